Background: an optimization exercise with open tools, aiming at small area and a short achievable clock period. Do not read the settings as production practice.
RTL that was checked went through simulation tests only; none was proved equivalent to the original.
The runs stand in the order in which they began. Some may have run side by side, so a run need not build on the results above it, and the first need not be the original design.
Some runs may be left out. An edit can pass the tests and still lose a function that they never use.
Function not checked in runs 9, 10, 13, 22 and 25: the RTL went through the layout flow alone.

[flow/run.sh]
#!/bin/bash
# synth_recipe.tcl (not shown) runs the flow's synth.tcl, then flattens the netlist and writes it again
# the make line also repeats each setting of config.mk as NAME=value (left out here)
make -C /OpenROAD-flow-scripts/flow DESIGN_CONFIG=/design/flow/config.mk WORK_HOME=/design/flow/orfs CLKGATE_MAP_FILE= SYNTH_SCRIPT=/design/flow/synth_recipe.tcl finish
[flow/config.mk]
export PLATFORM = sky130hd
export DESIGN_NAME = dadda_32_reg
export DESIGN_NICKNAME = dadda_32_reg
export VERILOG_FILES = /design/flow/design.v
export SDC_FILE = /design/flow/constraint.sdc
export NUM_CORES = 4
export LEC_CHECK = 0
export CAP_MARGIN = 20
export CORE_MARGIN = 2
export CORE_UTILIZATION = 40
export SLEW_MARGIN = 20
[flow/constraint.sdc]
create_clock -name core_clock -period 24.0 [get_ports {clk}]
set_input_delay 4.8000 -clock core_clock [delete_from_list [all_inputs] [get_ports {clk}]]
set_output_delay 4.8000 -clock core_clock [all_outputs]
set_load 0.01 [all_outputs]
[flow/design.v]
module dadda_32_reg(clk, A, B, Y);
    input clk;
    input [31:0] A;
    input [31:0] B;
    output reg [63:0] Y;
    reg [31:0] a_r, b_r;
    wire [63:0] p;
    dadda_32 mult(.A(a_r), .B(b_r), .Y(p));
    always @(posedge clk) begin
        a_r <= A;
        b_r <= B;
        Y   <= p;
    end
endmodule

module HA(a, b, Sum, Cout);
input a, b;  
output Sum, Cout;  
assign Sum = a ^ b; 
assign Cout = a & b; 
endmodule
module csa_dadda(A,B,Cin,Y,Cout);
input A,B,Cin;
output Y,Cout;
assign Y = A^B^Cin;
assign Cout = (A&B)|(A&Cin)|(B&Cin);
endmodule
module dadda_8(A,B,y);
    input [7:0] A;
    input [7:0] B;
    output wire [15:0] y;
    wire  gen_pp [0:7][7:0];
    wire [0:5]s1,c1;
    wire [0:13]s2,c2;   
    wire [0:9]s3,c3;
    wire [0:11]s4,c4;
    wire [0:13]s5,c5;
genvar i;
genvar j;
for(i = 0; i<8; i=i+1)begin
   for(j = 0; j<8;j = j+1)begin
      assign gen_pp[i][j] = A[j]*B[i];
end
end
    HA h1(.a(gen_pp[6][0]),.b(gen_pp[5][1]),.Sum(s1[0]),.Cout(c1[0]));
    HA h2(.a(gen_pp[4][3]),.b(gen_pp[3][4]),.Sum(s1[2]),.Cout(c1[2]));
    HA h3(.a(gen_pp[4][4]),.b(gen_pp[3][5]),.Sum(s1[4]),.Cout(c1[4]));
    csa_dadda c11(.A(gen_pp[7][0]),.B(gen_pp[6][1]),.Cin(gen_pp[5][2]),.Y(s1[1]),.Cout(c1[1]));
    csa_dadda c12(.A(gen_pp[7][1]),.B(gen_pp[6][2]),.Cin(gen_pp[5][3]),.Y(s1[3]),.Cout(c1[3]));     
    csa_dadda c13(.A(gen_pp[7][2]),.B(gen_pp[6][3]),.Cin(gen_pp[5][4]),.Y(s1[5]),.Cout(c1[5]));
    HA h4(.a(gen_pp[4][0]),.b(gen_pp[3][1]),.Sum(s2[0]),.Cout(c2[0]));
    HA h5(.a(gen_pp[2][3]),.b(gen_pp[1][4]),.Sum(s2[2]),.Cout(c2[2]));
    csa_dadda c21(.A(gen_pp[5][0]),.B(gen_pp[4][1]),.Cin(gen_pp[3][2]),.Y(s2[1]),.Cout(c2[1]));
    csa_dadda c22(.A(s1[0]),.B(gen_pp[4][2]),.Cin(gen_pp[3][3]),.Y(s2[3]),.Cout(c2[3]));
    csa_dadda c23(.A(gen_pp[2][4]),.B(gen_pp[1][5]),.Cin(gen_pp[0][6]),.Y(s2[4]),.Cout(c2[4]));
    csa_dadda c24(.A(s1[1]),.B(s1[2]),.Cin(c1[0]),.Y(s2[5]),.Cout(c2[5]));
    csa_dadda c25(.A(gen_pp[2][5]),.B(gen_pp[1][6]),.Cin(gen_pp[0][7]),.Y(s2[6]),.Cout(c2[6]));
    csa_dadda c26(.A(s1[3]),.B(s1[4]),.Cin(c1[1]),.Y(s2[7]),.Cout(c2[7]));
    csa_dadda c27(.A(c1[2]),.B(gen_pp[2][6]),.Cin(gen_pp[1][7]),.Y(s2[8]),.Cout(c2[8]));
    csa_dadda c28(.A(s1[5]),.B(c1[3]),.Cin(c1[4]),.Y(s2[9]),.Cout(c2[9]));
    csa_dadda c29(.A(gen_pp[4][5]),.B(gen_pp[3][6]),.Cin(gen_pp[2][7]),.Y(s2[10]),.Cout(c2[10]));
    csa_dadda c210(.A(gen_pp[7][3]),.B(c1[5]),.Cin(gen_pp[6][4]),.Y(s2[11]),.Cout(c2[11]));
    csa_dadda c211(.A(gen_pp[5][5]),.B(gen_pp[4][6]),.Cin(gen_pp[3][7]),.Y(s2[12]),.Cout(c2[12]));
    csa_dadda c212(.A(gen_pp[7][4]),.B(gen_pp[6][5]),.Cin(gen_pp[5][6]),.Y(s2[13]),.Cout(c2[13]));
    HA h6(.a(gen_pp[3][0]),.b(gen_pp[2][1]),.Sum(s3[0]),.Cout(c3[0]));
    csa_dadda c31(.A(s2[0]),.B(gen_pp[2][2]),.Cin(gen_pp[1][3]),.Y(s3[1]),.Cout(c3[1]));
    csa_dadda c32(.A(s2[1]),.B(s2[2]),.Cin(c2[0]),.Y(s3[2]),.Cout(c3[2]));
    csa_dadda c33(.A(c2[1]),.B(c2[2]),.Cin(s2[3]),.Y(s3[3]),.Cout(c3[3]));
    csa_dadda c34(.A(c2[3]),.B(c2[4]),.Cin(s2[5]),.Y(s3[4]),.Cout(c3[4]));
    csa_dadda c35(.A(c2[5]),.B(c2[6]),.Cin(s2[7]),.Y(s3[5]),.Cout(c3[5]));
    csa_dadda c36(.A(c2[7]),.B(c2[8]),.Cin(s2[9]),.Y(s3[6]),.Cout(c3[6]));
    csa_dadda c37(.A(c2[9]),.B(c2[10]),.Cin(s2[11]),.Y(s3[7]),.Cout(c3[7]));
    csa_dadda c38(.A(c2[11]),.B(c2[12]),.Cin(s2[13]),.Y(s3[8]),.Cout(c3[8]));
    csa_dadda c39(.A(gen_pp[7][5]),.B(gen_pp[6][6]),.Cin(gen_pp[5][7]),.Y(s3[9]),.Cout(c3[9]));
    HA h7(.a(gen_pp[2][0]),.b(gen_pp[1][1]),.Sum(s4[0]),.Cout(c4[0]));
    csa_dadda c41(.A(s3[0]),.B(gen_pp[1][2]),.Cin(gen_pp[0][3]),.Y(s4[1]),.Cout(c4[1]));
    csa_dadda c42(.A(c3[0]),.B(s3[1]),.Cin(gen_pp[0][4]),.Y(s4[2]),.Cout(c4[2]));
    csa_dadda c43(.A(c3[1]),.B(s3[2]),.Cin(gen_pp[0][5]),.Y(s4[3]),.Cout(c4[3]));
    csa_dadda c44(.A(c3[2]),.B(s3[3]),.Cin(s2[4]),.Y(s4[4]),.Cout(c4[4]));
    csa_dadda c45(.A(c3[3]),.B(s3[4]),.Cin(s2[6]),.Y(s4[5]),.Cout(c4[5]));
    csa_dadda c46(.A(c3[4]),.B(s3[5]),.Cin(s2[8]),.Y(s4[6]),.Cout(c4[6]));
    csa_dadda c47(.A(c3[5]),.B(s3[6]),.Cin(s2[10]),.Y(s4[7]),.Cout(c4[7]));
    csa_dadda c48(.A(c3[6]),.B(s3[7]),.Cin(s2[12]),.Y(s4[8]),.Cout(c4[8]));
    csa_dadda c49(.A(c3[7]),.B(s3[8]),.Cin(gen_pp[4][7]),.Y(s4[9]),.Cout(c4[9]));
    csa_dadda c410(.A(c3[8]),.B(s3[9]),.Cin(c2[13]),.Y(s4[10]),.Cout(c4[10]));
    csa_dadda c411(.A(c3[9]),.B(gen_pp[7][6]),.Cin(gen_pp[6][7]),.Y(s4[11]),.Cout(c4[11]));
    HA h8(.a(gen_pp[1][0]),.b(gen_pp[0][1]),.Sum(y[1]),.Cout(c5[0]));
    csa_dadda c51(.A(s4[0]),.B(gen_pp[0][2]),.Cin(c5[0]),.Y(y[2]),.Cout(c5[1]));
    csa_dadda c52(.A(c4[0]),.B(s4[1]),.Cin(c5[1]),.Y(y[3]),.Cout(c5[2]));
    csa_dadda c54(.A(c4[1]),.B(s4[2]),.Cin(c5[2]),.Y(y[4]),.Cout(c5[3]));
    csa_dadda c55(.A(c4[2]),.B(s4[3]),.Cin(c5[3]),.Y(y[5]),.Cout(c5[4]));
    csa_dadda c56(.A(c4[3]),.B(s4[4]),.Cin(c5[4]),.Y(y[6]),.Cout(c5[5]));
    csa_dadda c57(.A(c4[4]),.B(s4[5]),.Cin(c5[5]),.Y(y[7]),.Cout(c5[6]));
    csa_dadda c58(.A(c4[5]),.B(s4[6]),.Cin(c5[6]),.Y(y[8]),.Cout(c5[7]));
    csa_dadda c59(.A(c4[6]),.B(s4[7]),.Cin(c5[7]),.Y(y[9]),.Cout(c5[8]));
    csa_dadda c510(.A(c4[7]),.B(s4[8]),.Cin(c5[8]),.Y(y[10]),.Cout(c5[9]));
    csa_dadda c511(.A(c4[8]),.B(s4[9]),.Cin(c5[9]),.Y(y[11]),.Cout(c5[10]));
    csa_dadda c512(.A(c4[9]),.B(s4[10]),.Cin(c5[10]),.Y(y[12]),.Cout(c5[11]));
    csa_dadda c513(.A(c4[10]),.B(s4[11]),.Cin(c5[11]),.Y(y[13]),.Cout(c5[12]));
    csa_dadda c514(.A(c4[11]),.B(gen_pp[7][7]),.Cin(c5[12]),.Y(y[14]),.Cout(c5[13]));
    assign y[0] =  gen_pp[0][0];
    assign y[15] = c5[13];
endmodule 
module dadda_16(A,B,Y);
    input [15:0]A;
    input [15:0]B;
    output wire [31:0] Y;
    wire [15:0]y11,y12,y21,y22;
    wire [15:0]s_1,c_1;    
    wire [22:0] c_2;
    dadda_8 d1(.A(A[7:0]),.B(B[7:0]),.y(y11));
    dadda_8 d2(.A(A[7:0]),.B(B[15:8]),.y(y12));
    dadda_8 d3(.A(A[15:8]),.B(B[7:0]),.y(y21));
    dadda_8 d4(.A(A[15:8]),.B(B[15:8]),.y(y22));
    assign Y[7:0] = y11[7:0];
    csa_dadda c_11(.A(y11[8]),.B(y12[0]),.Cin(y21[0]),.Y(s_1[0]),.Cout(c_1[0]));
    assign Y[8] = s_1[0];
    csa_dadda c_12(.A(y11[9]),.B(y12[1]),.Cin(y21[1]),.Y(s_1[1]),.Cout(c_1[1]));
    csa_dadda c_13(.A(y11[10]),.B(y12[2]),.Cin(y21[2]),.Y(s_1[2]),.Cout(c_1[2]));
    csa_dadda c_14(.A(y11[11]),.B(y12[3]),.Cin(y21[3]),.Y(s_1[3]),.Cout(c_1[3]));
    csa_dadda c_15(.A(y11[12]),.B(y12[4]),.Cin(y21[4]),.Y(s_1[4]),.Cout(c_1[4]));
    csa_dadda c_16(.A(y11[13]),.B(y12[5]),.Cin(y21[5]),.Y(s_1[5]),.Cout(c_1[5]));
    csa_dadda c_17(.A(y11[14]),.B(y12[6]),.Cin(y21[6]),.Y(s_1[6]),.Cout(c_1[6]));
    csa_dadda c_18(.A(y11[15]),.B(y12[7]),.Cin(y21[7]),.Y(s_1[7]),.Cout(c_1[7]));
    csa_dadda c_19(.A(y22[0]),.B(y12[8]),.Cin(y21[8]),.Y(s_1[8]),.Cout(c_1[8]));
    csa_dadda c_110(.A(y22[1]),.B(y12[9]),.Cin(y21[9]),.Y(s_1[9]),.Cout(c_1[9]));
    csa_dadda c_111(.A(y22[2]),.B(y12[10]),.Cin(y21[10]),.Y(s_1[10]),.Cout(c_1[10]));
    csa_dadda c_112(.A(y22[3]),.B(y12[11]),.Cin(y21[11]),.Y(s_1[11]),.Cout(c_1[11]));
    csa_dadda c_113(.A(y22[4]),.B(y12[12]),.Cin(y21[12]),.Y(s_1[12]),.Cout(c_1[12]));
    csa_dadda c_114(.A(y22[5]),.B(y12[13]),.Cin(y21[13]),.Y(s_1[13]),.Cout(c_1[13]));
    csa_dadda c_115(.A(y22[6]),.B(y12[14]),.Cin(y21[14]),.Y(s_1[14]),.Cout(c_1[14]));
    csa_dadda c_116(.A(y22[7]),.B(y12[15]),.Cin(y21[15]),.Y(s_1[15]),.Cout(c_1[15]));
    HA h1(.a(s_1[1]),.b(c_1[0]),.Sum(Y[9]),.Cout(c_2[0]));
    csa_dadda c_22(.A(s_1[2]),.B(c_1[1]),.Cin(c_2[0]),.Y(Y[10]),.Cout(c_2[1]));
    csa_dadda c_23(.A(s_1[3]),.B(c_1[2]),.Cin(c_2[1]),.Y(Y[11]),.Cout(c_2[2]));
    csa_dadda c_24(.A(s_1[4]),.B(c_1[3]),.Cin(c_2[2]),.Y(Y[12]),.Cout(c_2[3]));
    csa_dadda c_25(.A(s_1[5]),.B(c_1[4]),.Cin(c_2[3]),.Y(Y[13]),.Cout(c_2[4]));
    csa_dadda c_26(.A(s_1[6]),.B(c_1[5]),.Cin(c_2[4]),.Y(Y[14]),.Cout(c_2[5]));
    csa_dadda c_27(.A(s_1[7]),.B(c_1[6]),.Cin(c_2[5]),.Y(Y[15]),.Cout(c_2[6]));
    csa_dadda c_28(.A(s_1[8]),.B(c_1[7]),.Cin(c_2[6]),.Y(Y[16]),.Cout(c_2[7]));
    csa_dadda c_29(.A(s_1[9]),.B(c_1[8]),.Cin(c_2[7]),.Y(Y[17]),.Cout(c_2[8]));
    csa_dadda c_210(.A(s_1[10]),.B(c_1[9]),.Cin(c_2[8]),.Y(Y[18]),.Cout(c_2[9]));
    csa_dadda c_211(.A(s_1[11]),.B(c_1[10]),.Cin(c_2[9]),.Y(Y[19]),.Cout(c_2[10]));
    csa_dadda c_212(.A(s_1[12]),.B(c_1[11]),.Cin(c_2[10]),.Y(Y[20]),.Cout(c_2[11]));
    csa_dadda c_213(.A(s_1[13]),.B(c_1[12]),.Cin(c_2[11]),.Y(Y[21]),.Cout(c_2[12]));
    csa_dadda c_214(.A(s_1[14]),.B(c_1[13]),.Cin(c_2[12]),.Y(Y[22]),.Cout(c_2[13]));
    csa_dadda c_215(.A(s_1[15]),.B(c_1[14]),.Cin(c_2[13]),.Y(Y[23]),.Cout(c_2[14]));
    csa_dadda c_216(.A(y22[8]),.B(c_1[15]),.Cin(c_2[14]),.Y(Y[24]),.Cout(c_2[15]));
    HA h2(.a(y22[9]),.b(c_2[15]),.Sum(Y[25]),.Cout(c_2[16]));
    HA h3(.a(y22[10]),.b(c_2[16]),.Sum(Y[26]),.Cout(c_2[17]));
    HA h4(.a(y22[11]),.b(c_2[17]),.Sum(Y[27]),.Cout(c_2[18]));
    HA h5(.a(y22[12]),.b(c_2[18]),.Sum(Y[28]),.Cout(c_2[19]));
    HA h6(.a(y22[13]),.b(c_2[19]),.Sum(Y[29]),.Cout(c_2[20]));
    HA h7(.a(y22[14]),.b(c_2[20]),.Sum(Y[30]),.Cout(c_2[21]));
    HA h8(.a(y22[15]),.b(c_2[21]),.Sum(Y[31]),.Cout(c_2[22]));
endmodule
module dadda_32(A,B,Y);
    input [31:0]A;
    input [31:0]B;  
    output wire [63:0] Y;
    wire [31:0]y11,y12,y21,y22;
    wire [31:0]s_1,c_1; 
    wire [46:0]c_2;
    dadda_16 d1(.A(A[15:0]),.B(B[15:0]),.Y(y11));
    assign Y[15:0] = y11[15:0];
    dadda_16 d2(.A(A[15:0]),.B(B[31:16]),.Y(y12));
    dadda_16 d3(.A(A[31:16]),.B(B[15:0]),.Y(y21));
    dadda_16 d4(.A(A[31:16]),.B(B[31:16]),.Y(y22));
    csa_dadda c_11(.A(y11[16]),.B(y12[0]),.Cin(y21[0]),.Y(s_1[0]),.Cout(c_1[0]));
    assign Y[16] = s_1[0];
    csa_dadda c_12(.A(y11[17]),.B(y12[1]),.Cin(y21[1]),.Y(s_1[1]),.Cout(c_1[1]));
    csa_dadda c_13(.A(y11[18]),.B(y12[2]),.Cin(y21[2]),.Y(s_1[2]),.Cout(c_1[2]));
    csa_dadda c_14(.A(y11[19]),.B(y12[3]),.Cin(y21[3]),.Y(s_1[3]),.Cout(c_1[3]));
    csa_dadda c_15(.A(y11[20]),.B(y12[4]),.Cin(y21[4]),.Y(s_1[4]),.Cout(c_1[4]));
    csa_dadda c_16(.A(y11[21]),.B(y12[5]),.Cin(y21[5]),.Y(s_1[5]),.Cout(c_1[5]));
    csa_dadda c_17(.A(y11[22]),.B(y12[6]),.Cin(y21[6]),.Y(s_1[6]),.Cout(c_1[6]));
    csa_dadda c_18(.A(y11[23]),.B(y12[7]),.Cin(y21[7]),.Y(s_1[7]),.Cout(c_1[7]));
    csa_dadda c_19(.A(y11[24]),.B(y12[8]),.Cin(y21[8]),.Y(s_1[8]),.Cout(c_1[8]));
    csa_dadda c_110(.A(y11[25]),.B(y12[9]),.Cin(y21[9]),.Y(s_1[9]),.Cout(c_1[9]));
    csa_dadda c_111(.A(y11[26]),.B(y12[10]),.Cin(y21[10]),.Y(s_1[10]),.Cout(c_1[10]));
    csa_dadda c_112(.A(y11[27]),.B(y12[11]),.Cin(y21[11]),.Y(s_1[11]),.Cout(c_1[11]));
    csa_dadda c_113(.A(y11[28]),.B(y12[12]),.Cin(y21[12]),.Y(s_1[12]),.Cout(c_1[12]));
    csa_dadda c_114(.A(y11[29]),.B(y12[13]),.Cin(y21[13]),.Y(s_1[13]),.Cout(c_1[13]));
    csa_dadda c_115(.A(y11[30]),.B(y12[14]),.Cin(y21[14]),.Y(s_1[14]),.Cout(c_1[14]));
    csa_dadda c_116(.A(y11[31]),.B(y12[15]),.Cin(y21[15]),.Y(s_1[15]),.Cout(c_1[15]));
    csa_dadda c_117(.A(y22[0]),.B(y12[16]),.Cin(y21[16]),.Y(s_1[16]),.Cout(c_1[16]));
    csa_dadda c_118(.A(y22[1]),.B(y12[17]),.Cin(y21[17]),.Y(s_1[17]),.Cout(c_1[17]));
    csa_dadda c_119(.A(y22[2]),.B(y12[18]),.Cin(y21[18]),.Y(s_1[18]),.Cout(c_1[18]));
    csa_dadda c_120(.A(y22[3]),.B(y12[19]),.Cin(y21[19]),.Y(s_1[19]),.Cout(c_1[19]));
    csa_dadda c_121(.A(y22[4]),.B(y12[20]),.Cin(y21[20]),.Y(s_1[20]),.Cout(c_1[20]));
    csa_dadda c_122(.A(y22[5]),.B(y12[21]),.Cin(y21[21]),.Y(s_1[21]),.Cout(c_1[21]));
    csa_dadda c_123(.A(y22[6]),.B(y12[22]),.Cin(y21[22]),.Y(s_1[22]),.Cout(c_1[22]));
    csa_dadda c_124(.A(y22[7]),.B(y12[23]),.Cin(y21[23]),.Y(s_1[23]),.Cout(c_1[23]));
    csa_dadda c_125(.A(y22[8]),.B(y12[24]),.Cin(y21[24]),.Y(s_1[24]),.Cout(c_1[24]));
    csa_dadda c_126(.A(y22[9]),.B(y12[25]),.Cin(y21[25]),.Y(s_1[25]),.Cout(c_1[25]));
    csa_dadda c_127(.A(y22[10]),.B(y12[26]),.Cin(y21[26]),.Y(s_1[26]),.Cout(c_1[26]));
    csa_dadda c_128(.A(y22[11]),.B(y12[27]),.Cin(y21[27]),.Y(s_1[27]),.Cout(c_1[27]));
    csa_dadda c_129(.A(y22[12]),.B(y12[28]),.Cin(y21[28]),.Y(s_1[28]),.Cout(c_1[28]));
    csa_dadda c_130(.A(y22[13]),.B(y12[29]),.Cin(y21[29]),.Y(s_1[29]),.Cout(c_1[29]));
    csa_dadda c_131(.A(y22[14]),.B(y12[30]),.Cin(y21[30]),.Y(s_1[30]),.Cout(c_1[30]));
    csa_dadda c_132(.A(y22[15]),.B(y12[31]),.Cin(y21[31]),.Y(s_1[31]),.Cout(c_1[31]));
    HA h1(.a(s_1[1]),.b(c_1[0]),.Sum(Y[17]),.Cout(c_2[0]));
    csa_dadda c_22(.A(s_1[2]),.B(c_1[1]),.Cin(c_2[0]),.Y(Y[18]),.Cout(c_2[1]));
    csa_dadda c_23(.A(s_1[3]),.B(c_1[2]),.Cin(c_2[1]),.Y(Y[19]),.Cout(c_2[2]));
    csa_dadda c_24(.A(s_1[4]),.B(c_1[3]),.Cin(c_2[2]),.Y(Y[20]),.Cout(c_2[3]));
    csa_dadda c_25(.A(s_1[5]),.B(c_1[4]),.Cin(c_2[3]),.Y(Y[21]),.Cout(c_2[4]));
    csa_dadda c_26(.A(s_1[6]),.B(c_1[5]),.Cin(c_2[4]),.Y(Y[22]),.Cout(c_2[5]));
    csa_dadda c_27(.A(s_1[7]),.B(c_1[6]),.Cin(c_2[5]),.Y(Y[23]),.Cout(c_2[6]));
    csa_dadda c_28(.A(s_1[8]),.B(c_1[7]),.Cin(c_2[6]),.Y(Y[24]),.Cout(c_2[7]));
    csa_dadda c_29(.A(s_1[9]),.B(c_1[8]),.Cin(c_2[7]),.Y(Y[25]),.Cout(c_2[8]));
    csa_dadda c_210(.A(s_1[10]),.B(c_1[9]),.Cin(c_2[8]),.Y(Y[26]),.Cout(c_2[9]));
    csa_dadda c_211(.A(s_1[11]),.B(c_1[10]),.Cin(c_2[9]),.Y(Y[27]),.Cout(c_2[10]));
    csa_dadda c_212(.A(s_1[12]),.B(c_1[11]),.Cin(c_2[10]),.Y(Y[28]),.Cout(c_2[11]));
    csa_dadda c_213(.A(s_1[13]),.B(c_1[12]),.Cin(c_2[11]),.Y(Y[29]),.Cout(c_2[12]));
    csa_dadda c_214(.A(s_1[14]),.B(c_1[13]),.Cin(c_2[12]),.Y(Y[30]),.Cout(c_2[13]));
    csa_dadda c_215(.A(s_1[15]),.B(c_1[14]),.Cin(c_2[13]),.Y(Y[31]),.Cout(c_2[14]));
    csa_dadda c_216(.A(s_1[16]),.B(c_1[15]),.Cin(c_2[14]),.Y(Y[32]),.Cout(c_2[15]));
    csa_dadda c_217(.A(s_1[17]),.B(c_1[16]),.Cin(c_2[15]),.Y(Y[33]),.Cout(c_2[16]));
    csa_dadda c_218(.A(s_1[18]),.B(c_1[17]),.Cin(c_2[16]),.Y(Y[34]),.Cout(c_2[17]));
    csa_dadda c_219(.A(s_1[19]),.B(c_1[18]),.Cin(c_2[17]),.Y(Y[35]),.Cout(c_2[18]));
    csa_dadda c_220(.A(s_1[20]),.B(c_1[19]),.Cin(c_2[18]),.Y(Y[36]),.Cout(c_2[19]));
    csa_dadda c_221(.A(s_1[21]),.B(c_1[20]),.Cin(c_2[19]),.Y(Y[37]),.Cout(c_2[20]));
    csa_dadda c_222(.A(s_1[22]),.B(c_1[21]),.Cin(c_2[20]),.Y(Y[38]),.Cout(c_2[21]));
    csa_dadda c_223(.A(s_1[23]),.B(c_1[22]),.Cin(c_2[21]),.Y(Y[39]),.Cout(c_2[22]));
    csa_dadda c_224(.A(s_1[24]),.B(c_1[23]),.Cin(c_2[22]),.Y(Y[40]),.Cout(c_2[23]));
    csa_dadda c_225(.A(s_1[25]),.B(c_1[24]),.Cin(c_2[23]),.Y(Y[41]),.Cout(c_2[24]));
    csa_dadda c_226(.A(s_1[26]),.B(c_1[25]),.Cin(c_2[24]),.Y(Y[42]),.Cout(c_2[25]));
    csa_dadda c_227(.A(s_1[27]),.B(c_1[26]),.Cin(c_2[25]),.Y(Y[43]),.Cout(c_2[26]));
    csa_dadda c_228(.A(s_1[28]),.B(c_1[27]),.Cin(c_2[26]),.Y(Y[44]),.Cout(c_2[27]));
    csa_dadda c_229(.A(s_1[29]),.B(c_1[28]),.Cin(c_2[27]),.Y(Y[45]),.Cout(c_2[28]));
    csa_dadda c_230(.A(s_1[30]),.B(c_1[29]),.Cin(c_2[28]),.Y(Y[46]),.Cout(c_2[29]));
    csa_dadda c_231(.A(s_1[31]),.B(c_1[30]),.Cin(c_2[29]),.Y(Y[47]),.Cout(c_2[30])); 
    csa_dadda c_232(.A(y22[16]),.B(c_1[31]),.Cin(c_2[30]),.Y(Y[48]),.Cout(c_2[31]));
    HA h2(.a(y22[17]),.b(c_2[31]),.Sum(Y[49]),.Cout(c_2[32]));
    HA h3(.a(y22[18]),.b(c_2[32]),.Sum(Y[50]),.Cout(c_2[33]));
    HA h4(.a(y22[19]),.b(c_2[33]),.Sum(Y[51]),.Cout(c_2[34]));
    HA h5(.a(y22[20]),.b(c_2[34]),.Sum(Y[52]),.Cout(c_2[35]));
    HA h6(.a(y22[21]),.b(c_2[35]),.Sum(Y[53]),.Cout(c_2[36]));
    HA h7(.a(y22[22]),.b(c_2[36]),.Sum(Y[54]),.Cout(c_2[37]));
    HA h8(.a(y22[23]),.b(c_2[37]),.Sum(Y[55]),.Cout(c_2[38]));
    HA h9(.a(y22[24]),.b(c_2[38]),.Sum(Y[56]),.Cout(c_2[39]));
    HA h10(.a(y22[25]),.b(c_2[39]),.Sum(Y[57]),.Cout(c_2[40]));
    HA h11(.a(y22[26]),.b(c_2[40]),.Sum(Y[58]),.Cout(c_2[41]));
    HA h12(.a(y22[27]),.b(c_2[41]),.Sum(Y[59]),.Cout(c_2[42]));
    HA h13(.a(y22[28]),.b(c_2[42]),.Sum(Y[60]),.Cout(c_2[43]));
    HA h14(.a(y22[29]),.b(c_2[43]),.Sum(Y[61]),.Cout(c_2[44]));
    HA h15(.a(y22[30]),.b(c_2[44]),.Sum(Y[62]),.Cout(c_2[45]));
    HA h16(.a(y22[31]),.b(c_2[45]),.Sum(Y[63]),.Cout(c_2[46]));
endmodule
==> impl_metrics.tcl, run 1 <==
set metrics [dict create \
    die_y_um 298 \
    yosysSeqAreaShare_pct 7.41 \
    finalWirelength_um 84100 \
    rsz0062_at_grt "no" \
    fin_crit_sh_pct 96.8 \
    hold_viol_final 0 \
    drive_gt1_share_pct 3.47 \
    end_kind "flip-flop" \
    remaining_drc_errors 0 \
    cts.repair.resized 0 \
    cts_htree_levels 4 \
    clock_sinks 128 \
    hp-class "reg2reg" \
    dieArea_mm2 0.0888 \
    synthToLayoutAreaGrowth_pct 8.36 \
    yosys_warnings 2 \
    place_area_mm2 0.0368 \
    clockRootBuffer "clkbuf_16" \
    start_util_pct 40.5 \
    via_count 21700 \
    clock_latency_ns 0.52 \
    cp.depth 80 \
    overflow 0 \
    fin_crit_ns 23.23 \
    critical_path_arrival_ns 23.62 \
    fill_cells 8443 \
    critPathBufInv 12 \
    postCtsSetupBuffers 0 \
    syn_area_mm2 0.0346 \
    ys_ff_latch 128 \
    cts_inserted_buffers 17 \
    slew_headroom_pct 41.7 \
    tns_ns 0 \
    grt_usage_pct 20.6 \
    clk_pin_slew_ns 0.07 \
    drv_cap 0 \
    critPathMaxFanout 4 \
    fin_nets 4748 \
    grt_max_degree 33 \
    fp.dieW_um 298 \
    grt_antenna_before_repair 7 \
    critical_path_class "reg2reg" \
    fmax_mhz 43.1 \
    core_area_mm2 0.0854 \
    hold_buffers 0 \
    worst_pin_slew_ns 0.874 \
    tritoncts "yes" \
    dp_hpwl_um 65100 \
    io_buffers 128 \
    fin_area_mm2 0.0375 \
    critPathSlowestCell "fa_1" \
    slew_violations 0 \
    worst-r2r-cell-count 80 \
    routedWlPerCell_um 17.8 \
    fin_util_pct 43.9 \
    postSynthCellCount 3530 \
    syn_avg_cell_area_um2 9.80 \
    cpMostUsedCell "fa_1" \
    cp.required_ns 24.40 \
    hold-path-cell-count 2 \
    start_kind "flip-flop" \
    ctsLongestPathBuffers 2 \
    cpPeakStageDelay_ns 0.54 \
    dp_slack_ns 0.262 \
    cp-startpoint "b_r[4]" \
    setup_viol 0 \
    worst_slack_ns 0.771 \
    gp_congestion 0.832 \
    grt_pass1_vias 24800 \
    ant_nets 0 \
    dr.pass1.iters 5 \
    rows 107 \
    drt_iter0_markers 910 \
    finalClockSkew_ns 0.0201 \
    vias_per_cell 4.61 \
    hold_start "a_r[0]" \
    outcome "no timing/DRC/antenna violations" \
    grt_first_pass_wirelength_um 139000 \
    ios 129 \
    synth_cell_types 12 \
    cp_top_family "adder cells" \
    timing.rr.start "b_r[4]" \
]
-- area by class of cell --
type | count | area (um^2) | share of cell area, %
flip-flops and latches | 128 | 2570 | 6.87
inverters | 1056 | 3960 | 10.6
clock inverters | 13 | 135 | 0.361
well taps | 1144 | 1430 | 3.82
repair buffers | 200 | 1830 | 4.87
diodes | 3 | 7.51 | 0.0200
clock buffers | 19 | 453 | 1.21
multi-input cells | 2154 | 27100 | 72.3
-- synth_stat cells --
master / count / share of area (%)
clkbuf_2: 90 / 1.3
inv_1: 1056 / 11
fa_1: 955 / 55
ha_1: 171 / 6.2
buf_4: 14 / 0.30
xor3_1: 1 / 0.069
dfxtp_1: 128 / 7.4
buf_2: 88 / 1.3
and2_1: 763 / 14
xnor2_1: 1 / 0.025
xor2_1: 2 / 0.051
nand2_1: 261 / 2.8
-- per-layer routing --
metal / global-route usage, % / vias to the layer above / share of wire, %
li1: - / 9599 / -
met1: 26.6 / 11600 / 41
met2: 35.1 / 438 / 50
met3: 3.57 / 91 / 5.2
met4: 6.75 / 0 / 2.9
met5: 0 / - / 0
-- layout by cell type, fill, tap and decap left out --
cell	n
fa_2	9
dfxtp_2	10
fa_1	946
xor2_1	2
clkdlybuf4s50_1	128
xnor2_1	1
xor3_1	1
inv_1	1055
ha_1	171
clkinv_2	5
clkinvlp_4	2
inv_2	1
clkbuf_16	17
and2_1	763
clkinv_4	2
dfxtp_1	118
inv_6	2
buf_6	1
diode_2	3
nand2_1	261
clkbuf_8	2
bufinv_16	2
buf_4	71
-- state kept, by name (all words and copies together), names as in the netlist --
register  cells
Y            64
a_r          32
b_r          32
-- path summary, 6_finish.rpt --
path	slack, ns	endpoint
worst max register to register	0.77	Y[63]
worst min register to register	0.74	Y[0]
worst min-delay path	0.74	Y[0]
worst max-delay path	0.77	Y[63]
-- per-stage QoR --
step,instances,hold WS [ns]
after floorplan,3530,0.635
after global placement,4682,0.764
after detailed placement,4682,0.755
after CTS,4714,0.750
after global routing,4714,0.762
final,4717,0.741
-- logic make-up (layout without fill, tap and decap cells) --
logic type	count (synthesis)	in the layout	synth area share, %
other	0	3	0
buffers and inverters	1248	1288	14.3
adders and majority gates	1126	1126	61.5
DFF	128	128	7.41
xor gates and xnor gates	4	4	0.145
and+or+nand+nor	1024	1024	16.6
-- worst register-to-register path, delay by kind of cell (launching register included) --
| family | cells | cell delay, ns |
|---|---|---|
| adders and majority gates | 66 | 21.73 |
| buffers and inverters | 12 | 0.74 |
| DFF | 1 | 0.34 |
| xor gates and xnor gates | 1 | 0.17 |
| and+or+nand+nor | 1 | 0.16 |
Power of run 1 is not shown: default switching activity piles up to over one toggle a cycle in this logic, so the estimate is an artifact.
## Run 2: large edit since run 1, in outline
flow/design.v: 249 -> 5031 lines; modules unchanged: 3
  dadda_32: edited, 93 -> 5004 lines, shown in part
  removed: dadda_8, dadda_16
==> module dadda_32 as of run 2, first 78 of 5004 lines <==
module dadda_32(A, B, Y);
    input [31:0] A;
    input [31:0] B;
    output wire [63:0] Y;
    wire pp_0_0;
    wire pp_0_1;
    wire pp_0_2;
    wire pp_0_3;
    wire pp_0_4;
    wire pp_0_5;
    wire pp_0_6;
    wire pp_0_7;
    wire pp_0_8;
    wire pp_0_9;
    wire pp_0_10;
    wire pp_0_11;
    wire pp_0_12;
    wire pp_0_13;
    wire pp_0_14;
    wire pp_0_15;
    wire pp_0_16;
    wire pp_0_17;
    wire pp_0_18;
    wire pp_0_19;
    wire pp_0_20;
    wire pp_0_21;
    wire pp_0_22;
    wire pp_0_23;
    wire pp_0_24;
    wire pp_0_25;
    wire pp_0_26;
    wire pp_0_27;
    wire pp_0_28;
    wire pp_0_29;
    wire pp_0_30;
    wire pp_0_31;
    wire pp_1_0;
    wire pp_1_1;
    wire pp_1_2;
    wire pp_1_3;
    wire pp_1_4;
    wire pp_1_5;
    wire pp_1_6;
    wire pp_1_7;
    wire pp_1_8;
    wire pp_1_9;
    wire pp_1_10;
    wire pp_1_11;
    wire pp_1_12;
    wire pp_1_13;
    wire pp_1_14;
    wire pp_1_15;
    wire pp_1_16;
    wire pp_1_17;
    wire pp_1_18;
    wire pp_1_19;
    wire pp_1_20;
    wire pp_1_21;
    wire pp_1_22;
    wire pp_1_23;
    wire pp_1_24;
    wire pp_1_25;
    wire pp_1_26;
    wire pp_1_27;
    wire pp_1_28;
    wire pp_1_29;
    wire pp_1_30;
    wire pp_1_31;
    wire pp_2_0;
    wire pp_2_1;
    wire pp_2_2;
    wire pp_2_3;
    wire pp_2_4;
    wire pp_2_5;
    wire pp_2_6;
    wire pp_2_7;
    wire pp_2_8;
    wire pp_2_9;
--- a/flow/config.mk
+++ b/flow/config.mk
@@ -9,3 +9,5 @@
 export CORE_MARGIN = 2
 export CORE_UTILIZATION = 40
 export SLEW_MARGIN = 20
+export SYNTH_HIERARCHICAL = 1
+export SYNTH_MINIMUM_KEEP_SIZE = 0
==> impl_metrics.tcl, run 2 <==
set metrics [dict create \
    outcome "no timing/DRC/antenna violations" \
    cp_cell_sequence "buf_4 -> nand2_1 -> fa_1 -> fa_1 -> fa_1 -> fa_1 -> fa_1 -> fa_1 -> fa_1 -> inv_1 -> ha_1 -> nand4_1 -> nor2_1 -> nand2_1 -> a31oi_1 -> o21ai_0 -> a2111oi_1 -> nor2_1 -> o211ai_1 -> a221oi_1 -> xnor2_1" \
    worst-r2r-cell-count 21 \
    synth.area.top_cells "fa_1 (60%), nand2_1 (13%), dfxtp_1 (8.6%)" \
    grt_first_pass_wirelength_um 157000 \
    cpPeakStageDelay_ns 0.83 \
    cts_htree_levels 4 \
    cp_top_family "adder cells" \
    overflow 0 \
    yosysSeqAreaShare_pct 8.57 \
    syn_avg_cell_area_um2 10.0 \
    drv_cap 0 \
    rsz0062_at_grt "no" \
    yosys.area.top_type_share_pct 60.3 \
    grt_max_degree 33 \
    grt_usage_pct 27.5 \
    vias_per_cell 5.67 \
    fmax_mhz 122 \
    slew_headroom_pct 16.4 \
    yosys_warnings 7 \
    yosysMostFrequentCell "nand2_1" \
    drive_gt1_share_pct 3.71 \
    dr.pass1.iters 6 \
    hp-class "reg2reg" \
    fin_crit_ns 8.17 \
    slew_violations 0 \
    largest_reg_flops 64 \
    cts_inserted_buffers 17 \
    worst_pin_slew_ns 1.24 \
    synth-edff-count 0 \
    timing.rr.start "a_r[16]" \
    ios 129 \
    cts.repair.resized 0 \
    cp.depth 21 \
    rows 100 \
    remaining_drc_errors 0 \
    io_buffers 128 \
    clock_latency_ns 0.50 \
    cp.required_ns 24.36 \
    layout_commonest_cell "nand2_1" \
    finalClockSkew_ns 0.0235 \
    synth_common_cells "nand2_1 (1,008), fa_1 (900), clkbuf_1 (206), inv_1 (202), dfxtp_1 (128)" \
    hold_buffers 0 \
    critical_path_arrival_ns 8.53 \
    synthToLayoutAreaGrowth_pct 9.27 \
    start_util_pct 40.3 \
    top_register "Y" \
    synth-async-reset-ratio_pct 0 \
    clock_sinks 128 \
    dp_hpwl_um 70500 \
    dp_slack_ns 16.09 \
    critical_path_class "reg2reg" \
    cpMostUsedCell "fa_1" \
    tns_ns 0 \
    via_count 22400 \
    end_kind "flip-flop" \
    fin_crit_sh_pct 34.0 \
    gp_congestion 0.918 \
    start_kind "flip-flop" \
    routedWlPerCell_um 25.3 \
    ctsLongestPathBuffers 2 \
    die_y_um 277 \
    grt_pass1_vias 25600 \
    postCtsSetupBuffers 0 \
    reg.largest.list "Y (64), a_r (32), b_r (32)" \
    yosysTopAreaCell "fa_1" \
    diodes 0 \
    r2r_setup_slack_ns 15.83 \
    setup_viol 0 \
    synth_cell_types 58 \
    critPathBufInv 2 \
    clk_pin_slew_ns 0.07 \
    grt_antenna_before_repair 0 \
    drt_iter0_markers 1954 \
    endpoint "Y[56]" \
    postSynthCellCount 2976 \
    ys_ff_latch 128 \
    critPathSlowestCell "dfxtp_1" \
    hold_start "b_r[0]" \
    clockRootBuffer "clkbuf_16" \
    fin_nets 4035 \
    finalWirelength_um 100000 \
    core_area_mm2 0.0742 \
    fp.dieW_um 277 \
    hold_viol_final 0 \
    tritoncts "yes" \
    dieArea_mm2 0.0769 \
    cp-startpoint "a_r[16]" \
    r2r-end "Y[56]" \
    critPathMaxFanout 19 \
    worst_slack_ns 15.83 \
    syn_area_mm2 0.0299 \
    ys.flop_type "dfxtp_1" \
    ant_nets 0 \
    layout_common_cells "nand2_1 (1,008), fa_1 (900), inv_1 (202)" \
]
run 2: metrics by stage:
stage / utilization, % / area (um^2) / hold slack, ns / instances
after floorplan: - / 29900 / 0.487 / 2976
after global placement: 43.2 / 32100 / 0.814 / 3927
after detailed placement: 43.2 / 32100 / 0.826 / 3927
after CTS: 44.0 / 32700 / 0.823 / 3959
after global routing: 44.0 / 32700 / 0.850 / 3959
final: 44.0 / 32700 / 0.825 / 3959
run 2: layout make-up:
cell class                      instances  area (um^2)
Clock buffer                           17          425
Clock inverter                         15          166
Fill cell                            7074        41500
Inverter                              202          758
Multi-Input combinational cell       2436        25800
Sequential cell                       128         2560
Tap cell                              969         1210
Timing Repair Buffer                  192         1760
run 2: per-layer routing:
metal / global-route usage (%) / vias to the layer above / wire [um] / share of wire [%]
met2: 44.5 / 1445 / 47200 / 47
met5: 0 / - / 0 / 0
met3: 6.51 / 335 / 10800 / 11
met4: 15.5 / 0 / 6530 / 6.5
met1: 33.9 / 11700 / 35800 / 36
li1: - / 8977 / - / -
run 2: cell families after synthesis:
| group | count (synthesis) | synth area share, % |
|---|---|---|
| adders and majority gates | 993 | 64.2 |
| and+or+nand+nor | 1179 | 15.8 |
| buffers and inverters | 412 | 5.19 |
| xor gates and xnor gates | 60 | 1.76 |
| DFF | 128 | 8.57 |
| AOI/OAI and AO/OA | 204 | 4.52 |
run 2: worst reg2reg max path, cell delays in order (launching register included):
cell and delay (ns):
dfxtp_1 0.83, buf_4 0.45, nand2_1 0.14, fa_1 0.52
fa_1 0.56, fa_1 0.44, fa_1 0.49, fa_1 0.42
fa_1 0.46, fa_1 0.49, inv_1 0.04, ha_1 0.45
nand4_1 0.20, nor2_1 0.24, nand2_1 0.09, a31oi_1 0.57
o21ai_0 0.31, a2111oi_1 0.65, nor2_1 0.14, o211ai_1 0.28
a221oi_1 0.13, xnor2_1 0.15
run 2: how the worst min path moves through the flow:
stage | to | slack (ns) | depth (start not counted)
after floorplan | Y[0] | 0.49 | 1
after global placement | Y[0] | 0.81 | 2
after detailed placement | Y[0] | 0.83 | 2
after CTS | Y[0] | 0.82 | 2
after global routing | Y[0] | 0.85 | 2
final | Y[0] | 0.83 | 2
run 2: per-module statistics from Yosys (local to each module, per instance):
| module | flops+latches | area [um^2] | cells inside | copies in the design |
|---|---|---|---|---|
| csa_dadda | 0 | 20.0 | 1 | 899 |
| dadda_32 | 0 | 9330 | 1949 | 1 |
| dadda_32_reg | 128 | 2560 | 128 | 1 |
Power of run 2 is left out for the same reason.
## Run 3: large edit since run 2, in outline
flow/design.v: 5031 -> 3371 lines; modules unchanged: 2
  HA: edited, 6 -> 5 lines
  dadda_32: edited, 5004 -> 3345 lines, shown in part
==> module HA as of run 3 <==
module HA(a, b, Sum, Cout);
input a, b;
output Sum, Cout;
csa_dadda fa(.A(a), .B(b), .Cin(1'b1), .Y(Sum), .Cout(Cout));
endmodule
==> module dadda_32 as of run 3, first 80 of 3345 lines <==
module dadda_32(A, B, Y);
    input [31:0] A;
    input [31:0] B;
    output wire [63:0] Y;
    wire one0;
    wire two0;
    wire neg0;
    wire bp_0_0;
    wire bp_0_1;
    wire bp_0_2;
    wire bp_0_3;
    wire bp_0_4;
    wire bp_0_5;
    wire bp_0_6;
    wire bp_0_7;
    wire bp_0_8;
    wire bp_0_9;
    wire bp_0_10;
    wire bp_0_11;
    wire bp_0_12;
    wire bp_0_13;
    wire bp_0_14;
    wire bp_0_15;
    wire bp_0_16;
    wire bp_0_17;
    wire bp_0_18;
    wire bp_0_19;
    wire bp_0_20;
    wire bp_0_21;
    wire bp_0_22;
    wire bp_0_23;
    wire bp_0_24;
    wire bp_0_25;
    wire bp_0_26;
    wire bp_0_27;
    wire bp_0_28;
    wire bp_0_29;
    wire bp_0_30;
    wire bp_0_31;
    wire bp_0_32;
    wire nn0;
    wire one1;
    wire two1;
    wire neg1;
    wire bp_1_0;
    wire bp_1_1;
    wire bp_1_2;
    wire bp_1_3;
    wire bp_1_4;
    wire bp_1_5;
    wire bp_1_6;
    wire bp_1_7;
    wire bp_1_8;
    wire bp_1_9;
    wire bp_1_10;
    wire bp_1_11;
    wire bp_1_12;
    wire bp_1_13;
    wire bp_1_14;
    wire bp_1_15;
    wire bp_1_16;
    wire bp_1_17;
    wire bp_1_18;
    wire bp_1_19;
    wire bp_1_20;
    wire bp_1_21;
    wire bp_1_22;
    wire bp_1_23;
    wire bp_1_24;
    wire bp_1_25;
    wire bp_1_26;
    wire bp_1_27;
    wire bp_1_28;
    wire bp_1_29;
    wire bp_1_30;
    wire bp_1_31;
    wire bp_1_32;
    wire nn1;
    wire one2;
    wire two2;
==> impl_metrics.tcl, run 3 <==
set metrics [dict create \
    outcome "no timing/DRC/antenna violations" \
    yosysMostFrequentCell "fa_1" \
    syn_avg_cell_area_um2 10.4 \
    grt_first_pass_wirelength_um 141000 \
    core_area_mm2 0.0655 \
    ant_nets 0 \
    r2r-end "Y[39]" \
    slew_violations 0 \
    via_count 20900 \
    fin_crit_sh_pct 34.4 \
    hold_buffers 0 \
    hold_ws_ns 0.761 \
    worst-r2r-cell-count 19 \
    vias_per_cell 6.22 \
    fin_cells 3362 \
    cp-startpoint "b_r[11]" \
    yosys.area.top_type_share_pct 40.1 \
    ys.flop_type "dfxtp_1" \
    largest_reg_flops 64 \
    clock_sinks 128 \
    fin_nets 3157 \
    clock_latency_ns 0.51 \
    dieArea_mm2 0.0679 \
    top_register "Y" \
    start_util_pct 40.2 \
    slew_headroom_pct 25.0 \
    rows 94 \
    fin_crit_ns 8.25 \
    cts.repair.resized 0 \
    rsz0062_at_grt "no" \
    synth-edff-count 0 \
    layout_common_cells "fa_1 (528), xnor2_1 (510), a22oi_1 (466)" \
    setup_viol 0 \
    postCtsSetupBuffers 0 \
    grt_antenna_before_repair 0 \
    grt_usage_pct 27.9 \
    synth-async-reset-ratio_pct 0 \
    tritoncts "yes" \
    worst_pin_slew_ns 1.12 \
    yosysTopAreaCell "fa_1" \
    io_buffers 128 \
    fp.dieW_um 261 \
    hp-class "reg2reg" \
    yosysSeqAreaShare_pct 9.73 \
    gp_congestion 0.890 \
    endpoint "Y[39]" \
    remaining_drc_errors 0 \
    clk_pin_slew_ns 0.08 \
    yosys_warnings 7 \
    dp_cells 3331 \
    fmax_mhz 121 \
    drive_gt1_share_pct 6.53 \
    cts_inserted_buffers 17 \
    fin_util_pct 44.1 \
    ys_ff_latch 128 \
    clockRootBuffer "clkbuf_16" \
    fill_cells 6190 \
    r2r_setup_slack_ns 15.75 \
    drt_iter0_markers 2576 \
    reg.largest.list "Y (64), a_r (32), b_r (32)" \
    start_kind "flip-flop" \
    critical_path_class "reg2reg" \
    finalWirelength_um 92200 \
    critical_path_arrival_ns 8.61 \
    synth_common_cells "fa_1 (528), xnor2_1 (510), a22oi_1 (466), clkbuf_1 (229), dfxtp_1 (128)" \
    routedWlPerCell_um 27.4 \
    grt_pass1_vias 22600 \
    grt_max_degree 71 \
    hold_viol_final 0 \
    postSynthCellCount 2541 \
    dr.pass1.iters 6 \
    synthToLayoutAreaGrowth_pct 9.67 \
    die_y_um 261 \
    ctsLongestPathBuffers 2 \
    timing.rr.start "b_r[11]" \
    critPathMaxFanout 23 \
    drv_cap 0 \
    end_kind "flip-flop" \
    diodes 0 \
    tns_ns 0 \
    overflow 0 \
    finalClockSkew_ns 0.0225 \
    ios 129 \
    cts_htree_levels 4 \
    synth_cell_types 63 \
    layout_commonest_cell "fa_1" \
    syn_area_mm2 0.0263 \
    dp_hpwl_um 60800 \
    cp.required_ns 24.36 \
    synth.area.top_cells "fa_1 (40%), xnor2_1 (17%), a22oi_1 (13%)" \
]
## run 3: kinds of logic after synthesis
kind of cell | after synthesis | synth area share (%)
fa+ha+maj | 606 | 43.9
other cells | 44 | 0.627
compound gates | 653 | 18.2
simple gates | 241 | 4.80
xor+xnor | 547 | 18.2
flops | 128 | 9.73
buf+inv | 322 | 4.59
## run 3: modules after synthesis, one instance, submodules excluded
module | cells inside | cell area (um^2) | flops+latches
HA | 1 | 3.75 | 0
dadda_32_reg | 128 | 2560 | 128
csa_dadda | 1 | 20.0 | 0
dadda_32 | 1846 | 13100 | 0
## run 3: area by class of cell
| cell class | instances | area (um^2) | area share, % |
|---|---|---|---|
| multi-input combinational | 2104 | 22700 | 78.6 |
| sequential | 128 | 2570 | 8.90 |
| timing repair buffer | 198 | 1820 | 6.30 |
| tap | 864 | 1080 | 3.74 |
| clock buffer | 19 | 443 | 1.53 |
| inverter | 37 | 139 | 0.481 |
| clock inverter | 12 | 134 | 0.464 |
## run 3: metal layers
metal  part of all wire (%)  GRT usage [%]
met2                     47           44.5
met3                     11           7.31
met1                     37           35.3
met5                  0.076          0.783
met4                    4.7           13.0
## run 3: worst max-delay path, stage by stage, from the launching register on
cell and delay, ns:
dfxtp_1 0.57, nor2b_1 0.62, inv_2 0.36, buf_4 0.38
xnor2_1 0.27, fa_1 0.50, fa_1 0.51, fa_1 0.59
fa_1 0.47, fa_1 0.54, fa_1 0.43, ha_1 0.38
nand2_1 0.12, nor4_1 0.66, a21boi_2 0.46, o21ai_1 0.21
o21ai_2 0.40, a21oi_1 0.22, nor4b_1 0.31, a211oi_1 0.08
## run 3: per-stage QoR
step	worst slack [ns]	instance area (um^2)
after floorplan	17.62	26400
after global placement	15.90	28300
after detailed placement	15.93	28300
after CTS	15.86	28900
after global routing	15.57	28900
final	15.75	28900
## run 3: how the worst min path moves through the flow
stage,to,start,cells after the start
2_1_floorplan,Y[0],b_r[1],2
3_3_place_gp,Y[0],b_r[1],1
3_5_place_dp,Y[0],b_r[1],1
4_1_cts,Y[0],b_r[1],1
5_1_grt,Y[0],b_r[1],1
6_report,Y[0],b_r[1],1
Power of run 3 is left out for the same reason.
## Run 4: large edit since run 3, in outline
flow/design.v: 3371 -> 5389 lines; modules unchanged: 3
  dadda_32: edited, 3345 -> 5363 lines, shown in part
==> module dadda_32 as of run 4, first 89 of 5363 lines <==
module dadda_32(A, B, Y);
    input [31:0] A;
    input [31:0] B;
    output wire [63:0] Y;
    wire pp_0_0;
    wire pp_0_1;
    wire pp_0_2;
    wire pp_0_3;
    wire pp_0_4;
    wire pp_0_5;
    wire pp_0_6;
    wire pp_0_7;
    wire pp_0_8;
    wire pp_0_9;
    wire pp_0_10;
    wire pp_0_11;
    wire pp_0_12;
    wire pp_0_13;
    wire pp_0_14;
    wire pp_0_15;
    wire pp_0_16;
    wire pp_0_17;
    wire pp_0_18;
    wire pp_0_19;
    wire pp_0_20;
    wire pp_0_21;
    wire pp_0_22;
    wire pp_0_23;
    wire pp_0_24;
    wire pp_0_25;
    wire pp_0_26;
    wire pp_0_27;
    wire pp_0_28;
    wire pp_0_29;
    wire pp_0_30;
    wire pp_0_31;
    wire pp_1_0;
    wire pp_1_1;
    wire pp_1_2;
    wire pp_1_3;
    wire pp_1_4;
    wire pp_1_5;
    wire pp_1_6;
    wire pp_1_7;
    wire pp_1_8;
    wire pp_1_9;
    wire pp_1_10;
    wire pp_1_11;
    wire pp_1_12;
    wire pp_1_13;
    wire pp_1_14;
    wire pp_1_15;
    wire pp_1_16;
    wire pp_1_17;
    wire pp_1_18;
    wire pp_1_19;
    wire pp_1_20;
    wire pp_1_21;
    wire pp_1_22;
    wire pp_1_23;
    wire pp_1_24;
    wire pp_1_25;
    wire pp_1_26;
    wire pp_1_27;
    wire pp_1_28;
    wire pp_1_29;
    wire pp_1_30;
    wire pp_1_31;
    wire pp_2_0;
    wire pp_2_1;
    wire pp_2_2;
    wire pp_2_3;
    wire pp_2_4;
    wire pp_2_5;
    wire pp_2_6;
    wire pp_2_7;
    wire pp_2_8;
    wire pp_2_9;
    wire pp_2_10;
    wire pp_2_11;
    wire pp_2_12;
    wire pp_2_13;
    wire pp_2_14;
    wire pp_2_15;
    wire pp_2_16;
    wire pp_2_17;
    wire pp_2_18;
    wire pp_2_19;
    wire pp_2_20;
==> impl_metrics.tcl, run 4 <==
set metrics [dict create \
    outcome "no timing/DRC/antenna violations" \
    critPathSlowestCell "dfxtp_1" \
    rsz0062_at_grt "no" \
    diodes 0 \
    io_buffers 128 \
    drt_iter0_markers 1917 \
    cp_top_family "adder cells" \
    routedWlPerCell_um 25.8 \
    dp_hpwl_um 64100 \
    synth_cell_types 56 \
    syn_area_mm2 0.0286 \
    hold_viol_final 0 \
    reg.largest.list "Y (64), a_r (32), b_r (32)" \
    slew_violations 0 \
    clock_sinks 128 \
    finalWirelength_um 93800 \
    tritoncts "yes" \
    cpPeakStageDelay_ns 0.65 \
    critical_path_class "reg2reg" \
    fin_crit_ns 7.93 \
    grt_first_pass_wirelength_um 147000 \
    overflow 0 \
    largest_reg_flops 64 \
    synth_common_cells "nand2_1 (1,039), fa_1 (934), clkbuf_1 (192), dfxtp_1 (128), ha_1 (62)" \
    setup_viol 0 \
    slew_headroom_pct 26.9 \
    core_area_mm2 0.0711 \
    dr.pass1.iters 7 \
    remaining_drc_errors 0 \
    fp.dieW_um 271 \
    start_kind "flip-flop" \
    cts.repair.resized 0 \
    end_kind "flip-flop" \
    grt_max_degree 33 \
    ant_nets 0 \
    grt_pass1_vias 24700 \
    drv_cap 0 \
    clock_latency_ns 0.52 \
    postCtsSetupBuffers 0 \
    layout_commonest_cell "nand2_1" \
    fill_cells 6593 \
    start_util_pct 40.2 \
    ys.flop_type "dfxtp_1" \
    fmax_mhz 126 \
    finalClockSkew_ns 0.0369 \
    syn_avg_cell_area_um2 10.8 \
    critPathBufInv 1 \
    yosysMostFrequentCell "nand2_1" \
    hold_buffers 0 \
    critPathMaxFanout 20 \
    fin_crit_sh_pct 33.0 \
    grt_antenna_before_repair 0 \
    cp_cell_sequence "buf_4 -> nand2_1 -> fa_1 -> fa_1 -> fa_1 -> fa_1 -> fa_1 -> fa_1 -> fa_1 -> fa_1 -> ha_1 -> nand4_1 -> nor2_1 -> nand3_1 -> nor2_1 -> o21ai_4 -> and2_1 -> o211ai_1 -> a31oi_1 -> xor2_1" \
    r2r_setup_slack_ns 16.07 \
    clk_pin_slew_ns 0.07 \
    ys_ff_latch 128 \
    cpMostUsedCell "fa_1" \
    cts_inserted_buffers 17 \
    drive_gt1_share_pct 4.74 \
    synth-async-reset-ratio_pct 0 \
    hp-class "reg2reg" \
    top_register "Y" \
    vias_per_cell 5.75 \
    via_count 20900 \
    cts_htree_levels 4 \
    yosys_warnings 7 \
    synth-edff-count 0 \
    cp.required_ns 24.37 \
    fin_nets 3729 \
    dieArea_mm2 0.0736 \
    yosys.area.top_type_share_pct 65.4 \
    tns_ns 0 \
    rows 98 \
    clockRootBuffer "clkbuf_16" \
    grt_usage_pct 26.9 \
    fin_util_pct 44.1 \
    die_y_um 271 \
    ios 129 \
    layout_common_cells "nand2_1 (1,039), fa_1 (934), clkdlybuf4s50_1 (128)" \
    synth.area.top_cells "fa_1 (65%), nand2_1 (14%), dfxtp_1 (9.0%)" \
    ctsLongestPathBuffers 2 \
    critical_path_arrival_ns 8.30 \
    gp_congestion 0.897 \
    yosysTopAreaCell "fa_1" \
    worst_pin_slew_ns 1.10 \
    postSynthCellCount 2656 \
    yosysSeqAreaShare_pct 8.96 \
    synthToLayoutAreaGrowth_pct 9.75 \
]
-- run 4: per-layer routing --
layer | share of wire (%) | global-route usage (%)
met4 | 4.8 | 12.3
met5 | 0 | 0
met2 | 48 | 43.4
met3 | 12 | 8.11
met1 | 36 | 33.3
-- run 4: worst min-delay path: cells and delay by family (launching register included) --
kind	cells	cell delay (ns)
DFF	1	0.29
buffers and inverters	1	0.27
and+or+nand+nor	1	0.20
-- run 4: per-stage QoR --
stage / cells / hold WS (ns) / instance area (um^2) / setup slack (ns)
6_report: 3631 / 0.807 / 31400 / 16.07
5_1_grt: 3631 / 0.842 / 31400 / 15.79
4_1_cts: 3631 / 0.792 / 31400 / 16.16
3_5_place_dp: 3599 / 0.784 / 30800 / 16.20
3_3_place_gp: 3599 / 0.781 / 30800 / 16.35
2_1_floorplan: 2656 / 0.485 / 28600 / 17.34
-- run 4: kinds of logic after synthesis --
kind of cell	count (synthesis)	synth area share (%)
and+or+nand+nor	1122	15.3
DFF	128	8.96
buffers and inverters	219	2.88
AOI/OAI and AO/OA	117	2.95
adders and majority gates	996	68.1
other	30	0.394
xor gates and xnor gates	44	1.35
-- run 4: final timing paths --
path / from / end / depth (start not counted)
setup reg to reg: b_r[18] / Y[58] / 20
hold reg to reg: a_r[0] / Y[0] / 2
hold / removal: a_r[0] / Y[0] / 2
setup / recovery: b_r[18] / Y[58] / 20
-- run 4: layout make-up --
class / count / area (um^2) / share of cell area, %
clock buffers: 19 / 453 / 1.44
clock inverters: 13 / 128 / 0.407
inverters: 27 / 101 / 0.323
multi-input cells: 2309 / 25200 / 80.3
flip-flops and latches: 128 / 2590 / 8.26
well taps: 950 / 1190 / 3.79
repair buffers: 185 / 1710 / 5.45
-- run 4: Yosys stat by module (local to each module, per instance) --
module        copies in the design  flops+latches
csa_dadda                      930              0
HA                              30              0
dadda_32_reg                     1            128
dadda_32                         1              0
Power of run 4 is left out for the same reason.
==> inputs of run 5 (changes only) <==
==> flow/design.v: back to that of run 3 <==
==> flow/flow/run.sh (new file) <==
#!/bin/bash
# The standard layout, with timing repair aiming for a setup slack of
# 16.5 ns at the design's 24 ns clock, so that the achieved period shrinks.
bash standard.sh SETUP_SLACK_MARGIN=16.5 finish > standard.log 2>&1
==> flow/standard.sh (new file) <==
#!/bin/bash
# synth_recipe.tcl (not shown) runs the flow's synth.tcl, then flattens the netlist and writes it again
# the make line also repeats each setting of config.mk as NAME=value (left out here)
make -C /OpenROAD-flow-scripts/flow DESIGN_CONFIG=/design/flow/config.mk WORK_HOME=/design/flow/orfs CLKGATE_MAP_FILE= SYNTH_SCRIPT=/design/flow/synth_recipe.tcl "${@:-finish}"
removed: flow/run.sh
==> impl_metrics.tcl, run 5 <==
set metrics [dict create \
    io_buffers 128 \
    cp.depth 20 \
    synth_top_family_by_area "adder cells" \
    drv_cap 0 \
    setup_viol 0 \
    dr.pass1.iters 8 \
    die_y_um 261 \
    cpMostUsedCell "fa_1" \
    endpoint "Y[39]" \
    synth_cell_types 63 \
    synth_compound_area_share_pct 18.2 \
    outcome "no timing/DRC/antenna violations" \
    rows 94 \
    clk_pin_slew_ns 0.08 \
    start_util_pct 40.2 \
    critical_path_class "reg2reg" \
    synthSimpleGateAreaFrac_pct 4.80 \
    via_count 20800 \
    cp-startpoint "b_r[1]" \
    synth_xor_area_share_pct 18.2 \
    synthToLayoutAreaGrowth_pct 10.2 \
    dp_hpwl_um 60800 \
    drt_iter0_markers 2577 \
    clock_latency_ns 0.51 \
    critPathBufInv 1 \
    syn_avg_cell_area_um2 10.4 \
    layout_commonest_cell "fa_1" \
    worst-r2r-cell-count 20 \
    hold-path-cell-count 1 \
    grt_usage_pct 27.9 \
    ctsLongestPathBuffers 2 \
    slew_headroom_pct 28.4 \
    timing.rr.start "b_r[1]" \
    r2r-end "Y[39]" \
    cts_htree_levels 4 \
    synth-async-reset-ratio_pct 0 \
    fp.dieW_um 261 \
    hp-class "reg2reg" \
    critPathSlowestCell "fa_1" \
    core_area_mm2 0.0655 \
    clockRootBuffer "clkbuf_16" \
    finalClockSkew_ns 0.0219 \
    tns_ns 0 \
    cts_inserted_buffers 17 \
    postCtsSetupBuffers 0 \
    fmax_mhz 137 \
    yosysSeqAreaShare_pct 9.73 \
    worst_pin_slew_ns 1.07 \
    critPathMaxFanout 32 \
    reg.largest.list "Y (64), a_r (32), b_r (32)" \
    synth.area.top_cells "fa_1 (40%), xnor2_1 (17%), a22oi_1 (13%)" \
    grt_pass1_vias 22700 \
    cp_cell_sequence "ha_1 -> buf_4 -> a22oi_1 -> xnor2_1 -> fa_1 -> fa_1 -> fa_1 -> fa_1 -> fa_1 -> fa_1 -> ha_1 -> nand2_1 -> or2_1 -> nor4_2 -> a21boi_4 -> o21ai_1 -> o21ai_4 -> a21oi_1 -> nor4b_1 -> a211oi_1" \
    start_kind "flip-flop" \
    ys_ff_latch 128 \
    cp_top_family "adder cells" \
    hold_viol_final 0 \
    drive_gt1_share_pct 7.13 \
    ant_nets 0 \
    layout_common_cells "fa_1 (528), xnor2_1 (509), a22oi_1 (466)" \
    top_register "Y" \
    ys.flop_type "dfxtp_1" \
    synth_common_cells "fa_1 (528), xnor2_1 (510), a22oi_1 (466), clkbuf_1 (229), dfxtp_1 (128)" \
    routedWlPerCell_um 27.5 \
    gp_congestion 0.890 \
    grt_first_pass_wirelength_um 141000 \
    fin_crit_sh_pct 30.5 \
    yosys_warnings 7 \
    yosysMostFrequentCell "fa_1" \
    cpPeakStageDelay_ns 0.54 \
    yosys.area.top_type_share_pct 40.1 \
    vias_per_cell 6.20 \
    fin_nets 3157 \
    synth.area.mux_share_pct 0 \
    diodes 0 \
    end_kind "flip-flop" \
    overflow 0 \
    grt_antenna_before_repair 0 \
    postSynthCellCount 2541 \
    grt_max_degree 71 \
    yosysTopAreaCell "fa_1" \
    ios 129 \
    remaining_drc_errors 0 \
    cp.required_ns 24.36 \
    r2r_setup_slack_ns 16.68 \
    clock_sinks 128 \
    largest_reg_flops 64 \
    critical_path_arrival_ns 7.68 \
    synth-edff-count 0 \
    tritoncts "yes" \
    slew_violations 0 \
    finalWirelength_um 92500 \
    fin_crit_ns 7.32 \
    syn_area_mm2 0.0263 \
    dieArea_mm2 0.0679 \
    synthAdderAreaFrac_pct 43.9 \
    rsz0062_at_grt "yes" \
]
-- run 5: cell count changes in the layout (fill, tap and decap cells not counted), moves of 16 or more --
cell	delta
fa_1	-406
nor2b_1	+34
dfxtp_2	-16
dfxtp_1	+16
conb_1	+27
a211oi_1	+31
xnor2_1	+481
a22oi_1	+465
nand2_1	-950
a31oi_1	+35
xor2_1	+21
-- run 5: layout make-up --
type / count / area, um^2
Clock buffer: 19 / 443
Clock inverter: 12 / 134
Fill cell: 6185 / 36500
Inverter: 37 / 151
Multi-Input combinational cell: 2104 / 22800
Sequential cell: 128 / 2570
Tap cell: 864 / 1080
Timing Repair Buffer: 198 / 1860
-- run 5: layer usage --
layer	global-route usage, %	wire (um)	vias up
met5	0.783	69	-
met4	13.0	4380	2
met3	7.51	9770	285
met2	44.6	43400	1329
met1	35.1	34900	10700
li1	-	-	8509
-- run 5: metrics by stage --
stage | std cells | instance area (um^2) | worst slack (ns) | hold slack (ns) | utilization (%)
global placement | 3330 | 28300 | 15.90 | 0.730 | 43.2
detailed placement | 3331 | 28300 | 15.93 | 0.755 | 43.2
global route | 3362 | 29000 | 16.49 | 0.659 | 44.3
CTS | 3362 | 28900 | 16.50 | 0.632 | 44.2
finish | 3362 | 29000 | 16.68 | 0.624 | 44.3
floorplan | 2554 | 26400 | 17.62 | 0.632 | -
-- run 5: how the worst min path moves through the flow --
stage            from   end  slack, ns
5_1_grt        b_r[1]  Y[0]       0.66
2_1_floorplan  b_r[1]  Y[0]       0.63
3_3_place_gp   b_r[1]  Y[0]       0.73
3_5_place_dp   b_r[1]  Y[0]       0.76
6_report       b_r[1]  Y[0]       0.62
4_1_cts        b_r[1]  Y[0]       0.63
-- run 5: cell families (layout without fill, tap and decap cells) --
family | count (synthesis) | in the layout
flops | 128 | 128
compound gates | 653 | 653
xor+xnor | 547 | 547
fa+ha+maj | 606 | 606
buf+inv | 322 | 266
other cells | 44 | 57
simple gates | 241 | 241
-- run 5: per-module statistics from Yosys (local to each module, per instance) --
module | flops+latches | area [um^2] | cells inside | copies in the design
dadda_32_reg | 128 | 2560 | 128 | 1
dadda_32 | 0 | 13100 | 1846 | 1
HA | 0 | 3.75 | 1 | 43
csa_dadda | 0 | 20.0 | 1 | 524
-- run 5: what timing repair did --
action | CTS | global route
hold endpoints to repair | 0 | 0
resized for setup | 20 | 17
hold buffers | 0 | 0
setup endpoints to repair | 28 | 14
Power of run 5 is left out for the same reason.
==> inputs of run 6 (changes only) <==
==> flow/flow/run.sh (replaced) <==
#!/bin/bash
# The standard layout, with timing repair aiming for a setup slack of
# 17.5 ns at the design's 24 ns clock, so that the achieved period shrinks.
bash standard.sh SETUP_SLACK_MARGIN=17.5 finish > standard.log 2>&1
==> impl_metrics.tcl, run 6 <==
set metrics [dict create \
    fin_crit_sh_pct 27.6 \
    hold_buffers 0 \
    rows 94 \
    yosysMostFrequentCell "fa_1" \
    drv_cap 0 \
    fmax_mhz 151 \
    synth_common_cells "fa_1 (528), xnor2_1 (510), a22oi_1 (466), clkbuf_1 (229), dfxtp_1 (128)" \
    slew_violations 0 \
    grt_antenna_before_repair 0 \
    routedLengthMet1_um 35600 \
    synth_cell_types 63 \
    grt_max_degree 71 \
    clock_latency_ns 0.51 \
    dp_hpwl_um 60800 \
    vias_per_cell 6.30 \
    end_kind "flip-flop" \
    dr.pass1.iters 7 \
    yosys_warnings 7 \
    hold_start "b_r[1]" \
    io_buffers 128 \
    ctsLongestPathBuffers 2 \
    largest_reg_flops 64 \
    reg.largest.list "Y (64), a_r (32), b_r (32)" \
    fin_nets 3234 \
    hold_viol_final 0 \
    hp-class "reg2reg" \
    syn_avg_cell_area_um2 10.4 \
    slew_headroom_pct 42.1 \
    gp_congestion 0.890 \
    core_area_mm2 0.0655 \
    clk_pin_slew_ns 0.08 \
    ys.flop_type "dfxtp_1" \
    via_count 21700 \
    cp.required_ns 24.39 \
    synth.area.top_cells "fa_1 (40%), xnor2_1 (17%), a22oi_1 (13%)" \
    yosys.area.top_type_share_pct 40.1 \
    drive_gt1_share_pct 15.0 \
    overflow 0 \
    outcome "no timing/DRC/antenna violations" \
    layout_common_cells "xnor2_1 (498), fa_1 (498), a22oi_1 (446)" \
    yosysSeqAreaShare_pct 9.73 \
    cts_htree_levels 4 \
    remaining_drc_errors 0 \
    critPathMaxFanout 8 \
    cp-startpoint "b_r[21]" \
    finalWirelength_um 97400 \
    top_register "Y" \
    start_kind "flip-flop" \
    critical_path_class "reg2reg" \
    clock_sinks 128 \
    ys_ff_latch 128 \
    timing.rr.start "b_r[21]" \
    clockRootBuffer "clkbuf_16" \
    tns_ns 0 \
    routedWlPerCell_um 28.3 \
    regArea_mm2 0.00262 \
    dieArea_mm2 0.0679 \
    yosysTopAreaCell "fa_1" \
    fin_crit_ns 6.62 \
    wl_met3_um 11000 \
    fill_cells 5967 \
    ant_nets 0 \
    postSynthCellCount 2541 \
    finalClockSkew_ns 0.0241 \
    grt_first_pass_wirelength_um 146000 \
    grt_pass1_vias 23300 \
    syn_area_mm2 0.0263 \
    die_y_um 261 \
    rsz0062_at_grt "yes" \
    synthToLayoutAreaGrowth_pct 19.1 \
    worst_pin_slew_ns 0.869 \
    multi_input_comb_area_mm2 0.0237 \
    fp.dieW_um 261 \
    grt_usage_pct 29.0 \
    synth-edff-count 0 \
    critical_path_arrival_ns 7.00 \
    wl_met2_um 45800 \
    ios 129 \
    drt_iter0_markers 2596 \
    top_layer_used "met4" \
    start_util_pct 40.2 \
    tritoncts "yes" \
    synth-async-reset-ratio_pct 0 \
    cts_inserted_buffers 17 \
    setup_viol 0 \
]
## run 6: cell counts after synthesis
Identical to the previous run, type by type.
## run 6: Yosys stat by module, one instance, submodules excluded
| module | cell area (um^2) | times used | flip-flops and latches | cells |
|---|---|---|---|---|
| dadda_32 | 13100 | 1 | 0 | 1846 |
| dadda_32_reg | 2560 | 1 | 128 | 128 |
| csa_dadda | 20.0 | 524 | 0 | 1 |
| HA | 3.75 | 43 | 0 | 1 |
## run 6: layout make-up
type                    count  area share (%)
clock buffers              19            1.41
well taps                 864            3.45
clock inverters            12           0.427
inverters                  37           0.539
flip-flops and latches    128            8.35
repair buffers            275            10.2
multi-input cells        2104            75.6
diodes                      1         0.00798
## run 6: worst paths after layout
| kind | end | slack, ns | cells after the start |
|---|---|---|---|
| hold / removal | Y[0] | 0.72 | 2 |
| setup / recovery | Y[55] | 17.38 | 23 |
| setup reg to reg | Y[55] | 17.38 | 23 |
| hold reg to reg | Y[0] | 0.72 | 2 |
## run 6: per-stage QoR
step	util, %	instances	setup slack [ns]	cell area [um^2]	hold slack (ns)
after global routing	47.8	3439	17.26	31300	0.753
after global placement	43.2	3330	15.90	28300	0.730
after floorplan	-	2554	17.62	26400	0.632
final	47.8	3440	17.38	31300	0.720
after CTS	47.0	3419	17.49	30800	0.715
after detailed placement	43.2	3331	15.93	28300	0.755
## run 6: metal layers
layer	track usage, %	vias up
met2	46.3	1486
met1	35.7	11200
met3	8.71	344
met5	0	-
met4	14.9	0
li1	-	8679
## run 6: cells by family after synthesis
group	after synthesis	share of synthesized area, %
AOI/OAI and AO/OA	653	18.2
xor gates and xnor gates	547	18.2
and+or+nand+nor	241	4.80
adders and majority gates	606	43.9
other	44	0.627
buffers and inverters	322	4.59
DFF	128	9.73
## run 6: critical path, stage by stage (launching register included)
cell      delay, ns
dfxtp_4        0.38
nand3b_1       0.21
o21ai_4        0.13
buf_12         0.18
buf_12         0.15
a22oi_2        0.07
xnor2_1        0.23
fa_1           0.48
fa_2           0.58
fa_2           0.46
fa_2           0.37
fa_1           0.46
fa_1           0.52
ha_4           0.31
nand2_2        0.05
or2_4          0.25
nor4_4         0.39
a21boi_4       0.37
buf_6          0.16
or2_4          0.12
a31o_4         0.19
a31o_1         0.23
a21oi_2        0.08
xor2_1         0.14
## run 6: repair_timing
item | CTS | global route
buffers inserted | 46 | 18
gates cloned | 11 | 2
gates resized for setup | 258 | 77
pin swaps | 51 | 53
setup endpoints to repair | 38 | 34
Power of run 6 is left out for the same reason.
==> inputs of run 7 (changes only) <==
==> flow/flow/run.sh (replaced) <==
#!/bin/bash
# The standard layout, with timing repair aiming for a setup slack of
# 18.5 ns at the design's 24 ns clock, so that the achieved period shrinks.
bash standard.sh SETUP_SLACK_MARGIN=18.5 finish > standard.log 2>&1
==> impl_metrics.tcl, run 7 <==
set metrics [dict create \
    fin_crit_ns 6.59 \
    hold_buffers 0 \
    cpMostUsedCell "fa_1" \
    syn_avg_cell_area_um2 10.4 \
    postSynthCellCount 2541 \
    fmax_mhz 152 \
    synth_cell_types 63 \
    tritoncts "yes" \
    fin_nets 3366 \
    yosys.area.top_type_share_pct 40.1 \
    grt_max_degree 63 \
    vias_per_cell 6.31 \
    finalClockSkew_ns 0.0585 \
    grt_util_met3_pct 9.55 \
    dp_hpwl_um 59500 \
    fin_crit_sh_pct 27.5 \
    dieArea_mm2 0.0679 \
    yosysTopAreaCell "fa_1" \
    multi_input_comb_area_mm2 0.0246 \
    met1_usage_pct 36.0 \
    cp_cell_sequence "nand2b_4 -> o21ai_4 -> clkbuf_16 -> a22oi_2 -> xnor2_2 -> fa_1 -> fa_1 -> fa_1 -> fa_1 -> fa_1 -> fa_1 -> ha_4 -> nand4_1 -> or2_4 -> nor4_4 -> a21boi_4 -> buf_4 -> o211ai_4 -> o211ai_4 -> buf_6 -> a21o_1 -> a21oi_2 -> xor2_1" \
    syn_area_mm2 0.0263 \
    core_area_mm2 0.0655 \
    layout_common_cells "fa_1 (476), xnor2_1 (463), a22oi_1 (426)" \
    fill_cells 5606 \
    rows 94 \
    finalWirelength_um 104000 \
    grt_pass1_vias 24300 \
    critPathSlowestCell "fa_1" \
    ant_nets 0 \
    grt_first_pass_wirelength_um 153000 \
    cp.required_ns 24.36 \
    ios 129 \
    cp_top_family "adder cells" \
    io_buffers 128 \
    grt_antenna_before_repair 3 \
    yosysSeqAreaShare_pct 9.73 \
    cts_inserted_buffers 17 \
    critPathBufInv 3 \
    gp_congestion 0.894 \
    dr.pass1.iters 7 \
    start_kind "flip-flop" \
    drive_gt1_share_pct 27.8 \
    synth_common_cells "fa_1 (528), xnor2_1 (510), a22oi_1 (466), clkbuf_1 (229), dfxtp_1 (128)" \
    diodes 0 \
    slew_violations 0 \
    drv_cap 0 \
    clock_sinks 128 \
    ctsLongestPathBuffers 2 \
    cpPeakStageDelay_ns 0.57 \
    largest_reg_flops 64 \
    critical_path_arrival_ns 6.96 \
    outcome "no timing/DRC/antenna violations" \
    overflow 0 \
    tns_ns 0 \
    grt_util_met2_pct 48.8 \
    end_kind "flip-flop" \
    hold_viol_final 0 \
    clockRootBuffer "clkbuf_16" \
    worst_pin_slew_ns 0.644 \
    die_y_um 261 \
    routedWlPerCell_um 29.2 \
    start_util_pct 40.2 \
    yosysMostFrequentCell "fa_1" \
    slew_headroom_pct 56.9 \
    regArea_mm2 0.00268 \
    reg.largest.list "Y (64), a_r (32), b_r (32)" \
    remaining_drc_errors 0 \
    synth-async-reset-ratio_pct 0 \
    setup_viol 0 \
    ys_ff_latch 128 \
    clk_pin_slew_ns 0.06 \
    grt-busiest-layer "met2" \
    hp-class "reg2reg" \
    clock_latency_ns 0.52 \
    cts_htree_levels 4 \
    top_register "Y" \
    synth.area.top_cells "fa_1 (40%), xnor2_1 (17%), a22oi_1 (13%)" \
    critical_path_class "reg2reg" \
    layout_commonest_cell "fa_1" \
    yosys_warnings 7 \
    rsz0062_at_grt "yes" \
    synth-edff-count 0 \
    drt_iter0_markers 2842 \
    ys.flop_type "dfxtp_1" \
    via_count 22600 \
    synthToLayoutAreaGrowth_pct 28.5 \
    grt_usage_pct 30.6 \
    fp.dieW_um 261 \
    critPathMaxFanout 6 \
]
[run 7: cell counts after synthesis]
Identical to the previous run, type by type.
[run 7: layout make-up]
class	instances	share of cell area (%)
multi-input cells	2104	72.7
repair buffers	407	14.0
flip-flops and latches	128	7.93
well taps	864	3.20
clock buffers	20	1.38
inverters	37	0.466
clock inverters	12	0.296
[run 7: Yosys stat by module (local to each module, per instance)]
module,area [um^2],cells
csa_dadda,20.0,1
dadda_32,13100,1846
dadda_32_reg,2560,128
HA,3.75,1
[run 7: logic make-up (layout without fill, tap and decap cells)]
family / after synthesis / count (layout) / share of synthesized area [%]
AOI/OAI and AO/OA: 653 / 653 / 18.2
xor gates and xnor gates: 547 / 547 / 18.2
adders and majority gates: 606 / 606 / 43.9
buffers and inverters: 322 / 476 / 4.59
DFF: 128 / 128 / 9.73
other: 44 / 57 / 0.627
and+or+nand+nor: 241 / 241 / 4.80
[run 7: worst min-delay path, delay by kind of cell (launching register included)]
kind | cells | cell delay [ns]
flops | 1 | 0.42
buf+inv | 1 | 0.15
xor+xnor | 1 | 0.06
[run 7: per-stage QoR]
step | cells | cell area, um^2 | utilization (%) | worst slack, ns | hold slack [ns]
after global routing | 3572 | 33800 | 51.6 | 17.23 | 0.699
after detailed placement | 3330 | 28900 | 44.1 | 16.15 | 0.583
final | 3572 | 33800 | 51.6 | 17.41 | 0.676
after floorplan | 2554 | 27400 | - | 18.09 | 0.604
after global placement | 3330 | 28900 | 44.1 | 16.40 | 0.577
after CTS | 3522 | 32500 | 49.6 | 17.49 | 0.678
[run 7: repair_timing]
action,in CTS,in global routing
pin swaps,104,159
resized for setup,573,190
gates cloned,18,4
buffers inserted,142,46
endpoints found under the setup margin,112,112
[run 7: metal layers]
layer / vias to the layer above / routed length [um]
li1: 8936 / -
met1: 11500 / 35900
met2: 1694 / 48300
met3: 463 / 12900
met4: 4 / 7270
met5: - / 23
[run 7: worst paths after layout]
path	from	endpoint	slack (ns)	cells after the start
worst max-delay path	b_r[20]	Y[59]	17.41	23
worst min-delay path	b_r[1]	Y[0]	0.68	2
worst max register to register	b_r[20]	Y[59]	17.41	23
worst min register to register	b_r[1]	Y[0]	0.68	2
Power of run 7 is left out for the same reason.
==> inputs of run 8 (changes only) <==
==> flow/flow/run.sh (replaced) <==
#!/bin/bash
# The standard layout, with timing repair aiming for a setup slack of
# 19.5 ns at the design's 24 ns clock, so that the achieved period shrinks.
bash standard.sh SETUP_SLACK_MARGIN=19.5 finish > standard.log 2>&1
==> impl_metrics.tcl, run 8 <==
set metrics [dict create \
    outcome "no timing/DRC/antenna violations" \
    core_area_mm2 0.0655 \
    fp.dieW_um 261 \
    via_count 22000 \
    cts_htree_levels 4 \
    synthToLayoutAreaGrowth_pct 24.8 \
    clk_pin_slew_ns 0.06 \
    clock_sinks 128 \
    fin_cells 3514 \
    fin_crit_sh_pct 27.4 \
    ios 129 \
    grt_usage_pct 30.5 \
    finalWirelength_um 102000 \
    remaining_drc_errors 0 \
    cts_inserted_buffers 17 \
    dp_cells 3325 \
    finalClockSkew_ns 0.0163 \
    cp_cell_sequence "buf_4 -> a22oi_1 -> xnor2_1 -> fa_1 -> fa_1 -> fa_2 -> fa_2 -> fa_1 -> fa_2 -> ha_4 -> a21o_1 -> a41oi_2 -> o31ai_4 -> o211ai_2 -> o211ai_4 -> o41a_4 -> o41ai_2" \
    drv_cap 0 \
    largest_reg_flops 64 \
    clockRootBuffer "clkbuf_16" \
    fin_crit_ns 6.57 \
    grt_max_degree 63 \
    hp-class "reg2reg" \
    io_buffers 128 \
    dr.pass1.iters 6 \
    layout_commonest_cell "fa_1" \
    ant_nets 0 \
    reg.largest.list "Y (64), a_r (32), b_r (32)" \
    critPathMaxFanout 34 \
    setup_viol 0 \
    slew_violations 0 \
    yosysSeqAreaShare_pct 9.73 \
    critical_path_class "reg2reg" \
    die_y_um 261 \
    dieArea_mm2 0.0679 \
    synth-async-reset-ratio_pct 0 \
    start_util_pct 40.2 \
    start_kind "flip-flop" \
    cpPeakStageDelay_ns 0.62 \
    grt_antenna_before_repair 2 \
    grt_first_pass_wirelength_um 152000 \
    tritoncts "yes" \
    tns_ns 0 \
    grt_pass1_vias 23700 \
    drt_iter0_markers 2768 \
    drive_gt1_share_pct 28.7 \
    overflow 0 \
    routedWlPerCell_um 29.2 \
    synth.area.top_cells "fa_1 (40%), xnor2_1 (17%), a22oi_1 (13%)" \
    yosys_warnings 7 \
    ys.flop_type "dfxtp_1" \
    yosysMostFrequentCell "fa_1" \
    critical_path_arrival_ns 6.96 \
    dp_hpwl_um 60300 \
    cp_top_family "adder cells" \
    gp_congestion 0.916 \
    worst_pin_slew_ns 0.717 \
    ctsLongestPathBuffers 2 \
    r2r_setup_slack_ns 17.43 \
    fin_nets 3305 \
    synth_cell_types 63 \
    slew_headroom_pct 52.2 \
    yosysTopAreaCell "fa_1" \
    rows 94 \
    layout_common_cells "fa_1 (492), xnor2_1 (465), a22oi_1 (426)" \
    synth_common_cells "fa_1 (528), xnor2_1 (510), a22oi_1 (466), clkbuf_1 (229), dfxtp_1 (128)" \
    end_kind "flip-flop" \
    hold_viol_final 0 \
    vias_per_cell 6.26 \
    syn_area_mm2 0.0263 \
    postSynthCellCount 2541 \
    clock_latency_ns 0.50 \
    ys_ff_latch 128 \
    cp.required_ns 24.39 \
    critPathBufInv 1 \
    top_register "Y" \
    syn_avg_cell_area_um2 10.4 \
    fmax_mhz 152 \
    yosys.area.top_type_share_pct 40.1 \
    synth-edff-count 0 \
    critPathSlowestCell "fa_2" \
    rsz0062_at_grt "yes" \
]
[run 8: cell counts after synthesis]
No cell type changed its count.
[run 8: cells by family after synthesis]
family / share of synthesized area [%]
and+or+nand+nor: 4.80
buffers and inverters: 4.59
DFF: 9.73
other: 0.627
adders and majority gates: 43.9
AOI/OAI and AO/OA: 18.2
xor gates and xnor gates: 18.2
[run 8: final timing paths]
kind | from | to | cells past startpoint
max | a_r[11] | Y[63] | 17
max reg2reg | a_r[11] | Y[63] | 17
min | b_r[1] | Y[0] | 1
min reg2reg | b_r[1] | Y[0] | 1
[run 8: metrics by stage]
stage / utilization (%) / setup WS [ns] / instance area [um^2] / hold slack (ns)
after detailed placement: 45.0 / 16.50 / 29500 / 0.586
final: 50.2 / 17.43 / 32900 / 0.535
after global placement: 45.0 / 16.64 / 29500 / 0.581
after global routing: 50.1 / 17.28 / 32900 / 0.541
after floorplan: - / 18.09 / 28200 / 0.596
after CTS: 48.5 / 17.49 / 31800 / 0.537
[run 8: timing repair]
item | CTS | global route
hold buffers | 0 | 0
endpoints found under the setup margin | 184 | 120
buffers inserted | 83 | 56
resized for setup | 689 | 101
pin swaps | 51 | 65
cloned | 12 | 3
[run 8: final cells by class]
cell class | instances | area, um^2
Sequential cell | 128 | 2710
Clock buffer | 17 | 425
Inverter | 37 | 153
Clock inverter | 15 | 185
Tap cell | 864 | 1080
Multi-Input combinational cell | 2105 | 24500
Antenna cell | 3 | 7.51
Timing Repair Buffer | 345 | 3840
Fill cell | 5750 | 32700
[run 8: Yosys stat by module (local to each module, per instance)]
module        copies in the design  area, um^2  cells
csa_dadda                      524        20.0      1
dadda_32                         1       13100   1846
HA                              43        3.75      1
dadda_32_reg                     1        2560    128
[run 8: routing by layer]
| metal | wire length [um] | track usage, % |
|---|---|---|
| met1 | 35900 | 36.9 |
| met2 | 47200 | 48.1 |
| met5 | 0 | 0 |
| met4 | 6790 | 16.7 |
| met3 | 12600 | 9.98 |
Power of run 8 is left out for the same reason.
--- run 9: outline of the changes from run 8 ---
flow/design.v: 3371 -> 3629 lines; modules unchanged: 3
  dadda_32: edited, 3345 -> 3603 lines, shown in part
==> module dadda_32, changes in run 9, first 19 of 1322 lines <==
@@ -2611,84 +2611,84 @@
     HA ha30 (.a(s345), .b(s347), .Sum(s621), .Cout(c622));
     csa_dadda fa280 (.A(c346), .B(c348), .Cin(s349), .Y(s623), .Cout(c624));
     HA ha31 (.a(s351), .b(s353), .Sum(s625), .Cout(c626));
-    csa_dadda fa281 (.A(s359), .B(c350), .Cin(c352), .Y(s627), .Cout(c628));
-    csa_dadda fa282 (.A(c354), .B(s355), .Cin(s357), .Y(s629), .Cout(c630));
-    csa_dadda fa283 (.A(c360), .B(c356), .Cin(c358), .Y(s631), .Cout(c632));
+    csa_dadda fa281 (.A(c350), .B(c352), .Cin(c354), .Y(s627), .Cout(c628));
+    csa_dadda fa282 (.A(s355), .B(s357), .Cin(s359), .Y(s629), .Cout(c630));
+    csa_dadda fa283 (.A(c356), .B(c358), .Cin(c360), .Y(s631), .Cout(c632));
     csa_dadda fa284 (.A(s361), .B(s363), .Cin(s365), .Y(s633), .Cout(c634));
     csa_dadda fa285 (.A(c362), .B(c364), .Cin(s367), .Y(s635), .Cout(c636));
     csa_dadda fa286 (.A(s369), .B(c366), .Cin(s371), .Y(s637), .Cout(c638));
     csa_dadda fa287 (.A(c368), .B(c370), .Cin(s373), .Y(s639), .Cout(c640));
-    csa_dadda fa288 (.A(c372), .B(s377), .Cin(s375), .Y(s641), .Cout(c642));
-    csa_dadda fa289 (.A(c374), .B(s379), .Cin(c378), .Y(s643), .Cout(c644));
-    csa_dadda fa290 (.A(s383), .B(c376), .Cin(s381), .Y(s645), .Cout(c646));
-    csa_dadda fa291 (.A(c380), .B(s385), .Cin(c384), .Y(s647), .Cout(c648));
-    csa_dadda fa292 (.A(s389), .B(c382), .Cin(s387), .Y(s649), .Cout(c650));
==> flow/flow/run.sh (replaced) <==
#!/bin/bash
# The standard layout, with timing repair aiming for a setup slack of
# 17.5 ns at the design's 24 ns clock, so that the achieved period shrinks.
bash standard.sh SETUP_SLACK_MARGIN=17.5 finish > standard.log 2>&1
==> impl_metrics.tcl, run 9 <==
set metrics [dict create \
    fp.dieW_um 266 \
    cts_htree_levels 4 \
    fin_cells 3684 \
    ios 129 \
    reg.largest.list "Y (64), a_r (32), b_r (32)" \
    setup_viol 0 \
    hold_ws_ns 0.973 \
    critical_path_arrival_ns 6.96 \
    routedWlPerCell_um 29.2 \
    worst_pin_slew_ns 0.881 \
    yosysTopAreaCell "fa_1" \
    dieArea_mm2 0.0710 \
    grt_usage_pct 30.0 \
    clock_latency_ns 0.51 \
    synth-async-reset-ratio_pct 0 \
    largest_reg_flops 64 \
    finalWirelength_um 108000 \
    io_buffers 128 \
    slew_violations 0 \
    synth_cell_types 79 \
    synth.area.top_cells "fa_1 (38%), xnor2_1 (16%), a22oi_1 (13%)" \
    ant_nets 0 \
    synth_common_cells "fa_1 (524), xnor2_1 (513), a22oi_1 (466), clkbuf_1 (235), dfxtp_1 (128)" \
    ctsLongestPathBuffers 2 \
    drv_cap 0 \
    fin_util_pct 47.9 \
    fmax_mhz 152 \
    rows 96 \
    finalClockSkew_ns 0.0257 \
    core_area_mm2 0.0683 \
    slew_headroom_pct 40.7 \
    via_count 23800 \
    synth-edff-count 0 \
    hold_viol_final 0 \
    fin_crit_sh_pct 27.4 \
    top_register "Y" \
    layout_common_cells "xnor2_1 (497), fa_1 (497), a22oi_1 (451)" \
    fin_nets 3454 \
    syn_avg_cell_area_um2 9.91 \
    drt_iter0_markers 3116 \
    grt_first_pass_wirelength_um 158000 \
    cts_inserted_buffers 17 \
    rsz0062_at_grt "yes" \
    grt_pass1_vias 25100 \
    ys_ff_latch 128 \
    vias_per_cell 6.46 \
    grt_antenna_before_repair 0 \
    critical_path_class "reg2reg" \
    hp-class "reg2reg" \
    grt_max_degree 66 \
    start_util_pct 40.3 \
    remaining_drc_errors 0 \
    dr.pass1.iters 8 \
    gp_congestion 0.902 \
    outcome "no timing/DRC/antenna violations" \
    postSynthCellCount 2780 \
    yosys.area.top_type_share_pct 38.1 \
    clockRootBuffer "clkbuf_16" \
    multi_input_comb_area_mm2 0.0250 \
    ys.flop_type "dfxtp_1" \
    clock_sinks 128 \
    clk_pin_slew_ns 0.07 \
    dp_hpwl_um 68300 \
    end_kind "flip-flop" \
    die_y_um 266 \
    regArea_mm2 0.00260 \
    drive_gt1_share_pct 15.1 \
    overflow 0 \
    tritoncts "yes" \
    tns_ns 0 \
    cp.required_ns 24.37 \
    syn_area_mm2 0.0275 \
    critPathMaxFanout 16 \
    yosys_warnings 7 \
    yosysMostFrequentCell "fa_1" \
    fin_crit_ns 6.59 \
    synthToLayoutAreaGrowth_pct 18.8 \
    yosysSeqAreaShare_pct 9.30 \
    dp_cells 3578 \
    fill_cells 6173 \
    start_kind "flip-flop" \
]
[run 9: changes by cell type after synthesis, sizes merged, moves of 27 or more]
cell	previous run	this run
a211oi	34	7
nor3	11	44
a21oi	37	103
nand2	89	122
nor2b	48	19
a31oi	36	8
xor2	37	66
[run 9: per-module statistics from Yosys, one instance, submodules excluded]
module | times used | flip-flops and latches | cells
dadda_32_reg | 1 | 128 | 128
dadda_32 | 1 | 0 | 2085
HA | 43 | 0 | 1
csa_dadda | 524 | 0 | 1
[run 9: repair_timing]
action,in CTS,in global routing
hold buffers,0,0
endpoints found under the setup margin,43,26
pin swaps,22,77
buffers inserted,18,42
gates resized for setup,221,171
cloned,8,5
[run 9: cell type report]
cell class / instances / area share [%]
inverter: 42 / 0.650
multi-input combinational: 2316 / 76.3
antenna: 1 / 0.00764
timing repair buffer: 283 / 9.95
clock inverter: 13 / 0.390
sequential: 128 / 7.95
tap: 882 / 3.37
clock buffer: 19 / 1.35
[run 9: worst max-delay path, stage by stage (launching register included)]
cell and delay (ns):
dfxtp_4 0.39, ha_4 0.18, nor2b_4 0.28, inv_4 0.22, xnor2_1 0.32, fa_1 0.47
fa_1 0.52, fa_1 0.45, fa_2 0.38, fa_1 0.57, fa_1 0.46, ha_4 0.27
a21oi_4 0.19, o21bai_1 0.09, a21o_1 0.27, a311oi_2 0.41, o22ai_2 0.16, a31oi_4 0.28
nor2_1 0.08, or4_1 0.46
[run 9: routing by layer]
layer | global-route usage, % | vias up | routed length, um
met4 | 17.7 | 0 | 7290
li1 | - | 9508 | -
met5 | 0 | - | 0
met3 | 7.88 | 484 | 13900
met1 | 37.6 | 11900 | 38400
met2 | 46.6 | 1889 | 48100
[run 9: path summary, 6_finish.rpt]
| check | from | to | slack (ns) | cells past startpoint |
|---|---|---|---|---|
| worst min-delay path | b_r[1] | Y[0] | 0.97 | 3 |
| worst max register to register | b_r[27] | Y[61] | 17.41 | 19 |
| worst max-delay path | b_r[27] | Y[61] | 17.41 | 19 |
| worst min register to register | b_r[1] | Y[0] | 0.97 | 3 |
[run 9: through the flow]
| stage | instance area [um^2] | worst slack, ns |
|---|---|---|
| 6_report | 32700 | 17.41 |
| 4_1_cts | 31400 | 17.42 |
| 3_3_place_gp | 29500 | 15.14 |
| 3_5_place_dp | 29500 | 15.15 |
| 5_1_grt | 32700 | 17.25 |
| 2_1_floorplan | 27600 | 17.65 |
[run 9: cells by family (layout without fill, tap and decap cells)]
kind of cell               Yosys count  after routing  share of synthesized area [%]
and+or+nand+nor                    333            333                           6.06
adders and majority gates          601            601                           41.6
muxes                                3              3                          0.114
AOI/OAI and AO/OA                  743            743                           19.1
other                               44             58                          0.600
buffers and inverters              349            357                           4.85
xor gates and xnor gates           579            579                           18.4
DFF                                128            128                           9.30
Power of run 9 is left out for the same reason.
==> inputs of run 10 (changes only) <==
--- a/flow/design.v
+++ b/flow/design.v
@@ -2977,653 +2977,5 @@
     assign ny[62] = c1044;
     assign nx[63] = c1046;
     assign ny[63] = s1047;
-    wire [63:0] g0, p0;
-    assign g0 = nx & ny;
-    assign p0 = nx ^ ny;
-    wire gc0; assign gc0 = g0[0] | p0[0];
-    wire gg1; assign gg1 = g0[1] | (p0[1] & gc0);
-    wire gg2; assign gg2 = g0[2] | (p0[2] & g0[1]);
-    wire pg2; assign pg2 = p0[2] & p0[1];
-    wire gg3; assign gg3 = g0[3] | (p0[3] & g0[2]);
-    wire pg3; assign pg3 = p0[3] & p0[2];
-    wire gg4; assign gg4 = g0[4] | (p0[4] & g0[3]);
-    wire pg4; assign pg4 = p0[4] & p0[3];
-    wire gg5; assign gg5 = g0[5] | (p0[5] & g0[4]);
-    wire pg5; assign pg5 = p0[5] & p0[4];
-    wire gg6; assign gg6 = g0[6] | (p0[6] & g0[5]);
-    wire pg6; assign pg6 = p0[6] & p0[5];
-    wire gg7; assign gg7 = g0[7] | (p0[7] & g0[6]);
-    wire pg7; assign pg7 = p0[7] & p0[6];
-    wire gg8; assign gg8 = g0[8] | (p0[8] & g0[7]);
-    wire pg8; assign pg8 = p0[8] & p0[7];
-    wire gg9; assign gg9 = g0[9] | (p0[9] & g0[8]);
-    wire pg9; assign pg9 = p0[9] & p0[8];
-    wire gg10; assign gg10 = g0[10] | (p0[10] & g0[9]);
-    wire pg10; assign pg10 = p0[10] & p0[9];
-    wire gg11; assign gg11 = g0[11] | (p0[11] & g0[10]);
-    wire pg11; assign pg11 = p0[11] & p0[10];
-    wire gg12; assign gg12 = g0[12] | (p0[12] & g0[11]);
-    wire pg12; assign pg12 = p0[12] & p0[11];
-    wire gg13; assign gg13 = g0[13] | (p0[13] & g0[12]);
-    wire pg13; assign pg13 = p0[13] & p0[12];
-    wire gg14; assign gg14 = g0[14] | (p0[14] & g0[13]);
-    wire pg14; assign pg14 = p0[14] & p0[13];
-    wire gg15; assign gg15 = g0[15] | (p0[15] & g0[14]);
-    wire pg15; assign pg15 = p0[15] & p0[14];
-    wire gg16; assign gg16 = g0[16] | (p0[16] & g0[15]);
-    wire pg16; assign pg16 = p0[16] & p0[15];
-    wire gg17; assign gg17 = g0[17] | (p0[17] & g0[16]);
-    wire pg17; assign pg17 = p0[17] & p0[16];
-    wire gg18; assign gg18 = g0[18] | (p0[18] & g0[17]);
-    wire pg18; assign pg18 = p0[18] & p0[17];
-    wire gg19; assign gg19 = g0[19] | (p0[19] & g0[18]);
-    wire pg19; assign pg19 = p0[19] & p0[18];
-    wire gg20; assign gg20 = g0[20] | (p0[20] & g0[19]);
-    wire pg20; assign pg20 = p0[20] & p0[19];
-    wire gg21; assign gg21 = g0[21] | (p0[21] & g0[20]);
-    wire pg21; assign pg21 = p0[21] & p0[20];
-    wire gg22; assign gg22 = g0[22] | (p0[22] & g0[21]);
-    wire pg22; assign pg22 = p0[22] & p0[21];
-    wire gg23; assign gg23 = g0[23] | (p0[23] & g0[22]);
-    wire pg23; assign pg23 = p0[23] & p0[22];
-    wire gg24; assign gg24 = g0[24] | (p0[24] & g0[23]);
-    wire pg24; assign pg24 = p0[24] & p0[23];
-    wire gg25; assign gg25 = g0[25] | (p0[25] & g0[24]);
-    wire pg25; assign pg25 = p0[25] & p0[24];
-    wire gg26; assign gg26 = g0[26] | (p0[26] & g0[25]);
-    wire pg26; assign pg26 = p0[26] & p0[25];
-    wire gg27; assign gg27 = g0[27] | (p0[27] & g0[26]);
-    wire pg27; assign pg27 = p0[27] & p0[26];
-    wire gg28; assign gg28 = g0[28] | (p0[28] & g0[27]);
-    wire pg28; assign pg28 = p0[28] & p0[27];
-    wire gg29; assign gg29 = g0[29] | (p0[29] & g0[28]);
-    wire pg29; assign pg29 = p0[29] & p0[28];
-    wire gg30; assign gg30 = g0[30] | (p0[30] & g0[29]);
-    wire pg30; assign pg30 = p0[30] & p0[29];
-    wire gg31; assign gg31 = g0[31] | (p0[31] & g0[30]);
-    wire pg31; assign pg31 = p0[31] & p0[30];
-    wire gg32; assign gg32 = g0[32] | (p0[32] & g0[31]);
-    wire pg32; assign pg32 = p0[32] & p0[31];
-    wire gg33; assign gg33 = g0[33] | (p0[33] & g0[32]);
-    wire pg33; assign pg33 = p0[33] & p0[32];
-    wire gg34; assign gg34 = g0[34] | (p0[34] & g0[33]);
-    wire pg34; assign pg34 = p0[34] & p0[33];
-    wire gg35; assign gg35 = g0[35] | (p0[35] & g0[34]);
-    wire pg35; assign pg35 = p0[35] & p0[34];
-    wire gg36; assign gg36 = g0[36] | (p0[36] & g0[35]);
-    wire pg36; assign pg36 = p0[36] & p0[35];
-    wire gg37; assign gg37 = g0[37] | (p0[37] & g0[36]);
-    wire pg37; assign pg37 = p0[37] & p0[36];
-    wire gg38; assign gg38 = g0[38] | (p0[38] & g0[37]);
-    wire pg38; assign pg38 = p0[38] & p0[37];
-    wire gg39; assign gg39 = g0[39] | (p0[39] & g0[38]);
-    wire pg39; assign pg39 = p0[39] & p0[38];
-    wire gg40; assign gg40 = g0[40] | (p0[40] & g0[39]);
-    wire pg40; assign pg40 = p0[40] & p0[39];
-    wire gg41; assign gg41 = g0[41] | (p0[41] & g0[40]);
-    wire pg41; assign pg41 = p0[41] & p0[40];
-    wire gg42; assign gg42 = g0[42] | (p0[42] & g0[41]);
-    wire pg42; assign pg42 = p0[42] & p0[41];
-    wire gg43; assign gg43 = g0[43] | (p0[43] & g0[42]);
-    wire pg43; assign pg43 = p0[43] & p0[42];
-    wire gg44; assign gg44 = g0[44] | (p0[44] & g0[43]);
-    wire pg44; assign pg44 = p0[44] & p0[43];
-    wire gg45; assign gg45 = g0[45] | (p0[45] & g0[44]);
-    wire pg45; assign pg45 = p0[45] & p0[44];
-    wire gg46; assign gg46 = g0[46] | (p0[46] & g0[45]);
-    wire pg46; assign pg46 = p0[46] & p0[45];
-    wire gg47; assign gg47 = g0[47] | (p0[47] & g0[46]);
-    wire pg47; assign pg47 = p0[47] & p0[46];
-    wire gg48; assign gg48 = g0[48] | (p0[48] & g0[47]);
-    wire pg48; assign pg48 = p0[48] & p0[47];
-    wire gg49; assign gg49 = g0[49] | (p0[49] & g0[48]);
-    wire pg49; assign pg49 = p0[49] & p0[48];
-    wire gg50; assign gg50 = g0[50] | (p0[50] & g0[49]);
-    wire pg50; assign pg50 = p0[50] & p0[49];
-    wire gg51; assign gg51 = g0[51] | (p0[51] & g0[50]);
-    wire pg51; assign pg51 = p0[51] & p0[50];
-    wire gg52; assign gg52 = g0[52] | (p0[52] & g0[51]);
-    wire pg52; assign pg52 = p0[52] & p0[51];
-    wire gg53; assign gg53 = g0[53] | (p0[53] & g0[52]);
-    wire pg53; assign pg53 = p0[53] & p0[52];
-    wire gg54; assign gg54 = g0[54] | (p0[54] & g0[53]);
-    wire pg54; assign pg54 = p0[54] & p0[53];
-    wire gg55; assign gg55 = g0[55] | (p0[55] & g0[54]);
-    wire pg55; assign pg55 = p0[55] & p0[54];
-    wire gg56; assign gg56 = g0[56] | (p0[56] & g0[55]);
-    wire pg56; assign pg56 = p0[56] & p0[55];
-    wire gg57; assign gg57 = g0[57] | (p0[57] & g0[56]);
-    wire pg57; assign pg57 = p0[57] & p0[56];
-    wire gg58; assign gg58 = g0[58] | (p0[58] & g0[57]);
-    wire pg58; assign pg58 = p0[58] & p0[57];
-    wire gg59; assign gg59 = g0[59] | (p0[59] & g0[58]);
-    wire pg59; assign pg59 = p0[59] & p0[58];
-    wire gg60; assign gg60 = g0[60] | (p0[60] & g0[59]);
-    wire pg60; assign pg60 = p0[60] & p0[59];
-    wire gg61; assign gg61 = g0[61] | (p0[61] & g0[60]);
-    wire pg61; assign pg61 = p0[61] & p0[60];
-    wire gg62; assign gg62 = g0[62] | (p0[62] & g0[61]);
-    wire pg62; assign pg62 = p0[62] & p0[61];
-    wire gg63; assign gg63 = g0[63] | (p0[63] & g0[62]);
-    wire pg63; assign pg63 = p0[63] & p0[62];
-    wire gg64; assign gg64 = gg2 | (pg2 & gc0);
-    wire gg65; assign gg65 = gg3 | (pg3 & gg1);
-    wire gg66; assign gg66 = gg4 | (pg4 & gg2);
-    wire pg66; assign pg66 = pg4 & pg2;
-    wire gg67; assign gg67 = gg5 | (pg5 & gg3);
-    wire pg67; assign pg67 = pg5 & pg3;
-    wire gg68; assign gg68 = gg6 | (pg6 & gg4);
-    wire pg68; assign pg68 = pg6 & pg4;
-    wire gg69; assign gg69 = gg7 | (pg7 & gg5);
-    wire pg69; assign pg69 = pg7 & pg5;
-    wire gg70; assign gg70 = gg8 | (pg8 & gg6);
-    wire pg70; assign pg70 = pg8 & pg6;
-    wire gg71; assign gg71 = gg9 | (pg9 & gg7);
-    wire pg71; assign pg71 = pg9 & pg7;
-    wire gg72; assign gg72 = gg10 | (pg10 & gg8);
-    wire pg72; assign pg72 = pg10 & pg8;
-    wire gg73; assign gg73 = gg11 | (pg11 & gg9);
-    wire pg73; assign pg73 = pg11 & pg9;
-    wire gg74; assign gg74 = gg12 | (pg12 & gg10);
-    wire pg74; assign pg74 = pg12 & pg10;
-    wire gg75; assign gg75 = gg13 | (pg13 & gg11);
-    wire pg75; assign pg75 = pg13 & pg11;
-    wire gg76; assign gg76 = gg14 | (pg14 & gg12);
-    wire pg76; assign pg76 = pg14 & pg12;
-    wire gg77; assign gg77 = gg15 | (pg15 & gg13);
-    wire pg77; assign pg77 = pg15 & pg13;
-    wire gg78; assign gg78 = gg16 | (pg16 & gg14);
-    wire pg78; assign pg78 = pg16 & pg14;
-    wire gg79; assign gg79 = gg17 | (pg17 & gg15);
-    wire pg79; assign pg79 = pg17 & pg15;
-    wire gg80; assign gg80 = gg18 | (pg18 & gg16);
-    wire pg80; assign pg80 = pg18 & pg16;
-    wire gg81; assign gg81 = gg19 | (pg19 & gg17);
-    wire pg81; assign pg81 = pg19 & pg17;
-    wire gg82; assign gg82 = gg20 | (pg20 & gg18);
-    wire pg82; assign pg82 = pg20 & pg18;
-    wire gg83; assign gg83 = gg21 | (pg21 & gg19);
-    wire pg83; assign pg83 = pg21 & pg19;
-    wire gg84; assign gg84 = gg22 | (pg22 & gg20);
-    wire pg84; assign pg84 = pg22 & pg20;
-    wire gg85; assign gg85 = gg23 | (pg23 & gg21);
-    wire pg85; assign pg85 = pg23 & pg21;
-    wire gg86; assign gg86 = gg24 | (pg24 & gg22);
-    wire pg86; assign pg86 = pg24 & pg22;
-    wire gg87; assign gg87 = gg25 | (pg25 & gg23);
-    wire pg87; assign pg87 = pg25 & pg23;
-    wire gg88; assign gg88 = gg26 | (pg26 & gg24);
-    wire pg88; assign pg88 = pg26 & pg24;
-    wire gg89; assign gg89 = gg27 | (pg27 & gg25);
-    wire pg89; assign pg89 = pg27 & pg25;
-    wire gg90; assign gg90 = gg28 | (pg28 & gg26);
-    wire pg90; assign pg90 = pg28 & pg26;
-    wire gg91; assign gg91 = gg29 | (pg29 & gg27);
-    wire pg91; assign pg91 = pg29 & pg27;
-    wire gg92; assign gg92 = gg30 | (pg30 & gg28);
-    wire pg92; assign pg92 = pg30 & pg28;
-    wire gg93; assign gg93 = gg31 | (pg31 & gg29);
-    wire pg93; assign pg93 = pg31 & pg29;
-    wire gg94; assign gg94 = gg32 | (pg32 & gg30);
-    wire pg94; assign pg94 = pg32 & pg30;
-    wire gg95; assign gg95 = gg33 | (pg33 & gg31);
-    wire pg95; assign pg95 = pg33 & pg31;
-    wire gg96; assign gg96 = gg34 | (pg34 & gg32);
-    wire pg96; assign pg96 = pg34 & pg32;
-    wire gg97; assign gg97 = gg35 | (pg35 & gg33);
-    wire pg97; assign pg97 = pg35 & pg33;
-    wire gg98; assign gg98 = gg36 | (pg36 & gg34);
-    wire pg98; assign pg98 = pg36 & pg34;
-    wire gg99; assign gg99 = gg37 | (pg37 & gg35);
-    wire pg99; assign pg99 = pg37 & pg35;
-    wire gg100; assign gg100 = gg38 | (pg38 & gg36);
-    wire pg100; assign pg100 = pg38 & pg36;
-    wire gg101; assign gg101 = gg39 | (pg39 & gg37);
-    wire pg101; assign pg101 = pg39 & pg37;
-    wire gg102; assign gg102 = gg40 | (pg40 & gg38);
-    wire pg102; assign pg102 = pg40 & pg38;
-    wire gg103; assign gg103 = gg41 | (pg41 & gg39);
-    wire pg103; assign pg103 = pg41 & pg39;
-    wire gg104; assign gg104 = gg42 | (pg42 & gg40);
-    wire pg104; assign pg104 = pg42 & pg40;
-    wire gg105; assign gg105 = gg43 | (pg43 & gg41);
-    wire pg105; assign pg105 = pg43 & pg41;
-    wire gg106; assign gg106 = gg44 | (pg44 & gg42);
-    wire pg106; assign pg106 = pg44 & pg42;
-    wire gg107; assign gg107 = gg45 | (pg45 & gg43);
-    wire pg107; assign pg107 = pg45 & pg43;
-    wire gg108; assign gg108 = gg46 | (pg46 & gg44);
-    wire pg108; assign pg108 = pg46 & pg44;
-    wire gg109; assign gg109 = gg47 | (pg47 & gg45);
-    wire pg109; assign pg109 = pg47 & pg45;
-    wire gg110; assign gg110 = gg48 | (pg48 & gg46);
-    wire pg110; assign pg110 = pg48 & pg46;
-    wire gg111; assign gg111 = gg49 | (pg49 & gg47);
-    wire pg111; assign pg111 = pg49 & pg47;
-    wire gg112; assign gg112 = gg50 | (pg50 & gg48);
-    wire pg112; assign pg112 = pg50 & pg48;
-    wire gg113; assign gg113 = gg51 | (pg51 & gg49);
-    wire pg113; assign pg113 = pg51 & pg49;
-    wire gg114; assign gg114 = gg52 | (pg52 & gg50);
-    wire pg114; assign pg114 = pg52 & pg50;
-    wire gg115; assign gg115 = gg53 | (pg53 & gg51);
-    wire pg115; assign pg115 = pg53 & pg51;
-    wire gg116; assign gg116 = gg54 | (pg54 & gg52);
-    wire pg116; assign pg116 = pg54 & pg52;
-    wire gg117; assign gg117 = gg55 | (pg55 & gg53);
-    wire pg117; assign pg117 = pg55 & pg53;
-    wire gg118; assign gg118 = gg56 | (pg56 & gg54);
-    wire pg118; assign pg118 = pg56 & pg54;
-    wire gg119; assign gg119 = gg57 | (pg57 & gg55);
-    wire pg119; assign pg119 = pg57 & pg55;
-    wire gg120; assign gg120 = gg58 | (pg58 & gg56);
-    wire pg120; assign pg120 = pg58 & pg56;
-    wire gg121; assign gg121 = gg59 | (pg59 & gg57);
-    wire pg121; assign pg121 = pg59 & pg57;
-    wire gg122; assign gg122 = gg60 | (pg60 & gg58);
-    wire pg122; assign pg122 = pg60 & pg58;
-    wire gg123; assign gg123 = gg61 | (pg61 & gg59);
-    wire pg123; assign pg123 = pg61 & pg59;
-    wire gg124; assign gg124 = gg62 | (pg62 & gg60);
-    wire pg124; assign pg124 = pg62 & pg60;
-    wire gg125; assign gg125 = gg63 | (pg63 & gg61);
-    wire pg125; assign pg125 = pg63 & pg61;
-    wire gg126; assign gg126 = gg66 | (pg66 & gc0);
-    wire gg127; assign gg127 = gg67 | (pg67 & gg1);
-    wire gg128; assign gg128 = gg68 | (pg68 & gg64);
-    wire gg129; assign gg129 = gg69 | (pg69 & gg65);
-    wire gg130; assign gg130 = gg70 | (pg70 & gg66);
-    wire pg130; assign pg130 = pg70 & pg66;
-    wire gg131; assign gg131 = gg71 | (pg71 & gg67);
-    wire pg131; assign pg131 = pg71 & pg67;
-    wire gg132; assign gg132 = gg72 | (pg72 & gg68);
-    wire pg132; assign pg132 = pg72 & pg68;
-    wire gg133; assign gg133 = gg73 | (pg73 & gg69);
-    wire pg133; assign pg133 = pg73 & pg69;
-    wire gg134; assign gg134 = gg74 | (pg74 & gg70);
-    wire pg134; assign pg134 = pg74 & pg70;
-    wire gg135; assign gg135 = gg75 | (pg75 & gg71);
-    wire pg135; assign pg135 = pg75 & pg71;
-    wire gg136; assign gg136 = gg76 | (pg76 & gg72);
-    wire pg136; assign pg136 = pg76 & pg72;
-    wire gg137; assign gg137 = gg77 | (pg77 & gg73);
-    wire pg137; assign pg137 = pg77 & pg73;
-    wire gg138; assign gg138 = gg78 | (pg78 & gg74);
-    wire pg138; assign pg138 = pg78 & pg74;
-    wire gg139; assign gg139 = gg79 | (pg79 & gg75);
-    wire pg139; assign pg139 = pg79 & pg75;
-    wire gg140; assign gg140 = gg80 | (pg80 & gg76);
-    wire pg140; assign pg140 = pg80 & pg76;
-    wire gg141; assign gg141 = gg81 | (pg81 & gg77);
-    wire pg141; assign pg141 = pg81 & pg77;
-    wire gg142; assign gg142 = gg82 | (pg82 & gg78);
-    wire pg142; assign pg142 = pg82 & pg78;
-    wire gg143; assign gg143 = gg83 | (pg83 & gg79);
-    wire pg143; assign pg143 = pg83 & pg79;
-    wire gg144; assign gg144 = gg84 | (pg84 & gg80);
-    wire pg144; assign pg144 = pg84 & pg80;
-    wire gg145; assign gg145 = gg85 | (pg85 & gg81);
-    wire pg145; assign pg145 = pg85 & pg81;
-    wire gg146; assign gg146 = gg86 | (pg86 & gg82);
-    wire pg146; assign pg146 = pg86 & pg82;
-    wire gg147; assign gg147 = gg87 | (pg87 & gg83);
-    wire pg147; assign pg147 = pg87 & pg83;
-    wire gg148; assign gg148 = gg88 | (pg88 & gg84);
-    wire pg148; assign pg148 = pg88 & pg84;
-    wire gg149; assign gg149 = gg89 | (pg89 & gg85);
-    wire pg149; assign pg149 = pg89 & pg85;
-    wire gg150; assign gg150 = gg90 | (pg90 & gg86);
-    wire pg150; assign pg150 = pg90 & pg86;
-    wire gg151; assign gg151 = gg91 | (pg91 & gg87);
-    wire pg151; assign pg151 = pg91 & pg87;
-    wire gg152; assign gg152 = gg92 | (pg92 & gg88);
-    wire pg152; assign pg152 = pg92 & pg88;
-    wire gg153; assign gg153 = gg93 | (pg93 & gg89);
-    wire pg153; assign pg153 = pg93 & pg89;
-    wire gg154; assign gg154 = gg94 | (pg94 & gg90);
-    wire pg154; assign pg154 = pg94 & pg90;
-    wire gg155; assign gg155 = gg95 | (pg95 & gg91);
-    wire pg155; assign pg155 = pg95 & pg91;
-    wire gg156; assign gg156 = gg96 | (pg96 & gg92);
-    wire pg156; assign pg156 = pg96 & pg92;
-    wire gg157; assign gg157 = gg97 | (pg97 & gg93);
-    wire pg157; assign pg157 = pg97 & pg93;
-    wire gg158; assign gg158 = gg98 | (pg98 & gg94);
-    wire pg158; assign pg158 = pg98 & pg94;
-    wire gg159; assign gg159 = gg99 | (pg99 & gg95);
-    wire pg159; assign pg159 = pg99 & pg95;
-    wire gg160; assign gg160 = gg100 | (pg100 & gg96);
-    wire pg160; assign pg160 = pg100 & pg96;
-    wire gg161; assign gg161 = gg101 | (pg101 & gg97);
-    wire pg161; assign pg161 = pg101 & pg97;
-    wire gg162; assign gg162 = gg102 | (pg102 & gg98);
-    wire pg162; assign pg162 = pg102 & pg98;
-    wire gg163; assign gg163 = gg103 | (pg103 & gg99);
-    wire pg163; assign pg163 = pg103 & pg99;
-    wire gg164; assign gg164 = gg104 | (pg104 & gg100);
-    wire pg164; assign pg164 = pg104 & pg100;
-    wire gg165; assign gg165 = gg105 | (pg105 & gg101);
-    wire pg165; assign pg165 = pg105 & pg101;
-    wire gg166; assign gg166 = gg106 | (pg106 & gg102);
-    wire pg166; assign pg166 = pg106 & pg102;
-    wire gg167; assign gg167 = gg107 | (pg107 & gg103);
-    wire pg167; assign pg167 = pg107 & pg103;
-    wire gg168; assign gg168 = gg108 | (pg108 & gg104);
-    wire pg168; assign pg168 = pg108 & pg104;
-    wire gg169; assign gg169 = gg109 | (pg109 & gg105);
-    wire pg169; assign pg169 = pg109 & pg105;
-    wire gg170; assign gg170 = gg110 | (pg110 & gg106);
-    wire pg170; assign pg170 = pg110 & pg106;
-    wire gg171; assign gg171 = gg111 | (pg111 & gg107);
-    wire pg171; assign pg171 = pg111 & pg107;
-    wire gg172; assign gg172 = gg112 | (pg112 & gg108);
-    wire pg172; assign pg172 = pg112 & pg108;
-    wire gg173; assign gg173 = gg113 | (pg113 & gg109);
-    wire pg173; assign pg173 = pg113 & pg109;
-    wire gg174; assign gg174 = gg114 | (pg114 & gg110);
-    wire pg174; assign pg174 = pg114 & pg110;
-    wire gg175; assign gg175 = gg115 | (pg115 & gg111);
-    wire pg175; assign pg175 = pg115 & pg111;
-    wire gg176; assign gg176 = gg116 | (pg116 & gg112);
-    wire pg176; assign pg176 = pg116 & pg112;
-    wire gg177; assign gg177 = gg117 | (pg117 & gg113);
-    wire pg177; assign pg177 = pg117 & pg113;
-    wire gg178; assign gg178 = gg118 | (pg118 & gg114);
-    wire pg178; assign pg178 = pg118 & pg114;
-    wire gg179; assign gg179 = gg119 | (pg119 & gg115);
-    wire pg179; assign pg179 = pg119 & pg115;
-    wire gg180; assign gg180 = gg120 | (pg120 & gg116);
-    wire pg180; assign pg180 = pg120 & pg116;
-    wire gg181; assign gg181 = gg121 | (pg121 & gg117);
-    wire pg181; assign pg181 = pg121 & pg117;
-    wire gg182; assign gg182 = gg122 | (pg122 & gg118);
-    wire pg182; assign pg182 = pg122 & pg118;
-    wire gg183; assign gg183 = gg123 | (pg123 & gg119);
-    wire pg183; assign pg183 = pg123 & pg119;
-    wire gg184; assign gg184 = gg124 | (pg124 & gg120);
-    wire pg184; assign pg184 = pg124 & pg120;
-    wire gg185; assign gg185 = gg125 | (pg125 & gg121);
-    wire pg185; assign pg185 = pg125 & pg121;
-    wire gg186; assign gg186 = gg130 | (pg130 & gc0);
-    wire gg187; assign gg187 = gg131 | (pg131 & gg1);
-    wire gg188; assign gg188 = gg132 | (pg132 & gg64);
-    wire gg189; assign gg189 = gg133 | (pg133 & gg65);
-    wire gg190; assign gg190 = gg134 | (pg134 & gg126);
-    wire gg191; assign gg191 = gg135 | (pg135 & gg127);
-    wire gg192; assign gg192 = gg136 | (pg136 & gg128);
-    wire gg193; assign gg193 = gg137 | (pg137 & gg129);
-    wire gg194; assign gg194 = gg138 | (pg138 & gg130);
-    wire pg194; assign pg194 = pg138 & pg130;
-    wire gg195; assign gg195 = gg139 | (pg139 & gg131);
-    wire pg195; assign pg195 = pg139 & pg131;
-    wire gg196; assign gg196 = gg140 | (pg140 & gg132);
-    wire pg196; assign pg196 = pg140 & pg132;
-    wire gg197; assign gg197 = gg141 | (pg141 & gg133);
-    wire pg197; assign pg197 = pg141 & pg133;
-    wire gg198; assign gg198 = gg142 | (pg142 & gg134);
-    wire pg198; assign pg198 = pg142 & pg134;
-    wire gg199; assign gg199 = gg143 | (pg143 & gg135);
-    wire pg199; assign pg199 = pg143 & pg135;
-    wire gg200; assign gg200 = gg144 | (pg144 & gg136);
-    wire pg200; assign pg200 = pg144 & pg136;
-    wire gg201; assign gg201 = gg145 | (pg145 & gg137);
-    wire pg201; assign pg201 = pg145 & pg137;
-    wire gg202; assign gg202 = gg146 | (pg146 & gg138);
-    wire pg202; assign pg202 = pg146 & pg138;
-    wire gg203; assign gg203 = gg147 | (pg147 & gg139);
-    wire pg203; assign pg203 = pg147 & pg139;
-    wire gg204; assign gg204 = gg148 | (pg148 & gg140);
-    wire pg204; assign pg204 = pg148 & pg140;
-    wire gg205; assign gg205 = gg149 | (pg149 & gg141);
-    wire pg205; assign pg205 = pg149 & pg141;
-    wire gg206; assign gg206 = gg150 | (pg150 & gg142);
-    wire pg206; assign pg206 = pg150 & pg142;
-    wire gg207; assign gg207 = gg151 | (pg151 & gg143);
-    wire pg207; assign pg207 = pg151 & pg143;
-    wire gg208; assign gg208 = gg152 | (pg152 & gg144);
-    wire pg208; assign pg208 = pg152 & pg144;
-    wire gg209; assign gg209 = gg153 | (pg153 & gg145);
-    wire pg209; assign pg209 = pg153 & pg145;
-    wire gg210; assign gg210 = gg154 | (pg154 & gg146);
-    wire pg210; assign pg210 = pg154 & pg146;
-    wire gg211; assign gg211 = gg155 | (pg155 & gg147);
-    wire pg211; assign pg211 = pg155 & pg147;
-    wire gg212; assign gg212 = gg156 | (pg156 & gg148);
-    wire pg212; assign pg212 = pg156 & pg148;
-    wire gg213; assign gg213 = gg157 | (pg157 & gg149);
-    wire pg213; assign pg213 = pg157 & pg149;
-    wire gg214; assign gg214 = gg158 | (pg158 & gg150);
-    wire pg214; assign pg214 = pg158 & pg150;
-    wire gg215; assign gg215 = gg159 | (pg159 & gg151);
-    wire pg215; assign pg215 = pg159 & pg151;
-    wire gg216; assign gg216 = gg160 | (pg160 & gg152);
-    wire pg216; assign pg216 = pg160 & pg152;
-    wire gg217; assign gg217 = gg161 | (pg161 & gg153);
-    wire pg217; assign pg217 = pg161 & pg153;
-    wire gg218; assign gg218 = gg162 | (pg162 & gg154);
-    wire pg218; assign pg218 = pg162 & pg154;
-    wire gg219; assign gg219 = gg163 | (pg163 & gg155);
-    wire pg219; assign pg219 = pg163 & pg155;
-    wire gg220; assign gg220 = gg164 | (pg164 & gg156);
-    wire pg220; assign pg220 = pg164 & pg156;
-    wire gg221; assign gg221 = gg165 | (pg165 & gg157);
-    wire pg221; assign pg221 = pg165 & pg157;
-    wire gg222; assign gg222 = gg166 | (pg166 & gg158);
-    wire pg222; assign pg222 = pg166 & pg158;
-    wire gg223; assign gg223 = gg167 | (pg167 & gg159);
-    wire pg223; assign pg223 = pg167 & pg159;
-    wire gg224; assign gg224 = gg168 | (pg168 & gg160);
-    wire pg224; assign pg224 = pg168 & pg160;
-    wire gg225; assign gg225 = gg169 | (pg169 & gg161);
-    wire pg225; assign pg225 = pg169 & pg161;
-    wire gg226; assign gg226 = gg170 | (pg170 & gg162);
-    wire pg226; assign pg226 = pg170 & pg162;
-    wire gg227; assign gg227 = gg171 | (pg171 & gg163);
-    wire pg227; assign pg227 = pg171 & pg163;
-    wire gg228; assign gg228 = gg172 | (pg172 & gg164);
-    wire pg228; assign pg228 = pg172 & pg164;
-    wire gg229; assign gg229 = gg173 | (pg173 & gg165);
-    wire pg229; assign pg229 = pg173 & pg165;
-    wire gg230; assign gg230 = gg174 | (pg174 & gg166);
-    wire pg230; assign pg230 = pg174 & pg166;
-    wire gg231; assign gg231 = gg175 | (pg175 & gg167);
-    wire pg231; assign pg231 = pg175 & pg167;
-    wire gg232; assign gg232 = gg176 | (pg176 & gg168);
-    wire pg232; assign pg232 = pg176 & pg168;
-    wire gg233; assign gg233 = gg177 | (pg177 & gg169);
-    wire pg233; assign pg233 = pg177 & pg169;
-    wire gg234; assign gg234 = gg178 | (pg178 & gg170);
-    wire pg234; assign pg234 = pg178 & pg170;
-    wire gg235; assign gg235 = gg179 | (pg179 & gg171);
-    wire pg235; assign pg235 = pg179 & pg171;
-    wire gg236; assign gg236 = gg180 | (pg180 & gg172);
-    wire pg236; assign pg236 = pg180 & pg172;
-    wire gg237; assign gg237 = gg181 | (pg181 & gg173);
-    wire pg237; assign pg237 = pg181 & pg173;
-    wire gg238; assign gg238 = gg182 | (pg182 & gg174);
-    wire pg238; assign pg238 = pg182 & pg174;
-    wire gg239; assign gg239 = gg183 | (pg183 & gg175);
-    wire pg239; assign pg239 = pg183 & pg175;
-    wire gg240; assign gg240 = gg184 | (pg184 & gg176);
-    wire pg240; assign pg240 = pg184 & pg176;
-    wire gg241; assign gg241 = gg185 | (pg185 & gg177);
-    wire pg241; assign pg241 = pg185 & pg177;
-    wire gg242; assign gg242 = gg194 | (pg194 & gc0);
-    wire gg243; assign gg243 = gg195 | (pg195 & gg1);
-    wire gg244; assign gg244 = gg196 | (pg196 & gg64);
-    wire gg245; assign gg245 = gg197 | (pg197 & gg65);
-    wire gg246; assign gg246 = gg198 | (pg198 & gg126);
-    wire gg247; assign gg247 = gg199 | (pg199 & gg127);
-    wire gg248; assign gg248 = gg200 | (pg200 & gg128);
-    wire gg249; assign gg249 = gg201 | (pg201 & gg129);
-    wire gg250; assign gg250 = gg202 | (pg202 & gg186);
-    wire gg251; assign gg251 = gg203 | (pg203 & gg187);
-    wire gg252; assign gg252 = gg204 | (pg204 & gg188);
-    wire gg253; assign gg253 = gg205 | (pg205 & gg189);
-    wire gg254; assign gg254 = gg206 | (pg206 & gg190);
-    wire gg255; assign gg255 = gg207 | (pg207 & gg191);
-    wire gg256; assign gg256 = gg208 | (pg208 & gg192);
-    wire gg257; assign gg257 = gg209 | (pg209 & gg193);
-    wire gg258; assign gg258 = gg210 | (pg210 & gg194);
-    wire pg258; assign pg258 = pg210 & pg194;
-    wire gg259; assign gg259 = gg211 | (pg211 & gg195);
-    wire pg259; assign pg259 = pg211 & pg195;
-    wire gg260; assign gg260 = gg212 | (pg212 & gg196);
-    wire pg260; assign pg260 = pg212 & pg196;
-    wire gg261; assign gg261 = gg213 | (pg213 & gg197);
-    wire pg261; assign pg261 = pg213 & pg197;
-    wire gg262; assign gg262 = gg214 | (pg214 & gg198);
-    wire pg262; assign pg262 = pg214 & pg198;
-    wire gg263; assign gg263 = gg215 | (pg215 & gg199);
-    wire pg263; assign pg263 = pg215 & pg199;
-    wire gg264; assign gg264 = gg216 | (pg216 & gg200);
-    wire pg264; assign pg264 = pg216 & pg200;
-    wire gg265; assign gg265 = gg217 | (pg217 & gg201);
-    wire pg265; assign pg265 = pg217 & pg201;
-    wire gg266; assign gg266 = gg218 | (pg218 & gg202);
-    wire pg266; assign pg266 = pg218 & pg202;
-    wire gg267; assign gg267 = gg219 | (pg219 & gg203);
-    wire pg267; assign pg267 = pg219 & pg203;
-    wire gg268; assign gg268 = gg220 | (pg220 & gg204);
-    wire pg268; assign pg268 = pg220 & pg204;
-    wire gg269; assign gg269 = gg221 | (pg221 & gg205);
-    wire pg269; assign pg269 = pg221 & pg205;
-    wire gg270; assign gg270 = gg222 | (pg222 & gg206);
-    wire pg270; assign pg270 = pg222 & pg206;
-    wire gg271; assign gg271 = gg223 | (pg223 & gg207);
-    wire pg271; assign pg271 = pg223 & pg207;
-    wire gg272; assign gg272 = gg224 | (pg224 & gg208);
-    wire pg272; assign pg272 = pg224 & pg208;
-    wire gg273; assign gg273 = gg225 | (pg225 & gg209);
-    wire pg273; assign pg273 = pg225 & pg209;
-    wire gg274; assign gg274 = gg226 | (pg226 & gg210);
-    wire pg274; assign pg274 = pg226 & pg210;
-    wire gg275; assign gg275 = gg227 | (pg227 & gg211);
-    wire pg275; assign pg275 = pg227 & pg211;
-    wire gg276; assign gg276 = gg228 | (pg228 & gg212);
-    wire pg276; assign pg276 = pg228 & pg212;
-    wire gg277; assign gg277 = gg229 | (pg229 & gg213);
-    wire pg277; assign pg277 = pg229 & pg213;
-    wire gg278; assign gg278 = gg230 | (pg230 & gg214);
-    wire pg278; assign pg278 = pg230 & pg214;
-    wire gg279; assign gg279 = gg231 | (pg231 & gg215);
-    wire pg279; assign pg279 = pg231 & pg215;
-    wire gg280; assign gg280 = gg232 | (pg232 & gg216);
-    wire pg280; assign pg280 = pg232 & pg216;
-    wire gg281; assign gg281 = gg233 | (pg233 & gg217);
-    wire pg281; assign pg281 = pg233 & pg217;
-    wire gg282; assign gg282 = gg234 | (pg234 & gg218);
-    wire pg282; assign pg282 = pg234 & pg218;
-    wire gg283; assign gg283 = gg235 | (pg235 & gg219);
-    wire pg283; assign pg283 = pg235 & pg219;
-    wire gg284; assign gg284 = gg236 | (pg236 & gg220);
-    wire pg284; assign pg284 = pg236 & pg220;
-    wire gg285; assign gg285 = gg237 | (pg237 & gg221);
-    wire pg285; assign pg285 = pg237 & pg221;
-    wire gg286; assign gg286 = gg238 | (pg238 & gg222);
-    wire pg286; assign pg286 = pg238 & pg222;
-    wire gg287; assign gg287 = gg239 | (pg239 & gg223);
-    wire pg287; assign pg287 = pg239 & pg223;
-    wire gg288; assign gg288 = gg240 | (pg240 & gg224);
-    wire pg288; assign pg288 = pg240 & pg224;
-    wire gg289; assign gg289 = gg241 | (pg241 & gg225);
-    wire pg289; assign pg289 = pg241 & pg225;
-    wire gg290; assign gg290 = gg258 | (pg258 & gc0);
-    wire gg291; assign gg291 = gg259 | (pg259 & gg1);
-    wire gg292; assign gg292 = gg260 | (pg260 & gg64);
-    wire gg293; assign gg293 = gg261 | (pg261 & gg65);
-    wire gg294; assign gg294 = gg262 | (pg262 & gg126);
-    wire gg295; assign gg295 = gg263 | (pg263 & gg127);
-    wire gg296; assign gg296 = gg264 | (pg264 & gg128);
-    wire gg297; assign gg297 = gg265 | (pg265 & gg129);
-    wire gg298; assign gg298 = gg266 | (pg266 & gg186);
-    wire gg299; assign gg299 = gg267 | (pg267 & gg187);
-    wire gg300; assign gg300 = gg268 | (pg268 & gg188);
-    wire gg301; assign gg301 = gg269 | (pg269 & gg189);
-    wire gg302; assign gg302 = gg270 | (pg270 & gg190);
-    wire gg303; assign gg303 = gg271 | (pg271 & gg191);
-    wire gg304; assign gg304 = gg272 | (pg272 & gg192);
-    wire gg305; assign gg305 = gg273 | (pg273 & gg193);
-    wire gg306; assign gg306 = gg274 | (pg274 & gg242);
-    wire gg307; assign gg307 = gg275 | (pg275 & gg243);
-    wire gg308; assign gg308 = gg276 | (pg276 & gg244);
-    wire gg309; assign gg309 = gg277 | (pg277 & gg245);
-    wire gg310; assign gg310 = gg278 | (pg278 & gg246);
-    wire gg311; assign gg311 = gg279 | (pg279 & gg247);
-    wire gg312; assign gg312 = gg280 | (pg280 & gg248);
-    wire gg313; assign gg313 = gg281 | (pg281 & gg249);
-    wire gg314; assign gg314 = gg282 | (pg282 & gg250);
-    wire gg315; assign gg315 = gg283 | (pg283 & gg251);
-    wire gg316; assign gg316 = gg284 | (pg284 & gg252);
-    wire gg317; assign gg317 = gg285 | (pg285 & gg253);
-    wire gg318; assign gg318 = gg286 | (pg286 & gg254);
-    wire gg319; assign gg319 = gg287 | (pg287 & gg255);
-    wire gg320; assign gg320 = gg288 | (pg288 & gg256);
-    wire gg321; assign gg321 = gg289 | (pg289 & gg257);
-    wire [63:0] cc;
-    assign cc[0] = gc0;
-    assign cc[1] = gg1;
-    assign cc[2] = gg64;
-    assign cc[3] = gg65;
-    assign cc[4] = gg126;
-    assign cc[5] = gg127;
-    assign cc[6] = gg128;
-    assign cc[7] = gg129;
-    assign cc[8] = gg186;
-    assign cc[9] = gg187;
-    assign cc[10] = gg188;
-    assign cc[11] = gg189;
-    assign cc[12] = gg190;
-    assign cc[13] = gg191;
-    assign cc[14] = gg192;
-    assign cc[15] = gg193;
-    assign cc[16] = gg242;
-    assign cc[17] = gg243;
-    assign cc[18] = gg244;
-    assign cc[19] = gg245;
-    assign cc[20] = gg246;
-    assign cc[21] = gg247;
-    assign cc[22] = gg248;
-    assign cc[23] = gg249;
-    assign cc[24] = gg250;
-    assign cc[25] = gg251;
-    assign cc[26] = gg252;
-    assign cc[27] = gg253;
-    assign cc[28] = gg254;
-    assign cc[29] = gg255;
-    assign cc[30] = gg256;
-    assign cc[31] = gg257;
-    assign cc[32] = gg290;
-    assign cc[33] = gg291;
-    assign cc[34] = gg292;
-    assign cc[35] = gg293;
-    assign cc[36] = gg294;
-    assign cc[37] = gg295;
-    assign cc[38] = gg296;
-    assign cc[39] = gg297;
-    assign cc[40] = gg298;
-    assign cc[41] = gg299;
-    assign cc[42] = gg300;
-    assign cc[43] = gg301;
-    assign cc[44] = gg302;
-    assign cc[45] = gg303;
-    assign cc[46] = gg304;
-    assign cc[47] = gg305;
-    assign cc[48] = gg306;
-    assign cc[49] = gg307;
-    assign cc[50] = gg308;
-    assign cc[51] = gg309;
-    assign cc[52] = gg310;
-    assign cc[53] = gg311;
-    assign cc[54] = gg312;
-    assign cc[55] = gg313;
-    assign cc[56] = gg314;
-    assign cc[57] = gg315;
-    assign cc[58] = gg316;
-    assign cc[59] = gg317;
-    assign cc[60] = gg318;
-    assign cc[61] = gg319;
-    assign cc[62] = gg320;
-    assign cc[63] = gg321;
-    assign Y = ~(p0 ^ {cc[62:0], 1'b1});
+    assign Y = ~(nx + ny + 64'd1);
 endmodule
==> impl_metrics.tcl, run 10 <==
set metrics [dict create \
    core_area_mm2 0.0685 \
    r2r-end "Y[54]" \
    hold_viol_final 0 \
    ios 129 \
    gp_congestion 0.945 \
    critical_path_class "reg2reg" \
    postSynthCellCount 2757 \
    synth-async-reset-ratio_pct 0 \
    fin_cells 3678 \
    slew_violations 0 \
    finalClockSkew_ns 0.0195 \
    routedWlPerCell_um 29.1 \
    die_y_um 267 \
    remaining_drc_errors 0 \
    cpPeakStageDelay_ns 0.59 \
    syn_avg_cell_area_um2 10.0 \
    fp.dieW_um 267 \
    fin_crit_sh_pct 27.2 \
    synthToLayoutAreaGrowth_pct 19.6 \
    drt_iter0_markers 2994 \
    hold_ws_ns 0.667 \
    drv_cap 0 \
    grt_usage_pct 29.0 \
    ant_nets 0 \
    via_count 23600 \
    hold-path-cell-count 2 \
    synth_common_cells "fa_1 (524), xnor2_1 (523), a22oi_1 (466), clkbuf_1 (232), dfxtp_1 (128)" \
    critPathMaxFanout 19 \
    outcome "no timing/DRC/antenna violations" \
    grt_pass1_vias 24900 \
    synth-edff-count 0 \
    ys_ff_latch 128 \
    layout_common_cells "xnor2_1 (500), fa_1 (488), a22oi_1 (438)" \
    end_kind "flip-flop" \
    reg.largest.list "Y (64), a_r (32), b_r (32)" \
    rsz0062_at_grt "yes" \
    critPathSlowestCell "fa_1" \
    drive_gt1_share_pct 16.6 \
    cp_cell_sequence "nand3b_1 -> o21ai_4 -> buf_6 -> a22oi_1 -> xnor2_1 -> fa_1 -> fa_1 -> fa_1 -> fa_2 -> fa_1 -> fa_2 -> ha_4 -> nand4_1 -> or3_4 -> a211oi_4 -> buf_6 -> o21ai_4 -> a21oi_4 -> nor2_2 -> o311ai_1" \
    dr.pass1.iters 6 \
    cpMostUsedCell "fa_1" \
    clk_pin_slew_ns 0.07 \
    rows 96 \
    synth_cell_types 82 \
    yosys.area.top_type_share_pct 38.0 \
    grt_first_pass_wirelength_um 154000 \
    finalWirelength_um 107000 \
    hold_path_end "Y[0]" \
    ctsLongestPathBuffers 2 \
    top_register "Y" \
    cts_htree_levels 4 \
    dp_cells 3548 \
    syn_area_mm2 0.0276 \
    clock_sinks 128 \
    largest_reg_flops 64 \
    cp-startpoint "b_r[21]" \
    fmax_mhz 153 \
    setup_viol 0 \
    io_buffers 128 \
    cts_inserted_buffers 17 \
    hold_start "b_r[1]" \
    tritoncts "yes" \
    multi_input_comb_area_mm2 0.0250 \
    hold_buffers 0 \
    hp-class "reg2reg" \
    grt_antenna_before_repair 1 \
    start_util_pct 40.3 \
    yosys_warnings 7 \
    grt_max_degree 63 \
    synth.area.top_cells "fa_1 (38%), xnor2_1 (17%), a22oi_1 (13%)" \
    dieArea_mm2 0.0712 \
    fill_cells 6189 \
    slew_headroom_pct 53.1 \
    ys.flop_type "dfxtp_1" \
    critical_path_arrival_ns 6.92 \
    yosysSeqAreaShare_pct 9.28 \
    layout_commonest_cell "xnor2_1" \
    fin_nets 3448 \
    tns_ns 0 \
    cp.required_ns 24.40 \
    vias_per_cell 6.41 \
    overflow 0 \
    clock_latency_ns 0.50 \
    worst_pin_slew_ns 0.696 \
    clockRootBuffer "clkbuf_16" \
    timing.rr.start "b_r[21]" \
    regArea_mm2 0.00262 \
    yosysMostFrequentCell "fa_1" \
    r2r_setup_slack_ns 17.48 \
    yosysTopAreaCell "fa_1" \
    start_kind "flip-flop" \
    fin_crit_ns 6.52 \
    dp_hpwl_um 68000 \
    worst-r2r-cell-count 20 \
]
run 10: area by class of cell:
| class | instances | area share, % |
|---|---|---|
| Sequential cell | 128 | 7.93 |
| Antenna cell | 1 | 0.00757 |
| Multi-Input combinational cell | 2294 | 75.8 |
| Clock buffer | 18 | 1.33 |
| Timing Repair Buffer | 302 | 10.6 |
| Timing Repair inverter | 1 | 0.0265 |
| Tap cell | 882 | 3.34 |
| Inverter | 38 | 0.557 |
| Clock inverter | 14 | 0.424 |
run 10: worst max path at each step:
stage | to | slack (ns) | cells after the start
finish | Y[54] | 17.48 | 20
global route | Y[59] | 17.35 | 19
CTS | Y[54] | 17.42 | 20
detailed placement | Y[54] | 15.99 | 18
global placement | Y[62] | 16.08 | 18
floorplan | Y[49] | 17.67 | 21
run 10: per-layer routing:
metal  GRT usage [%]  vias to the layer above  wire, um
met2            46.7                     1801     49400
met1            34.5                    11900     37400
met3            8.06                      437     12600
met5          0.0693                        -         0
met4            17.4                        0      7590
li1                -                     9484         -
run 10: critical path: cells and delay by family (launching register included):
kind                       cells  cell delay [ns]
AOI/OAI and AO/OA              6             1.08
xor gates and xnor gates       1             0.24
adders and majority gates      7             3.27
buffers and inverters          2             0.42
DFF                            1             0.38
and+or+nand+nor                4             1.01
run 10: per-module statistics from Yosys (local to each module, per instance):
module,cells,flops+latches
HA,1,0
dadda_32,2062,0
dadda_32_reg,128,128
csa_dadda,1,0
run 10: cell families (layout without fill, tap and decap cells):
logic type	after synthesis	in the layout	share of synthesized area (%)
simple gates	304	304	5.70
xor+xnor	554	554	17.6
compound gates	776	776	20.3
fa+ha+maj	601	601	41.5
flops	128	128	9.28
other cells	44	58	0.598
mux	2	2	0.0725
buf+inv	348	373	5.03
run 10: stage by stage:
stage	setup slack, ns	util (%)	cell area (um^2)
global placement	16.08	43.0	29500
detailed placement	15.99	43.0	29500
floorplan	17.67	-	27700
CTS	17.42	45.4	31100
global route	17.35	48.3	33000
finish	17.48	48.3	33000
run 10: what timing repair did:
action                                  in CTS  in global routing
endpoints found under the setup margin      37                 28
cloned                                       2                 19
pin swaps                                   19                 77
setup buffers                               15                 61
gates resized for setup                    190                221
Power of run 10 is left out for the same reason.
==> inputs of run 11 (changes only) <==
--- a/flow/design.v
+++ b/flow/design.v
@@ -16,7 +16,18 @@
 module HA(a, b, Sum, Cout);
 input a, b;
 output Sum, Cout;
-csa_dadda fa(.A(a), .B(b), .Cin(1'b1), .Y(Sum), .Cout(Cout));
+HA_sum s(.a(a), .b(b), .y(Sum));
+HA_carry c(.a(a), .b(b), .y(Cout));
+endmodule
+module HA_sum(a, b, y);
+input a, b;
+output y;
+assign y = ~(a ^ b);
+endmodule
+module HA_carry(a, b, y);
+input a, b;
+output y;
+assign y = a | b;
 endmodule
 module csa_dadda(A,B,Cin,Y,Cout);
 input A,B,Cin;
@@ -2637,84 +2648,84 @@
     HA ha30 (.a(s345), .b(s347), .Sum(s621), .Cout(c622));
     csa_dadda fa280 (.A(c346), .B(c348), .Cin(s349), .Y(s623), .Cout(c624));
     HA ha31 (.a(s351), .b(s353), .Sum(s625), .Cout(c626));
-    csa_dadda fa281 (.A(c350), .B(c352), .Cin(c354), .Y(s627), .Cout(c628));
-    csa_dadda fa282 (.A(s355), .B(s357), .Cin(s359), .Y(s629), .Cout(c630));
-    csa_dadda fa283 (.A(c356), .B(c358), .Cin(c360), .Y(s631), .Cout(c632));
+    csa_dadda fa281 (.A(s359), .B(c350), .Cin(c352), .Y(s627), .Cout(c628));
+    csa_dadda fa282 (.A(c354), .B(s355), .Cin(s357), .Y(s629), .Cout(c630));
+    csa_dadda fa283 (.A(c360), .B(c356), .Cin(c358), .Y(s631), .Cout(c632));
     csa_dadda fa284 (.A(s361), .B(s363), .Cin(s365), .Y(s633), .Cout(c634));
     csa_dadda fa285 (.A(c362), .B(c364), .Cin(s367), .Y(s635), .Cout(c636));
     csa_dadda fa286 (.A(s369), .B(c366), .Cin(s371), .Y(s637), .Cout(c638));
     csa_dadda fa287 (.A(c368), .B(c370), .Cin(s373), .Y(s639), .Cout(c640));
-    csa_dadda fa288 (.A(c372), .B(s375), .Cin(s377), .Y(s641), .Cout(c642));
-    csa_dadda fa289 (.A(c374), .B(s379), .Cin(c376), .Y(s643), .Cout(c644));
-    csa_dadda fa290 (.A(c378), .B(s381), .Cin(s383), .Y(s645), .Cout(c646));
-    csa_dadda fa291 (.A(c380), .B(s385), .Cin(c382), .Y(s647), .Cout(c648));
-    csa_dadda fa292 (.A(c384), .B(s387), .Cin(s389), .Y(s649), .Cout(c650));
-    csa_dadda fa293 (.A(c386), .B(c388), .Cin(c390), .Y(s651), .Cout(c652));
-    csa_dadda fa294 (.A(s391), .B(s393), .Cin(s395), .Y(s653), .Cout(c654));
-    csa_dadda fa295 (.A(c392), .B(c394), .Cin(c396), .Y(s655), .Cout(c656));
-    csa_dadda fa296 (.A(s397), .B(s399), .Cin(s401), .Y(s657), .Cout(c658));
-    csa_dadda fa297 (.A(c398), .B(c400), .Cin(c402), .Y(s659), .Cout(c660));
-    csa_dadda fa298 (.A(s403), .B(s405), .Cin(s407), .Y(s661), .Cout(c662));
-    csa_dadda fa299 (.A(c404), .B(c406), .Cin(c408), .Y(s663), .Cout(c664));
+    csa_dadda fa288 (.A(c372), .B(s377), .Cin(s375), .Y(s641), .Cout(c642));
+    csa_dadda fa289 (.A(c374), .B(s379), .Cin(c378), .Y(s643), .Cout(c644));
+    csa_dadda fa290 (.A(s383), .B(c376), .Cin(s381), .Y(s645), .Cout(c646));
+    csa_dadda fa291 (.A(c380), .B(s385), .Cin(c384), .Y(s647), .Cout(c648));
+    csa_dadda fa292 (.A(s389), .B(c382), .Cin(s387), .Y(s649), .Cout(c650));
+    csa_dadda fa293 (.A(c386), .B(c390), .Cin(s395), .Y(s651), .Cout(c652));
+    csa_dadda fa294 (.A(c388), .B(s391), .Cin(s393), .Y(s653), .Cout(c654));
+    csa_dadda fa295 (.A(c396), .B(s401), .Cin(c392), .Y(s655), .Cout(c656));
+    csa_dadda fa296 (.A(c394), .B(s397), .Cin(s399), .Y(s657), .Cout(c658));
+    csa_dadda fa297 (.A(c402), .B(s407), .Cin(c398), .Y(s659), .Cout(c660));
+    csa_dadda fa298 (.A(c400), .B(s403), .Cin(s405), .Y(s661), .Cout(c662));
+    csa_dadda fa299 (.A(c408), .B(c404), .Cin(c406), .Y(s663), .Cout(c664));
     csa_dadda fa300 (.A(s409), .B(s411), .Cin(s413), .Y(s665), .Cout(c666));
     csa_dadda fa301 (.A(c410), .B(c412), .Cin(s415), .Y(s667), .Cout(c668));
     csa_dadda fa302 (.A(s417), .B(c414), .Cin(s419), .Y(s669), .Cout(c670));
     csa_dadda fa303 (.A(c416), .B(c418), .Cin(s421), .Y(s671), .Cout(c672));
     csa_dadda fa304 (.A(s423), .B(c420), .Cin(s425), .Y(s673), .Cout(c674));
     csa_dadda fa305 (.A(c422), .B(c424), .Cin(s427), .Y(s675), .Cout(c676));
-    csa_dadda fa306 (.A(c426), .B(s429), .Cin(s431), .Y(s677), .Cout(c678));
-    csa_dadda fa307 (.A(c428), .B(s433), .Cin(c430), .Y(s679), .Cout(c680));
-    csa_dadda fa308 (.A(c432), .B(s435), .Cin(s437), .Y(s681), .Cout(c682));
-    csa_dadda fa309 (.A(c434), .B(s439), .Cin(c436), .Y(s683), .Cout(c684));
-    csa_dadda fa310 (.A(c438), .B(s441), .Cin(s443), .Y(s685), .Cout(c686));
-    csa_dadda fa311 (.A(c440), .B(s445), .Cin(c442), .Y(s687), .Cout(c688));
-    csa_dadda fa312 (.A(c444), .B(s447), .Cin(s449), .Y(s689), .Cout(c690));
-    csa_dadda fa313 (.A(c446), .B(c448), .Cin(s451), .Y(s691), .Cout(c692));
-    csa_dadda fa314 (.A(c450), .B(s453), .Cin(s455), .Y(s693), .Cout(c694));
-    csa_dadda fa315 (.A(s457), .B(c452), .Cin(c454), .Y(s695), .Cout(c696));
-    csa_dadda fa316 (.A(c456), .B(s459), .Cin(s461), .Y(s697), .Cout(c698));
+    csa_dadda fa306 (.A(c426), .B(s431), .Cin(s429), .Y(s677), .Cout(c678));
+    csa_dadda fa307 (.A(c428), .B(s433), .Cin(c432), .Y(s679), .Cout(c680));
+    csa_dadda fa308 (.A(s437), .B(c430), .Cin(s435), .Y(s681), .Cout(c682));
+    csa_dadda fa309 (.A(c434), .B(s439), .Cin(c438), .Y(s683), .Cout(c684));
+    csa_dadda fa310 (.A(s443), .B(c436), .Cin(s441), .Y(s685), .Cout(c686));
+    csa_dadda fa311 (.A(c440), .B(s445), .Cin(c444), .Y(s687), .Cout(c688));
+    csa_dadda fa312 (.A(s449), .B(c442), .Cin(s447), .Y(s689), .Cout(c690));
+    csa_dadda fa313 (.A(c446), .B(c450), .Cin(s455), .Y(s691), .Cout(c692));
+    csa_dadda fa314 (.A(c448), .B(s451), .Cin(s453), .Y(s693), .Cout(c694));
+    csa_dadda fa315 (.A(s457), .B(c456), .Cin(c452), .Y(s695), .Cout(c696));
+    csa_dadda fa316 (.A(c454), .B(s459), .Cin(s461), .Y(s697), .Cout(c698));
     csa_dadda fa317 (.A(c458), .B(s463), .Cin(c460), .Y(s699), .Cout(c700));
     csa_dadda fa318 (.A(c462), .B(s465), .Cin(s467), .Y(s701), .Cout(c702));
     csa_dadda fa319 (.A(c464), .B(s469), .Cin(c466), .Y(s703), .Cout(c704));
     csa_dadda fa320 (.A(c468), .B(s471), .Cin(s473), .Y(s705), .Cout(c706));
     csa_dadda fa321 (.A(c470), .B(s475), .Cin(c472), .Y(s707), .Cout(c708));
     csa_dadda fa322 (.A(s477), .B(c474), .Cin(s479), .Y(s709), .Cout(c710));
-    csa_dadda fa323 (.A(c476), .B(s481), .Cin(c478), .Y(s711), .Cout(c712));
-    csa_dadda fa324 (.A(c480), .B(s483), .Cin(s485), .Y(s713), .Cout(c714));
-    csa_dadda fa325 (.A(s487), .B(c482), .Cin(c484), .Y(s715), .Cout(c716));
-    csa_dadda fa326 (.A(c486), .B(s489), .Cin(s491), .Y(s717), .Cout(c718));
-    csa_dadda fa327 (.A(c488), .B(s493), .Cin(c490), .Y(s719), .Cout(c720));
-    csa_dadda fa328 (.A(c492), .B(s495), .Cin(s497), .Y(s721), .Cout(c722));
-    csa_dadda fa329 (.A(c494), .B(s499), .Cin(c496), .Y(s723), .Cout(c724));
-    csa_dadda fa330 (.A(s501), .B(c498), .Cin(s503), .Y(s725), .Cout(c726));
-    csa_dadda fa331 (.A(c500), .B(s505), .Cin(c502), .Y(s727), .Cout(c728));
-    csa_dadda fa332 (.A(c504), .B(s507), .Cin(s509), .Y(s729), .Cout(c730));
+    csa_dadda fa323 (.A(c476), .B(s481), .Cin(s485), .Y(s711), .Cout(c712));
+    csa_dadda fa324 (.A(c478), .B(c480), .Cin(s483), .Y(s713), .Cout(c714));
+    csa_dadda fa325 (.A(s487), .B(c482), .Cin(c486), .Y(s715), .Cout(c716));
+    csa_dadda fa326 (.A(c484), .B(s489), .Cin(s491), .Y(s717), .Cout(c718));
+    csa_dadda fa327 (.A(c488), .B(s493), .Cin(s497), .Y(s719), .Cout(c720));
+    csa_dadda fa328 (.A(c490), .B(c492), .Cin(s495), .Y(s721), .Cout(c722));
+    csa_dadda fa329 (.A(c494), .B(s499), .Cin(c498), .Y(s723), .Cout(c724));
+    csa_dadda fa330 (.A(c496), .B(s501), .Cin(s503), .Y(s725), .Cout(c726));
+    csa_dadda fa331 (.A(c500), .B(s505), .Cin(s509), .Y(s727), .Cout(c728));
+    csa_dadda fa332 (.A(c502), .B(c504), .Cin(s507), .Y(s729), .Cout(c730));
     csa_dadda fa333 (.A(c506), .B(s511), .Cin(s513), .Y(s731), .Cout(c732));
-    csa_dadda fa334 (.A(c508), .B(c510), .Cin(s515), .Y(s733), .Cout(c734));
+    csa_dadda fa334 (.A(c510), .B(c508), .Cin(s515), .Y(s733), .Cout(c734));
     csa_dadda fa335 (.A(c512), .B(c514), .Cin(s517), .Y(s735), .Cout(c736));
-    csa_dadda fa336 (.A(s519), .B(c516), .Cin(s521), .Y(s737), .Cout(c738));
+    csa_dadda fa336 (.A(s519), .B(s521), .Cin(c516), .Y(s737), .Cout(c738));
     csa_dadda fa337 (.A(c518), .B(c520), .Cin(s523), .Y(s739), .Cout(c740));
     csa_dadda fa338 (.A(s525), .B(c522), .Cin(s527), .Y(s741), .Cout(c742));
-    csa_dadda fa339 (.A(c524), .B(c526), .Cin(s529), .Y(s743), .Cout(c744));
-    csa_dadda fa340 (.A(s531), .B(s533), .Cin(c528), .Y(s745), .Cout(c746));
-    csa_dadda fa341 (.A(c530), .B(c532), .Cin(c534), .Y(s747), .Cout(c748));
+    csa_dadda fa339 (.A(s533), .B(c524), .Cin(c526), .Y(s743), .Cout(c744));
+    csa_dadda fa340 (.A(s529), .B(s531), .Cin(c528), .Y(s745), .Cout(c746));
+    csa_dadda fa341 (.A(c534), .B(c530), .Cin(c532), .Y(s747), .Cout(c748));
     csa_dadda fa342 (.A(s535), .B(s537), .Cin(s539), .Y(s749), .Cout(c750));
-    csa_dadda fa343 (.A(c536), .B(c538), .Cin(c540), .Y(s751), .Cout(c752));
-    csa_dadda fa344 (.A(s541), .B(s543), .Cin(s545), .Y(s753), .Cout(c754));
-    csa_dadda fa345 (.A(s547), .B(c542), .Cin(c544), .Y(s755), .Cout(c756));
-    csa_dadda fa346 (.A(c546), .B(s549), .Cin(s551), .Y(s757), .Cout(c758));
-    csa_dadda fa347 (.A(c548), .B(s553), .Cin(c550), .Y(s759), .Cout(c760));
-    csa_dadda fa348 (.A(c552), .B(s555), .Cin(s557), .Y(s761), .Cout(c762));
+    csa_dadda fa343 (.A(s545), .B(c536), .Cin(c538), .Y(s751), .Cout(c752));
+    csa_dadda fa344 (.A(c540), .B(s541), .Cin(s543), .Y(s753), .Cout(c754));
+    csa_dadda fa345 (.A(s547), .B(c546), .Cin(c542), .Y(s755), .Cout(c756));
+    csa_dadda fa346 (.A(c544), .B(s549), .Cin(s551), .Y(s757), .Cout(c758));
+    csa_dadda fa347 (.A(c548), .B(s553), .Cin(s557), .Y(s759), .Cout(c760));
+    csa_dadda fa348 (.A(c550), .B(c552), .Cin(s555), .Y(s761), .Cout(c762));
     csa_dadda fa349 (.A(c554), .B(s559), .Cin(s561), .Y(s763), .Cout(c764));
-    csa_dadda fa350 (.A(c556), .B(c558), .Cin(s563), .Y(s765), .Cout(c766));
+    csa_dadda fa350 (.A(c558), .B(c556), .Cin(s563), .Y(s765), .Cout(c766));
     csa_dadda fa351 (.A(c560), .B(c562), .Cin(s565), .Y(s767), .Cout(c768));
-    csa_dadda fa352 (.A(s567), .B(c564), .Cin(s569), .Y(s769), .Cout(c770));
+    csa_dadda fa352 (.A(s567), .B(s569), .Cin(c564), .Y(s769), .Cout(c770));
     csa_dadda fa353 (.A(c566), .B(c568), .Cin(s571), .Y(s771), .Cout(c772));
     csa_dadda fa354 (.A(s573), .B(c570), .Cin(s575), .Y(s773), .Cout(c774));
-    csa_dadda fa355 (.A(c572), .B(c574), .Cin(s577), .Y(s775), .Cout(c776));
-    csa_dadda fa356 (.A(s579), .B(s581), .Cin(c576), .Y(s777), .Cout(c778));
-    csa_dadda fa357 (.A(bp_15_23), .B(c578), .Cin(c580), .Y(s779), .Cout(c780));
-    csa_dadda fa358 (.A(c582), .B(s583), .Cin(s585), .Y(s781), .Cout(c782));
+    csa_dadda fa355 (.A(s581), .B(c572), .Cin(c574), .Y(s775), .Cout(c776));
+    csa_dadda fa356 (.A(s577), .B(s579), .Cin(c576), .Y(s777), .Cout(c778));
+    csa_dadda fa357 (.A(bp_15_23), .B(c582), .Cin(c578), .Y(s779), .Cout(c780));
+    csa_dadda fa358 (.A(c580), .B(s583), .Cin(s585), .Y(s781), .Cout(c782));
     csa_dadda fa359 (.A(bp_15_24), .B(c584), .Cin(c586), .Y(s783), .Cout(c784));
     HA ha32 (.a(s587), .b(s589), .Sum(s785), .Cout(c786));
     csa_dadda fa360 (.A(bp_13_29), .B(bp_14_27), .Cin(bp_15_25), .Y(s787), .Cout(c788));
@@ -2732,21 +2743,21 @@
     csa_dadda fa370 (.A(bp_2_2), .B(bp_3_0), .Cin(s595), .Y(s811), .Cout(c812));
     csa_dadda fa371 (.A(bp_3_1), .B(c596), .Cin(s597), .Y(s813), .Cout(c814));
     csa_dadda fa372 (.A(c598), .B(s599), .Cin(s601), .Y(s815), .Cout(c816));
-    csa_dadda fa373 (.A(c600), .B(c602), .Cin(s603), .Y(s817), .Cout(c818));
-    csa_dadda fa374 (.A(c604), .B(c606), .Cin(s607), .Y(s819), .Cout(c820));
+    csa_dadda fa373 (.A(s605), .B(c600), .Cin(c602), .Y(s817), .Cout(c818));
+    csa_dadda fa374 (.A(c606), .B(c604), .Cin(s607), .Y(s819), .Cout(c820));
     csa_dadda fa375 (.A(c608), .B(s611), .Cin(c610), .Y(s821), .Cout(c822));
-    csa_dadda fa376 (.A(c612), .B(c614), .Cin(s615), .Y(s823), .Cout(c824));
-    csa_dadda fa377 (.A(c616), .B(c618), .Cin(s619), .Y(s825), .Cout(c826));
-    csa_dadda fa378 (.A(c620), .B(c622), .Cin(s623), .Y(s827), .Cout(c828));
-    csa_dadda fa379 (.A(c624), .B(c626), .Cin(s627), .Y(s829), .Cout(c830));
+    csa_dadda fa376 (.A(c612), .B(c614), .Cin(s617), .Y(s823), .Cout(c824));
+    csa_dadda fa377 (.A(c618), .B(s621), .Cin(c616), .Y(s825), .Cout(c826));
+    csa_dadda fa378 (.A(c622), .B(s625), .Cin(c620), .Y(s827), .Cout(c828));
+    csa_dadda fa379 (.A(c626), .B(c624), .Cin(s627), .Y(s829), .Cout(c830));
     csa_dadda fa380 (.A(c628), .B(c630), .Cin(s631), .Y(s831), .Cout(c832));
     csa_dadda fa381 (.A(c632), .B(s635), .Cin(c634), .Y(s833), .Cout(c834));
     csa_dadda fa382 (.A(c636), .B(s639), .Cin(c638), .Y(s835), .Cout(c836));
     csa_dadda fa383 (.A(c640), .B(s643), .Cin(c642), .Y(s837), .Cout(c838));
     csa_dadda fa384 (.A(c644), .B(s647), .Cin(c646), .Y(s839), .Cout(c840));
-    csa_dadda fa385 (.A(c648), .B(c650), .Cin(s651), .Y(s841), .Cout(c842));
-    csa_dadda fa386 (.A(c652), .B(c654), .Cin(s655), .Y(s843), .Cout(c844));
-    csa_dadda fa387 (.A(c656), .B(c658), .Cin(s659), .Y(s845), .Cout(c846));
+    csa_dadda fa385 (.A(c648), .B(s651), .Cin(c650), .Y(s841), .Cout(c842));
+    csa_dadda fa386 (.A(c652), .B(s655), .Cin(c654), .Y(s843), .Cout(c844));
+    csa_dadda fa387 (.A(c656), .B(s659), .Cin(c658), .Y(s845), .Cout(c846));
     csa_dadda fa388 (.A(c660), .B(c662), .Cin(s663), .Y(s847), .Cout(c848));
     csa_dadda fa389 (.A(c664), .B(s667), .Cin(c666), .Y(s849), .Cout(c850));
     csa_dadda fa390 (.A(c668), .B(s671), .Cin(c670), .Y(s851), .Cout(c852));
@@ -2759,30 +2770,30 @@
     csa_dadda fa397 (.A(c696), .B(s699), .Cin(c698), .Y(s865), .Cout(c866));
     csa_dadda fa398 (.A(c700), .B(s703), .Cin(c702), .Y(s867), .Cout(c868));
     csa_dadda fa399 (.A(c704), .B(s707), .Cin(c706), .Y(s869), .Cout(c870));
-    csa_dadda fa400 (.A(c708), .B(s711), .Cin(c710), .Y(s871), .Cout(c872));
-    csa_dadda fa401 (.A(c712), .B(s715), .Cin(c714), .Y(s873), .Cout(c874));
+    csa_dadda fa400 (.A(s711), .B(c708), .Cin(c710), .Y(s871), .Cout(c872));
+    csa_dadda fa401 (.A(s715), .B(c712), .Cin(c714), .Y(s873), .Cout(c874));
     csa_dadda fa402 (.A(c716), .B(s719), .Cin(c718), .Y(s875), .Cout(c876));
-    csa_dadda fa403 (.A(c720), .B(s723), .Cin(c722), .Y(s877), .Cout(c878));
+    csa_dadda fa403 (.A(s723), .B(c720), .Cin(c722), .Y(s877), .Cout(c878));
     csa_dadda fa404 (.A(c724), .B(s727), .Cin(c726), .Y(s879), .Cout(c880));
     csa_dadda fa405 (.A(s731), .B(c728), .Cin(c730), .Y(s881), .Cout(c882));
     csa_dadda fa406 (.A(c732), .B(s735), .Cin(c734), .Y(s883), .Cout(c884));
     csa_dadda fa407 (.A(c736), .B(s739), .Cin(c738), .Y(s885), .Cout(c886));
     csa_dadda fa408 (.A(c740), .B(s743), .Cin(c742), .Y(s887), .Cout(c888));
     csa_dadda fa409 (.A(c744), .B(s747), .Cin(s749), .Y(s889), .Cout(c890));
-    csa_dadda fa410 (.A(c748), .B(c750), .Cin(s751), .Y(s891), .Cout(c892));
-    csa_dadda fa411 (.A(c752), .B(c754), .Cin(s755), .Y(s893), .Cout(c894));
-    csa_dadda fa412 (.A(c756), .B(s759), .Cin(c758), .Y(s895), .Cout(c896));
+    csa_dadda fa410 (.A(c748), .B(s751), .Cin(c750), .Y(s891), .Cout(c892));
+    csa_dadda fa411 (.A(c752), .B(s755), .Cin(c754), .Y(s893), .Cout(c894));
+    csa_dadda fa412 (.A(s759), .B(c756), .Cin(c758), .Y(s895), .Cout(c896));
     csa_dadda fa413 (.A(s763), .B(c760), .Cin(c762), .Y(s897), .Cout(c898));
     csa_dadda fa414 (.A(c764), .B(s767), .Cin(c766), .Y(s899), .Cout(c900));
     csa_dadda fa415 (.A(c768), .B(s771), .Cin(c770), .Y(s901), .Cout(c902));
     csa_dadda fa416 (.A(c772), .B(s775), .Cin(c774), .Y(s903), .Cout(c904));
     csa_dadda fa417 (.A(c776), .B(s779), .Cin(s781), .Y(s905), .Cout(c906));
-    csa_dadda fa418 (.A(c780), .B(c782), .Cin(s783), .Y(s907), .Cout(c908));
-    csa_dadda fa419 (.A(s787), .B(c784), .Cin(c786), .Y(s909), .Cout(c910));
-    csa_dadda fa420 (.A(c788), .B(s791), .Cin(c790), .Y(s911), .Cout(c912));
+    csa_dadda fa418 (.A(s785), .B(c780), .Cin(c782), .Y(s907), .Cout(c908));
+    csa_dadda fa419 (.A(s787), .B(c786), .Cin(c784), .Y(s909), .Cout(c910));
+    csa_dadda fa420 (.A(c788), .B(s791), .Cin(s793), .Y(s911), .Cout(c912));
     csa_dadda fa421 (.A(c792), .B(s795), .Cin(c794), .Y(s913), .Cout(c914));
-    csa_dadda fa422 (.A(c796), .B(s799), .Cin(s801), .Y(s915), .Cout(c916));
-    csa_dadda fa423 (.A(bp_15_29), .B(c800), .Cin(c802), .Y(s917), .Cout(c918));
+    csa_dadda fa422 (.A(s801), .B(c796), .Cin(s799), .Y(s915), .Cout(c916));
+    csa_dadda fa423 (.A(bp_15_29), .B(c802), .Cin(c800), .Y(s917), .Cout(c918));
     csa_dadda fa424 (.A(bp_15_30), .B(c804), .Cin(s805), .Y(s919), .Cout(c920));
     csa_dadda fa425 (.A(pp_16_29), .B(neg14), .Cin(bp_15_31), .Y(s921), .Cout(c922));
     csa_dadda fa426 (.A(1'b0), .B(pp_16_30), .Cin(bp_15_32), .Y(s923), .Cout(c924));
@@ -2793,23 +2804,23 @@
     HA ha38 (.a(c810), .b(s811), .Sum(s933), .Cout(c934));
     HA ha39 (.a(c812), .b(s813), .Sum(s935), .Cout(c936));
     HA ha40 (.a(c814), .b(s815), .Sum(s937), .Cout(c938));
-    csa_dadda fa428 (.A(s605), .B(c816), .Cin(s817), .Y(s939), .Cout(c940));
-    csa_dadda fa429 (.A(c818), .B(s609), .Cin(s819), .Y(s941), .Cout(c942));
-    csa_dadda fa430 (.A(c820), .B(s613), .Cin(s821), .Y(s943), .Cout(c944));
-    csa_dadda fa431 (.A(s617), .B(c822), .Cin(s823), .Y(s945), .Cout(c946));
-    csa_dadda fa432 (.A(s621), .B(c824), .Cin(s825), .Y(s947), .Cout(c948));
-    csa_dadda fa433 (.A(s625), .B(c826), .Cin(s827), .Y(s949), .Cout(c950));
+    csa_dadda fa428 (.A(s603), .B(c816), .Cin(s817), .Y(s939), .Cout(c940));
+    csa_dadda fa429 (.A(s609), .B(c818), .Cin(s819), .Y(s941), .Cout(c942));
+    csa_dadda fa430 (.A(s613), .B(c820), .Cin(s821), .Y(s943), .Cout(c944));
+    csa_dadda fa431 (.A(s615), .B(c822), .Cin(s823), .Y(s945), .Cout(c946));
+    csa_dadda fa432 (.A(s619), .B(c824), .Cin(s825), .Y(s947), .Cout(c948));
+    csa_dadda fa433 (.A(s623), .B(c826), .Cin(s827), .Y(s949), .Cout(c950));
     csa_dadda fa434 (.A(s629), .B(c828), .Cin(s829), .Y(s951), .Cout(c952));
-    csa_dadda fa435 (.A(c830), .B(s831), .Cin(s633), .Y(s953), .Cout(c954));
-    csa_dadda fa436 (.A(c832), .B(s637), .Cin(s833), .Y(s955), .Cout(c956));
+    csa_dadda fa435 (.A(s633), .B(c830), .Cin(s831), .Y(s953), .Cout(c954));
+    csa_dadda fa436 (.A(s637), .B(c832), .Cin(s833), .Y(s955), .Cout(c956));
     csa_dadda fa437 (.A(s641), .B(c834), .Cin(s835), .Y(s957), .Cout(c958));
     csa_dadda fa438 (.A(s645), .B(c836), .Cin(s837), .Y(s959), .Cout(c960));
     csa_dadda fa439 (.A(s649), .B(c838), .Cin(s839), .Y(s961), .Cout(c962));
     csa_dadda fa440 (.A(s653), .B(c840), .Cin(s841), .Y(s963), .Cout(c964));
     csa_dadda fa441 (.A(s657), .B(c842), .Cin(s843), .Y(s965), .Cout(c966));
     csa_dadda fa442 (.A(s661), .B(c844), .Cin(s845), .Y(s967), .Cout(c968));
-    csa_dadda fa443 (.A(c846), .B(s847), .Cin(s665), .Y(s969), .Cout(c970));
-    csa_dadda fa444 (.A(c848), .B(s669), .Cin(s849), .Y(s971), .Cout(c972));
+    csa_dadda fa443 (.A(s665), .B(c846), .Cin(s847), .Y(s969), .Cout(c970));
+    csa_dadda fa444 (.A(s669), .B(c848), .Cin(s849), .Y(s971), .Cout(c972));
     csa_dadda fa445 (.A(s673), .B(c850), .Cin(s851), .Y(s973), .Cout(c974));
     csa_dadda fa446 (.A(s677), .B(c852), .Cin(s853), .Y(s975), .Cout(c976));
     csa_dadda fa447 (.A(s681), .B(c854), .Cin(s855), .Y(s977), .Cout(c978));
@@ -2838,10 +2849,10 @@
     csa_dadda fa470 (.A(s773), .B(c900), .Cin(s901), .Y(s1023), .Cout(c1024));
     csa_dadda fa471 (.A(s777), .B(c902), .Cin(s903), .Y(s1025), .Cout(c1026));
     csa_dadda fa472 (.A(c778), .B(s905), .Cin(c904), .Y(s1027), .Cout(c1028));
-    csa_dadda fa473 (.A(s785), .B(c906), .Cin(s907), .Y(s1029), .Cout(c1030));
+    csa_dadda fa473 (.A(s783), .B(c906), .Cin(s907), .Y(s1029), .Cout(c1030));
     csa_dadda fa474 (.A(s789), .B(c908), .Cin(s909), .Y(s1031), .Cout(c1032));
-    csa_dadda fa475 (.A(s793), .B(c910), .Cin(s911), .Y(s1033), .Cout(c1034));
-    csa_dadda fa476 (.A(s797), .B(c912), .Cin(s913), .Y(s1035), .Cout(c1036));
+    csa_dadda fa475 (.A(c790), .B(s911), .Cin(c910), .Y(s1033), .Cout(c1034));
+    csa_dadda fa476 (.A(s797), .B(s913), .Cin(c912), .Y(s1035), .Cout(c1036));
     csa_dadda fa477 (.A(c798), .B(s915), .Cin(c914), .Y(s1037), .Cout(c1038));
     csa_dadda fa478 (.A(s803), .B(c916), .Cin(s917), .Y(s1039), .Cout(c1040));
     HA ha41 (.a(c918), .b(s919), .Sum(s1041), .Cout(c1042));
@@ -2855,8 +2866,8 @@
     assign ny[1] = 1'b1;
     assign nx[2] = s925;
     assign ny[2] = 1'b1;
-    assign nx[3] = c926;
-    assign ny[3] = s927;
+    assign nx[3] = s927;
+    assign ny[3] = c926;
     assign nx[4] = c928;
     assign ny[4] = s929;
     assign nx[5] = c930;
@@ -2963,19 +2974,409 @@
     assign ny[55] = s1031;
     assign nx[56] = c1032;
     assign ny[56] = s1033;
-    assign nx[57] = c1034;
-    assign ny[57] = s1035;
-    assign nx[58] = c1036;
-    assign ny[58] = s1037;
+    assign nx[57] = s1035;
+    assign ny[57] = c1034;
+    assign nx[58] = s1037;
+    assign ny[58] = c1036;
     assign nx[59] = s1039;
     assign ny[59] = c1038;
-    assign nx[60] = c1040;
-    assign ny[60] = s1041;
+    assign nx[60] = s1041;
+    assign ny[60] = c1040;
     assign nx[61] = c1042;
     assign ny[61] = s1043;
     assign nx[62] = s1045;
     assign ny[62] = c1044;
     assign nx[63] = c1046;
     assign ny[63] = s1047;
-    assign Y = ~(nx + ny + 64'd1);
+    wire [63:0] g0, p0;
+    assign g0 = nx & ny;
+    assign p0 = nx ^ ny;
+    wire gc0; assign gc0 = g0[0] | p0[0];
+    wire gg1; assign gg1 = g0[1] | (p0[1] & gc0);
+    wire gg2; assign gg2 = g0[3] | (p0[3] & g0[2]);
+    wire pg2; assign pg2 = p0[3] & p0[2];
+    wire gg3; assign gg3 = g0[5] | (p0[5] & g0[4]);
+    wire pg3; assign pg3 = p0[5] & p0[4];
+    wire gg4; assign gg4 = g0[7] | (p0[7] & g0[6]);
+    wire pg4; assign pg4 = p0[7] & p0[6];
+    wire gg5; assign gg5 = g0[9] | (p0[9] & g0[8]);
+    wire pg5; assign pg5 = p0[9] & p0[8];
+    wire gg6; assign gg6 = g0[11] | (p0[11] & g0[10]);
+    wire pg6; assign pg6 = p0[11] & p0[10];
+    wire gg7; assign gg7 = g0[13] | (p0[13] & g0[12]);
+    wire pg7; assign pg7 = p0[13] & p0[12];
+    wire gg8; assign gg8 = g0[15] | (p0[15] & g0[14]);
+    wire pg8; assign pg8 = p0[15] & p0[14];
+    wire gg9; assign gg9 = g0[17] | (p0[17] & g0[16]);
+    wire pg9; assign pg9 = p0[17] & p0[16];
+    wire gg10; assign gg10 = g0[19] | (p0[19] & g0[18]);
+    wire pg10; assign pg10 = p0[19] & p0[18];
+    wire gg11; assign gg11 = g0[21] | (p0[21] & g0[20]);
+    wire pg11; assign pg11 = p0[21] & p0[20];
+    wire gg12; assign gg12 = g0[23] | (p0[23] & g0[22]);
+    wire pg12; assign pg12 = p0[23] & p0[22];
+    wire gg13; assign gg13 = g0[25] | (p0[25] & g0[24]);
+    wire pg13; assign pg13 = p0[25] & p0[24];
+    wire gg14; assign gg14 = g0[27] | (p0[27] & g0[26]);
+    wire pg14; assign pg14 = p0[27] & p0[26];
+    wire gg15; assign gg15 = g0[29] | (p0[29] & g0[28]);
+    wire pg15; assign pg15 = p0[29] & p0[28];
+    wire gg16; assign gg16 = g0[31] | (p0[31] & g0[30]);
+    wire pg16; assign pg16 = p0[31] & p0[30];
+    wire gg17; assign gg17 = g0[33] | (p0[33] & g0[32]);
+    wire pg17; assign pg17 = p0[33] & p0[32];
+    wire gg18; assign gg18 = g0[35] | (p0[35] & g0[34]);
+    wire pg18; assign pg18 = p0[35] & p0[34];
+    wire gg19; assign gg19 = g0[37] | (p0[37] & g0[36]);
+    wire pg19; assign pg19 = p0[37] & p0[36];
+    wire gg20; assign gg20 = g0[39] | (p0[39] & g0[38]);
+    wire pg20; assign pg20 = p0[39] & p0[38];
+    wire gg21; assign gg21 = g0[41] | (p0[41] & g0[40]);
+    wire pg21; assign pg21 = p0[41] & p0[40];
+    wire gg22; assign gg22 = g0[43] | (p0[43] & g0[42]);
+    wire pg22; assign pg22 = p0[43] & p0[42];
+    wire gg23; assign gg23 = g0[45] | (p0[45] & g0[44]);
+    wire pg23; assign pg23 = p0[45] & p0[44];
+    wire gg24; assign gg24 = g0[47] | (p0[47] & g0[46]);
+    wire pg24; assign pg24 = p0[47] & p0[46];
+    wire gg25; assign gg25 = g0[49] | (p0[49] & g0[48]);
+    wire pg25; assign pg25 = p0[49] & p0[48];
+    wire gg26; assign gg26 = g0[51] | (p0[51] & g0[50]);
+    wire pg26; assign pg26 = p0[51] & p0[50];
+    wire gg27; assign gg27 = g0[53] | (p0[53] & g0[52]);
+    wire pg27; assign pg27 = p0[53] & p0[52];
+    wire gg28; assign gg28 = g0[55] | (p0[55] & g0[54]);
+    wire pg28; assign pg28 = p0[55] & p0[54];
+    wire gg29; assign gg29 = g0[57] | (p0[57] & g0[56]);
+    wire pg29; assign pg29 = p0[57] & p0[56];
+    wire gg30; assign gg30 = g0[59] | (p0[59] & g0[58]);
+    wire pg30; assign pg30 = p0[59] & p0[58];
+    wire gg31; assign gg31 = g0[61] | (p0[61] & g0[60]);
+    wire pg31; assign pg31 = p0[61] & p0[60];
+    wire gg32; assign gg32 = g0[63] | (p0[63] & g0[62]);
+    wire pg32; assign pg32 = p0[63] & p0[62];
+    wire gg33; assign gg33 = g0[2] | (p0[2] & gg1);
+    wire gg34; assign gg34 = gg2 | (pg2 & gg1);
+    wire gg35; assign gg35 = g0[6] | (p0[6] & gg3);
+    wire pg35; assign pg35 = p0[6] & pg3;
+    wire gg36; assign gg36 = gg4 | (pg4 & gg3);
+    wire pg36; assign pg36 = pg4 & pg3;
+    wire gg37; assign gg37 = g0[10] | (p0[10] & gg5);
+    wire pg37; assign pg37 = p0[10] & pg5;
+    wire gg38; assign gg38 = gg6 | (pg6 & gg5);
+    wire pg38; assign pg38 = pg6 & pg5;
+    wire gg39; assign gg39 = g0[14] | (p0[14] & gg7);
+    wire pg39; assign pg39 = p0[14] & pg7;
+    wire gg40; assign gg40 = gg8 | (pg8 & gg7);
+    wire pg40; assign pg40 = pg8 & pg7;
+    wire gg41; assign gg41 = g0[18] | (p0[18] & gg9);
+    wire pg41; assign pg41 = p0[18] & pg9;
+    wire gg42; assign gg42 = gg10 | (pg10 & gg9);
+    wire pg42; assign pg42 = pg10 & pg9;
+    wire gg43; assign gg43 = g0[22] | (p0[22] & gg11);
+    wire pg43; assign pg43 = p0[22] & pg11;
+    wire gg44; assign gg44 = gg12 | (pg12 & gg11);
+    wire pg44; assign pg44 = pg12 & pg11;
+    wire gg45; assign gg45 = g0[26] | (p0[26] & gg13);
+    wire pg45; assign pg45 = p0[26] & pg13;
+    wire gg46; assign gg46 = gg14 | (pg14 & gg13);
+    wire pg46; assign pg46 = pg14 & pg13;
+    wire gg47; assign gg47 = g0[30] | (p0[30] & gg15);
+    wire pg47; assign pg47 = p0[30] & pg15;
+    wire gg48; assign gg48 = gg16 | (pg16 & gg15);
+    wire pg48; assign pg48 = pg16 & pg15;
+    wire gg49; assign gg49 = g0[34] | (p0[34] & gg17);
+    wire pg49; assign pg49 = p0[34] & pg17;
+    wire gg50; assign gg50 = gg18 | (pg18 & gg17);
+    wire pg50; assign pg50 = pg18 & pg17;
+    wire gg51; assign gg51 = g0[38] | (p0[38] & gg19);
+    wire pg51; assign pg51 = p0[38] & pg19;
+    wire gg52; assign gg52 = gg20 | (pg20 & gg19);
+    wire pg52; assign pg52 = pg20 & pg19;
+    wire gg53; assign gg53 = g0[42] | (p0[42] & gg21);
+    wire pg53; assign pg53 = p0[42] & pg21;
+    wire gg54; assign gg54 = gg22 | (pg22 & gg21);
+    wire pg54; assign pg54 = pg22 & pg21;
+    wire gg55; assign gg55 = g0[46] | (p0[46] & gg23);
+    wire pg55; assign pg55 = p0[46] & pg23;
+    wire gg56; assign gg56 = gg24 | (pg24 & gg23);
+    wire pg56; assign pg56 = pg24 & pg23;
+    wire gg57; assign gg57 = g0[50] | (p0[50] & gg25);
+    wire pg57; assign pg57 = p0[50] & pg25;
+    wire gg58; assign gg58 = gg26 | (pg26 & gg25);
+    wire pg58; assign pg58 = pg26 & pg25;
+    wire gg59; assign gg59 = g0[54] | (p0[54] & gg27);
+    wire pg59; assign pg59 = p0[54] & pg27;
+    wire gg60; assign gg60 = gg28 | (pg28 & gg27);
+    wire pg60; assign pg60 = pg28 & pg27;
+    wire gg61; assign gg61 = g0[58] | (p0[58] & gg29);
+    wire pg61; assign pg61 = p0[58] & pg29;
+    wire gg62; assign gg62 = gg30 | (pg30 & gg29);
+    wire pg62; assign pg62 = pg30 & pg29;
+    wire gg63; assign gg63 = g0[62] | (p0[62] & gg31);
+    wire pg63; assign pg63 = p0[62] & pg31;
+    wire gg64; assign gg64 = gg32 | (pg32 & gg31);
+    wire pg64; assign pg64 = pg32 & pg31;
+    wire gg65; assign gg65 = g0[4] | (p0[4] & gg34);
+    wire gg66; assign gg66 = gg3 | (pg3 & gg34);
+    wire gg67; assign gg67 = gg35 | (pg35 & gg34);
+    wire gg68; assign gg68 = gg36 | (pg36 & gg34);
+    wire gg69; assign gg69 = g0[12] | (p0[12] & gg38);
+    wire pg69; assign pg69 = p0[12] & pg38;
+    wire gg70; assign gg70 = gg7 | (pg7 & gg38);
+    wire pg70; assign pg70 = pg7 & pg38;
+    wire gg71; assign gg71 = gg39 | (pg39 & gg38);
+    wire pg71; assign pg71 = pg39 & pg38;
+    wire gg72; assign gg72 = gg40 | (pg40 & gg38);
+    wire pg72; assign pg72 = pg40 & pg38;
+    wire gg73; assign gg73 = g0[20] | (p0[20] & gg42);
+    wire pg73; assign pg73 = p0[20] & pg42;
+    wire gg74; assign gg74 = gg11 | (pg11 & gg42);
+    wire pg74; assign pg74 = pg11 & pg42;
+    wire gg75; assign gg75 = gg43 | (pg43 & gg42);
+    wire pg75; assign pg75 = pg43 & pg42;
+    wire gg76; assign gg76 = gg44 | (pg44 & gg42);
+    wire pg76; assign pg76 = pg44 & pg42;
+    wire gg77; assign gg77 = g0[28] | (p0[28] & gg46);
+    wire pg77; assign pg77 = p0[28] & pg46;
+    wire gg78; assign gg78 = gg15 | (pg15 & gg46);
+    wire pg78; assign pg78 = pg15 & pg46;
+    wire gg79; assign gg79 = gg47 | (pg47 & gg46);
+    wire pg79; assign pg79 = pg47 & pg46;
+    wire gg80; assign gg80 = gg48 | (pg48 & gg46);
+    wire pg80; assign pg80 = pg48 & pg46;
+    wire gg81; assign gg81 = g0[36] | (p0[36] & gg50);
+    wire pg81; assign pg81 = p0[36] & pg50;
+    wire gg82; assign gg82 = gg19 | (pg19 & gg50);
+    wire pg82; assign pg82 = pg19 & pg50;
+    wire gg83; assign gg83 = gg51 | (pg51 & gg50);
+    wire pg83; assign pg83 = pg51 & pg50;
+    wire gg84; assign gg84 = gg52 | (pg52 & gg50);
+    wire pg84; assign pg84 = pg52 & pg50;
+    wire gg85; assign gg85 = g0[44] | (p0[44] & gg54);
+    wire pg85; assign pg85 = p0[44] & pg54;
+    wire gg86; assign gg86 = gg23 | (pg23 & gg54);
+    wire pg86; assign pg86 = pg23 & pg54;
+    wire gg87; assign gg87 = gg55 | (pg55 & gg54);
+    wire pg87; assign pg87 = pg55 & pg54;
+    wire gg88; assign gg88 = gg56 | (pg56 & gg54);
+    wire pg88; assign pg88 = pg56 & pg54;
+    wire gg89; assign gg89 = g0[52] | (p0[52] & gg58);
+    wire pg89; assign pg89 = p0[52] & pg58;
+    wire gg90; assign gg90 = gg27 | (pg27 & gg58);
+    wire pg90; assign pg90 = pg27 & pg58;
+    wire gg91; assign gg91 = gg59 | (pg59 & gg58);
+    wire pg91; assign pg91 = pg59 & pg58;
+    wire gg92; assign gg92 = gg60 | (pg60 & gg58);
+    wire pg92; assign pg92 = pg60 & pg58;
+    wire gg93; assign gg93 = g0[60] | (p0[60] & gg62);
+    wire pg93; assign pg93 = p0[60] & pg62;
+    wire gg94; assign gg94 = gg31 | (pg31 & gg62);
+    wire pg94; assign pg94 = pg31 & pg62;
+    wire gg95; assign gg95 = gg63 | (pg63 & gg62);
+    wire pg95; assign pg95 = pg63 & pg62;
+    wire gg96; assign gg96 = gg64 | (pg64 & gg62);
+    wire pg96; assign pg96 = pg64 & pg62;
+    wire gg97; assign gg97 = g0[8] | (p0[8] & gg68);
+    wire gg98; assign gg98 = gg5 | (pg5 & gg68);
+    wire gg99; assign gg99 = gg37 | (pg37 & gg68);
+    wire gg100; assign gg100 = gg38 | (pg38 & gg68);
+    wire gg101; assign gg101 = gg69 | (pg69 & gg68);
+    wire gg102; assign gg102 = gg70 | (pg70 & gg68);
+    wire gg103; assign gg103 = gg71 | (pg71 & gg68);
+    wire gg104; assign gg104 = gg72 | (pg72 & gg68);
+    wire gg105; assign gg105 = g0[24] | (p0[24] & gg76);
+    wire pg105; assign pg105 = p0[24] & pg76;
+    wire gg106; assign gg106 = gg13 | (pg13 & gg76);
+    wire pg106; assign pg106 = pg13 & pg76;
+    wire gg107; assign gg107 = gg45 | (pg45 & gg76);
+    wire pg107; assign pg107 = pg45 & pg76;
+    wire gg108; assign gg108 = gg46 | (pg46 & gg76);
+    wire pg108; assign pg108 = pg46 & pg76;
+    wire gg109; assign gg109 = gg77 | (pg77 & gg76);
+    wire pg109; assign pg109 = pg77 & pg76;
+    wire gg110; assign gg110 = gg78 | (pg78 & gg76);
+    wire pg110; assign pg110 = pg78 & pg76;
+    wire gg111; assign gg111 = gg79 | (pg79 & gg76);
+    wire pg111; assign pg111 = pg79 & pg76;
+    wire gg112; assign gg112 = gg80 | (pg80 & gg76);
+    wire pg112; assign pg112 = pg80 & pg76;
+    wire gg113; assign gg113 = g0[40] | (p0[40] & gg84);
+    wire pg113; assign pg113 = p0[40] & pg84;
+    wire gg114; assign gg114 = gg21 | (pg21 & gg84);
+    wire pg114; assign pg114 = pg21 & pg84;
+    wire gg115; assign gg115 = gg53 | (pg53 & gg84);
+    wire pg115; assign pg115 = pg53 & pg84;
+    wire gg116; assign gg116 = gg54 | (pg54 & gg84);
+    wire pg116; assign pg116 = pg54 & pg84;
+    wire gg117; assign gg117 = gg85 | (pg85 & gg84);
+    wire pg117; assign pg117 = pg85 & pg84;
+    wire gg118; assign gg118 = gg86 | (pg86 & gg84);
+    wire pg118; assign pg118 = pg86 & pg84;
+    wire gg119; assign gg119 = gg87 | (pg87 & gg84);
+    wire pg119; assign pg119 = pg87 & pg84;
+    wire gg120; assign gg120 = gg88 | (pg88 & gg84);
+    wire pg120; assign pg120 = pg88 & pg84;
+    wire gg121; assign gg121 = g0[56] | (p0[56] & gg92);
+    wire pg121; assign pg121 = p0[56] & pg92;
+    wire gg122; assign gg122 = gg29 | (pg29 & gg92);
+    wire pg122; assign pg122 = pg29 & pg92;
+    wire gg123; assign gg123 = gg61 | (pg61 & gg92);
+    wire pg123; assign pg123 = pg61 & pg92;
+    wire gg124; assign gg124 = gg62 | (pg62 & gg92);
+    wire pg124; assign pg124 = pg62 & pg92;
+    wire gg125; assign gg125 = gg93 | (pg93 & gg92);
+    wire pg125; assign pg125 = pg93 & pg92;
+    wire gg126; assign gg126 = gg94 | (pg94 & gg92);
+    wire pg126; assign pg126 = pg94 & pg92;
+    wire gg127; assign gg127 = gg95 | (pg95 & gg92);
+    wire pg127; assign pg127 = pg95 & pg92;
+    wire gg128; assign gg128 = gg96 | (pg96 & gg92);
+    wire pg128; assign pg128 = pg96 & pg92;
+    wire gg129; assign gg129 = g0[16] | (p0[16] & gg104);
+    wire gg130; assign gg130 = gg9 | (pg9 & gg104);
+    wire gg131; assign gg131 = gg41 | (pg41 & gg104);
+    wire gg132; assign gg132 = gg42 | (pg42 & gg104);
+    wire gg133; assign gg133 = gg73 | (pg73 & gg104);
+    wire gg134; assign gg134 = gg74 | (pg74 & gg104);
+    wire gg135; assign gg135 = gg75 | (pg75 & gg104);
+    wire gg136; assign gg136 = gg76 | (pg76 & gg104);
+    wire gg137; assign gg137 = gg105 | (pg105 & gg104);
+    wire gg138; assign gg138 = gg106 | (pg106 & gg104);
+    wire gg139; assign gg139 = gg107 | (pg107 & gg104);
+    wire gg140; assign gg140 = gg108 | (pg108 & gg104);
+    wire gg141; assign gg141 = gg109 | (pg109 & gg104);
+    wire gg142; assign gg142 = gg110 | (pg110 & gg104);
+    wire gg143; assign gg143 = gg111 | (pg111 & gg104);
+    wire gg144; assign gg144 = gg112 | (pg112 & gg104);
+    wire gg145; assign gg145 = g0[48] | (p0[48] & gg120);
+    wire pg145; assign pg145 = p0[48] & pg120;
+    wire gg146; assign gg146 = gg25 | (pg25 & gg120);
+    wire pg146; assign pg146 = pg25 & pg120;
+    wire gg147; assign gg147 = gg57 | (pg57 & gg120);
+    wire pg147; assign pg147 = pg57 & pg120;
+    wire gg148; assign gg148 = gg58 | (pg58 & gg120);
+    wire pg148; assign pg148 = pg58 & pg120;
+    wire gg149; assign gg149 = gg89 | (pg89 & gg120);
+    wire pg149; assign pg149 = pg89 & pg120;
+    wire gg150; assign gg150 = gg90 | (pg90 & gg120);
+    wire pg150; assign pg150 = pg90 & pg120;
+    wire gg151; assign gg151 = gg91 | (pg91 & gg120);
+    wire pg151; assign pg151 = pg91 & pg120;
+    wire gg152; assign gg152 = gg92 | (pg92 & gg120);
+    wire pg152; assign pg152 = pg92 & pg120;
+    wire gg153; assign gg153 = gg121 | (pg121 & gg120);
+    wire pg153; assign pg153 = pg121 & pg120;
+    wire gg154; assign gg154 = gg122 | (pg122 & gg120);
+    wire pg154; assign pg154 = pg122 & pg120;
+    wire gg155; assign gg155 = gg123 | (pg123 & gg120);
+    wire pg155; assign pg155 = pg123 & pg120;
+    wire gg156; assign gg156 = gg124 | (pg124 & gg120);
+    wire pg156; assign pg156 = pg124 & pg120;
+    wire gg157; assign gg157 = gg125 | (pg125 & gg120);
+    wire pg157; assign pg157 = pg125 & pg120;
+    wire gg158; assign gg158 = gg126 | (pg126 & gg120);
+    wire pg158; assign pg158 = pg126 & pg120;
+    wire gg159; assign gg159 = gg127 | (pg127 & gg120);
+    wire pg159; assign pg159 = pg127 & pg120;
+    wire gg160; assign gg160 = gg128 | (pg128 & gg120);
+    wire pg160; assign pg160 = pg128 & pg120;
+    wire gg161; assign gg161 = g0[32] | (p0[32] & gg144);
+    wire gg162; assign gg162 = gg17 | (pg17 & gg144);
+    wire gg163; assign gg163 = gg49 | (pg49 & gg144);
+    wire gg164; assign gg164 = gg50 | (pg50 & gg144);
+    wire gg165; assign gg165 = gg81 | (pg81 & gg144);
+    wire gg166; assign gg166 = gg82 | (pg82 & gg144);
+    wire gg167; assign gg167 = gg83 | (pg83 & gg144);
+    wire gg168; assign gg168 = gg84 | (pg84 & gg144);
+    wire gg169; assign gg169 = gg113 | (pg113 & gg144);
+    wire gg170; assign gg170 = gg114 | (pg114 & gg144);
+    wire gg171; assign gg171 = gg115 | (pg115 & gg144);
+    wire gg172; assign gg172 = gg116 | (pg116 & gg144);
+    wire gg173; assign gg173 = gg117 | (pg117 & gg144);
+    wire gg174; assign gg174 = gg118 | (pg118 & gg144);
+    wire gg175; assign gg175 = gg119 | (pg119 & gg144);
+    wire gg176; assign gg176 = gg120 | (pg120 & gg144);
+    wire gg177; assign gg177 = gg145 | (pg145 & gg144);
+    wire gg178; assign gg178 = gg146 | (pg146 & gg144);
+    wire gg179; assign gg179 = gg147 | (pg147 & gg144);
+    wire gg180; assign gg180 = gg148 | (pg148 & gg144);
+    wire gg181; assign gg181 = gg149 | (pg149 & gg144);
+    wire gg182; assign gg182 = gg150 | (pg150 & gg144);
+    wire gg183; assign gg183 = gg151 | (pg151 & gg144);
+    wire gg184; assign gg184 = gg152 | (pg152 & gg144);
+    wire gg185; assign gg185 = gg153 | (pg153 & gg144);
+    wire gg186; assign gg186 = gg154 | (pg154 & gg144);
+    wire gg187; assign gg187 = gg155 | (pg155 & gg144);
+    wire gg188; assign gg188 = gg156 | (pg156 & gg144);
+    wire gg189; assign gg189 = gg157 | (pg157 & gg144);
+    wire gg190; assign gg190 = gg158 | (pg158 & gg144);
+    wire gg191; assign gg191 = gg159 | (pg159 & gg144);
+    wire gg192; assign gg192 = gg160 | (pg160 & gg144);
+    wire [63:0] cc;
+    assign cc[0] = gc0;
+    assign cc[1] = gg1;
+    assign cc[2] = gg33;
+    assign cc[3] = gg34;
+    assign cc[4] = gg65;
+    assign cc[5] = gg66;
+    assign cc[6] = gg67;
+    assign cc[7] = gg68;
+    assign cc[8] = gg97;
+    assign cc[9] = gg98;
+    assign cc[10] = gg99;
+    assign cc[11] = gg100;
+    assign cc[12] = gg101;
+    assign cc[13] = gg102;
+    assign cc[14] = gg103;
+    assign cc[15] = gg104;
+    assign cc[16] = gg129;
+    assign cc[17] = gg130;
+    assign cc[18] = gg131;
+    assign cc[19] = gg132;
+    assign cc[20] = gg133;
+    assign cc[21] = gg134;
+    assign cc[22] = gg135;
+    assign cc[23] = gg136;
+    assign cc[24] = gg137;
+    assign cc[25] = gg138;
+    assign cc[26] = gg139;
+    assign cc[27] = gg140;
+    assign cc[28] = gg141;
+    assign cc[29] = gg142;
+    assign cc[30] = gg143;
+    assign cc[31] = gg144;
+    assign cc[32] = gg161;
+    assign cc[33] = gg162;
+    assign cc[34] = gg163;
+    assign cc[35] = gg164;
+    assign cc[36] = gg165;
+    assign cc[37] = gg166;
+    assign cc[38] = gg167;
+    assign cc[39] = gg168;
+    assign cc[40] = gg169;
+    assign cc[41] = gg170;
+    assign cc[42] = gg171;
+    assign cc[43] = gg172;
+    assign cc[44] = gg173;
+    assign cc[45] = gg174;
+    assign cc[46] = gg175;
+    assign cc[47] = gg176;
+    assign cc[48] = gg177;
+    assign cc[49] = gg178;
+    assign cc[50] = gg179;
+    assign cc[51] = gg180;
+    assign cc[52] = gg181;
+    assign cc[53] = gg182;
+    assign cc[54] = gg183;
+    assign cc[55] = gg184;
+    assign cc[56] = gg185;
+    assign cc[57] = gg186;
+    assign cc[58] = gg187;
+    assign cc[59] = gg188;
+    assign cc[60] = gg189;
+    assign cc[61] = gg190;
+    assign cc[62] = gg191;
+    assign cc[63] = gg192;
+    assign Y = ~(p0 ^ {cc[62:0], 1'b1});
 endmodule
==> impl_metrics.tcl, run 11 <==
set metrics [dict create \
    vias_per_cell 6.30 \
    grt_pass1_vias 23100 \
    core_area_mm2 0.0643 \
    synth-async-reset-ratio_pct 0 \
    grt_max_degree 55 \
    grt-busiest-layer "met2" \
    clock_sinks 128 \
    grt_util_met3_pct 9.02 \
    synth_cell_types 63 \
    met1_usage_pct 35.0 \
    clk_pin_slew_ns 0.06 \
    synth_common_cells "xnor2_1 (553), fa_1 (485), a22oi_1 (466), clkbuf_1 (229), dfxtp_1 (128)" \
    clock_latency_ns 0.51 \
    critical_path_arrival_ns 6.86 \
    yosys_warnings 7 \
    fin_nets 3177 \
    grt_antenna_before_repair 0 \
    worst_pin_slew_ns 0.817 \
    rsz0062_at_grt "yes" \
    ant_nets 0 \
    largest_reg_flops 64 \
    io_buffers 128 \
    remaining_drc_errors 0 \
    cts_htree_levels 4 \
    end_kind "flip-flop" \
    yosys.area.top_type_share_pct 37.4 \
    drive_gt1_share_pct 15.3 \
    start_kind "flip-flop" \
    start_util_pct 40.3 \
    outcome "no timing/DRC/antenna violations" \
    fill_cells 5831 \
    r2r_setup_slack_ns 17.52 \
    ctsLongestPathBuffers 2 \
    dp_hpwl_um 59300 \
    r2r-end "Y[63]" \
    grt_first_pass_wirelength_um 144000 \
    cp.required_ns 24.38 \
    cp-startpoint "b_r[19]" \
    fin_crit_sh_pct 27.0 \
    syn_avg_cell_area_um2 10.2 \
    hp-class "reg2reg" \
    critical_path_class "reg2reg" \
    worst-r2r-cell-count 21 \
    overflow 0 \
    reg.largest.list "Y (64), a_r (32), b_r (32)" \
    ys.flop_type "dfxtp_1" \
    ios 129 \
    layout_common_cells "xnor2_1 (528), fa_1 (460), a22oi_1 (439)" \
    hold_viol_final 0 \
    tritoncts "yes" \
    fmax_mhz 154 \
    rows 93 \
    grt_util_met2_pct 45.1 \
    layout_commonest_cell "xnor2_1" \
    setup_viol 0 \
    slew_violations 0 \
    routedWlPerCell_um 28.1 \
    dr.pass1.iters 7 \
    timing.rr.start "b_r[19]" \
    gp_congestion 0.908 \
    slew_headroom_pct 45.5 \
    fin_crit_ns 6.48 \
    synth.area.top_cells "fa_1 (37%), xnor2_1 (19%), a22oi_1 (13%)" \
    fp.dieW_um 259 \
    yosysMostFrequentCell "xnor2_1" \
    yosysSeqAreaShare_pct 9.87 \
    clockRootBuffer "clkbuf_16" \
    via_count 21500 \
    drt_iter0_markers 2482 \
    drv_cap 0 \
    critPathMaxFanout 10 \
    finalClockSkew_ns 0.0270 \
    postSynthCellCount 2541 \
    die_y_um 259 \
    finalWirelength_um 96000 \
    grt_usage_pct 28.8 \
    syn_area_mm2 0.0260 \
    synthToLayoutAreaGrowth_pct 19.2 \
    endpoint "Y[63]" \
    diodes 0 \
    tns_ns 0 \
    yosysTopAreaCell "fa_1" \
    synth-edff-count 0 \
    ys_ff_latch 128 \
    dieArea_mm2 0.0669 \
    top_register "Y" \
    cts_inserted_buffers 17 \
]
-- run 11: cell count changes in the layout (fill, tap and decap cells not counted), moves of 13 or more --
cell and change:
buf_4 -30, nand2_1 -33, conb_1 -43, ha_1 +13, clkbuf_16 -14, a21oi_1 -38
fa_1 -28, xnor2_1 +28, or2_1 +41, a21o_1 -33
-- run 11: metrics by stage --
stage	utilization (%)	hold WS, ns	worst slack, ns	instance area (um^2)	cells
after floorplan	-	0.632	17.77	26000	2554
after global placement	43.4	0.720	16.32	27900	3320
after detailed placement	43.4	0.732	16.22	27900	3320
after CTS	46.7	0.590	17.49	30100	3387
after global routing	48.1	0.617	17.43	30900	3417
final	48.1	0.581	17.52	30900	3417
-- run 11: cells by family after synthesis --
group,after synthesis,share of synthesized area [%]
buffers and inverters,322,4.66
and+or+nand+nor,284,5.90
DFF,128,9.87
other,1,0.0145
AOI/OAI and AO/OA,653,18.5
xor gates and xnor gates,590,19.9
adders and majority gates,563,41.2
-- run 11: critical path, stage by stage (launching register included) --
cell	delay (ns)
dfxtp_4	0.37
ha_4	0.34
buf_12	0.16
buf_4	0.14
a22oi_2	0.09
xnor2_2	0.19
fa_2	0.64
fa_1	0.47
fa_1	0.56
fa_2	0.40
fa_1	0.49
fa_2	0.66
ha_4	0.25
a21o_1	0.20
a31oi_2	0.20
or4_4	0.17
o211ai_4	0.10
nand3_2	0.12
o211ai_4	0.11
o41a_4	0.41
a41oi_2	0.17
o41ai_2	0.10
-- run 11: worst min-delay path by stage --
stage | end | slack [ns] | cells after the start | from
after floorplan | Y[0] | 0.63 | 2 | b_r[1]
after global placement | Y[0] | 0.72 | 1 | b_r[1]
after detailed placement | Y[0] | 0.73 | 1 | b_r[1]
after CTS | Y[0] | 0.59 | 1 | b_r[1]
after global routing | Y[0] | 0.62 | 1 | b_r[1]
final | Y[0] | 0.58 | 1 | b_r[1]
-- run 11: metal layers --
layer  vias to the layer above  routed length (um)
met5                         -                   0
met4                         0                5940
met3                       379               11300
met2                      1510               43900
met1                     10900               34900
li1                       8732                   -
-- run 11: layout make-up --
class                           instances  area (um^2)  share of cell area [%]
Multi-Input combinational cell       2104        23400                    75.6
Tap cell                              855         1070                    3.46
Inverter                               37          183                   0.591
Sequential cell                       128         2620                    8.48
Timing Repair Buffer                  261         3070                    9.92
Clock buffer                           19          443                    1.43
Clock inverter                         13          163                   0.526
-- run 11: per-module statistics from Yosys (local to each module, per instance), excerpt --
module / cell area (um^2) / flops+latches / cells inside / copies in the design
HA_carry: 6.26 / 0 / 1 / 43
HA_sum: 8.76 / 0 / 1 / 43
csa_dadda: 20.0 / 0 / 1 / 481
dadda_32: 13100 / 0 / 1846 / 1
dadda_32_reg: 2560 / 128 / 128 / 1
-- run 11: what timing repair did --
item | CTS | global route
hold buffers | 0 | 0
buffers inserted | 28 | 27
endpoints found under the setup margin | 35 | 28
cloned | 7 | 3
pin swaps | 32 | 80
gates resized for setup | 229 | 116
Power of run 11 is left out for the same reason.
==> inputs of run 12 (changes only) <==
--- a/flow/config.mk
+++ b/flow/config.mk
@@ -7,7 +7,7 @@
 export LEC_CHECK = 0
 export CAP_MARGIN = 20
 export CORE_MARGIN = 2
-export CORE_UTILIZATION = 40
+export CORE_UTILIZATION = 55
 export SLEW_MARGIN = 20
 export SYNTH_HIERARCHICAL = 1
 export SYNTH_MINIMUM_KEEP_SIZE = 0
==> impl_metrics.tcl, run 12 <==
set metrics [dict create \
    outcome "no timing/DRC/antenna violations" \
    overflow 0 \
    tns_ns 0 \
    regArea_mm2 0.00265 \
    cp.required_ns 24.37 \
    gp_congestion 0.909 \
    setup_viol 0 \
    fmax_mhz 156 \
    synth-edff-count 0 \
    diodes 0 \
    fp.dieW_um 221 \
    synth_common_cells "xnor2_1 (553), fa_1 (485), a22oi_1 (466), clkbuf_1 (229), dfxtp_1 (128)" \
    cts_inserted_buffers 17 \
    cp_top_family "adder cells" \
    grt_max_degree 63 \
    core_area_mm2 0.0466 \
    dr.pass1.iters 7 \
    vias_per_cell 6.85 \
    fin_crit_sh_pct 26.8 \
    synth-async-reset-ratio_pct 0 \
    fin_crit_ns 6.43 \
    ios 129 \
    yosys.area.top_type_share_pct 37.4 \
    ys.flop_type "dfxtp_1" \
    synth.area.top_cells "fa_1 (37%), xnor2_1 (19%), a22oi_1 (13%)" \
    drive_gt1_share_pct 15.8 \
    hold_viol_final 0 \
    synth_cell_types 63 \
    synthToLayoutAreaGrowth_pct 18.8 \
    remaining_drc_errors 0 \
    multi_input_comb_area_mm2 0.0235 \
    die_y_um 221 \
    cpMostUsedCell "fa_1" \
    grt_first_pass_wirelength_um 143000 \
    syn_avg_cell_area_um2 10.2 \
    dieArea_mm2 0.0489 \
    yosys_warnings 7 \
    fill_cells 3693 \
    critPathBufInv 2 \
    grt_usage_pct 38.7 \
    yosysTopAreaCell "fa_1" \
    clock_sinks 128 \
    finalWirelength_um 95100 \
    drv_cap 0 \
    routedWlPerCell_um 30.0 \
    critical_path_arrival_ns 6.80 \
    fin_nets 3178 \
    critical_path_class "reg2reg" \
    fin_util_pct 66.2 \
    layout_common_cells "xnor2_1 (516), fa_1 (460), a22oi_1 (437)" \
    clk_pin_slew_ns 0.06 \
    critPathMaxFanout 9 \
    largest_reg_flops 64 \
    via_count 21700 \
    slew_headroom_pct 38.8 \
    rsz0062_at_grt "yes" \
    rows 79 \
    cts_htree_levels 4 \
    slew_violations 0 \
    postSynthCellCount 2541 \
    tritoncts "yes" \
    cp_cell_sequence "nand2b_4 -> o21ai_4 -> buf_4 -> buf_6 -> a22oi_2 -> xnor2_2 -> fa_1 -> fa_1 -> fa_1 -> fa_1 -> fa_1 -> fa_2 -> ha_4 -> a21o_1 -> a31oi_4 -> or4_4 -> o211ai_4 -> nand3_2 -> o211ai_4 -> o41a_4 -> a41oi_2 -> o41ai_2" \
    start_kind "flip-flop" \
    ctsLongestPathBuffers 2 \
    dp_hpwl_um 59300 \
    clockRootBuffer "clkbuf_16" \
    critPathSlowestCell "fa_2" \
    finalClockSkew_ns 0.0187 \
    worst_pin_slew_ns 0.918 \
    start_util_pct 55.7 \
    cpPeakStageDelay_ns 0.65 \
    ys_ff_latch 128 \
    yosysMostFrequentCell "xnor2_1" \
    layout_commonest_cell "xnor2_1" \
    drt_iter0_markers 2954 \
    grt_antenna_before_repair 0 \
    ant_nets 0 \
    syn_area_mm2 0.0260 \
    end_kind "flip-flop" \
    reg.largest.list "Y (64), a_r (32), b_r (32)" \
    hp-class "reg2reg" \
    top_register "Y" \
    yosysSeqAreaShare_pct 9.87 \
    io_buffers 128 \
    grt_pass1_vias 22800 \
    clock_latency_ns 0.50 \
    hold_buffers 0 \
]
==> run 12: per-module statistics from Yosys (local to each module, per instance), excerpt <==
module,copies in the design,area (um^2),cells
HA_carry,43,6.26,1
csa_dadda,481,20.0,1
HA_sum,43,8.76,1
dadda_32,1,13100,1846
dadda_32_reg,1,2560,128
==> run 12: kinds of logic (layout without fill, tap and decap cells) <==
logic type / Yosys count / after routing / synth area share [%]
adder cells (fa/ha/maj): 563 / 563 / 41.2
buffers and inverters: 322 / 328 / 4.66
other: 1 / 14 / 0.0145
AO/OA/AOI/OAI: 653 / 654 / 18.5
XOR/XNOR: 590 / 590 / 19.9
AND/OR/NAND/NOR: 284 / 284 / 5.90
flip-flops: 128 / 128 / 9.87
==> run 12: through the flow <==
| stage | setup WS [ns] | hold slack [ns] | area, um^2 | cells |
|---|---|---|---|---|
| after floorplan | 17.77 | 0.632 | 26000 | 2554 |
| after global placement | 16.67 | 0.689 | 27600 | 3070 |
| after detailed placement | 16.59 | 0.694 | 27600 | 3070 |
| after CTS | 17.49 | 0.564 | 29500 | 3128 |
| after global routing | 17.44 | 0.605 | 30800 | 3168 |
| final | 17.57 | 0.583 | 30800 | 3168 |
==> run 12: final timing paths <==
kind | start | endpoint | slack (ns) | cells past startpoint
worst max-delay path | b_r[22] | Y[63] | 17.57 | 22
worst max register to register | b_r[22] | Y[63] | 17.57 | 22
worst min-delay path | b_r[1] | Y[0] | 0.58 | 1
worst min register to register | b_r[1] | Y[0] | 0.58 | 1
==> run 12: repair_timing <==
item | 4_1_cts | 5_1_grt
endpoints found under the setup margin | 34 | 28
gates cloned | 6 | 8
gates resized for setup | 212 | 166
pin swaps | 22 | 64
setup buffers | 22 | 32
==> run 12: worst reg2reg max path: cells and delay by family (launching register included) <==
family,cells,cell delay [ns]
adder cells (fa/ha/maj),7,3.34
AO/OA/AOI/OAI,9,1.70
AND/OR/NAND/NOR,3,0.44
flip-flops,1,0.36
buffers and inverters,2,0.29
XOR/XNOR,1,0.18
==> run 12: layer usage <==
| layer | up-vias | global-route usage [%] | part of all wire (%) |
|---|---|---|---|
| met1 | 11000 | 50.5 | 37 |
| met2 | 1596 | 59.7 | 46 |
| met5 | - | 0 | 0 |
| met4 | 0 | 18.7 | 4.8 |
| li1 | 8734 | - | - |
| met3 | 357 | 10.6 | 12 |
==> run 12: final cells by class <==
type                            instances  share of cell area, %
Inverter                               37                  0.572
Clock buffer                           20                   1.45
Sequential cell                       128                   8.60
Timing Repair Buffer                  261                   10.1
Multi-Input combinational cell       2105                   76.3
Clock inverter                         10                  0.528
Tap cell                              607                   2.46
Power of run 12 is left out for the same reason.
==> inputs of run 13 (changes only) <==
--- a/flow/design.v
+++ b/flow/design.v
@@ -2993,390 +2993,372 @@
     assign p0 = nx ^ ny;
     wire gc0; assign gc0 = g0[0] | p0[0];
     wire gg1; assign gg1 = g0[1] | (p0[1] & gc0);
-    wire gg2; assign gg2 = g0[3] | (p0[3] & g0[2]);
-    wire pg2; assign pg2 = p0[3] & p0[2];
-    wire gg3; assign gg3 = g0[5] | (p0[5] & g0[4]);
-    wire pg3; assign pg3 = p0[5] & p0[4];
-    wire gg4; assign gg4 = g0[7] | (p0[7] & g0[6]);
-    wire pg4; assign pg4 = p0[7] & p0[6];
-    wire gg5; assign gg5 = g0[9] | (p0[9] & g0[8]);
-    wire pg5; assign pg5 = p0[9] & p0[8];
-    wire gg6; assign gg6 = g0[11] | (p0[11] & g0[10]);
-    wire pg6; assign pg6 = p0[11] & p0[10];
-    wire gg7; assign gg7 = g0[13] | (p0[13] & g0[12]);
-    wire pg7; assign pg7 = p0[13] & p0[12];
-    wire gg8; assign gg8 = g0[15] | (p0[15] & g0[14]);
-    wire pg8; assign pg8 = p0[15] & p0[14];
-    wire gg9; assign gg9 = g0[17] | (p0[17] & g0[16]);
-    wire pg9; assign pg9 = p0[17] & p0[16];
-    wire gg10; assign gg10 = g0[19] | (p0[19] & g0[18]);
-    wire pg10; assign pg10 = p0[19] & p0[18];
-    wire gg11; assign gg11 = g0[21] | (p0[21] & g0[20]);
-    wire pg11; assign pg11 = p0[21] & p0[20];
-    wire gg12; assign gg12 = g0[23] | (p0[23] & g0[22]);
-    wire pg12; assign pg12 = p0[23] & p0[22];
-    wire gg13; assign gg13 = g0[25] | (p0[25] & g0[24]);
-    wire pg13; assign pg13 = p0[25] & p0[24];
-    wire gg14; assign gg14 = g0[27] | (p0[27] & g0[26]);
-    wire pg14; assign pg14 = p0[27] & p0[26];
-    wire gg15; assign gg15 = g0[29] | (p0[29] & g0[28]);
-    wire pg15; assign pg15 = p0[29] & p0[28];
-    wire gg16; assign gg16 = g0[31] | (p0[31] & g0[30]);
-    wire pg16; assign pg16 = p0[31] & p0[30];
-    wire gg17; assign gg17 = g0[33] | (p0[33] & g0[32]);
-    wire pg17; assign pg17 = p0[33] & p0[32];
-    wire gg18; assign gg18 = g0[35] | (p0[35] & g0[34]);
-    wire pg18; assign pg18 = p0[35] & p0[34];
-    wire gg19; assign gg19 = g0[37] | (p0[37] & g0[36]);
-    wire pg19; assign pg19 = p0[37] & p0[36];
-    wire gg20; assign gg20 = g0[39] | (p0[39] & g0[38]);
-    wire pg20; assign pg20 = p0[39] & p0[38];
-    wire gg21; assign gg21 = g0[41] | (p0[41] & g0[40]);
-    wire pg21; assign pg21 = p0[41] & p0[40];
-    wire gg22; assign gg22 = g0[43] | (p0[43] & g0[42]);
-    wire pg22; assign pg22 = p0[43] & p0[42];
-    wire gg23; assign gg23 = g0[45] | (p0[45] & g0[44]);
-    wire pg23; assign pg23 = p0[45] & p0[44];
-    wire gg24; assign gg24 = g0[47] | (p0[47] & g0[46]);
-    wire pg24; assign pg24 = p0[47] & p0[46];
-    wire gg25; assign gg25 = g0[49] | (p0[49] & g0[48]);
-    wire pg25; assign pg25 = p0[49] & p0[48];
-    wire gg26; assign gg26 = g0[51] | (p0[51] & g0[50]);
-    wire pg26; assign pg26 = p0[51] & p0[50];
-    wire gg27; assign gg27 = g0[53] | (p0[53] & g0[52]);
-    wire pg27; assign pg27 = p0[53] & p0[52];
-    wire gg28; assign gg28 = g0[55] | (p0[55] & g0[54]);
-    wire pg28; assign pg28 = p0[55] & p0[54];
-    wire gg29; assign gg29 = g0[57] | (p0[57] & g0[56]);
-    wire pg29; assign pg29 = p0[57] & p0[56];
-    wire gg30; assign gg30 = g0[59] | (p0[59] & g0[58]);
-    wire pg30; assign pg30 = p0[59] & p0[58];
-    wire gg31; assign gg31 = g0[61] | (p0[61] & g0[60]);
-    wire pg31; assign pg31 = p0[61] & p0[60];
-    wire gg32; assign gg32 = g0[63] | (p0[63] & g0[62]);
-    wire pg32; assign pg32 = p0[63] & p0[62];
-    wire gg33; assign gg33 = g0[2] | (p0[2] & gg1);
-    wire gg34; assign gg34 = gg2 | (pg2 & gg1);
-    wire gg35; assign gg35 = g0[6] | (p0[6] & gg3);
-    wire pg35; assign pg35 = p0[6] & pg3;
-    wire gg36; assign gg36 = gg4 | (pg4 & gg3);
-    wire pg36; assign pg36 = pg4 & pg3;
-    wire gg37; assign gg37 = g0[10] | (p0[10] & gg5);
-    wire pg37; assign pg37 = p0[10] & pg5;
-    wire gg38; assign gg38 = gg6 | (pg6 & gg5);
-    wire pg38; assign pg38 = pg6 & pg5;
-    wire gg39; assign gg39 = g0[14] | (p0[14] & gg7);
-    wire pg39; assign pg39 = p0[14] & pg7;
-    wire gg40; assign gg40 = gg8 | (pg8 & gg7);
-    wire pg40; assign pg40 = pg8 & pg7;
-    wire gg41; assign gg41 = g0[18] | (p0[18] & gg9);
-    wire pg41; assign pg41 = p0[18] & pg9;
-    wire gg42; assign gg42 = gg10 | (pg10 & gg9);
-    wire pg42; assign pg42 = pg10 & pg9;
-    wire gg43; assign gg43 = g0[22] | (p0[22] & gg11);
-    wire pg43; assign pg43 = p0[22] & pg11;
-    wire gg44; assign gg44 = gg12 | (pg12 & gg11);
-    wire pg44; assign pg44 = pg12 & pg11;
-    wire gg45; assign gg45 = g0[26] | (p0[26] & gg13);
-    wire pg45; assign pg45 = p0[26] & pg13;
-    wire gg46; assign gg46 = gg14 | (pg14 & gg13);
-    wire pg46; assign pg46 = pg14 & pg13;
-    wire gg47; assign gg47 = g0[30] | (p0[30] & gg15);
-    wire pg47; assign pg47 = p0[30] & pg15;
-    wire gg48; assign gg48 = gg16 | (pg16 & gg15);
-    wire pg48; assign pg48 = pg16 & pg15;
-    wire gg49; assign gg49 = g0[34] | (p0[34] & gg17);
-    wire pg49; assign pg49 = p0[34] & pg17;
-    wire gg50; assign gg50 = gg18 | (pg18 & gg17);
-    wire pg50; assign pg50 = pg18 & pg17;
-    wire gg51; assign gg51 = g0[38] | (p0[38] & gg19);
-    wire pg51; assign pg51 = p0[38] & pg19;
-    wire gg52; assign gg52 = gg20 | (pg20 & gg19);
-    wire pg52; assign pg52 = pg20 & pg19;
-    wire gg53; assign gg53 = g0[42] | (p0[42] & gg21);
-    wire pg53; assign pg53 = p0[42] & pg21;
-    wire gg54; assign gg54 = gg22 | (pg22 & gg21);
-    wire pg54; assign pg54 = pg22 & pg21;
-    wire gg55; assign gg55 = g0[46] | (p0[46] & gg23);
-    wire pg55; assign pg55 = p0[46] & pg23;
-    wire gg56; assign gg56 = gg24 | (pg24 & gg23);
-    wire pg56; assign pg56 = pg24 & pg23;
-    wire gg57; assign gg57 = g0[50] | (p0[50] & gg25);
-    wire pg57; assign pg57 = p0[50] & pg25;
-    wire gg58; assign gg58 = gg26 | (pg26 & gg25);
-    wire pg58; assign pg58 = pg26 & pg25;
-    wire gg59; assign gg59 = g0[54] | (p0[54] & gg27);
-    wire pg59; assign pg59 = p0[54] & pg27;
-    wire gg60; assign gg60 = gg28 | (pg28 & gg27);
-    wire pg60; assign pg60 = pg28 & pg27;
-    wire gg61; assign gg61 = g0[58] | (p0[58] & gg29);
-    wire pg61; assign pg61 = p0[58] & pg29;
-    wire gg62; assign gg62 = gg30 | (pg30 & gg29);
-    wire pg62; assign pg62 = pg30 & pg29;
-    wire gg63; assign gg63 = g0[62] | (p0[62] & gg31);
-    wire pg63; assign pg63 = p0[62] & pg31;
-    wire gg64; assign gg64 = gg32 | (pg32 & gg31);
-    wire pg64; assign pg64 = pg32 & pg31;
-    wire gg65; assign gg65 = g0[4] | (p0[4] & gg34);
-    wire gg66; assign gg66 = gg3 | (pg3 & gg34);
-    wire gg67; assign gg67 = gg35 | (pg35 & gg34);
-    wire gg68; assign gg68 = gg36 | (pg36 & gg34);
-    wire gg69; assign gg69 = g0[12] | (p0[12] & gg38);
-    wire pg69; assign pg69 = p0[12] & pg38;
-    wire gg70; assign gg70 = gg7 | (pg7 & gg38);
-    wire pg70; assign pg70 = pg7 & pg38;
-    wire gg71; assign gg71 = gg39 | (pg39 & gg38);
-    wire pg71; assign pg71 = pg39 & pg38;
-    wire gg72; assign gg72 = gg40 | (pg40 & gg38);
-    wire pg72; assign pg72 = pg40 & pg38;
-    wire gg73; assign gg73 = g0[20] | (p0[20] & gg42);
-    wire pg73; assign pg73 = p0[20] & pg42;
-    wire gg74; assign gg74 = gg11 | (pg11 & gg42);
-    wire pg74; assign pg74 = pg11 & pg42;
-    wire gg75; assign gg75 = gg43 | (pg43 & gg42);
-    wire pg75; assign pg75 = pg43 & pg42;
-    wire gg76; assign gg76 = gg44 | (pg44 & gg42);
-    wire pg76; assign pg76 = pg44 & pg42;
-    wire gg77; assign gg77 = g0[28] | (p0[28] & gg46);
-    wire pg77; assign pg77 = p0[28] & pg46;
-    wire gg78; assign gg78 = gg15 | (pg15 & gg46);
-    wire pg78; assign pg78 = pg15 & pg46;
-    wire gg79; assign gg79 = gg47 | (pg47 & gg46);
-    wire pg79; assign pg79 = pg47 & pg46;
-    wire gg80; assign gg80 = gg48 | (pg48 & gg46);
-    wire pg80; assign pg80 = pg48 & pg46;
-    wire gg81; assign gg81 = g0[36] | (p0[36] & gg50);
-    wire pg81; assign pg81 = p0[36] & pg50;
-    wire gg82; assign gg82 = gg19 | (pg19 & gg50);
-    wire pg82; assign pg82 = pg19 & pg50;
-    wire gg83; assign gg83 = gg51 | (pg51 & gg50);
-    wire pg83; assign pg83 = pg51 & pg50;
-    wire gg84; assign gg84 = gg52 | (pg52 & gg50);
-    wire pg84; assign pg84 = pg52 & pg50;
-    wire gg85; assign gg85 = g0[44] | (p0[44] & gg54);
-    wire pg85; assign pg85 = p0[44] & pg54;
-    wire gg86; assign gg86 = gg23 | (pg23 & gg54);
-    wire pg86; assign pg86 = pg23 & pg54;
-    wire gg87; assign gg87 = gg55 | (pg55 & gg54);
-    wire pg87; assign pg87 = pg55 & pg54;
-    wire gg88; assign gg88 = gg56 | (pg56 & gg54);
-    wire pg88; assign pg88 = pg56 & pg54;
-    wire gg89; assign gg89 = g0[52] | (p0[52] & gg58);
-    wire pg89; assign pg89 = p0[52] & pg58;
-    wire gg90; assign gg90 = gg27 | (pg27 & gg58);
-    wire pg90; assign pg90 = pg27 & pg58;
-    wire gg91; assign gg91 = gg59 | (pg59 & gg58);
-    wire pg91; assign pg91 = pg59 & pg58;
-    wire gg92; assign gg92 = gg60 | (pg60 & gg58);
-    wire pg92; assign pg92 = pg60 & pg58;
-    wire gg93; assign gg93 = g0[60] | (p0[60] & gg62);
-    wire pg93; assign pg93 = p0[60] & pg62;
-    wire gg94; assign gg94 = gg31 | (pg31 & gg62);
-    wire pg94; assign pg94 = pg31 & pg62;
-    wire gg95; assign gg95 = gg63 | (pg63 & gg62);
-    wire pg95; assign pg95 = pg63 & pg62;
-    wire gg96; assign gg96 = gg64 | (pg64 & gg62);
-    wire pg96; assign pg96 = pg64 & pg62;
-    wire gg97; assign gg97 = g0[8] | (p0[8] & gg68);
-    wire gg98; assign gg98 = gg5 | (pg5 & gg68);
-    wire gg99; assign gg99 = gg37 | (pg37 & gg68);
-    wire gg100; assign gg100 = gg38 | (pg38 & gg68);
-    wire gg101; assign gg101 = gg69 | (pg69 & gg68);
-    wire gg102; assign gg102 = gg70 | (pg70 & gg68);
-    wire gg103; assign gg103 = gg71 | (pg71 & gg68);
-    wire gg104; assign gg104 = gg72 | (pg72 & gg68);
-    wire gg105; assign gg105 = g0[24] | (p0[24] & gg76);
-    wire pg105; assign pg105 = p0[24] & pg76;
-    wire gg106; assign gg106 = gg13 | (pg13 & gg76);
-    wire pg106; assign pg106 = pg13 & pg76;
-    wire gg107; assign gg107 = gg45 | (pg45 & gg76);
-    wire pg107; assign pg107 = pg45 & pg76;
-    wire gg108; assign gg108 = gg46 | (pg46 & gg76);
-    wire pg108; assign pg108 = pg46 & pg76;
-    wire gg109; assign gg109 = gg77 | (pg77 & gg76);
-    wire pg109; assign pg109 = pg77 & pg76;
-    wire gg110; assign gg110 = gg78 | (pg78 & gg76);
-    wire pg110; assign pg110 = pg78 & pg76;
-    wire gg111; assign gg111 = gg79 | (pg79 & gg76);
-    wire pg111; assign pg111 = pg79 & pg76;
-    wire gg112; assign gg112 = gg80 | (pg80 & gg76);
-    wire pg112; assign pg112 = pg80 & pg76;
-    wire gg113; assign gg113 = g0[40] | (p0[40] & gg84);
-    wire pg113; assign pg113 = p0[40] & pg84;
-    wire gg114; assign gg114 = gg21 | (pg21 & gg84);
-    wire pg114; assign pg114 = pg21 & pg84;
-    wire gg115; assign gg115 = gg53 | (pg53 & gg84);
-    wire pg115; assign pg115 = pg53 & pg84;
-    wire gg116; assign gg116 = gg54 | (pg54 & gg84);
-    wire pg116; assign pg116 = pg54 & pg84;
-    wire gg117; assign gg117 = gg85 | (pg85 & gg84);
-    wire pg117; assign pg117 = pg85 & pg84;
-    wire gg118; assign gg118 = gg86 | (pg86 & gg84);
-    wire pg118; assign pg118 = pg86 & pg84;
-    wire gg119; assign gg119 = gg87 | (pg87 & gg84);
-    wire pg119; assign pg119 = pg87 & pg84;
-    wire gg120; assign gg120 = gg88 | (pg88 & gg84);
-    wire pg120; assign pg120 = pg88 & pg84;
-    wire gg121; assign gg121 = g0[56] | (p0[56] & gg92);
-    wire pg121; assign pg121 = p0[56] & pg92;
-    wire gg122; assign gg122 = gg29 | (pg29 & gg92);
-    wire pg122; assign pg122 = pg29 & pg92;
-    wire gg123; assign gg123 = gg61 | (pg61 & gg92);
-    wire pg123; assign pg123 = pg61 & pg92;
-    wire gg124; assign gg124 = gg62 | (pg62 & gg92);
-    wire pg124; assign pg124 = pg62 & pg92;
-    wire gg125; assign gg125 = gg93 | (pg93 & gg92);
-    wire pg125; assign pg125 = pg93 & pg92;
-    wire gg126; assign gg126 = gg94 | (pg94 & gg92);
-    wire pg126; assign pg126 = pg94 & pg92;
-    wire gg127; assign gg127 = gg95 | (pg95 & gg92);
-    wire pg127; assign pg127 = pg95 & pg92;
-    wire gg128; assign gg128 = gg96 | (pg96 & gg92);
-    wire pg128; assign pg128 = pg96 & pg92;
-    wire gg129; assign gg129 = g0[16] | (p0[16] & gg104);
-    wire gg130; assign gg130 = gg9 | (pg9 & gg104);
-    wire gg131; assign gg131 = gg41 | (pg41 & gg104);
-    wire gg132; assign gg132 = gg42 | (pg42 & gg104);
-    wire gg133; assign gg133 = gg73 | (pg73 & gg104);
-    wire gg134; assign gg134 = gg74 | (pg74 & gg104);
-    wire gg135; assign gg135 = gg75 | (pg75 & gg104);
-    wire gg136; assign gg136 = gg76 | (pg76 & gg104);
-    wire gg137; assign gg137 = gg105 | (pg105 & gg104);
-    wire gg138; assign gg138 = gg106 | (pg106 & gg104);
-    wire gg139; assign gg139 = gg107 | (pg107 & gg104);
-    wire gg140; assign gg140 = gg108 | (pg108 & gg104);
-    wire gg141; assign gg141 = gg109 | (pg109 & gg104);
-    wire gg142; assign gg142 = gg110 | (pg110 & gg104);
-    wire gg143; assign gg143 = gg111 | (pg111 & gg104);
-    wire gg144; assign gg144 = gg112 | (pg112 & gg104);
-    wire gg145; assign gg145 = g0[48] | (p0[48] & gg120);
-    wire pg145; assign pg145 = p0[48] & pg120;
-    wire gg146; assign gg146 = gg25 | (pg25 & gg120);
-    wire pg146; assign pg146 = pg25 & pg120;
-    wire gg147; assign gg147 = gg57 | (pg57 & gg120);
-    wire pg147; assign pg147 = pg57 & pg120;
-    wire gg148; assign gg148 = gg58 | (pg58 & gg120);
-    wire pg148; assign pg148 = pg58 & pg120;
-    wire gg149; assign gg149 = gg89 | (pg89 & gg120);
-    wire pg149; assign pg149 = pg89 & pg120;
-    wire gg150; assign gg150 = gg90 | (pg90 & gg120);
-    wire pg150; assign pg150 = pg90 & pg120;
-    wire gg151; assign gg151 = gg91 | (pg91 & gg120);
-    wire pg151; assign pg151 = pg91 & pg120;
-    wire gg152; assign gg152 = gg92 | (pg92 & gg120);
-    wire pg152; assign pg152 = pg92 & pg120;
-    wire gg153; assign gg153 = gg121 | (pg121 & gg120);
-    wire pg153; assign pg153 = pg121 & pg120;
-    wire gg154; assign gg154 = gg122 | (pg122 & gg120);
-    wire pg154; assign pg154 = pg122 & pg120;
-    wire gg155; assign gg155 = gg123 | (pg123 & gg120);
-    wire pg155; assign pg155 = pg123 & pg120;
-    wire gg156; assign gg156 = gg124 | (pg124 & gg120);
-    wire pg156; assign pg156 = pg124 & pg120;
-    wire gg157; assign gg157 = gg125 | (pg125 & gg120);
-    wire pg157; assign pg157 = pg125 & pg120;
-    wire gg158; assign gg158 = gg126 | (pg126 & gg120);
-    wire pg158; assign pg158 = pg126 & pg120;
-    wire gg159; assign gg159 = gg127 | (pg127 & gg120);
-    wire pg159; assign pg159 = pg127 & pg120;
-    wire gg160; assign gg160 = gg128 | (pg128 & gg120);
-    wire pg160; assign pg160 = pg128 & pg120;
-    wire gg161; assign gg161 = g0[32] | (p0[32] & gg144);
-    wire gg162; assign gg162 = gg17 | (pg17 & gg144);
-    wire gg163; assign gg163 = gg49 | (pg49 & gg144);
-    wire gg164; assign gg164 = gg50 | (pg50 & gg144);
-    wire gg165; assign gg165 = gg81 | (pg81 & gg144);
-    wire gg166; assign gg166 = gg82 | (pg82 & gg144);
-    wire gg167; assign gg167 = gg83 | (pg83 & gg144);
-    wire gg168; assign gg168 = gg84 | (pg84 & gg144);
-    wire gg169; assign gg169 = gg113 | (pg113 & gg144);
-    wire gg170; assign gg170 = gg114 | (pg114 & gg144);
-    wire gg171; assign gg171 = gg115 | (pg115 & gg144);
-    wire gg172; assign gg172 = gg116 | (pg116 & gg144);
-    wire gg173; assign gg173 = gg117 | (pg117 & gg144);
-    wire gg174; assign gg174 = gg118 | (pg118 & gg144);
-    wire gg175; assign gg175 = gg119 | (pg119 & gg144);
-    wire gg176; assign gg176 = gg120 | (pg120 & gg144);
-    wire gg177; assign gg177 = gg145 | (pg145 & gg144);
-    wire gg178; assign gg178 = gg146 | (pg146 & gg144);
-    wire gg179; assign gg179 = gg147 | (pg147 & gg144);
-    wire gg180; assign gg180 = gg148 | (pg148 & gg144);
-    wire gg181; assign gg181 = gg149 | (pg149 & gg144);
-    wire gg182; assign gg182 = gg150 | (pg150 & gg144);
-    wire gg183; assign gg183 = gg151 | (pg151 & gg144);
-    wire gg184; assign gg184 = gg152 | (pg152 & gg144);
-    wire gg185; assign gg185 = gg153 | (pg153 & gg144);
-    wire gg186; assign gg186 = gg154 | (pg154 & gg144);
-    wire gg187; assign gg187 = gg155 | (pg155 & gg144);
-    wire gg188; assign gg188 = gg156 | (pg156 & gg144);
-    wire gg189; assign gg189 = gg157 | (pg157 & gg144);
-    wire gg190; assign gg190 = gg158 | (pg158 & gg144);
-    wire gg191; assign gg191 = gg159 | (pg159 & gg144);
-    wire gg192; assign gg192 = gg160 | (pg160 & gg144);
+    wire gg2; assign gg2 = g0[2] | (p0[2] & gg1);
+    wire gg3; assign gg3 = g0[3] | (p0[3] & gg2);
+    wire gg4; assign gg4 = g0[5] | (p0[5] & g0[4]);
+    wire pg4; assign pg4 = p0[5] & p0[4];
+    wire gg5; assign gg5 = g0[4] | (p0[4] & gg3);
+    wire gg6; assign gg6 = gg4 | (pg4 & gg3);
+    wire gg7; assign gg7 = g0[6] | (p0[6] & gg6);
+    wire gg8; assign gg8 = g0[8] | (p0[8] & g0[7]);
+    wire pg8; assign pg8 = p0[8] & p0[7];
+    wire gg9; assign gg9 = g0[7] | (p0[7] & gg7);
+    wire gg10; assign gg10 = gg8 | (pg8 & gg7);
+    wire gg11; assign gg11 = g0[10] | (p0[10] & g0[9]);
+    wire pg11; assign pg11 = p0[10] & p0[9];
+    wire gg12; assign gg12 = g0[11] | (p0[11] & gg11);
+    wire pg12; assign pg12 = p0[11] & pg11;
+    wire gg13; assign gg13 = g0[9] | (p0[9] & gg10);
+    wire gg14; assign gg14 = gg11 | (pg11 & gg10);
+    wire gg15; assign gg15 = gg12 | (pg12 & gg10);
+    wire gg16; assign gg16 = g0[13] | (p0[13] & g0[12]);
+    wire pg16; assign pg16 = p0[13] & p0[12];
+    wire gg17; assign gg17 = g0[12] | (p0[12] & gg15);
+    wire gg18; assign gg18 = gg16 | (pg16 & gg15);
+    wire gg19; assign gg19 = g0[15] | (p0[15] & g0[14]);
+    wire pg19; assign pg19 = p0[15] & p0[14];
+    wire gg20; assign gg20 = g0[16] | (p0[16] & gg19);
+    wire pg20; assign pg20 = p0[16] & pg19;
+    wire gg21; assign gg21 = g0[14] | (p0[14] & gg18);
+    wire gg22; assign gg22 = gg19 | (pg19 & gg18);
+    wire gg23; assign gg23 = gg20 | (pg20 & gg18);
+    wire gg24; assign gg24 = g0[18] | (p0[18] & g0[17]);
+    wire pg24; assign pg24 = p0[18] & p0[17];
+    wire gg25; assign gg25 = g0[17] | (p0[17] & gg23);
+    wire gg26; assign gg26 = gg24 | (pg24 & gg23);
+    wire gg27; assign gg27 = g0[20] | (p0[20] & g0[19]);
+    wire pg27; assign pg27 = p0[20] & p0[19];
+    wire gg28; assign gg28 = g0[21] | (p0[21] & gg27);
+    wire pg28; assign pg28 = p0[21] & pg27;
+    wire gg29; assign gg29 = g0[19] | (p0[19] & gg26);
+    wire gg30; assign gg30 = gg27 | (pg27 & gg26);
+    wire gg31; assign gg31 = gg28 | (pg28 & gg26);
+    wire gg32; assign gg32 = g0[23] | (p0[23] & g0[22]);
+    wire pg32; assign pg32 = p0[23] & p0[22];
+    wire gg33; assign gg33 = g0[24] | (p0[24] & gg32);
+    wire pg33; assign pg33 = p0[24] & pg32;
+    wire gg34; assign gg34 = g0[25] | (p0[25] & gg33);
+    wire pg34; assign pg34 = p0[25] & pg33;
+    wire gg35; assign gg35 = g0[22] | (p0[22] & gg31);
+    wire gg36; assign gg36 = gg32 | (pg32 & gg31);
+    wire gg37; assign gg37 = gg33 | (pg33 & gg31);
+    wire gg38; assign gg38 = gg34 | (pg34 & gg31);
+    wire gg39; assign gg39 = g0[27] | (p0[27] & g0[26]);
+    wire pg39; assign pg39 = p0[27] & p0[26];
+    wire gg40; assign gg40 = g0[28] | (p0[28] & gg39);
+    wire pg40; assign pg40 = p0[28] & pg39;
+    wire gg41; assign gg41 = g0[30] | (p0[30] & g0[29]);
+    wire pg41; assign pg41 = p0[30] & p0[29];
+    wire gg42; assign gg42 = g0[29] | (p0[29] & gg40);
+    wire pg42; assign pg42 = p0[29] & pg40;
+    wire gg43; assign gg43 = gg41 | (pg41 & gg40);
+    wire pg43; assign pg43 = pg41 & pg40;
+    wire gg44; assign gg44 = g0[26] | (p0[26] & gg38);
+    wire gg45; assign gg45 = gg39 | (pg39 & gg38);
+    wire gg46; assign gg46 = gg40 | (pg40 & gg38);
+    wire gg47; assign gg47 = gg42 | (pg42 & gg38);
+    wire gg48; assign gg48 = gg43 | (pg43 & gg38);
+    wire gg49; assign gg49 = g0[32] | (p0[32] & g0[31]);
+    wire pg49; assign pg49 = p0[32] & p0[31];
+    wire gg50; assign gg50 = g0[33] | (p0[33] & gg49);
+    wire pg50; assign pg50 = p0[33] & pg49;
+    wire gg51; assign gg51 = g0[35] | (p0[35] & g0[34]);
+    wire pg51; assign pg51 = p0[35] & p0[34];
+    wire gg52; assign gg52 = g0[36] | (p0[36] & gg51);
+    wire pg52; assign pg52 = p0[36] & pg51;
+    wire gg53; assign gg53 = g0[34] | (p0[34] & gg50);
+    wire pg53; assign pg53 = p0[34] & pg50;
+    wire gg54; assign gg54 = gg51 | (pg51 & gg50);
+    wire pg54; assign pg54 = pg51 & pg50;
+    wire gg55; assign gg55 = gg52 | (pg52 & gg50);
+    wire pg55; assign pg55 = pg52 & pg50;
+    wire gg56; assign gg56 = g0[31] | (p0[31] & gg48);
+    wire gg57; assign gg57 = gg49 | (pg49 & gg48);
+    wire gg58; assign gg58 = gg50 | (pg50 & gg48);
+    wire gg59; assign gg59 = gg53 | (pg53 & gg48);
+    wire gg60; assign gg60 = gg54 | (pg54 & gg48);
+    wire gg61; assign gg61 = gg55 | (pg55 & gg48);
+    wire gg62; assign gg62 = g0[38] | (p0[38] & g0[37]);
+    wire pg62; assign pg62 = p0[38] & p0[37];
+    wire gg63; assign gg63 = g0[40] | (p0[40] & g0[39]);
+    wire pg63; assign pg63 = p0[40] & p0[39];
+    wire gg64; assign gg64 = g0[39] | (p0[39] & gg62);
+    wire pg64; assign pg64 = p0[39] & pg62;
+    wire gg65; assign gg65 = gg63 | (pg63 & gg62);
+    wire pg65; assign pg65 = pg63 & pg62;
+    wire gg66; assign gg66 = g0[42] | (p0[42] & g0[41]);
+    wire pg66; assign pg66 = p0[42] & p0[41];
+    wire gg67; assign gg67 = g0[44] | (p0[44] & g0[43]);
+    wire pg67; assign pg67 = p0[44] & p0[43];
+    wire gg68; assign gg68 = g0[43] | (p0[43] & gg66);
+    wire pg68; assign pg68 = p0[43] & pg66;
+    wire gg69; assign gg69 = gg67 | (pg67 & gg66);
+    wire pg69; assign pg69 = pg67 & pg66;
+    wire gg70; assign gg70 = g0[41] | (p0[41] & gg65);
+    wire pg70; assign pg70 = p0[41] & pg65;
+    wire gg71; assign gg71 = gg66 | (pg66 & gg65);
+    wire pg71; assign pg71 = pg66 & pg65;
+    wire gg72; assign gg72 = gg68 | (pg68 & gg65);
+    wire pg72; assign pg72 = pg68 & pg65;
+    wire gg73; assign gg73 = gg69 | (pg69 & gg65);
+    wire pg73; assign pg73 = pg69 & pg65;
+    wire gg74; assign gg74 = g0[48] | (p0[48] & g0[47]);
+    wire pg74; assign pg74 = p0[48] & p0[47];
+    wire gg75; assign gg75 = g0[47] | (p0[47] & g0[46]);
+    wire pg75; assign pg75 = p0[47] & p0[46];
+    wire gg76; assign gg76 = gg74 | (pg74 & g0[46]);
+    wire pg76; assign pg76 = pg74 & p0[46];
+    wire gg77; assign gg77 = g0[46] | (p0[46] & g0[45]);
+    wire pg77; assign pg77 = p0[46] & p0[45];
+    wire gg78; assign gg78 = gg75 | (pg75 & g0[45]);
+    wire pg78; assign pg78 = pg75 & p0[45];
+    wire gg79; assign gg79 = gg76 | (pg76 & g0[45]);
+    wire pg79; assign pg79 = pg76 & p0[45];
+    wire gg80; assign gg80 = g0[50] | (p0[50] & g0[49]);
+    wire pg80; assign pg80 = p0[50] & p0[49];
+    wire gg81; assign gg81 = g0[52] | (p0[52] & g0[51]);
+    wire pg81; assign pg81 = p0[52] & p0[51];
+    wire gg82; assign gg82 = g0[51] | (p0[51] & gg80);
+    wire pg82; assign pg82 = p0[51] & pg80;
+    wire gg83; assign gg83 = gg81 | (pg81 & gg80);
+    wire pg83; assign pg83 = pg81 & pg80;
+    wire gg84; assign gg84 = g0[54] | (p0[54] & g0[53]);
+    wire pg84; assign pg84 = p0[54] & p0[53];
+    wire gg85; assign gg85 = g0[57] | (p0[57] & g0[56]);
+    wire pg85; assign pg85 = p0[57] & p0[56];
+    wire gg86; assign gg86 = g0[56] | (p0[56] & g0[55]);
+    wire pg86; assign pg86 = p0[56] & p0[55];
+    wire gg87; assign gg87 = gg85 | (pg85 & g0[55]);
+    wire pg87; assign pg87 = pg85 & p0[55];
+    wire gg88; assign gg88 = g0[59] | (p0[59] & g0[58]);
+    wire pg88; assign pg88 = p0[59] & p0[58];
+    wire gg89; assign gg89 = g0[61] | (p0[61] & g0[60]);
+    wire pg89; assign pg89 = p0[61] & p0[60];
+    wire gg90; assign gg90 = g0[63] | (p0[63] & g0[62]);
+    wire pg90; assign pg90 = p0[63] & p0[62];
+    wire gg91; assign gg91 = g0[62] | (p0[62] & gg89);
+    wire pg91; assign pg91 = p0[62] & pg89;
+    wire gg92; assign gg92 = gg90 | (pg90 & gg89);
+    wire pg92; assign pg92 = pg90 & pg89;
+    wire gg93; assign gg93 = g0[60] | (p0[60] & gg88);
+    wire pg93; assign pg93 = p0[60] & pg88;
+    wire gg94; assign gg94 = gg89 | (pg89 & gg88);
+    wire pg94; assign pg94 = pg89 & pg88;
+    wire gg95; assign gg95 = gg91 | (pg91 & gg88);
+    wire pg95; assign pg95 = pg91 & pg88;
+    wire gg96; assign gg96 = gg92 | (pg92 & gg88);
+    wire pg96; assign pg96 = pg92 & pg88;
+    wire gg97; assign gg97 = g0[58] | (p0[58] & gg87);
+    wire pg97; assign pg97 = p0[58] & pg87;
+    wire gg98; assign gg98 = gg88 | (pg88 & gg87);
+    wire pg98; assign pg98 = pg88 & pg87;
+    wire gg99; assign gg99 = gg93 | (pg93 & gg87);
+    wire pg99; assign pg99 = pg93 & pg87;
+    wire gg100; assign gg100 = gg94 | (pg94 & gg87);
+    wire pg100; assign pg100 = pg94 & pg87;
+    wire gg101; assign gg101 = gg95 | (pg95 & gg87);
+    wire pg101; assign pg101 = pg95 & pg87;
+    wire gg102; assign gg102 = gg96 | (pg96 & gg87);
+    wire pg102; assign pg102 = pg96 & pg87;
+    wire gg103; assign gg103 = g0[55] | (p0[55] & gg84);
+    wire pg103; assign pg103 = p0[55] & pg84;
+    wire gg104; assign gg104 = gg86 | (pg86 & gg84);
+    wire pg104; assign pg104 = pg86 & pg84;
+    wire gg105; assign gg105 = gg87 | (pg87 & gg84);
+    wire pg105; assign pg105 = pg87 & pg84;
+    wire gg106; assign gg106 = gg97 | (pg97 & gg84);
+    wire pg106; assign pg106 = pg97 & pg84;
+    wire gg107; assign gg107 = gg98 | (pg98 & gg84);
+    wire pg107; assign pg107 = pg98 & pg84;
+    wire gg108; assign gg108 = gg99 | (pg99 & gg84);
+    wire pg108; assign pg108 = pg99 & pg84;
+    wire gg109; assign gg109 = gg100 | (pg100 & gg84);
+    wire pg109; assign pg109 = pg100 & pg84;
+    wire gg110; assign gg110 = gg101 | (pg101 & gg84);
+    wire pg110; assign pg110 = pg101 & pg84;
+    wire gg111; assign gg111 = gg102 | (pg102 & gg84);
+    wire pg111; assign pg111 = pg102 & pg84;
+    wire gg112; assign gg112 = g0[53] | (p0[53] & gg83);
+    wire pg112; assign pg112 = p0[53] & pg83;
+    wire gg113; assign gg113 = gg84 | (pg84 & gg83);
+    wire pg113; assign pg113 = pg84 & pg83;
+    wire gg114; assign gg114 = gg103 | (pg103 & gg83);
+    wire pg114; assign pg114 = pg103 & pg83;
+    wire gg115; assign gg115 = gg104 | (pg104 & gg83);
+    wire pg115; assign pg115 = pg104 & pg83;
+    wire gg116; assign gg116 = gg105 | (pg105 & gg83);
+    wire pg116; assign pg116 = pg105 & pg83;
+    wire gg117; assign gg117 = gg106 | (pg106 & gg83);
+    wire pg117; assign pg117 = pg106 & pg83;
+    wire gg118; assign gg118 = gg107 | (pg107 & gg83);
+    wire pg118; assign pg118 = pg107 & pg83;
+    wire gg119; assign gg119 = gg108 | (pg108 & gg83);
+    wire pg119; assign pg119 = pg108 & pg83;
+    wire gg120; assign gg120 = gg109 | (pg109 & gg83);
+    wire pg120; assign pg120 = pg109 & pg83;
+    wire gg121; assign gg121 = gg110 | (pg110 & gg83);
+    wire pg121; assign pg121 = pg110 & pg83;
+    wire gg122; assign gg122 = gg111 | (pg111 & gg83);
+    wire pg122; assign pg122 = pg111 & pg83;
+    wire gg123; assign gg123 = g0[49] | (p0[49] & gg79);
+    wire pg123; assign pg123 = p0[49] & pg79;
+    wire gg124; assign gg124 = gg80 | (pg80 & gg79);
+    wire pg124; assign pg124 = pg80 & pg79;
+    wire gg125; assign gg125 = gg82 | (pg82 & gg79);
+    wire pg125; assign pg125 = pg82 & pg79;
+    wire gg126; assign gg126 = gg83 | (pg83 & gg79);
+    wire pg126; assign pg126 = pg83 & pg79;
+    wire gg127; assign gg127 = gg112 | (pg112 & gg79);
+    wire pg127; assign pg127 = pg112 & pg79;
+    wire gg128; assign gg128 = gg113 | (pg113 & gg79);
+    wire pg128; assign pg128 = pg113 & pg79;
+    wire gg129; assign gg129 = gg114 | (pg114 & gg79);
+    wire pg129; assign pg129 = pg114 & pg79;
+    wire gg130; assign gg130 = gg115 | (pg115 & gg79);
+    wire pg130; assign pg130 = pg115 & pg79;
+    wire gg131; assign gg131 = gg116 | (pg116 & gg79);
+    wire pg131; assign pg131 = pg116 & pg79;
+    wire gg132; assign gg132 = gg117 | (pg117 & gg79);
+    wire pg132; assign pg132 = pg117 & pg79;
+    wire gg133; assign gg133 = gg118 | (pg118 & gg79);
+    wire pg133; assign pg133 = pg118 & pg79;
+    wire gg134; assign gg134 = gg119 | (pg119 & gg79);
+    wire pg134; assign pg134 = pg119 & pg79;
+    wire gg135; assign gg135 = gg120 | (pg120 & gg79);
+    wire pg135; assign pg135 = pg120 & pg79;
+    wire gg136; assign gg136 = gg121 | (pg121 & gg79);
+    wire pg136; assign pg136 = pg121 & pg79;
+    wire gg137; assign gg137 = gg122 | (pg122 & gg79);
+    wire pg137; assign pg137 = pg122 & pg79;
+    wire gg138; assign gg138 = g0[45] | (p0[45] & gg73);
+    wire pg138; assign pg138 = p0[45] & pg73;
+    wire gg139; assign gg139 = gg77 | (pg77 & gg73);
+    wire pg139; assign pg139 = pg77 & pg73;
+    wire gg140; assign gg140 = gg78 | (pg78 & gg73);
+    wire pg140; assign pg140 = pg78 & pg73;
+    wire gg141; assign gg141 = gg79 | (pg79 & gg73);
+    wire pg141; assign pg141 = pg79 & pg73;
+    wire gg142; assign gg142 = gg123 | (pg123 & gg73);
+    wire pg142; assign pg142 = pg123 & pg73;
+    wire gg143; assign gg143 = gg124 | (pg124 & gg73);
+    wire pg143; assign pg143 = pg124 & pg73;
+    wire gg144; assign gg144 = gg125 | (pg125 & gg73);
+    wire pg144; assign pg144 = pg125 & pg73;
+    wire gg145; assign gg145 = gg126 | (pg126 & gg73);
+    wire pg145; assign pg145 = pg126 & pg73;
+    wire gg146; assign gg146 = gg127 | (pg127 & gg73);
+    wire pg146; assign pg146 = pg127 & pg73;
+    wire gg147; assign gg147 = gg128 | (pg128 & gg73);
+    wire pg147; assign pg147 = pg128 & pg73;
+    wire gg148; assign gg148 = gg129 | (pg129 & gg73);
+    wire pg148; assign pg148 = pg129 & pg73;
+    wire gg149; assign gg149 = gg130 | (pg130 & gg73);
+    wire pg149; assign pg149 = pg130 & pg73;
+    wire gg150; assign gg150 = gg131 | (pg131 & gg73);
+    wire pg150; assign pg150 = pg131 & pg73;
+    wire gg151; assign gg151 = gg132 | (pg132 & gg73);
+    wire pg151; assign pg151 = pg132 & pg73;
+    wire gg152; assign gg152 = gg133 | (pg133 & gg73);
+    wire pg152; assign pg152 = pg133 & pg73;
+    wire gg153; assign gg153 = gg134 | (pg134 & gg73);
+    wire pg153; assign pg153 = pg134 & pg73;
+    wire gg154; assign gg154 = gg135 | (pg135 & gg73);
+    wire pg154; assign pg154 = pg135 & pg73;
+    wire gg155; assign gg155 = gg136 | (pg136 & gg73);
+    wire pg155; assign pg155 = pg136 & pg73;
+    wire gg156; assign gg156 = gg137 | (pg137 & gg73);
+    wire pg156; assign pg156 = pg137 & pg73;
+    wire gg157; assign gg157 = g0[37] | (p0[37] & gg61);
+    wire gg158; assign gg158 = gg62 | (pg62 & gg61);
+    wire gg159; assign gg159 = gg64 | (pg64 & gg61);
+    wire gg160; assign gg160 = gg65 | (pg65 & gg61);
+    wire gg161; assign gg161 = gg70 | (pg70 & gg61);
+    wire gg162; assign gg162 = gg71 | (pg71 & gg61);
+    wire gg163; assign gg163 = gg72 | (pg72 & gg61);
+    wire gg164; assign gg164 = gg73 | (pg73 & gg61);
+    wire gg165; assign gg165 = gg138 | (pg138 & gg61);
+    wire gg166; assign gg166 = gg139 | (pg139 & gg61);
+    wire gg167; assign gg167 = gg140 | (pg140 & gg61);
+    wire gg168; assign gg168 = gg141 | (pg141 & gg61);
+    wire gg169; assign gg169 = gg142 | (pg142 & gg61);
+    wire gg170; assign gg170 = gg143 | (pg143 & gg61);
+    wire gg171; assign gg171 = gg144 | (pg144 & gg61);
+    wire gg172; assign gg172 = gg145 | (pg145 & gg61);
+    wire gg173; assign gg173 = gg146 | (pg146 & gg61);
+    wire gg174; assign gg174 = gg147 | (pg147 & gg61);
+    wire gg175; assign gg175 = gg148 | (pg148 & gg61);
+    wire gg176; assign gg176 = gg149 | (pg149 & gg61);
+    wire gg177; assign gg177 = gg150 | (pg150 & gg61);
+    wire gg178; assign gg178 = gg151 | (pg151 & gg61);
+    wire gg179; assign gg179 = gg152 | (pg152 & gg61);
+    wire gg180; assign gg180 = gg153 | (pg153 & gg61);
+    wire gg181; assign gg181 = gg154 | (pg154 & gg61);
+    wire gg182; assign gg182 = gg155 | (pg155 & gg61);
+    wire gg183; assign gg183 = gg156 | (pg156 & gg61);
     wire [63:0] cc;
     assign cc[0] = gc0;
     assign cc[1] = gg1;
-    assign cc[2] = gg33;
-    assign cc[3] = gg34;
-    assign cc[4] = gg65;
-    assign cc[5] = gg66;
-    assign cc[6] = gg67;
-    assign cc[7] = gg68;
-    assign cc[8] = gg97;
-    assign cc[9] = gg98;
-    assign cc[10] = gg99;
-    assign cc[11] = gg100;
-    assign cc[12] = gg101;
-    assign cc[13] = gg102;
-    assign cc[14] = gg103;
-    assign cc[15] = gg104;
-    assign cc[16] = gg129;
-    assign cc[17] = gg130;
-    assign cc[18] = gg131;
-    assign cc[19] = gg132;
-    assign cc[20] = gg133;
-    assign cc[21] = gg134;
-    assign cc[22] = gg135;
-    assign cc[23] = gg136;
-    assign cc[24] = gg137;
-    assign cc[25] = gg138;
-    assign cc[26] = gg139;
-    assign cc[27] = gg140;
-    assign cc[28] = gg141;
-    assign cc[29] = gg142;
-    assign cc[30] = gg143;
-    assign cc[31] = gg144;
-    assign cc[32] = gg161;
-    assign cc[33] = gg162;
-    assign cc[34] = gg163;
-    assign cc[35] = gg164;
-    assign cc[36] = gg165;
-    assign cc[37] = gg166;
-    assign cc[38] = gg167;
-    assign cc[39] = gg168;
-    assign cc[40] = gg169;
-    assign cc[41] = gg170;
-    assign cc[42] = gg171;
-    assign cc[43] = gg172;
-    assign cc[44] = gg173;
-    assign cc[45] = gg174;
-    assign cc[46] = gg175;
-    assign cc[47] = gg176;
-    assign cc[48] = gg177;
-    assign cc[49] = gg178;
-    assign cc[50] = gg179;
-    assign cc[51] = gg180;
-    assign cc[52] = gg181;
-    assign cc[53] = gg182;
-    assign cc[54] = gg183;
-    assign cc[55] = gg184;
-    assign cc[56] = gg185;
-    assign cc[57] = gg186;
-    assign cc[58] = gg187;
-    assign cc[59] = gg188;
-    assign cc[60] = gg189;
-    assign cc[61] = gg190;
-    assign cc[62] = gg191;
-    assign cc[63] = gg192;
+    assign cc[2] = gg2;
+    assign cc[3] = gg3;
+    assign cc[4] = gg5;
+    assign cc[5] = gg6;
+    assign cc[6] = gg7;
+    assign cc[7] = gg9;
+    assign cc[8] = gg10;
+    assign cc[9] = gg13;
+    assign cc[10] = gg14;
+    assign cc[11] = gg15;
+    assign cc[12] = gg17;
+    assign cc[13] = gg18;
+    assign cc[14] = gg21;
+    assign cc[15] = gg22;
+    assign cc[16] = gg23;
+    assign cc[17] = gg25;
+    assign cc[18] = gg26;
+    assign cc[19] = gg29;
+    assign cc[20] = gg30;
+    assign cc[21] = gg31;
+    assign cc[22] = gg35;
+    assign cc[23] = gg36;
+    assign cc[24] = gg37;
+    assign cc[25] = gg38;
+    assign cc[26] = gg44;
+    assign cc[27] = gg45;
+    assign cc[28] = gg46;
+    assign cc[29] = gg47;
+    assign cc[30] = gg48;
+    assign cc[31] = gg56;
+    assign cc[32] = gg57;
+    assign cc[33] = gg58;
+    assign cc[34] = gg59;
+    assign cc[35] = gg60;
+    assign cc[36] = gg61;
+    assign cc[37] = gg157;
+    assign cc[38] = gg158;
+    assign cc[39] = gg159;
+    assign cc[40] = gg160;
+    assign cc[41] = gg161;
+    assign cc[42] = gg162;
+    assign cc[43] = gg163;
+    assign cc[44] = gg164;
+    assign cc[45] = gg165;
+    assign cc[46] = gg166;
+    assign cc[47] = gg167;
+    assign cc[48] = gg168;
+    assign cc[49] = gg169;
+    assign cc[50] = gg170;
+    assign cc[51] = gg171;
+    assign cc[52] = gg172;
+    assign cc[53] = gg173;
+    assign cc[54] = gg174;
+    assign cc[55] = gg175;
+    assign cc[56] = gg176;
+    assign cc[57] = gg177;
+    assign cc[58] = gg178;
+    assign cc[59] = gg179;
+    assign cc[60] = gg180;
+    assign cc[61] = gg181;
+    assign cc[62] = gg182;
+    assign cc[63] = gg183;
     assign Y = ~(p0 ^ {cc[62:0], 1'b1});
 endmodule
==> flow/flow/run.sh (replaced) <==
#!/bin/bash
# The standard layout, with timing repair aiming for a setup slack of
# 17.5 ns at the design's 24 ns clock, so that the achieved period shrinks,
# and the smallest buffer on each port.
bash standard.sh SETUP_SLACK_MARGIN=17.5 'BUFFER_PORTS_ARGS=-buffer_cell sky130_fd_sc_hd__buf_1' finish > standard.log 2>&1
==> impl_metrics.tcl, run 13 <==
set metrics [dict create \
    synth_common_cells "xnor2_1 (547), fa_1 (494), a22oi_1 (465), clkbuf_1 (225), dfxtp_1 (128)" \
    remaining_drc_errors 0 \
    grt_first_pass_wirelength_um 148000 \
    r2r_setup_slack_ns 17.43 \
    drv_cap 0 \
    finalClockSkew_ns 0.0283 \
    hold_start "b_r[1]" \
    gp_congestion 0.903 \
    diodes 0 \
    fp.dieW_um 221 \
    critPathMaxFanout 6 \
    fin_crit_ns 6.57 \
    synth_cell_types 57 \
    worst_pin_slew_ns 0.716 \
    hold-path-cell-count 2 \
    start_kind "flip-flop" \
    layout_commonest_cell "xnor2_1" \
    timing.rr.start "b_r[19]" \
    syn_avg_cell_area_um2 10.2 \
    yosysTopAreaCell "fa_1" \
    hp-class "reg2reg" \
    fin_nets 3267 \
    syn_area_mm2 0.0259 \
    hold_ws_ns 0.875 \
    hold_viol_final 0 \
    routedWlPerCell_um 31.8 \
    drive_gt1_share_pct 19.0 \
    reg.largest.list "Y (64), a_r (32), b_r (32)" \
    overflow 0 \
    tritoncts "yes" \
    regArea_mm2 0.00266 \
    clock_sinks 128 \
    worst-r2r-cell-count 20 \
    clock_latency_ns 0.51 \
    yosys_warnings 7 \
    fin_util_pct 67.2 \
    io_buffers 128 \
    critical_path_class "reg2reg" \
    outcome "no timing/DRC/antenna violations" \
    fmax_mhz 152 \
    rsz0062_at_grt "yes" \
    hold_path_end "Y[0]" \
    tns_ns 0 \
    multi_input_comb_area_mm2 0.0235 \
    clk_pin_slew_ns 0.06 \
    yosysSeqAreaShare_pct 9.89 \
    dr.pass1.iters 7 \
    synth-edff-count 0 \
    core_area_mm2 0.0466 \
    grt_usage_pct 40.9 \
    grt_antenna_before_repair 2 \
    layout_common_cells "xnor2_1 (511), fa_1 (456), a22oi_1 (431)" \
    grt_max_degree 64 \
    cp.required_ns 24.38 \
    ios 129 \
    dieArea_mm2 0.0489 \
    r2r-end "Y[55]" \
    cts_htree_levels 4 \
    ant_nets 0 \
    hold_buffers 0 \
    fin_crit_sh_pct 27.4 \
    synth-async-reset-ratio_pct 0 \
    start_util_pct 55.7 \
    yosys.area.top_type_share_pct 38.2 \
    finalWirelength_um 103000 \
    cts_inserted_buffers 17 \
    ys.flop_type "dfxtp_1" \
    fill_cells 3502 \
    synthToLayoutAreaGrowth_pct 20.7 \
    clockRootBuffer "clkbuf_16" \
    slew_headroom_pct 52.3 \
    ys_ff_latch 128 \
    grt_pass1_vias 23700 \
    drt_iter0_markers 3465 \
    slew_violations 0 \
    top_register "Y" \
    ctsLongestPathBuffers 2 \
    setup_viol 0 \
    synth.area.top_cells "fa_1 (38%), xnor2_1 (18%), a22oi_1 (13%)" \
    dp_slack_ns 16.28 \
    vias_per_cell 6.99 \
    end_kind "flip-flop" \
    postSynthCellCount 2543 \
    dp_hpwl_um 59700 \
    yosysMostFrequentCell "xnor2_1" \
    worst_slack_ns 17.43 \
    critical_path_arrival_ns 6.95 \
    die_y_um 221 \
    largest_reg_flops 64 \
    via_count 22700 \
    rows 79 \
]
## run 13: final cells by class
type,instances,area share (%)
timing repair buffer,337,11.1
clock buffer,21,1.54
clock inverter,10,0.404
tap,607,2.43
inverter,54,0.836
timing repair inverter,1,0.0280
multi-input combinational,2093,75.2
sequential,128,8.49
## run 13: critical path, cell delays in order, from the launching register on
cell	delay (ns)
dfxtp_4	0.40
ha_4	0.25
buf_12	0.16
buf_4	0.16
a22oi_1	0.27
xnor2_1	0.18
fa_1	0.50
fa_1	0.54
or2_1	0.25
fa_1	0.50
fa_1	0.44
fa_1	0.52
ha_4	0.31
inv_2	0.05
or3_4	0.42
or3_4	0.39
a211o_4	0.42
a21oi_2	0.17
or2_4	0.15
a311oi_2	0.10
a211o_1	0.25
## run 13: worst max-delay path by stage
stage | end | slack [ns] | startpoint | depth (start not counted)
2_1_floorplan | Y[55] | 17.57 | b_r[21] | 20
3_3_place_gp | Y[57] | 16.35 | b_r[5] | 20
3_5_place_dp | Y[57] | 16.28 | b_r[5] | 20
4_1_cts | Y[57] | 17.50 | b_r[1] | 21
5_1_grt | Y[55] | 17.33 | b_r[21] | 23
6_report | Y[55] | 17.43 | b_r[19] | 20
## run 13: kinds of logic (layout without fill, tap and decap cells)
logic type	Yosys count	after routing	synth area share [%]
AO/OA/AOI/OAI	619	619	17.1
XOR/XNOR	609	609	20.6
adder cells (fa/ha/maj)	570	570	41.8
buffers and inverters	335	423	4.85
AND/OR/NAND/NOR	279	279	5.71
flip-flops	128	128	9.89
multiplexers	2	2	0.0772
other	1	14	0.0145
## run 13: stage by stage
step	cells	cell area (um^2)
2_1_floorplan	2556	26000
3_3_place_gp	3080	26800
3_5_place_dp	3080	26800
4_1_cts	3176	29700
5_1_grt	3251	31300
6_report	3251	31300
## run 13: repair_timing
item,4_1_cts,5_1_grt
gates cloned,21,15
endpoints found under the setup margin,42,32
pin swaps,34,79
buffers inserted,44,60
gates resized for setup,288,142
## run 13: modules after synthesis (local to each module, per instance), excerpt
module        copies in the design  cells inside  flops+latches
HA_sum                          43             1              0
csa_dadda                      481             1              0
dadda_32                         1          1848              0
HA_carry                        43             1              0
dadda_32_reg                     1           128            128
## run 13: layer usage
metal	routed length (um)	GRT usage, %
met2	45300	61.7
met5	5	0
met1	34500	49.6
met4	8820	27.6
met3	14600	13.8
Power of run 13 is left out for the same reason.
==> inputs of run 14 (changes only) <==
==> flow/design.v: back to that of run 11 <==
==> impl_metrics.tcl, run 14 <==
set metrics [dict create \
    reg.largest.list "Y (64), a_r (32), b_r (32)" \
    yosys_warnings 7 \
    grt_max_degree 66 \
    ios 129 \
    fin_crit_ns 6.43 \
    synthToLayoutAreaGrowth_pct 13.4 \
    regArea_mm2 0.00263 \
    tns_ns 0 \
    synth_cell_types 63 \
    postSynthCellCount 2541 \
    grt_antenna_before_repair 1 \
    dieArea_mm2 0.0489 \
    ctsLongestPathBuffers 2 \
    fmax_mhz 156 \
    fin_crit_sh_pct 26.8 \
    rows 79 \
    end_kind "flip-flop" \
    fill_cells 3842 \
    fin_area_mm2 0.0294 \
    start_util_pct 55.7 \
    multi_input_comb_area_mm2 0.0233 \
    hp-class "reg2reg" \
    yosysSeqAreaShare_pct 9.87 \
    gp_congestion 0.896 \
    clk_pin_slew_ns 0.06 \
    rsz0062_at_grt "yes" \
    layout_common_cells "xnor2_1 (510), fa_1 (478), a22oi_1 (437)" \
    drt_iter0_markers 2731 \
    fin_cells 3149 \
    clockRootBuffer "clkbuf_16" \
    layout_commonest_cell "xnor2_1" \
    outcome "no timing/DRC/antenna violations" \
    slew_headroom_pct 50.1 \
    synth-edff-count 0 \
    syn_area_mm2 0.0260 \
    critical_path_class "reg2reg" \
    finalClockSkew_ns 0.0249 \
    grt_usage_pct 37.5 \
    cts_inserted_buffers 17 \
    core_area_mm2 0.0466 \
    drv_cap 0 \
    slew_violations 0 \
    drive_gt1_share_pct 13.7 \
    setup_viol 0 \
    via_count 21300 \
    r2r_setup_slack_ns 17.57 \
    synth_common_cells "xnor2_1 (553), fa_1 (485), a22oi_1 (466), clkbuf_1 (229), dfxtp_1 (128)" \
    cp.required_ns 24.37 \
    ys.flop_type "dfxtp_1" \
    synth.area.top_cells "fa_1 (37%), xnor2_1 (19%), a22oi_1 (13%)" \
    ant_nets 0 \
    clock_latency_ns 0.50 \
    dr.pass1.iters 6 \
    yosysMostFrequentCell "xnor2_1" \
    critical_path_arrival_ns 6.80 \
    tritoncts "yes" \
    yosysTopAreaCell "fa_1" \
    fp.dieW_um 221 \
    hold_viol_final 0 \
    hold-path-cell-count 1 \
    finalWirelength_um 91500 \
    die_y_um 221 \
    cts_htree_levels 4 \
    worst_pin_slew_ns 0.749 \
    clock_sinks 128 \
    overflow 0 \
    top_register "Y" \
    grt_first_pass_wirelength_um 138000 \
    dp_cells 3072 \
    yosys.area.top_type_share_pct 37.4 \
    routedWlPerCell_um 29.1 \
    synth-async-reset-ratio_pct 0 \
    syn_avg_cell_area_um2 10.2 \
    dp_hpwl_um 58600 \
    diodes 0 \
    place_area_mm2 0.0268 \
    largest_reg_flops 64 \
    worst-r2r-cell-count 20 \
    hold_ws_ns 0.576 \
    fin_nets 3157 \
    remaining_drc_errors 0 \
    start_kind "flip-flop" \
    io_buffers 128 \
    vias_per_cell 6.76 \
    critPathMaxFanout 32 \
    ys_ff_latch 128 \
    grt_pass1_vias 22600 \
]
## run 14: cell count changes in the layout (fill, tap and decap cells not counted), moves of 21 or more
cell and change:
a211oi_1 +29, xor2_1 -22, buf_4 -60, a21oi_1 -27
a31oi_1 +33, fa_1 +22, nor3_1 -28, buf_12 -21
nor2b_1 +33, fa_2 -31
## run 14: Yosys stat by module (local to each module, per instance), a selection
module        flops+latches  cells
dadda_32_reg            128    128
csa_dadda                 0      1
dadda_32                  0   1846
HA_sum                    0      1
HA_carry                  0      1
## run 14: path summary, 6_finish.rpt
kind                 from     to
setup reg to reg  b_r[29]  Y[62]
setup / recovery  b_r[29]  Y[62]
hold reg to reg    b_r[1]   Y[0]
hold / removal     b_r[1]   Y[0]
## run 14: through the flow
stage	worst slack [ns]	utilization (%)
after floorplan	17.77	-
after global placement	16.61	57.5
after detailed placement	16.53	57.5
after CTS	17.49	60.9
after global routing	17.46	63.2
final	17.57	63.2
## run 14: timing repair
item / in CTS / in global routing
gates cloned: 3 / 4
pin swaps: 13 / 21
setup endpoints to repair: 35 / 30
buffers inserted: 18 / 20
hold buffers: 0 / 0
gates resized for setup: 171 / 152
## run 14: worst max-delay path, stage by stage, from the launching register on
cell and delay [ns]:
dfxtp_2 0.36, ha_1 0.34, buf_12 0.23, a22oi_1 0.14
xnor2_1 0.27, fa_1 0.48, fa_1 0.53, fa_1 0.45
fa_1 0.40, fa_1 0.56, fa_1 0.44, ha_2 0.42
a21o_1 0.18, a31oi_4 0.05, or4_4 0.57, o211ai_4 0.13
nand3_2 0.14, o211ai_4 0.13, o41a_4 0.22, a21oi_1 0.09
xor2_1 0.14
## run 14: final cells by class
cell class	instances	area share (%)
clock inverter	11	0.523
multi-input combinational	2104	79.1
timing repair buffer	241	6.63
clock buffer	21	1.60
inverter	37	0.655
sequential	128	8.95
tap	607	2.58
## run 14: cell families (layout without fill, tap and decap cells)
logic type / after synthesis / in the layout / synth area share (%)
compound gates: 653 / 653 / 18.5
xor+xnor: 590 / 590 / 19.9
fa+ha+maj: 563 / 563 / 41.2
buf+inv: 322 / 310 / 4.66
flops: 128 / 128 / 9.87
other cells: 1 / 14 / 0.0145
simple gates: 284 / 284 / 5.90
## run 14: layer usage
metal / share of wire, % / up-vias / track usage (%)
li1: - / 8700 / -
met1: 37 / 10700 / 48.8
met2: 45 / 1518 / 57.7
met3: 12 / 366 / 10.5
met4: 5.3 / 2 / 18.5
met5: 0.021 / - / 0
Power of run 14 is left out for the same reason.
==> inputs of run 15 (changes only) <==
--- a/flow/config.mk
+++ b/flow/config.mk
@@ -8,6 +8,7 @@
 export CAP_MARGIN = 20
 export CORE_MARGIN = 2
 export CORE_UTILIZATION = 55
+export CTS_BUF_LIST = sky130_fd_sc_hd__clkbuf_4 sky130_fd_sc_hd__clkbuf_8
 export SLEW_MARGIN = 20
 export SYNTH_HIERARCHICAL = 1
 export SYNTH_MINIMUM_KEEP_SIZE = 0
==> impl_metrics.tcl, run 15 <==
set metrics [dict create \
    clk_pin_slew_ns 0.10 \
    r2r_setup_slack_ns 17.51 \
    ios 129 \
    clockRootBuffer "clkbuf_8" \
    via_count 21500 \
    clock_sinks 128 \
    fill_cells 3767 \
    start_kind "flip-flop" \
    tns_ns 0 \
    endpoint "Y[62]" \
    finalWirelength_um 93200 \
    setup_viol 0 \
    wl_met3_um 10800 \
    cts_inserted_buffers 17 \
    critical_path_class "reg2reg" \
    largest_reg_flops 64 \
    tritoncts "yes" \
    fmax_mhz 154 \
    gp_congestion 0.896 \
    synth.area.top_cells "fa_1 (37%), xnor2_1 (19%), a22oi_1 (13%)" \
    yosys.area.top_type_share_pct 37.4 \
    rows 79 \
    worst-r2r-cell-count 22 \
    dr.pass1.iters 9 \
    synth-edff-count 0 \
    fp.dieW_um 221 \
    fin_nets 3181 \
    critical_path_arrival_ns 6.95 \
    r2r-end "Y[62]" \
    drv_cap 0 \
    routedWlPerCell_um 29.4 \
    remaining_drc_errors 0 \
    worst_pin_slew_ns 0.714 \
    hold_ws_ns 0.575 \
    worst_slack_ns 17.51 \
    yosysMostFrequentCell "xnor2_1" \
    grt_pass1_vias 22500 \
    wl_met2_um 42300 \
    synthToLayoutAreaGrowth_pct 14.6 \
    rsz0062_at_grt "no" \
    cp-startpoint "b_r[20]" \
    drive_gt1_share_pct 15.3 \
    reg.largest.list "Y (64), a_r (32), b_r (32)" \
    die_y_um 221 \
    ys_ff_latch 128 \
    yosysSeqAreaShare_pct 9.87 \
    ant_nets 0 \
    yosys_warnings 7 \
    synth-async-reset-ratio_pct 0 \
    core_area_mm2 0.0466 \
    layout_common_cells "xnor2_1 (518), fa_1 (465), a22oi_1 (437)" \
    finalClockSkew_ns 0.0338 \
    slew_headroom_pct 52.4 \
    yosysTopAreaCell "fa_1" \
    dp_hpwl_um 58600 \
    critPathMaxFanout 11 \
    dieArea_mm2 0.0489 \
    top_layer_used "met4" \
    ctsLongestPathBuffers 2 \
    clock_latency_ns 0.58 \
    hp-class "reg2reg" \
    vias_per_cell 6.79 \
    grt_max_degree 66 \
    grt_first_pass_wirelength_um 138000 \
    routedLengthMet1_um 34800 \
    grt_antenna_before_repair 1 \
    dp_cells 3072 \
    slew_violations 0 \
    fin_crit_sh_pct 27.0 \
    cp.required_ns 24.46 \
    hold_viol_final 0 \
    grt_usage_pct 37.5 \
    hold_buffers 0 \
    start_util_pct 55.7 \
    postSynthCellCount 2541 \
    cts_htree_levels 4 \
    syn_area_mm2 0.0260 \
    syn_avg_cell_area_um2 10.2 \
    overflow 0 \
    outcome "no timing/DRC/antenna violations" \
    io_buffers 128 \
    hold-path-cell-count 1 \
    top_register "Y" \
    fin_crit_ns 6.49 \
    synth_common_cells "xnor2_1 (553), fa_1 (485), a22oi_1 (466), clkbuf_1 (229), dfxtp_1 (128)" \
    dp_slack_ns 16.53 \
    end_kind "flip-flop" \
    fin_cells 3174 \
    timing.rr.start "b_r[20]" \
    layout_commonest_cell "xnor2_1" \
    synth_cell_types 63 \
    ys.flop_type "dfxtp_1" \
    drt_iter0_markers 2945 \
]
[run 15: modules after synthesis (local to each module, per instance), excerpt]
module	copies in the design	cells inside	flops+latches	area, um^2
csa_dadda	481	1	0	20.0
dadda_32	1	1846	0	13100
dadda_32_reg	1	128	128	2560
HA_sum	43	1	0	8.76
HA_carry	43	1	0	6.26
[run 15: routing by layer]
layer | vias up | global-route usage, %
li1 | 8763 | -
met1 | 10800 | 49.7
met2 | 1602 | 57.5
met3 | 394 | 9.83
met4 | 0 | 17.6
met5 | - | 0.489
[run 15: final cells by class]
type / count / area, um^2 / area share [%]
Timing Repair Buffer: 265 / 2300 / 7.74
Multi-Input combinational cell: 2104 / 23400 / 78.7
Clock buffer: 21 / 283 / 0.951
Antenna cell: 1 / 2.50 / 0.00841
Tap cell: 607 / 759 / 2.55
Sequential cell: 128 / 2640 / 8.89
Clock inverter: 11 / 154 / 0.517
Inverter: 37 / 195 / 0.656
[run 15: worst min path at each step]
stage / to / from
finish: Y[0] / b_r[1]
global route: Y[0] / b_r[1]
CTS: Y[0] / b_r[1]
detailed placement: Y[0] / b_r[1]
global placement: Y[0] / b_r[1]
floorplan: Y[0] / b_r[1]
[run 15: cells by family (layout without fill, tap and decap cells)]
family          after synthesis  in the layout  share of synthesized area, %
compound gates              653            653                          18.5
buf+inv                     322            334                          4.66
other cells                   1             15                        0.0145
flops                       128            128                          9.87
xor+xnor                    590            590                          19.9
simple gates                284            284                          5.90
fa+ha+maj                   563            563                          41.2
[run 15: critical path: stages (launching register included)]
cell and delay [ns]:
dfxtp_1 0.36, nand2b_1 0.20, o21ai_4 0.19, buf_4 0.16, buf_8 0.15, a22oi_1 0.09
xnor2_1 0.20, fa_1 0.50, fa_1 0.51, fa_1 0.55, fa_1 0.41, fa_1 0.52
fa_2 0.48, ha_4 0.32, a21o_1 0.17, a31oi_4 0.12, or4_4 0.56, o211ai_4 0.14
nand3_2 0.13, o211ai_4 0.14, o41a_4 0.23, a21oi_1 0.09, xor2_1 0.14
[run 15: stage by stage]
| stage | util [%] | instance area (um^2) |
|---|---|---|
| floorplan | - | 26000 |
| global placement | 57.5 | 26800 |
| detailed placement | 57.5 | 26800 |
| CTS | 60.5 | 28200 |
| global route | 63.9 | 29700 |
| finish | 63.9 | 29700 |
[run 15: what timing repair did]
item / 4_1_cts / 5_1_grt
buffers inserted: 18 / 37
pin swaps: 12 / 57
setup endpoints to repair: 35 / 29
cloned: 3 / 11
gates resized for setup: 171 / 187
Power of run 15 is left out for the same reason.
==> inputs of run 16 (changes only) <==
--- a/flow/config.mk
+++ b/flow/config.mk
@@ -7,8 +7,8 @@
 export LEC_CHECK = 0
 export CAP_MARGIN = 20
 export CORE_MARGIN = 2
-export CORE_UTILIZATION = 55
-export CTS_BUF_LIST = sky130_fd_sc_hd__clkbuf_4 sky130_fd_sc_hd__clkbuf_8
+export CORE_UTILIZATION = 70
+export PLACE_DENSITY = 0.8
 export SLEW_MARGIN = 20
 export SYNTH_HIERARCHICAL = 1
 export SYNTH_MINIMUM_KEEP_SIZE = 0
==> impl_metrics.tcl, run 16 <==
set metrics [dict create \
    synthToLayoutAreaGrowth_pct 12.0 \
    critPathMaxFanout 33 \
    hold_viol_final 0 \
    setup_viol 0 \
    yosys.area.top_type_share_pct 37.4 \
    r2r-end "Y[59]" \
    reg.largest.list "Y (64), a_r (32), b_r (32)" \
    ys_ff_latch 128 \
    ant_nets 0 \
    drive_gt1_share_pct 12.7 \
    slew_violations 0 \
    remaining_drc_errors 0 \
    fin_nets 3148 \
    grt_usage_pct 45.8 \
    clockRootBuffer "clkbuf_16" \
    fp.dieW_um 197 \
    drv_cap 0 \
    synth_cell_types 63 \
    hold_path_end "Y[0]" \
    grt_first_pass_wirelength_um 132000 \
    top_register "Y" \
    die_y_um 197 \
    hold-path-cell-count 2 \
    cp_cell_sequence "ha_1 -> nor2b_4 -> inv_2 -> buf_8 -> xnor2_1 -> fa_1 -> fa_1 -> fa_1 -> fa_1 -> fa_1 -> fa_1 -> ha_4 -> a21o_1 -> a31oi_4 -> or4_4 -> o211ai_4 -> nand3_2 -> o211ai_4 -> a21o_1 -> a21oi_1 -> xor2_1" \
    dieArea_mm2 0.0386 \
    postSynthCellCount 2541 \
    dr.pass1.iters 12 \
    gp_congestion 1.00 \
    layout_common_cells "xnor2_1 (526), fa_1 (479), a22oi_1 (443)" \
    core_area_mm2 0.0365 \
    layout_commonest_cell "xnor2_1" \
    clk_pin_slew_ns 0.06 \
    finalWirelength_um 89700 \
    cp_top_family "adder cells" \
    tritoncts "yes" \
    cpPeakStageDelay_ns 0.56 \
    grt_max_degree 63 \
    fmax_mhz 154 \
    timing.rr.start "b_r[29]" \
    slew_headroom_pct 55.1 \
    yosysTopAreaCell "fa_1" \
    dp_hpwl_um 55600 \
    end_kind "flip-flop" \
    synth-edff-count 0 \
    clock_sinks 128 \
    start_kind "flip-flop" \
    r2r_setup_slack_ns 17.51 \
    ctsLongestPathBuffers 2 \
    met1_usage_pct 54.2 \
    vias_per_cell 7.40 \
    dp_cells 2933 \
    syn_area_mm2 0.0260 \
    critical_path_class "reg2reg" \
    cpMostUsedCell "fa_1" \
    syn_avg_cell_area_um2 10.2 \
    rows 70 \
    outcome "no timing/DRC/antenna violations" \
    fin_util_pct 79.6 \
    tns_ns 0 \
    synth.area.top_cells "fa_1 (37%), xnor2_1 (19%), a22oi_1 (13%)" \
    ys.flop_type "dfxtp_1" \
    grt_pass1_vias 23500 \
    critPathSlowestCell "or4_4" \
    start_util_pct 71.1 \
    drt_iter0_markers 3393 \
    fin_cells 3001 \
    overflow 0 \
    synth_common_cells "xnor2_1 (553), fa_1 (485), a22oi_1 (466), clkbuf_1 (229), dfxtp_1 (128)" \
    worst-r2r-cell-count 21 \
    fin_crit_sh_pct 27.0 \
    yosysMostFrequentCell "xnor2_1" \
    cts_inserted_buffers 17 \
    hold_ws_ns 0.696 \
    rsz0062_at_grt "yes" \
    synth-async-reset-ratio_pct 0 \
    grt_util_met2_pct 69.1 \
    grt_antenna_before_repair 1 \
    cp.required_ns 24.35 \
    hold_start "b_r[1]" \
    critical_path_arrival_ns 6.84 \
    cts_htree_levels 4 \
    clock_latency_ns 0.48 \
    fin_crit_ns 6.49 \
    finalClockSkew_ns 0.00917 \
    worst_pin_slew_ns 0.674 \
    yosysSeqAreaShare_pct 9.87 \
    grt-busiest-layer "met2" \
    ios 129 \
    io_buffers 128 \
    grt_util_met3_pct 16.6 \
    largest_reg_flops 64 \
    critPathBufInv 2 \
    yosys_warnings 7 \
    routedWlPerCell_um 29.9 \
    hp-class "reg2reg" \
    via_count 22200 \
]
[run 16: modules after synthesis (local to each module, per instance), excerpt]
module | times used | cells
csa_dadda | 481 | 1
dadda_32_reg | 1 | 128
HA_carry | 43 | 1
HA_sum | 43 | 1
dadda_32 | 1 | 1846
[run 16: cell families after synthesis]
| group | Yosys count | share of synthesized area (%) |
|---|---|---|
| xor+xnor | 590 | 19.9 |
| flops | 128 | 9.87 |
| fa+ha+maj | 563 | 41.2 |
| simple gates | 284 | 5.90 |
| other cells | 1 | 0.0145 |
| buf+inv | 322 | 4.66 |
| compound gates | 653 | 18.5 |
[run 16: routing by layer]
| metal | routed length (um) | share of wire (%) | vias up |
|---|---|---|---|
| met5 | 13 | 0.014 | - |
| met4 | 7910 | 8.8 | 2 |
| met3 | 14100 | 16 | 686 |
| met2 | 38900 | 43 | 2144 |
| met1 | 28800 | 32 | 10700 |
| li1 | - | - | 8676 |
[run 16: layout make-up]
cell class,instances,area (um^2)
multi-input combinational,2104,23200
fill,2270,7460
sequential,128,2620
timing repair buffer,232,1890
tap,468,586
clock buffer,17,425
inverter,37,186
clock inverter,14,179
antenna,1,2.50
[run 16: worst min-delay path, delay by kind of cell (launching register included)]
kind                      cells  cell delay [ns]
DFF                           1             0.42
buffers and inverters         1             0.15
xor gates and xnor gates      1             0.07
[run 16: timing repair]
item | CTS | global route
setup endpoints to repair | 35 | 30
pin swaps | 7 | 25
gates resized for setup | 142 | 162
cloned | 2 | 7
hold buffers | 0 | 0
buffers inserted | 6 | 21
[run 16: how the worst max path moves through the flow]
stage / start / endpoint / slack [ns] / cells past startpoint
finish: b_r[29] / Y[59] / 17.51 / 21
global route: b_r[29] / Y[59] / 17.41 / 21
CTS: a_r[23] / Y[39] / 17.49 / 21
detailed placement: b_r[1] / Y[39] / 16.13 / 20
global placement: b_r[1] / Y[39] / 16.25 / 20
floorplan: b_r[21] / Y[59] / 17.77 / 21
[run 16: through the flow]
step	worst slack, ns	instance area (um^2)
3_3_place_gp	16.25	26600
5_1_grt	17.41	29100
3_5_place_dp	16.13	26600
2_1_floorplan	17.77	26000
4_1_cts	17.49	27900
6_report	17.51	29100
Power of run 16 is left out for the same reason.
==> inputs of run 17 (changes only) <==
==> flow/flow/run.sh (replaced) <==
#!/bin/bash
# The standard layout, with timing repair aiming for a setup slack of
# 17.5 ns at the design's 24 ns clock, so that the achieved period shrinks,
# the smallest buffer on each port, and a light load in ABC's mapping so that
# the single-gate modules map to the smallest cells (timing repair sizes them).
bash standard.sh SETUP_SLACK_MARGIN=17.5 'BUFFER_PORTS_ARGS=-buffer_cell sky130_fd_sc_hd__buf_1' ABC_LOAD_IN_FF=1 finish > standard.log 2>&1
--- a/flow/config.mk
+++ b/flow/config.mk
@@ -7,8 +7,7 @@
 export LEC_CHECK = 0
 export CAP_MARGIN = 20
 export CORE_MARGIN = 2
-export CORE_UTILIZATION = 70
-export PLACE_DENSITY = 0.8
+export CORE_UTILIZATION = 55
 export SLEW_MARGIN = 20
 export SYNTH_HIERARCHICAL = 1
 export SYNTH_MINIMUM_KEEP_SIZE = 0
==> impl_metrics.tcl, run 17 <==
set metrics [dict create \
    ctsLongestPathBuffers 2 \
    grt_first_pass_wirelength_um 139000 \
    slew_violations 0 \
    cts_inserted_buffers 17 \
    worst_pin_slew_ns 0.672 \
    grt_antenna_before_repair 0 \
    clockRootBuffer "clkbuf_16" \
    hold_path_end "Y[0]" \
    critPathMaxFanout 5 \
    synth-async-reset-ratio_pct 0 \
    hold-path-cell-count 1 \
    critical_path_arrival_ns 6.78 \
    routedWlPerCell_um 29.5 \
    tns_ns 0 \
    fin_crit_sh_pct 26.6 \
    hold_viol_final 0 \
    timing.rr.start "b_r[20]" \
    die_y_um 221 \
    finalClockSkew_ns 0.0125 \
    synth_common_cells "xnor2_1 (553), fa_1 (485), a22oi_1 (466), clkbuf_1 (234), dfxtp_1 (128)" \
    cts_htree_levels 4 \
    syn_avg_cell_area_um2 10.2 \
    top_register "Y" \
    rsz0062_at_grt "yes" \
    dieArea_mm2 0.0489 \
    clock_latency_ns 0.51 \
    r2r-end "Y[62]" \
    io_buffers 128 \
    layout_commonest_cell "xnor2_1" \
    yosysMostFrequentCell "xnor2_1" \
    end_kind "flip-flop" \
    remaining_drc_errors 0 \
    finalWirelength_um 94200 \
    ys_ff_latch 128 \
    critical_path_class "reg2reg" \
    start_util_pct 55.7 \
    drive_gt1_share_pct 16.7 \
    slew_headroom_pct 55.2 \
    synth_cell_types 62 \
    fill_cells 3680 \
    synth.area.top_cells "fa_1 (37%), xnor2_1 (19%), a22oi_1 (13%)" \
    largest_reg_flops 64 \
    cp-startpoint "b_r[20]" \
    ant_nets 0 \
    diodes 0 \
    setup_viol 0 \
    rows 79 \
    ys.flop_type "dfxtp_1" \
    yosysTopAreaCell "fa_1" \
    grt_usage_pct 37.6 \
    fin_crit_ns 6.39 \
    hp-class "reg2reg" \
    postSynthCellCount 2541 \
    via_count 21600 \
    yosysSeqAreaShare_pct 9.88 \
    drt_iter0_markers 2620 \
    worst-r2r-cell-count 22 \
    yosys.area.top_type_share_pct 37.4 \
    overflow 0 \
    layout_common_cells "xnor2_1 (506), fa_1 (471), a22oi_1 (427)" \
    core_area_mm2 0.0466 \
    gp_congestion 0.897 \
    start_kind "flip-flop" \
    fin_nets 3198 \
    multi_input_comb_area_mm2 0.0236 \
    grt_pass1_vias 22500 \
    drv_cap 0 \
    dp_hpwl_um 58100 \
    regArea_mm2 0.00265 \
    ios 129 \
    yosys_warnings 7 \
    syn_area_mm2 0.0259 \
    tritoncts "yes" \
    r2r_setup_slack_ns 17.61 \
    clock_sinks 128 \
    synth-edff-count 0 \
    cp.required_ns 24.39 \
    reg.largest.list "Y (64), a_r (32), b_r (32)" \
    synthToLayoutAreaGrowth_pct 16.7 \
    clk_pin_slew_ns 0.07 \
    outcome "no timing/DRC/antenna violations" \
    hold_start "b_r[1]" \
    fmax_mhz 156 \
    dr.pass1.iters 7 \
    grt_max_degree 64 \
    vias_per_cell 6.77 \
    fp.dieW_um 221 \
]
-- run 17: cell types whose count changed after synthesis, sizes merged --
cell,previous run,this run
clkbuf,229,234
buf,56,51
-- run 17: worst max-delay path by stage --
stage | end | slack [ns] | depth (start not counted)
2_1_floorplan | Y[59] | 17.80 | 21
3_3_place_gp | Y[39] | 16.42 | 18
3_5_place_dp | Y[39] | 16.39 | 19
4_1_cts | Y[39] | 17.45 | 20
5_1_grt | Y[63] | 17.44 | 20
6_report | Y[62] | 17.61 | 22
-- run 17: logic make-up (layout without fill, tap and decap cells) --
group | Yosys count | count (layout) | share of synthesized area [%]
other | 1 | 14 | 0.0145
XOR/XNOR | 590 | 590 | 19.9
flip-flops | 128 | 128 | 9.88
AO/OA/AOI/OAI | 653 | 654 | 18.4
AND/OR/NAND/NOR | 284 | 284 | 5.90
adder cells (fa/ha/maj) | 563 | 563 | 41.2
buffers and inverters | 322 | 350 | 4.66
-- run 17: metrics by stage --
step / instances / cell area [um^2] / hold WS (ns) / setup slack [ns] / util, %
4_1_cts: 3125 / 28400 / 0.543 / 17.45 / 61.1
3_3_place_gp: 3069 / 26700 / 0.645 / 16.42 / 57.4
3_5_place_dp: 3069 / 26700 / 0.640 / 16.39 / 57.4
2_1_floorplan: 2554 / 26000 / 0.632 / 17.80 / -
6_report: 3190 / 30300 / 0.577 / 17.61 / 65.0
5_1_grt: 3190 / 30300 / 0.595 / 17.44 / 65.0
-- run 17: final cells by class --
class	instances	share of cell area, %
clock buffer	19	1.46
clock inverter	13	0.430
multi-input combinational	2105	77.8
inverter	37	0.645
sequential	128	8.74
tap	607	2.51
timing repair buffer	280	8.34
timing repair inverter	1	0.0289
-- run 17: worst max-delay path, stage by stage (launching register included) --
cell      delay [ns]
dfxtp_2         0.35
nand2b_4        0.15
o21ai_4         0.21
buf_12          0.16
buf_6           0.18
a22oi_1         0.11
xnor2_1         0.27
fa_1            0.51
fa_1            0.54
fa_1            0.42
fa_1            0.43
fa_1            0.52
fa_1            0.47
ha_4            0.34
nand4_1         0.08
buf_4           0.17
nor4_4          0.43
and3_1          0.23
o211ai_2        0.11
o211ai_4        0.15
o41a_4          0.22
a21oi_2         0.07
xor2_1          0.14
-- run 17: timing repair --
item,CTS,global route
pin swaps,16,65
hold buffers,0,0
buffers inserted,20,53
endpoints found under the setup margin,35,32
gates cloned,4,12
gates resized for setup,194,211
endpoints found under the hold margin,0,0
-- run 17: layer usage --
layer  vias to the layer above  GRT usage (%)  wire length (um)
met5                         -              0                 0
met4                         0           18.2              4810
met3                       389           11.0             11900
met2                      1540           58.1             43400
met1                     10900           48.7             34100
li1                       8785              -                 -
-- run 17: Yosys stat by module, one instance, submodules excluded, a selection --
module | copies in the design | flops+latches | cells inside
HA_carry | 43 | 0 | 1
HA_sum | 43 | 0 | 1
csa_dadda | 481 | 0 | 1
dadda_32 | 1 | 0 | 1846
dadda_32_reg | 1 | 128 | 128
Power of run 17 is left out for the same reason.
==> run 18: too many edits to list; what changed since run 17 <==
flow/design.v: 3382 -> 4777 lines; modules unchanged: 5
  c_inv: new, 4 lines
  c_nand2: new, 4 lines
  c_nor2: new, 4 lines
  c_xor2: new, 4 lines
  c_xnor2: new, 4 lines
  c_aoi21: new, 4 lines
  c_oai21: new, 4 lines
  c_aoi22: new, 4 lines, not shown
  dadda_32: edited, 3345 -> 4708 lines, not shown
==> module c_inv as of run 18 <==
module c_inv(a, y);
input a; output y;
assign y = ~a;
endmodule
==> module c_nand2 as of run 18 <==
module c_nand2(a, b, y);
input a, b; output y;
assign y = ~(a & b);
endmodule
==> module c_nor2 as of run 18 <==
module c_nor2(a, b, y);
input a, b; output y;
assign y = ~(a | b);
endmodule
==> module c_xor2 as of run 18 <==
module c_xor2(a, b, y);
input a, b; output y;
assign y = a ^ b;
endmodule
==> module c_xnor2 as of run 18 <==
module c_xnor2(a, b, y);
input a, b; output y;
assign y = ~(a ^ b);
endmodule
==> module c_aoi21 as of run 18 <==
module c_aoi21(a1, a2, b1, y);
input a1, a2, b1; output y;
assign y = ~((a1 & a2) | b1);
endmodule
==> module c_oai21 as of run 18 <==
module c_oai21(a1, a2, b1, y);
input a1, a2, b1; output y;
assign y = ~((a1 | a2) & b1);
endmodule
==> impl_metrics.tcl, run 18 <==
set metrics [dict create \
    setup_viol 0 \
    critPathSlowestCell "fa_1" \
    slew_headroom_pct 27.8 \
    ys_ff_latch 128 \
    place_area_mm2 0.0274 \
    critPathBufInv 4 \
    drive_gt1_share_pct 7.42 \
    outcome "no timing/DRC/antenna violations" \
    fp.dieW_um 220 \
    wl_met3_um 10500 \
    grt_max_degree 36 \
    largest_reg_flops 64 \
    cp.required_ns 24.38 \
    cpMostUsedCell "fa_1" \
    synthToLayoutAreaGrowth_pct 10.7 \
    clk_pin_slew_ns 0.08 \
    finalWirelength_um 92500 \
    diodes 0 \
    start_kind "flip-flop" \
    dp_hpwl_um 56200 \
    slew_violations 0 \
    gp_congestion 0.902 \
    layout_commonest_cell "xor2_1" \
    critical_path_arrival_ns 6.69 \
    critPathMaxFanout 17 \
    ios 129 \
    syn_area_mm2 0.0257 \
    grt_first_pass_wirelength_um 143000 \
    fill_cells 4004 \
    routedLengthMet1_um 32700 \
    worst_pin_slew_ns 1.08 \
    synth_cell_types 19 \
    io_buffers 128 \
    grt_antenna_before_repair 0 \
    start_util_pct 55.5 \
    reg.largest.list "Y (64), a_r (32), b_r (32)" \
    syn_avg_cell_area_um2 10.1 \
    synth.area.top_cells "fa_1 (37%), xor2_1 (21%), a22oi_1 (14%)" \
    clock_sinks 128 \
    drt_iter0_markers 2435 \
    dr.pass1.iters 7 \
    ctsLongestPathBuffers 2 \
    regArea_mm2 0.00259 \
    ys.flop_type "dfxtp_1" \
    dieArea_mm2 0.0485 \
    core_area_mm2 0.0464 \
    grt_usage_pct 39.7 \
    wl_met2_um 43600 \
    yosys.area.top_type_share_pct 37.4 \
    multi_input_comb_area_mm2 0.0229 \
    cpPeakStageDelay_ns 0.64 \
    fin_crit_sh_pct 26.3 \
    yosysTopAreaCell "fa_1" \
    ant_nets 0 \
    cts_htree_levels 4 \
    fin_crit_ns 6.31 \
    hold_buffers 0 \
    dp_slack_ns 15.98 \
    synth_common_cells "xor2_1 (623), a22oi_1 (496), fa_1 (481), nand2_1 (175), nor2_1 (140)" \
    remaining_drc_errors 0 \
    clock_latency_ns 0.49 \
    critical_path_class "reg2reg" \
    fin_area_mm2 0.0285 \
    worst_slack_ns 17.69 \
    top_register "Y" \
    via_count 22400 \
    tritoncts "yes" \
    yosysMostFrequentCell "xor2_1" \
    die_y_um 220 \
    end_kind "flip-flop" \
    routedWlPerCell_um 27.3 \
    cp_top_family "adder cells" \
    drv_cap 0 \
    hp-class "reg2reg" \
    rows 79 \
    cp_cell_sequence "nand2_1 -> o22ai_4 -> buf_4 -> a22oi_1 -> xor2_1 -> fa_1 -> fa_1 -> fa_1 -> fa_1 -> fa_1 -> fa_1 -> nor2_1 -> nor2_1 -> nand2_1 -> nor2_1 -> nand2_1 -> o21ai_2 -> buf_12 -> clkinvlp_4 -> buf_4 -> o21ai_1 -> xnor2_1" \
    synth-async-reset-ratio_pct 0 \
    yosysSeqAreaShare_pct 9.96 \
    tns_ns 0 \
    hold_viol_final 0 \
    finalClockSkew_ns 0.0141 \
    synth-edff-count 0 \
    fin_nets 3326 \
    cts_inserted_buffers 17 \
    layout_common_cells "xor2_1 (623), a22oi_1 (495), fa_1 (481)" \
    fmax_mhz 158 \
    overflow 0 \
    clockRootBuffer "clkbuf_16" \
    yosys_warnings 7 \
    grt_pass1_vias 24500 \
    rsz0062_at_grt "yes" \
    postSynthCellCount 2560 \
    vias_per_cell 6.63 \
    top_layer_used "met4" \
]
## run 18: changes by cell type after synthesis, moves of 52 or more
cell      before  now
inv_1         21   73
nor2_1        19  140
clkbuf_1     234    0
o21ai_1       21  110
xor2_1        37  623
nand2_1       89  175
buf_4          0   64
ha_1          78   15
xnor2_1      553   75
## run 18: timing repair
action                     CTS  global route
gates cloned                 3             0
pin swaps                    4             2
setup buffers               15            14
resized for setup           19            42
setup endpoints to repair   32            27
## run 18: Yosys stat by module, one instance, submodules excluded, a selection
module | cells inside | cell area [um^2]
c_xor2 | 1 | 8.76
c_oai21 | 1 | 5.00
c_aoi22 | 1 | 7.51
c_inv | 1 | 3.75
dadda_32_reg | 128 | 2560
c_nand2 | 1 | 3.75
c_xnor2 | 1 | 8.76
c_aoi21 | 1 | 5.00
HA_sum | 1 | 8.76
dadda_32 | 142 | 1050
c_nor2 | 1 | 3.75
HA_carry | 1 | 6.26
csa_dadda | 1 | 20.0
## run 18: through the flow
step / cells / utilization (%) / hold slack [ns]
after floorplan: 2578 / - / 0.948
after global placement: 3321 / 59.0 / 0.938
after detailed placement: 3321 / 59.0 / 0.946
after CTS: 3371 / 60.9 / 0.976
after global routing: 3385 / 61.4 / 1.01
final: 3385 / 61.4 / 0.963
## run 18: metal layers
layer | track usage, % | vias up
li1 | - | 9208
met1 | 47.8 | 11200
met2 | 64.2 | 1597
met3 | 10.4 | 463
met4 | 23.7 | 0
met5 | 0 | -
## run 18: final timing paths
kind | start | to | slack [ns] | depth (start not counted)
worst max-delay path | b_r[1] | Y[33] | 17.69 | 22
worst min-delay path | b_r[0] | Y[0] | 0.96 | 4
worst max register to register | b_r[1] | Y[33] | 17.69 | 22
worst min register to register | b_r[0] | Y[0] | 0.96 | 4
## run 18: cells by family (layout without fill, tap and decap cells)
logic type	Yosys count	after routing	share of synthesized area (%)
buffers and inverters	137	334	2.93
AO/OA/AOI/OAI	697	699	18.4
other	2	20	0.0292
adder cells (fa/ha/maj)	496	496	38.2
flip-flops	128	128	9.96
XOR/XNOR	698	698	23.8
AND/OR/NAND/NOR	402	403	6.77
## run 18: area by class of cell
type	instances	share of cell area [%]
tap	607	2.67
multi-input combinational	2316	80.3
clock inverter	15	0.488
sequential	128	9.09
clock buffer	17	1.49
timing repair buffer	229	4.99
inverter	73	1.00
## run 18: worst min-delay path, cell delays in order, from the launching register on
cell and delay (ns):
dfxtp_1 0.30, buf_4 0.25, nand2_1 0.12, xor2_1 0.09
xor2_1 0.16
Power of run 18 is left out for the same reason.
==> inputs of run 19 (changes only) <==
==> flow/flow/run.sh (replaced) <==
#!/bin/bash
# The standard layout, with timing repair aiming for a setup slack of
# 18 ns at the design's 24 ns clock, so that the achieved period shrinks,
# the smallest buffer on each port, and a light load in ABC's mapping so that
# the single-gate modules map to the smallest cells (timing repair sizes them).
bash standard.sh SETUP_SLACK_MARGIN=18 'BUFFER_PORTS_ARGS=-buffer_cell sky130_fd_sc_hd__buf_1' ABC_LOAD_IN_FF=1 finish > standard.log 2>&1
==> impl_metrics.tcl, run 19 <==
set metrics [dict create \
    outcome "no timing/DRC/antenna violations" \
    clock_sinks 128 \
    yosysTopAreaCell "fa_1" \
    diodes 0 \
    drive_gt1_share_pct 13.5 \
    slew_violations 0 \
    synth.area.top_cells "fa_1 (37%), xor2_1 (21%), a22oi_1 (14%)" \
    io_buffers 128 \
    dp_hpwl_um 56700 \
    slew_headroom_pct 54.8 \
    grt_usage_pct 40.6 \
    start_util_pct 55.5 \
    dr.pass1.iters 6 \
    grt_antenna_before_repair 0 \
    layout_commonest_cell "xor2_1" \
    clk_pin_slew_ns 0.07 \
    grt_max_degree 36 \
    critical_path_arrival_ns 6.30 \
    vias_per_cell 6.66 \
    overflow 0 \
    finalWirelength_um 98600 \
    r2r_setup_slack_ns 18.12 \
    syn_avg_cell_area_um2 10.1 \
    end_kind "flip-flop" \
    ios 129 \
    fin_crit_sh_pct 24.5 \
    core_area_mm2 0.0464 \
    rsz0062_at_grt "yes" \
    yosysSeqAreaShare_pct 9.96 \
    clockRootBuffer "clkbuf_16" \
    cts_inserted_buffers 17 \
    yosys_warnings 7 \
    reg.largest.list "Y (64), a_r (32), b_r (32)" \
    drv_cap 0 \
    via_count 22800 \
    critPathMaxFanout 32 \
    worst_pin_slew_ns 0.678 \
    largest_reg_flops 64 \
    fp.dieW_um 220 \
    yosys.area.top_type_share_pct 37.4 \
    postSynthCellCount 2560 \
    drt_iter0_markers 2311 \
    fin_crit_ns 5.88 \
    tns_ns 0 \
    synthToLayoutAreaGrowth_pct 17.2 \
    dieArea_mm2 0.0485 \
    cts_htree_levels 4 \
    place_area_mm2 0.0274 \
    synth_common_cells "xor2_1 (623), a22oi_1 (496), fa_1 (481), nand2_1 (175), nor2_1 (140)" \
    remaining_drc_errors 0 \
    grt_first_pass_wirelength_um 145000 \
    fin_area_mm2 0.0302 \
    fin_util_pct 65.0 \
    ant_nets 0 \
    ys_ff_latch 128 \
    synth-async-reset-ratio_pct 0 \
    die_y_um 220 \
    grt_pass1_vias 24400 \
    fin_nets 3362 \
    hp-class "reg2reg" \
    rows 79 \
    fmax_mhz 170 \
    layout_common_cells "xor2_1 (608), fa_1 (454), a22oi_1 (451)" \
    finalClockSkew_ns 0.0221 \
    tritoncts "yes" \
    syn_area_mm2 0.0257 \
    critical_path_class "reg2reg" \
    yosysMostFrequentCell "xor2_1" \
    cp.required_ns 24.41 \
    ys.flop_type "dfxtp_1" \
    synth-edff-count 0 \
    ctsLongestPathBuffers 2 \
    routedWlPerCell_um 28.8 \
    clock_latency_ns 0.50 \
    hold_viol_final 0 \
    dp_slack_ns 16.76 \
    top_register "Y" \
    synth_cell_types 19 \
    worst_slack_ns 18.12 \
    setup_viol 0 \
    start_kind "flip-flop" \
    gp_congestion 0.906 \
]
==> run 19: cell count changes in the layout (fill, tap and decap cells not counted), sizes merged <==
cell and change:
clkbuf +10, clkinv -1, bufbuf +2, o21ai -1
clkinvlp -1, buf +25, bufinv +1, inv +1
==> run 19: metrics by stage <==
| stage | cells | hold slack, ns |
|---|---|---|
| floorplan | 2578 | 0.948 |
| global placement | 3313 | 0.932 |
| detailed placement | 3315 | 0.941 |
| CTS | 3375 | 0.944 |
| global route | 3421 | 0.942 |
| finish | 3421 | 0.884 |
==> run 19: worst paths after layout <==
| kind | start | endpoint | cells past startpoint |
|---|---|---|---|
| worst max-delay path | b_r[19] | Y[58] | 19 |
| worst min-delay path | b_r[0] | Y[0] | 4 |
| worst max register to register | b_r[19] | Y[58] | 19 |
| worst min register to register | b_r[0] | Y[0] | 4 |
==> run 19: layout make-up <==
class	count	area (um^2)
Inverter	73	284
Tap cell	607	759
Fill cell	3784	16200
Multi-Input combinational cell	2315	23600
Sequential cell	128	2630
Clock inverter	15	161
Clock buffer	17	425
Timing Repair Buffer	266	2310
==> run 19: Yosys stat by module, one instance, submodules excluded, excerpt <==
module / cell area (um^2) / flip-flops and latches
dadda_32_reg: 2560 / 128
csa_dadda: 20.0 / 0
c_xor2: 8.76 / 0
c_xnor2: 8.76 / 0
HA_sum: 8.76 / 0
c_aoi22: 7.51 / 0
HA_carry: 6.26 / 0
c_oai21: 5.00 / 0
c_aoi21: 5.00 / 0
c_inv: 3.75 / 0
c_nand2: 3.75 / 0
c_nor2: 3.75 / 0
==> run 19: kinds of logic (layout without fill, tap and decap cells) <==
kind of cell    after synthesis  in the layout  synth area share (%)
other cells                   2             20                0.0292
fa+ha+maj                   496            496                  38.2
buf+inv                     137            371                  2.93
simple gates                402            403                  6.77
compound gates              697            698                  18.4
xor+xnor                    698            698                  23.8
flops                       128            128                  9.96
==> run 19: per-layer routing <==
layer / GRT usage, % / wire length (um)
met1: 48.6 / 34700
met2: 66.1 / 45300
met3: 10.6 / 11600
met4: 23.9 / 6990
met5: 0 / 0
==> run 19: worst max-delay path: stages, from the launching register on <==
cell and delay, ns:
dfxtp_2 0.36, ha_1 0.33, buf_12 0.19, a22oi_2 0.20
xor2_1 0.28, fa_1 0.49, fa_1 0.55, fa_1 0.44
fa_1 0.39, fa_1 0.46, fa_2 0.61, nor2_4 0.05
nor2_1 0.21, nand2_2 0.13, o21ai_4 0.31, a21oi_4 0.12
buf_4 0.18, o21ai_1 0.17, a21oi_2 0.05, xor2_1 0.22
==> run 19: repair_timing <==
action | 4_1_cts | 5_1_grt
pin swaps | 7 | 57
hold buffers | 0 | 0
gates resized for setup | 91 | 216
setup endpoints to repair | 36 | 32
setup buffers | 24 | 35
cloned | 4 | 11
Power of run 19 is left out for the same reason.
==> inputs of run 20 (changes only) <==
==> flow/flow/run.sh (replaced) <==
#!/bin/bash
# The standard layout, with timing repair aiming for a setup slack of
# 17 ns at the design's 24 ns clock, so that the achieved period shrinks,
# the smallest buffer on each port, and a light load in ABC's mapping so that
# the single-gate modules map to the smallest cells (timing repair sizes them).
bash standard.sh SETUP_SLACK_MARGIN=17 'BUFFER_PORTS_ARGS=-buffer_cell sky130_fd_sc_hd__buf_1' ABC_LOAD_IN_FF=1 finish > standard.log 2>&1
==> impl_metrics.tcl, run 20 <==
set metrics [dict create \
    outcome "no timing/DRC/antenna violations" \
    yosysTopAreaCell "fa_1" \
    clk_pin_slew_ns 0.07 \
    fin_crit_sh_pct 27.9 \
    critical_path_arrival_ns 7.08 \
    synth-edff-count 0 \
    finalWirelength_um 93000 \
    worst_pin_slew_ns 1.13 \
    rows 79 \
    r2r-end "Y[63]" \
    slew_headroom_pct 24.8 \
    cts_htree_levels 4 \
    ys_ff_latch 128 \
    largest_reg_flops 64 \
    cp.required_ns 24.39 \
    drt_iter0_markers 2374 \
    hold_viol_final 0 \
    top_register "Y" \
    slew_violations 0 \
    synth.area.top_cells "fa_1 (37%), xor2_1 (21%), a22oi_1 (14%)" \
    yosysMostFrequentCell "xor2_1" \
    critPathMaxFanout 35 \
    grt_first_pass_wirelength_um 142000 \
    fin_crit_ns 6.69 \
    cts_inserted_buffers 17 \
    reg.largest.list "Y (64), a_r (32), b_r (32)" \
    remaining_drc_errors 0 \
    timing.rr.start "b_r[31]" \
    syn_avg_cell_area_um2 10.1 \
    vias_per_cell 6.57 \
    postSynthCellCount 2560 \
    synthToLayoutAreaGrowth_pct 9.06 \
    yosysSeqAreaShare_pct 9.96 \
    core_area_mm2 0.0464 \
    finalClockSkew_ns 0.0240 \
    rsz0062_at_grt "no" \
    diodes 0 \
    tritoncts "yes" \
    ios 129 \
    fill_cells 3966 \
    endpoint "Y[63]" \
    fmax_mhz 149 \
    via_count 22100 \
    ys.flop_type "dfxtp_1" \
    synth_cell_types 19 \
    ctsLongestPathBuffers 2 \
    routedWlPerCell_um 27.6 \
    layout_commonest_cell "xor2_1" \
    dp_hpwl_um 57100 \
    hp-class "reg2reg" \
    synth_common_cells "xor2_1 (623), a22oi_1 (496), fa_1 (481), nand2_1 (175), nor2_1 (140)" \
    setup_viol 0 \
    grt_usage_pct 39.5 \
    overflow 0 \
    critical_path_class "reg2reg" \
    dr.pass1.iters 7 \
    synth-async-reset-ratio_pct 0 \
    die_y_um 220 \
    grt_antenna_before_repair 0 \
    drv_cap 0 \
    worst-r2r-cell-count 19 \
    clock_sinks 128 \
    yosys_warnings 7 \
    fin_nets 3304 \
    syn_area_mm2 0.0257 \
    gp_congestion 0.916 \
    clockRootBuffer "clkbuf_16" \
    io_buffers 128 \
    drive_gt1_share_pct 6.28 \
    layout_common_cells "xor2_1 (623), a22oi_1 (496), fa_1 (481)" \
    cp-startpoint "b_r[31]" \
    dieArea_mm2 0.0485 \
    start_util_pct 55.5 \
    fp.dieW_um 220 \
    clock_latency_ns 0.51 \
    r2r_setup_slack_ns 17.31 \
    ant_nets 0 \
    grt_pass1_vias 24000 \
    start_kind "flip-flop" \
    tns_ns 0 \
    grt_max_degree 39 \
    yosys.area.top_type_share_pct 37.4 \
    end_kind "flip-flop" \
]
-- run 20: changes by cell type in the layout (fill, tap and decap cells not counted), moves of 15 or more --
cell / before / now
a22oi_1: 451 / 496
a22oi_2: 45 / 0
buf_12: 34 / 0
fa_1: 454 / 481
fa_2: 27 / 0
nor2_1: 118 / 139
dfxtp_4: 15 / 0
xor2_1: 608 / 623
xor2_2: 15 / 0
-- run 20: repair_timing --
action                     4_1_cts  5_1_grt
hold buffers                     0        0
gates cloned                     0        1
resized for setup                5        9
setup endpoints to repair       23       23
pin swaps                        1        0
buffers inserted                 4        4
-- run 20: cells by family after synthesis --
family          share of synthesized area, %
flops                                   9.96
compound gates                          18.4
fa+ha+maj                               38.2
buf+inv                                 2.93
xor+xnor                                23.8
simple gates                            6.77
other cells                           0.0292
-- run 20: layout make-up --
type / instances / area (um^2) / area share, %
clock buffers: 18 / 439 / 1.57
multi-input cells: 2314 / 22800 / 81.1
inverters: 73 / 278 / 0.990
repair buffers: 209 / 1100 / 3.93
well taps: 607 / 759 / 2.71
clock inverters: 14 / 134 / 0.477
flip-flops and latches: 128 / 2580 / 9.19
-- run 20: stage by stage --
step / utilization [%] / area (um^2) / hold slack (ns) / cells / worst slack [ns]
after floorplan: - / 25900 / 1.07 / 2578 / 17.11
after global placement: 59.0 / 27400 / 0.936 / 3322 / 16.29
after detailed placement: 59.0 / 27400 / 0.949 / 3322 / 16.14
after CTS: 60.4 / 28000 / 0.967 / 3358 / 17.01
after global routing: 60.5 / 28100 / 1.02 / 3363 / 17.01
final: 60.5 / 28100 / 0.965 / 3363 / 17.31
-- run 20: worst min-delay path by stage --
stage                     startpoint  endpoint  slack, ns  cells past startpoint
after floorplan               a_r[0]      Y[0]       1.07                      4
after global placement        b_r[0]      Y[0]       0.94                      4
after detailed placement      b_r[0]      Y[0]       0.95                      4
after CTS                     b_r[0]      Y[0]       0.97                      4
after global routing          b_r[0]      Y[0]       1.02                      4
final                         b_r[0]      Y[0]       0.96                      4
-- run 20: Yosys stat by module, one instance, submodules excluded, a selection --
module,times used,flip-flops and latches,cells
dadda_32,1,0,142
c_nor2,140,0,1
c_xor2,623,0,1
c_nand2,173,0,1
HA_carry,43,0,1
dadda_32_reg,1,128,128
c_aoi22,496,0,1
c_inv,73,0,1
csa_dadda,481,0,1
c_oai21,109,0,1
HA_sum,43,0,1
c_xnor2,32,0,1
c_aoi21,77,0,1
-- run 20: per-layer routing --
layer / vias to the layer above / routed length, um / track usage (%)
met5: - / 0 / 0
met4: 0 / 5790 / 23.2
met3: 439 / 10800 / 10.5
met2: 1475 / 43600 / 63.8
met1: 11000 / 32800 / 47.7
li1: 9171 / - / -
-- run 20: critical path, stage by stage, from the launching register on --
cell and delay [ns]:
dfxtp_1 0.30, buf_4 0.45, nor2b_4 0.54, buf_6 0.46, xor2_1 0.22, fa_1 0.45
fa_1 0.52, fa_1 0.43, fa_1 0.39, fa_1 0.45, fa_1 0.55, nor2_1 0.09
nor2_1 0.22, nand2_1 0.12, o21ai_1 0.58, a21oi_4 0.14, inv_1 0.30, a21oi_1 0.13
o21ai_1 0.12, xnor2_1 0.09
Power of run 20 is left out for the same reason.
==> inputs of run 21 (changes only) <==
==> flow/flow/run.sh (replaced) <==
#!/bin/bash
# The standard layout, with timing repair aiming for a setup slack of
# 18.5 ns at the design's 24 ns clock, so that the achieved period shrinks,
# the smallest buffer on each port, and a light load in ABC's mapping so that
# the single-gate modules map to the smallest cells (timing repair sizes them).
bash standard.sh SETUP_SLACK_MARGIN=18.5 'BUFFER_PORTS_ARGS=-buffer_cell sky130_fd_sc_hd__buf_1' ABC_LOAD_IN_FF=1 finish > standard.log 2>&1
==> impl_metrics.tcl, run 21 <==
set metrics [dict create \
    yosysSeqAreaShare_pct 9.96 \
    drv_cap 0 \
    grt_antenna_before_repair 5 \
    hold_viol_final 0 \
    yosysMostFrequentCell "xor2_1" \
    end_kind "flip-flop" \
    cpPeakStageDelay_ns 0.69 \
    grt_max_degree 36 \
    hp-class "reg2reg" \
    slew_headroom_pct 53.6 \
    clock_sinks 128 \
    io_buffers 128 \
    start_util_pct 55.5 \
    vias_per_cell 6.75 \
    routedWlPerCell_um 30.6 \
    hold_ws_ns 0.989 \
    cp_cell_sequence "buf_12 -> nand2b_4 -> o21ai_4 -> buf_12 -> buf_12 -> a22oi_2 -> xor2_1 -> fa_1 -> fa_1 -> fa_1 -> fa_2 -> fa_1 -> fa_2 -> nor2_4 -> nor2_4 -> a21oi_4 -> o21ai_4 -> a21oi_4 -> buf_4 -> buf_12 -> o21ai_2 -> a21oi_2 -> xor2_1" \
    finalClockSkew_ns 0.0180 \
    critical_path_arrival_ns 6.30 \
    fin_nets 3482 \
    largest_reg_flops 64 \
    synth.area.top_cells "fa_1 (37%), xor2_1 (21%), a22oi_1 (14%)" \
    remaining_drc_errors 0 \
    fin_crit_ns 5.88 \
    clock_latency_ns 0.51 \
    via_count 23900 \
    dieArea_mm2 0.0485 \
    ys_ff_latch 128 \
    fp.dieW_um 220 \
    die_y_um 220 \
    fill_cells 3417 \
    timing.rr.start "b_r[21]" \
    reg.largest.list "Y (64), a_r (32), b_r (32)" \
    layout_common_cells "xor2_1 (602), a22oi_1 (447), fa_1 (425)" \
    cts_inserted_buffers 17 \
    slew_violations 0 \
    ctsLongestPathBuffers 2 \
    synth-edff-count 0 \
    start_kind "flip-flop" \
    grt_pass1_vias 25000 \
    hold_path_end "Y[0]" \
    r2r_setup_slack_ns 18.12 \
    hold_start "b_r[1]" \
    dp_slack_ns 16.50 \
    hold_buffers 0 \
    clk_pin_slew_ns 0.08 \
    top_register "Y" \
    critical_path_class "reg2reg" \
    r2r-end "Y[58]" \
    worst_pin_slew_ns 0.696 \
    critPathMaxFanout 8 \
    core_area_mm2 0.0464 \
    synth_common_cells "xor2_1 (623), a22oi_1 (496), fa_1 (481), nand2_1 (175), nor2_1 (140)" \
    drive_gt1_share_pct 25.4 \
    rsz0062_at_grt "yes" \
    dp_hpwl_um 56400 \
    fin_crit_sh_pct 24.5 \
    yosysTopAreaCell "fa_1" \
    fmax_mhz 170 \
    tritoncts "yes" \
    synth-async-reset-ratio_pct 0 \
    yosys_warnings 7 \
    dr.pass1.iters 8 \
    hold-path-cell-count 3 \
    outcome "no timing/DRC/antenna violations" \
    overflow 0 \
    synthToLayoutAreaGrowth_pct 28.3 \
    ant_nets 0 \
    cp_top_family "adder cells" \
    critPathBufInv 5 \
    worst-r2r-cell-count 23 \
    gp_congestion 0.908 \
    syn_avg_cell_area_um2 10.1 \
    cp.required_ns 24.42 \
    postSynthCellCount 2560 \
    cts_htree_levels 4 \
    tns_ns 0 \
    yosys.area.top_type_share_pct 37.4 \
    layout_commonest_cell "xor2_1" \
    setup_viol 0 \
    drt_iter0_markers 3158 \
    grt_first_pass_wirelength_um 156000 \
    synth_cell_types 19 \
    critPathSlowestCell "fa_2" \
    worst_slack_ns 18.12 \
    clockRootBuffer "clkbuf_16" \
    grt_usage_pct 44.6 \
    ys.flop_type "dfxtp_1" \
    syn_area_mm2 0.0257 \
    finalWirelength_um 109000 \
    ios 129 \
    rows 79 \
    multi_input_comb_area_mm2 0.0244 \
    regArea_mm2 0.00271 \
]
-- run 21: changes by cell type in the layout (fill, tap and decap cells not counted), sizes merged --
cell and delta:
bufinv +1, diode +2, clkbuf +5, buf +156, clkinv +2, inv -4, o22ai +1, bufbuf +15
clkinvlp +2
-- run 21: through the flow --
stage	utilization (%)	instance area [um^2]	instances
2_1_floorplan	-	26100	2578
3_3_place_gp	59.0	27400	3311
3_5_place_dp	59.0	27400	3311
4_1_cts	67.5	31300	3484
5_1_grt	71.2	33000	3542
6_report	71.2	33000	3543
-- run 21: modules after synthesis, one instance, submodules excluded, excerpt --
module | cell area [um^2] | cells | times used | flip-flops and latches
dadda_32_reg | 2560 | 128 | 1 | 128
c_xor2 | 8.76 | 1 | 623 | 0
c_nand2 | 3.75 | 1 | 173 | 0
c_xnor2 | 8.76 | 1 | 32 | 0
c_nor2 | 3.75 | 1 | 140 | 0
c_aoi21 | 5.00 | 1 | 77 | 0
c_inv | 3.75 | 1 | 73 | 0
csa_dadda | 20.0 | 1 | 481 | 0
c_aoi22 | 7.51 | 1 | 496 | 0
dadda_32 | 1050 | 142 | 1 | 0
c_oai21 | 5.00 | 1 | 109 | 0
HA_sum | 8.76 | 1 | 43 | 0
-- run 21: cells by family after synthesis --
group | Yosys count | synth area share [%]
buffers and inverters | 137 | 2.93
DFF | 128 | 9.96
and+or+nand+nor | 402 | 6.77
other | 2 | 0.0292
AOI/OAI and AO/OA | 697 | 18.4
xor gates and xnor gates | 698 | 23.8
adders and majority gates | 496 | 38.2
-- run 21: worst max-delay path by stage --
stage                       end  cells after the start  startpoint  slack (ns)
after floorplan           Y[33]                     19      b_r[1]       18.04
after global placement    Y[57]                     17      b_r[3]       16.59
after detailed placement  Y[50]                     18      b_r[1]       16.50
after CTS                 Y[33]                      1       Y[33]       18.18
after global routing      Y[51]                     22     b_r[25]       17.97
final                     Y[58]                     23     b_r[21]       18.12
-- run 21: repair_timing --
action | CTS | global route
pin swaps | 102 | 97
endpoints found under the setup margin | 109 | 101
setup buffers | 116 | 51
cloned | 25 | 6
gates resized for setup | 439 | 236
-- run 21: cell type report --
type                            count  share of cell area (%)
Antenna cell                        2                  0.0152
Clock buffer                       17                    1.29
Clock inverter                     15                   0.565
Inverter                           73                   0.883
Multi-Input combinational cell   2315                    74.0
Sequential cell                   128                    8.20
Tap cell                          607                    2.30
Timing Repair Buffer              386                    12.8
-- run 21: metal layers --
metal	GRT usage, %	part of all wire [%]	wire length, um	up-vias
li1	-	-	-	9531
met1	53.4	34	36700	11900
met2	67.7	45	48700	1899
met3	14.0	13	13700	611
met4	33.1	8.5	9270	5
met5	0	0.096	104	-
-- run 21: worst min-delay path, stage by stage, from the launching register on --
cell and delay (ns):
dfxtp_4 0.40, buf_4 0.18, inv_1 0.22, xor2_1 0.12
Power of run 21 is left out for the same reason.
--- run 22: outline of the changes from run 21 ---
flow/design.v: 4777 -> 4994 lines; modules unchanged: 13
  dadda_32: edited, 4708 -> 4925 lines, shown in part
==> module dadda_32, changes in run 22, first 18 of 1231 lines <==
@@ -4199,510 +4199,727 @@
     wire ad190; c_nor2 u190 (.a(nx[63]), .b(ny[63]), .y(ad190));
     wire ad191; c_nand2 u191 (.a(nx[63]), .b(ny[63]), .y(ad191));
     wire ad192; c_oai21 u192 (.a1(ad66), .a2(ad65), .b1(ad67), .y(ad192));
-    wire ad193; c_oai21 u193 (.a1(ad70), .a2(ad69), .b1(ad71), .y(ad193));
-    wire ad194; c_nor2 u194 (.a(ad70), .b(ad68), .y(ad194));
-    wire ad195; c_oai21 u195 (.a1(ad74), .a2(ad73), .b1(ad75), .y(ad195));
-    wire ad196; c_nor2 u196 (.a(ad74), .b(ad72), .y(ad196));
-    wire ad197; c_oai21 u197 (.a1(ad78), .a2(ad77), .b1(ad79), .y(ad197));
-    wire ad198; c_nor2 u198 (.a(ad78), .b(ad76), .y(ad198));
-    wire ad199; c_oai21 u199 (.a1(ad82), .a2(ad81), .b1(ad83), .y(ad199));
-    wire ad200; c_nor2 u200 (.a(ad82), .b(ad80), .y(ad200));
-    wire ad201; c_oai21 u201 (.a1(ad86), .a2(ad85), .b1(ad87), .y(ad201));
-    wire ad202; c_nor2 u202 (.a(ad86), .b(ad84), .y(ad202));
-    wire ad203; c_oai21 u203 (.a1(ad90), .a2(ad89), .b1(ad91), .y(ad203));
-    wire ad204; c_nor2 u204 (.a(ad90), .b(ad88), .y(ad204));
-    wire ad205; c_oai21 u205 (.a1(ad94), .a2(ad93), .b1(ad95), .y(ad205));
-    wire ad206; c_nor2 u206 (.a(ad94), .b(ad92), .y(ad206));
==> flow/flow/run.sh (replaced) <==
#!/bin/bash
# The standard layout, with timing repair aiming for a setup slack of
# 18 ns at the design's 24 ns clock, so that the achieved period shrinks,
# the smallest buffer on each port, and a light load in ABC's mapping so that
# the single-gate modules map to the smallest cells (timing repair sizes them).
bash standard.sh SETUP_SLACK_MARGIN=18 'BUFFER_PORTS_ARGS=-buffer_cell sky130_fd_sc_hd__buf_1' ABC_LOAD_IN_FF=1 finish > standard.log 2>&1
==> impl_metrics.tcl, run 22 <==
set metrics [dict create \
    outcome "no timing/DRC/antenna violations" \
    yosys_warnings 7 \
    multi_input_comb_area_mm2 0.0244 \
    routedWlPerCell_um 30.7 \
    core_area_mm2 0.0478 \
    diodes 0 \
    clockRootBuffer "clkbuf_16" \
    critPathMaxFanout 1 \
    postSynthCellCount 2777 \
    clock_latency_ns 0.49 \
    hp-class "reg2reg" \
    dr.pass1.iters 7 \
    cp.required_ns 19.20 \
    finalWirelength_um 111000 \
    rsz0062_at_grt "yes" \
    ios 129 \
    cts_inserted_buffers 17 \
    dieArea_mm2 0.0503 \
    setup_viol 0 \
    hold_viol_final 0 \
    ctsLongestPathBuffers 2 \
    slew_violations 0 \
    synth_top_family_by_area "adder cells" \
    critPathSlowestCell "dfxtp_1" \
    grt_max_degree 36 \
    synth_cell_types 19 \
    grt_first_pass_wirelength_um 166000 \
    fmax_mhz 169 \
    synth_compound_area_share_pct 20.1 \
    grt_pass1_vias 27100 \
    drive_gt1_share_pct 10.2 \
    ys.flop_type "dfxtp_1" \
    synth_common_cells "xor2_1 (634), a22oi_1 (496), fa_1 (481), nand2_1 (234), nor2_1 (210)" \
    finalClockSkew_ns 0.0110 \
    top_register "Y" \
    yosysTopAreaCell "fa_1" \
    start_kind "flip-flop" \
    slew_headroom_pct 43.0 \
    vias_per_cell 7.00 \
    cpPeakStageDelay_ns 0.45 \
    synthSimpleGateAreaFrac_pct 8.34 \
    cp_cell_sequence "buf_1" \
    dp_slack_ns 16.76 \
    regArea_mm2 0.00259 \
    worst_slack_ns 18.07 \
    io_buffers 128 \
    via_count 25200 \
    overflow 0 \
    synthToLayoutAreaGrowth_pct 12.5 \
    yosysMostFrequentCell "xor2_1" \
    critPathBufInv 1 \
    cp_top_family "flip-flops" \
    synth-async-reset-ratio_pct 0 \
    synth_xor_area_share_pct 22.9 \
    fin_crit_ns 5.93 \
    tritoncts "yes" \
    fin_nets 3533 \
    end_kind "primary output" \
    tns_ns 0 \
    synth.area.top_cells "fa_1 (36%), xor2_1 (21%), a22oi_1 (14%)" \
    syn_avg_cell_area_um2 9.62 \
    cts_htree_levels 4 \
    synthAdderAreaFrac_pct 36.8 \
    worst_pin_slew_ns 0.855 \
    remaining_drc_errors 0 \
    fin_crit_sh_pct 24.7 \
    synth-edff-count 0 \
    rows 80 \
    clock_sinks 128 \
    syn_area_mm2 0.0267 \
    grt_usage_pct 44.5 \
    ant_nets 0 \
    yosysSeqAreaShare_pct 9.60 \
    largest_reg_flops 64 \
    grt_antenna_before_repair 0 \
    fp.dieW_um 224 \
    yosys.area.top_type_share_pct 36.1 \
    die_y_um 224 \
    layout_common_cells "xor2_1 (630), a22oi_1 (485), fa_1 (467)" \
    clk_pin_slew_ns 0.07 \
    drt_iter0_markers 3743 \
    fill_cells 4119 \
    dp_hpwl_um 73300 \
    gp_congestion 1.03 \
    fin_util_pct 62.8 \
    start_util_pct 55.8 \
    synth.area.mux_share_pct 0 \
    drv_cap 0 \
    layout_commonest_cell "xor2_1" \
    reg.largest.list "Y (64), a_r (32), b_r (32)" \
    hold_buffers 0 \
    critical_path_arrival_ns 1.13 \
    ys_ff_latch 128 \
    critical_path_class "reg2out" \
]
==> run 22: cell count changes in the layout (fill, tap and decap cells not counted), sizes merged, moves of 11 or more <==
cell,before,now
o21ai,122,181
bufbuf,15,1
xor2,623,634
buf,365,212
inv,78,40
a21oi,77,147
xnor2,75,64
nor2,140,210
nand2,175,234
==> run 22: layer usage <==
layer  global-route usage [%]  share of wire [%]  vias to the layer above
met5                        0                  0                        -
met4                     24.2                6.2                        0
met3                     17.9                 15                      601
met2                     68.0                 44                     2256
met1                     53.9                 35                    12300
li1                         -                  -                    10000
==> run 22: area by class of cell <==
type,instances,share of cell area (%)
clock inverters,14,0.554
flip-flops and latches,128,8.61
clock buffers,18,1.46
inverters,32,0.400
repair buffers,221,5.21
well taps,615,2.56
multi-input cells,2572,81.2
==> run 22: worst reg2reg max path: stages (launching register included) <==
cell     delay (ns)
dfxtp_4        0.40
buf_12         0.17
ha_1           0.35
buf_12         0.20
a22oi_2        0.21
xor2_1         0.23
fa_1           0.47
fa_1           0.44
fa_1           0.44
fa_1           0.44
fa_1           0.42
fa_1           0.55
nor2_2         0.24
o21ai_2        0.11
a21oi_2        0.19
o21ai_2        0.13
a21oi_2        0.23
o21ai_1        0.12
a21oi_2        0.29
xor2_2         0.21
==> run 22: per-stage QoR <==
| stage | std cells | instance area, um^2 | hold slack [ns] |
|---|---|---|---|
| after floorplan | 2795 | 26900 | 1.07 |
| after global placement | 3550 | 28300 | 0.986 |
| after detailed placement | 3550 | 28300 | 0.997 |
| after CTS | 3589 | 29400 | 1.01 |
| after global routing | 3600 | 30000 | 0.974 |
| final | 3600 | 30000 | 0.924 |
==> run 22: cell families (layout without fill, tap and decap cells) <==
group | Yosys count | count (layout)
other | 2 | 20
AOI/OAI and AO/OA | 826 | 827
and+or+nand+nor | 531 | 531
DFF | 128 | 128
adders and majority gates | 496 | 496
buffers and inverters | 96 | 285
xor gates and xnor gates | 698 | 698
==> run 22: modules after synthesis (local to each module, per instance), excerpt <==
| module | flip-flops and latches | cells inside | times used | area [um^2] |
|---|---|---|---|---|
| c_inv | 0 | 1 | 32 | 3.75 |
| dadda_32 | 0 | 142 | 1 | 1050 |
| HA_carry | 0 | 1 | 43 | 6.26 |
| c_aoi22 | 0 | 1 | 496 | 7.51 |
| c_nand2 | 0 | 1 | 232 | 3.75 |
| c_aoi21 | 0 | 1 | 147 | 5.00 |
| c_xnor2 | 0 | 1 | 21 | 8.76 |
| c_oai21 | 0 | 1 | 168 | 5.00 |
| csa_dadda | 0 | 1 | 481 | 20.0 |
| c_xor2 | 0 | 1 | 634 | 8.76 |
| c_nor2 | 0 | 1 | 210 | 3.75 |
| HA_sum | 0 | 1 | 43 | 8.76 |
| dadda_32_reg | 128 | 128 | 1 | 2560 |
==> run 22: timing repair <==
action / in CTS / in global routing
endpoints found under the setup margin: 44 / 36
gates cloned: 2 / 3
pin swaps: 4 / 15
buffers inserted: 5 / 8
gates resized for setup: 84 / 166
==> run 22: worst paths after layout <==
| kind | start | to | slack [ns] | depth (start not counted) |
|---|---|---|---|---|
| max | Y[24] | Y[24] | 18.07 | 1 |
| min | b_r[0] | Y[0] | 0.92 | 4 |
| max reg2reg | b_r[1] | Y[42] | 18.08 | 19 |
| min reg2reg | b_r[0] | Y[0] | 0.92 | 4 |
Power of run 22 is left out for the same reason.
--- run 23: outline of the changes from run 22 ---
flow/design.v: 4994 -> 4736 lines; modules unchanged: 13
  dadda_32: edited, 4925 -> 4667 lines, shown in part
==> module dadda_32, changes in run 23, first 18 of 1190 lines <==
@@ -4199,727 +4199,469 @@
     wire ad190; c_nor2 u190 (.a(nx[63]), .b(ny[63]), .y(ad190));
     wire ad191; c_nand2 u191 (.a(nx[63]), .b(ny[63]), .y(ad191));
     wire ad192; c_oai21 u192 (.a1(ad66), .a2(ad65), .b1(ad67), .y(ad192));
-    wire ad193; c_oai21 u193 (.a1(ad68), .a2(ad67), .b1(ad69), .y(ad193));
-    wire ad194; c_nor2 u194 (.a(ad68), .b(ad66), .y(ad194));
-    wire ad195; c_oai21 u195 (.a1(ad70), .a2(ad69), .b1(ad71), .y(ad195));
-    wire ad196; c_nor2 u196 (.a(ad70), .b(ad68), .y(ad196));
-    wire ad197; c_oai21 u197 (.a1(ad72), .a2(ad71), .b1(ad73), .y(ad197));
-    wire ad198; c_nor2 u198 (.a(ad72), .b(ad70), .y(ad198));
-    wire ad199; c_oai21 u199 (.a1(ad74), .a2(ad73), .b1(ad75), .y(ad199));
-    wire ad200; c_nor2 u200 (.a(ad74), .b(ad72), .y(ad200));
-    wire ad201; c_oai21 u201 (.a1(ad76), .a2(ad75), .b1(ad77), .y(ad201));
-    wire ad202; c_nor2 u202 (.a(ad76), .b(ad74), .y(ad202));
-    wire ad203; c_oai21 u203 (.a1(ad78), .a2(ad77), .b1(ad79), .y(ad203));
-    wire ad204; c_nor2 u204 (.a(ad78), .b(ad76), .y(ad204));
-    wire ad205; c_oai21 u205 (.a1(ad80), .a2(ad79), .b1(ad81), .y(ad205));
-    wire ad206; c_nor2 u206 (.a(ad80), .b(ad78), .y(ad206));
==> flow/flow/run.sh (replaced) <==
#!/bin/bash
# The standard layout, with timing repair aiming for a setup slack of
# 17.75 ns at the design's 24 ns clock, so that the achieved period shrinks,
# the smallest buffer on each port, and a light load in ABC's mapping so that
# the single-gate modules map to the smallest cells (timing repair sizes them).
bash standard.sh SETUP_SLACK_MARGIN=17.75 'BUFFER_PORTS_ARGS=-buffer_cell sky130_fd_sc_hd__buf_1' ABC_LOAD_IN_FF=1 finish > standard.log 2>&1
==> impl_metrics.tcl, run 23 <==
set metrics [dict create \
    hold_viol_final 0 \
    critPathSlowestCell "fa_1" \
    hp-class "reg2reg" \
    syn_avg_cell_area_um2 10.2 \
    hold-path-cell-count 3 \
    clock_sinks 128 \
    drive_gt1_share_pct 7.83 \
    synth_common_cells "xor2_1 (613), a22oi_1 (496), fa_1 (481), nand2_1 (180), nor2_1 (135)" \
    slew_violations 0 \
    remaining_drc_errors 0 \
    drt_iter0_markers 2896 \
    cp.depth 19 \
    core_area_mm2 0.0463 \
    start_kind "flip-flop" \
    setup_viol 0 \
    io_buffers 128 \
    cp_top_family "adder cells" \
    synthToLayoutAreaGrowth_pct 11.3 \
    cp_cell_sequence "ha_1 -> buf_4 -> a22oi_1 -> xor2_1 -> fa_1 -> fa_1 -> fa_1 -> fa_1 -> fa_1 -> fa_1 -> nor2_1 -> nor2_2 -> nand2_1 -> nor2_2 -> nand2_1 -> o21ai_1 -> a21oi_4 -> buf_4 -> xor2_1" \
    fill_cells 3984 \
    dieArea_mm2 0.0482 \
    ctsLongestPathBuffers 2 \
    cpPeakStageDelay_ns 0.57 \
    top_register "Y" \
    cp-startpoint "b_r[5]" \
    cp.required_ns 24.39 \
    cpMostUsedCell "fa_1" \
    fp.dieW_um 220 \
    grt_max_degree 40 \
    ios 129 \
    start_util_pct 55.3 \
    layout_commonest_cell "xor2_1" \
    end_kind "flip-flop" \
    overflow 0 \
    critical_path_class "reg2reg" \
    grt_pass1_vias 24100 \
    hold_start "b_r[1]" \
    timing.rr.start "b_r[5]" \
    ys_ff_latch 128 \
    slew_headroom_pct 33.9 \
    fin_crit_ns 6.10 \
    yosysTopAreaCell "fa_1" \
    postSynthCellCount 2519 \
    rows 79 \
    yosysSeqAreaShare_pct 10.0 \
    dp_cells 3280 \
    layout_common_cells "xor2_1 (613), a22oi_1 (495), fa_1 (480)" \
    dr.pass1.iters 6 \
    yosysMostFrequentCell "xor2_1" \
    ys.flop_type "dfxtp_1" \
    vias_per_cell 6.77 \
    fin_crit_sh_pct 25.4 \
    reg.largest.list "Y (64), a_r (32), b_r (32)" \
    grt_antenna_before_repair 0 \
    largest_reg_flops 64 \
    clock_latency_ns 0.51 \
    grt_usage_pct 42.4 \
    synth-async-reset-ratio_pct 0 \
    syn_area_mm2 0.0256 \
    tns_ns 0 \
    clockRootBuffer "clkbuf_16" \
    fin_nets 3268 \
    worst_pin_slew_ns 0.991 \
    tritoncts "yes" \
    cts_htree_levels 4 \
    drv_cap 0 \
    fmax_mhz 164 \
    die_y_um 220 \
    synth.area.top_cells "fa_1 (38%), xor2_1 (21%), a22oi_1 (15%)" \
    synth-edff-count 0 \
    outcome "no timing/DRC/antenna violations" \
    via_count 22500 \
    r2r_setup_slack_ns 17.90 \
    yosys.area.top_type_share_pct 37.6 \
    gp_congestion 0.962 \
    worst-r2r-cell-count 19 \
    finalClockSkew_ns 0.0210 \
    rsz0062_at_grt "yes" \
    fin_cells 3327 \
    dp_hpwl_um 63500 \
    clk_pin_slew_ns 0.08 \
    diodes 0 \
    ant_nets 0 \
    yosys_warnings 7 \
    critPathBufInv 2 \
    hold_buffers 0 \
    critPathMaxFanout 32 \
    grt_first_pass_wirelength_um 149000 \
    cts_inserted_buffers 17 \
    critical_path_arrival_ns 6.49 \
    finalWirelength_um 99800 \
    routedWlPerCell_um 30.0 \
    synth_cell_types 19 \
]
==> run 23: changes by cell type after synthesis <==
cell | before | now
xnor2_1 | 64 | 85
a21oi_1 | 147 | 72
nand2_1 | 234 | 180
nor2_1 | 210 | 135
xor2_1 | 634 | 613
o21ai_1 | 169 | 115
==> run 23: metrics by stage <==
step                utilization, %  worst slack (ns)  hold slack (ns)  cell area (um^2)
floorplan                        -             17.79             1.07             25700
global placement              58.7             17.10             1.01             27100
detailed placement            58.7             17.05             1.03             27100
CTS                           60.5             17.74             1.01             28000
global route                  61.5             17.72             1.06             28500
finish                        61.5             17.90             1.02             28500
==> run 23: final cells by class <==
type / instances / area (um^2) / area share (%)
well taps: 607 / 759 / 2.67
multi-input cells: 2313 / 23000 / 80.7
flip-flops and latches: 128 / 2570 / 9.05
inverters: 32 / 120 / 0.422
clock buffers: 17 / 425 / 1.49
repair buffers: 215 / 1410 / 4.96
clock inverters: 15 / 195 / 0.686
==> run 23: per-module statistics from Yosys, one instance, submodules excluded, a selection <==
module        copies in the design  cell area [um^2]  cells  flip-flops and latches
c_xor2                         613              8.76      1                       0
HA_sum                          43              8.76      1                       0
dadda_32                         1              1050    142                       0
HA_carry                        43              6.26      1                       0
c_inv                           32              3.75      1                       0
c_nand2                        178              3.75      1                       0
dadda_32_reg                     1              2560    128                     128
c_oai21                        114              5.00      1                       0
csa_dadda                      481              20.0      1                       0
c_nor2                         135              3.75      1                       0
c_xnor2                         42              8.76      1                       0
c_aoi21                         72              5.00      1                       0
c_aoi22                        496              7.51      1                       0
==> run 23: final timing paths <==
| kind | endpoint |
|---|---|
| hold reg to reg | Y[0] |
| setup / recovery | Y[42] |
| hold / removal | Y[0] |
| setup reg to reg | Y[42] |
==> run 23: metal layers <==
layer	GRT usage [%]	share of wire, %
met1	54.6	37
met2	62.6	44
met3	14.2	13
met4	23.5	5.5
met5	0	0
==> run 23: logic make-up after synthesis <==
group	count (synthesis)	share of synthesized area [%]
AND/OR/NAND/NOR	402	6.81
adder cells (fa/ha/maj)	496	38.4
other	2	0.0294
flip-flops	128	10.0
XOR/XNOR	698	23.9
buffers and inverters	96	2.35
AO/OA/AOI/OAI	697	18.5
==> run 23: worst min-delay path, stage by stage (launching register included) <==
cell and delay [ns]:
dfxtp_4 0.42, clkbuf_16 0.22, xor2_1 0.16, xor2_1 0.17
==> run 23: what timing repair did <==
action | CTS | global route
cloned | 0 | 2
setup buffers | 5 | 8
pin swaps | 1 | 7
gates resized for setup | 39 | 79
endpoints found under the setup margin | 41 | 38
Power of run 23 is left out for the same reason.
==> inputs of run 24 (changes only) <==
==> flow/flow/run.sh (replaced) <==
#!/bin/bash
# The standard layout, with timing repair aiming for a setup slack of
# 18 ns at the design's 24 ns clock, so that the achieved period shrinks,
# the smallest buffer on each port, and a light load in ABC's mapping so that
# the single-gate modules map to the smallest cells (timing repair sizes them).
bash standard.sh SETUP_SLACK_MARGIN=18 'BUFFER_PORTS_ARGS=-buffer_cell sky130_fd_sc_hd__buf_1' ABC_LOAD_IN_FF=1 finish > standard.log 2>&1
==> impl_metrics.tcl, run 24 <==
set metrics [dict create \
    start_util_pct 55.3 \
    syn_area_mm2 0.0256 \
    start_kind "flip-flop" \
    grt_pass1_vias 24400 \
    drt_iter0_markers 3280 \
    yosysSeqAreaShare_pct 10.0 \
    yosysTopAreaCell "fa_1" \
    hold-path-cell-count 4 \
    hold_buffers 0 \
    grt_first_pass_wirelength_um 154000 \
    dieArea_mm2 0.0482 \
    finalWirelength_um 105000 \
    dp_hpwl_um 63400 \
    ys_ff_latch 128 \
    hp-class "reg2reg" \
    yosysMostFrequentCell "xor2_1" \
    end_kind "flip-flop" \
    slew_violations 0 \
    fin_nets 3302 \
    wl_met2_um 45100 \
    routedLengthMet1_um 38300 \
    synth-async-reset-ratio_pct 0 \
    synthToLayoutAreaGrowth_pct 14.3 \
    rows 79 \
    synth_cell_types 19 \
    cp.required_ns 24.42 \
    tritoncts "yes" \
    slew_headroom_pct 38.9 \
    layout_common_cells "xor2_1 (612), a22oi_1 (489), fa_1 (476)" \
    worst_pin_slew_ns 0.916 \
    fmax_mhz 168 \
    hold_start "b_r[0]" \
    critical_path_arrival_ns 6.36 \
    timing.rr.start "b_r[1]" \
    cts_htree_levels 4 \
    io_buffers 128 \
    r2r-end "Y[51]" \
    synth.area.top_cells "fa_1 (38%), xor2_1 (21%), a22oi_1 (15%)" \
    critPathMaxFanout 12 \
    worst-r2r-cell-count 19 \
    routedWlPerCell_um 31.3 \
    synth_common_cells "xor2_1 (613), a22oi_1 (496), fa_1 (481), nand2_1 (180), nor2_1 (135)" \
    grt_antenna_before_repair 2 \
    outcome "no timing/DRC/antenna violations" \
    grt_usage_pct 44.3 \
    overflow 0 \
    cp-startpoint "b_r[1]" \
    hold_path_end "Y[0]" \
    drv_cap 0 \
    tns_ns 0 \
    core_area_mm2 0.0463 \
    postSynthCellCount 2519 \
    setup_viol 0 \
    clockRootBuffer "clkbuf_16" \
    top_layer_used "met5" \
    die_y_um 220 \
    ys.flop_type "dfxtp_1" \
    rsz0062_at_grt "yes" \
    via_count 23200 \
    gp_congestion 1.00 \
    top_register "Y" \
    r2r_setup_slack_ns 18.05 \
    clock_sinks 128 \
    fin_crit_sh_pct 24.8 \
    fp.dieW_um 220 \
    clk_pin_slew_ns 0.07 \
    critical_path_class "reg2reg" \
    finalClockSkew_ns 0.0202 \
    clock_latency_ns 0.50 \
    dr.pass1.iters 6 \
    grt_max_degree 36 \
    ant_nets 0 \
    remaining_drc_errors 0 \
    reg.largest.list "Y (64), a_r (32), b_r (32)" \
    syn_avg_cell_area_um2 10.2 \
    ios 129 \
    yosys_warnings 7 \
    yosys.area.top_type_share_pct 37.6 \
    wl_met3_um 14800 \
    layout_commonest_cell "xor2_1" \
    largest_reg_flops 64 \
    fin_crit_ns 5.95 \
    cts_inserted_buffers 17 \
    synth-edff-count 0 \
    vias_per_cell 6.88 \
    drive_gt1_share_pct 11.3 \
    worst_slack_ns 18.05 \
    hold_viol_final 0 \
    dp_slack_ns 16.76 \
    ctsLongestPathBuffers 2 \
]
run 24: cell counts after synthesis:
No cell type changed its count.
run 24: per-module statistics from Yosys (local to each module, per instance), a selection:
| module | cells inside | cell area (um^2) |
|---|---|---|
| HA_sum | 1 | 8.76 |
| csa_dadda | 1 | 20.0 |
| c_aoi21 | 1 | 5.00 |
| c_nor2 | 1 | 3.75 |
| dadda_32_reg | 128 | 2560 |
| c_inv | 1 | 3.75 |
| c_xnor2 | 1 | 8.76 |
| c_oai21 | 1 | 5.00 |
| c_xor2 | 1 | 8.76 |
| c_aoi22 | 1 | 7.51 |
| HA_carry | 1 | 6.26 |
run 24: metrics by stage:
step / cells / area [um^2] / hold slack, ns / util [%]
3_3_place_gp: 3278 / 27200 / 1.00 / 58.7
3_5_place_dp: 3278 / 27200 / 1.01 / 58.7
5_1_grt: 3361 / 29200 / 0.998 / 63.2
4_1_cts: 3337 / 28400 / 0.945 / 61.3
6_report: 3363 / 29200 / 0.960 / 63.2
2_1_floorplan: 2537 / 25800 / 0.948 / -
run 24: repair_timing:
| item | CTS | global route |
|---|---|---|
| endpoints found under the setup margin | 47 | 42 |
| cloned | 3 | 3 |
| setup buffers | 24 | 21 |
| pin swaps | 7 | 12 |
| resized for setup | 78 | 163 |
| endpoints found under the hold margin | 0 | 0 |
run 24: routing by layer:
metal,up-vias,GRT usage [%]
met5,-,0
met4,4,25.4
met3,470,15.7
met2,1920,65.6
met1,11600,56.2
li1,9183,-
run 24: cells by family (layout without fill, tap and decap cells):
group	count (synthesis)	in the layout	share of synthesized area, %
adder cells (fa/ha/maj)	496	496	38.4
other	2	22	0.0294
buffers and inverters	96	310	2.35
AO/OA/AOI/OAI	697	699	18.5
AND/OR/NAND/NOR	402	403	6.81
XOR/XNOR	698	698	23.9
flip-flops	128	128	10.0
run 24: area by class of cell:
cell class                 count  area (um^2)
antenna                        2         5.00
clock buffer                  17          425
clock inverter                15          153
fill                        3826        17000
inverter                      32          120
multi-input combinational   2316        23300
sequential                   128         2600
tap                          607          759
timing repair buffer         246         1890
run 24: worst max path at each step:
stage,end,slack (ns),cells past startpoint
6_report,Y[51],18.05,19
3_3_place_gp,Y[41],16.85,19
2_1_floorplan,Y[61],18.00,20
5_1_grt,Y[61],17.89,20
4_1_cts,Y[41],17.98,21
3_5_place_dp,Y[41],16.76,19
run 24: critical path: stages, from the launching register on:
cell and delay, ns:
dfxtp_4 0.41, clkbuf_4 0.21, buf_4 0.16, o22ai_4 0.31
buf_4 0.27, a22oi_1 0.10, xor2_1 0.19, fa_1 0.45
fa_1 0.44, fa_1 0.51, fa_1 0.56, nor2_1 0.08
nor2_1 0.49, nand2_1 0.19, nor2_1 0.33, nand2_1 0.20
o21ai_2 0.47, a21oi_2 0.16, o21ai_1 0.19, xnor2_1 0.13
Power of run 24 is left out for the same reason.
==> inputs of run 25 (changes only) <==
--- a/flow/design.v
+++ b/flow/design.v
@@ -4267,343 +4267,343 @@
     wire ad189; c_nand2 u189 (.a(nx[62]), .b(ny[62]), .y(ad189));
     wire ad190; c_nor2 u190 (.a(nx[63]), .b(ny[63]), .y(ad190));
     wire ad191; c_nand2 u191 (.a(nx[63]), .b(ny[63]), .y(ad191));
-    wire ad192; c_oai21 u192 (.a1(ad66), .a2(ad65), .b1(ad67), .y(ad192));
-    wire ad193; c_oai21 u193 (.a1(ad70), .a2(ad69), .b1(ad71), .y(ad193));
-    wire ad194; c_nor2 u194 (.a(ad70), .b(ad68), .y(ad194));
-    wire ad195; c_oai21 u195 (.a1(ad74), .a2(ad73), .b1(ad75), .y(ad195));
-    wire ad196; c_nor2 u196 (.a(ad74), .b(ad72), .y(ad196));
-    wire ad197; c_oai21 u197 (.a1(ad78), .a2(ad77), .b1(ad79), .y(ad197));
-    wire ad198; c_nor2 u198 (.a(ad78), .b(ad76), .y(ad198));
-    wire ad199; c_oai21 u199 (.a1(ad82), .a2(ad81), .b1(ad83), .y(ad199));
-    wire ad200; c_nor2 u200 (.a(ad82), .b(ad80), .y(ad200));
-    wire ad201; c_oai21 u201 (.a1(ad86), .a2(ad85), .b1(ad87), .y(ad201));
-    wire ad202; c_nor2 u202 (.a(ad86), .b(ad84), .y(ad202));
-    wire ad203; c_oai21 u203 (.a1(ad90), .a2(ad89), .b1(ad91), .y(ad203));
-    wire ad204; c_nor2 u204 (.a(ad90), .b(ad88), .y(ad204));
-    wire ad205; c_oai21 u205 (.a1(ad94), .a2(ad93), .b1(ad95), .y(ad205));
-    wire ad206; c_nor2 u206 (.a(ad94), .b(ad92), .y(ad206));
-    wire ad207; c_oai21 u207 (.a1(ad98), .a2(ad97), .b1(ad99), .y(ad207));
-    wire ad208; c_nor2 u208 (.a(ad98), .b(ad96), .y(ad208));
-    wire ad209; c_oai21 u209 (.a1(ad102), .a2(ad101), .b1(ad103), .y(ad209));
-    wire ad210; c_nor2 u210 (.a(ad102), .b(ad100), .y(ad210));
-    wire ad211; c_oai21 u211 (.a1(ad106), .a2(ad105), .b1(ad107), .y(ad211));
-    wire ad212; c_nor2 u212 (.a(ad106), .b(ad104), .y(ad212));
-    wire ad213; c_oai21 u213 (.a1(ad110), .a2(ad109), .b1(ad111), .y(ad213));
-    wire ad214; c_nor2 u214 (.a(ad110), .b(ad108), .y(ad214));
-    wire ad215; c_oai21 u215 (.a1(ad114), .a2(ad113), .b1(ad115), .y(ad215));
-    wire ad216; c_nor2 u216 (.a(ad114), .b(ad112), .y(ad216));
-    wire ad217; c_oai21 u217 (.a1(ad118), .a2(ad117), .b1(ad119), .y(ad217));
-    wire ad218; c_nor2 u218 (.a(ad118), .b(ad116), .y(ad218));
-    wire ad219; c_oai21 u219 (.a1(ad122), .a2(ad121), .b1(ad123), .y(ad219));
-    wire ad220; c_nor2 u220 (.a(ad122), .b(ad120), .y(ad220));
-    wire ad221; c_oai21 u221 (.a1(ad126), .a2(ad125), .b1(ad127), .y(ad221));
-    wire ad222; c_nor2 u222 (.a(ad126), .b(ad124), .y(ad222));
-    wire ad223; c_oai21 u223 (.a1(ad130), .a2(ad129), .b1(ad131), .y(ad223));
-    wire ad224; c_nor2 u224 (.a(ad130), .b(ad128), .y(ad224));
-    wire ad225; c_oai21 u225 (.a1(ad134), .a2(ad133), .b1(ad135), .y(ad225));
-    wire ad226; c_nor2 u226 (.a(ad134), .b(ad132), .y(ad226));
-    wire ad227; c_oai21 u227 (.a1(ad138), .a2(ad137), .b1(ad139), .y(ad227));
-    wire ad228; c_nor2 u228 (.a(ad138), .b(ad136), .y(ad228));
-    wire ad229; c_oai21 u229 (.a1(ad142), .a2(ad141), .b1(ad143), .y(ad229));
-    wire ad230; c_nor2 u230 (.a(ad142), .b(ad140), .y(ad230));
-    wire ad231; c_oai21 u231 (.a1(ad146), .a2(ad145), .b1(ad147), .y(ad231));
-    wire ad232; c_nor2 u232 (.a(ad146), .b(ad144), .y(ad232));
-    wire ad233; c_oai21 u233 (.a1(ad150), .a2(ad149), .b1(ad151), .y(ad233));
-    wire ad234; c_nor2 u234 (.a(ad150), .b(ad148), .y(ad234));
-    wire ad235; c_oai21 u235 (.a1(ad154), .a2(ad153), .b1(ad155), .y(ad235));
-    wire ad236; c_nor2 u236 (.a(ad154), .b(ad152), .y(ad236));
-    wire ad237; c_oai21 u237 (.a1(ad158), .a2(ad157), .b1(ad159), .y(ad237));
-    wire ad238; c_nor2 u238 (.a(ad158), .b(ad156), .y(ad238));
-    wire ad239; c_oai21 u239 (.a1(ad162), .a2(ad161), .b1(ad163), .y(ad239));
-    wire ad240; c_nor2 u240 (.a(ad162), .b(ad160), .y(ad240));
-    wire ad241; c_oai21 u241 (.a1(ad166), .a2(ad165), .b1(ad167), .y(ad241));
-    wire ad242; c_nor2 u242 (.a(ad166), .b(ad164), .y(ad242));
-    wire ad243; c_oai21 u243 (.a1(ad170), .a2(ad169), .b1(ad171), .y(ad243));
-    wire ad244; c_nor2 u244 (.a(ad170), .b(ad168), .y(ad244));
-    wire ad245; c_oai21 u245 (.a1(ad174), .a2(ad173), .b1(ad175), .y(ad245));
-    wire ad246; c_nor2 u246 (.a(ad174), .b(ad172), .y(ad246));
-    wire ad247; c_oai21 u247 (.a1(ad178), .a2(ad177), .b1(ad179), .y(ad247));
-    wire ad248; c_nor2 u248 (.a(ad178), .b(ad176), .y(ad248));
-    wire ad249; c_oai21 u249 (.a1(ad182), .a2(ad181), .b1(ad183), .y(ad249));
-    wire ad250; c_nor2 u250 (.a(ad182), .b(ad180), .y(ad250));
-    wire ad251; c_oai21 u251 (.a1(ad186), .a2(ad185), .b1(ad187), .y(ad251));
-    wire ad252; c_nor2 u252 (.a(ad186), .b(ad184), .y(ad252));
-    wire ad253; c_oai21 u253 (.a1(ad190), .a2(ad189), .b1(ad191), .y(ad253));
-    wire ad254; c_nor2 u254 (.a(ad190), .b(ad188), .y(ad254));
-    wire ad255; c_aoi21 u255 (.a1(ad194), .a2(ad192), .b1(ad193), .y(ad255));
-    wire ad256; c_aoi21 u256 (.a1(ad196), .a2(ad193), .b1(ad195), .y(ad256));
-    wire ad257; c_nand2 u257 (.a(ad196), .b(ad194), .y(ad257));
-    wire ad258; c_aoi21 u258 (.a1(ad198), .a2(ad195), .b1(ad197), .y(ad258));
-    wire ad259; c_nand2 u259 (.a(ad198), .b(ad196), .y(ad259));
-    wire ad260; c_aoi21 u260 (.a1(ad200), .a2(ad197), .b1(ad199), .y(ad260));
-    wire ad261; c_nand2 u261 (.a(ad200), .b(ad198), .y(ad261));
-    wire ad262; c_aoi21 u262 (.a1(ad202), .a2(ad199), .b1(ad201), .y(ad262));
-    wire ad263; c_nand2 u263 (.a(ad202), .b(ad200), .y(ad263));
-    wire ad264; c_aoi21 u264 (.a1(ad204), .a2(ad201), .b1(ad203), .y(ad264));
-    wire ad265; c_nand2 u265 (.a(ad204), .b(ad202), .y(ad265));
-    wire ad266; c_aoi21 u266 (.a1(ad206), .a2(ad203), .b1(ad205), .y(ad266));
-    wire ad267; c_nand2 u267 (.a(ad206), .b(ad204), .y(ad267));
-    wire ad268; c_aoi21 u268 (.a1(ad208), .a2(ad205), .b1(ad207), .y(ad268));
-    wire ad269; c_nand2 u269 (.a(ad208), .b(ad206), .y(ad269));
-    wire ad270; c_aoi21 u270 (.a1(ad210), .a2(ad207), .b1(ad209), .y(ad270));
-    wire ad271; c_nand2 u271 (.a(ad210), .b(ad208), .y(ad271));
-    wire ad272; c_aoi21 u272 (.a1(ad212), .a2(ad209), .b1(ad211), .y(ad272));
-    wire ad273; c_nand2 u273 (.a(ad212), .b(ad210), .y(ad273));
-    wire ad274; c_aoi21 u274 (.a1(ad214), .a2(ad211), .b1(ad213), .y(ad274));
-    wire ad275; c_nand2 u275 (.a(ad214), .b(ad212), .y(ad275));
-    wire ad276; c_aoi21 u276 (.a1(ad216), .a2(ad213), .b1(ad215), .y(ad276));
-    wire ad277; c_nand2 u277 (.a(ad216), .b(ad214), .y(ad277));
-    wire ad278; c_aoi21 u278 (.a1(ad218), .a2(ad215), .b1(ad217), .y(ad278));
-    wire ad279; c_nand2 u279 (.a(ad218), .b(ad216), .y(ad279));
-    wire ad280; c_aoi21 u280 (.a1(ad220), .a2(ad217), .b1(ad219), .y(ad280));
-    wire ad281; c_nand2 u281 (.a(ad220), .b(ad218), .y(ad281));
-    wire ad282; c_aoi21 u282 (.a1(ad222), .a2(ad219), .b1(ad221), .y(ad282));
-    wire ad283; c_nand2 u283 (.a(ad222), .b(ad220), .y(ad283));
-    wire ad284; c_aoi21 u284 (.a1(ad224), .a2(ad221), .b1(ad223), .y(ad284));
-    wire ad285; c_nand2 u285 (.a(ad224), .b(ad222), .y(ad285));
-    wire ad286; c_aoi21 u286 (.a1(ad226), .a2(ad223), .b1(ad225), .y(ad286));
-    wire ad287; c_nand2 u287 (.a(ad226), .b(ad224), .y(ad287));
-    wire ad288; c_aoi21 u288 (.a1(ad228), .a2(ad225), .b1(ad227), .y(ad288));
-    wire ad289; c_nand2 u289 (.a(ad228), .b(ad226), .y(ad289));
-    wire ad290; c_aoi21 u290 (.a1(ad230), .a2(ad227), .b1(ad229), .y(ad290));
-    wire ad291; c_nand2 u291 (.a(ad230), .b(ad228), .y(ad291));
-    wire ad292; c_aoi21 u292 (.a1(ad232), .a2(ad229), .b1(ad231), .y(ad292));
-    wire ad293; c_nand2 u293 (.a(ad232), .b(ad230), .y(ad293));
-    wire ad294; c_aoi21 u294 (.a1(ad234), .a2(ad231), .b1(ad233), .y(ad294));
-    wire ad295; c_nand2 u295 (.a(ad234), .b(ad232), .y(ad295));
-    wire ad296; c_aoi21 u296 (.a1(ad236), .a2(ad233), .b1(ad235), .y(ad296));
-    wire ad297; c_nand2 u297 (.a(ad236), .b(ad234), .y(ad297));
-    wire ad298; c_aoi21 u298 (.a1(ad238), .a2(ad235), .b1(ad237), .y(ad298));
-    wire ad299; c_nand2 u299 (.a(ad238), .b(ad236), .y(ad299));
-    wire ad300; c_aoi21 u300 (.a1(ad240), .a2(ad237), .b1(ad239), .y(ad300));
-    wire ad301; c_nand2 u301 (.a(ad240), .b(ad238), .y(ad301));
-    wire ad302; c_aoi21 u302 (.a1(ad242), .a2(ad239), .b1(ad241), .y(ad302));
-    wire ad303; c_nand2 u303 (.a(ad242), .b(ad240), .y(ad303));
-    wire ad304; c_aoi21 u304 (.a1(ad244), .a2(ad241), .b1(ad243), .y(ad304));
-    wire ad305; c_nand2 u305 (.a(ad244), .b(ad242), .y(ad305));
-    wire ad306; c_aoi21 u306 (.a1(ad246), .a2(ad243), .b1(ad245), .y(ad306));
-    wire ad307; c_nand2 u307 (.a(ad246), .b(ad244), .y(ad307));
-    wire ad308; c_aoi21 u308 (.a1(ad248), .a2(ad245), .b1(ad247), .y(ad308));
-    wire ad309; c_nand2 u309 (.a(ad248), .b(ad246), .y(ad309));
-    wire ad310; c_aoi21 u310 (.a1(ad250), .a2(ad247), .b1(ad249), .y(ad310));
-    wire ad311; c_nand2 u311 (.a(ad250), .b(ad248), .y(ad311));
-    wire ad312; c_aoi21 u312 (.a1(ad252), .a2(ad249), .b1(ad251), .y(ad312));
-    wire ad313; c_nand2 u313 (.a(ad252), .b(ad250), .y(ad313));
-    wire ad314; c_aoi21 u314 (.a1(ad254), .a2(ad251), .b1(ad253), .y(ad314));
-    wire ad315; c_nand2 u315 (.a(ad254), .b(ad252), .y(ad315));
+    wire ad192; c_aoi21 u192 (.a1(ad67), .a2(ad65), .b1(ad66), .y(ad192));
+    wire ad193; c_aoi21 u193 (.a1(ad71), .a2(ad68), .b1(ad70), .y(ad193));
+    wire ad194; c_nand2 u194 (.a(ad71), .b(ad69), .y(ad194));
+    wire ad195; c_aoi21 u195 (.a1(ad75), .a2(ad72), .b1(ad74), .y(ad195));
+    wire ad196; c_nand2 u196 (.a(ad75), .b(ad73), .y(ad196));
+    wire ad197; c_aoi21 u197 (.a1(ad79), .a2(ad76), .b1(ad78), .y(ad197));
+    wire ad198; c_nand2 u198 (.a(ad79), .b(ad77), .y(ad198));
+    wire ad199; c_aoi21 u199 (.a1(ad83), .a2(ad80), .b1(ad82), .y(ad199));
+    wire ad200; c_nand2 u200 (.a(ad83), .b(ad81), .y(ad200));
+    wire ad201; c_aoi21 u201 (.a1(ad87), .a2(ad84), .b1(ad86), .y(ad201));
+    wire ad202; c_nand2 u202 (.a(ad87), .b(ad85), .y(ad202));
+    wire ad203; c_aoi21 u203 (.a1(ad91), .a2(ad88), .b1(ad90), .y(ad203));
+    wire ad204; c_nand2 u204 (.a(ad91), .b(ad89), .y(ad204));
+    wire ad205; c_aoi21 u205 (.a1(ad95), .a2(ad92), .b1(ad94), .y(ad205));
+    wire ad206; c_nand2 u206 (.a(ad95), .b(ad93), .y(ad206));
+    wire ad207; c_aoi21 u207 (.a1(ad99), .a2(ad96), .b1(ad98), .y(ad207));
+    wire ad208; c_nand2 u208 (.a(ad99), .b(ad97), .y(ad208));
+    wire ad209; c_aoi21 u209 (.a1(ad103), .a2(ad100), .b1(ad102), .y(ad209));
+    wire ad210; c_nand2 u210 (.a(ad103), .b(ad101), .y(ad210));
+    wire ad211; c_aoi21 u211 (.a1(ad107), .a2(ad104), .b1(ad106), .y(ad211));
+    wire ad212; c_nand2 u212 (.a(ad107), .b(ad105), .y(ad212));
+    wire ad213; c_aoi21 u213 (.a1(ad111), .a2(ad108), .b1(ad110), .y(ad213));
+    wire ad214; c_nand2 u214 (.a(ad111), .b(ad109), .y(ad214));
+    wire ad215; c_aoi21 u215 (.a1(ad115), .a2(ad112), .b1(ad114), .y(ad215));
+    wire ad216; c_nand2 u216 (.a(ad115), .b(ad113), .y(ad216));
+    wire ad217; c_aoi21 u217 (.a1(ad119), .a2(ad116), .b1(ad118), .y(ad217));
+    wire ad218; c_nand2 u218 (.a(ad119), .b(ad117), .y(ad218));
+    wire ad219; c_aoi21 u219 (.a1(ad123), .a2(ad120), .b1(ad122), .y(ad219));
+    wire ad220; c_nand2 u220 (.a(ad123), .b(ad121), .y(ad220));
+    wire ad221; c_aoi21 u221 (.a1(ad127), .a2(ad124), .b1(ad126), .y(ad221));
+    wire ad222; c_nand2 u222 (.a(ad127), .b(ad125), .y(ad222));
+    wire ad223; c_aoi21 u223 (.a1(ad131), .a2(ad128), .b1(ad130), .y(ad223));
+    wire ad224; c_nand2 u224 (.a(ad131), .b(ad129), .y(ad224));
+    wire ad225; c_aoi21 u225 (.a1(ad135), .a2(ad132), .b1(ad134), .y(ad225));
+    wire ad226; c_nand2 u226 (.a(ad135), .b(ad133), .y(ad226));
+    wire ad227; c_aoi21 u227 (.a1(ad139), .a2(ad136), .b1(ad138), .y(ad227));
+    wire ad228; c_nand2 u228 (.a(ad139), .b(ad137), .y(ad228));
+    wire ad229; c_aoi21 u229 (.a1(ad143), .a2(ad140), .b1(ad142), .y(ad229));
+    wire ad230; c_nand2 u230 (.a(ad143), .b(ad141), .y(ad230));
+    wire ad231; c_aoi21 u231 (.a1(ad147), .a2(ad144), .b1(ad146), .y(ad231));
+    wire ad232; c_nand2 u232 (.a(ad147), .b(ad145), .y(ad232));
+    wire ad233; c_aoi21 u233 (.a1(ad151), .a2(ad148), .b1(ad150), .y(ad233));
+    wire ad234; c_nand2 u234 (.a(ad151), .b(ad149), .y(ad234));
+    wire ad235; c_aoi21 u235 (.a1(ad155), .a2(ad152), .b1(ad154), .y(ad235));
+    wire ad236; c_nand2 u236 (.a(ad155), .b(ad153), .y(ad236));
+    wire ad237; c_aoi21 u237 (.a1(ad159), .a2(ad156), .b1(ad158), .y(ad237));
+    wire ad238; c_nand2 u238 (.a(ad159), .b(ad157), .y(ad238));
+    wire ad239; c_aoi21 u239 (.a1(ad163), .a2(ad160), .b1(ad162), .y(ad239));
+    wire ad240; c_nand2 u240 (.a(ad163), .b(ad161), .y(ad240));
+    wire ad241; c_aoi21 u241 (.a1(ad167), .a2(ad164), .b1(ad166), .y(ad241));
+    wire ad242; c_nand2 u242 (.a(ad167), .b(ad165), .y(ad242));
+    wire ad243; c_aoi21 u243 (.a1(ad171), .a2(ad168), .b1(ad170), .y(ad243));
+    wire ad244; c_nand2 u244 (.a(ad171), .b(ad169), .y(ad244));
+    wire ad245; c_aoi21 u245 (.a1(ad175), .a2(ad172), .b1(ad174), .y(ad245));
+    wire ad246; c_nand2 u246 (.a(ad175), .b(ad173), .y(ad246));
+    wire ad247; c_aoi21 u247 (.a1(ad179), .a2(ad176), .b1(ad178), .y(ad247));
+    wire ad248; c_nand2 u248 (.a(ad179), .b(ad177), .y(ad248));
+    wire ad249; c_aoi21 u249 (.a1(ad183), .a2(ad180), .b1(ad182), .y(ad249));
+    wire ad250; c_nand2 u250 (.a(ad183), .b(ad181), .y(ad250));
+    wire ad251; c_aoi21 u251 (.a1(ad187), .a2(ad184), .b1(ad186), .y(ad251));
+    wire ad252; c_nand2 u252 (.a(ad187), .b(ad185), .y(ad252));
+    wire ad253; c_aoi21 u253 (.a1(ad191), .a2(ad188), .b1(ad190), .y(ad253));
+    wire ad254; c_nand2 u254 (.a(ad191), .b(ad189), .y(ad254));
+    wire ad255; c_oai21 u255 (.a1(ad194), .a2(ad192), .b1(ad193), .y(ad255));
+    wire ad256; c_oai21 u256 (.a1(ad196), .a2(ad193), .b1(ad195), .y(ad256));
+    wire ad257; c_nor2 u257 (.a(ad196), .b(ad194), .y(ad257));
+    wire ad258; c_oai21 u258 (.a1(ad198), .a2(ad195), .b1(ad197), .y(ad258));
+    wire ad259; c_nor2 u259 (.a(ad198), .b(ad196), .y(ad259));
+    wire ad260; c_oai21 u260 (.a1(ad200), .a2(ad197), .b1(ad199), .y(ad260));
+    wire ad261; c_nor2 u261 (.a(ad200), .b(ad198), .y(ad261));
+    wire ad262; c_oai21 u262 (.a1(ad202), .a2(ad199), .b1(ad201), .y(ad262));
+    wire ad263; c_nor2 u263 (.a(ad202), .b(ad200), .y(ad263));
+    wire ad264; c_oai21 u264 (.a1(ad204), .a2(ad201), .b1(ad203), .y(ad264));
+    wire ad265; c_nor2 u265 (.a(ad204), .b(ad202), .y(ad265));
+    wire ad266; c_oai21 u266 (.a1(ad206), .a2(ad203), .b1(ad205), .y(ad266));
+    wire ad267; c_nor2 u267 (.a(ad206), .b(ad204), .y(ad267));
+    wire ad268; c_oai21 u268 (.a1(ad208), .a2(ad205), .b1(ad207), .y(ad268));
+    wire ad269; c_nor2 u269 (.a(ad208), .b(ad206), .y(ad269));
+    wire ad270; c_oai21 u270 (.a1(ad210), .a2(ad207), .b1(ad209), .y(ad270));
+    wire ad271; c_nor2 u271 (.a(ad210), .b(ad208), .y(ad271));
+    wire ad272; c_oai21 u272 (.a1(ad212), .a2(ad209), .b1(ad211), .y(ad272));
+    wire ad273; c_nor2 u273 (.a(ad212), .b(ad210), .y(ad273));
+    wire ad274; c_oai21 u274 (.a1(ad214), .a2(ad211), .b1(ad213), .y(ad274));
+    wire ad275; c_nor2 u275 (.a(ad214), .b(ad212), .y(ad275));
+    wire ad276; c_oai21 u276 (.a1(ad216), .a2(ad213), .b1(ad215), .y(ad276));
+    wire ad277; c_nor2 u277 (.a(ad216), .b(ad214), .y(ad277));
+    wire ad278; c_oai21 u278 (.a1(ad218), .a2(ad215), .b1(ad217), .y(ad278));
+    wire ad279; c_nor2 u279 (.a(ad218), .b(ad216), .y(ad279));
+    wire ad280; c_oai21 u280 (.a1(ad220), .a2(ad217), .b1(ad219), .y(ad280));
+    wire ad281; c_nor2 u281 (.a(ad220), .b(ad218), .y(ad281));
+    wire ad282; c_oai21 u282 (.a1(ad222), .a2(ad219), .b1(ad221), .y(ad282));
+    wire ad283; c_nor2 u283 (.a(ad222), .b(ad220), .y(ad283));
+    wire ad284; c_oai21 u284 (.a1(ad224), .a2(ad221), .b1(ad223), .y(ad284));
+    wire ad285; c_nor2 u285 (.a(ad224), .b(ad222), .y(ad285));
+    wire ad286; c_oai21 u286 (.a1(ad226), .a2(ad223), .b1(ad225), .y(ad286));
+    wire ad287; c_nor2 u287 (.a(ad226), .b(ad224), .y(ad287));
+    wire ad288; c_oai21 u288 (.a1(ad228), .a2(ad225), .b1(ad227), .y(ad288));
+    wire ad289; c_nor2 u289 (.a(ad228), .b(ad226), .y(ad289));
+    wire ad290; c_oai21 u290 (.a1(ad230), .a2(ad227), .b1(ad229), .y(ad290));
+    wire ad291; c_nor2 u291 (.a(ad230), .b(ad228), .y(ad291));
+    wire ad292; c_oai21 u292 (.a1(ad232), .a2(ad229), .b1(ad231), .y(ad292));
+    wire ad293; c_nor2 u293 (.a(ad232), .b(ad230), .y(ad293));
+    wire ad294; c_oai21 u294 (.a1(ad234), .a2(ad231), .b1(ad233), .y(ad294));
+    wire ad295; c_nor2 u295 (.a(ad234), .b(ad232), .y(ad295));
+    wire ad296; c_oai21 u296 (.a1(ad236), .a2(ad233), .b1(ad235), .y(ad296));
+    wire ad297; c_nor2 u297 (.a(ad236), .b(ad234), .y(ad297));
+    wire ad298; c_oai21 u298 (.a1(ad238), .a2(ad235), .b1(ad237), .y(ad298));
+    wire ad299; c_nor2 u299 (.a(ad238), .b(ad236), .y(ad299));
+    wire ad300; c_oai21 u300 (.a1(ad240), .a2(ad237), .b1(ad239), .y(ad300));
+    wire ad301; c_nor2 u301 (.a(ad240), .b(ad238), .y(ad301));
+    wire ad302; c_oai21 u302 (.a1(ad242), .a2(ad239), .b1(ad241), .y(ad302));
+    wire ad303; c_nor2 u303 (.a(ad242), .b(ad240), .y(ad303));
+    wire ad304; c_oai21 u304 (.a1(ad244), .a2(ad241), .b1(ad243), .y(ad304));
+    wire ad305; c_nor2 u305 (.a(ad244), .b(ad242), .y(ad305));
+    wire ad306; c_oai21 u306 (.a1(ad246), .a2(ad243), .b1(ad245), .y(ad306));
+    wire ad307; c_nor2 u307 (.a(ad246), .b(ad244), .y(ad307));
+    wire ad308; c_oai21 u308 (.a1(ad248), .a2(ad245), .b1(ad247), .y(ad308));
+    wire ad309; c_nor2 u309 (.a(ad248), .b(ad246), .y(ad309));
+    wire ad310; c_oai21 u310 (.a1(ad250), .a2(ad247), .b1(ad249), .y(ad310));
+    wire ad311; c_nor2 u311 (.a(ad250), .b(ad248), .y(ad311));
+    wire ad312; c_oai21 u312 (.a1(ad252), .a2(ad249), .b1(ad251), .y(ad312));
+    wire ad313; c_nor2 u313 (.a(ad252), .b(ad250), .y(ad313));
+    wire ad314; c_oai21 u314 (.a1(ad254), .a2(ad251), .b1(ad253), .y(ad314));
+    wire ad315; c_nor2 u315 (.a(ad254), .b(ad252), .y(ad315));
     wire ad316; c_inv u316 (.a(ad192), .y(ad316));
-    wire ad317; c_oai21 u317 (.a1(ad257), .a2(ad316), .b1(ad256), .y(ad317));
-    wire ad318; c_oai21 u318 (.a1(ad259), .a2(ad255), .b1(ad258), .y(ad318));
-    wire ad319; c_oai21 u319 (.a1(ad261), .a2(ad256), .b1(ad260), .y(ad319));
-    wire ad320; c_nor2 u320 (.a(ad261), .b(ad257), .y(ad320));
-    wire ad321; c_oai21 u321 (.a1(ad263), .a2(ad258), .b1(ad262), .y(ad321));
-    wire ad322; c_nor2 u322 (.a(ad263), .b(ad259), .y(ad322));
-    wire ad323; c_oai21 u323 (.a1(ad265), .a2(ad260), .b1(ad264), .y(ad323));
-    wire ad324; c_nor2 u324 (.a(ad265), .b(ad261), .y(ad324));
-    wire ad325; c_oai21 u325 (.a1(ad267), .a2(ad262), .b1(ad266), .y(ad325));
-    wire ad326; c_nor2 u326 (.a(ad267), .b(ad263), .y(ad326));
-    wire ad327; c_oai21 u327 (.a1(ad269), .a2(ad264), .b1(ad268), .y(ad327));
-    wire ad328; c_nor2 u328 (.a(ad269), .b(ad265), .y(ad328));
-    wire ad329; c_oai21 u329 (.a1(ad271), .a2(ad266), .b1(ad270), .y(ad329));
-    wire ad330; c_nor2 u330 (.a(ad271), .b(ad267), .y(ad330));
-    wire ad331; c_oai21 u331 (.a1(ad273), .a2(ad268), .b1(ad272), .y(ad331));
-    wire ad332; c_nor2 u332 (.a(ad273), .b(ad269), .y(ad332));
-    wire ad333; c_oai21 u333 (.a1(ad275), .a2(ad270), .b1(ad274), .y(ad333));
-    wire ad334; c_nor2 u334 (.a(ad275), .b(ad271), .y(ad334));
-    wire ad335; c_oai21 u335 (.a1(ad277), .a2(ad272), .b1(ad276), .y(ad335));
-    wire ad336; c_nor2 u336 (.a(ad277), .b(ad273), .y(ad336));
-    wire ad337; c_oai21 u337 (.a1(ad279), .a2(ad274), .b1(ad278), .y(ad337));
-    wire ad338; c_nor2 u338 (.a(ad279), .b(ad275), .y(ad338));
-    wire ad339; c_oai21 u339 (.a1(ad281), .a2(ad276), .b1(ad280), .y(ad339));
-    wire ad340; c_nor2 u340 (.a(ad281), .b(ad277), .y(ad340));
-    wire ad341; c_oai21 u341 (.a1(ad283), .a2(ad278), .b1(ad282), .y(ad341));
-    wire ad342; c_nor2 u342 (.a(ad283), .b(ad279), .y(ad342));
-    wire ad343; c_oai21 u343 (.a1(ad285), .a2(ad280), .b1(ad284), .y(ad343));
-    wire ad344; c_nor2 u344 (.a(ad285), .b(ad281), .y(ad344));
-    wire ad345; c_oai21 u345 (.a1(ad287), .a2(ad282), .b1(ad286), .y(ad345));
-    wire ad346; c_nor2 u346 (.a(ad287), .b(ad283), .y(ad346));
-    wire ad347; c_oai21 u347 (.a1(ad289), .a2(ad284), .b1(ad288), .y(ad347));
-    wire ad348; c_nor2 u348 (.a(ad289), .b(ad285), .y(ad348));
-    wire ad349; c_oai21 u349 (.a1(ad291), .a2(ad286), .b1(ad290), .y(ad349));
-    wire ad350; c_nor2 u350 (.a(ad291), .b(ad287), .y(ad350));
-    wire ad351; c_oai21 u351 (.a1(ad293), .a2(ad288), .b1(ad292), .y(ad351));
-    wire ad352; c_nor2 u352 (.a(ad293), .b(ad289), .y(ad352));
-    wire ad353; c_oai21 u353 (.a1(ad295), .a2(ad290), .b1(ad294), .y(ad353));
-    wire ad354; c_nor2 u354 (.a(ad295), .b(ad291), .y(ad354));
-    wire ad355; c_oai21 u355 (.a1(ad297), .a2(ad292), .b1(ad296), .y(ad355));
-    wire ad356; c_nor2 u356 (.a(ad297), .b(ad293), .y(ad356));
-    wire ad357; c_oai21 u357 (.a1(ad299), .a2(ad294), .b1(ad298), .y(ad357));
-    wire ad358; c_nor2 u358 (.a(ad299), .b(ad295), .y(ad358));
-    wire ad359; c_oai21 u359 (.a1(ad301), .a2(ad296), .b1(ad300), .y(ad359));
-    wire ad360; c_nor2 u360 (.a(ad301), .b(ad297), .y(ad360));
-    wire ad361; c_oai21 u361 (.a1(ad303), .a2(ad298), .b1(ad302), .y(ad361));
-    wire ad362; c_nor2 u362 (.a(ad303), .b(ad299), .y(ad362));
-    wire ad363; c_oai21 u363 (.a1(ad305), .a2(ad300), .b1(ad304), .y(ad363));
-    wire ad364; c_nor2 u364 (.a(ad305), .b(ad301), .y(ad364));
-    wire ad365; c_oai21 u365 (.a1(ad307), .a2(ad302), .b1(ad306), .y(ad365));
-    wire ad366; c_nor2 u366 (.a(ad307), .b(ad303), .y(ad366));
-    wire ad367; c_oai21 u367 (.a1(ad309), .a2(ad304), .b1(ad308), .y(ad367));
-    wire ad368; c_nor2 u368 (.a(ad309), .b(ad305), .y(ad368));
-    wire ad369; c_oai21 u369 (.a1(ad311), .a2(ad306), .b1(ad310), .y(ad369));
-    wire ad370; c_nor2 u370 (.a(ad311), .b(ad307), .y(ad370));
-    wire ad371; c_oai21 u371 (.a1(ad313), .a2(ad308), .b1(ad312), .y(ad371));
-    wire ad372; c_nor2 u372 (.a(ad313), .b(ad309), .y(ad372));
-    wire ad373; c_oai21 u373 (.a1(ad315), .a2(ad310), .b1(ad314), .y(ad373));
-    wire ad374; c_nor2 u374 (.a(ad315), .b(ad311), .y(ad374));
-    wire ad375; c_aoi21 u375 (.a1(ad320), .a2(ad192), .b1(ad319), .y(ad375));
+    wire ad317; c_aoi21 u317 (.a1(ad257), .a2(ad316), .b1(ad256), .y(ad317));
+    wire ad318; c_aoi21 u318 (.a1(ad259), .a2(ad255), .b1(ad258), .y(ad318));
+    wire ad319; c_aoi21 u319 (.a1(ad261), .a2(ad256), .b1(ad260), .y(ad319));
+    wire ad320; c_nand2 u320 (.a(ad261), .b(ad257), .y(ad320));
+    wire ad321; c_aoi21 u321 (.a1(ad263), .a2(ad258), .b1(ad262), .y(ad321));
+    wire ad322; c_nand2 u322 (.a(ad263), .b(ad259), .y(ad322));
+    wire ad323; c_aoi21 u323 (.a1(ad265), .a2(ad260), .b1(ad264), .y(ad323));
+    wire ad324; c_nand2 u324 (.a(ad265), .b(ad261), .y(ad324));
+    wire ad325; c_aoi21 u325 (.a1(ad267), .a2(ad262), .b1(ad266), .y(ad325));
+    wire ad326; c_nand2 u326 (.a(ad267), .b(ad263), .y(ad326));
+    wire ad327; c_aoi21 u327 (.a1(ad269), .a2(ad264), .b1(ad268), .y(ad327));
+    wire ad328; c_nand2 u328 (.a(ad269), .b(ad265), .y(ad328));
+    wire ad329; c_aoi21 u329 (.a1(ad271), .a2(ad266), .b1(ad270), .y(ad329));
+    wire ad330; c_nand2 u330 (.a(ad271), .b(ad267), .y(ad330));
+    wire ad331; c_aoi21 u331 (.a1(ad273), .a2(ad268), .b1(ad272), .y(ad331));
+    wire ad332; c_nand2 u332 (.a(ad273), .b(ad269), .y(ad332));
+    wire ad333; c_aoi21 u333 (.a1(ad275), .a2(ad270), .b1(ad274), .y(ad333));
+    wire ad334; c_nand2 u334 (.a(ad275), .b(ad271), .y(ad334));
+    wire ad335; c_aoi21 u335 (.a1(ad277), .a2(ad272), .b1(ad276), .y(ad335));
+    wire ad336; c_nand2 u336 (.a(ad277), .b(ad273), .y(ad336));
+    wire ad337; c_aoi21 u337 (.a1(ad279), .a2(ad274), .b1(ad278), .y(ad337));
+    wire ad338; c_nand2 u338 (.a(ad279), .b(ad275), .y(ad338));
+    wire ad339; c_aoi21 u339 (.a1(ad281), .a2(ad276), .b1(ad280), .y(ad339));
+    wire ad340; c_nand2 u340 (.a(ad281), .b(ad277), .y(ad340));
+    wire ad341; c_aoi21 u341 (.a1(ad283), .a2(ad278), .b1(ad282), .y(ad341));
+    wire ad342; c_nand2 u342 (.a(ad283), .b(ad279), .y(ad342));
+    wire ad343; c_aoi21 u343 (.a1(ad285), .a2(ad280), .b1(ad284), .y(ad343));
+    wire ad344; c_nand2 u344 (.a(ad285), .b(ad281), .y(ad344));
+    wire ad345; c_aoi21 u345 (.a1(ad287), .a2(ad282), .b1(ad286), .y(ad345));
+    wire ad346; c_nand2 u346 (.a(ad287), .b(ad283), .y(ad346));
+    wire ad347; c_aoi21 u347 (.a1(ad289), .a2(ad284), .b1(ad288), .y(ad347));
+    wire ad348; c_nand2 u348 (.a(ad289), .b(ad285), .y(ad348));
+    wire ad349; c_aoi21 u349 (.a1(ad291), .a2(ad286), .b1(ad290), .y(ad349));
+    wire ad350; c_nand2 u350 (.a(ad291), .b(ad287), .y(ad350));
+    wire ad351; c_aoi21 u351 (.a1(ad293), .a2(ad288), .b1(ad292), .y(ad351));
+    wire ad352; c_nand2 u352 (.a(ad293), .b(ad289), .y(ad352));
+    wire ad353; c_aoi21 u353 (.a1(ad295), .a2(ad290), .b1(ad294), .y(ad353));
+    wire ad354; c_nand2 u354 (.a(ad295), .b(ad291), .y(ad354));
+    wire ad355; c_aoi21 u355 (.a1(ad297), .a2(ad292), .b1(ad296), .y(ad355));
+    wire ad356; c_nand2 u356 (.a(ad297), .b(ad293), .y(ad356));
+    wire ad357; c_aoi21 u357 (.a1(ad299), .a2(ad294), .b1(ad298), .y(ad357));
+    wire ad358; c_nand2 u358 (.a(ad299), .b(ad295), .y(ad358));
+    wire ad359; c_aoi21 u359 (.a1(ad301), .a2(ad296), .b1(ad300), .y(ad359));
+    wire ad360; c_nand2 u360 (.a(ad301), .b(ad297), .y(ad360));
+    wire ad361; c_aoi21 u361 (.a1(ad303), .a2(ad298), .b1(ad302), .y(ad361));
+    wire ad362; c_nand2 u362 (.a(ad303), .b(ad299), .y(ad362));
+    wire ad363; c_aoi21 u363 (.a1(ad305), .a2(ad300), .b1(ad304), .y(ad363));
+    wire ad364; c_nand2 u364 (.a(ad305), .b(ad301), .y(ad364));
+    wire ad365; c_aoi21 u365 (.a1(ad307), .a2(ad302), .b1(ad306), .y(ad365));
+    wire ad366; c_nand2 u366 (.a(ad307), .b(ad303), .y(ad366));
+    wire ad367; c_aoi21 u367 (.a1(ad309), .a2(ad304), .b1(ad308), .y(ad367));
+    wire ad368; c_nand2 u368 (.a(ad309), .b(ad305), .y(ad368));
+    wire ad369; c_aoi21 u369 (.a1(ad311), .a2(ad306), .b1(ad310), .y(ad369));
+    wire ad370; c_nand2 u370 (.a(ad311), .b(ad307), .y(ad370));
+    wire ad371; c_aoi21 u371 (.a1(ad313), .a2(ad308), .b1(ad312), .y(ad371));
+    wire ad372; c_nand2 u372 (.a(ad313), .b(ad309), .y(ad372));
+    wire ad373; c_aoi21 u373 (.a1(ad315), .a2(ad310), .b1(ad314), .y(ad373));
+    wire ad374; c_nand2 u374 (.a(ad315), .b(ad311), .y(ad374));
+    wire ad375; c_oai21 u375 (.a1(ad320), .a2(ad192), .b1(ad319), .y(ad375));
     wire ad376; c_inv u376 (.a(ad255), .y(ad376));
-    wire ad377; c_aoi21 u377 (.a1(ad322), .a2(ad376), .b1(ad321), .y(ad377));
-    wire ad378; c_aoi21 u378 (.a1(ad324), .a2(ad317), .b1(ad323), .y(ad378));
-    wire ad379; c_aoi21 u379 (.a1(ad326), .a2(ad318), .b1(ad325), .y(ad379));
-    wire ad380; c_aoi21 u380 (.a1(ad328), .a2(ad319), .b1(ad327), .y(ad380));
-    wire ad381; c_nand2 u381 (.a(ad328), .b(ad320), .y(ad381));
-    wire ad382; c_aoi21 u382 (.a1(ad330), .a2(ad321), .b1(ad329), .y(ad382));
-    wire ad383; c_nand2 u383 (.a(ad330), .b(ad322), .y(ad383));
-    wire ad384; c_aoi21 u384 (.a1(ad332), .a2(ad323), .b1(ad331), .y(ad384));
-    wire ad385; c_nand2 u385 (.a(ad332), .b(ad324), .y(ad385));
-    wire ad386; c_aoi21 u386 (.a1(ad334), .a2(ad325), .b1(ad333), .y(ad386));
-    wire ad387; c_nand2 u387 (.a(ad334), .b(ad326), .y(ad387));
-    wire ad388; c_aoi21 u388 (.a1(ad336), .a2(ad327), .b1(ad335), .y(ad388));
-    wire ad389; c_nand2 u389 (.a(ad336), .b(ad328), .y(ad389));
-    wire ad390; c_aoi21 u390 (.a1(ad338), .a2(ad329), .b1(ad337), .y(ad390));
-    wire ad391; c_nand2 u391 (.a(ad338), .b(ad330), .y(ad391));
-    wire ad392; c_aoi21 u392 (.a1(ad340), .a2(ad331), .b1(ad339), .y(ad392));
-    wire ad393; c_nand2 u393 (.a(ad340), .b(ad332), .y(ad393));
-    wire ad394; c_aoi21 u394 (.a1(ad342), .a2(ad333), .b1(ad341), .y(ad394));
-    wire ad395; c_nand2 u395 (.a(ad342), .b(ad334), .y(ad395));
-    wire ad396; c_aoi21 u396 (.a1(ad344), .a2(ad335), .b1(ad343), .y(ad396));
-    wire ad397; c_nand2 u397 (.a(ad344), .b(ad336), .y(ad397));
-    wire ad398; c_aoi21 u398 (.a1(ad346), .a2(ad337), .b1(ad345), .y(ad398));
-    wire ad399; c_nand2 u399 (.a(ad346), .b(ad338), .y(ad399));
-    wire ad400; c_aoi21 u400 (.a1(ad348), .a2(ad339), .b1(ad347), .y(ad400));
-    wire ad401; c_nand2 u401 (.a(ad348), .b(ad340), .y(ad401));
-    wire ad402; c_aoi21 u402 (.a1(ad350), .a2(ad341), .b1(ad349), .y(ad402));
-    wire ad403; c_nand2 u403 (.a(ad350), .b(ad342), .y(ad403));
-    wire ad404; c_aoi21 u404 (.a1(ad352), .a2(ad343), .b1(ad351), .y(ad404));
-    wire ad405; c_nand2 u405 (.a(ad352), .b(ad344), .y(ad405));
-    wire ad406; c_aoi21 u406 (.a1(ad354), .a2(ad345), .b1(ad353), .y(ad406));
-    wire ad407; c_nand2 u407 (.a(ad354), .b(ad346), .y(ad407));
-    wire ad408; c_aoi21 u408 (.a1(ad356), .a2(ad347), .b1(ad355), .y(ad408));
-    wire ad409; c_nand2 u409 (.a(ad356), .b(ad348), .y(ad409));
-    wire ad410; c_aoi21 u410 (.a1(ad358), .a2(ad349), .b1(ad357), .y(ad410));
-    wire ad411; c_nand2 u411 (.a(ad358), .b(ad350), .y(ad411));
-    wire ad412; c_aoi21 u412 (.a1(ad360), .a2(ad351), .b1(ad359), .y(ad412));
-    wire ad413; c_nand2 u413 (.a(ad360), .b(ad352), .y(ad413));
-    wire ad414; c_aoi21 u414 (.a1(ad362), .a2(ad353), .b1(ad361), .y(ad414));
-    wire ad415; c_nand2 u415 (.a(ad362), .b(ad354), .y(ad415));
-    wire ad416; c_aoi21 u416 (.a1(ad364), .a2(ad355), .b1(ad363), .y(ad416));
-    wire ad417; c_nand2 u417 (.a(ad364), .b(ad356), .y(ad417));
-    wire ad418; c_aoi21 u418 (.a1(ad366), .a2(ad357), .b1(ad365), .y(ad418));
-    wire ad419; c_nand2 u419 (.a(ad366), .b(ad358), .y(ad419));
-    wire ad420; c_aoi21 u420 (.a1(ad368), .a2(ad359), .b1(ad367), .y(ad420));
-    wire ad421; c_nand2 u421 (.a(ad368), .b(ad360), .y(ad421));
-    wire ad422; c_aoi21 u422 (.a1(ad370), .a2(ad361), .b1(ad369), .y(ad422));
-    wire ad423; c_nand2 u423 (.a(ad370), .b(ad362), .y(ad423));
-    wire ad424; c_aoi21 u424 (.a1(ad372), .a2(ad363), .b1(ad371), .y(ad424));
-    wire ad425; c_nand2 u425 (.a(ad372), .b(ad364), .y(ad425));
-    wire ad426; c_aoi21 u426 (.a1(ad374), .a2(ad365), .b1(ad373), .y(ad426));
-    wire ad427; c_nand2 u427 (.a(ad374), .b(ad366), .y(ad427));
-    wire ad428; c_oai21 u428 (.a1(ad381), .a2(ad316), .b1(ad380), .y(ad428));
-    wire ad429; c_oai21 u429 (.a1(ad383), .a2(ad255), .b1(ad382), .y(ad429));
+    wire ad377; c_oai21 u377 (.a1(ad322), .a2(ad376), .b1(ad321), .y(ad377));
+    wire ad378; c_oai21 u378 (.a1(ad324), .a2(ad317), .b1(ad323), .y(ad378));
+    wire ad379; c_oai21 u379 (.a1(ad326), .a2(ad318), .b1(ad325), .y(ad379));
+    wire ad380; c_oai21 u380 (.a1(ad328), .a2(ad319), .b1(ad327), .y(ad380));
+    wire ad381; c_nor2 u381 (.a(ad328), .b(ad320), .y(ad381));
+    wire ad382; c_oai21 u382 (.a1(ad330), .a2(ad321), .b1(ad329), .y(ad382));
+    wire ad383; c_nor2 u383 (.a(ad330), .b(ad322), .y(ad383));
+    wire ad384; c_oai21 u384 (.a1(ad332), .a2(ad323), .b1(ad331), .y(ad384));
+    wire ad385; c_nor2 u385 (.a(ad332), .b(ad324), .y(ad385));
+    wire ad386; c_oai21 u386 (.a1(ad334), .a2(ad325), .b1(ad333), .y(ad386));
+    wire ad387; c_nor2 u387 (.a(ad334), .b(ad326), .y(ad387));
+    wire ad388; c_oai21 u388 (.a1(ad336), .a2(ad327), .b1(ad335), .y(ad388));
+    wire ad389; c_nor2 u389 (.a(ad336), .b(ad328), .y(ad389));
+    wire ad390; c_oai21 u390 (.a1(ad338), .a2(ad329), .b1(ad337), .y(ad390));
+    wire ad391; c_nor2 u391 (.a(ad338), .b(ad330), .y(ad391));
+    wire ad392; c_oai21 u392 (.a1(ad340), .a2(ad331), .b1(ad339), .y(ad392));
+    wire ad393; c_nor2 u393 (.a(ad340), .b(ad332), .y(ad393));
+    wire ad394; c_oai21 u394 (.a1(ad342), .a2(ad333), .b1(ad341), .y(ad394));
+    wire ad395; c_nor2 u395 (.a(ad342), .b(ad334), .y(ad395));
+    wire ad396; c_oai21 u396 (.a1(ad344), .a2(ad335), .b1(ad343), .y(ad396));
+    wire ad397; c_nor2 u397 (.a(ad344), .b(ad336), .y(ad397));
+    wire ad398; c_oai21 u398 (.a1(ad346), .a2(ad337), .b1(ad345), .y(ad398));
+    wire ad399; c_nor2 u399 (.a(ad346), .b(ad338), .y(ad399));
+    wire ad400; c_oai21 u400 (.a1(ad348), .a2(ad339), .b1(ad347), .y(ad400));
+    wire ad401; c_nor2 u401 (.a(ad348), .b(ad340), .y(ad401));
+    wire ad402; c_oai21 u402 (.a1(ad350), .a2(ad341), .b1(ad349), .y(ad402));
+    wire ad403; c_nor2 u403 (.a(ad350), .b(ad342), .y(ad403));
+    wire ad404; c_oai21 u404 (.a1(ad352), .a2(ad343), .b1(ad351), .y(ad404));
+    wire ad405; c_nor2 u405 (.a(ad352), .b(ad344), .y(ad405));
+    wire ad406; c_oai21 u406 (.a1(ad354), .a2(ad345), .b1(ad353), .y(ad406));
+    wire ad407; c_nor2 u407 (.a(ad354), .b(ad346), .y(ad407));
+    wire ad408; c_oai21 u408 (.a1(ad356), .a2(ad347), .b1(ad355), .y(ad408));
+    wire ad409; c_nor2 u409 (.a(ad356), .b(ad348), .y(ad409));
+    wire ad410; c_oai21 u410 (.a1(ad358), .a2(ad349), .b1(ad357), .y(ad410));
+    wire ad411; c_nor2 u411 (.a(ad358), .b(ad350), .y(ad411));
+    wire ad412; c_oai21 u412 (.a1(ad360), .a2(ad351), .b1(ad359), .y(ad412));
+    wire ad413; c_nor2 u413 (.a(ad360), .b(ad352), .y(ad413));
+    wire ad414; c_oai21 u414 (.a1(ad362), .a2(ad353), .b1(ad361), .y(ad414));
+    wire ad415; c_nor2 u415 (.a(ad362), .b(ad354), .y(ad415));
+    wire ad416; c_oai21 u416 (.a1(ad364), .a2(ad355), .b1(ad363), .y(ad416));
+    wire ad417; c_nor2 u417 (.a(ad364), .b(ad356), .y(ad417));
+    wire ad418; c_oai21 u418 (.a1(ad366), .a2(ad357), .b1(ad365), .y(ad418));
+    wire ad419; c_nor2 u419 (.a(ad366), .b(ad358), .y(ad419));
+    wire ad420; c_oai21 u420 (.a1(ad368), .a2(ad359), .b1(ad367), .y(ad420));
+    wire ad421; c_nor2 u421 (.a(ad368), .b(ad360), .y(ad421));
+    wire ad422; c_oai21 u422 (.a1(ad370), .a2(ad361), .b1(ad369), .y(ad422));
+    wire ad423; c_nor2 u423 (.a(ad370), .b(ad362), .y(ad423));
+    wire ad424; c_oai21 u424 (.a1(ad372), .a2(ad363), .b1(ad371), .y(ad424));
+    wire ad425; c_nor2 u425 (.a(ad372), .b(ad364), .y(ad425));
+    wire ad426; c_oai21 u426 (.a1(ad374), .a2(ad365), .b1(ad373), .y(ad426));
+    wire ad427; c_nor2 u427 (.a(ad374), .b(ad366), .y(ad427));
+    wire ad428; c_aoi21 u428 (.a1(ad381), .a2(ad316), .b1(ad380), .y(ad428));
+    wire ad429; c_aoi21 u429 (.a1(ad383), .a2(ad255), .b1(ad382), .y(ad429));
     wire ad430; c_inv u430 (.a(ad317), .y(ad430));
-    wire ad431; c_oai21 u431 (.a1(ad385), .a2(ad430), .b1(ad384), .y(ad431));
+    wire ad431; c_aoi21 u431 (.a1(ad385), .a2(ad430), .b1(ad384), .y(ad431));
     wire ad432; c_inv u432 (.a(ad318), .y(ad432));
-    wire ad433; c_oai21 u433 (.a1(ad387), .a2(ad432), .b1(ad386), .y(ad433));
-    wire ad434; c_oai21 u434 (.a1(ad389), .a2(ad375), .b1(ad388), .y(ad434));
-    wire ad435; c_oai21 u435 (.a1(ad391), .a2(ad377), .b1(ad390), .y(ad435));
-    wire ad436; c_oai21 u436 (.a1(ad393), .a2(ad378), .b1(ad392), .y(ad436));
-    wire ad437; c_oai21 u437 (.a1(ad395), .a2(ad379), .b1(ad394), .y(ad437));
-    wire ad438; c_oai21 u438 (.a1(ad397), .a2(ad380), .b1(ad396), .y(ad438));
-    wire ad439; c_nor2 u439 (.a(ad397), .b(ad381), .y(ad439));
-    wire ad440; c_oai21 u440 (.a1(ad399), .a2(ad382), .b1(ad398), .y(ad440));
-    wire ad441; c_nor2 u441 (.a(ad399), .b(ad383), .y(ad441));
-    wire ad442; c_oai21 u442 (.a1(ad401), .a2(ad384), .b1(ad400), .y(ad442));
-    wire ad443; c_nor2 u443 (.a(ad401), .b(ad385), .y(ad443));
-    wire ad444; c_oai21 u444 (.a1(ad403), .a2(ad386), .b1(ad402), .y(ad444));
-    wire ad445; c_nor2 u445 (.a(ad403), .b(ad387), .y(ad445));
-    wire ad446; c_oai21 u446 (.a1(ad405), .a2(ad388), .b1(ad404), .y(ad446));
-    wire ad447; c_nor2 u447 (.a(ad405), .b(ad389), .y(ad447));
-    wire ad448; c_oai21 u448 (.a1(ad407), .a2(ad390), .b1(ad406), .y(ad448));
-    wire ad449; c_nor2 u449 (.a(ad407), .b(ad391), .y(ad449));
-    wire ad450; c_oai21 u450 (.a1(ad409), .a2(ad392), .b1(ad408), .y(ad450));
-    wire ad451; c_nor2 u451 (.a(ad409), .b(ad393), .y(ad451));
-    wire ad452; c_oai21 u452 (.a1(ad411), .a2(ad394), .b1(ad410), .y(ad452));
-    wire ad453; c_nor2 u453 (.a(ad411), .b(ad395), .y(ad453));
-    wire ad454; c_oai21 u454 (.a1(ad413), .a2(ad396), .b1(ad412), .y(ad454));
-    wire ad455; c_nor2 u455 (.a(ad413), .b(ad397), .y(ad455));
-    wire ad456; c_oai21 u456 (.a1(ad415), .a2(ad398), .b1(ad414), .y(ad456));
-    wire ad457; c_nor2 u457 (.a(ad415), .b(ad399), .y(ad457));
-    wire ad458; c_oai21 u458 (.a1(ad417), .a2(ad400), .b1(ad416), .y(ad458));
-    wire ad459; c_nor2 u459 (.a(ad417), .b(ad401), .y(ad459));
-    wire ad460; c_oai21 u460 (.a1(ad419), .a2(ad402), .b1(ad418), .y(ad460));
-    wire ad461; c_nor2 u461 (.a(ad419), .b(ad403), .y(ad461));
-    wire ad462; c_oai21 u462 (.a1(ad421), .a2(ad404), .b1(ad420), .y(ad462));
-    wire ad463; c_nor2 u463 (.a(ad421), .b(ad405), .y(ad463));
-    wire ad464; c_oai21 u464 (.a1(ad423), .a2(ad406), .b1(ad422), .y(ad464));
-    wire ad465; c_nor2 u465 (.a(ad423), .b(ad407), .y(ad465));
-    wire ad466; c_oai21 u466 (.a1(ad425), .a2(ad408), .b1(ad424), .y(ad466));
-    wire ad467; c_nor2 u467 (.a(ad425), .b(ad409), .y(ad467));
-    wire ad468; c_oai21 u468 (.a1(ad427), .a2(ad410), .b1(ad426), .y(ad468));
-    wire ad469; c_nor2 u469 (.a(ad427), .b(ad411), .y(ad469));
-    wire ad470; c_aoi21 u470 (.a1(ad439), .a2(ad192), .b1(ad438), .y(ad470));
-    wire ad471; c_aoi21 u471 (.a1(ad441), .a2(ad376), .b1(ad440), .y(ad471));
-    wire ad472; c_aoi21 u472 (.a1(ad443), .a2(ad317), .b1(ad442), .y(ad472));
-    wire ad473; c_aoi21 u473 (.a1(ad445), .a2(ad318), .b1(ad444), .y(ad473));
+    wire ad433; c_aoi21 u433 (.a1(ad387), .a2(ad432), .b1(ad386), .y(ad433));
+    wire ad434; c_aoi21 u434 (.a1(ad389), .a2(ad375), .b1(ad388), .y(ad434));
+    wire ad435; c_aoi21 u435 (.a1(ad391), .a2(ad377), .b1(ad390), .y(ad435));
+    wire ad436; c_aoi21 u436 (.a1(ad393), .a2(ad378), .b1(ad392), .y(ad436));
+    wire ad437; c_aoi21 u437 (.a1(ad395), .a2(ad379), .b1(ad394), .y(ad437));
+    wire ad438; c_aoi21 u438 (.a1(ad397), .a2(ad380), .b1(ad396), .y(ad438));
+    wire ad439; c_nand2 u439 (.a(ad397), .b(ad381), .y(ad439));
+    wire ad440; c_aoi21 u440 (.a1(ad399), .a2(ad382), .b1(ad398), .y(ad440));
+    wire ad441; c_nand2 u441 (.a(ad399), .b(ad383), .y(ad441));
+    wire ad442; c_aoi21 u442 (.a1(ad401), .a2(ad384), .b1(ad400), .y(ad442));
+    wire ad443; c_nand2 u443 (.a(ad401), .b(ad385), .y(ad443));
+    wire ad444; c_aoi21 u444 (.a1(ad403), .a2(ad386), .b1(ad402), .y(ad444));
+    wire ad445; c_nand2 u445 (.a(ad403), .b(ad387), .y(ad445));
+    wire ad446; c_aoi21 u446 (.a1(ad405), .a2(ad388), .b1(ad404), .y(ad446));
+    wire ad447; c_nand2 u447 (.a(ad405), .b(ad389), .y(ad447));
+    wire ad448; c_aoi21 u448 (.a1(ad407), .a2(ad390), .b1(ad406), .y(ad448));
+    wire ad449; c_nand2 u449 (.a(ad407), .b(ad391), .y(ad449));
+    wire ad450; c_aoi21 u450 (.a1(ad409), .a2(ad392), .b1(ad408), .y(ad450));
+    wire ad451; c_nand2 u451 (.a(ad409), .b(ad393), .y(ad451));
+    wire ad452; c_aoi21 u452 (.a1(ad411), .a2(ad394), .b1(ad410), .y(ad452));
+    wire ad453; c_nand2 u453 (.a(ad411), .b(ad395), .y(ad453));
+    wire ad454; c_aoi21 u454 (.a1(ad413), .a2(ad396), .b1(ad412), .y(ad454));
+    wire ad455; c_nand2 u455 (.a(ad413), .b(ad397), .y(ad455));
+    wire ad456; c_aoi21 u456 (.a1(ad415), .a2(ad398), .b1(ad414), .y(ad456));
+    wire ad457; c_nand2 u457 (.a(ad415), .b(ad399), .y(ad457));
+    wire ad458; c_aoi21 u458 (.a1(ad417), .a2(ad400), .b1(ad416), .y(ad458));
+    wire ad459; c_nand2 u459 (.a(ad417), .b(ad401), .y(ad459));
+    wire ad460; c_aoi21 u460 (.a1(ad419), .a2(ad402), .b1(ad418), .y(ad460));
+    wire ad461; c_nand2 u461 (.a(ad419), .b(ad403), .y(ad461));
+    wire ad462; c_aoi21 u462 (.a1(ad421), .a2(ad404), .b1(ad420), .y(ad462));
+    wire ad463; c_nand2 u463 (.a(ad421), .b(ad405), .y(ad463));
+    wire ad464; c_aoi21 u464 (.a1(ad423), .a2(ad406), .b1(ad422), .y(ad464));
+    wire ad465; c_nand2 u465 (.a(ad423), .b(ad407), .y(ad465));
+    wire ad466; c_aoi21 u466 (.a1(ad425), .a2(ad408), .b1(ad424), .y(ad466));
+    wire ad467; c_nand2 u467 (.a(ad425), .b(ad409), .y(ad467));
+    wire ad468; c_aoi21 u468 (.a1(ad427), .a2(ad410), .b1(ad426), .y(ad468));
+    wire ad469; c_nand2 u469 (.a(ad427), .b(ad411), .y(ad469));
+    wire ad470; c_oai21 u470 (.a1(ad439), .a2(ad192), .b1(ad438), .y(ad470));
+    wire ad471; c_oai21 u471 (.a1(ad441), .a2(ad376), .b1(ad440), .y(ad471));
+    wire ad472; c_oai21 u472 (.a1(ad443), .a2(ad317), .b1(ad442), .y(ad472));
+    wire ad473; c_oai21 u473 (.a1(ad445), .a2(ad318), .b1(ad444), .y(ad473));
     wire ad474; c_inv u474 (.a(ad375), .y(ad474));
-    wire ad475; c_aoi21 u475 (.a1(ad447), .a2(ad474), .b1(ad446), .y(ad475));
+    wire ad475; c_oai21 u475 (.a1(ad447), .a2(ad474), .b1(ad446), .y(ad475));
     wire ad476; c_inv u476 (.a(ad377), .y(ad476));
-    wire ad477; c_aoi21 u477 (.a1(ad449), .a2(ad476), .b1(ad448), .y(ad477));
+    wire ad477; c_oai21 u477 (.a1(ad449), .a2(ad476), .b1(ad448), .y(ad477));
     wire ad478; c_inv u478 (.a(ad378), .y(ad478));
-    wire ad479; c_aoi21 u479 (.a1(ad451), .a2(ad478), .b1(ad450), .y(ad479));
+    wire ad479; c_oai21 u479 (.a1(ad451), .a2(ad478), .b1(ad450), .y(ad479));
     wire ad480; c_inv u480 (.a(ad379), .y(ad480));
-    wire ad481; c_aoi21 u481 (.a1(ad453), .a2(ad480), .b1(ad452), .y(ad481));
-    wire ad482; c_aoi21 u482 (.a1(ad455), .a2(ad428), .b1(ad454), .y(ad482));
-    wire ad483; c_aoi21 u483 (.a1(ad457), .a2(ad429), .b1(ad456), .y(ad483));
-    wire ad484; c_aoi21 u484 (.a1(ad459), .a2(ad431), .b1(ad458), .y(ad484));
-    wire ad485; c_aoi21 u485 (.a1(ad461), .a2(ad433), .b1(ad460), .y(ad485));
-    wire ad486; c_aoi21 u486 (.a1(ad463), .a2(ad434), .b1(ad462), .y(ad486));
-    wire ad487; c_aoi21 u487 (.a1(ad465), .a2(ad435), .b1(ad464), .y(ad487));
-    wire ad488; c_aoi21 u488 (.a1(ad467), .a2(ad436), .b1(ad466), .y(ad488));
-    wire ad489; c_aoi21 u489 (.a1(ad469), .a2(ad437), .b1(ad468), .y(ad489));
-    wire ad490; c_oai21 u490 (.a1(ad68), .a2(ad316), .b1(ad69), .y(ad490));
-    wire ad491; c_oai21 u491 (.a1(ad72), .a2(ad255), .b1(ad73), .y(ad491));
-    wire ad492; c_oai21 u492 (.a1(ad76), .a2(ad430), .b1(ad77), .y(ad492));
-    wire ad493; c_oai21 u493 (.a1(ad80), .a2(ad432), .b1(ad81), .y(ad493));
-    wire ad494; c_oai21 u494 (.a1(ad84), .a2(ad375), .b1(ad85), .y(ad494));
-    wire ad495; c_oai21 u495 (.a1(ad88), .a2(ad377), .b1(ad89), .y(ad495));
-    wire ad496; c_oai21 u496 (.a1(ad92), .a2(ad378), .b1(ad93), .y(ad496));
-    wire ad497; c_oai21 u497 (.a1(ad96), .a2(ad379), .b1(ad97), .y(ad497));
+    wire ad481; c_oai21 u481 (.a1(ad453), .a2(ad480), .b1(ad452), .y(ad481));
+    wire ad482; c_oai21 u482 (.a1(ad455), .a2(ad428), .b1(ad454), .y(ad482));
+    wire ad483; c_oai21 u483 (.a1(ad457), .a2(ad429), .b1(ad456), .y(ad483));
+    wire ad484; c_oai21 u484 (.a1(ad459), .a2(ad431), .b1(ad458), .y(ad484));
+    wire ad485; c_oai21 u485 (.a1(ad461), .a2(ad433), .b1(ad460), .y(ad485));
+    wire ad486; c_oai21 u486 (.a1(ad463), .a2(ad434), .b1(ad462), .y(ad486));
+    wire ad487; c_oai21 u487 (.a1(ad465), .a2(ad435), .b1(ad464), .y(ad487));
+    wire ad488; c_oai21 u488 (.a1(ad467), .a2(ad436), .b1(ad466), .y(ad488));
+    wire ad489; c_oai21 u489 (.a1(ad469), .a2(ad437), .b1(ad468), .y(ad489));
+    wire ad490; c_aoi21 u490 (.a1(ad69), .a2(ad316), .b1(ad68), .y(ad490));
+    wire ad491; c_aoi21 u491 (.a1(ad73), .a2(ad255), .b1(ad72), .y(ad491));
+    wire ad492; c_aoi21 u492 (.a1(ad77), .a2(ad430), .b1(ad76), .y(ad492));
+    wire ad493; c_aoi21 u493 (.a1(ad81), .a2(ad432), .b1(ad80), .y(ad493));
+    wire ad494; c_aoi21 u494 (.a1(ad85), .a2(ad375), .b1(ad84), .y(ad494));
+    wire ad495; c_aoi21 u495 (.a1(ad89), .a2(ad377), .b1(ad88), .y(ad495));
+    wire ad496; c_aoi21 u496 (.a1(ad93), .a2(ad378), .b1(ad92), .y(ad496));
+    wire ad497; c_aoi21 u497 (.a1(ad97), .a2(ad379), .b1(ad96), .y(ad497));
     wire ad498; c_inv u498 (.a(ad428), .y(ad498));
-    wire ad499; c_oai21 u499 (.a1(ad100), .a2(ad498), .b1(ad101), .y(ad499));
+    wire ad499; c_aoi21 u499 (.a1(ad101), .a2(ad498), .b1(ad100), .y(ad499));
     wire ad500; c_inv u500 (.a(ad429), .y(ad500));
-    wire ad501; c_oai21 u501 (.a1(ad104), .a2(ad500), .b1(ad105), .y(ad501));
+    wire ad501; c_aoi21 u501 (.a1(ad105), .a2(ad500), .b1(ad104), .y(ad501));
     wire ad502; c_inv u502 (.a(ad431), .y(ad502));
-    wire ad503; c_oai21 u503 (.a1(ad108), .a2(ad502), .b1(ad109), .y(ad503));
+    wire ad503; c_aoi21 u503 (.a1(ad109), .a2(ad502), .b1(ad108), .y(ad503));
     wire ad504; c_inv u504 (.a(ad433), .y(ad504));
-    wire ad505; c_oai21 u505 (.a1(ad112), .a2(ad504), .b1(ad113), .y(ad505));
+    wire ad505; c_aoi21 u505 (.a1(ad113), .a2(ad504), .b1(ad112), .y(ad505));
     wire ad506; c_inv u506 (.a(ad434), .y(ad506));
-    wire ad507; c_oai21 u507 (.a1(ad116), .a2(ad506), .b1(ad117), .y(ad507));
+    wire ad507; c_aoi21 u507 (.a1(ad117), .a2(ad506), .b1(ad116), .y(ad507));
     wire ad508; c_inv u508 (.a(ad435), .y(ad508));
-    wire ad509; c_oai21 u509 (.a1(ad120), .a2(ad508), .b1(ad121), .y(ad509));
+    wire ad509; c_aoi21 u509 (.a1(ad121), .a2(ad508), .b1(ad120), .y(ad509));
     wire ad510; c_inv u510 (.a(ad436), .y(ad510));
-    wire ad511; c_oai21 u511 (.a1(ad124), .a2(ad510), .b1(ad125), .y(ad511));
+    wire ad511; c_aoi21 u511 (.a1(ad125), .a2(ad510), .b1(ad124), .y(ad511));
     wire ad512; c_inv u512 (.a(ad437), .y(ad512));
-    wire ad513; c_oai21 u513 (.a1(ad128), .a2(ad512), .b1(ad129), .y(ad513));
-    wire ad514; c_oai21 u514 (.a1(ad132), .a2(ad470), .b1(ad133), .y(ad514));
-    wire ad515; c_oai21 u515 (.a1(ad136), .a2(ad471), .b1(ad137), .y(ad515));
-    wire ad516; c_oai21 u516 (.a1(ad140), .a2(ad472), .b1(ad141), .y(ad516));
-    wire ad517; c_oai21 u517 (.a1(ad144), .a2(ad473), .b1(ad145), .y(ad517));
-    wire ad518; c_oai21 u518 (.a1(ad148), .a2(ad475), .b1(ad149), .y(ad518));
-    wire ad519; c_oai21 u519 (.a1(ad152), .a2(ad477), .b1(ad153), .y(ad519));
-    wire ad520; c_oai21 u520 (.a1(ad156), .a2(ad479), .b1(ad157), .y(ad520));
-    wire ad521; c_oai21 u521 (.a1(ad160), .a2(ad481), .b1(ad161), .y(ad521));
-    wire ad522; c_oai21 u522 (.a1(ad164), .a2(ad482), .b1(ad165), .y(ad522));
-    wire ad523; c_oai21 u523 (.a1(ad168), .a2(ad483), .b1(ad169), .y(ad523));
-    wire ad524; c_oai21 u524 (.a1(ad172), .a2(ad484), .b1(ad173), .y(ad524));
-    wire ad525; c_oai21 u525 (.a1(ad176), .a2(ad485), .b1(ad177), .y(ad525));
-    wire ad526; c_oai21 u526 (.a1(ad180), .a2(ad486), .b1(ad181), .y(ad526));
-    wire ad527; c_oai21 u527 (.a1(ad184), .a2(ad487), .b1(ad185), .y(ad527));
-    wire ad528; c_oai21 u528 (.a1(ad188), .a2(ad488), .b1(ad189), .y(ad528));
+    wire ad513; c_aoi21 u513 (.a1(ad129), .a2(ad512), .b1(ad128), .y(ad513));
+    wire ad514; c_aoi21 u514 (.a1(ad133), .a2(ad470), .b1(ad132), .y(ad514));
+    wire ad515; c_aoi21 u515 (.a1(ad137), .a2(ad471), .b1(ad136), .y(ad515));
+    wire ad516; c_aoi21 u516 (.a1(ad141), .a2(ad472), .b1(ad140), .y(ad516));
+    wire ad517; c_aoi21 u517 (.a1(ad145), .a2(ad473), .b1(ad144), .y(ad517));
+    wire ad518; c_aoi21 u518 (.a1(ad149), .a2(ad475), .b1(ad148), .y(ad518));
+    wire ad519; c_aoi21 u519 (.a1(ad153), .a2(ad477), .b1(ad152), .y(ad519));
+    wire ad520; c_aoi21 u520 (.a1(ad157), .a2(ad479), .b1(ad156), .y(ad520));
+    wire ad521; c_aoi21 u521 (.a1(ad161), .a2(ad481), .b1(ad160), .y(ad521));
+    wire ad522; c_aoi21 u522 (.a1(ad165), .a2(ad482), .b1(ad164), .y(ad522));
+    wire ad523; c_aoi21 u523 (.a1(ad169), .a2(ad483), .b1(ad168), .y(ad523));
+    wire ad524; c_aoi21 u524 (.a1(ad173), .a2(ad484), .b1(ad172), .y(ad524));
+    wire ad525; c_aoi21 u525 (.a1(ad177), .a2(ad485), .b1(ad176), .y(ad525));
+    wire ad526; c_aoi21 u526 (.a1(ad181), .a2(ad486), .b1(ad180), .y(ad526));
+    wire ad527; c_aoi21 u527 (.a1(ad185), .a2(ad487), .b1(ad184), .y(ad527));
+    wire ad528; c_aoi21 u528 (.a1(ad189), .a2(ad488), .b1(ad188), .y(ad528));
     wire [63:0] yy;
     assign yy[0] = ad1;
     wire ad529; c_xor2 u529 (.a(ad2), .b(ad65), .y(ad529));
==> impl_metrics.tcl, run 25 <==
set metrics [dict create \
    met1_usage_pct 56.5 \
    critical_path_arrival_ns 6.32 \
    finalWirelength_um 106000 \
    grt_first_pass_wirelength_um 154000 \
    fin_crit_ns 5.95 \
    grt_antenna_before_repair 1 \
    slew_headroom_pct 40.5 \
    synth.area.top_cells "fa_1 (38%), xor2_1 (21%), a22oi_1 (15%)" \
    clockRootBuffer "clkbuf_16" \
    dr.pass1.iters 7 \
    via_count 22900 \
    ios 129 \
    drt_iter0_markers 3389 \
    rsz0062_at_grt "yes" \
    synth_cell_types 19 \
    hold_buffers 0 \
    dp_cells 3273 \
    top_register "Y" \
    hp-class "reg2reg" \
    outcome "no timing/DRC/antenna violations" \
    grt_util_met3_pct 15.7 \
    postSynthCellCount 2519 \
    ys.flop_type "dfxtp_1" \
    yosys_warnings 7 \
    hold_viol_final 0 \
    cts_inserted_buffers 17 \
    core_area_mm2 0.0463 \
    fin_crit_sh_pct 24.8 \
    grt_util_met2_pct 64.9 \
    slew_violations 0 \
    remaining_drc_errors 0 \
    fin_util_pct 63.5 \
    ant_nets 0 \
    syn_area_mm2 0.0256 \
    overflow 0 \
    largest_reg_flops 64 \
    gp_congestion 0.949 \
    end_kind "flip-flop" \
    drv_cap 0 \
    fp.dieW_um 220 \
    grt_pass1_vias 24700 \
    grt-busiest-layer "met2" \
    clock_latency_ns 0.50 \
    tritoncts "yes" \
    clock_sinks 128 \
    synth_common_cells "xor2_1 (613), a22oi_1 (496), fa_1 (481), nand2_1 (200), dfxtp_1 (128)" \
    reg.largest.list "Y (64), a_r (32), b_r (32)" \
    grt_max_degree 36 \
    grt_usage_pct 44.3 \
    fmax_mhz 168 \
    vias_per_cell 6.82 \
    synth-async-reset-ratio_pct 0 \
    dp_hpwl_um 62600 \
    yosysMostFrequentCell "xor2_1" \
    start_util_pct 55.3 \
    synth-edff-count 0 \
    finalClockSkew_ns 0.0192 \
    cts_htree_levels 4 \
    die_y_um 220 \
    critPathMaxFanout 32 \
    critical_path_class "reg2reg" \
    start_kind "flip-flop" \
    layout_commonest_cell "xor2_1" \
    rows 79 \
    dieArea_mm2 0.0482 \
    diodes 0 \
    ctsLongestPathBuffers 2 \
    yosysSeqAreaShare_pct 10.0 \
    worst_pin_slew_ns 0.887 \
    layout_common_cells "xor2_1 (611), a22oi_1 (495), fa_1 (479)" \
    synthToLayoutAreaGrowth_pct 14.9 \
    fin_cells 3360 \
    drive_gt1_share_pct 11.2 \
    yosys.area.top_type_share_pct 37.6 \
    clk_pin_slew_ns 0.07 \
    cp.required_ns 24.37 \
    setup_viol 0 \
    io_buffers 128 \
    tns_ns 0 \
    syn_avg_cell_area_um2 10.2 \
    fin_nets 3301 \
    routedWlPerCell_um 31.6 \
    ys_ff_latch 128 \
    yosysTopAreaCell "fa_1" \
]
## run 25: changes by cell type in the layout (fill, tap and decap cells not counted), sizes merged, moves of 2 or more
cell	before	now
diode	2	0
nor2	135	115
nand2	180	200
o21ai	128	85
clkinv	3	5
a21oi	72	114
## run 25: final cells by class
class	instances	area, um^2
inverters	32	120
repair buffers	246	1970
flip-flops and latches	128	2600
well taps	607	759
clock inverters	15	151
fillers	3792	16900
multi-input cells	2315	23400
clock buffers	17	425
## run 25: path summary, 6_finish.rpt
check,cells after the start,startpoint,to,slack [ns]
worst max-delay path,20,b_r[23],Y[31],18.05
worst min-delay path,4,b_r[0],Y[0],0.99
worst max register to register,20,b_r[23],Y[31],18.05
worst min register to register,4,b_r[0],Y[0],0.99
## run 25: per-module statistics from Yosys (local to each module, per instance), excerpt
module	area, um^2	flip-flops and latches	cells	times used
c_inv	3.75	0	1	32
dadda_32_reg	2560	128	128	1
c_xnor2	8.76	0	1	42
c_aoi21	5.00	0	1	114
dadda_32	1050	0	142	1
c_xor2	8.76	0	1	613
HA_carry	6.26	0	1	43
csa_dadda	20.0	0	1	481
HA_sum	8.76	0	1	43
c_nand2	3.75	0	1	198
c_oai21	5.00	0	1	72
## run 25: timing repair
action                                  in CTS  in global routing
endpoints found under the setup margin      46                 40
buffers inserted                            25                 24
hold endpoints to repair                     0                  0
gates resized for setup                     78                152
gates cloned                                 2                  4
pin swaps                                    6                 22
## run 25: per-layer routing
layer / part of all wire (%) / vias to the layer above
met3: 15 / 485
li1: - / 9161
met1: 36 / 11300
met4: 6.7 / 0
met5: 0 / -
met2: 42 / 1989
## run 25: logic make-up after synthesis
logic type	share of synthesized area, %
simple gates	6.81
compound gates	18.5
buf+inv	2.35
xor+xnor	23.9
flops	10.0
other cells	0.0294
fa+ha+maj	38.4
## run 25: metrics by stage
stage	area (um^2)	setup slack, ns	hold slack [ns]
final	29400	18.05	0.991
after global routing	29400	17.89	1.02
after CTS	28400	18.00	0.996
after detailed placement	27100	16.58	1.03
after global placement	27100	16.59	1.01
after floorplan	25800	18.01	0.948
## run 25: worst max-delay path, stage by stage, from the launching register on
cell	delay, ns
dfxtp_2	0.44
nand2b_1	0.11
o21ai_2	0.17
buf_12	0.28
a22oi_1	0.12
xor2_1	0.19
fa_1	0.54
fa_1	0.44
fa_1	0.50
fa_1	0.41
fa_1	0.45
fa_1	0.60
nand2_1	0.10
a21oi_2	0.25
o21ai_1	0.19
a21oi_2	0.18
o21ai_1	0.13
a21oi_2	0.28
inv_1	0.07
a21oi_1	0.16
xnor2_1	0.21
Power of run 25 is left out for the same reason.
==> inputs of run 26 (changes only) <==
==> flow/design.v: back to that of run 23 <==
--- a/flow/config.mk
+++ b/flow/config.mk
@@ -7,7 +7,9 @@
 export LEC_CHECK = 0
 export CAP_MARGIN = 20
 export CORE_MARGIN = 2
-export CORE_UTILIZATION = 55
+export CORE_UTILIZATION = 62
+export CTS_BUF_LIST = sky130_fd_sc_hd__clkbuf_8
+export PLACE_DENSITY = 0.7
 export SLEW_MARGIN = 20
 export SYNTH_HIERARCHICAL = 1
 export SYNTH_MINIMUM_KEEP_SIZE = 0
==> impl_metrics.tcl, run 26 <==
set metrics [dict create \
    outcome "no timing/DRC/antenna violations" \
    ctsLongestPathBuffers 2 \
    via_count 23500 \
    syn_avg_cell_area_um2 10.2 \
    dp_hpwl_um 61500 \
    yosys_warnings 7 \
    top_register "Y" \
    finalClockSkew_ns 0.0334 \
    rows 74 \
    fin_cells 3287 \
    drv_cap 0 \
    grt_usage_pct 46.8 \
    yosys.area.top_type_share_pct 37.6 \
    reg.largest.list "Y (64), a_r (32), b_r (32)" \
    cp_cell_sequence "buf_1" \
    cp.required_ns 19.20 \
    rsz0062_at_grt "yes" \
    largest_reg_flops 64 \
    critical_path_class "reg2out" \
    gp_congestion 1.02 \
    clock_latency_ns 0.60 \
    routedWlPerCell_um 31.1 \
    start_util_pct 62.8 \
    end_kind "primary output" \
    fin_crit_ns 5.99 \
    hp-class "reg2reg" \
    tritoncts "yes" \
    worst_pin_slew_ns 0.970 \
    dr.pass1.iters 7 \
    dp_slack_ns 16.82 \
    clk_pin_slew_ns 0.11 \
    synth.area.top_cells "fa_1 (38%), xor2_1 (21%), a22oi_1 (15%)" \
    critPathSlowestCell "dfxtp_1" \
    hold_viol_final 0 \
    slew_headroom_pct 35.3 \
    fin_crit_sh_pct 24.9 \
    grt_first_pass_wirelength_um 149000 \
    critPathBufInv 1 \
    ios 129 \
    worst_slack_ns 18.01 \
    fp.dieW_um 207 \
    hold_buffers 0 \
    start_kind "flip-flop" \
    synthToLayoutAreaGrowth_pct 13.4 \
    layout_commonest_cell "xor2_1" \
    place_area_mm2 0.0271 \
    dp_cells 3203 \
    cts_inserted_buffers 17 \
    synth_cell_types 19 \
    syn_area_mm2 0.0256 \
    fmax_mhz 167 \
    postSynthCellCount 2519 \
    layout_common_cells "xor2_1 (607), a22oi_1 (475), fa_1 (475)" \
    clock_sinks 128 \
    io_buffers 128 \
    cp.depth 1 \
    drt_iter0_markers 3471 \
    remaining_drc_errors 0 \
    worst-r2r-cell-count 18 \
    cpPeakStageDelay_ns 0.42 \
    grt_max_degree 36 \
    fill_cells 3125 \
    yosysSeqAreaShare_pct 10.0 \
    clockRootBuffer "clkbuf_8" \
    ys_ff_latch 128 \
    critPathMaxFanout 1 \
    cp_top_family "flip-flops" \
    ys.flop_type "dfxtp_1" \
    synth-edff-count 0 \
    hold-path-cell-count 4 \
    ant_nets 0 \
    tns_ns 0 \
    fin_nets 3301 \
    fin_area_mm2 0.0290 \
    synth-async-reset-ratio_pct 0 \
    synth_common_cells "xor2_1 (613), a22oi_1 (496), fa_1 (481), nand2_1 (180), nor2_1 (135)" \
    setup_viol 0 \
    dieArea_mm2 0.0429 \
    overflow 0 \
    grt_pass1_vias 24600 \
    core_area_mm2 0.0407 \
    critical_path_arrival_ns 1.19 \
    grt_antenna_before_repair 1 \
    drive_gt1_share_pct 12.1 \
    yosysTopAreaCell "fa_1" \
    slew_violations 0 \
    vias_per_cell 7.14 \
    yosysMostFrequentCell "xor2_1" \
    cts_htree_levels 4 \
    die_y_um 207 \
    finalWirelength_um 102000 \
]
==> run 26: changes by cell type after synthesis, sizes merged <==
| cell | change |
|---|---|
| o21ai | +42 |
| a21oi | -42 |
| nor2 | +20 |
| nand2 | -20 |
==> run 26: path summary, 6_finish.rpt <==
| kind | from | to | slack, ns |
|---|---|---|---|
| setup reg to reg | b_r[3] | Y[23] | 18.01 |
| setup / recovery | Y[39] | Y[39] | 18.01 |
| hold reg to reg | b_r[0] | Y[0] | 0.94 |
| hold / removal | b_r[0] | Y[0] | 0.94 |
==> run 26: per-layer routing <==
layer / up-vias / track usage (%) / share of wire (%)
met5: - / 0.111 / 0
met4: 0 / 30.4 / 7.9
met3: 563 / 17.7 / 16
met2: 2219 / 67.8 / 42
met1: 11500 / 58.7 / 34
li1: 9165 / - / -
==> run 26: timing repair <==
action | 4_1_cts | 5_1_grt
endpoints found under the setup margin | 47 | 44
pin swaps | 6 | 26
gates cloned | 3 | 3
setup buffers | 23 | 21
gates resized for setup | 54 | 206
==> run 26: cell type report <==
type                            count  area (um^2)  area share [%]
Multi-Input combinational cell   2316        23400            80.5
Clock buffer                       18          248           0.854
Antenna cell                        2         5.00          0.0172
Clock inverter                     14          155           0.535
Tap cell                          532          666            2.29
Sequential cell                   128         2600            8.97
Timing Repair Buffer              245         1850            6.39
Inverter                           32          120           0.414
==> run 26: kinds of logic (layout without fill, tap and decap cells) <==
family,after synthesis,after routing,share of synthesized area [%]
buffers and inverters,96,309,2.35
AND/OR/NAND/NOR,402,403,6.81
other,2,22,0.0294
XOR/XNOR,698,698,23.9
flip-flops,128,128,10.0
adder cells (fa/ha/maj),496,496,38.4
AO/OA/AOI/OAI,697,699,18.5
==> run 26: per-module statistics from Yosys (local to each module, per instance), excerpt <==
module / times used / cells / flops+latches
c_aoi21: 72 / 1 / 0
c_aoi22: 496 / 1 / 0
c_nor2: 135 / 1 / 0
dadda_32: 1 / 142 / 0
c_inv: 32 / 1 / 0
c_xnor2: 42 / 1 / 0
csa_dadda: 481 / 1 / 0
dadda_32_reg: 1 / 128 / 128
c_xor2: 613 / 1 / 0
c_nand2: 178 / 1 / 0
==> run 26: through the flow <==
step | util [%] | hold WS [ns]
floorplan | - | 0.948
global placement | 66.4 | 1.01
detailed placement | 66.4 | 1.02
CTS | 68.7 | 0.952
global route | 71.2 | 0.993
finish | 71.2 | 0.941
Power of run 26 is left out for the same reason.
==> inputs of run 27 (changes only) <==
==> flow/config.mk (replaced) <==
export PLATFORM = sky130hd
export DESIGN_NAME = dadda_32_reg
export DESIGN_NICKNAME = dadda_32_reg
export VERILOG_FILES = /design/flow/design.v
export SDC_FILE = /design/flow/constraint.sdc
export NUM_CORES = 4
export LEC_CHECK = 0
export CAP_MARGIN = 0
export CORE_MARGIN = 2
export CORE_UTILIZATION = 55
export CTS_BUF_LIST = sky130_fd_sc_hd__clkbuf_8
export SLEW_MARGIN = 0
export SYNTH_HIERARCHICAL = 1
export SYNTH_MINIMUM_KEEP_SIZE = 0
==> impl_metrics.tcl, run 27 <==
set metrics [dict create \
    clk_pin_slew_ns 0.09 \
    vias_per_cell 6.88 \
    dp_hpwl_um 63400 \
    grt_max_degree 36 \
    hold_viol_final 0 \
    reg.largest.list "Y (64), a_r (32), b_r (32)" \
    yosysTopAreaCell "fa_1" \
    critPathSlowestCell "dfxtp_1" \
    finalClockSkew_ns 0.0247 \
    yosysSeqAreaShare_pct 10.0 \
    synthToLayoutAreaGrowth_pct 13.5 \
    finalWirelength_um 105000 \
    fin_crit_ns 5.94 \
    cp_cell_sequence "buf_1" \
    start_kind "flip-flop" \
    clock_sinks 128 \
    largest_reg_flops 64 \
    io_buffers 128 \
    worst-r2r-cell-count 19 \
    fin_crit_sh_pct 24.8 \
    yosys.area.top_type_share_pct 37.6 \
    syn_area_mm2 0.0256 \
    drt_iter0_markers 3282 \
    hold_buffers 0 \
    grt_usage_pct 44.3 \
    setup_viol 0 \
    syn_avg_cell_area_um2 10.2 \
    tritoncts "yes" \
    grt_antenna_before_repair 4 \
    hold_ws_ns 0.966 \
    core_area_mm2 0.0463 \
    fin_nets 3305 \
    slew_headroom_pct 42.6 \
    outcome "no timing/DRC/antenna violations" \
    hold-path-cell-count 4 \
    ys.flop_type "dfxtp_1" \
    rsz0062_at_grt "yes" \
    yosys_warnings 7 \
    die_y_um 220 \
    grt_pass1_vias 24400 \
    drv_cap 0 \
    ys_ff_latch 128 \
    synth_cell_types 19 \
    clockRootBuffer "clkbuf_8" \
    layout_commonest_cell "xor2_1" \
    synth-async-reset-ratio_pct 0 \
    gp_congestion 1.00 \
    dp_slack_ns 16.76 \
    fin_area_mm2 0.0290 \
    drive_gt1_share_pct 11.5 \
    postSynthCellCount 2519 \
    top_register "Y" \
    yosysMostFrequentCell "xor2_1" \
    critPathBufInv 1 \
    worst_pin_slew_ns 0.860 \
    cts_inserted_buffers 17 \
    ios 129 \
    dieArea_mm2 0.0482 \
    ctsLongestPathBuffers 2 \
    remaining_drc_errors 0 \
    cpPeakStageDelay_ns 0.40 \
    rows 79 \
    hold_path_end "Y[0]" \
    critical_path_class "reg2out" \
    overflow 0 \
    cp.required_ns 19.20 \
    end_kind "primary output" \
    routedWlPerCell_um 31.3 \
    fmax_mhz 168 \
    place_area_mm2 0.0272 \
    critical_path_arrival_ns 1.14 \
    clock_latency_ns 0.59 \
    start_util_pct 55.3 \
    critPathMaxFanout 1 \
    timing.rr.start "b_r[1]" \
    r2r-end "Y[23]" \
    via_count 23200 \
    synth.area.top_cells "fa_1 (38%), xor2_1 (21%), a22oi_1 (15%)" \
    cts_htree_levels 4 \
    synth_common_cells "xor2_1 (613), a22oi_1 (496), fa_1 (481), nand2_1 (180), nor2_1 (135)" \
    r2r_setup_slack_ns 18.09 \
    cp_top_family "flip-flops" \
    hp-class "reg2reg" \
    worst_slack_ns 18.06 \
    fp.dieW_um 220 \
    hold_start "b_r[0]" \
    slew_violations 0 \
    grt_first_pass_wirelength_um 154000 \
    tns_ns 0 \
    layout_common_cells "xor2_1 (612), a22oi_1 (491), fa_1 (477)" \
    dr.pass1.iters 8 \
    ant_nets 0 \
    synth-edff-count 0 \
]
==> run 27: final cells by class <==
class | instances | area [um^2]
Antenna cell | 3 | 7.51
Clock buffer | 17 | 234
Clock inverter | 15 | 153
Fill cell | 3873 | 17200
Inverter | 32 | 120
Multi-Input combinational cell | 2316 | 23300
Sequential cell | 128 | 2600
Tap cell | 607 | 759
Timing Repair Buffer | 249 | 1890
==> run 27: cells by family (layout without fill, tap and decap cells) <==
family                     after synthesis  after routing  synth area share (%)
buffers and inverters                   96            313                  2.35
adders and majority gates              496            496                  38.4
AOI/OAI and AO/OA                      697            699                  18.5
other                                    2             23                0.0294
and+or+nand+nor                        402            403                  6.81
xor gates and xnor gates               698            698                  23.9
DFF                                    128            128                  10.0
==> run 27: timing repair <==
item                                    CTS  global route
setup buffers                            25            23
gates cloned                              3             3
pin swaps                                 7            12
resized for setup                        79           158
endpoints found under the setup margin   48            44
==> run 27: modules after synthesis (local to each module, per instance), a selection <==
module | cells inside | copies in the design | flip-flops and latches
dadda_32_reg | 128 | 1 | 128
dadda_32 | 142 | 1 | 0
HA_sum | 1 | 43 | 0
c_xnor2 | 1 | 42 | 0
c_aoi22 | 1 | 496 | 0
HA_carry | 1 | 43 | 0
c_nand2 | 1 | 178 | 0
==> run 27: how the worst max path moves through the flow <==
stage,start,end,slack [ns],depth (start not counted)
6_report,Y[29],Y[29],18.06,1
4_1_cts,b_r[9],Y[41],17.98,21
5_1_grt,b_r[0],Y[61],17.94,21
3_3_place_gp,b_r[31],Y[41],16.85,19
3_5_place_dp,b_r[31],Y[41],16.76,19
2_1_floorplan,b_r[11],Y[61],18.00,20
==> run 27: metrics by stage <==
step | cells | utilization [%]
after floorplan | 2537 | -
after global placement | 3278 | 58.7
after detailed placement | 3278 | 58.7
after CTS | 3338 | 60.9
after global routing | 3365 | 62.7
final | 3367 | 62.8
==> run 27: worst min-delay path: cells and delay by family (launching register included) <==
kind                   cells  cell delay, ns
flip-flops                 1            0.34
XOR/XNOR                   2            0.27
buffers and inverters      1            0.18
AND/OR/NAND/NOR            1            0.10
==> run 27: routing by layer <==
layer	vias up	share of wire, %	wire (um)	track usage (%)
met5	-	0.025	26	0
met4	4	6.7	7050	24.6
met3	496	15	15300	16.1
met2	2043	43	45000	65.6
met1	11500	36	37800	56.1
li1	9176	-	-	-
Power of run 27 is left out for the same reason.
==> inputs of run 28 (changes only) <==
--- a/flow/config.mk
+++ b/flow/config.mk
@@ -5,10 +5,10 @@
 export SDC_FILE = /design/flow/constraint.sdc
 export NUM_CORES = 4
 export LEC_CHECK = 0
-export CAP_MARGIN = 0
+export CAP_MARGIN = 20
 export CORE_MARGIN = 2
 export CORE_UTILIZATION = 55
 export CTS_BUF_LIST = sky130_fd_sc_hd__clkbuf_8
-export SLEW_MARGIN = 0
+export SLEW_MARGIN = 20
 export SYNTH_HIERARCHICAL = 1
 export SYNTH_MINIMUM_KEEP_SIZE = 0
==> impl_metrics.tcl, run 28 <==
set metrics [dict create \
    syn_area_mm2 0.0256 \
    synth_top_family_by_area "adder cells" \
    grt_first_pass_wirelength_um 154000 \
    ios 129 \
    synthSimpleGateAreaFrac_pct 6.81 \
    ant_nets 0 \
    postSynthCellCount 2519 \
    top_register "Y" \
    critPathBufInv 1 \
    layout_commonest_cell "xor2_1" \
    cts_inserted_buffers 17 \
    timing.rr.start "b_r[1]" \
    ctsLongestPathBuffers 2 \
    hold-path-cell-count 4 \
    cpPeakStageDelay_ns 0.40 \
    synthAdderAreaFrac_pct 38.4 \
    cp_top_family "flip-flops" \
    core_area_mm2 0.0463 \
    rsz0062_at_grt "yes" \
    cp-startpoint "Y[29]" \
    synth-edff-count 0 \
    synth.area.mux_share_pct 0 \
    overflow 0 \
    fin_nets 3305 \
    outcome "no timing/DRC/antenna violations" \
    clock_latency_ns 0.59 \
    tritoncts "yes" \
    finalWirelength_um 105000 \
    critPathMaxFanout 1 \
    grt_antenna_before_repair 4 \
    dr.pass1.iters 8 \
    synth_compound_area_share_pct 18.5 \
    grt_usage_pct 44.3 \
    worst_pin_slew_ns 0.860 \
    dieArea_mm2 0.0482 \
    synth.area.top_cells "fa_1 (38%), xor2_1 (21%), a22oi_1 (15%)" \
    fin_crit_sh_pct 24.8 \
    dp_hpwl_um 63400 \
    yosysMostFrequentCell "xor2_1" \
    synth_cell_types 19 \
    io_buffers 128 \
    ys_ff_latch 128 \
    fmax_mhz 168 \
    synth_common_cells "xor2_1 (613), a22oi_1 (496), fa_1 (481), nand2_1 (180), nor2_1 (135)" \
    fp.dieW_um 220 \
    drv_cap 0 \
    synth_xor_area_share_pct 23.9 \
    reg.largest.list "Y (64), a_r (32), b_r (32)" \
    finalClockSkew_ns 0.0247 \
    slew_violations 0 \
    synth-async-reset-ratio_pct 0 \
    critical_path_arrival_ns 1.14 \
    end_kind "primary output" \
    via_count 23200 \
    gp_congestion 1.00 \
    yosysSeqAreaShare_pct 10.0 \
    die_y_um 220 \
    cts_htree_levels 4 \
    layout_common_cells "xor2_1 (612), a22oi_1 (491), fa_1 (477)" \
    rows 79 \
    cp_cell_sequence "buf_1" \
    hold_viol_final 0 \
    drt_iter0_markers 3282 \
    remaining_drc_errors 0 \
    slew_headroom_pct 42.6 \
    critical_path_class "reg2out" \
    start_kind "flip-flop" \
    syn_avg_cell_area_um2 10.2 \
    clockRootBuffer "clkbuf_8" \
    largest_reg_flops 64 \
    hp-class "reg2reg" \
    drive_gt1_share_pct 11.5 \
    ys.flop_type "dfxtp_1" \
    setup_viol 0 \
    routedWlPerCell_um 31.3 \
    fin_crit_ns 5.94 \
    hold_start "b_r[0]" \
    cp.required_ns 19.20 \
    worst-r2r-cell-count 19 \
    hold_buffers 0 \
    tns_ns 0 \
    vias_per_cell 6.88 \
    grt_max_degree 36 \
    yosys_warnings 7 \
    start_util_pct 55.3 \
    clock_sinks 128 \
    cp.depth 1 \
    synthToLayoutAreaGrowth_pct 13.5 \
    grt_pass1_vias 24400 \
    yosys.area.top_type_share_pct 37.6 \
    critPathSlowestCell "dfxtp_1" \
    yosysTopAreaCell "fa_1" \
    clk_pin_slew_ns 0.09 \
]
## run 28: cell counts in the layout (fill, tap and decap cells not counted)
Identical to the previous run, type by type.
## run 28: metrics by stage
stage	area (um^2)	instances	hold slack, ns	utilization (%)	worst slack (ns)
2_1_floorplan	25800	2537	0.948	-	18.00
3_3_place_gp	27200	3278	1.00	58.7	16.85
3_5_place_dp	27200	3278	1.01	58.7	16.76
4_1_cts	28200	3338	0.956	60.9	17.98
5_1_grt	29000	3365	1.00	62.7	17.94
6_report	29000	3367	0.966	62.8	18.06
## run 28: final timing paths
kind,to,slack [ns]
hold / removal,Y[0],0.97
setup / recovery,Y[29],18.06
hold reg to reg,Y[0],0.97
setup reg to reg,Y[23],18.09
## run 28: what timing repair did
action,4_1_cts,5_1_grt
gates resized for setup,79,158
buffers inserted,25,23
pin swaps,7,12
endpoints found under the setup margin,48,44
cloned,3,3
## run 28: modules after synthesis, one instance, submodules excluded, excerpt
module	flip-flops and latches	cell area (um^2)	cells inside	copies in the design
dadda_32_reg	128	2560	128	1
csa_dadda	0	20.0	1	481
c_nand2	0	3.75	1	178
c_xor2	0	8.76	1	613
HA_sum	0	8.76	1	43
c_nor2	0	3.75	1	135
c_xnor2	0	8.76	1	42
c_inv	0	3.75	1	32
## run 28: cell type report
type,count,area (um^2)
Sequential cell,128,2600
Clock inverter,15,153
Timing Repair Buffer,249,1890
Antenna cell,3,7.51
Tap cell,607,759
Fill cell,3873,17200
Clock buffer,17,234
Multi-Input combinational cell,2316,23300
Inverter,32,120
## run 28: per-layer routing
layer | track usage (%) | vias to the layer above | part of all wire, %
li1 | - | 9176 | -
met3 | 16.1 | 496 | 15
met2 | 65.6 | 2043 | 43
met4 | 24.6 | 4 | 6.7
met5 | 0 | - | 0.025
met1 | 56.1 | 11500 | 36
## run 28: cells by family after synthesis
| kind of cell | after synthesis |
|---|---|
| flops | 128 |
| fa+ha+maj | 496 |
| simple gates | 402 |
| xor+xnor | 698 |
| buf+inv | 96 |
| other cells | 2 |
| compound gates | 697 |
Power of run 28 is left out for the same reason.
==> inputs of run 29 (changes only) <==
==> flow/flow/run.sh (replaced) <==
#!/bin/bash
# The standard layout, with timing repair aiming for a setup slack of
# 18.25 ns at the design's 24 ns clock, so that the achieved period shrinks,
# the smallest buffer on each port, and a light load in ABC's mapping so that
# the single-gate modules map to the smallest cells (timing repair sizes them).
bash standard.sh SETUP_SLACK_MARGIN=18.25 'BUFFER_PORTS_ARGS=-buffer_cell sky130_fd_sc_hd__buf_1' ABC_LOAD_IN_FF=1 finish > standard.log 2>&1
==> impl_metrics.tcl, run 29 <==
set metrics [dict create \
    r2r_setup_slack_ns 18.17 \
    grt_antenna_before_repair 1 \
    cp.depth 1 \
    clockRootBuffer "clkbuf_8" \
    drt_iter0_markers 3726 \
    yosysMostFrequentCell "xor2_1" \
    finalClockSkew_ns 0.0190 \
    tritoncts "yes" \
    vias_per_cell 6.97 \
    dr.pass1.iters 7 \
    top_register "Y" \
    dieArea_mm2 0.0482 \
    outcome "no timing/DRC/antenna violations" \
    yosys_warnings 7 \
    reg.largest.list "Y (64), a_r (32), b_r (32)" \
    cp_cell_sequence "buf_6" \
    synth-async-reset-ratio_pct 0 \
    largest_reg_flops 64 \
    overflow 0 \
    fin_crit_ns 5.85 \
    remaining_drc_errors 0 \
    yosysSeqAreaShare_pct 10.0 \
    hold_buffers 0 \
    drive_gt1_share_pct 23.2 \
    cp.required_ns 19.20 \
    ctsLongestPathBuffers 2 \
    fin_nets 3372 \
    ant_nets 0 \
    postSynthCellCount 2519 \
    grt_max_degree 36 \
    layout_common_cells "xor2_1 (599), a22oi_1 (463), fa_1 (442)" \
    critical_path_arrival_ns 1.05 \
    cts_htree_levels 4 \
    synth_cell_types 19 \
    clock_latency_ns 0.58 \
    finalWirelength_um 114000 \
    rows 79 \
    dp_hpwl_um 64800 \
    fill_cells 3546 \
    synth_common_cells "xor2_1 (613), a22oi_1 (496), fa_1 (481), nand2_1 (180), nor2_1 (135)" \
    hold_path_end "Y[0]" \
    r2r-end "Y[43]" \
    critPathMaxFanout 1 \
    hold_start "b_r[0]" \
    end_kind "primary output" \
    yosysTopAreaCell "fa_1" \
    slew_violations 0 \
    worst-r2r-cell-count 23 \
    fmax_mhz 171 \
    regArea_mm2 0.00268 \
    io_buffers 128 \
    clock_sinks 128 \
    hold_viol_final 0 \
    rsz0062_at_grt "yes" \
    core_area_mm2 0.0463 \
    synthToLayoutAreaGrowth_pct 23.7 \
    tns_ns 0 \
    via_count 23900 \
    grt_usage_pct 45.9 \
    clk_pin_slew_ns 0.10 \
    grt_first_pass_wirelength_um 160000 \
    gp_congestion 0.990 \
    ys.flop_type "dfxtp_1" \
    ios 129 \
    critPathBufInv 1 \
    layout_commonest_cell "xor2_1" \
    setup_viol 0 \
    critPathSlowestCell "dfxtp_2" \
    cpPeakStageDelay_ns 0.36 \
    slew_headroom_pct 44.4 \
    cp_top_family "flip-flops" \
    die_y_um 220 \
    multi_input_comb_area_mm2 0.0243 \
    fin_crit_sh_pct 24.4 \
    syn_area_mm2 0.0256 \
    fp.dieW_um 220 \
    routedWlPerCell_um 33.3 \
    syn_avg_cell_area_um2 10.2 \
    critical_path_class "reg2out" \
    start_kind "flip-flop" \
    cts_inserted_buffers 17 \
    synth-edff-count 0 \
    drv_cap 0 \
    yosys.area.top_type_share_pct 37.6 \
    timing.rr.start "b_r[1]" \
    ys_ff_latch 128 \
    grt_pass1_vias 25200 \
    start_util_pct 55.3 \
    hp-class "reg2reg" \
    worst_pin_slew_ns 0.835 \
    hold-path-cell-count 4 \
    synth.area.top_cells "fa_1 (38%), xor2_1 (21%), a22oi_1 (15%)" \
]
[run 29: cell counts after synthesis]
No cell type changed its count.
[run 29: through the flow]
| stage | cell area (um^2) | utilization, % | hold slack [ns] | setup WS, ns | std cells |
|---|---|---|---|---|---|
| after floorplan | 25900 | - | 0.958 | 18.25 | 2537 |
| after global placement | 27200 | 58.8 | 0.871 | 16.95 | 3283 |
| after detailed placement | 27200 | 58.8 | 0.883 | 16.97 | 3283 |
| after CTS | 29200 | 63.2 | 0.989 | 18.12 | 3354 |
| after global routing | 31600 | 68.4 | 1.01 | 18.03 | 3431 |
| final | 31600 | 68.4 | 0.966 | 18.15 | 3432 |
[run 29: how the worst max path moves through the flow]
stage                        to  startpoint
after floorplan           Y[61]     b_r[31]
after global placement    Y[43]     b_r[31]
after detailed placement  Y[43]     b_r[31]
after CTS                 Y[39]       Y[39]
after global routing      Y[45]     b_r[21]
final                     Y[23]       Y[23]
[run 29: timing repair]
action	4_1_cts	5_1_grt
setup endpoints to repair	112	105
gates cloned	3	19
resized for setup	329	335
pin swaps	23	91
buffers inserted	36	58
[run 29: layer usage]
metal	vias up	wire (um)	track usage, %
met5	-	232	0.417
met4	6	8020	25.8
met3	563	17900	17.8
met2	2158	48600	68.2
met1	11900	39600	57.1
li1	9294	-	-
[run 29: cells by family (layout without fill, tap and decap cells)]
group	after synthesis	after routing	synth area share, %
xor+xnor	698	698	23.9
compound gates	697	697	18.5
fa+ha+maj	496	496	38.4
simple gates	402	402	6.81
flops	128	128	10.0
buf+inv	96	383	2.35
other cells	2	21	0.0294
[run 29: worst min-delay path, cell delays in order (launching register included)]
cell       delay, ns
dfxtp_4         0.39
clkbuf_16       0.18
nand2_1         0.08
xor2_1          0.10
xor2_1          0.16
[run 29: Yosys stat by module (local to each module, per instance), a selection]
module	copies in the design	area [um^2]	flops+latches	cells
HA_carry	43	6.26	0	1
HA_sum	43	8.76	0	1
c_aoi21	72	5.00	0	1
c_aoi22	496	7.51	0	1
c_inv	32	3.75	0	1
c_nand2	178	3.75	0	1
c_nor2	135	3.75	0	1
c_oai21	114	5.00	0	1
c_xnor2	42	8.76	0	1
c_xor2	613	8.76	0	1
csa_dadda	481	20.0	0	1
dadda_32	1	1050	0	142
dadda_32_reg	1	2560	128	128
[run 29: final cells by class]
type	instances	share of cell area, %
clock inverters	15	0.435
clock buffers	17	0.739
multi-input cells	2313	76.8
repair buffers	319	10.8
flip-flops and latches	128	8.48
inverters	32	0.380
diodes	1	0.00791
well taps	607	2.40
Power of run 29 is left out for the same reason.
==> inputs of run 30 (changes only) <==
==> flow/flow/run.sh (replaced) <==
#!/bin/bash
# The standard layout, with timing repair aiming for a setup slack of
# 18 ns at the design's 24 ns clock, so that the achieved period shrinks,
# the smallest buffer on each port, and a light load in ABC's mapping so that
# the single-gate modules map to the smallest cells (timing repair sizes them).
bash standard.sh SETUP_SLACK_MARGIN=18 'BUFFER_PORTS_ARGS=-buffer_cell sky130_fd_sc_hd__buf_1' ABC_LOAD_IN_FF=1 finish > standard.log 2>&1
--- a/flow/config.mk
+++ b/flow/config.mk
@@ -8,7 +8,7 @@
 export CAP_MARGIN = 20
 export CORE_MARGIN = 2
 export CORE_UTILIZATION = 55
-export CTS_BUF_LIST = sky130_fd_sc_hd__clkbuf_8
+export CTS_BUF_LIST = sky130_fd_sc_hd__clkbuf_4 sky130_fd_sc_hd__clkbuf_8
 export SLEW_MARGIN = 20
 export SYNTH_HIERARCHICAL = 1
 export SYNTH_MINIMUM_KEEP_SIZE = 0
==> impl_metrics.tcl, run 30 <==
set metrics [dict create \
    synth_common_cells "xor2_1 (613), a22oi_1 (496), fa_1 (481), nand2_1 (180), nor2_1 (135)" \
    grt_pass1_vias 24400 \
    synth-edff-count 0 \
    layout_common_cells "xor2_1 (612), a22oi_1 (491), fa_1 (477)" \
    grt_usage_pct 44.3 \
    start_util_pct 55.3 \
    drt_iter0_markers 3282 \
    tritoncts "yes" \
    grt_max_degree 36 \
    yosys_warnings 7 \
    layout_commonest_cell "xor2_1" \
    vias_per_cell 6.88 \
    via_count 23200 \
    dr.pass1.iters 8 \
    die_y_um 220 \
    postSynthCellCount 2519 \
    clock_latency_ns 0.59 \
    remaining_drc_errors 0 \
    finalWirelength_um 105000 \
    yosys.area.top_type_share_pct 37.6 \
    drv_cap 0 \
    clockRootBuffer "clkbuf_8" \
    grt_first_pass_wirelength_um 154000 \
    tns_ns 0 \
    hold_viol_final 0 \
    rsz0062_at_grt "yes" \
    ys_ff_latch 128 \
    cpPeakStageDelay_ns 0.40 \
    synthToLayoutAreaGrowth_pct 13.5 \
    start_kind "flip-flop" \
    fin_crit_ns 5.94 \
    outcome "no timing/DRC/antenna violations" \
    grt_antenna_before_repair 4 \
    clk_pin_slew_ns 0.09 \
    worst_pin_slew_ns 0.860 \
    cp_cell_sequence "buf_1" \
    yosysTopAreaCell "fa_1" \
    slew_headroom_pct 42.6 \
    ys.flop_type "dfxtp_1" \
    synth-async-reset-ratio_pct 0 \
    critPathMaxFanout 1 \
    fmax_mhz 168 \
    cp_top_family "flip-flops" \
    finalClockSkew_ns 0.0247 \
    gp_congestion 1.00 \
    synth.area.top_cells "fa_1 (38%), xor2_1 (21%), a22oi_1 (15%)" \
    clock_sinks 128 \
    ant_nets 0 \
    critical_path_class "reg2out" \
    rows 79 \
    syn_avg_cell_area_um2 10.2 \
    cp.required_ns 19.20 \
    yosysSeqAreaShare_pct 10.0 \
    overflow 0 \
    setup_viol 0 \
    fill_cells 3873 \
    ios 129 \
    hp-class "reg2reg" \
    largest_reg_flops 64 \
    io_buffers 128 \
    fp.dieW_um 220 \
    drive_gt1_share_pct 11.5 \
    top_register "Y" \
    critPathSlowestCell "dfxtp_1" \
    cts_inserted_buffers 17 \
    ctsLongestPathBuffers 2 \
    syn_area_mm2 0.0256 \
    slew_violations 0 \
    reg.largest.list "Y (64), a_r (32), b_r (32)" \
    critPathBufInv 1 \
    synth_cell_types 19 \
    dp_hpwl_um 63400 \
    cts_htree_levels 4 \
    critical_path_arrival_ns 1.14 \
    fin_crit_sh_pct 24.8 \
    routedWlPerCell_um 31.3 \
    hold_buffers 0 \
    end_kind "primary output" \
    fin_nets 3305 \
    dieArea_mm2 0.0482 \
    core_area_mm2 0.0463 \
    yosysMostFrequentCell "xor2_1" \
]
[run 30: cell counts after synthesis]
No cell type changed its count.
[run 30: final cells by class]
type	count	area, um^2	share of cell area (%)
multi-input combinational	2316	23300	80.1
sequential	128	2600	8.97
timing repair buffer	249	1890	6.52
tap	607	759	2.62
clock buffer	17	234	0.806
clock inverter	15	153	0.526
inverter	32	120	0.414
antenna	3	7.51	0.0259
[run 30: path summary, 6_finish.rpt]
path,start,to,slack (ns),cells after the start
worst min-delay path,b_r[0],Y[0],0.97,4
worst max-delay path,Y[29],Y[29],18.06,1
worst min register to register,b_r[0],Y[0],0.97,4
worst max register to register,b_r[1],Y[23],18.09,19
[run 30: cell families (layout without fill, tap and decap cells)]
family	count (synthesis)	in the layout	share of synthesized area, %
other cells	2	23	0.0294
simple gates	402	403	6.81
fa+ha+maj	496	496	38.4
flops	128	128	10.0
buf+inv	96	313	2.35
xor+xnor	698	698	23.9
compound gates	697	699	18.5
[run 30: worst min-delay path, delay by kind of cell (launching register included)]
family,cells,cell delay (ns)
xor+xnor,2,0.27
simple gates,1,0.10
buf+inv,1,0.18
flops,1,0.34
[run 30: per-module statistics from Yosys, one instance, submodules excluded, excerpt]
module | area [um^2] | cells
c_nor2 | 3.75 | 1
dadda_32 | 1050 | 142
c_xor2 | 8.76 | 1
csa_dadda | 20.0 | 1
dadda_32_reg | 2560 | 128
c_nand2 | 3.75 | 1
c_aoi22 | 7.51 | 1
c_oai21 | 5.00 | 1
HA_sum | 8.76 | 1
c_inv | 3.75 | 1
[run 30: per-layer routing]
metal	wire, um	GRT usage [%]	vias up	part of all wire [%]
met4	7050	24.6	4	6.7
met5	26	0	-	0.025
met2	45000	65.6	2043	43
met1	37800	56.1	11500	36
met3	15300	16.1	496	15
li1	-	-	9176	-
[run 30: repair_timing]
item | in CTS | in global routing
buffers inserted | 25 | 23
pin swaps | 7 | 12
resized for setup | 79 | 158
setup endpoints to repair | 48 | 44
gates cloned | 3 | 3
[run 30: through the flow]
step	hold slack [ns]	setup slack, ns	area, um^2	std cells	utilization [%]
finish	0.966	18.06	29000	3367	62.8
CTS	0.956	17.98	28200	3338	60.9
global route	1.00	17.94	29000	3365	62.7
floorplan	0.948	18.00	25800	2537	-
global placement	1.00	16.85	27200	3278	58.7
detailed placement	1.01	16.76	27200	3278	58.7
Power of run 30 is left out for the same reason.
==> inputs of run 31 (changes only) <==
--- a/flow/config.mk
+++ b/flow/config.mk
@@ -8,7 +8,8 @@
 export CAP_MARGIN = 20
 export CORE_MARGIN = 2
 export CORE_UTILIZATION = 55
-export CTS_BUF_LIST = sky130_fd_sc_hd__clkbuf_4 sky130_fd_sc_hd__clkbuf_8
+export CTS_BUF_LIST = sky130_fd_sc_hd__clkbuf_8
+export GPL_ROUTABILITY_DRIVEN = 0
 export SLEW_MARGIN = 20
 export SYNTH_HIERARCHICAL = 1
 export SYNTH_MINIMUM_KEEP_SIZE = 0
==> impl_metrics.tcl, run 31 <==
set metrics [dict create \
    tns_ns 0 \
    fin_crit_ns 5.95 \
    fin_util_pct 62.6 \
    outcome "no timing/DRC/antenna violations" \
    grt_antenna_before_repair 3 \
    remaining_drc_errors 0 \
    cpPeakStageDelay_ns 0.39 \
    ios 129 \
    ys.flop_type "dfxtp_1" \
    yosys.area.top_type_share_pct 37.6 \
    worst-r2r-cell-count 16 \
    r2r-end "Y[24]" \
    ys_ff_latch 128 \
    yosysMostFrequentCell "xor2_1" \
    overflow 0 \
    routedLengthMet1_um 37900 \
    rsz0062_at_grt "yes" \
    cp.depth 1 \
    endpoint "Y[29]" \
    ctsLongestPathBuffers 2 \
    postSynthCellCount 2519 \
    synth_common_cells "xor2_1 (613), a22oi_1 (496), fa_1 (481), nand2_1 (180), nor2_1 (135)" \
    clk_pin_slew_ns 0.10 \
    timing.rr.start "b_r[11]" \
    clock_sinks 128 \
    slew_violations 0 \
    synth.area.top_cells "fa_1 (38%), xor2_1 (21%), a22oi_1 (15%)" \
    hp-class "reg2reg" \
    synth_cell_types 19 \
    cp_cell_sequence "buf_1" \
    critical_path_arrival_ns 1.15 \
    ant_nets 0 \
    hold_buffers 0 \
    layout_common_cells "xor2_1 (610), a22oi_1 (483), fa_1 (479)" \
    slew_headroom_pct 38.6 \
    finalClockSkew_ns 0.0261 \
    cp-startpoint "Y[29]" \
    io_buffers 128 \
    via_count 23000 \
    finalWirelength_um 104000 \
    fmax_mhz 168 \
    reg.largest.list "Y (64), a_r (32), b_r (32)" \
    rows 79 \
    tritoncts "yes" \
    vias_per_cell 6.87 \
    routedWlPerCell_um 30.9 \
    fin_crit_sh_pct 24.8 \
    layout_commonest_cell "xor2_1" \
    fin_nets 3290 \
    wl_met3_um 14200 \
    drt_iter0_markers 3068 \
    cts_htree_levels 4 \
    fill_cells 3921 \
    wl_met2_um 45200 \
    yosysSeqAreaShare_pct 10.0 \
    core_area_mm2 0.0463 \
    hold_viol_final 0 \
    dieArea_mm2 0.0482 \
    drive_gt1_share_pct 10.8 \
    syn_area_mm2 0.0256 \
    drv_cap 0 \
    top_layer_used "met5" \
    synthToLayoutAreaGrowth_pct 13.3 \
    clockRootBuffer "clkbuf_8" \
    r2r_setup_slack_ns 18.09 \
    end_kind "primary output" \
    synth-async-reset-ratio_pct 0 \
    grt_first_pass_wirelength_um 152000 \
    start_kind "flip-flop" \
    yosys_warnings 7 \
    die_y_um 220 \
    critPathBufInv 1 \
    cp_top_family "flip-flops" \
    critical_path_class "reg2out" \
    critPathMaxFanout 1 \
    cp.required_ns 19.20 \
    critPathSlowestCell "dfxtp_2" \
    clock_latency_ns 0.59 \
    start_util_pct 55.3 \
    largest_reg_flops 64 \
    yosysTopAreaCell "fa_1" \
    worst_pin_slew_ns 0.920 \
    dr.pass1.iters 7 \
    fp.dieW_um 220 \
    grt_usage_pct 43.6 \
    synth-edff-count 0 \
    setup_viol 0 \
    top_register "Y" \
    grt_max_degree 36 \
    syn_avg_cell_area_um2 10.2 \
    cts_inserted_buffers 17 \
    dp_hpwl_um 61900 \
    grt_pass1_vias 24600 \
]
-- run 31: cells by family (layout without fill, tap and decap cells) --
family,count (synthesis),after routing,share of synthesized area [%]
flip-flops,128,128,10.0
buffers and inverters,96,298,2.35
AO/OA/AOI/OAI,697,699,18.5
XOR/XNOR,698,698,23.9
AND/OR/NAND/NOR,402,403,6.81
adder cells (fa/ha/maj),496,496,38.4
other,2,22,0.0294
-- run 31: per-module statistics from Yosys, one instance, submodules excluded, excerpt --
module | flops+latches | copies in the design | cell area, um^2
dadda_32_reg | 128 | 1 | 2560
c_xnor2 | 0 | 42 | 8.76
c_aoi21 | 0 | 72 | 5.00
csa_dadda | 0 | 481 | 20.0
c_oai21 | 0 | 114 | 5.00
HA_sum | 0 | 43 | 8.76
dadda_32 | 0 | 1 | 1050
c_nor2 | 0 | 135 | 3.75
c_aoi22 | 0 | 496 | 7.51
c_xor2 | 0 | 613 | 8.76
c_inv | 0 | 32 | 3.75
c_nand2 | 0 | 178 | 3.75
HA_carry | 0 | 43 | 6.26
-- run 31: per-layer routing --
| metal | global-route usage (%) | vias up |
|---|---|---|
| met4 | 25.2 | 2 |
| met2 | 65.1 | 1877 |
| met5 | 0 | - |
| met1 | 55.3 | 11600 |
| li1 | - | 9142 |
| met3 | 14.7 | 449 |
-- run 31: timing repair --
action                                  in CTS  in global routing
endpoints found under the setup margin      48                 43
pin swaps                                    5                 15
cloned                                       3                  2
resized for setup                           61                163
buffers inserted                            21                 16
-- run 31: worst reg2reg max path, cell delays in order (launching register included) --
cell     delay [ns]
dfxtp_1        0.37
ha_1           0.30
buf_4          0.46
a22oi_1        0.21
xor2_1         0.19
fa_1           0.46
fa_1           0.51
fa_1           0.40
fa_1           0.51
fa_1           0.47
nor2_1         0.21
o21ai_1        0.20
a21oi_1        0.22
o21ai_1        0.12
a21oi_1        0.23
o21ai_1        0.23
xnor2_1        0.64
-- run 31: worst min path at each step --
stage / from / to / depth (start not counted)
3_3_place_gp: b_r[0] / Y[0] / 4
2_1_floorplan: b_r[1] / Y[0] / 3
6_report: b_r[0] / Y[0] / 4
5_1_grt: b_r[0] / Y[0] / 4
4_1_cts: a_r[0] / Y[0] / 4
3_5_place_dp: b_r[0] / Y[0] / 4
-- run 31: stage by stage --
stage	cell area [um^2]	instances	setup WS [ns]	hold WS, ns
3_3_place_gp	27100	3275	16.82	1.02
6_report	29000	3351	18.05	0.993
2_1_floorplan	25800	2537	18.00	0.948
4_1_cts	28100	3331	17.98	1.08
3_5_place_dp	27100	3275	16.86	1.03
5_1_grt	29000	3350	17.93	1.03
-- run 31: cell type report --
cell class | instances | area, um^2 | area share [%]
Inverter | 32 | 120 | 0.415
Clock inverter | 15 | 199 | 0.687
Timing Repair Buffer | 234 | 1790 | 6.18
Clock buffer | 17 | 234 | 0.807
Tap cell | 607 | 759 | 2.62
Multi-Input combinational cell | 2316 | 23300 | 80.3
Antenna cell | 2 | 5.00 | 0.0173
Sequential cell | 128 | 2590 | 8.96
Power of run 31 is left out for the same reason.

afterwards: timing with drivers on the ports:
How much do the figures lean on ideal ports? The routed layouts below were timed once more, with nothing changed but the port constraints.
Step 1 assumes that a clkbuf_16 drives the clock port and a buf_2 every other input.
Step 2 times the ports against the registers' clock, not the clock port: input delays grow and output delays shrink by t, the midpoint of the rising clock arrivals with the driver on.
Three values: ideal ports, drivers, drivers and shift; two values: the first two.
run	shift t [ns]	setup slack, ns	hold slack, ns	clock arrival spread, ns	worst slew at a driven data input, ns
run 1	0.571	0.771 / 0.771 / 0.771	0.741 / 0.741 / 0.741	0.020 / 0.020	0.07
run 2	0.550	15.834 / 15.834 / 15.834	0.825 / 0.825 / 0.825	0.023 / 0.024	0.05
run 3	0.562	15.755 / 15.755 / 15.755	0.761 / 0.761 / 0.761	0.025 / 0.024	0.05
run 4	0.560	16.074 / 16.074 / 16.074	0.807 / 0.807 / 0.807	0.037 / 0.037	0.04
run 5	0.563	16.682 / 16.682 / 16.682	0.624 / 0.624 / 0.624	0.024 / 0.024	0.05
run 6	0.564	17.384 / 17.384 / 17.384	0.720 / 0.720 / 0.720	0.024 / 0.025	0.05
run 7	0.550	17.405 / 17.405 / 17.405	0.676 / 0.676 / 0.676	0.059 / 0.059	0.07
run 8	0.558	17.432 / 17.432 / 17.432	0.535 / 0.535 / 0.535	0.017 / 0.018	0.05
run 9	0.555	17.414 / 17.414 / 17.414	0.973 / 0.973 / 0.973	0.025 / 0.025	0.04
run 10	0.554	17.482 / 17.482 / 17.482	0.667 / 0.667 / 0.667	0.020 / 0.020	0.05
run 11	0.564	17.522 / 17.522 / 17.522	0.581 / 0.581 / 0.581	0.027 / 0.027	0.05
run 12	0.556	17.569 / 17.569 / 17.569	0.583 / 0.583 / 0.583	0.020 / 0.020	0.04
run 13	0.554	17.428 / 17.428 / 17.428	0.875 / 0.875 / 0.875	0.029 / 0.028	0.05
run 14	0.548	17.570 / 17.570 / 17.570	0.576 / 0.576 / 0.576	0.025 / 0.025	0.03
run 15	0.615	17.513 / 17.513 / 17.513	0.575 / 0.575 / 0.575	0.044 / 0.043	0.04
run 16	0.528	17.513 / 17.513 / 17.513	0.696 / 0.696 / 0.696	0.010 / 0.009	0.04
run 17	0.561	17.608 / 17.608 / 17.608	0.577 / 0.577 / 0.577	0.013 / 0.013	0.04
run 18	0.549	17.686 / 17.686 / 17.686	0.963 / 0.963 / 0.963	0.014 / 0.014	0.04
run 19	0.551	18.116 / 18.069 / 18.116	0.884 / 0.884 / 0.884	0.023 / 0.023	0.04
run 20	0.559	17.311 / 17.311 / 17.311	0.965 / 0.965 / 0.965	0.024 / 0.025	0.04
run 21	0.567	18.120 / 18.120 / 18.120	0.989 / 0.989 / 0.989	0.018 / 0.018	0.04
run 22	0.546	18.074 / 18.012 / 18.084	0.924 / 0.924 / 0.924	0.011 / 0.011	0.04
run 23	0.556	17.898 / 17.898 / 17.898	1.023 / 1.023 / 1.023	0.021 / 0.021	0.05
run 24	0.552	18.053 / 18.053 / 18.053	0.960 / 0.960 / 0.960	0.021 / 0.021	0.04
run 25	0.552	18.053 / 18.050 / 18.053	0.991 / 0.991 / 0.991	0.019 / 0.019	0.04
run 26	0.637	18.014 / 17.959 / 18.014	0.941 / 0.941 / 0.941	0.033 / 0.033	0.04
run 27	0.631	18.057 / 17.999 / 18.089	0.966 / 0.966 / 0.966	0.026 / 0.025	0.04
run 28	0.631	18.057 / 17.999 / 18.089	0.966 / 0.966 / 0.966	0.026 / 0.025	0.04
run 29	0.625	18.155 / 18.096 / 18.171	0.966 / 0.966 / 0.966	0.019 / 0.019	0.04
run 30	0.631	18.057 / 17.999 / 18.089	0.966 / 0.966 / 0.966	0.026 / 0.025	0.04
run 31	0.638	18.055 / 17.994 / 18.092	0.993 / 0.993 / 0.993	0.026 / 0.026	0.04
After both steps setup and hold are still met in every run listed.
